This is an optimization exercise on Yosys and OpenROAD, whose aim is small area, a short achievable clock period and few clock cycles, not a production implementation.
RTL that was checked went through simulation tests only; none was proved equivalent to the original.
The runs stand in the order in which they began. Some may have run side by side, so a run need not build on the results above it, and the first need not be the original design.
Not every run is shown, and edits may drop behaviour that the tests do not exercise.
The RTL of runs 3 to 15, 18 to 20 and 22 to 28 was laid out without a check of its function.
Power and IR drop assume default switching activity.

--- flow/config.mk ---
export PLATFORM = sky130hd
export DESIGN_NAME = is_prime
export DESIGN_NICKNAME = is_prime
export VERILOG_FILES = /design/flow/design.v
export SDC_FILE = /design/flow/constraint.sdc
export NUM_CORES = 4
export LEC_CHECK = 0
export CAP_MARGIN = 20
export CORE_MARGIN = 2
export CORE_UTILIZATION = 40
export SLEW_MARGIN = 20
--- flow/constraint.sdc ---
create_clock -name core_clock -period 5.0 [get_ports {clk}]
set_input_delay 1.0000 -clock core_clock [delete_from_list [all_inputs] [get_ports {clk}]]
set_output_delay 1.0000 -clock core_clock [all_outputs]
set_load 0.01 [all_outputs]
--- flow/design.v ---
module modulo_is_zero #(
    parameter WIDTH=32
)
(
    input              clk,
    input              rst_n,
    input              valid_i,
    output             ready_i,
    input  [WIDTH-1:0] a,
    input  [WIDTH-1:0] b,
    output             y,
    output             valid_o,
    input              ready_o
);
localparam COUNTER_WIDTH = $clog2(WIDTH+2);
reg [WIDTH-1:0] dividend;
reg [(2*WIDTH-1)-1:0] divisor;
reg busy;
reg [COUNTER_WIDTH-1:0] counter;
wire compute_done = (busy) && ((counter == 0) || (dividend == 0));
wire is_zero = (dividend == 0);
always @(posedge clk) begin
    if (~rst_n)
        busy <= 1'b0;
    else if (valid_i && ready_i)
        busy <= 1'b1;
    else if (valid_o && ready_o)
        busy <= 1'b0;
    else
        busy <= busy;
end
always @(posedge clk) begin
    if (valid_i && ready_i)
        counter <= WIDTH;
    else if (busy)
        counter <= counter - 1;
    else
        counter <= counter;
end
always @(posedge clk) begin
    if (valid_i && ready_i)
        divisor <= b << (WIDTH-1);
    else if (busy)
        divisor <= divisor >> 1;
    else
        divisor <= divisor;
end
always @(posedge clk) begin
    if (valid_i && ready_i)
        dividend <= a;
    else if (busy)
        dividend <= (dividend < divisor) ? dividend : (dividend - divisor);
    else
        dividend <= dividend;
end
assign ready_i = ~busy;
assign valid_o = compute_done;
assign y = is_zero;
endmodule
`timescale 1ns / 1ps
module is_prime
#(
    parameter WIDTH = 32
) (
    input clk,
    input rst_n,
    input valid_i,
    output ready_i,
    input [WIDTH-1:0] number,
    output reg result,
    output valid_o,
    input ready_o
);
    parameter IDLE=3'b000, PRE_CHECK = 3'b001, START = 3'b010, WAIT = 3'b011, DONE = 3'b100, FAIL= 3'b101;
    reg [2:0] state, next_state;
    reg [WIDTH-1:0] testnum;
    reg plusone;
    reg [WIDTH-1:0] num_q;
    wire sub_valid_i, sub_ready_i;
    wire sub_valid_o, sub_ready_o;
    wire modulo_result;
    assign valid_o = state==DONE;
    assign ready_i = state==IDLE;
    assign sub_valid_i = state == START;
    assign sub_ready_o = 1;
     modulo_is_zero m1(.clk(clk), .rst_n(rst_n), .a(num_q), .b(testnum), .y(modulo_result), .valid_o(sub_valid_o), .valid_i(sub_valid_i), .ready_i(sub_ready_i), .ready_o(sub_ready_o));
    always @(*) begin
        plusone = 0;
        if (state == WAIT) begin
            if ((sub_valid_o == 1) && (modulo_result == 0) && ( (num_q>>1) >= testnum) &&
                    testnum <= {(WIDTH/2){1'b1}})
                plusone = 1;
        end
    end
    always @(posedge clk, negedge rst_n) begin
        if (!rst_n) begin
            result <= 1'b0;
        end else begin
            case (state)
            PRE_CHECK: begin
                if(num_q == 2)
                    result <= 1;
                else
                    result <= 0;
            end
            WAIT: begin
                if((testnum > (num_q>>1) || testnum > {(WIDTH/2){1'b1}}) && (sub_valid_o == 1) && (modulo_result == 0))
                    result <= 1;
                else
                    result <= 0;
            end
            default: begin
                result <= result;
            end
            endcase
        end
    end
    always @(*) begin
        next_state = state;
        casex(state)
            IDLE:       begin
                            if(valid_i) begin
                                next_state = PRE_CHECK;
                            end else begin
                                next_state = IDLE;
                            end
                        end
            PRE_CHECK:  begin
                            if(num_q == 1 || num_q == 2) begin
                                next_state = DONE;
                            end else begin
                                next_state = START;
                            end
                        end
            START:      begin
                            next_state = WAIT;
                        end
            WAIT:       begin
                            if ((modulo_result == 1 && sub_valid_o == 1 ) || ((testnum > (num_q>>1) || testnum > {(WIDTH/2){1'b1}})   && sub_valid_o == 1 && modulo_result == 0)) begin
                                next_state = DONE;
                            end else if (!modulo_result && sub_valid_o == 1 && (  (num_q>>1) >= testnum) && testnum <= {(WIDTH/2){1'b1}}) begin
                                next_state = START;
                            end else begin
                                next_state = WAIT;
                            end
                        end
            DONE:       begin
                            if (ready_o) begin
                                next_state = IDLE;
                            end else begin
                                next_state = DONE;
                            end
                        end
            default:    begin
                            next_state = IDLE;
                        end
        endcase
    end
    always @(posedge clk, negedge rst_n) begin
        if (!rst_n) begin
            state <= IDLE;
        end else begin
            state <= next_state;
        end
    end
    always @(posedge clk) begin
            if (valid_i && ready_i)
                num_q <= number;
            if( state == IDLE) begin
                testnum <= 2;
            end
            else if(testnum[0] == 1'b1 && plusone) begin
                testnum <= testnum + 2;
            end
            else if(testnum[0] != 1'b1 && plusone) begin
                testnum <= testnum + 1;
            end 
            else begin
                testnum <= testnum;
            end
    end
endmodule
--- flow/run.sh ---
#!/bin/bash
# synth_recipe.tcl (not shown) runs the flow's synth.tcl, then flattens the netlist and writes it again
# the make line also repeats each setting of config.mk as NAME=value (left out here)
make -C /OpenROAD-flow-scripts/flow DESIGN_CONFIG=/design/flow/config.mk WORK_HOME=/design/flow/orfs CLKGATE_MAP_FILE= SYNTH_SCRIPT=/design/flow/synth_recipe.tcl finish
==> run notes, run 1 <==
Clock Power Share=22.9%; FP Rows=54; unique cell type count in the Yosys netlist=80; vias in the first global route=roughly 6400; Switch Pwr=0.001957 W; post_cts resized=0; setup violators final=0; Final Critical Period=3.290 ns; die area=approximately 23000 µm²; Num CTS Buffers=17; Hold Buf Count CTS=0; Critical Path RT=4.00 ns; # IOs=39; Crit Path Class=flip-flop to output pin; drt wl/cell=17.33 µm; vias per std cell=~5.4; Clock Latency Late Sink=roughly 0.43 ns; routed wire length=21330 µm; TritonCTS clock tree=yes; Switching Fraction=~37%; CP max FO=18; Synth Net Count=1004; fin util=46.36%; RSZ-0062 raised after global routing=false; mapped cell area=approximately 8900 µm²; Synth area leaders=edfxtp_1 32%, dfxtp_1 16%, ha_1 9.3%; met3 usage=2.807%; Clock Skew=0.009341 ns; global-route wire length before repair=34190 µm; chip width=153.2 µm; fin worst setup slack=1.710 ns; Worst-Margin Slew=0.9063 ns; R2R setup slack=1.95 ns; Core Footprint=21820 µm²; Fmax=around 0.30 GHz; number of fill cells=2075; combinational share of power=37.1%; Max-cap violations=0; pwr dens=approximately 530 nW/µm²; outcome=complete, no violations; # Post-CTS Setup Buffers=0; proportion of layout cells with a drive suffix above 1=6.835%; met2 Use GR=28.83%; synthesized area per cell=9.886 µm²; Initial Util=40.82%; DRT Pass-1 Iters=5; initial antenna violation count=0; Post-Syn Instances=901; pre-CTS setup slack=2.007 ns; cell taking the most area after synthesis=edfxtp_1; most frequent cells in the layout=101 x nand2_1, 96 x edfxtp_1, 83 x inv_1; met1 Use GR=26.20%; clock transition at the registers of the reported paths=0.06 ns; fin. max-slew vios=0; commonest non-fill, non-tap cell in the layout=nand2_1; Yosys top cell area share=32.36%; Setup crit start kind=flip-flop; setup_tns=0 ns; root buffer cell=clkbuf_16; Area growth, synth to finish=13.58%; Reg power frac=between 40% and 50%; clock sinks=170; clock tree buffer depth=2; Worst slew margin=38.02%; worst hold margin=~0.48 ns; R2R depth=9; period utilization=between 60% and 70%; largest net degree at the start of global routing=54; Via Count=roughly 6700; # diodes=0; #FFs+latches synth=170; Yosys warnings=2; final-report hold violation count=0; GRT overflow=0; EDFF count, synth=96; Initial DRC Count=~640; Final HPWL DP=16020 µm; I/O Buffers=38; register area share after synthesis=49.22%; Max H-tree Level=4; peak supply drop=0.2602 mV; WP data arrival=2.29 ns; most used flip-flop cell after synthesis=edfxtp_1; hold depth=2; Hold Crit Class=flip-flop to flip-flop; GRT Overall Usage=between 10% and 20%; Final nets=roughly 1000; drt drc=0; routability cong.=0.9216; Crit. End Element=output pin; Power Internal=0.003371 W; global routing's busiest layer=met2; asr flop ratio synth=2.353%; Lkg Pwr=3.602 nW; Die H=153.2 µm; post-route ant nets=0
Yosys cell counts (13+ instances only):
library cell and n:
nand2_1 101, edfxtp_1 96, inv_1 84, o21ai_0 76
dfxtp_1 70, ha_1 66, a21oi_1 61, nor2_1 42
o22ai_1 31, nor4_1 30, clkbuf_1 23, and2_1 18
nand4_1 15, nor3_1 14, a21o_1 13, xnor2_1 13
xor2_1 13
critical path, cell delays in order, from the launching register on:
cell             delay, ns
dfrtp_1               0.49
or3_1                 0.66
inv_1                 0.16
clkdlybuf4s50_1       0.54
worst paths after layout:
check	to	from
worst max-delay path	ready_i	state[0]$_DFF_PN0_
worst min-delay path	testnum[5]$_SDFFE_PP0P_	testnum[5]$_SDFFE_PP0P_
worst max register to register	m1.dividend[4]$_DFFE_PP_	m1.dividend[14]$_DFFE_PP_
worst min register to register	testnum[5]$_SDFFE_PP0P_	testnum[5]$_SDFFE_PP0P_
max in group asynchronous	state[0]$_DFF_PN0_	rst_n
min in group asynchronous	state[2]$_DFF_PN0_	rst_n
flip-flops by register name (all words and copies together) (netlist names):
name,count
m1.divisor,63
m1.dividend,32
num_q,32
testnum,32
m1.counter,6
state,3
m1.busy,1
result,1
metrics by stage:
stage               area (µm²)  std cells  power [W]
finish                   10120       1231   0.005328
global route             10120       1231   0.005686
CTS                      10120       1231   0.005356
detailed placement        9577       1199   0.004115
global placement          9577       1199   0.004102
floorplan                 8907        901   0.003629
logic make-up (layout without fill, tap and decap cells):
kind of cell,Yosys count,count (layout),synth area share (%)
and+or+nand+nor,277,277,16.13
AOI/OAI and AO/OA,243,243,17.04
DFF,170,170,49.22
buffers and inverters,114,164,5.099
adders and majority gates,67,67,9.496
xor gates and xnor gates,26,26,2.557
muxes,4,4,0.4636
power by group through the flow:
stage | Combinational (W) | Sequential (W) | Clock, W
2_1_floorplan | 0.00153 | 0.00210 | 0
3_3_place_gp | 0.00195 | 0.00216 | 0
3_5_place_dp | 0.00196 | 0.00216 | 0
4_1_cts | 0.00197 | 0.00213 | 0.00125
5_1_grt | 0.00221 | 0.00217 | 0.00131
6_report | 0.00197 | 0.00213 | 0.00122
routing by layer:
layer,vias to the layer above,share of wire (%)
met5,-,0
met4,0,2.3
met3,28,3.6
met2,133,45
met1,3129,49
li1,3384,-
area by class of cell:
type                       count  area, µm²  area share [%]
timing repair buffer          46      440.4           4.353
clock buffer                  21      471.7           4.662
sequential                   170       4384           43.33
inverter                      86      322.8           3.191
tap                          280      350.3           3.463
multi-input combinational    617       4079           40.32
clock inverter                11      68.82          0.6802
Testbench counts, summed over its fixed seeds: cycles 14,012,754.
==> run 2: changes to the inputs <==
==> flow/design.v (replaced) <==
module mont_step #(
    parameter K = 2,
    parameter W = 34
) (
    input  [W-1:0] s,
    input  [W-1:0] c,
    input  [K-1:0] a,
    input  [32:0]  b,
    input  [31:0]  n,
    output [W-1:0] s_o,
    output [W-1:0] c_o
);
    wire [W-1:0] ss [0:K];
    wire [W-1:0] cc [0:K];
    assign ss[0] = s;
    assign cc[0] = c;
    genvar k;
    generate
        for (k = 0; k < K; k = k + 1) begin : g_it
            wire [W-1:0] pp = a[k] ? {{(W-33){1'b0}}, b} : {W{1'b0}};
            wire         q  = ss[k][0] ^ cc[k][0] ^ pp[0];
            wire [W-1:0] qn = q ? {{(W-32){1'b0}}, n} : {W{1'b0}};
            wire [W-1:0] s1 = ss[k] ^ cc[k] ^ pp;
            wire [W:0]   c1 = {(ss[k] & cc[k]) | (ss[k] & pp) | (cc[k] & pp), 1'b0};
            wire [W:0]   s1x = {1'b0, s1};
            wire [W:0]   qnx = {1'b0, qn};
            wire [W:0]   s2 = s1x ^ c1 ^ qnx;
            wire [W:0]   c2 = (s1x & c1) | (s1x & qnx) | (c1 & qnx);
            assign ss[k+1] = s2[W:1];
            assign cc[k+1] = c2[W-1:0];
        end
    endgenerate
    assign s_o = ss[K];
    assign c_o = cc[K];
endmodule
`timescale 1ns / 1ps
module is_prime
#(
    parameter WIDTH = 32
) (
    input clk,
    input rst_n,
    input valid_i,
    output ready_i,
    input [WIDTH-1:0] number,
    output reg result,
    output valid_o,
    input ready_o
);
    localparam K  = 2;           
    localparam NC = 17;          
    localparam M  = K * NC;      
    localparam W  = 34;          
    localparam [2:0] ST_IDLE  = 3'd0,
                     ST_CLASS = 3'd1,
                     ST_SETUP = 3'd2,
                     ST_EXP   = 3'd3,
                     ST_MUL   = 3'd4,
                     ST_CONV  = 3'd5,
                     ST_DBL   = 3'd6,
                     ST_DONE  = 3'd7;
    localparam [1:0] OP_SQR  = 2'd0,     
                     OP_MULA = 2'd1,     
                     OP_CHK  = 2'd2,     
                     OP_SQRC = 2'd3;     
    reg [2:0]   state;
    reg [1:0]   op;
    reg [31:0]  n;
    reg [32:0]  x;           
    reg [32:0]  ar;          
    reg [W-1:0] sr, cr;      
    reg [K-1:0] ab;          
    reg [5:0]   cnt;
    reg [4:0]   e;           
    reg [1:0]   base;        
    reg [1:0]   r3;
    reg [2:0]   r5, r7;
    reg [3:0]   r11, r13;
    reg [4:0]   r17, r19, r23;
    assign ready_i = (state == ST_IDLE);
    assign valid_o = (state == ST_DONE);
    wire nbit = n[e];
    reg [4:0] top;           
    reg [4:0] spos;          
    integer i;
    always @(*) begin
        top = 5'd0;
        for (i = 0; i < 32; i = i + 1)
            if (n[i]) top = i[4:0];
        spos = 5'd0;
        for (i = 31; i >= 1; i = i - 1)
            if (n[i]) spos = i[4:0];
    end
    wire at_s = (e == spos);
    wire any_zero = (r3 == 0) | (r5 == 0) | (r7 == 0) | (r11 == 0) |
                    (r13 == 0) | (r17 == 0) | (r19 == 0) | (r23 == 0);
    wire small_n = (n[31:9] == 0);
    reg  small_prime;
    always @(*) begin
        case (n[4:0])
            5'd3, 5'd5, 5'd7, 5'd11, 5'd13, 5'd17, 5'd19, 5'd23: small_prime = (n[31:5] == 0);
            default: small_prime = 1'b0;
        endcase
    end
    wire [32:0]  bop   = (op == OP_MULA) ? ar : (op == OP_CHK) ? 33'd1 : x;
    wire [K-1:0] abits = (cnt == 0) ? x[K-1:0] : ab;
    wire [W-1:0] s_nx, c_nx;
    mont_step #(.K(K), .W(W)) u_step (
        .s(sr), .c(cr), .a(abits), .b(bop), .n(n), .s_o(s_nx), .c_o(c_nx)
    );
    wire [K-1:0] ab_nx = ({{(K*NC+K){1'b0}}, x} >> (K * (cnt + 1)));
    wire        conv = (state == ST_CONV);
    wire [34:0] ca   = {1'b0, sr} | (conv ? 35'd0 : {1'b0, x, 1'b0});
    wire [34:0] cb   = {1'b0, cr} | (conv ? 35'd0 : {2'b11, ~n, 1'b1});
    wire [34:0] sum  = ca + cb + {34'd0, ~conv};
    wire [32:0] dsel = sum[34] ? {x[31:0], 1'b0} : sum[32:0];
    wire [32:0] y = sum[32:0];
    wire chk_pass = (y == {1'b0, n[31:1], 1'b0}) | (at_s & (y == 33'd1));
    reg [32:0] cbase;
    always @(*) begin
        case (base)
            2'd0: cbase = 33'd7;
            default: cbase = 33'd61;
        endcase
    end
    reg [2:0] st_n;
    reg [1:0] op_n;
    reg [4:0] e_n;
    reg [1:0] base_n;
    reg [5:0] cnt_n;
    reg       res_n;
    reg       setup_start;     
    always @(*) begin
        st_n = state; op_n = op; e_n = e; base_n = base; cnt_n = cnt + 1;
        res_n = result; setup_start = 1'b0;
        case (state)
            ST_IDLE: begin
                if (valid_i) st_n = ST_CLASS;
            end
            ST_CLASS: begin
                if (!n[0] || n[31:1] == 0) begin
                    res_n = (n == 32'd2);
                    st_n  = ST_DONE;
                end else begin
                    base_n = 2'd0;
                    setup_start = 1'b1;
                end
            end
            ST_SETUP: begin
                e_n = e - 1;
                if (cnt == M - 1) begin
                    if (base == 0 && small_n) begin
                        res_n = !any_zero | small_prime;
                        st_n  = ST_DONE;
                    end else if (base == 0 && any_zero) begin
                        res_n = 1'b0;
                        st_n  = ST_DONE;
                    end else begin
                        e_n  = top;
                        st_n = ST_EXP;
                    end
                end
            end
            ST_EXP, ST_DBL: begin
                cnt_n = 0;
                st_n  = ST_MUL;
                if (at_s) op_n = OP_CHK;
                else begin op_n = OP_SQR; e_n = e - 1; end
            end
            ST_MUL: begin
                if (cnt == NC - 1) st_n = ST_CONV;
            end
            ST_CONV: begin
                cnt_n = 0;
                st_n  = ST_MUL;
                case (op)
                    OP_SQR: begin
                        if (nbit) begin
                            if (base == 0) st_n = ST_DBL;
                            else op_n = OP_MULA;
                        end else if (at_s) op_n = OP_CHK;
                        else begin op_n = OP_SQR; e_n = e - 1; end
                    end
                    OP_MULA: begin
                        if (at_s) op_n = OP_CHK;
                        else begin op_n = OP_SQR; e_n = e - 1; end
                    end
                    OP_SQRC: op_n = OP_CHK;
                    default: begin  
                        if (chk_pass) begin
                            if (base == 2) begin
                                res_n = 1'b1;
                                st_n  = ST_DONE;
                            end else begin
                                base_n = base + 1;
                                setup_start = 1'b1;
                            end
                        end else if (e == 1) begin
                            res_n = 1'b0;
                            st_n  = ST_DONE;
                        end else begin
                            op_n = OP_SQRC;
                            e_n  = e - 1;
                        end
                    end
                endcase
            end
            ST_DONE: begin
                if (ready_o) st_n = ST_IDLE;
            end
            default: st_n = ST_IDLE;
        endcase
        if (setup_start) begin
            st_n  = ST_SETUP;
            cnt_n = 0;
            e_n   = 5'd31;
        end
    end
    always @(posedge clk, negedge rst_n) begin
        if (!rst_n) begin
            state  <= ST_IDLE;
            result <= 1'b0;
        end else begin
            state  <= st_n;
            result <= res_n;
        end
    end
    always @(posedge clk) begin
        op   <= op_n;
        e    <= e_n;
        base <= base_n;
        cnt  <= cnt_n;
        if (state == ST_IDLE && valid_i)
            n <= number;
        sr <= (state == ST_MUL) ? s_nx : {W{1'b0}};
        cr <= (state == ST_MUL) ? c_nx : {W{1'b0}};
        ab <= ab_nx;
        if (setup_start)
            x <= (state == ST_CLASS) ? 33'd2 : cbase;
        else if (state == ST_SETUP || state == ST_DBL)
            x <= dsel;
        else if (state == ST_CONV && op != OP_CHK)
            x <= y;
        if (state == ST_SETUP && cnt == M - 1)
            ar <= dsel;
        if (setup_start) begin
            r3 <= 0; r5 <= 0; r7 <= 0; r11 <= 0; r13 <= 0; r17 <= 0; r19 <= 0; r23 <= 0;
        end else if (state == ST_SETUP && cnt < 32) begin
            r3  <= rmod3 ({r3,  nbit});
            r5  <= rmod5 ({r5,  nbit});
            r7  <= rmod7 ({r7,  nbit});
            r11 <= rmod11({r11, nbit});
            r13 <= rmod13({r13, nbit});
            r17 <= rmod17({r17, nbit});
            r19 <= rmod19({r19, nbit});
            r23 <= rmod23({r23, nbit});
        end
    end
    function [1:0] rmod3(input [2:0] t);  rmod3  = (t >= 3)  ? t - 3  : t; endfunction
    function [2:0] rmod5(input [3:0] t);  rmod5  = (t >= 5)  ? t - 5  : t; endfunction
    function [2:0] rmod7(input [3:0] t);  rmod7  = (t >= 7)  ? t - 7  : t; endfunction
    function [3:0] rmod11(input [4:0] t); rmod11 = (t >= 11) ? t - 11 : t; endfunction
    function [3:0] rmod13(input [4:0] t); rmod13 = (t >= 13) ? t - 13 : t; endfunction
    function [4:0] rmod17(input [5:0] t); rmod17 = (t >= 17) ? t - 17 : t; endfunction
    function [4:0] rmod19(input [5:0] t); rmod19 = (t >= 19) ? t - 19 : t; endfunction
    function [4:0] rmod23(input [5:0] t); rmod23 = (t >= 23) ? t - 23 : t; endfunction
endmodule
==> run notes, run 2 <==
outcome=complete, but fails checks (was complete, no violations); Layout Check Fails=setup timing; most frequent cells in the layout=402 x buf_4, 234 x nor2_1, 195 x nand2_1 (was 101 x nand2_1, 96 x edfxtp_1, 83 x inv_1); EDFF count, synth=102 (was 96); Clock Latency Late Sink=0.60 ns (was 0.43 ns); CP max FO=7 (was 18); most used flip-flop cell after synthesis=dfxtp_1 (was edfxtp_1); # IOs=39 (unchanged); Area growth, synth to finish=30.67% (was 13.58%); proportion of layout cells with a drive suffix above 1=24.89% (was 6.835%); mapped cell area=19180 µm² (was 8907 µm²); global-route wire length before repair=111600 µm (was 34190 µm); Final nets=2785 (was 1041); number of fill cells=4348 (was 2075); Crit Path Class=flip-flop to flip-flop (was flip-flop to output pin); largest net degree at the start of global routing=47 (was 54); fin. max-slew vios=0 (unchanged); drt drc=0 (unchanged); Register Area=5405 µm² (was 4384 µm²); clock tree buffer depth=3 (was 2); vias in the first global route=18596 (was 6396); clock transition at the registers of the reported paths=0.06 ns (about the same); DRT Pass-1 Iters=5 (unchanged); final-report hold violation count=0 (unchanged); GRT Overall Usage=29.56% (was 18.54%); #FFs+latches synth=218 (was 170); cell taking the most area after synthesis=edfxtp_1 (unchanged); setup violators final=113 (was 0); Yosys top cell area share=15.97% (was 32.36%); Regs by FF count=cr x34, sr x34; Worst slew margin=43.38% (was 38.02%); post-route ant nets=0 (unchanged); Worst path slowest cell=or4_4 (was or3_1); root buffer cell=clkbuf_16 (unchanged); Final HPWL DP=57050 µm (was 16020 µm); synthesized area per cell=8.706 µm² (was 9.886 µm²); unique cell type count in the Yosys netlist=97 (was 80); Crit. End Element=flip-flop (was output pin); Yosys warnings=2 (unchanged); Worst-Margin Slew=0.8387 ns (was 0.9063 ns); Post-synth top cells=239 x nor2_1, 201 x nand2_1, 183 x inv_1 (was 101 x nand2_1, 96 x edfxtp_1, 84 x inv_1); Synth Net Count=2427 (was 1004); WP data arrival=5.65 ns (was 2.29 ns); RSZ-0062 raised after global routing=true (was false); GRT overflow=0 (unchanged); vias per std cell=5.735 (was 5.422); crit-path max cell delay=0.55 ns (was 0.66 ns); register area share after synthesis=28.18% (was 49.22%); Initial Util=40.34% (was 40.82%); commonest non-fill, non-tap cell in the layout=buf_4 (was nand2_1); Clock Skew=0.04181 ns (was 0.009341 ns); Post-Syn Instances=2203 (was 901); multi-input logic area=13430 µm² (was 4079 µm²); r2r startpoint=state[2]$_DFFE_PN0P_ (was m1.dividend[14]$_DFFE_PP_); # diodes=0 (unchanged); Setup crit start kind=flip-flop (unchanged); Via Count=18342 (was 6674); CP Cell Sequence=nand2_4 -> nor2_4 -> inv_4 -> buf_12 -> fa_2 -> inv_2 -> fa_2 -> xnor2_2 -> a2111oi_4 -> buf_4 -> nand4_1 -> a2111oi_4 -> buf_4 -> o2111ai_4 -> or4_4 -> o41ai_4 -> o311ai_4 -> and2_4 -> clkinv_4 -> or3_4 -> buf_6 -> buf_12 (was or3_1 -> inv_1 -> clkdlybuf4s50_1); Max H-tree Level=1 (was 4); Initial DRC Count=1537 (was 642); drt wl/cell=22.96 µm (was 17.33 µm); routability cong.=1.004 (was 0.9216); HP Start=r23[4]$_SDFFE_PP0P_ (was testnum[5]$_SDFFE_PP0P_); clock sinks=218 (was 170); Critical Path RT=5.32 ns (was 4.00 ns); routed wire length=73430 µm (was 21330 µm); Fmax=0.1875 GHz (was 0.3039 GHz); initial antenna violation count=1 (was 0); chip width=223.0 µm (was 153.2 µm); fin worst setup slack=-0.3323 ns (was 1.710 ns); die area=49720 µm² (was 23480 µm²); count leader, synth=nor2_1 (was nand2_1); Final Critical Period=5.332 ns (was 3.290 ns); I/O Buffers=38 (unchanged); Max-cap violations=0 (unchanged); FP Rows=80 (was 54); Core Footprint=47550 µm² (was 21820 µm²); Crit. Startpoint=state[2]$_DFFE_PN0P_ (was state[0]$_DFF_PN0_); fin util=52.71% (was 46.36%); asr flop ratio synth=1.835% (was 2.353%); Synth area leaders=edfxtp_1 16%, fa_1 14%, dfxtp_1 12% (was edfxtp_1 32%, dfxtp_1 16%, ha_1 9.3%); Die H=223.0 µm (was 153.2 µm); TritonCTS clock tree=yes (unchanged); period utilization=106.6% (was 65.81%); Hold Buf Count CTS=0 (unchanged); Hold Crit Class=flip-flop to flip-flop (unchanged); Num CTS Buffers=28 (was 17)
## run 2: cell types whose count changed after synthesis, moves of 38 or more
cell and delta:
xnor2_1 +40, and2_1 +63, clkbuf_1 +83, fa_1 +130
nor2_1 +197, a211oi_1 +44, mux2i_1 +63, nand3_1 +38
a21o_1 +59, a21oi_1 +71, nand2_1 +100, dfxtp_1 +42
inv_1 +99
## run 2: kinds of logic (layout without fill, tap and decap cells)
family                   count (synthesis)  after routing  synth area share (%)
XOR/XNOR                                72             72                 3.653
AND/OR/NAND/NOR                        803            803                 20.39
buffers and inverters                  325            705                 6.719
multiplexers                            86             86                 5.675
flip-flops                             218            218                 28.18
adder cells (fa/ha/maj)                188            188                 17.39
AO/OA/AOI/OAI                          511            511                 17.99
## run 2: cell type report
cell class                      count  share of cell area (%)
Tap cell                          615                   3.070
Timing Repair Buffer              466                   15.33
Clock inverter                      8                  0.3844
Multi-Input combinational cell   1660                   53.58
Inverter                          187                   2.831
Clock buffer                       44                   3.240
Sequential cell                   218                   21.57
## run 2: per-stage QoR
stage                     hold slack [ns]  cells  instance area [µm²]  setup slack [ns]  setup TNS, ns
after floorplan                    0.4482   2203                19350           -0.3217         -17.02
after global placement             0.4636   3116                23030            -1.015        -103.47
after detailed placement           0.4699   3116                23030           -0.8247         -82.48
after CTS                          0.4812   3189                24620           -0.2895         -13.55
after global routing               0.5064   3198                25060           -0.4633         -36.55
final                              0.4772   3198                25060           -0.3323         -19.18
## run 2: metal layers
layer / track usage, % / vias to the layer above / wire, µm
li1: - / 8429 / -
met1: 38.87 / 9037 / 31280
met2: 48.31 / 708 / 33880
met3: 4.451 / 168 / 4704
met4: 13.14 / 0 / 3565
met5: 0 / - / 0
## run 2: worst paths after layout
kind | endpoint | slack [ns] | depth (start not counted)
worst min-delay path | r23[4]$_SDFFE_PP0P_ | 0.48 | 2
worst min register to register | r23[4]$_SDFFE_PP0P_ | 0.48 | 2
max in group asynchronous | state[1]$_DFFE_PN0P_ | 4.14 | 1
worst max-delay path | x[27]$_SDFFCE_PP0P_ | -0.33 | 22
worst max register to register | x[27]$_SDFFCE_PP0P_ | -0.33 | 22
min in group asynchronous | result$_DFFE_PN0P_ | 0.64 | 1
## run 2: repair_timing
action,in CTS,in global routing
setup buffers,18,13
cloned,4,1
resized for setup,93,71
setup endpoints to repair,116,115
pin swaps,20,30
## run 2: critical path, delay by kind of cell (launching register included)
| family | cells | cell delay [ns] |
|---|---|---|
| simple gates | 6 | 1.36 |
| compound gates | 5 | 1.31 |
| buf+inv | 8 | 0.99 |
| fa+ha+maj | 2 | 0.80 |
| flops | 1 | 0.40 |
| xor+xnor | 1 | 0.17 |
Testbench counts for the RTL of run 2, summed over its fixed seeds: cycles 39,338.
Power of run 2 is left out: the tool's default activity adds up to more than one toggle a clock period on the data nets, which glitch-free logic cannot reach.
==> run 3: changes to the inputs <==
==> flow/design.v (replaced) <==
module mont_step #(
    parameter K = 2,
    parameter W = 34
) (
    input  [W-1:0] s,
    input  [W-1:0] c,
    input  [K-1:0] a,
    input  [32:0]  b,
    input  [31:0]  n,
    output [W-1:0] s_o,
    output [W-1:0] c_o
);
    wire [W-1:0] ss [0:K];
    wire [W-1:0] cc [0:K];
    assign ss[0] = s;
    assign cc[0] = c;
    genvar k;
    generate
        for (k = 0; k < K; k = k + 1) begin : g_it
            wire [W-1:0] pp = a[k] ? {{(W-33){1'b0}}, b} : {W{1'b0}};
            wire         q  = ss[k][0] ^ cc[k][0] ^ pp[0];
            wire [W-1:0] qn = q ? {{(W-32){1'b0}}, n} : {W{1'b0}};
            wire [W-1:0] s1 = ss[k] ^ cc[k] ^ pp;
            wire [W:0]   c1 = {(ss[k] & cc[k]) | (ss[k] & pp) | (cc[k] & pp), 1'b0};
            wire [W:0]   s1x = {1'b0, s1};
            wire [W:0]   qnx = {1'b0, qn};
            wire [W:0]   s2 = s1x ^ c1 ^ qnx;
            wire [W:0]   c2 = (s1x & c1) | (s1x & qnx) | (c1 & qnx);
            assign ss[k+1] = s2[W:1];
            assign cc[k+1] = c2[W-1:0];
        end
    endgenerate
    assign s_o = ss[K];
    assign c_o = cc[K];
endmodule
`timescale 1ns / 1ps
module is_prime
#(
    parameter WIDTH = 32
) (
    input clk,
    input rst_n,
    input valid_i,
    output ready_i,
    input [WIDTH-1:0] number,
    output reg result,
    output valid_o,
    input ready_o
);
    localparam K  = 2;           
    localparam NC = 17;          
    localparam M  = K * NC;      
    localparam W  = 34;          
    localparam S_IDLE  = 0,
               S_CLASS = 1,
               S_SETUP = 2,      
               S_EXP   = 3,      
               S_MUL   = 4,      
               S_CONV  = 5,      
               S_DBL   = 6,      
               S_CHK   = 7,      
               S_DONE  = 8;
    localparam NS = 9;
    localparam [1:0] OP_SQR  = 2'd0,     
                     OP_SQRC = 2'd1,     
                     OP_MULA = 2'd2,     
                     OP_CHK  = 2'd3;     
    reg [NS-1:0] st;
    reg [1:0]   op;
    reg [31:0]  n;
    reg [32:0]  x;           
    reg [32:0]  ar;          
    reg [W-1:0] sr, cr;      
    reg [K-1:0] ab;          
    reg [5:0]   cnt;
    reg [4:0]   e;           
    reg [4:0]   spos;        
    reg [1:0]   base;        
    reg [1:0]   r3;
    reg [2:0]   r5, r7;
    reg [3:0]   r11, r13;
    reg [4:0]   r17, r19, r23;
    assign ready_i = st[S_IDLE];
    assign valid_o = st[S_DONE];
    wire nbit = n[e];
    wire at_s = (e == spos);
    wire any_zero = (r3 == 0) | (r5 == 0) | (r7 == 0) | (r11 == 0) |
                    (r13 == 0) | (r17 == 0) | (r19 == 0) | (r23 == 0);
    wire small_n = (n[31:9] == 0);
    reg  small_prime;
    always @(*) begin
        case (n[4:0])
            5'd3, 5'd5, 5'd7, 5'd11, 5'd13, 5'd17, 5'd19, 5'd23: small_prime = (n[31:5] == 0);
            default: small_prime = 1'b0;
        endcase
    end
    wire [32:0]  bop   = op[1] ? ar : x;
    wire [K-1:0] abits = (cnt == 0) ? x[K-1:0] : ab;
    wire [W-1:0] s_nx, c_nx;
    mont_step #(.K(K), .W(W)) u_step (
        .s(sr), .c(cr), .a(abits), .b(bop), .n(n), .s_o(s_nx), .c_o(c_nx)
    );
    wire [K*NC+K-1:0] xz = {{(K*NC+K-33){1'b0}}, x};
    wire [K-1:0] ab_nx = xz[K * cnt[4:0] + K +: K];
    wire        conv = st[S_CONV];
    wire [34:0] ca   = {1'b0, sr} | (conv ? 35'd0 : {1'b0, x, 1'b0});
    wire [34:0] cb   = {1'b0, cr} | (conv ? 35'd0 : {2'b11, ~n, 1'b1});
    wire [34:0] sum  = ca + cb + {34'd0, ~conv};
    wire [32:0] dsel = sum[34] ? {x[31:0], 1'b0} : sum[32:0];
    wire [32:0] y    = sum[32:0];
    wire chk_pass = (ar == {1'b0, n[31:1], 1'b0}) | (at_s & (ar == 33'd1));
    reg [NS-1:0] st_n;
    reg [1:0] op_n;
    reg [4:0] e_n;
    reg [1:0] base_n;
    reg [5:0] cnt_n;
    reg       res_n;
    reg       setup_start;     
    task advance;
        begin
            st_n[S_MUL] = 1'b1;
            cnt_n = 0;
            if (at_s) op_n = OP_CHK;
            else begin op_n = OP_SQR; e_n = e - 1; end
        end
    endtask
    always @(*) begin
        st_n = {NS{1'b0}}; op_n = op; e_n = e; base_n = base; cnt_n = cnt + 1;
        res_n = result; setup_start = 1'b0;
        if (st[S_IDLE]) begin
            if (valid_i) st_n[S_CLASS] = 1'b1;
            else st_n[S_IDLE] = 1'b1;
        end
        if (st[S_CLASS]) begin
            if (!n[0] || n[31:1] == 0) begin
                res_n = (n == 32'd2);
                st_n[S_DONE] = 1'b1;
            end else begin
                base_n = 2'd0;
                setup_start = 1'b1;
            end
        end
        if (st[S_SETUP]) begin
            e_n = e - 1;
            if (cnt == 32 && base == 0 && (small_n || any_zero)) begin
                res_n = !any_zero | small_prime;
                st_n[S_DONE] = 1'b1;
            end else if (cnt == M - 1) begin
                e_n = 5'd31;
                st_n[S_EXP] = 1'b1;
            end else
                st_n[S_SETUP] = 1'b1;
        end
        if (st[S_EXP]) begin
            if (!nbit) begin
                e_n = e - 1;
                st_n[S_EXP] = 1'b1;
            end else
                advance;
        end
        if (st[S_DBL])
            advance;
        if (st[S_MUL]) begin
            if (cnt == NC - 1) st_n[S_CONV] = 1'b1;
            else st_n[S_MUL] = 1'b1;
        end
        if (st[S_CONV]) begin
            cnt_n = 0;
            case (op)
                OP_SQR: begin
                    if (nbit) begin
                        if (base == 0) st_n[S_DBL] = 1'b1;
                        else begin op_n = OP_MULA; st_n[S_MUL] = 1'b1; end
                    end else advance;
                end
                OP_MULA: advance;
                OP_SQRC: begin op_n = OP_CHK; st_n[S_MUL] = 1'b1; end
                default: st_n[S_CHK] = 1'b1;
            endcase
        end
        if (st[S_CHK]) begin
            cnt_n = 0;
            if (chk_pass) begin
                if (base == 2) begin
                    res_n = 1'b1;
                    st_n[S_DONE] = 1'b1;
                end else begin
                    base_n = base + 1;
                    setup_start = 1'b1;
                end
            end else if (e == 1) begin
                res_n = 1'b0;
                st_n[S_DONE] = 1'b1;
            end else begin
                op_n = OP_SQRC;
                e_n  = e - 1;
                st_n[S_MUL] = 1'b1;
            end
        end
        if (st[S_DONE]) begin
            if (ready_o) st_n[S_IDLE] = 1'b1;
            else st_n[S_DONE] = 1'b1;
        end
        if (setup_start) begin
            st_n[S_SETUP] = 1'b1;
            cnt_n = 0;
            e_n   = 5'd31;
        end
    end
    always @(posedge clk, negedge rst_n) begin
        if (!rst_n) begin
            st     <= {{(NS-1){1'b0}}, 1'b1};
            result <= 1'b0;
        end else begin
            st     <= st_n;
            result <= res_n;
        end
    end
    always @(posedge clk) begin
        op   <= op_n;
        e    <= e_n;
        base <= base_n;
        cnt  <= cnt_n;
        if (st[S_IDLE] && valid_i)
            n <= number;
        sr <= st[S_MUL] ? s_nx : {W{1'b0}};
        cr <= st[S_MUL] ? c_nx : {W{1'b0}};
        ab <= ab_nx;
        if (setup_start)
            x <= st[S_CLASS] ? 33'd2 : (base == 0) ? 33'd7 : 33'd61;
        else if (st[S_SETUP] || st[S_DBL])
            x <= dsel;
        else if (st[S_CONV] && op != OP_CHK)
            x <= y;
        if (st[S_SETUP] && cnt == M - 1)
            ar <= dsel;
        else if (st[S_CONV] && op == OP_CHK)
            ar <= y;
        else if (st_n[S_MUL] && op_n == OP_CHK)
            ar <= 33'd1;
        if (st[S_SETUP] && !cnt[5] && nbit && e != 0)
            spos <= e;
        if (setup_start) begin
            r3 <= 0; r5 <= 0; r7 <= 0; r11 <= 0; r13 <= 0; r17 <= 0; r19 <= 0; r23 <= 0;
        end else begin
            r3  <= rmod3 ({r3,  nbit});
            r5  <= rmod5 ({r5,  nbit});
            r7  <= rmod7 ({r7,  nbit});
            r11 <= rmod11({r11, nbit});
            r13 <= rmod13({r13, nbit});
            r17 <= rmod17({r17, nbit});
            r19 <= rmod19({r19, nbit});
            r23 <= rmod23({r23, nbit});
        end
    end
    function [1:0] rmod3(input [2:0] t);  rmod3  = (t >= 3)  ? t - 3  : t; endfunction
    function [2:0] rmod5(input [3:0] t);  rmod5  = (t >= 5)  ? t - 5  : t; endfunction
    function [2:0] rmod7(input [3:0] t);  rmod7  = (t >= 7)  ? t - 7  : t; endfunction
    function [3:0] rmod11(input [4:0] t); rmod11 = (t >= 11) ? t - 11 : t; endfunction
    function [3:0] rmod13(input [4:0] t); rmod13 = (t >= 13) ? t - 13 : t; endfunction
    function [4:0] rmod17(input [5:0] t); rmod17 = (t >= 17) ? t - 17 : t; endfunction
    function [4:0] rmod19(input [5:0] t); rmod19 = (t >= 19) ? t - 19 : t; endfunction
    function [4:0] rmod23(input [5:0] t); rmod23 = (t >= 23) ? t - 23 : t; endfunction
endmodule
--- a/flow/config.mk
+++ b/flow/config.mk
@@ -5,7 +5,9 @@
 export SDC_FILE = /design/flow/constraint.sdc
 export NUM_CORES = 4
 export LEC_CHECK = 0
+export ABC_CLOCK_PERIOD_IN_PS = 2500
 export CAP_MARGIN = 20
 export CORE_MARGIN = 2
 export CORE_UTILIZATION = 40
+export SETUP_SLACK_MARGIN = 2.0
 export SLEW_MARGIN = 20
==> run notes, run 3 <==
R2R setup slack=0.98 ns (was -0.33 ns); Critical Path RT=5.47 ns (was 5.32 ns); fin worst setup slack=0.9762 ns (was -0.3323 ns); Worst Hold End=st[0]$_DFF_PN1_ (was r23[4]$_SDFFE_PP0P_); #FFs+latches synth=229 (was 218); CP max FO=5 (was 7); clock sinks=229 (was 218); Via Count=14026 (was 18342); Worst slew margin=21.82% (was 43.38%); I/O Buffers=38 (unchanged); Crit Path Class=flip-flop to flip-flop (unchanged); commonest non-fill, non-tap cell in the layout=inv_1 (was buf_4); FP Rows=74 (was 80); Post-Syn Instances=1715 (was 2203); GRT overflow=0 (unchanged); asr flop ratio synth=4.367% (was 1.835%); most frequent cells in the layout=161 x inv_1, 129 x nor2_1, 109 x dfxtp_1 (was 402 x buf_4, 234 x nor2_1, 195 x nand2_1); clock tree buffer depth=3 (unchanged); setup_tns=0 ns (was -19.18 ns); GRT Overall Usage=24.33% (was 29.56%); number of fill cells=3494 (was 4348); count leader, synth=inv_1 (was nor2_1); largest net degree at the start of global routing=71 (was 47); global-route wire length before repair=82300 µm (was 111600 µm); Initial DRC Count=1137 (was 1537); Synth Net Count=1941 (was 2427); Clock Latency Late Sink=0.58 ns (was 0.60 ns); Post-synth top cells=178 x inv_1, 146 x nor2_1, 131 x fa_1 (was 239 x nor2_1, 201 x nand2_1, 183 x inv_1); r2r startpoint=cnt[1]$_SDFF_PP0_ (was state[2]$_DFFE_PN0P_); pre-CTS setup slack=0.5551 ns (was -0.8247 ns); Worst-Margin Slew=1.173 ns (was 0.8387 ns); reg2reg end=sr[6]$_SDFF_PN0_ (was x[27]$_SDFFCE_PP0P_); Num CTS Buffers=29 (was 28); Hold Crit Class=flip-flop to flip-flop (unchanged); Crit. Startpoint=cnt[1]$_SDFF_PP0_ (was state[2]$_DFFE_PN0P_); Regs by FF count=cr x34, sr x34 (unchanged); final-report hold violation count=0 (unchanged); # IOs=39 (unchanged); drt wl/cell=22.19 µm (was 22.96 µm); vias in the first global route=14048 (was 18596); Max-cap violations=0 (unchanged); multi-input logic area=11730 µm² (was 13430 µm²); proportion of layout cells with a drive suffix above 1=29.30% (was 24.89%); mapped cell area=16740 µm² (was 19180 µm²); chip width=208.6 µm (was 223.0 µm); HP Start=st[0]$_DFF_PN1_ (was r23[4]$_SDFFE_PP0P_); vias per std cell=5.786 (was 5.735); Register Area=5688 µm² (was 5405 µm²); die area=43490 µm² (was 49720 µm²); fin. max-slew vios=0 (unchanged); DRT Pass-1 Iters=5 (unchanged); Final nets=2096 (was 2785); Initial Util=40.71% (was 40.34%); routed wire length=53790 µm (was 73430 µm); Core Footprint=41110 µm² (was 47550 µm²); unique cell type count in the Yosys netlist=74 (was 97); drt drc=0 (unchanged); Yosys warnings=2 (unchanged); most used flip-flop cell after synthesis=dfxtp_1 (unchanged); Clock Skew=0.03325 ns (was 0.04181 ns); clock transition at the registers of the reported paths=0.06 ns (about the same); TritonCTS clock tree=yes (unchanged); Die H=208.6 µm (was 223.0 µm); post-route ant nets=0 (unchanged); initial antenna violation count=1 (unchanged); Hold Buf Count CTS=0 (unchanged); period utilization=80.48% (was 106.6%); Final Critical Period=4.024 ns (was 5.332 ns); register area share after synthesis=33.86% (was 28.18%); routability cong.=0.8555 (was 1.004); cell taking the most area after synthesis=edfxtp_1 (unchanged); hold depth=2 (unchanged); Crit. End Element=flip-flop (unchanged); Area growth, synth to finish=33.59% (was 30.67%); R2R depth=15 (was 22); EDFF count, synth=103 (was 102); root buffer cell=clkbuf_16 (unchanged); setup violators final=0 (was 113); Yosys top cell area share=18.48% (was 15.97%); Setup crit start kind=flip-flop (unchanged); Final HPWL DP=33570 µm (was 57050 µm); Fmax=0.2485 GHz (was 0.1875 GHz); WP data arrival=4.50 ns (was 5.65 ns); RSZ-0062 raised after global routing=true (unchanged); Synth area leaders=edfxtp_1 18%, fa_1 16%, dfxtp_1 14% (was edfxtp_1 16%, fa_1 14%, dfxtp_1 12%); fin util=54.39% (was 52.71%); Max H-tree Level=1 (unchanged); outcome=complete, no violations (was complete, but fails checks); synthesized area per cell=9.759 µm² (was 8.706 µm²)
run 3: cell types whose count changed after synthesis, sizes merged, moves of 25 or more:
cell    change
nor2      -102
a21oi      -55
clkbuf     -46
nor3       -25
a21o       -27
a211oi     -34
o21ai      -32
nand2     -117
run 3: through the flow:
step           cell area, µm²  hold WS (ns)  instances
6_report                22360        0.4788       2424
5_1_grt                 22360        0.5056       2424
4_1_cts                 21410        0.4835       2398
3_5_place_dp            18070        0.4739       2228
3_3_place_gp            18070        0.4634       2228
2_1_floorplan           17270        0.4064       1715
run 3: layer usage:
| layer | part of all wire [%] | vias up | track usage, % | wire (µm) |
|---|---|---|---|---|
| met3 | 8.2 | 151 | 4.181 | 4416 |
| li1 | - | 6260 | - | - |
| met5 | 0 | - | 0 | 0 |
| met1 | 41 | 7020 | 32.31 | 22180 |
| met2 | 47 | 595 | 39.89 | 25040 |
| met4 | 4.0 | 0 | 9.138 | 2155 |
run 3: cells by family after synthesis:
logic type | synth area share (%)
xor gates and xnor gates | 4.030
adders and majority gates | 20.08
buffers and inverters | 6.213
and+or+nand+nor | 15.98
AOI/OAI and AO/OA | 13.90
muxes | 5.936
DFF | 33.86
run 3: final cells by class:
type	instances	share of cell area (%)
clock buffers	41	3.817
diodes	1	0.01119
clock inverters	11	0.3638
inverters	179	3.078
multi-input cells	1223	52.47
flip-flops and latches	229	25.44
repair buffers	206	11.73
repair inverters	2	0.1119
well taps	532	2.977
run 3: worst max-delay path: stages (launching register included):
cell       delay, ns
dfxtp_2         0.32
inv_2           0.07
ha_4            0.14
nand2_4         0.05
nor3_4          0.18
mux2i_4         0.36
nor2_4          0.05
fa_2            0.59
nand2_2         0.07
fa_1            0.54
fa_2            0.49
buf_12          0.18
clkbuf_16       0.18
nor2b_4         0.12
fa_2            0.43
and2_1          0.14
run 3: what timing repair did:
item                       in CTS  in global routing
setup endpoints to repair     242                239
gates resized for setup       246                154
pin swaps                      69                 94
setup buffers                  96                 23
gates cloned                   22                  2
run 3: worst max path at each step:
stage	end	slack [ns]
detailed placement	sr[19]$_SDFF_PN0_	0.56
floorplan	sr[22]$_SDFF_PN0_	0.62
global route	sr[6]$_SDFF_PN0_	0.86
finish	sr[6]$_SDFF_PN0_	0.98
CTS	sr[2]$_SDFF_PN0_	1.06
global placement	sr[22]$_SDFF_PN0_	0.63
Power of run 3 is left out for the same reason.
==> run 4: changes to the inputs <==
--- a/flow/design.v
+++ b/flow/design.v
@@ -47,8 +47,8 @@
     output valid_o,
     input ready_o
 );
-    localparam K  = 2;           
-    localparam NC = 17;          
+    localparam K  = 4;           
+    localparam NC = 9;           
     localparam M  = K * NC;      
     localparam W  = 34;          
     localparam S_IDLE  = 0,
@@ -101,7 +101,7 @@
         .s(sr), .c(cr), .a(abits), .b(bop), .n(n), .s_o(s_nx), .c_o(c_nx)
     );
     wire [K*NC+K-1:0] xz = {{(K*NC+K-33){1'b0}}, x};
-    wire [K-1:0] ab_nx = xz[K * cnt[4:0] + K +: K];
+    wire [K-1:0] ab_nx = xz[K * cnt + K +: K];
     wire        conv = st[S_CONV];
     wire [34:0] ca   = {1'b0, sr} | (conv ? 35'd0 : {1'b0, x, 1'b0});
     wire [34:0] cb   = {1'b0, cr} | (conv ? 35'd0 : {2'b11, ~n, 1'b1});
==> run notes, run 4 <==
# diodes=0 (was 1); Clock Latency Late Sink=0.58 ns (about the same); most used flip-flop cell after synthesis=dfxtp_1 (unchanged); Initial DRC Count=1465 (was 1137); routability cong.=0.9226 (was 0.8555); chip width=228.9 µm (was 208.6 µm); DRT Pass-1 Iters=5 (unchanged); Worst path slowest cell=fa_2 (unchanged); proportion of layout cells with a drive suffix above 1=25.70% (was 29.30%); HP Start=r5[1]$_SDFF_PN0_ (was st[0]$_DFF_PN1_); drt wl/cell=20.47 µm (was 22.19 µm); die area=52370 µm² (was 43490 µm²); count leader, synth=fa_1 (was inv_1); # IOs=39 (unchanged); #FFs+latches synth=231 (was 229); GRT overflow=0 (unchanged); CP max FO=14 (was 5); TritonCTS clock tree=yes (unchanged); I/O Buffers=38 (unchanged); Crit Path Class=flip-flop to flip-flop (unchanged); final-report hold violation count=0 (unchanged); GRT Overall Usage=22.98% (was 24.33%); # placed instances=2801 (was 2228); synthesized area per cell=10.16 µm² (was 9.759 µm²); mapped cell area=20220 µm² (was 16740 µm²); unique cell type count in the Yosys netlist=79 (was 74); crit-path max cell delay=0.61 ns (was 0.59 ns); commonest non-fill, non-tap cell in the layout=fa_1 (was inv_1); Max-cap violations=0 (unchanged); Max H-tree Level=1 (unchanged); Worst-Margin Slew=0.9827 ns (was 1.173 ns); Die H=228.9 µm (was 208.6 µm); Area growth, synth to finish=29.55% (was 33.59%); post-route ant nets=0 (unchanged); vias in the first global route=16563 (was 14048); Synth area leaders=fa_1 26%, edfxtp_1 15%, dfxtp_1 12% (was edfxtp_1 18%, fa_1 16%, dfxtp_1 14%); cell taking the most area after synthesis=fa_1 (was edfxtp_1); Hold Crit Class=flip-flop to flip-flop (unchanged); drt drc=0 (unchanged); Final Critical Period=6.371 ns (was 4.024 ns); reg2reg end=sr[19]$_SDFF_PN0_ (was sr[6]$_SDFF_PN0_); RSZ-0062 raised after global routing=true (unchanged); Crit. End Element=flip-flop (unchanged); Worst slew margin=33.56% (was 21.82%); Layout Cells excl Fill=2956 (was 2424); Fmax=0.1570 GHz (was 0.2485 GHz); Layout Check Fails=setup timing; Post-synth top cells=261 x fa_1, 207 x inv_1, 166 x nand2_1 (was 178 x inv_1, 146 x nor2_1, 131 x fa_1); hold depth=2 (unchanged); outcome=complete, but fails checks (was complete, no violations); largest net degree at the start of global routing=70 (was 71); Yosys warnings=2 (unchanged); CP dominant cell by count=fa_1 (was fa_2); r2r startpoint=cnt[3]$_SDFF_PP0_ (was cnt[1]$_SDFF_PP0_); routed wire length=60520 µm (was 53790 µm); period utilization=127.4% (was 80.48%); Regs by FF count=cr x34, sr x34 (unchanged); register area share after synthesis=28.22% (was 33.86%); setup violators final=66 (was 0); CP Cell Sequence=or3_4 -> nand2b_4 -> mux2i_4 -> inv_2 -> nand2_2 -> fa_2 -> buf_6 -> nand2b_4 -> fa_1 -> fa_1 -> inv_2 -> fa_1 -> inv_1 -> fa_1 -> nand2b_4 -> fa_1 -> fa_2 -> buf_6 -> buf_12 -> nor2b_1 -> fa_1 -> and2_1 (was inv_2 -> ha_4 -> nand2_4 -> nor3_4 -> mux2i_4 -> nor2_4 -> fa_2 -> nand2_2 -> fa_1 -> fa_2 -> buf_12 -> clkbuf_16 -> nor2b_4 -> fa_2 -> and2_1); Num CTS Buffers=30 (was 29); setup_tns=-80.99 ns (was 0 ns); EDFF count, synth=103 (unchanged); R2R depth=22 (was 15); global-route wire length before repair=93850 µm (was 82300 µm); WP data arrival=6.84 ns (was 4.50 ns); Core Footprint=50070 µm² (was 41110 µm²); vias per std cell=5.364 (was 5.786); Critical Path RT=5.47 ns (about the same); Clock Skew=0.01728 ns (was 0.03325 ns); Final HPWL DP=43040 µm (was 33570 µm); fin. max-slew vios=0 (unchanged); Final nets=2621 (was 2096); fin util=52.33% (was 54.39%); Initial Util=40.39% (was 40.71%); root buffer cell=clkbuf_16 (unchanged); Yosys top cell area share=25.84% (was 18.48%); Setup crit start kind=flip-flop (unchanged); Via Count=15855 (was 14026); pre-CTS setup slack=-1.381 ns (was 0.5551 ns); clock tree buffer depth=3 (unchanged); clock transition at the registers of the reported paths=0.06 ns (about the same); FP Rows=82 (was 74); R2R setup slack=-1.37 ns (was 0.98 ns); Synth Net Count=2351 (was 1941); fin worst setup slack=-1.371 ns (was 0.9762 ns); asr flop ratio synth=4.329% (was 4.367%); initial antenna violation count=1 (unchanged); Post-Syn Instances=1990 (was 1715); clock sinks=231 (was 229); most frequent cells in the layout=228 x fa_1, 203 x buf_4, 199 x inv_1 (was 161 x inv_1, 129 x nor2_1, 109 x dfxtp_1); Worst Hold End=r5[2]$_SDFF_PN0_ (was st[0]$_DFF_PN1_)
==> run 4: changes by cell type after synthesis, moves of 14 or more <==
cell	delta
buf_2	-14
nand3_1	-39
a21oi_1	-21
nand2b_1	+90
xor2_1	+35
mux2_2	+25
inv_1	+29
nor2b_1	+32
nand2_1	+81
xnor2_1	-28
fa_1	+130
==> run 4: area by class of cell <==
class	count	area [µm²]
Clock inverter	18	175.2
Fill cell	4465	23870
Clock buffer	38	853.3
Tap cell	672	840.8
Timing Repair Buffer	317	3282
Inverter	208	790.8
Multi-Input combinational cell	1472	14530
Sequential cell	231	5723
==> run 4: per-layer routing <==
layer / routed length [µm] / global-route usage (%) / share of wire (%)
met1: 25210 / 30.60 / 42
met2: 28960 / 38.48 / 48
met5: 0 / 0 / 0
met3: 4267 / 3.568 / 7.1
met4: 2089 / 7.386 / 3.5
==> run 4: worst max-delay path: cells and delay by family, from the launching register on <==
kind	cells	cell delay (ns)
and+or+nand+nor	7	1.13
muxes	1	0.22
buffers and inverters	6	0.58
adders and majority gates	8	3.99
DFF	1	0.32
==> run 4: worst max-delay path by stage <==
stage | from | endpoint | slack [ns] | cells past startpoint
floorplan | cnt[0]$_SDFF_PP0_ | sr[30]$_SDFF_PN0_ | -1.67 | 27
global placement | cnt[5]$_SDFF_PP0_ | sr[30]$_SDFF_PN0_ | -1.26 | 22
detailed placement | cnt[5]$_SDFF_PP0_ | sr[30]$_SDFF_PN0_ | -1.38 | 22
CTS | cnt[3]$_SDFF_PP0_ | sr[29]$_SDFF_PN0_ | -1.37 | 23
global route | cnt[3]$_SDFF_PP0_ | sr[27]$_SDFF_PN0_ | -1.50 | 22
finish | cnt[3]$_SDFF_PP0_ | sr[19]$_SDFF_PN0_ | -1.37 | 22
==> run 4: kinds of logic (layout without fill, tap and decap cells) <==
kind of cell	count (synthesis)	count (layout)	synth area share, %
flip-flops	231	231	28.22
XOR/XNOR	85	85	3.718
AO/OA/AOI/OAI	287	287	9.577
buffers and inverters	287	581	5.395
adder cells (fa/ha/maj)	325	325	29.80
multiplexers	100	100	6.304
AND/OR/NAND/NOR	675	675	16.99
==> run 4: stage by stage <==
stage               area, µm²  hold slack (ns)
finish                  26200           0.4958
global route            26200           0.5180
CTS                     25230           0.4811
detailed placement      22760           0.4732
global placement        22760           0.4592
floorplan               20540           0.4064
==> run 4: what timing repair did <==
action                     in CTS  in global routing
setup buffers                  40                 41
setup endpoints to repair     251                251
pin swaps                      81                 60
hold buffers                    0                  0
gates resized for setup       179                129
hold endpoints to repair        0                  0
cloned                         15                  3
Power of run 4 is left out for the same reason.
==> run 5: changes to the inputs <==
--- a/flow/design.v
+++ b/flow/design.v
@@ -47,8 +47,8 @@
     output valid_o,
     input ready_o
 );
-    localparam K  = 4;           
-    localparam NC = 9;           
+    localparam K  = 2;           
+    localparam NC = 17;          
     localparam M  = K * NC;      
     localparam W  = 34;          
     localparam S_IDLE  = 0,
@@ -72,6 +72,7 @@
     reg [32:0]  ar;          
     reg [W-1:0] sr, cr;      
     reg [K-1:0] ab;          
+    reg         first;       
     reg [5:0]   cnt;
     reg [4:0]   e;           
     reg [4:0]   spos;        
@@ -95,7 +96,7 @@
         endcase
     end
     wire [32:0]  bop   = op[1] ? ar : x;
-    wire [K-1:0] abits = (cnt == 0) ? x[K-1:0] : ab;
+    wire [K-1:0] abits = first ? x[K-1:0] : ab;
     wire [W-1:0] s_nx, c_nx;
     mont_step #(.K(K), .W(W)) u_step (
         .s(sr), .c(cr), .a(abits), .b(bop), .n(n), .s_o(s_nx), .c_o(c_nx)
@@ -226,6 +227,7 @@
         sr <= st[S_MUL] ? s_nx : {W{1'b0}};
         cr <= st[S_MUL] ? c_nx : {W{1'b0}};
         ab <= ab_nx;
+        first <= !st[S_MUL];
         if (setup_start)
             x <= st[S_CLASS] ? 33'd2 : (base == 0) ? 33'd7 : 33'd61;
         else if (st[S_SETUP] || st[S_DBL])
==> flow/config.mk (replaced) <==
export PLATFORM = sky130hd
export DESIGN_NAME = is_prime
export DESIGN_NICKNAME = is_prime
export VERILOG_FILES = /design/flow/design.v
export SDC_FILE = /design/flow/constraint.sdc
export NUM_CORES = 4
export LEC_CHECK = 0
export CAP_MARGIN = 20
export CORE_MARGIN = 2
export CORE_UTILIZATION = 40
export SLEW_MARGIN = 20
==> run notes, run 5 <==
FP Rows=75 (was 82); RSZ-0062 raised after global routing=false (was true); Initial Util=40.26% (was 40.39%); Crit Path Class=flip-flop to flip-flop (unchanged); GRT overflow=0 (unchanged); multi-input logic area=10220 µm² (was 14530 µm²); vias per std cell=5.624 (was 5.364); r2r startpoint=st[5]$_DFF_PN0_ (was cnt[3]$_SDFF_PP0_); Post-Syn Instances=1712 (was 1990); routability cong.=0.9093 (was 0.9226); Final HPWL DP=34590 µm (was 43040 µm); # diodes=0 (unchanged); Synth area leaders=edfxtp_1 18%, fa_1 16%, dfxtp_1 14% (was fa_1 26%, edfxtp_1 15%, dfxtp_1 12%); clock sinks=230 (was 231); die area=43680 µm² (was 52370 µm²); Max-cap violations=0 (unchanged); drt wl/cell=20.27 µm (was 20.47 µm); Worst slew margin=28.17% (was 33.56%); unique cell type count in the Yosys netlist=75 (was 79); setup violators final=0 (was 66); Synth Net Count=1938 (was 2351); Die H=209.0 µm (was 228.9 µm); Num CTS Buffers=30 (unchanged); count leader, synth=inv_1 (was fa_1); TritonCTS clock tree=yes (unchanged); # IOs=39 (unchanged); Worst-Margin Slew=1.076 ns (was 0.9827 ns); clock tree buffer depth=3 (unchanged); mapped cell area=16810 µm² (was 20220 µm²); cell taking the most area after synthesis=edfxtp_1 (was fa_1); Core Footprint=41760 µm² (was 50070 µm²); Setup crit start kind=flip-flop (unchanged); I/O Buffers=38 (unchanged); Via Count=12935 (was 15855); Hold Buf Count CTS=0 (unchanged); post_cts resized=0 (was 179); Regs by FF count=cr x34, sr x34 (unchanged); Post-synth top cells=168 x inv_1, 167 x nor2_1, 131 x fa_1 (was 261 x fa_1, 207 x inv_1, 166 x nand2_1); HP Start=st[0]$_DFF_PN1_ (was r5[1]$_SDFF_PN0_); asr flop ratio synth=4.348% (was 4.329%); DRT Pass-1 Iters=5 (unchanged); #FFs+latches synth=230 (was 231); pre-CTS setup slack=0.2853 ns (was -1.381 ns); Final Critical Period=4.776 ns (was 6.371 ns); worst hold margin=0.4827 ns (was 0.4958 ns); commonest non-fill, non-tap cell in the layout=inv_1 (was fa_1); largest net degree at the start of global routing=70 (unchanged); final-report hold violation count=0 (unchanged); most frequent cells in the layout=168 x inv_1, 166 x nor2_1, 131 x fa_1 (was 228 x fa_1, 203 x buf_4, 199 x inv_1); outcome=complete, no violations (was complete, but fails checks); global-route wire length before repair=74710 µm (was 93850 µm); Fmax=0.2094 GHz (was 0.1570 GHz); WP data arrival=5.09 ns (was 6.84 ns); chip width=209.0 µm (was 228.9 µm); Initial DRC Count=950 (was 1465); GRT Overall Usage=21.76% (was 22.98%); reg2reg end=ar[30]$_DFFE_PP_ (was sr[19]$_SDFF_PN0_); Yosys top cell area share=18.40% (was 25.84%); setup_tns=0 ns (was -80.99 ns); period utilization=95.52% (was 127.4%); routed wire length=46620 µm (was 60520 µm); number of fill cells=3954 (was 4465); Yosys warnings=2 (unchanged); Register Area=5689 µm² (was 5723 µm²); CP max FO=24 (was 14); Hold Crit Class=flip-flop to flip-flop (unchanged); drt drc=0 (unchanged); fin worst setup slack=0.2238 ns (was -1.371 ns); Final nets=1963 (was 2621); root buffer cell=clkbuf_16 (unchanged); # Post-CTS Setup Buffers=0 (was 40); R2R setup slack=0.22 ns (was -1.37 ns); Crit. End Element=flip-flop (unchanged); Area growth, synth to finish=12.04% (was 29.55%); Clock Skew=0.03664 ns (was 0.01728 ns); register area share after synthesis=33.83% (was 28.22%); Max H-tree Level=1 (unchanged); synthesized area per cell=9.820 µm² (was 10.16 µm²); fin. max-slew vios=0 (unchanged); R2R depth=13 (was 22); vias in the first global route=13244 (was 16563); Worst Hold End=st[0]$_DFF_PN1_ (was r5[2]$_SDFF_PN0_); hold depth=2 (unchanged); clock transition at the registers of the reported paths=0.06 ns (about the same); post-route ant nets=0 (unchanged); EDFF count, synth=103 (unchanged); initial antenna violation count=0 (was 1); Critical Path RT=5.31 ns (was 5.47 ns); most used flip-flop cell after synthesis=dfxtp_1 (unchanged); proportion of layout cells with a drive suffix above 1=8.518% (was 25.70%); Clock Latency Late Sink=0.59 ns (was 0.58 ns)
run 5: worst max-delay path, cell delays in order (launching register included):
cell,delay [ns]
dfrtp_1,0.40
inv_2,0.41
fa_1,0.35
fa_1,0.25
a211oi_1,0.10
o21ai_1,0.29
nand4_1,0.19
a41o_1,0.39
a211o_1,0.40
o211a_1,0.30
nor3_2,0.80
nor3_4,0.10
buf_4,0.25
mux2_2,0.28
run 5: worst max path at each step:
| stage | start | endpoint | cells after the start |
|---|---|---|---|
| 6_report | st[5]$_DFF_PN0_ | ar[30]$_DFFE_PP_ | 13 |
| 5_1_grt | st[5]$_DFF_PN0_ | x[3]$_DFFE_PP_ | 12 |
| 4_1_cts | st[5]$_DFF_PN0_ | ar[30]$_DFFE_PP_ | 13 |
| 3_5_place_dp | st[5]$_DFF_PN0_ | ar[22]$_DFFE_PP_ | 13 |
| 3_3_place_gp | st[5]$_DFF_PN0_ | ar[20]$_DFFE_PP_ | 13 |
| 2_1_floorplan | st[5]$_DFF_PN0_ | ar[11]$_DFFE_PP_ | 15 |
run 5: cell type report:
class	count	share of cell area (%)
timing repair buffer	72	3.375
clock buffer	38	4.311
multi-input combinational	1233	54.25
sequential	230	30.20
inverter	170	3.388
clock inverter	18	0.8901
tap	539	3.580
run 5: kinds of logic (layout without fill, tap and decap cells):
group	count (synthesis)	count (layout)	share of synthesized area, %
multiplexers	88	88	6.892
flip-flops	230	230	33.83
adder cells (fa/ha/maj)	190	190	19.99
AND/OR/NAND/NOR	547	547	16.37
XOR/XNOR	73	73	3.803
AO/OA/AOI/OAI	335	335	13.36
buffers and inverters	249	298	5.761
run 5: per-layer routing:
metal	up-vias	share of wire (%)	wire length (µm)	GRT usage, %
li1	5944	-	-	-
met1	6422	43	20160	29.95
met2	472	45	21190	34.74
met3	97	7.9	3664	3.637
met4	0	3.4	1608	7.685
met5	-	0	0	0
run 5: stage by stage:
step / util (%) / instance area, µm² / cells
after floorplan: - / 16810 / 1712
after global placement: 42.74 / 17850 / 2244
after detailed placement: 42.74 / 17850 / 2244
after CTS: 45.09 / 18830 / 2300
after global routing: 45.11 / 18840 / 2300
final: 45.11 / 18840 / 2300
Power of run 5 is not shown: the default activity estimate is doubtful for this run.
==> run 6: changes to the inputs <==
--- a/flow/config.mk
+++ b/flow/config.mk
@@ -5,7 +5,9 @@
 export SDC_FILE = /design/flow/constraint.sdc
 export NUM_CORES = 4
 export LEC_CHECK = 0
+export ABC_CLOCK_PERIOD_IN_PS = 2000
 export CAP_MARGIN = 20
 export CORE_MARGIN = 2
 export CORE_UTILIZATION = 40
+export SETUP_SLACK_MARGIN = 2.5
 export SLEW_MARGIN = 20
==> run notes, run 6 <==
outcome=complete, no violations (unchanged); Crit. End Element=flip-flop (unchanged); commonest non-fill, non-tap cell in the layout=nor2_1 (was inv_1); die area=43680 µm² (unchanged); Initial DRC Count=1449 (was 950); initial antenna violation count=0 (unchanged); largest net degree at the start of global routing=69 (was 70); Via Count=14431 (was 12935); post-route ant nets=0 (unchanged); unique cell type count in the Yosys netlist=75 (unchanged); Yosys warnings=2 (unchanged); Die H=209.0 µm (unchanged); number of fill cells=3398 (was 3954); chip width=209.0 µm (unchanged); Yosys top cell area share=18.40% (unchanged); clock tree buffer depth=3 (unchanged); routability cong.=0.9209 (was 0.9093); final-report hold violation count=0 (unchanged); Regs by FF count=cr x34, sr x34 (unchanged); placed standard-cell area=18320 µm² (was 17850 µm²); Worst-Margin Slew=1.173 ns (was 1.076 ns); post-route cell area=23360 µm² (was 18840 µm²); vias per std cell=5.733 (was 5.624); Fmax=0.2536 GHz (was 0.2094 GHz); # placed instances=2241 (was 2244); routed wire length=56970 µm (was 46620 µm); Max H-tree Level=1 (unchanged); Hold Crit Class=flip-flop to flip-flop (unchanged); Post-synth top cells=168 x inv_1, 167 x nor2_1, 131 x fa_1 (unchanged); WP data arrival=4.29 ns (was 5.09 ns); GRT Overall Usage=25.05% (was 21.76%); Final nets=2180 (was 1963); synthesized area per cell=9.820 µm² (unchanged); Max-cap violations=0 (unchanged); Critical Path RT=5.34 ns (was 5.31 ns); Core Footprint=41760 µm² (unchanged); fin. max-slew vios=0 (unchanged); CP dominant cell by count=buf_6 (was fa_1); TritonCTS clock tree=yes (unchanged); Layout Cells excl Fill=2517 (was 2300); proportion of layout cells with a drive suffix above 1=34.23% (was 8.518%); Clock Latency Late Sink=0.59 ns (about the same); # IOs=39 (unchanged); vias in the first global route=14434 (was 13244); worst hold margin=0.4921 ns (was 0.4827 ns); most frequent cells in the layout=148 x nor2_1, 142 x inv_1, 112 x dfxtp_1 (was 168 x inv_1, 166 x nor2_1, 131 x fa_1); asr flop ratio synth=4.348% (unchanged); Worst path slowest cell=edfxtp_1 (was nor3_2); Synth Net Count=1938 (unchanged); Synth area leaders=edfxtp_1 18%, fa_1 16%, dfxtp_1 14% (unchanged); setup violators final=0 (unchanged); global-route wire length before repair=84830 µm (was 74710 µm); mapped cell area=16810 µm² (unchanged); Final HPWL DP=33790 µm (was 34590 µm); Initial Util=40.26% (unchanged); DRT Pass-1 Iters=6 (was 5); I/O Buffers=38 (unchanged); cell taking the most area after synthesis=edfxtp_1 (unchanged); GRT overflow=0 (unchanged); CP max FO=8 (was 24); CP Cell Sequence=buf_6 -> buf_4 -> a21o_1 -> fa_2 -> a211oi_4 -> o21ai_4 -> nand4_1 -> a41o_2 -> a211o_4 -> o211ai_1 -> buf_4 -> a211oi_4 -> buf_6 -> buf_6 -> buf_12 -> buf_16 -> nor3_2 -> o21a_1 (was inv_2 -> fa_1 -> fa_1 -> a211oi_1 -> o21ai_1 -> nand4_1 -> a41o_1 -> a211o_1 -> o211a_1 -> nor3_2 -> nor3_4 -> buf_4 -> mux2_2); Num CTS Buffers=30 (unchanged); root buffer cell=clkbuf_16 (unchanged); most used flip-flop cell after synthesis=dfxtp_1 (unchanged); crit-path max cell delay=0.48 ns (was 0.80 ns); EDFF count, synth=103 (unchanged); Final Critical Period=3.943 ns (was 4.776 ns); drt wl/cell=22.63 µm (was 20.27 µm); #FFs+latches synth=230 (unchanged); period utilization=78.85% (was 95.52%); Area growth, synth to finish=38.98% (was 12.04%); RSZ-0062 raised after global routing=true (was false); Crit Path Class=flip-flop to flip-flop (unchanged); register area share after synthesis=33.83% (unchanged); clock sinks=230 (unchanged); Post-Syn Instances=1712 (unchanged); setup_tns=0 ns (unchanged); Setup crit start kind=flip-flop (unchanged); count leader, synth=inv_1 (unchanged); FP Rows=75 (unchanged); # diodes=0 (unchanged); drt drc=0 (unchanged); clock transition at the registers of the reported paths=0.06 ns (about the same); Clock Skew=0.01841 ns (was 0.03664 ns); Worst slew margin=21.51% (was 28.17%)
run 6: cell counts after synthesis:
No cell type changed its count.
run 6: timing repair:
item / 4_1_cts / 5_1_grt
endpoints found under the setup margin: 258 / 256
setup buffers: 115 / 79
pin swaps: 110 / 137
cloned: 25 / 1
hold buffers: 0 / 0
gates resized for setup: 319 / 226
run 6: logic make-up after synthesis:
family,Yosys count,share of synthesized area [%]
AND/OR/NAND/NOR,547,16.37
AO/OA/AOI/OAI,335,13.36
buffers and inverters,249,5.761
flip-flops,230,33.83
adder cells (fa/ha/maj),190,19.99
multiplexers,88,6.892
XOR/XNOR,73,3.803
run 6: routing by layer:
layer / track usage, % / vias up / part of all wire [%] / wire [µm]
li1: - / 6398 / - / -
met1: 32.78 / 7111 / 39 / 22360
met2: 41.14 / 728 / 47 / 26740
met3: 4.448 / 194 / 9.0 / 5120
met4: 10.27 / 0 / 4.8 / 2747
met5: 0 / - / 0 / 0
run 6: area by class of cell:
| type | instances | area [µm²] | share of cell area (%) |
|---|---|---|---|
| Multi-Input combinational cell | 1239 | 12100 | 51.77 |
| Sequential cell | 230 | 5704 | 24.41 |
| Timing Repair Buffer | 281 | 3224 | 13.80 |
| Clock buffer | 41 | 875.8 | 3.749 |
| Tap cell | 539 | 674.4 | 2.887 |
| Inverter | 170 | 661.9 | 2.833 |
| Clock inverter | 15 | 105.1 | 0.4498 |
| Timing Repair inverter | 2 | 22.52 | 0.09640 |
run 6: critical path, delay by kind of cell (launching register included):
family / cells / cell delay, ns
DFF: 1 / 0.48
AOI/OAI and AO/OA: 8 / 1.65
adders and majority gates: 1 / 0.43
buffers and inverters: 7 / 0.95
and+or+nand+nor: 2 / 0.17
run 6: per-stage QoR:
step                      worst slack (ns)  util (%)
after floorplan                      1.262         -
after global placement              0.5956     43.87
after global routing                0.9650     55.95
after detailed placement            0.5201     43.87
final                                1.057     55.95
after CTS                            1.067     52.50
run 6: final timing paths:
| kind | start | end | slack, ns | depth (start not counted) |
|---|---|---|---|---|
| min in group asynchronous | rst_n | st[8]$_DFF_PN0_ | 0.76 | 1 |
| max | x[0]$_DFFE_PP_ | x[19]$_SDFFCE_PN0P_ | 1.06 | 18 |
| max reg2reg | x[0]$_DFFE_PP_ | x[19]$_SDFFCE_PN0P_ | 1.06 | 18 |
| max in group asynchronous | rst_n | st[5]$_DFF_PN0_ | 3.86 | 1 |
| min reg2reg | st[0]$_DFF_PN1_ | st[0]$_DFF_PN1_ | 0.49 | 2 |
| min | st[0]$_DFF_PN1_ | st[0]$_DFF_PN1_ | 0.49 | 2 |
Power of run 6 is not shown: the default activity estimate is doubtful for this run.
==> run 7: changes to the inputs <==
==> flow/config.mk (replaced) <==
export PLATFORM = sky130hd
export DESIGN_NAME = is_prime
export DESIGN_NICKNAME = is_prime
export VERILOG_FILES = /design/flow/design.v
export SDC_FILE = /design/flow/constraint.sdc
export NUM_CORES = 4
export LEC_CHECK = 0
export ABC_CLOCK_PERIOD_IN_PS = 3000
export CAP_MARGIN = 20
export CORE_MARGIN = 2
export CORE_UTILIZATION = 40
export SETUP_SLACK_MARGIN = 1.7
export SLEW_MARGIN = 20
==> run notes, run 7 <==
# diodes=0 (unchanged); outcome=complete, no violations (unchanged); vias in the first global route=13826 (was 14434); vias per std cell=5.722 (was 5.733); FP Rows=75 (unchanged); GRT Overall Usage=23.71% (was 25.05%); setup violators final=0 (unchanged); CP max FO=5 (was 8); WP data arrival=4.32 ns (was 4.29 ns); post-synthesis simple-gate area fraction=16.37% (unchanged); setup_tns=0 ns (unchanged); EDFF count, synth=103 (unchanged); clock tree buffer depth=3 (unchanged); Synth Area in Adders=19.99% (unchanged); period utilization=76.93% (was 78.85%); die area=43680 µm² (unchanged); initial antenna violation count=0 (unchanged); unique cell type count in the Yosys netlist=75 (unchanged); drt drc=0 (unchanged); Post-synth top cells=168 x inv_1, 167 x nor2_1, 131 x fa_1 (unchanged); post-route ant nets=0 (unchanged); I/O Buffers=38 (unchanged); Initial Util=40.26% (unchanged); count leader, synth=inv_1 (unchanged); global-route wire length before repair=80240 µm (was 84830 µm); Yosys top cell area share=18.40% (unchanged); most frequent cells in the layout=166 x inv_1, 157 x nor2_1, 112 x dfxtp_1 (was 148 x nor2_1, 142 x inv_1, 112 x dfxtp_1); most used flip-flop cell after synthesis=dfxtp_1 (unchanged); Synth Net Count=1938 (unchanged); Final Critical Period=3.847 ns (was 3.943 ns); GRT overflow=0 (unchanged); chip width=209.0 µm (unchanged); Hold Crit Class=flip-flop to flip-flop (unchanged); Max H-tree Level=1 (unchanged); Synth Area in Compound Gates=13.36% (unchanged); # IOs=39 (unchanged); Crit. Startpoint=x[0]$_DFFE_PP_ (unchanged); register area share after synthesis=33.83% (unchanged); Area growth, synth to finish=29.67% (was 38.98%); fin. max-slew vios=0 (unchanged); Num CTS Buffers=30 (unchanged); Critical Path RT=5.48 ns (was 5.34 ns); #FFs+latches synth=230 (unchanged); xor and xnor area share after synthesis=3.803% (unchanged); TritonCTS clock tree=yes (unchanged); Worst slew margin=23.14% (was 21.51%); commonest non-fill, non-tap cell in the layout=inv_1 (was nor2_1); Regs by FF count=cr x34, sr x34 (unchanged); drt wl/cell=21.99 µm (was 22.63 µm); asr flop ratio synth=4.348% (unchanged); largest net degree at the start of global routing=69 (unchanged); Final HPWL DP=33680 µm (was 33790 µm); cell taking the most area after synthesis=edfxtp_1 (unchanged); mux share of post-synthesis cell area=6.892% (unchanged); Clock Latency Late Sink=0.58 ns (was 0.59 ns); Worst-Margin Slew=1.149 ns (was 1.173 ns); worst hold margin=0.4947 ns (was 0.4921 ns); Setup crit start kind=flip-flop (unchanged); largest family of logic cells by synthesized area=adder cells (unchanged); Synth area leaders=edfxtp_1 18%, fa_1 16%, dfxtp_1 14% (unchanged); number of fill cells=3642 (was 3398); root buffer cell=clkbuf_16 (unchanged); final-report hold violation count=0 (unchanged); Yosys warnings=2 (unchanged); routability cong.=0.9245 (was 0.9209); r2r startpoint=x[0]$_DFFE_PP_ (unchanged); Clock Skew=0.01080 ns (was 0.01841 ns); proportion of layout cells with a drive suffix above 1=24.99% (was 34.23%); Via Count=13915 (was 14431); routed wire length=53470 µm (was 56970 µm); DRT Pass-1 Iters=5 (was 6); RSZ-0062 raised after global routing=true (unchanged); Core Footprint=41760 µm² (unchanged); HP Start=st[0]$_DFF_PN1_ (unchanged); Post-Syn Instances=1712 (unchanged); Max-cap violations=0 (unchanged); Fmax=0.2600 GHz (was 0.2536 GHz); Crit Path Class=flip-flop to flip-flop (unchanged); synthesized area per cell=9.820 µm² (unchanged); Final nets=2095 (was 2180); clock transition at the registers of the reported paths=0.06 ns (about the same); Crit. End Element=flip-flop (unchanged); mapped cell area=16810 µm² (unchanged); Die H=209.0 µm (unchanged); clock sinks=230 (unchanged); Initial DRC Count=1265 (was 1449)
-- run 7: cell counts after synthesis --
No cell type changed its count.
-- run 7: final timing paths --
check                                    to  slack [ns]  cells past startpoint
setup / recovery           sr[8]$_SDFF_PN0_        1.15                     13
hold / removal              st[0]$_DFF_PN1_        0.49                      2
setup reg to reg           sr[8]$_SDFF_PN0_        1.15                     13
hold reg to reg             st[0]$_DFF_PN1_        0.49                      2
max in group asynchronous   st[5]$_DFF_PN0_        3.89                      1
min in group asynchronous   st[4]$_DFF_PN0_        0.75                      1
-- run 7: final cells by class --
cell class	instances	area (µm²)	share of cell area, %
Clock buffer	41	853.3	3.914
Multi-Input combinational cell	1242	11490	52.69
Timing Repair inverter	2	12.51	0.05740
Clock inverter	15	157.7	0.7232
Tap cell	539	674.4	3.094
Inverter	170	659.4	3.025
Timing Repair Buffer	193	2258	10.36
Sequential cell	230	5697	26.13
-- run 7: worst max-delay path: stages (launching register included) --
cell and delay [ns]:
edfxtp_1 0.49, mux2i_4 0.27, nor2_2 0.09, fa_1 0.53
buf_6 0.12, nand2_4 0.05, fa_1 0.56, fa_1 0.47
buf_6 0.18, buf_12 0.14, buf_16 0.15, nor2b_4 0.11
fa_2 0.43, and2_4 0.16
-- run 7: cells by family after synthesis --
| kind of cell | count (synthesis) |
|---|---|
| buf+inv | 249 |
| flops | 230 |
| mux | 88 |
| fa+ha+maj | 190 |
| xor+xnor | 73 |
| simple gates | 547 |
| compound gates | 335 |
-- run 7: layer usage --
layer | vias to the layer above | GRT usage [%] | part of all wire, %
li1 | 6255 | - | -
met1 | 6931 | 32.08 | 42
met2 | 580 | 37.80 | 46
met3 | 149 | 3.772 | 8.1
met4 | 0 | 10.20 | 4.5
met5 | - | 0 | 0
-- run 7: metrics by stage --
stage               cell area (µm²)  setup WS, ns  utilization, %  std cells
global route                  21800         1.047           52.20       2432
detailed placement            18090        0.5688           43.32       2244
floorplan                     17210         1.262               -       1712
finish                        21800         1.154           52.20       2432
CTS                           20830         1.204           49.88       2385
global placement              18090        0.6737           43.32       2244
-- run 7: repair_timing --
| action | in CTS | in global routing |
|---|---|---|
| gates resized for setup | 234 | 123 |
| hold buffers | 0 | 0 |
| buffers inserted | 66 | 39 |
| endpoints found under the setup margin | 240 | 231 |
| pin swaps | 54 | 67 |
| gates cloned | 19 | 8 |
Power of run 7 is not shown: the default activity estimate is doubtful for this run.
==> run 8: changes to the inputs <==
--- a/flow/design.v
+++ b/flow/design.v
@@ -1,37 +1,37 @@
 module mont_step #(
-    parameter K = 2,
     parameter W = 34
 ) (
     input  [W-1:0] s,
     input  [W-1:0] c,
-    input  [K-1:0] a,
+    input  [1:0]   a,
     input  [32:0]  b,
     input  [31:0]  n,
     output [W-1:0] s_o,
     output [W-1:0] c_o
 );
-    wire [W-1:0] ss [0:K];
-    wire [W-1:0] cc [0:K];
-    assign ss[0] = s;
-    assign cc[0] = c;
-    genvar k;
-    generate
-        for (k = 0; k < K; k = k + 1) begin : g_it
-            wire [W-1:0] pp = a[k] ? {{(W-33){1'b0}}, b} : {W{1'b0}};
-            wire         q  = ss[k][0] ^ cc[k][0] ^ pp[0];
-            wire [W-1:0] qn = q ? {{(W-32){1'b0}}, n} : {W{1'b0}};
-            wire [W-1:0] s1 = ss[k] ^ cc[k] ^ pp;
-            wire [W:0]   c1 = {(ss[k] & cc[k]) | (ss[k] & pp) | (cc[k] & pp), 1'b0};
-            wire [W:0]   s1x = {1'b0, s1};
-            wire [W:0]   qnx = {1'b0, qn};
-            wire [W:0]   s2 = s1x ^ c1 ^ qnx;
-            wire [W:0]   c2 = (s1x & c1) | (s1x & qnx) | (c1 & qnx);
-            assign ss[k+1] = s2[W:1];
-            assign cc[k+1] = c2[W-1:0];
-        end
-    endgenerate
-    assign s_o = ss[K];
-    assign c_o = cc[K];
+    wire [W-1:0] p0 = a[0] ? {{(W-33){1'b0}}, b} : {W{1'b0}};
+    wire [W-1:0] p1 = a[1] ? {{(W-33){1'b0}}, b} : {W{1'b0}};
+    wire q0 = s[0] ^ c[0] ^ p0[0];
+    wire m0 = (s[0] & c[0]) | (s[0] & p0[0]) | (c[0] & p0[0]);
+    wire q1 = s[1] ^ c[1] ^ p0[1] ^ p1[0] ^ m0 ^ (q0 & ~n[1]);
+    wire [W-1:0] n0 = q0 ? {{(W-32){1'b0}}, n} : {W{1'b0}};
+    wire [W-1:0] n1 = q1 ? {{(W-32){1'b0}}, n} : {W{1'b0}};
+    wire [W-1:0] u1 = s ^ c ^ p0;
+    wire [W:0]   v1 = {(s & c) | (s & p0) | (c & p0), 1'b0};
+    wire [W:0]   u1x = {1'b0, u1};
+    wire [W:0]   n0x = {1'b0, n0};
+    wire [W:0]   u2 = u1x ^ v1 ^ n0x;
+    wire [W:0]   v2 = (u1x & v1) | (u1x & n0x) | (v1 & n0x);
+    wire [W-1:0] ts = u2[W:1];
+    wire [W-1:0] tc = v2[W-1:0];
+    wire [W-1:0] u3 = ts ^ tc ^ p1;
+    wire [W:0]   v3 = {(ts & tc) | (ts & p1) | (tc & p1), 1'b0};
+    wire [W:0]   u3x = {1'b0, u3};
+    wire [W:0]   n1x = {1'b0, n1};
+    wire [W:0]   u4 = u3x ^ v3 ^ n1x;
+    wire [W:0]   v4 = (u3x & v3) | (u3x & n1x) | (v3 & n1x);
+    assign s_o = u4[W:1];
+    assign c_o = v4[W-1:0];
 endmodule
 `timescale 1ns / 1ps
 module is_prime
@@ -59,20 +59,19 @@
                S_CONV  = 5,      
                S_DBL   = 6,      
                S_CHK   = 7,      
-               S_DONE  = 8;
-    localparam NS = 9;
+               S_DONE  = 8,
+               S_HORN  = 9;      
+    localparam NS = 10;
     localparam [1:0] OP_SQR  = 2'd0,     
                      OP_SQRC = 2'd1,     
-                     OP_MULA = 2'd2,     
                      OP_CHK  = 2'd3;     
     reg [NS-1:0] st;
     reg [1:0]   op;
     reg [31:0]  n;
-    reg [32:0]  x;           
+    reg [33:0]  x;           
     reg [32:0]  ar;          
     reg [W-1:0] sr, cr;      
     reg [K-1:0] ab;          
-    reg         first;       
     reg [5:0]   cnt;
     reg [4:0]   e;           
     reg [4:0]   spos;        
@@ -95,19 +94,48 @@
             default: small_prime = 1'b0;
         endcase
     end
-    wire [32:0]  bop   = op[1] ? ar : x;
-    wire [K-1:0] abits = first ? x[K-1:0] : ab;
+    wire [32:0]  bop   = op[1] ? ar : x[32:0];
+    wire         mul   = st[S_MUL];
+    wire [K-1:0] abits = mul ? ab : {K{1'b0}};
+    wire [W-1:0] s_in  = mul ? sr : {W{1'b0}};
+    wire [W-1:0] c_in  = mul ? cr : {W{1'b0}};
     wire [W-1:0] s_nx, c_nx;
-    mont_step #(.K(K), .W(W)) u_step (
-        .s(sr), .c(cr), .a(abits), .b(bop), .n(n), .s_o(s_nx), .c_o(c_nx)
+    mont_step #(.W(W)) u_step (
+        .s(s_in), .c(c_in), .a(abits), .b(bop), .n(n), .s_o(s_nx), .c_o(c_nx)
     );
-    wire [K*NC+K-1:0] xz = {{(K*NC+K-33){1'b0}}, x};
+    wire [K*NC+K-1:0] xz = {{(K*NC+K-33){1'b0}}, x[32:0]};
     wire [K-1:0] ab_nx = xz[K * cnt + K +: K];
+    localparam [1:0] H_DBL = 2'd0, H_ADD = 2'd1, H_RED = 2'd2;
+    reg [1:0] hop;
+    reg       hlast;
+    always @(*) begin
+        hop = H_DBL; hlast = 1'b0;
+        if (base == 1) begin           
+            case (cnt[3:0])
+                4'd1, 4'd4: hop = H_ADD;
+                4'd2, 4'd5: hop = H_RED;
+                default:    hop = H_DBL;
+            endcase
+            hlast = (cnt[3:0] == 4'd5);
+        end else begin                 
+            case (cnt[3:0])
+                4'd1, 4'd4, 4'd7, 4'd11: hop = H_ADD;
+                4'd2, 4'd5, 4'd8, 4'd12: hop = H_RED;
+                default:                 hop = H_DBL;
+            endcase
+            hlast = (cnt[3:0] == 4'd12);
+        end
+    end
+    wire do_dbl = st[S_SETUP] | st[S_DBL] | (st[S_HORN] & (hop == H_DBL));
+    wire do_add = st[S_HORN] & (hop == H_ADD);
+    wire do_red = st[S_HORN] & (hop == H_RED);
     wire        conv = st[S_CONV];
-    wire [34:0] ca   = {1'b0, sr} | (conv ? 35'd0 : {1'b0, x, 1'b0});
-    wire [34:0] cb   = {1'b0, cr} | (conv ? 35'd0 : {2'b11, ~n, 1'b1});
-    wire [34:0] sum  = ca + cb + {34'd0, ~conv};
-    wire [32:0] dsel = sum[34] ? {x[31:0], 1'b0} : sum[32:0];
+    wire [34:0] ca   = {1'b0, sr} | (do_dbl ? {1'b0, x[32:0], 1'b0} : 35'd0)
+                                  | (do_add | do_red ? {1'b0, x} : 35'd0);
+    wire [34:0] cb   = {1'b0, cr} | (do_dbl | do_red ? {2'b11, ~n, 1'b1} : 35'd0)
+                                  | (do_add ? {2'b00, ar} : 35'd0);
+    wire [34:0] sum  = ca + cb + {34'd0, do_dbl | do_red};
+    wire        neg  = sum[34];
     wire [32:0] y    = sum[32:0];
     wire chk_pass = (ar == {1'b0, n[31:1], 1'b0}) | (at_s & (ar == 33'd1));
     reg [NS-1:0] st_n;
@@ -161,6 +189,10 @@
         end
         if (st[S_DBL])
             advance;
+        if (st[S_HORN]) begin
+            if (hlast) advance;
+            else st_n[S_HORN] = 1'b1;
+        end
         if (st[S_MUL]) begin
             if (cnt == NC - 1) st_n[S_CONV] = 1'b1;
             else st_n[S_MUL] = 1'b1;
@@ -171,10 +203,9 @@
                 OP_SQR: begin
                     if (nbit) begin
                         if (base == 0) st_n[S_DBL] = 1'b1;
-                        else begin op_n = OP_MULA; st_n[S_MUL] = 1'b1; end
+                        else begin cnt_n = 0; st_n[S_HORN] = 1'b1; end
                     end else advance;
                 end
-                OP_MULA: advance;
                 OP_SQRC: begin op_n = OP_CHK; st_n[S_MUL] = 1'b1; end
                 default: st_n[S_CHK] = 1'b1;
             endcase
@@ -208,6 +239,16 @@
             e_n   = 5'd31;
         end
     end
+    reg [33:0] x_nx;
+    always @(*) begin
+        x_nx = x;
+        if (setup_start)
+            x_nx = st[S_CLASS] ? 34'd2 : (base == 0) ? 34'd7 : 34'd61;
+        else if (do_dbl)
+            x_nx = neg ? {x[32:0], 1'b0} : sum[33:0];
+        else if ((do_red && !neg) || do_add || (st[S_CONV] && op != OP_CHK))
+            x_nx = sum[33:0];
+    end
     always @(posedge clk, negedge rst_n) begin
         if (!rst_n) begin
             st     <= {{(NS-1){1'b0}}, 1'b1};
@@ -224,22 +265,14 @@
         cnt  <= cnt_n;
         if (st[S_IDLE] && valid_i)
             n <= number;
-        sr <= st[S_MUL] ? s_nx : {W{1'b0}};
-        cr <= st[S_MUL] ? c_nx : {W{1'b0}};
-        ab <= ab_nx;
-        first <= !st[S_MUL];
-        if (setup_start)
-            x <= st[S_CLASS] ? 33'd2 : (base == 0) ? 33'd7 : 33'd61;
-        else if (st[S_SETUP] || st[S_DBL])
-            x <= dsel;
-        else if (st[S_CONV] && op != OP_CHK)
-            x <= y;
-        if (st[S_SETUP] && cnt == M - 1)
-            ar <= dsel;
-        else if (st[S_CONV] && op == OP_CHK)
+        sr <= s_nx;
+        cr <= c_nx;
+        ab <= (st_n[S_MUL] && !mul) ? x_nx[K-1:0] : ab_nx;
+        x  <= x_nx;
+        if (st_n[S_MUL] && op_n == OP_CHK)
+            ar <= 33'd1;
+        else if (st[S_CONV])
             ar <= y;
-        else if (st_n[S_MUL] && op_n == OP_CHK)
-            ar <= 33'd1;
         if (st[S_SETUP] && !cnt[5] && nbit && e != 0)
             spos <= e;
         if (setup_start) begin
==> run notes, run 8 <==
outcome=complete, no violations (unchanged); combinational share of power=54.3%; most used flip-flop cell after synthesis=dfxtp_1 (unchanged); largest net degree at the start of global routing=40 (was 69); Synth Area in Adders=20.22% (was 19.99%); vias in the first global route=14458 (was 13826); post-synthesis simple-gate area fraction=16.48% (was 16.37%); # diodes=0 (unchanged); HP Start=r5[2]$_SDFF_PP0_ (was st[0]$_DFF_PN1_); pwr dens=575.3 nW/µm²; WP data arrival=4.97 ns (was 4.32 ns); count leader, synth=nor2_1 (was inv_1); EDFF count, synth=69 (was 103); Fmax=0.2214 GHz (was 0.2600 GHz); xor and xnor area share after synthesis=4.568% (was 3.803%); Area growth, synth to finish=30.41% (was 29.67%); Clock Power Share=between 10% and 20%; Hold Crit Class=flip-flop to flip-flop (unchanged); Synth Area in Compound Gates=14.22% (was 13.36%); peak supply drop=0.3195 mV; I/O Buffers=38 (unchanged); drt drc=0 (unchanged); CP max FO=13 (was 5); most frequent cells in the layout=182 x nor2_1, 144 x dfxtp_1, 132 x inv_1 (was 166 x inv_1, 157 x nor2_1, 112 x dfxtp_1); Post-synth top cells=188 x nor2_1, 157 x inv_1, 153 x dfxtp_1 (was 168 x inv_1, 167 x nor2_1, 131 x fa_1); # placed instances=2279 (was 2244); cell taking the most area after synthesis=dfxtp_1 (was edfxtp_1); clock sinks=233 (was 230); Worst slew margin=54.30% (was 23.14%); Reg power frac=about a quarter; Final nets=2118 (was 2095); fin. max-slew vios=0 (unchanged); Max-cap violations=0 (unchanged); Switching Fraction=41.88%; Yosys top cell area share=18.36% (was 18.40%); # IOs=39 (unchanged); RSZ-0062 raised after global routing=true (unchanged); Worst-Margin Slew=0.6798 ns (was 1.149 ns); Die H=208.2 µm (was 209.0 µm); Critical Path RT=5.45 ns (was 5.48 ns); R2R setup slack=0.48 ns (was 1.15 ns); Clock Latency Late Sink=0.58 ns (about the same); register area share after synthesis=32.44% (was 33.83%); chip width=208.2 µm (was 209.0 µm); Crit Path Class=flip-flop to flip-flop (unchanged); Setup crit start kind=flip-flop (unchanged); Register Area=5435 µm² (was 5697 µm²); proportion of layout cells with a drive suffix above 1=26.95% (was 24.99%); initial antenna violation count=0 (unchanged); setup_tns=0 ns (unchanged); Initial Util=40.67% (was 40.26%); Post-Syn Instances=1748 (was 1712); Power Internal=0.007273 W; drt wl/cell=22.25 µm (was 21.99 µm); #FFs+latches synth=233 (was 230); die area=43350 µm² (was 43680 µm²); Clock Skew=0.01077 ns (was 0.01080 ns); Layout Cells excl Fill=2447 (was 2432); Via Count=14102 (was 13915); GRT Overall Usage=24.60% (was 23.71%); r2r startpoint=cnt[1]$_SDFF_PP0_ (was x[0]$_DFFE_PP_); Switch Pwr=0.005241 W; clock tree buffer depth=3 (unchanged); root buffer cell=clkbuf_16 (unchanged); mapped cell area=16680 µm² (was 16810 µm²); clock transition at the registers of the reported paths=0.06 ns (about the same); unique cell type count in the Yosys netlist=87 (was 75); Yosys warnings=1 (was 2); Regs by FF count=cr x34, sr x34, x x34 (was cr x34, sr x34); Lkg Pwr=8.951 nW; Synth Net Count=1975 (was 1938); TritonCTS clock tree=yes (unchanged); asr flop ratio synth=4.721% (was 4.348%); final-report hold violation count=0 (unchanged); Max H-tree Level=1 (unchanged); Core Footprint=41020 µm² (was 41760 µm²); fin util=53.03% (was 52.20%); largest family of logic cells by synthesized area=adder cells (unchanged); routed wire length=54440 µm (was 53470 µm); Final Critical Period=4.517 ns (was 3.847 ns); multi-input logic area=12060 µm² (was 11490 µm²); pre-CTS setup slack=0.1447 ns (was 0.5688 ns); FP Rows=74 (was 75); commonest non-fill, non-tap cell in the layout=nor2_1 (was inv_1); Synth area leaders=dfxtp_1 18%, fa_1 16%, edfxtp_1 12% (was edfxtp_1 18%, fa_1 16%, dfxtp_1 14%); DRT Pass-1 Iters=5 (unchanged); mux share of post-synthesis cell area=6.646% (was 6.892%); fin worst setup slack=0.4831 ns (was 1.154 ns); Initial DRC Count=1084 (was 1265); number of fill cells=3595 (was 3642); synthesized area per cell=9.542 µm² (was 9.820 µm²); Worst Hold End=r5[2]$_SDFF_PP0_ (was st[0]$_DFF_PN1_); Crit. End Element=flip-flop (unchanged); global-route wire length before repair=83370 µm (was 80240 µm); vias per std cell=5.763 (was 5.722); Final HPWL DP=35860 µm (was 33680 µm); period utilization=90.34% (was 76.93%); routability cong.=0.9503 (was 0.9245); Num CTS Buffers=30 (unchanged); Hold Buf Count CTS=0 (unchanged); reg2reg end=ab[1]$_DFF_P_ (was sr[8]$_SDFF_PN0_); setup violators final=0 (unchanged); GRT overflow=0 (unchanged); R2R depth=21 (was 13); post-route ant nets=0 (unchanged); hold depth=2 (unchanged)
## run 8: metal layers
metal	GRT usage, %	part of all wire, %	vias to the layer above	routed length [µm]
met5	0	0	-	0
met4	9.799	5.1	0	2781
met3	4.362	7.3	159	3983
met2	41.39	47	558	25480
met1	31.41	41	7038	22200
li1	-	-	6347	-
## run 8: how the worst max path moves through the flow
stage	startpoint	end	slack (ns)	depth (start not counted)
3_3_place_gp	cnt[3]$_SDFF_PP0_	x[29]$_SDFFCE_PP0P_	0.23	16
3_5_place_dp	cnt[1]$_SDFF_PP0_	ab[0]$_DFF_P_	0.14	19
6_report	cnt[1]$_SDFF_PP0_	ab[1]$_DFF_P_	0.48	21
2_1_floorplan	cnt[0]$_SDFF_PP0_	ab[0]$_DFF_P_	0.19	21
4_1_cts	cnt[1]$_SDFF_PP0_	x[29]$_SDFFCE_PP0P_	0.57	19
5_1_grt	cnt[1]$_SDFF_PP0_	ab[1]$_DFF_P_	0.39	21
## run 8: cell type report
type                       count  area share (%)
inverter                     158           2.784
tap                          532           3.060
multi-input combinational   1283           55.42
sequential                   233           24.99
clock inverter                20           1.404
timing repair buffer         185           8.645
clock buffer                  36           3.699
## run 8: worst max-delay path, cell delays in order, from the launching register on
cell	delay [ns]
dfxtp_2	0.36
inv_4	0.06
ha_4	0.18
mux2i_4	0.18
a2bb2oi_4	0.20
nor3b_4	0.07
buf_12	0.13
or2_4	0.34
a221o_1	0.38
ha_1	0.41
and4_1	0.29
nand4_1	0.09
buf_4	0.19
nor4_4	0.30
buf_4	0.17
o31ai_4	0.09
buf_6	0.17
buf_6	0.11
a31o_4	0.21
o221ai_2	0.17
o211a_1	0.21
o31ai_2	0.07
## run 8: what timing repair did
item                       4_1_cts  5_1_grt
setup buffers                   71       33
resized for setup              230      114
setup endpoints to repair      207      201
pin swaps                      134       75
gates cloned                     5        3
## run 8: power by group through the flow
stage / clock network (W) / logic, W / registers (W)
finish: 0.00246 / 0.00680 / 0.00325
global route: 0.00258 / 0.00734 / 0.00330
CTS: 0.00252 / 0.00597 / 0.00319
detailed placement: 0 / 0.00514 / 0.00323
global placement: 0 / 0.00505 / 0.00321
floorplan: 0 / 0.00403 / 0.00290
## run 8: per-stage QoR
stage,power [W],hold WS (ns),area (µm²)
after global placement,0.008266,0.4582,18170
final,0.01251,0.4766,21750
after floorplan,0.006931,0.4029,17240
after CTS,0.01168,0.4789,20950
after global routing,0.01321,0.5278,21750
after detailed placement,0.008370,0.4689,18170
## run 8: kinds of logic (layout without fill, tap and decap cells)
kind of cell	count (synthesis)	in the layout
buf+inv	235	399
flops	233	233
xor+xnor	87	87
mux	94	94
fa+ha+maj	191	191
compound gates	357	358
simple gates	551	553
==> run 9: changes to the inputs <==
==> flow/config.mk (replaced) <==
export PLATFORM = sky130hd
export DESIGN_NAME = is_prime
export DESIGN_NICKNAME = is_prime
export VERILOG_FILES = /design/flow/design.v
export SDC_FILE = /design/flow/constraint.sdc
export NUM_CORES = 4
export LEC_CHECK = 0
export ABC_CLOCK_PERIOD_IN_PS = 2500
export CAP_MARGIN = 20
export CORE_MARGIN = 2
export CORE_UTILIZATION = 40
export SETUP_SLACK_MARGIN = 2.2
export SLEW_MARGIN = 20
==> run notes, run 9 <==
outcome=complete, no violations (unchanged); Initial DRC Count=1391 (was 1084); Area growth, synth to finish=43.24% (was 30.41%); FP Rows=74 (unchanged); placed standard-cell area=18430 µm² (was 18170 µm²); # IOs=39 (unchanged); peak supply drop=0.3767 mV (was 0.3195 mV); Synth Net Count=1975 (unchanged); reg2reg end=ab[1]$_DFF_P_ (unchanged); CP max FO=6 (was 13); final-report hold violation count=0 (unchanged); TritonCTS clock tree=yes (unchanged); Worst Hold End=st[0]$_DFF_PN1_ (was r5[2]$_SDFF_PP0_); die area=43350 µm² (unchanged); Max-cap violations=0 (unchanged); Final HPWL DP=36290 µm (was 35860 µm); R2R depth=18 (was 21); CP dominant cell by count=buf_6; Post-synth top cells=188 x nor2_1, 157 x inv_1, 153 x dfxtp_1 (unchanged); CP Cell Sequence=or3b_4 -> a2bb2oi_4 -> and3_4 -> or2_4 -> buf_8 -> buf_6 -> a221o_1 -> ha_4 -> and4_4 -> o2111ai_4 -> a2111oi_4 -> o31ai_4 -> buf_6 -> buf_6 -> a31o_4 -> o221ai_2 -> o211a_1 -> o31ai_4 (was inv_4 -> ha_4 -> mux2i_4 -> a2bb2oi_4 -> nor3b_4 -> buf_12 -> or2_4 -> a221o_1 -> ha_1 -> and4_1 -> nand4_1 -> buf_4 -> nor4_4 -> buf_4 -> o31ai_4 -> buf_6 -> buf_6 -> a31o_4 -> o221ai_2 -> o211a_1 -> o31ai_2); proportion of layout cells with a drive suffix above 1=35.94% (was 26.95%); Worst path slowest cell=a2111oi_4 (was ha_1); post-route ant nets=0 (unchanged); routed wire length=61010 µm (was 54440 µm); routability cong.=0.9486 (was 0.9503); GRT Overall Usage=26.97% (was 24.60%); Fmax=0.2196 GHz (was 0.2214 GHz); crit-path max cell delay=0.43 ns (was 0.41 ns); Crit path depth=18 (was 21); Worst-Margin Slew=1.030 ns (was 0.6798 ns); Core Footprint=41020 µm² (unchanged); Lkg Pwr=9.761 nW (was 8.951 nW); Clock Skew=0.03771 ns (was 0.01077 ns); Max H-tree Level=1 (unchanged); CP Buf/Inv Count=4 (was 6); I/O Buffers=38 (unchanged); RSZ-0062 raised after global routing=true (unchanged); Crit. End Element=flip-flop (unchanged); fin. max-slew vios=0 (unchanged); clock tree buffer depth=3 (unchanged); chip width=208.2 µm (unchanged); Die H=208.2 µm (unchanged); register area share after synthesis=32.44% (unchanged); setup_tns=0 ns (unchanged); global-route wire length before repair=90250 µm (was 83370 µm); Worst slew margin=31.32% (was 54.30%); r2r startpoint=base[1]$_DFF_P_ (was cnt[1]$_SDFF_PP0_); CP top delay family=compound AO/OA/AOI/OAI gates (unchanged); HP Start=st[0]$_DFF_PN1_ (was r5[2]$_SDFF_PP0_); WP data arrival=4.98 ns (was 4.97 ns); asr flop ratio synth=4.721% (unchanged); initial antenna violation count=2 (was 0); Post-Syn Instances=1748 (unchanged); most frequent cells in the layout=170 x nor2_1, 141 x dfxtp_1, 134 x buf_4 (was 182 x nor2_1, 144 x dfxtp_1, 132 x inv_1); EDFF count, synth=69 (unchanged); Crit Path Class=flip-flop to flip-flop (unchanged); Initial Util=40.67% (unchanged); Final nets=2213 (was 2118); period utilization=91.08% (was 90.34%); Setup crit start kind=flip-flop (unchanged); Synth area leaders=dfxtp_1 18%, fa_1 16%, edfxtp_1 12% (unchanged); Critical Path RT=5.43 ns (was 5.45 ns); count leader, synth=nor2_1 (unchanged); drt drc=0 (unchanged); largest net degree at the start of global routing=39 (was 40); Hold Buf Count CTS=0 (unchanged); fin util=58.25% (was 53.03%); setup violators final=0 (unchanged); Regs by FF count=cr x34, sr x34, x x34 (unchanged); drt wl/cell=23.99 µm (was 22.25 µm); pwr dens=582.5 nW/µm² (was 575.3 nW/µm²); mapped cell area=16680 µm² (unchanged); Hold Crit Class=flip-flop to flip-flop (unchanged); #FFs+latches synth=233 (unchanged); Yosys warnings=1 (unchanged); Layout Cells excl Fill=2543 (was 2447); most used flip-flop cell after synthesis=dfxtp_1 (unchanged); commonest non-fill, non-tap cell in the layout=nor2_1 (unchanged); Num CTS Buffers=29 (was 30); multi-input logic area=12850 µm² (was 12060 µm²); hold depth=2 (unchanged); cell taking the most area after synthesis=dfxtp_1 (unchanged); Register Area=5444 µm² (was 5435 µm²); Via Count=15217 (was 14102); number of fill cells=3283 (was 3595); R2R setup slack=0.45 ns (was 0.48 ns); synthesized area per cell=9.542 µm² (unchanged); clock transition at the registers of the reported paths=0.06 ns (about the same); DRT Pass-1 Iters=6 (was 5); post-route cell area=23890 µm² (was 21750 µm²); clock sinks=233 (unchanged); # placed instances=2278 (was 2279); root buffer cell=clkbuf_16 (unchanged); vias per std cell=5.984 (was 5.763); unique cell type count in the Yosys netlist=87 (unchanged); GRT overflow=0 (unchanged); Final Critical Period=4.554 ns (was 4.517 ns); Yosys top cell area share=18.36% (unchanged); Clock Latency Late Sink=0.60 ns (was 0.58 ns); vias in the first global route=14963 (was 14458)
[run 9: cell counts after synthesis]
Identical to the previous run, type by type.
[run 9: timing repair]
item                                    4_1_cts  5_1_grt
endpoints found under the setup margin      226      218
pin swaps                                   116      115
resized for setup                           298      186
buffers inserted                            110       72
gates cloned                                 25        2
[run 9: how the worst max path moves through the flow]
stage / end / slack (ns) / start
floorplan: ab[0]$_DFF_P_ / 0.19 / cnt[0]$_SDFF_PP0_
global placement: x[29]$_SDFFCE_PP0P_ / 0.12 / cnt[1]$_SDFF_PP0_
detailed placement: x[22]$_SDFFCE_PP0P_ / 0.05 / cnt[1]$_SDFF_PP0_
CTS: ab[1]$_DFF_P_ / 0.55 / base[1]$_DFF_P_
global route: ab[1]$_DFF_P_ / 0.39 / base[1]$_DFF_P_
finish: ab[1]$_DFF_P_ / 0.45 / base[1]$_DFF_P_
[run 9: power breakdown]
group / internal [W] / switching (W) / total, W / leakage, nW
logic: 0.00411 / 0.00417 / 0.00828 / 7.19
clock network: 0.00133 / 0.000941 / 0.00227 / 0.500
registers: 0.00255 / 0.000814 / 0.00336 / 2.07
[run 9: final cells by class]
| cell class | instances | share of cell area (%) |
|---|---|---|
| Multi-Input combinational cell | 1284 | 53.78 |
| Sequential cell | 233 | 22.79 |
| Timing Repair Buffer | 280 | 13.82 |
| Clock buffer | 34 | 3.425 |
| Tap cell | 532 | 2.786 |
| Inverter | 158 | 2.566 |
| Clock inverter | 20 | 0.8222 |
| Antenna cell | 2 | 0.02095 |
[run 9: cells by family (layout without fill, tap and decap cells)]
group	after synthesis	in the layout	share of synthesized area, %
simple gates	551	554	16.48
mux	94	94	6.646
other cells	0	2	0
compound gates	357	358	14.22
xor+xnor	87	87	4.568
flops	233	233	32.44
fa+ha+maj	191	191	20.22
buf+inv	235	492	5.416
[run 9: per-layer routing]
metal  global-route usage (%)  vias up  share of wire (%)  wire, µm
met5                        0        -                  0         0
met4                    12.50        0                5.2      3179
met3                    5.857      232                 10      6312
met2                    42.79      857                 46     28060
met1                    35.26     7536                 38     23460
li1                         -     6592                  -         -
[run 9: stage by stage]
step | worst slack (ns) | hold WS [ns] | total power, W
floorplan | 0.1907 | 0.4029 | 0.007064
global placement | 0.1174 | 0.4574 | 0.008289
detailed placement | 0.04554 | 0.4711 | 0.008405
CTS | 0.5543 | 0.4873 | 0.01230
global route | 0.3876 | 0.5155 | 0.01452
finish | 0.4459 | 0.4855 | 0.01392
[run 9: worst min-delay path: stages (launching register included)]
cell	delay, ns
dfstp_2	0.37
inv_1	0.04
o21ai_0	0.07
==> run 10: changes to the inputs <==
--- a/flow/design.v
+++ b/flow/design.v
@@ -106,29 +106,26 @@
     wire [K*NC+K-1:0] xz = {{(K*NC+K-33){1'b0}}, x[32:0]};
     wire [K-1:0] ab_nx = xz[K * cnt + K +: K];
     localparam [1:0] H_DBL = 2'd0, H_ADD = 2'd1, H_RED = 2'd2;
-    reg [1:0] hop;
-    reg       hlast;
-    always @(*) begin
-        hop = H_DBL; hlast = 1'b0;
-        if (base == 1) begin           
-            case (cnt[3:0])
-                4'd1, 4'd4: hop = H_ADD;
-                4'd2, 4'd5: hop = H_RED;
-                default:    hop = H_DBL;
-            endcase
-            hlast = (cnt[3:0] == 4'd5);
-        end else begin                 
-            case (cnt[3:0])
-                4'd1, 4'd4, 4'd7, 4'd11: hop = H_ADD;
-                4'd2, 4'd5, 4'd8, 4'd12: hop = H_RED;
-                default:                 hop = H_DBL;
-            endcase
-            hlast = (cnt[3:0] == 4'd12);
-        end
-    end
-    wire do_dbl = st[S_SETUP] | st[S_DBL] | (st[S_HORN] & (hop == H_DBL));
-    wire do_add = st[S_HORN] & (hop == H_ADD);
-    wire do_red = st[S_HORN] & (hop == H_RED);
+    function [1:0] hop_of(input [1:0] b, input [3:0] k);
+        begin
+            hop_of = H_DBL;
+            if (b == 1) begin              
+                case (k)
+                    4'd1, 4'd4: hop_of = H_ADD;
+                    4'd2, 4'd5: hop_of = H_RED;
+                    default:    hop_of = H_DBL;
+                endcase
+            end else begin                 
+                case (k)
+                    4'd1, 4'd4, 4'd7, 4'd11: hop_of = H_ADD;
+                    4'd2, 4'd5, 4'd8, 4'd12: hop_of = H_RED;
+                    default:                 hop_of = H_DBL;
+                endcase
+            end
+        end
+    endfunction
+    wire hlast = (base == 1) ? (cnt[3:0] == 4'd5) : (cnt[3:0] == 4'd12);
+    reg do_dbl, do_add, do_red, do_cx;
     wire        conv = st[S_CONV];
     wire [34:0] ca   = {1'b0, sr} | (do_dbl ? {1'b0, x[32:0], 1'b0} : 35'd0)
                                   | (do_add | do_red ? {1'b0, x} : 35'd0);
@@ -246,7 +243,7 @@
             x_nx = st[S_CLASS] ? 34'd2 : (base == 0) ? 34'd7 : 34'd61;
         else if (do_dbl)
             x_nx = neg ? {x[32:0], 1'b0} : sum[33:0];
-        else if ((do_red && !neg) || do_add || (st[S_CONV] && op != OP_CHK))
+        else if ((do_red && !neg) || do_add || do_cx)
             x_nx = sum[33:0];
     end
     always @(posedge clk, negedge rst_n) begin
@@ -265,6 +262,10 @@
         cnt  <= cnt_n;
         if (st[S_IDLE] && valid_i)
             n <= number;
+        do_dbl <= st_n[S_SETUP] | st_n[S_DBL] | (st_n[S_HORN] & (hop_of(base_n, cnt_n[3:0]) == H_DBL));
+        do_add <= st_n[S_HORN] & (hop_of(base_n, cnt_n[3:0]) == H_ADD);
+        do_red <= st_n[S_HORN] & (hop_of(base_n, cnt_n[3:0]) == H_RED);
+        do_cx  <= st_n[S_CONV] & (op_n != OP_CHK);
         sr <= s_nx;
         cr <= c_nx;
         ab <= (st_n[S_MUL] && !mul) ? x_nx[K-1:0] : ab_nx;
==> flow/config.mk (replaced) <==
export PLATFORM = sky130hd
export DESIGN_NAME = is_prime
export DESIGN_NICKNAME = is_prime
export VERILOG_FILES = /design/flow/design.v
export SDC_FILE = /design/flow/constraint.sdc
export NUM_CORES = 4
export LEC_CHECK = 0
export ABC_CLOCK_PERIOD_IN_PS = 3000
export CAP_MARGIN = 20
export CORE_MARGIN = 2
export CORE_UTILIZATION = 40
export SETUP_SLACK_MARGIN = 1.7
export SLEW_MARGIN = 20
==> run notes, run 10 <==
Via Count=14731 (was 15217); Max H-tree Level=1 (unchanged); Synth Net Count=2055 (was 1975); Num CTS Buffers=30 (was 29); CP max FO=8 (was 6); Setup crit start kind=flip-flop (unchanged); clock tree buffer depth=3 (unchanged); drt wl/cell=21.92 µm (was 23.99 µm); Clock Latency Late Sink=0.59 ns (was 0.60 ns); Max-cap violations=0 (unchanged); Synth area leaders=dfxtp_1 18%, fa_1 15%, edfxtp_1 12% (was dfxtp_1 18%, fa_1 16%, edfxtp_1 12%); Post-synth top cells=201 x nor2_1, 164 x inv_1, 155 x dfxtp_1 (was 188 x nor2_1, 157 x inv_1, 153 x dfxtp_1); worst hold margin=0.4778 ns (was 0.4855 ns); Worst-Margin Slew=1.117 ns (was 1.030 ns); chip width=211.2 µm (was 208.2 µm); Lkg Pwr=9.144 nW (was 9.761 nW); clock sinks=235 (was 233); Worst slew margin=24.88% (was 31.32%); # diodes=0 (was 2); setup violators final=0 (unchanged); asr flop ratio synth=4.681% (was 4.721%); FP Rows=75 (was 74); Core Footprint=42130 µm² (was 41020 µm²); global-route wire length before repair=84970 µm (was 90250 µm); Crit Path Class=flip-flop to flip-flop (unchanged); most used flip-flop cell after synthesis=dfxtp_1 (unchanged); Final nets=2224 (was 2213); root buffer cell=clkbuf_16 (unchanged); Post-Syn Instances=1829 (was 1748); count leader, synth=nor2_1 (unchanged); setup_tns=0 ns (unchanged); Hold Buf Count CTS=0 (unchanged); CP Cell Sequence=or2_4 -> a21o_1 -> fa_2 -> fa_2 -> a211oi_2 -> o21bai_2 -> a221oi_4 -> o22ai_4 -> a211oi_4 -> or2_4 -> buf_12 -> buf_4 -> mux2_4 -> nand2_1 -> a21oi_1 (was or3b_4 -> a2bb2oi_4 -> and3_4 -> or2_4 -> buf_8 -> buf_6 -> a221o_1 -> ha_4 -> and4_4 -> o2111ai_4 -> a2111oi_4 -> o31ai_4 -> buf_6 -> buf_6 -> a31o_4 -> o221ai_2 -> o211a_1 -> o31ai_4); Final HPWL DP=36640 µm (was 36290 µm); Initial DRC Count=1327 (was 1391); EDFF count, synth=69 (unchanged); vias per std cell=5.752 (was 5.984); routability cong.=0.9420 (was 0.9486); number of fill cells=3694 (was 3283); period utilization=80.53% (was 91.08%); overall power=0.01317 W (was 0.01392 W); placed standard-cell area=18270 µm² (was 18430 µm²); largest net degree at the start of global routing=42 (was 39); WP data arrival=4.34 ns (was 4.98 ns); most frequent cells in the layout=184 x nor2_1, 145 x inv_1, 145 x dfxtp_1 (was 170 x nor2_1, 141 x dfxtp_1, 134 x buf_4); die area=44610 µm² (was 43350 µm²); routed wire length=56140 µm (was 61010 µm); cell taking the most area after synthesis=dfxtp_1 (unchanged); post-route cell area=22180 µm² (was 23890 µm²); DRT Pass-1 Iters=5 (was 6); I/O Buffers=38 (unchanged); Regs by FF count=cr x34, sr x34, x x34 (unchanged); Yosys warnings=1 (unchanged); Worst path slowest cell=fa_2 (was a2111oi_4); # IOs=39 (unchanged); GRT Overall Usage=24.61% (was 26.97%); clock transition at the registers of the reported paths=0.06 ns (about the same); mapped cell area=17170 µm² (was 16680 µm²); Die H=211.2 µm (was 208.2 µm); RSZ-0062 raised after global routing=true (unchanged); synthesized area per cell=9.390 µm² (was 9.542 µm²); Crit. End Element=flip-flop (unchanged); initial antenna violation count=0 (was 2); fin util=52.64% (was 58.25%); pwr dens=593.7 nW/µm² (was 582.5 nW/µm²); register area share after synthesis=31.74% (was 32.44%); Final Critical Period=4.027 ns (was 4.554 ns); Initial Util=40.76% (was 40.67%); TritonCTS clock tree=yes (unchanged); vias in the first global route=14536 (was 14963); Fmax=0.2484 GHz (was 0.2196 GHz); Area growth, synth to finish=29.13% (was 43.24%); Yosys top cell area share=18.07% (was 18.36%); post-route ant nets=0 (unchanged); proportion of layout cells with a drive suffix above 1=26.85% (was 35.94%); #FFs+latches synth=235 (was 233); drt drc=0 (unchanged); fin. max-slew vios=0 (unchanged); Hold Crit Class=flip-flop to flip-flop (unchanged); GRT overflow=0 (unchanged); Clock Skew=0.02061 ns (was 0.03771 ns); crit-path max cell delay=0.38 ns (was 0.43 ns); peak supply drop=0.3157 mV (was 0.3767 mV); final-report hold violation count=0 (unchanged); Critical Path RT=5.31 ns (was 5.43 ns); outcome=complete, no violations (unchanged); commonest non-fill, non-tap cell in the layout=nor2_1 (unchanged); unique cell type count in the Yosys netlist=84 (was 87)
run 10: cell families after synthesis:
logic type	Yosys count	synth area share, %
AO/OA/AOI/OAI	345	13.62
AND/OR/NAND/NOR	622	17.73
XOR/XNOR	81	4.131
adder cells (fa/ha/maj)	190	19.57
multiplexers	103	7.373
flip-flops	235	31.74
buffers and inverters	253	5.843
run 10: final cells by class:
class                           count  area, µm²  share of cell area, %
Sequential cell                   235       5480                  24.71
Clock inverter                     10      73.82                 0.3329
Multi-Input combinational cell   1347      12230                  55.16
Timing Repair Buffer              218       2215                  9.986
Inverter                          166      628.1                  2.832
Tap cell                          539      674.4                  3.041
Clock buffer                       46      872.1                  3.932
run 10: worst paths after layout:
path                            startpoint                 end  slack (ns)  cells after the start
setup / recovery            do_add$_DFF_P_  x[8]$_SDFFCE_PP0P_        0.97                     15
hold / removal             st[0]$_DFF_PN1_     st[0]$_DFF_PN1_        0.48                      2
setup reg to reg            do_add$_DFF_P_  x[8]$_SDFFCE_PP0P_        0.97                     15
hold reg to reg            st[0]$_DFF_PN1_     st[0]$_DFF_PN1_        0.48                      2
max in group asynchronous            rst_n     st[4]$_DFF_PN0_        3.79                      1
min in group asynchronous            rst_n     st[2]$_DFF_PN0_        0.79                      1
run 10: worst max-delay path: cells and delay by family (launching register included):
family	cells	cell delay [ns]
AOI/OAI and AO/OA	7	1.47
adders and majority gates	2	0.75
and+or+nand+nor	3	0.63
DFF	1	0.37
muxes	1	0.29
buffers and inverters	2	0.25
run 10: per-layer routing:
layer / wire length [µm] / track usage [%]
met5: 0 / 0
met4: 2230 / 9.058
met3: 4340 / 3.940
met2: 25740 / 39.30
met1: 23830 / 33.74
run 10: report_power, final:
part	leakage [nW]	switching [W]	total [W]	internal, W
registers	2.08	0.000807	0.00342	0.00261
clock network	0.469	0.000866	0.00211	0.00124
logic	6.59	0.00412	0.00764	0.00352
total	9.14	0.00579	0.0132	0.00737
run 10: repair_timing:
item	in CTS	in global routing
buffers inserted	88	55
pin swaps	93	118
gates resized for setup	185	229
cloned	9	3
setup endpoints to repair	196	153
run 10: per-stage QoR:
step | std cells | setup slack, ns
6_report | 2561 | 0.9735
5_1_grt | 2561 | 0.8553
4_1_cts | 2503 | 1.066
3_5_place_dp | 2350 | 0.6179
3_3_place_gp | 2350 | 0.7483
2_1_floorplan | 1829 | 1.008
==> run 11: changes to the inputs <==
--- a/flow/design.v
+++ b/flow/design.v
@@ -3,35 +3,37 @@
 ) (
     input  [W-1:0] s,
     input  [W-1:0] c,
+    input          ci,
     input  [1:0]   a,
     input  [32:0]  b,
     input  [31:0]  n,
     output [W-1:0] s_o,
-    output [W-1:0] c_o
+    output [W-1:0] c_o,
+    output         ci_o
 );
-    wire [W-1:0] p0 = a[0] ? {{(W-33){1'b0}}, b} : {W{1'b0}};
-    wire [W-1:0] p1 = a[1] ? {{(W-33){1'b0}}, b} : {W{1'b0}};
-    wire q0 = s[0] ^ c[0] ^ p0[0];
-    wire m0 = (s[0] & c[0]) | (s[0] & p0[0]) | (c[0] & p0[0]);
-    wire q1 = s[1] ^ c[1] ^ p0[1] ^ p1[0] ^ m0 ^ (q0 & ~n[1]);
-    wire [W-1:0] n0 = q0 ? {{(W-32){1'b0}}, n} : {W{1'b0}};
-    wire [W-1:0] n1 = q1 ? {{(W-32){1'b0}}, n} : {W{1'b0}};
-    wire [W-1:0] u1 = s ^ c ^ p0;
-    wire [W:0]   v1 = {(s & c) | (s & p0) | (c & p0), 1'b0};
-    wire [W:0]   u1x = {1'b0, u1};
-    wire [W:0]   n0x = {1'b0, n0};
-    wire [W:0]   u2 = u1x ^ v1 ^ n0x;
-    wire [W:0]   v2 = (u1x & v1) | (u1x & n0x) | (v1 & n0x);
-    wire [W-1:0] ts = u2[W:1];
-    wire [W-1:0] tc = v2[W-1:0];
-    wire [W-1:0] u3 = ts ^ tc ^ p1;
-    wire [W:0]   v3 = {(ts & tc) | (ts & p1) | (tc & p1), 1'b0};
-    wire [W:0]   u3x = {1'b0, u3};
-    wire [W:0]   n1x = {1'b0, n1};
-    wire [W:0]   u4 = u3x ^ v3 ^ n1x;
-    wire [W:0]   v4 = (u3x & v3) | (u3x & n1x) | (v3 & n1x);
-    assign s_o = u4[W:1];
-    assign c_o = v4[W-1:0];
+    localparam WT = W + 3;
+    wire [WT-1:0] p0 = a[0] ? {{(WT-33){1'b0}}, b} : {WT{1'b0}};
+    wire [WT-1:0] p1 = a[1] ? {{(WT-33){1'b0}}, b} : {WT{1'b0}};
+    wire [WT-1:0] sx = {{(WT-W){1'b0}}, s};
+    wire [WT-1:0] cx = {{(WT-W){1'b0}}, c};
+    wire [2:0] k0 = s[0] + c[0] + ci + p0[0];
+    wire q0  = s[0] ^ c[0] ^ ci ^ p0[0];
+    wire c0m = (k0 == 3'd1) | (k0 == 3'd2);      
+    wire q1  = s[1] ^ c[1] ^ p0[1] ^ (q0 & n[1]) ^ c0m ^ p1[0];
+    wire [WT-1:0] m0 = q0 ? {{(WT-32){1'b0}}, n} : {WT{1'b0}};
+    wire [WT-1:0] m1 = q1 ? {{(WT-33){1'b0}}, n, 1'b0} : {WT{1'b0}};
+    wire [WT-1:0] o2 = {p1[WT-2:0], ci};
+    wire [WT-1:0] u1 = sx ^ cx ^ p0;
+    wire [WT-1:0] v1 = {((sx & cx) | (sx & p0) | (cx & p0)), 1'b0};
+    wire [WT-1:0] u2 = u1 ^ v1 ^ o2;
+    wire [WT-1:0] v2 = {((u1 & v1) | (u1 & o2) | (v1 & o2)), 1'b0};
+    wire [WT-1:0] u3 = u2 ^ v2 ^ m0;
+    wire [WT-1:0] v3 = {((u2 & v2) | (u2 & m0) | (v2 & m0)), 1'b0};
+    wire [WT-1:0] u4 = u3 ^ v3 ^ m1;
+    wire [WT-1:0] v4 = (u3 & v3) | (u3 & m1) | (v3 & m1);
+    assign s_o  = u4[W+1:2];
+    assign c_o  = v4[W:1];
+    assign ci_o = v4[0];
 endmodule
 `timescale 1ns / 1ps
 module is_prime
@@ -71,6 +73,7 @@
     reg [33:0]  x;           
     reg [32:0]  ar;          
     reg [W-1:0] sr, cr;      
+    reg         ci;
     reg [K-1:0] ab;          
     reg [5:0]   cnt;
     reg [4:0]   e;           
@@ -99,9 +102,12 @@
     wire [K-1:0] abits = mul ? ab : {K{1'b0}};
     wire [W-1:0] s_in  = mul ? sr : {W{1'b0}};
     wire [W-1:0] c_in  = mul ? cr : {W{1'b0}};
+    wire         ci_in = mul & ci;
     wire [W-1:0] s_nx, c_nx;
+    wire         ci_nx;
     mont_step #(.W(W)) u_step (
-        .s(s_in), .c(c_in), .a(abits), .b(bop), .n(n), .s_o(s_nx), .c_o(c_nx)
+        .s(s_in), .c(c_in), .ci(ci_in), .a(abits), .b(bop), .n(n),
+        .s_o(s_nx), .c_o(c_nx), .ci_o(ci_nx)
     );
     wire [K*NC+K-1:0] xz = {{(K*NC+K-33){1'b0}}, x[32:0]};
     wire [K-1:0] ab_nx = xz[K * cnt + K +: K];
@@ -126,12 +132,13 @@
     endfunction
     wire hlast = (base == 1) ? (cnt[3:0] == 4'd5) : (cnt[3:0] == 4'd12);
     reg do_dbl, do_add, do_red, do_cx;
+    reg sa_x2, sa_x1, sb_n, sb_ar;    
     wire        conv = st[S_CONV];
-    wire [34:0] ca   = {1'b0, sr} | (do_dbl ? {1'b0, x[32:0], 1'b0} : 35'd0)
-                                  | (do_add | do_red ? {1'b0, x} : 35'd0);
-    wire [34:0] cb   = {1'b0, cr} | (do_dbl | do_red ? {2'b11, ~n, 1'b1} : 35'd0)
-                                  | (do_add ? {2'b00, ar} : 35'd0);
-    wire [34:0] sum  = ca + cb + {34'd0, do_dbl | do_red};
+    wire [34:0] ca   = {1'b0, sr} | (sa_x2 ? {1'b0, x[32:0], 1'b0} : 35'd0)
+                                  | (sa_x1 ? {1'b0, x} : 35'd0);
+    wire [34:0] cb   = {1'b0, cr} | (sb_n ? {2'b11, ~n, 1'b1} : 35'd0)
+                                  | (sb_ar ? {2'b00, ar} : 35'd0);
+    wire [34:0] sum  = ca + cb + {34'd0, sb_n | ci};
     wire        neg  = sum[34];
     wire [32:0] y    = sum[32:0];
     wire chk_pass = (ar == {1'b0, n[31:1], 1'b0}) | (at_s & (ar == 33'd1));
@@ -266,6 +273,11 @@
         do_add <= st_n[S_HORN] & (hop_of(base_n, cnt_n[3:0]) == H_ADD);
         do_red <= st_n[S_HORN] & (hop_of(base_n, cnt_n[3:0]) == H_RED);
         do_cx  <= st_n[S_CONV] & (op_n != OP_CHK);
+        sa_x2 <= st_n[S_SETUP] | st_n[S_DBL] | (st_n[S_HORN] & (hop_of(base_n, cnt_n[3:0]) == H_DBL));
+        sa_x1 <= st_n[S_HORN] & (hop_of(base_n, cnt_n[3:0]) != H_DBL);
+        sb_n  <= st_n[S_SETUP] | st_n[S_DBL] | (st_n[S_HORN] & (hop_of(base_n, cnt_n[3:0]) != H_ADD));
+        sb_ar <= st_n[S_HORN] & (hop_of(base_n, cnt_n[3:0]) == H_ADD);
+        ci <= ci_nx;
         sr <= s_nx;
         cr <= c_nx;
         ab <= (st_n[S_MUL] && !mul) ? x_nx[K-1:0] : ab_nx;
==> run notes, run 11 <==
Switch Pwr=0.007519 W (was 0.005794 W); met1 Use GR=35.18% (was 33.74%); Final Critical Period=3.983 ns (was 4.027 ns); Max-cap violations=0 (unchanged); initial antenna violation count=0 (unchanged); Synth Net Count=2097 (was 2055); Clock Latency Late Sink=0.59 ns (about the same); r2r startpoint=n[0]$_DFFE_PP_ (was do_add$_DFF_P_); clock sinks=237 (was 235); CP Cell Sequence=inv_1 -> a221o_1 -> fa_2 -> a211oi_2 -> o21ai_2 -> and2_4 -> o2111a_2 -> a211oi_4 -> buf_6 -> mux2i_4 -> a21oi_4 -> o21ba_4 -> a221o_1 (was or2_4 -> a21o_1 -> fa_2 -> fa_2 -> a211oi_2 -> o21bai_2 -> a221oi_4 -> o22ai_4 -> a211oi_4 -> or2_4 -> buf_12 -> buf_4 -> mux2_4 -> nand2_1 -> a21oi_1); TritonCTS clock tree=yes (unchanged); GRT overflow=0 (unchanged); most frequent cells in the layout=170 x inv_1, 151 x dfxtp_1, 147 x buf_4 (was 184 x nor2_1, 145 x inv_1, 145 x dfxtp_1); met2 Use GR=44.42% (was 39.30%); # IOs=39 (unchanged); Core Footprint=43270 µm² (was 42130 µm²); multi-input logic area=12460 µm² (was 12230 µm²); Area growth, synth to finish=33.03% (was 29.13%); #FFs+latches synth=237 (was 235); Regs by FF count=cr x34, sr x34, x x34 (unchanged); setup violators final=0 (unchanged); Clock Power Share=13.6% (was 16.0%); setup_tns=0 ns (unchanged); Layout Cells excl Fill=2693 (was 2561); Critical Path RT=5.34 ns (was 5.31 ns); xor and xnor area share after synthesis=3.982% (was 4.131%); Hold Buf Count CTS=0 (unchanged); Worst Hold End=st[0]$_DFF_PN1_ (unchanged); CP top delay family=compound AO/OA/AOI/OAI gates (unchanged); mux share of post-synthesis cell area=5.973% (was 7.373%); Crit path depth=13 (was 15); combinational share of power=63.6% (was 58.0%); unique cell type count in the Yosys netlist=83 (was 84); Final nets=2312 (was 2224); GRT Overall Usage=27.08% (was 24.61%); Hold Crit Class=flip-flop to flip-flop (unchanged); post-route ant nets=0 (unchanged); post-synthesis simple-gate area fraction=18.39% (was 17.73%); drt wl/cell=23.37 µm (was 21.92 µm); Post-synth top cells=191 x inv_1, 157 x dfxtp_1, 142 x nor2_1 (was 201 x nor2_1, 164 x inv_1, 155 x dfxtp_1); HP Start=st[0]$_DFF_PN1_ (unchanged); most used flip-flop cell after synthesis=dfxtp_1 (unchanged); register area share after synthesis=31.21% (was 31.74%); vias per std cell=5.882 (was 5.752); Switching Fraction=44.67% (was 44.00%); Worst slew margin=39.67% (was 24.88%); crit-path max cell delay=0.43 ns (was 0.38 ns); chip width=213.7 µm (was 211.2 µm); reg2reg end=x[5]$_DFFE_PP_ (was x[8]$_SDFFCE_PP0P_); Power Internal=0.009313 W (was 0.007373 W); period utilization=79.67% (was 80.53%); die area=45690 µm² (was 44610 µm²); Final HPWL DP=39610 µm (was 36640 µm); I/O Buffers=38 (unchanged); pwr dens=719.0 nW/µm² (was 593.7 nW/µm²); Register Area=5518 µm² (was 5480 µm²); drt drc=0 (unchanged); global-route wire length before repair=93930 µm (was 84970 µm); met3 usage=4.511% (was 3.940%); hold depth=2 (unchanged); proportion of layout cells with a drive suffix above 1=29.22% (was 26.85%); peak supply drop=0.3393 mV (was 0.3157 mV); commonest non-fill, non-tap cell in the layout=inv_1 (was nor2_1); Synth area leaders=dfxtp_1 18%, fa_1 15%, edfxtp_1 12% (unchanged); mapped cell area=17600 µm² (was 17170 µm²); Initial Util=40.67% (was 40.76%); largest net degree at the start of global routing=45 (was 42); Synth Area in Compound Gates=14.95% (was 13.62%); cell taking the most area after synthesis=dfxtp_1 (unchanged); Crit Path Class=flip-flop to flip-flop (unchanged); final-report hold violation count=0 (unchanged); Yosys warnings=1 (unchanged); Worst path slowest cell=a221o_1 (was fa_2); Num CTS Buffers=30 (unchanged); EDFF count, synth=69 (unchanged); Die H=213.7 µm (was 211.2 µm); largest family of logic cells by synthesized area=adder cells (unchanged); clock tree buffer depth=3 (unchanged); Initial DRC Count=1604 (was 1327); Lkg Pwr=9.536 nW (was 9.144 nW); routability cong.=0.9472 (was 0.9420); outcome=complete, no violations (unchanged); Worst-Margin Slew=0.9040 ns (was 1.117 ns); Via Count=15841 (was 14731); # diodes=0 (unchanged); WP data arrival=4.32 ns (was 4.34 ns); Fmax=0.2510 GHz (was 0.2484 GHz); Clock Skew=0.01610 ns (was 0.02061 ns); fin. max-slew vios=0 (unchanged); R2R depth=13 (was 15); Crit. End Element=flip-flop (unchanged); vias in the first global route=15883 (was 14536); DRT Pass-1 Iters=6 (was 5); CP Buf/Inv Count=2 (unchanged); CP max FO=6 (was 8); # placed instances=2446 (was 2350); count leader, synth=inv_1 (was nor2_1); Yosys top cell area share=17.86% (was 18.07%); RSZ-0062 raised after global routing=true (unchanged); Reg power frac=22.8% (was 26.0%); synthesized area per cell=9.415 µm² (was 9.390 µm²); global routing's busiest layer=met2 (unchanged); root buffer cell=clkbuf_16 (unchanged); Setup crit start kind=flip-flop (unchanged); Synth Area in Adders=19.16% (was 19.57%); Post-Syn Instances=1869 (was 1829); routed wire length=62930 µm (was 56140 µm); asr flop ratio synth=4.641% (was 4.681%); FP Rows=76 (was 75); CP dominant cell by count=a221o_1; number of fill cells=3742 (was 3694); Max H-tree Level=1 (unchanged); clock transition at the registers of the reported paths=0.07 ns (was 0.06 ns); R2R setup slack=1.02 ns (was 0.97 ns)
## run 11: changes by cell type in the layout (fill, tap and decap cells not counted), sizes merged, moves of 11 or more
cell,change
nand2b,+11
mux2i,-29
nor2,-59
or3,+11
o21ai,-23
a221o,+33
and3,+17
inv,+27
mux2,+15
nor2b,+25
buf,+52
clkbuf,-11
## run 11: power by group through the flow
stage	registers (W)	clock network [W]	logic, W
floorplan	0.00323	0	0.00563
global placement	0.00385	0	0.00687
detailed placement	0.00387	0	0.00705
CTS	0.00382	0.00232	0.00930
global route	0.00388	0.00239	0.0114
finish	0.00384	0.00229	0.0107
## run 11: per-stage QoR
| stage | setup WS [ns] | utilization (%) | power, W | hold slack [ns] | area [µm²] |
|---|---|---|---|---|---|
| after floorplan | 1.159 | - | 0.008861 | 0.4064 | 17900 |
| after global placement | 0.6773 | 43.65 | 0.01073 | 0.4549 | 18890 |
| after detailed placement | 0.6301 | 43.70 | 0.01092 | 0.4790 | 18910 |
| after CTS | 1.108 | 51.48 | 0.01543 | 0.4910 | 22270 |
| after global routing | 0.9688 | 54.10 | 0.01770 | 0.5279 | 23410 |
| final | 1.017 | 54.10 | 0.01683 | 0.4868 | 23410 |
## run 11: worst max-delay path by stage
stage | startpoint | endpoint | slack (ns)
6_report | n[0]$_DFFE_PP_ | x[5]$_DFFE_PP_ | 1.02
5_1_grt | do_add$_DFF_P_ | x[5]$_DFFE_PP_ | 0.97
4_1_cts | do_add$_DFF_P_ | x[5]$_DFFE_PP_ | 1.11
3_5_place_dp | e[2]$_SDFF_PP1_ | do_add$_DFF_P_ | 0.63
3_3_place_gp | e[2]$_SDFF_PP1_ | do_add$_DFF_P_ | 0.68
2_1_floorplan | do_add$_DFF_P_ | x[4]$_DFFE_PP_ | 1.16
## run 11: routing by layer
| layer | vias up | wire (µm) |
|---|---|---|
| li1 | 6957 | - |
| met1 | 7886 | 24950 |
| met2 | 782 | 29120 |
| met3 | 216 | 5585 |
| met4 | 0 | 3274 |
| met5 | - | 0 |
## run 11: logic make-up after synthesis
family                   after synthesis
flip-flops                           237
AND/OR/NAND/NOR                      630
buffers and inverters                285
AO/OA/AOI/OAI                        360
XOR/XNOR                              80
adder cells (fa/ha/maj)              192
multiplexers                          85
## run 11: worst register-to-register path: stages (launching register included)
cell and delay [ns]:
edfxtp_1 0.42, inv_1 0.16, a221o_1 0.43, fa_2 0.39
a211oi_2 0.29, o21ai_2 0.11, and2_4 0.16, o2111a_2 0.28
a211oi_4 0.25, buf_6 0.16, mux2i_4 0.37, a21oi_4 0.14
o21ba_4 0.26, a221o_1 0.32
## run 11: cell type report
cell class              instances  share of cell area [%]
clock buffers                  36                   3.437
clock inverters                20                  0.9461
inverters                     193                   3.127
multi-input cells            1352                   53.24
flip-flops and latches        237                   23.57
well taps                     585                   3.127
repair buffers                269                   12.53
repair inverters                1                 0.02673
## run 11: what timing repair did
item | 4_1_cts | 5_1_grt
setup endpoints to repair | 215 | 201
setup buffers | 118 | 51
cloned | 21 | 1
pin swaps | 135 | 110
resized for setup | 252 | 174
==> run 12: changes to the inputs <==
==> flow/config.mk (replaced) <==
export PLATFORM = sky130hd
export DESIGN_NAME = is_prime
export DESIGN_NICKNAME = is_prime
export VERILOG_FILES = /design/flow/design.v
export SDC_FILE = /design/flow/constraint.sdc
export NUM_CORES = 4
export LEC_CHECK = 0
export ABC_CLOCK_PERIOD_IN_PS = 2200
export CAP_MARGIN = 20
export CORE_MARGIN = 2
export CORE_UTILIZATION = 40
export SETUP_SLACK_MARGIN = 2.0
export SLEW_MARGIN = 20
==> run notes, run 12 <==
outcome=complete, no violations (unchanged); multi-input logic area=12910 µm² (was 12460 µm²); R2R setup slack=1.04 ns (was 1.02 ns); GRT overflow=0 (unchanged); routability cong.=0.9223 (was 0.9472); CP Cell Sequence=buf_12 -> buf_4 -> a221o_1 -> ha_1 -> nand3_1 -> nor3_1 -> and2_4 -> o2111a_2 -> a211oi_4 -> buf_6 -> mux2i_4 -> and2_4 -> buf_12 -> or4_1 -> a21oi_1 (was inv_1 -> a221o_1 -> fa_2 -> a211oi_2 -> o21ai_2 -> and2_4 -> o2111a_2 -> a211oi_4 -> buf_6 -> mux2i_4 -> a21oi_4 -> o21ba_4 -> a221o_1); Worst path slowest cell=or4_1 (was a221o_1); #FFs+latches synth=237 (unchanged); unique cell type count in the Yosys netlist=83 (unchanged); Clock Latency Late Sink=0.59 ns (about the same); Worst-Margin Slew=0.9610 ns (was 0.9040 ns); die area=45690 µm² (unchanged); DRT Pass-1 Iters=6 (unchanged); mapped cell area=17600 µm² (unchanged); I/O Buffers=38 (unchanged); Switching Fraction=44.61% (was 44.67%); hold depth=2 (unchanged); Fmax=0.2522 GHz (was 0.2510 GHz); fin util=55.66% (was 54.10%); R2R depth=15 (was 13); count leader, synth=inv_1 (unchanged); largest net degree at the start of global routing=39 (was 45); post-route ant nets=0 (unchanged); Clock Skew=0.01699 ns (was 0.01610 ns); RSZ-0062 raised after global routing=true (unchanged); most frequent cells in the layout=158 x inv_1, 151 x dfxtp_1, 124 x buf_4 (was 170 x inv_1, 151 x dfxtp_1, 147 x buf_4); peak supply drop=0.3669 mV (was 0.3393 mV); Final Critical Period=3.965 ns (was 3.983 ns); Reg power frac=22.7% (was 22.8%); crit-path max cell delay=0.54 ns (was 0.43 ns); setup violators final=0 (unchanged); Yosys top cell area share=17.86% (unchanged); uppermost layer routed=met5 (was met4); clock transition at the registers of the reported paths=0.06 ns (was 0.07 ns); Register Area=5515 µm² (was 5518 µm²); clock sinks=237 (unchanged); asr flop ratio synth=4.641% (unchanged); WP data arrival=4.39 ns (was 4.32 ns); Area growth, synth to finish=36.86% (was 33.03%); register area share after synthesis=31.21% (unchanged); TritonCTS clock tree=yes (unchanged); Yosys warnings=1 (unchanged); fin worst setup slack=1.035 ns (was 1.017 ns); drt wl/cell=23.91 µm (was 23.37 µm); Hold Crit Class=flip-flop to flip-flop (unchanged); Synth Net Count=2097 (unchanged); Switch Pwr=0.007683 W (was 0.007519 W); pre-CTS setup slack=0.4076 ns (was 0.6301 ns); Max-cap violations=0 (unchanged); drt drc=0 (unchanged); vias per std cell=5.853 (was 5.882); Setup crit start kind=flip-flop (unchanged); commonest non-fill, non-tap cell in the layout=inv_1 (unchanged); fin. max-slew vios=0 (unchanged); period utilization=79.30% (was 79.67%); synthesized area per cell=9.415 µm² (unchanged); Crit. Startpoint=do_add$_DFF_P_ (was n[0]$_DFFE_PP_); setup_tns=0 ns (unchanged); Final nets=2309 (was 2312); Core Footprint=43270 µm² (unchanged); Worst slew margin=35.87% (was 39.67%); Regs by FF count=cr x34, sr x34, x x34 (unchanged); routed wire length=64300 µm (was 62930 µm); Lkg Pwr=9.717 nW (was 9.536 nW); CP max FO=8 (was 6); chip width=213.7 µm (unchanged); M1 WL=25230 µm (was 24950 µm); reg2reg end=x[20]$_SDFFCE_PP0P_ (was x[5]$_DFFE_PP_); Final HPWL DP=38670 µm (was 39610 µm); vias in the first global route=15649 (was 15883); most used flip-flop cell after synthesis=dfxtp_1 (unchanged); Power Internal=0.009541 W (was 0.009313 W); clock tree buffer depth=3 (unchanged); global-route wire length before repair=95080 µm (was 93930 µm); number of fill cells=3650 (was 3742); initial antenna violation count=2 (was 0); met2 routed WL=29340 µm (was 29120 µm); Initial DRC Count=1617 (was 1604); cell taking the most area after synthesis=dfxtp_1 (unchanged); GRT Overall Usage=27.85% (was 27.08%); # IOs=39 (unchanged); EDFF count, synth=69 (unchanged); Crit Path Class=flip-flop to flip-flop (unchanged); Num CTS Buffers=30 (unchanged); Clock Power Share=13.5% (was 13.6%); Worst Hold End=st[0]$_DFF_PN1_ (unchanged); Max H-tree Level=1 (unchanged); proportion of layout cells with a drive suffix above 1=32.13% (was 29.22%); Crit. End Element=flip-flop (unchanged); # diodes=0 (unchanged); pwr dens=715.2 nW/µm² (was 719.0 nW/µm²); Initial Util=40.67% (unchanged); Die H=213.7 µm (unchanged); Hold Buf Count CTS=0 (unchanged); Via Count=15739 (was 15841); HP Start=st[0]$_DFF_PN1_ (unchanged); final-report hold violation count=0 (unchanged); Post-synth top cells=191 x inv_1, 157 x dfxtp_1, 142 x nor2_1 (unchanged); Critical Path RT=5.43 ns (was 5.34 ns); metal3 WL=6154 µm (was 5585 µm); Synth area leaders=dfxtp_1 18%, fa_1 15%, edfxtp_1 12% (unchanged); r2r startpoint=do_add$_DFF_P_ (was n[0]$_DFFE_PP_); root buffer cell=clkbuf_16 (unchanged); combinational share of power=63.8% (was 63.6%); FP Rows=76 (unchanged); Post-Syn Instances=1869 (unchanged)
## run 12: logic make-up after synthesis
logic type | after synthesis | share of synthesized area [%]
buf+inv | 285 | 6.335
fa+ha+maj | 192 | 19.16
mux | 85 | 5.973
xor+xnor | 80 | 3.982
flops | 237 | 31.21
compound gates | 360 | 14.95
simple gates | 630 | 18.39
## run 12: power groups by stage
| stage | combinational [W] | clock, W | sequential, W |
|---|---|---|---|
| after floorplan | 0.00608 | 0 | 0.00325 |
| after global placement | 0.00714 | 0 | 0.00388 |
| after detailed placement | 0.00730 | 0 | 0.00389 |
| after CTS | 0.00962 | 0.00237 | 0.00384 |
| after global routing | 0.0117 | 0.00243 | 0.00396 |
| final | 0.0110 | 0.00233 | 0.00391 |
## run 12: area by class of cell
cell class,count,area share [%]
well taps,585,3.039
repair inverters,1,0.06754
clock inverters,9,0.4780
multi-input cells,1351,53.63
repair buffers,267,12.93
flip-flops and latches,237,22.90
inverters,193,3.039
clock buffers,46,3.922
## run 12: timing repair
item                                    4_1_cts  5_1_grt
pin swaps                                   136       93
setup buffers                               128       51
endpoints found under the setup margin      221      214
hold endpoints to repair                      0        0
cloned                                       22        2
resized for setup                           264      162
## run 12: metrics by stage
step	total power, W	instance area [µm²]	cells	hold slack, ns
2_1_floorplan	0.009330	18520	1869	0.4064
3_3_place_gp	0.01102	19280	2431	0.4603
3_5_place_dp	0.01119	19280	2431	0.4648
4_1_cts	0.01583	22990	2636	0.4766
5_1_grt	0.01812	24080	2689	0.5414
6_report	0.01722	24080	2689	0.4835
## run 12: worst max-delay path: cells and delay by family, from the launching register on
| family | cells | cell delay, ns |
|---|---|---|
| buffers and inverters | 4 | 0.58 |
| flip-flops | 1 | 0.36 |
| multiplexers | 1 | 0.20 |
| AO/OA/AOI/OAI | 4 | 0.77 |
| AND/OR/NAND/NOR | 5 | 1.50 |
| adder cells (fa/ha/maj) | 1 | 0.37 |
## run 12: routing by layer
layer | up-vias | GRT usage (%)
met5 | - | 0
met3 | 225 | 5.111
li1 | 6942 | -
met4 | 2 | 14.13
met2 | 834 | 44.45
met1 | 7736 | 36.31
## run 12: how the worst max path moves through the flow
stage	endpoint	slack [ns]	cells past startpoint
detailed placement	x[5]$_DFFE_PP_	0.41	10
CTS	x[5]$_DFFE_PP_	1.15	15
global route	x[20]$_SDFFCE_PP0P_	0.98	15
global placement	x[5]$_DFFE_PP_	0.46	10
finish	x[20]$_SDFFCE_PP0P_	1.04	15
floorplan	x[4]$_DFFE_PP_	1.16	16
==> run 13: changes to the inputs <==
--- a/flow/design.v
+++ b/flow/design.v
@@ -132,6 +132,7 @@
     endfunction
     wire hlast = (base == 1) ? (cnt[3:0] == 4'd5) : (cnt[3:0] == 4'd12);
     reg do_dbl, do_add, do_red, do_cx;
+    reg do_sum, do_cond;              
     reg sa_x2, sa_x1, sb_n, sb_ar;    
     wire        conv = st[S_CONV];
     wire [34:0] ca   = {1'b0, sr} | (sa_x2 ? {1'b0, x[32:0], 1'b0} : 35'd0)
@@ -243,16 +244,17 @@
             e_n   = 5'd31;
         end
     end
-    reg [33:0] x_nx;
+    reg [33:0] x_alt;
     always @(*) begin
-        x_nx = x;
-        if (setup_start)
-            x_nx = st[S_CLASS] ? 34'd2 : (base == 0) ? 34'd7 : 34'd61;
-        else if (do_dbl)
-            x_nx = neg ? {x[32:0], 1'b0} : sum[33:0];
-        else if ((do_red && !neg) || do_add || do_cx)
-            x_nx = sum[33:0];
+        if (do_dbl)
+            x_alt = {x[32:0], 1'b0};
+        else if (setup_start)
+            x_alt = st[S_CLASS] ? 34'd2 : (base == 0) ? 34'd7 : 34'd61;
+        else
+            x_alt = x;
     end
+    wire       take_sum = do_sum | (do_cond & !neg);
+    wire [33:0] x_nx = take_sum ? sum[33:0] : x_alt;
     always @(posedge clk, negedge rst_n) begin
         if (!rst_n) begin
             st     <= {{(NS-1){1'b0}}, 1'b1};
@@ -277,6 +279,9 @@
         sa_x1 <= st_n[S_HORN] & (hop_of(base_n, cnt_n[3:0]) != H_DBL);
         sb_n  <= st_n[S_SETUP] | st_n[S_DBL] | (st_n[S_HORN] & (hop_of(base_n, cnt_n[3:0]) != H_ADD));
         sb_ar <= st_n[S_HORN] & (hop_of(base_n, cnt_n[3:0]) == H_ADD);
+        do_sum  <= (st_n[S_HORN] & (hop_of(base_n, cnt_n[3:0]) == H_ADD)) |
+                   (st_n[S_CONV] & (op_n != OP_CHK));
+        do_cond <= st_n[S_SETUP] | st_n[S_DBL] | (st_n[S_HORN] & (hop_of(base_n, cnt_n[3:0]) != H_ADD));
         ci <= ci_nx;
         sr <= s_nx;
         cr <= c_nx;
==> flow/config.mk (replaced) <==
export PLATFORM = sky130hd
export DESIGN_NAME = is_prime
export DESIGN_NICKNAME = is_prime
export VERILOG_FILES = /design/flow/design.v
export SDC_FILE = /design/flow/constraint.sdc
export NUM_CORES = 4
export LEC_CHECK = 0
export ABC_CLOCK_PERIOD_IN_PS = 3000
export CAP_MARGIN = 20
export CORE_MARGIN = 2
export CORE_UTILIZATION = 40
export SETUP_SLACK_MARGIN = 1.7
export SLEW_MARGIN = 20
==> run notes, run 13 <==
#FFs+latches synth=236 (was 237); Final HPWL DP=33150 µm (was 38670 µm); Final Critical Period=3.561 ns (was 3.965 ns); largest net degree at the start of global routing=46 (was 39); GRT Overall Usage=23.62% (was 27.85%); commonest non-fill, non-tap cell in the layout=nand2_1 (was inv_1); Synth area leaders=dfxtp_1 19%, fa_1 16%, edfxtp_1 12% (was dfxtp_1 18%, fa_1 15%, edfxtp_1 12%); Worst slew margin=34.42% (was 35.87%); Worst-Margin Slew=0.9824 ns (was 0.9610 ns); Regs by FF count=cr x34, sr x34, x x34 (unchanged); # IOs=39 (unchanged); number of fill cells=3772 (was 3650); fin. max-slew vios=0 (unchanged); setup violators final=0 (unchanged); initial antenna violation count=1 (was 2); Hold Buf Count CTS=0 (unchanged); Via Count=13745 (was 15739); Initial Util=40.64% (was 40.67%); period utilization=71.23% (was 79.30%); unique cell type count in the Yosys netlist=74 (was 83); vias per std cell=5.578 (was 5.853); Synth Net Count=1992 (was 2097); peak supply drop=0.3029 mV (was 0.3669 mV); asr flop ratio synth=4.661% (was 4.641%); cell taking the most area after synthesis=dfxtp_1 (unchanged); root buffer cell=clkbuf_16 (unchanged); crit-path max cell delay=0.54 ns (about the same); Setup crit start kind=flip-flop (unchanged); fin worst setup slack=1.439 ns (was 1.035 ns); global-route wire length before repair=80130 µm (was 95080 µm); CP Cell Sequence=nor4_2 -> nand4_1 -> buf_4 -> nor4bb_4 -> nor2_1 -> or4_4 -> inv_4 -> nand2_4 -> ha_2 -> o21a_1 -> a31o_1 -> or2_1 -> o31ai_2 (was buf_12 -> buf_4 -> a221o_1 -> ha_1 -> nand3_1 -> nor3_1 -> and2_4 -> o2111a_2 -> a211oi_4 -> buf_6 -> mux2i_4 -> and2_4 -> buf_12 -> or4_1 -> a21oi_1); post-route ant nets=0 (unchanged); clock tree buffer depth=3 (unchanged); register area share after synthesis=32.89% (was 31.21%); drt drc=0 (unchanged); Max-cap violations=0 (unchanged); CP max FO=6 (was 8); final-report hold violation count=0 (unchanged); vias in the first global route=14057 (was 15649); most frequent cells in the layout=194 x nand2_1, 148 x dfxtp_1, 125 x inv_1 (was 158 x inv_1, 151 x dfxtp_1, 124 x buf_4); pre-CTS setup slack=0.7103 ns (was 0.4076 ns); TritonCTS clock tree=yes (unchanged); FP Rows=74 (was 76); clock sinks=236 (was 237); EDFF count, synth=69 (unchanged); WP data arrival=4.01 ns (was 4.39 ns); Worst path slowest cell=or4_4 (was or4_1); clock transition at the registers of the reported paths=0.06 ns (about the same); most used flip-flop cell after synthesis=dfxtp_1 (unchanged); Area growth, synth to finish=26.82% (was 36.86%); Yosys warnings=1 (unchanged); RSZ-0062 raised after global routing=true (unchanged); Clock Latency Late Sink=0.58 ns (was 0.59 ns); Crit Path Class=flip-flop to flip-flop (unchanged); I/O Buffers=38 (unchanged); GRT overflow=0 (unchanged); mapped cell area=16630 µm² (was 17600 µm²); Post-Syn Instances=1764 (was 1869); routability cong.=0.9025 (was 0.9223); setup_tns=0 ns (unchanged); Hold Crit Class=flip-flop to flip-flop (unchanged); Post-synth top cells=203 x nand2_1, 161 x inv_1, 156 x dfxtp_1 (was 191 x inv_1, 157 x dfxtp_1, 142 x nor2_1); CP Buf/Inv Count=2 (was 4); DRT Pass-1 Iters=5 (was 6); Max H-tree Level=1 (unchanged); Num CTS Buffers=29 (was 30); synthesized area per cell=9.429 µm² (was 9.415 µm²); proportion of layout cells with a drive suffix above 1=24.81% (was 32.13%); Crit. End Element=flip-flop (unchanged); Final nets=2136 (was 2309); pwr dens=632.2 nW/µm² (was 715.2 nW/µm²); Die H=207.9 µm (was 213.7 µm); CP top delay family=simple AND/OR/NAND/NOR gates (unchanged); Initial DRC Count=945 (was 1617); chip width=207.9 µm (was 213.7 µm); count leader, synth=nand2_1 (was inv_1); die area=43230 µm² (was 45690 µm²); drt wl/cell=21.00 µm (was 23.91 µm); Clock Skew=0.01877 ns (was 0.01699 ns); Fmax=0.2808 GHz (was 0.2522 GHz); overall power=0.01333 W (was 0.01722 W); Critical Path RT=5.45 ns (was 5.43 ns); routed wire length=51740 µm (was 64300 µm); Yosys top cell area share=18.78% (was 17.86%); Core Footprint=40920 µm² (was 43270 µm²); outcome=complete, no violations (unchanged); Lkg Pwr=8.651 nW (was 9.717 nW)
-- run 13: changes by cell type after synthesis, sizes merged, moves of 9 or more --
| cell | before | now |
|---|---|---|
| nor3 | 36 | 20 |
| inv | 192 | 161 |
| mux2i | 42 | 51 |
| and3 | 29 | 7 |
| a21oi | 101 | 122 |
| o21ai | 52 | 82 |
| a221o | 68 | 4 |
| nand2 | 126 | 203 |
| nand3 | 39 | 25 |
| xor2 | 14 | 23 |
| nor2 | 142 | 104 |
-- run 13: tightest hold or removal path, cell delays in order (launching register included) --
cell and delay (ns):
dfstp_2 0.37, inv_1 0.04, o21ai_0 0.06
-- run 13: timing repair --
action                                  CTS  global route
gates resized for setup                 160           175
buffers inserted                         88            26
pin swaps                                71           105
gates cloned                             14             1
endpoints found under the setup margin  201           182
-- run 13: layout make-up --
class	instances	area [µm²]	area share [%]
Antenna cell	1	2.502	0.01186
Tap cell	532	665.6	3.156
Timing Repair Buffer	187	2037	9.657
Clock inverter	19	231.5	1.097
Sequential cell	236	5497	26.06
Clock buffer	35	788.3	3.737
Inverter	162	620.6	2.942
Multi-Input combinational cell	1292	11250	53.34
-- run 13: logic make-up after synthesis --
kind of cell,share of synthesized area (%)
flip-flops,32.89
buffers and inverters,5.521
XOR/XNOR,4.528
AO/OA/AOI/OAI,11.53
multiplexers,7.470
AND/OR/NAND/NOR,17.79
adder cells (fa/ha/maj),20.26
-- run 13: per-layer routing --
layer,vias up,GRT usage (%),wire (µm)
met5,-,0,0
met4,0,9.269,2184
met3,135,4.513,4215
met2,510,37.81,23650
met1,6834,31.61,21690
li1,6266,-,-
-- run 13: final timing paths --
check,start,endpoint,slack (ns),depth (start not counted)
hold reg to reg,st[0]$_DFF_PN1_,st[0]$_DFF_PN1_,0.48,2
setup reg to reg,n[29]$_DFFE_PP_,do_dbl$_DFF_P_,1.44,13
setup / recovery,n[29]$_DFFE_PP_,do_dbl$_DFF_P_,1.44,13
max in group asynchronous,rst_n,st[4]$_DFF_PN0_,3.73,1
hold / removal,st[0]$_DFF_PN1_,st[0]$_DFF_PN1_,0.48,2
min in group asynchronous,rst_n,st[1]$_DFF_PN0_,0.82,1
-- run 13: report_power, final --
group	switching, W	internal [W]	total (W)	leakage, nW
registers	0.000959	0.00276	0.00372	2.09
clock network	0.000892	0.00138	0.00227	0.503
logic	0.00389	0.00346	0.00735	6.06
total	0.00574	0.00760	0.0133	8.65
-- run 13: metrics by stage --
step	cell area [µm²]	hold slack [ns]	instances	utilization, %
2_1_floorplan	16910	0.4064	1764	-
3_3_place_gp	17730	0.4584	2280	43.33
3_5_place_dp	17730	0.4644	2280	43.33
4_1_cts	20320	0.4745	2436	49.66
5_1_grt	21090	0.5291	2463	51.54
6_report	21090	0.4793	2464	51.54
==> run 14: changes to the inputs <==
--- a/flow/config.mk
+++ b/flow/config.mk
@@ -8,6 +8,6 @@
 export ABC_CLOCK_PERIOD_IN_PS = 3000
 export CAP_MARGIN = 20
 export CORE_MARGIN = 2
-export CORE_UTILIZATION = 40
+export CORE_UTILIZATION = 60
 export SETUP_SLACK_MARGIN = 1.7
 export SLEW_MARGIN = 20
==> run notes, run 14 <==
Hold Crit Class=flip-flop to flip-flop (unchanged); Via Count=14155 (was 13745); fin. max-slew vios=0 (unchanged); multi-input logic area=11390 µm² (was 11250 µm²); Initial DRC Count=1359 (was 945); WP data arrival=3.88 ns (was 4.01 ns); # IOs=39 (unchanged); Synth Net Count=1992 (unchanged); CP Cell Sequence=clkinvlp_4 -> buf_8 -> buf_12 -> o21ai_0 -> ha_1 -> a21oi_1 -> o21ai_1 -> a32o_1 -> o21bai_2 -> nand2_2 -> buf_6 -> a211o_4 -> buf_12 -> a31o_2 (was nor4_2 -> nand4_1 -> buf_4 -> nor4bb_4 -> nor2_1 -> or4_4 -> inv_4 -> nand2_4 -> ha_2 -> o21a_1 -> a31o_1 -> or2_1 -> o31ai_2); outcome=complete, no violations (unchanged); I/O Buffers=38 (unchanged); chip width=170.5 µm (was 207.9 µm); Post-Syn Instances=1764 (unchanged); GRT Overall Usage=34.28% (was 23.62%); clock tree buffer depth=3 (unchanged); hold depth=2 (unchanged); Worst-Margin Slew=1.054 ns (was 0.9824 ns); Max-cap violations=0 (unchanged); unique cell type count in the Yosys netlist=74 (unchanged); vias per std cell=6.109 (was 5.578); asr flop ratio synth=4.661% (unchanged); routability cong.=0.9470 (was 0.9025); Yosys top cell area share=18.78% (unchanged); Synth area leaders=dfxtp_1 19%, fa_1 16%, edfxtp_1 12% (unchanged); commonest non-fill, non-tap cell in the layout=nand2_1 (unchanged); fin util=78.10% (was 51.54%); GRT overflow=0 (unchanged); Fmax=0.2804 GHz (was 0.2808 GHz); Clock Skew=0.01596 ns (was 0.01877 ns); number of fill cells=1771 (was 3772); mapped cell area=16630 µm² (unchanged); vias in the first global route=13595 (was 14057); Crit. End Element=flip-flop (unchanged); most used flip-flop cell after synthesis=dfxtp_1 (unchanged); Register Area=5500 µm² (was 5497 µm²); count leader, synth=nand2_1 (unchanged); placed standard-cell area=17510 µm² (was 17730 µm²); routed wire length=51920 µm (was 51740 µm); EDFF count, synth=69 (unchanged); Num CTS Buffers=28 (was 29); crit-path max cell delay=0.40 ns (was 0.54 ns); synthesized area per cell=9.429 µm² (unchanged); setup_tns=0 ns (unchanged); register area share after synthesis=32.89% (unchanged); setup violators final=0 (unchanged); CP max FO=14 (was 6); period utilization=71.32% (was 71.23%); Regs by FF count=cr x34, sr x34, x x34 (unchanged); Max H-tree Level=1 (unchanged); most frequent cells in the layout=191 x nand2_1, 147 x dfxtp_1, 144 x inv_1 (was 194 x nand2_1, 148 x dfxtp_1, 125 x inv_1); post-route cell area=21170 µm² (was 21090 µm²); Final Critical Period=3.566 ns (was 3.561 ns); Clock Latency Late Sink=0.56 ns (was 0.58 ns); drt wl/cell=22.41 µm (was 21.00 µm); TritonCTS clock tree=yes (unchanged); proportion of layout cells with a drive suffix above 1=24.18% (was 24.81%); peak supply drop=0.3529 mV (was 0.3029 mV); HP Start=st[0]$_DFF_PN1_ (unchanged); RSZ-0062 raised after global routing=true (unchanged); R2R depth=14 (was 13); Final HPWL DP=31730 µm (was 33150 µm); drt drc=0 (unchanged); Setup crit start kind=flip-flop (unchanged); Crit Path Class=flip-flop to flip-flop (unchanged); Die H=170.5 µm (was 207.9 µm); reg2reg end=x[29]$_DFFE_PP_ (was do_dbl$_DFF_P_); R2R setup slack=1.43 ns (was 1.44 ns); clock transition at the registers of the reported paths=0.06 ns (about the same); largest net degree at the start of global routing=74 (was 46); Initial Util=61.38% (was 40.64%); Worst path slowest cell=a211o_4 (was or4_4); root buffer cell=clkbuf_16 (unchanged); global-route wire length before repair=76570 µm (was 80130 µm); Post-synth top cells=203 x nand2_1, 161 x inv_1, 156 x dfxtp_1 (unchanged); Area growth, synth to finish=27.25% (was 26.82%); Worst Hold End=st[0]$_DFF_PN1_ (unchanged); r2r startpoint=do_cond$_DFF_P_ (was n[29]$_DFFE_PP_); Worst slew margin=29.72% (was 34.42%); FP Rows=60 (was 74); cell taking the most area after synthesis=dfxtp_1 (unchanged); clock sinks=236 (unchanged); pwr dens=657.5 nW/µm² (was 632.2 nW/µm²); initial antenna violation count=1 (unchanged); Critical Path RT=5.31 ns (was 5.45 ns); Core Footprint=27100 µm² (was 40920 µm²); Final nets=2149 (was 2136); #FFs+latches synth=236 (unchanged); Yosys warnings=1 (unchanged); DRT Pass-1 Iters=5 (unchanged); die area=29070 µm² (was 43230 µm²); CP dominant cell by count=buf_12; post-route ant nets=0 (unchanged); final-report hold violation count=0 (unchanged); Lkg Pwr=8.766 nW (was 8.651 nW)
[run 14: critical path, delay by kind of cell (launching register included)]
family,cells,cell delay [ns]
buf+inv,5,0.78
flops,1,0.38
compound gates,7,1.68
fa+ha+maj,1,0.35
simple gates,1,0.11
[run 14: worst max-delay path by stage]
stage,start,endpoint,cells after the start
2_1_floorplan,sa_x1$_DFF_P_,x[10]$_DFFE_PP_,15
3_3_place_gp,e[1]$_SDFF_PP1_,do_dbl$_DFF_P_,12
3_5_place_dp,e[1]$_SDFF_PP1_,do_dbl$_DFF_P_,12
4_1_cts,sb_ar$_DFF_P_,x[25]$_DFFE_PP_,12
5_1_grt,do_cond$_DFF_P_,x[32]$_DFFE_PP_,15
6_report,do_cond$_DFF_P_,x[29]$_DFFE_PP_,14
[run 14: cells by family after synthesis]
logic type	count (synthesis)	synth area share, %
multiplexers	99	7.470
buffers and inverters	240	5.521
adder cells (fa/ha/maj)	192	20.26
flip-flops	236	32.89
XOR/XNOR	86	4.528
AO/OA/AOI/OAI	313	11.53
AND/OR/NAND/NOR	598	17.79
[run 14: metal layers]
metal,wire length [µm],GRT usage (%),vias to the layer above
li1,-,-,6294
met1,20810,46.10,6940
met2,23880,55.99,746
met3,4890,6.223,175
met4,2350,12.00,0
met5,0,0,-
[run 14: final cells by class]
cell class | count | area share [%]
multi-input combinational | 1292 | 53.81
sequential | 236 | 25.99
timing repair buffer | 201 | 10.65
clock buffer | 41 | 3.830
inverter | 162 | 2.926
tap | 372 | 2.199
clock inverter | 8 | 0.5438
antenna | 5 | 0.05911
[run 14: metrics by stage]
step / total power [W] / instances / hold WS, ns / worst slack (ns)
3_5_place_dp: 0.009242 / 2119 / 0.4683 / 0.7863
6_report: 0.01392 / 2317 / 0.4769 / 1.434
2_1_floorplan: 0.007747 / 1764 / 0.4064 / 1.606
5_1_grt: 0.01465 / 2312 / 0.4954 / 1.324
4_1_cts: 0.01242 / 2248 / 0.4799 / 1.555
3_3_place_gp: 0.009112 / 2119 / 0.4653 / 0.7906
[run 14: repair_timing]
| item | CTS | global route |
|---|---|---|
| buffers inserted | 67 | 59 |
| resized for setup | 181 | 177 |
| pin swaps | 83 | 93 |
| setup endpoints to repair | 198 | 177 |
| hold buffers | 0 | 0 |
| gates cloned | 13 | 5 |
[run 14: power breakdown]
part	switching, W	internal, W
clock	0.000840	0.00127
sequential	0.000931	0.00276
combinational	0.00421	0.00391
==> run 15: changes to the inputs <==
--- a/flow/design.v
+++ b/flow/design.v
@@ -62,8 +62,9 @@
                S_DBL   = 6,      
                S_CHK   = 7,      
                S_DONE  = 8,
-               S_HORN  = 9;      
-    localparam NS = 10;
+               S_HORN  = 9,      
+               S_CHKW  = 10;     
+    localparam NS = 11;
     localparam [1:0] OP_SQR  = 2'd0,     
                      OP_SQRC = 2'd1,     
                      OP_CHK  = 2'd3;     
@@ -86,18 +87,19 @@
     assign ready_i = st[S_IDLE];
     assign valid_o = st[S_DONE];
     wire nbit = n[e];
+    reg  nbr;                
     wire at_s = (e == spos);
     wire any_zero = (r3 == 0) | (r5 == 0) | (r7 == 0) | (r11 == 0) |
                     (r13 == 0) | (r17 == 0) | (r19 == 0) | (r23 == 0);
-    wire small_n = (n[31:9] == 0);
-    reg  small_prime;
+    reg n_le1, n_eq2, small_n, small_prime;
+    reg sp_in;
     always @(*) begin
-        case (n[4:0])
-            5'd3, 5'd5, 5'd7, 5'd11, 5'd13, 5'd17, 5'd19, 5'd23: small_prime = (n[31:5] == 0);
-            default: small_prime = 1'b0;
+        case (number[4:0])
+            5'd3, 5'd5, 5'd7, 5'd11, 5'd13, 5'd17, 5'd19, 5'd23: sp_in = (number[31:5] == 0);
+            default: sp_in = 1'b0;
         endcase
     end
-    wire [32:0]  bop   = op[1] ? ar : x[32:0];
+    wire [32:0]  bop   = x[32:0];
     wire         mul   = st[S_MUL];
     wire [K-1:0] abits = mul ? ab : {K{1'b0}};
     wire [W-1:0] s_in  = mul ? sr : {W{1'b0}};
@@ -142,7 +144,8 @@
     wire [34:0] sum  = ca + cb + {34'd0, sb_n | ci};
     wire        neg  = sum[34];
     wire [32:0] y    = sum[32:0];
-    wire chk_pass = (ar == {1'b0, n[31:1], 1'b0}) | (at_s & (ar == 33'd1));
+    reg  eq_m1, eq_1;        
+    wire chk_pass = eq_m1 | (at_s & eq_1);
     reg [NS-1:0] st_n;
     reg [1:0] op_n;
     reg [4:0] e_n;
@@ -166,8 +169,8 @@
             else st_n[S_IDLE] = 1'b1;
         end
         if (st[S_CLASS]) begin
-            if (!n[0] || n[31:1] == 0) begin
-                res_n = (n == 32'd2);
+            if (!n[0] || n_le1) begin
+                res_n = n_eq2;
                 st_n[S_DONE] = 1'b1;
             end else begin
                 base_n = 2'd0;
@@ -176,7 +179,7 @@
         end
         if (st[S_SETUP]) begin
             e_n = e - 1;
-            if (cnt == 32 && base == 0 && (small_n || any_zero)) begin
+            if (cnt == M - 1 && base == 0 && (small_n || any_zero)) begin
                 res_n = !any_zero | small_prime;
                 st_n[S_DONE] = 1'b1;
             end else if (cnt == M - 1) begin
@@ -212,9 +215,11 @@
                     end else advance;
                 end
                 OP_SQRC: begin op_n = OP_CHK; st_n[S_MUL] = 1'b1; end
-                default: st_n[S_CHK] = 1'b1;
+                default: st_n[S_CHKW] = 1'b1;
             endcase
         end
+        if (st[S_CHKW])
+            st_n[S_CHK] = 1'b1;
         if (st[S_CHK]) begin
             cnt_n = 0;
             if (chk_pass) begin
@@ -269,8 +274,15 @@
         e    <= e_n;
         base <= base_n;
         cnt  <= cnt_n;
-        if (st[S_IDLE] && valid_i)
+        if (st[S_IDLE] && valid_i) begin
             n <= number;
+            n_le1 <= (number[31:1] == 0);
+            n_eq2 <= (number == 32'd2);
+            small_n <= (number[31:9] == 0);
+            small_prime <= sp_in;
+        end
+        eq_m1 <= (ar == {1'b0, n[31:1], 1'b0});
+        eq_1  <= (ar == 33'd1);
         do_dbl <= st_n[S_SETUP] | st_n[S_DBL] | (st_n[S_HORN] & (hop_of(base_n, cnt_n[3:0]) == H_DBL));
         do_add <= st_n[S_HORN] & (hop_of(base_n, cnt_n[3:0]) == H_ADD);
         do_red <= st_n[S_HORN] & (hop_of(base_n, cnt_n[3:0]) == H_RED);
@@ -285,25 +297,27 @@
         ci <= ci_nx;
         sr <= s_nx;
         cr <= c_nx;
-        ab <= (st_n[S_MUL] && !mul) ? x_nx[K-1:0] : ab_nx;
+        if (st_n[S_MUL] && !mul)
+            ab <= (op_n == OP_CHK) ? {{(K-1){1'b0}}, 1'b1} : x_nx[K-1:0];
+        else
+            ab <= (op == OP_CHK) ? {K{1'b0}} : ab_nx;
         x  <= x_nx;
-        if (st_n[S_MUL] && op_n == OP_CHK)
-            ar <= 33'd1;
-        else if (st[S_CONV])
+        if (st[S_CONV])
             ar <= y;
         if (st[S_SETUP] && !cnt[5] && nbit && e != 0)
             spos <= e;
-        if (setup_start) begin
+        nbr <= nbit;
+        if (!st[S_SETUP] || cnt == 0) begin
             r3 <= 0; r5 <= 0; r7 <= 0; r11 <= 0; r13 <= 0; r17 <= 0; r19 <= 0; r23 <= 0;
         end else begin
-            r3  <= rmod3 ({r3,  nbit});
-            r5  <= rmod5 ({r5,  nbit});
-            r7  <= rmod7 ({r7,  nbit});
-            r11 <= rmod11({r11, nbit});
-            r13 <= rmod13({r13, nbit});
-            r17 <= rmod17({r17, nbit});
-            r19 <= rmod19({r19, nbit});
-            r23 <= rmod23({r23, nbit});
+            r3  <= rmod3 ({r3,  nbr});
+            r5  <= rmod5 ({r5,  nbr});
+            r7  <= rmod7 ({r7,  nbr});
+            r11 <= rmod11({r11, nbr});
+            r13 <= rmod13({r13, nbr});
+            r17 <= rmod17({r17, nbr});
+            r19 <= rmod19({r19, nbr});
+            r23 <= rmod23({r23, nbr});
         end
     end
     function [1:0] rmod3(input [2:0] t);  rmod3  = (t >= 3)  ? t - 3  : t; endfunction
--- a/flow/config.mk
+++ b/flow/config.mk
@@ -8,6 +8,6 @@
 export ABC_CLOCK_PERIOD_IN_PS = 3000
 export CAP_MARGIN = 20
 export CORE_MARGIN = 2
-export CORE_UTILIZATION = 60
+export CORE_UTILIZATION = 40
 export SETUP_SLACK_MARGIN = 1.7
 export SLEW_MARGIN = 20
==> run notes, run 15 <==
#FFs+latches synth=244 (was 236); R2R setup slack=1.10 ns (was 1.43 ns); I/O Buffers=38 (unchanged); asr flop ratio synth=4.918% (was 4.661%); largest net degree at the start of global routing=55 (was 74); Yosys warnings=1 (unchanged); chip width=209.6 µm (was 170.5 µm); Num CTS Buffers=30 (was 28); Worst-Margin Slew=1.067 ns (was 1.054 ns); Fmax=0.2567 GHz (was 0.2804 GHz); crit-path max cell delay=0.52 ns (was 0.40 ns); Hold Buf Count CTS=0 (unchanged); Initial DRC Count=1235 (was 1359); register area share after synthesis=35.54% (was 32.89%); post-route cell area=20480 µm² (was 21170 µm²); FP Rows=75 (was 60); clock tree buffer depth=3 (unchanged); outcome=complete, no violations (unchanged); GRT overflow=0 (unchanged); Final HPWL DP=36840 µm (was 31730 µm); Worst path slowest cell=mux4_2 (was a211o_4); GRT Overall Usage=24.52% (was 34.28%); RSZ-0062 raised after global routing=true (unchanged); count leader, synth=inv_1 (was nand2_1); proportion of layout cells with a drive suffix above 1=16.58% (was 24.18%); Max H-tree Level=1 (unchanged); Clock Latency Late Sink=0.59 ns (was 0.56 ns); Layout Cells excl Fill=2391 (was 2317); Area growth, synth to finish=21.18% (was 27.25%); Yosys top cell area share=18.83% (was 18.78%); CP max FO=3 (was 14); unique cell type count in the Yosys netlist=80 (was 74); WP data arrival=4.41 ns (was 3.88 ns); clock sinks=244 (was 236); CP Cell Sequence=mux4_2 -> mux2i_4 -> a22oi_2 -> nand2_2 -> clkinv_4 -> a21oi_4 -> nand3_4 -> ha_4 -> or2_4 -> mux2i_1 -> mux4_2 -> o211ai_1 -> o311ai_1 -> o21bai_1 -> buf_4 -> buf_6 -> a221oi_2 -> o21ai_1 (was clkinvlp_4 -> buf_8 -> buf_12 -> o21ai_0 -> ha_1 -> a21oi_1 -> o21ai_1 -> a32o_1 -> o21bai_2 -> nand2_2 -> buf_6 -> a211o_4 -> buf_12 -> a31o_2); mapped cell area=16900 µm² (was 16630 µm²); DRT Pass-1 Iters=5 (unchanged); clock transition at the registers of the reported paths=0.06 ns (about the same); # IOs=39 (unchanged); most used flip-flop cell after synthesis=dfxtp_1 (unchanged); Post-synth top cells=180 x inv_1, 170 x nand2_1, 129 x fa_1 (was 203 x nand2_1, 161 x inv_1, 156 x dfxtp_1); TritonCTS clock tree=yes (unchanged); Synth Net Count=1934 (was 1992); Max-cap violations=0 (unchanged); R2R depth=18 (was 14); CP top delay family=multiplexers (was compound AO/OA/AOI/OAI gates); die area=43910 µm² (was 29070 µm²); Hold Crit Class=flip-flop to flip-flop (unchanged); setup_tns=0 ns (unchanged); Core Footprint=41850 µm² (was 27100 µm²); Post-Syn Instances=1706 (was 1764); # diodes=0 (was 5); routability cong.=0.9371 (was 0.9470); post-route ant nets=0 (unchanged); Final nets=2056 (was 2149); vias per std cell=5.754 (was 6.109); final-report hold violation count=0 (unchanged); CP dominant cell by count=mux4_2 (was buf_12); Worst Hold End=st[7]$_DFF_PN0_ (was st[0]$_DFF_PN1_); Setup crit start kind=flip-flop (unchanged); HP Start=st[10]$_DFF_PN0_ (was st[0]$_DFF_PN1_); drt wl/cell=22.32 µm (was 22.41 µm); fin. max-slew vios=0 (unchanged); global-route wire length before repair=82530 µm (was 76570 µm); Initial Util=40.38% (was 61.38%); commonest non-fill, non-tap cell in the layout=inv_1 (was nand2_1); Regs by FF count=cr x34, sr x34, x x34 (unchanged); most frequent cells in the layout=180 x inv_1, 165 x nand2_1, 127 x fa_1 (was 191 x nand2_1, 147 x dfxtp_1, 144 x inv_1); cell taking the most area after synthesis=edfxtp_1 (was dfxtp_1); Crit. End Element=flip-flop (unchanged); initial antenna violation count=0 (was 1); r2r startpoint=n[19]$_DFFE_PP_ (was do_cond$_DFF_P_); Critical Path RT=5.51 ns (was 5.31 ns); EDFF count, synth=106 (was 69); Clock Skew=0.02278 ns (was 0.01596 ns); vias in the first global route=13770 (was 13595); Crit Path Class=flip-flop to flip-flop (unchanged); drt drc=0 (unchanged); setup violators final=0 (unchanged); peak supply drop=0.3275 mV (was 0.3529 mV); hold depth=0 (was 2); CP Buf/Inv Count=3 (was 5); Lkg Pwr=8.887 nW (was 8.766 nW); Die H=209.6 µm (was 170.5 µm); reg2reg end=do_cond$_DFF_P_ (was x[29]$_DFFE_PP_); overall power=0.009400 W (was 0.01392 W); Final Critical Period=3.895 ns (was 3.566 ns); period utilization=77.90% (was 71.32%); root buffer cell=clkbuf_16 (unchanged); pwr dens=459.0 nW/µm² (was 657.5 nW/µm²); synthesized area per cell=9.907 µm² (was 9.429 µm²); fin worst setup slack=1.105 ns (was 1.434 ns); number of fill cells=3828 (was 1771); Synth area leaders=edfxtp_1 19%, fa_1 15%, dfxtp_1 15% (was dfxtp_1 19%, fa_1 16%, edfxtp_1 12%); routed wire length=53360 µm (was 51920 µm); placed standard-cell area=18100 µm² (was 17510 µm²); Worst slew margin=28.31% (was 29.72%); # placed instances=2254 (was 2119); pre-CTS setup slack=0.3673 ns (was 0.7863 ns); Via Count=13757 (was 14155)
## run 15: cell types whose count changed in the layout (fill, tap and decap cells not counted), sizes merged, moves of 22 or more
cell	delta
dfxtp	-30
nand2	-32
a221o	+32
inv	+23
mux2	-24
a21oi	-25
and2	-23
mux2i	-24
buf	-39
edfxtp	+37
a211oi	+29
and3	+36
o21ai	-53
a21o	+22
## run 15: worst reg2reg max path, delay by kind of cell, from the launching register on
kind,cells,cell delay [ns]
flip-flops,1,0.49
buffers and inverters,3,0.31
AO/OA/AOI/OAI,7,1.02
AND/OR/NAND/NOR,3,0.33
multiplexers,4,1.35
adder cells (fa/ha/maj),1,0.32
## run 15: final cells by class
type,count,area (µm²),area share [%]
repair buffers,155,1511,7.380
clock inverters,10,68.82,0.3360
well taps,539,674.4,3.293
inverters,182,688.2,3.360
multi-input cells,1215,10570,51.62
clock buffers,46,939.7,4.588
flip-flops and latches,244,6027,29.43
## run 15: worst max-delay path by stage
stage / from / end / slack, ns / depth (start not counted)
after floorplan: do_cond$_DFF_P_ / x[10]$_DFFE_PP_ / 1.16 / 13
after global placement: do_dbl$_DFF_P_ / x[15]$_DFFE_PP_ / 0.44 / 11
after detailed placement: do_dbl$_DFF_P_ / x[14]$_DFFE_PP_ / 0.37 / 11
after CTS: n[31]$_DFFE_PP_ / do_dbl$_DFF_P_ / 1.09 / 16
after global routing: n[31]$_DFFE_PP_ / do_dbl$_DFF_P_ / 0.96 / 16
final: n[19]$_DFFE_PP_ / do_cond$_DFF_P_ / 1.10 / 18
## run 15: per-stage QoR
stage	hold slack [ns]	util, %
6_report	0.3532	48.94
5_1_grt	0.3694	48.94
4_1_cts	0.3544	47.96
3_5_place_dp	0.3464	43.24
3_3_place_gp	0.3326	43.22
2_1_floorplan	0.3312	-
## run 15: what timing repair did
action	in CTS	in global routing
pin swaps	32	32
setup endpoints to repair	149	139
setup buffers	57	17
cloned	7	0
gates resized for setup	80	61
## run 15: power breakdown
part	leakage (nW)	internal (W)	switching (W)	total, W
Combinational	6.22	0.00181	0.00229	0.00411
Clock	0.500	0.00130	0.000922	0.00222
Sequential	2.17	0.00256	0.000512	0.00308
## run 15: cells by family after synthesis
family,count (synthesis),synth area share [%]
AND/OR/NAND/NOR,561,16.51
AO/OA/AOI/OAI,326,14.01
buffers and inverters,252,5.760
flip-flops,244,35.54
adder cells (fa/ha/maj),192,19.94
XOR/XNOR,83,4.301
multiplexers,48,3.931
## run 15: per-layer routing
| layer | wire length [µm] | GRT usage [%] |
|---|---|---|
| met1 | 23280 | 34.53 |
| met2 | 23510 | 38.57 |
| met3 | 4730 | 4.788 |
| met4 | 1843 | 6.970 |
| met5 | 0 | 0 |
==> run 16: changes to the inputs <==
--- a/flow/design.v
+++ b/flow/design.v
@@ -62,9 +62,8 @@
                S_DBL   = 6,      
                S_CHK   = 7,      
                S_DONE  = 8,
-               S_HORN  = 9,      
-               S_CHKW  = 10;     
-    localparam NS = 11;
+               S_HORN  = 9;      
+    localparam NS = 10;
     localparam [1:0] OP_SQR  = 2'd0,     
                      OP_SQRC = 2'd1,     
                      OP_CHK  = 2'd3;     
@@ -91,12 +90,12 @@
     wire at_s = (e == spos);
     wire any_zero = (r3 == 0) | (r5 == 0) | (r7 == 0) | (r11 == 0) |
                     (r13 == 0) | (r17 == 0) | (r19 == 0) | (r23 == 0);
-    reg n_le1, n_eq2, small_n, small_prime;
-    reg sp_in;
+    wire small_n = (n[31:9] == 0);
+    reg  small_prime;
     always @(*) begin
-        case (number[4:0])
-            5'd3, 5'd5, 5'd7, 5'd11, 5'd13, 5'd17, 5'd19, 5'd23: sp_in = (number[31:5] == 0);
-            default: sp_in = 1'b0;
+        case (n[4:0])
+            5'd3, 5'd5, 5'd7, 5'd11, 5'd13, 5'd17, 5'd19, 5'd23: small_prime = (n[31:5] == 0);
+            default: small_prime = 1'b0;
         endcase
     end
     wire [32:0]  bop   = x[32:0];
@@ -144,8 +143,7 @@
     wire [34:0] sum  = ca + cb + {34'd0, sb_n | ci};
     wire        neg  = sum[34];
     wire [32:0] y    = sum[32:0];
-    reg  eq_m1, eq_1;        
-    wire chk_pass = eq_m1 | (at_s & eq_1);
+    wire chk_pass = (ar == {1'b0, n[31:1], 1'b0}) | (at_s & (ar == 33'd1));
     reg [NS-1:0] st_n;
     reg [1:0] op_n;
     reg [4:0] e_n;
@@ -169,8 +167,8 @@
             else st_n[S_IDLE] = 1'b1;
         end
         if (st[S_CLASS]) begin
-            if (!n[0] || n_le1) begin
-                res_n = n_eq2;
+            if (!n[0] || n[31:1] == 0) begin
+                res_n = (n == 32'd2);
                 st_n[S_DONE] = 1'b1;
             end else begin
                 base_n = 2'd0;
@@ -215,11 +213,9 @@
                     end else advance;
                 end
                 OP_SQRC: begin op_n = OP_CHK; st_n[S_MUL] = 1'b1; end
-                default: st_n[S_CHKW] = 1'b1;
+                default: st_n[S_CHK] = 1'b1;
             endcase
         end
-        if (st[S_CHKW])
-            st_n[S_CHK] = 1'b1;
         if (st[S_CHK]) begin
             cnt_n = 0;
             if (chk_pass) begin
@@ -274,15 +270,8 @@
         e    <= e_n;
         base <= base_n;
         cnt  <= cnt_n;
-        if (st[S_IDLE] && valid_i) begin
+        if (st[S_IDLE] && valid_i)
             n <= number;
-            n_le1 <= (number[31:1] == 0);
-            n_eq2 <= (number == 32'd2);
-            small_n <= (number[31:9] == 0);
-            small_prime <= sp_in;
-        end
-        eq_m1 <= (ar == {1'b0, n[31:1], 1'b0});
-        eq_1  <= (ar == 33'd1);
         do_dbl <= st_n[S_SETUP] | st_n[S_DBL] | (st_n[S_HORN] & (hop_of(base_n, cnt_n[3:0]) == H_DBL));
         do_add <= st_n[S_HORN] & (hop_of(base_n, cnt_n[3:0]) == H_ADD);
         do_red <= st_n[S_HORN] & (hop_of(base_n, cnt_n[3:0]) == H_RED);
==> run notes, run 16 <==
Switch Pwr=0.004272 W (was 0.003726 W); setup violators final=0 (unchanged); CP max FO=7 (was 3); peak supply drop=0.2792 mV (was 0.3275 mV); placed standard-cell area=17480 µm² (was 18100 µm²); period utilization=69.27% (was 77.90%); global-route wire length before repair=80300 µm (was 82530 µm); Synth area leaders=edfxtp_1 19%, fa_1 16%, dfxtp_1 15% (was edfxtp_1 19%, fa_1 15%, dfxtp_1 15%); routed wire length=52530 µm (was 53360 µm); Setup crit start kind=flip-flop (unchanged); RSZ-0062 raised after global routing=true (unchanged); Clock Skew=0.01457 ns (was 0.02278 ns); Via Count=13617 (was 13757); mapped cell area=16380 µm² (was 16900 µm²); most used flip-flop cell after synthesis=dfxtp_1 (unchanged); largest net degree at the start of global routing=37 (was 55); Yosys top cell area share=18.70% (was 18.83%); # diodes=0 (unchanged); Fmax=0.2887 GHz (was 0.2567 GHz); Critical Path RT=5.47 ns (was 5.51 ns); Hold Crit Class=flip-flop to flip-flop (unchanged); Crit. End Element=flip-flop (unchanged); Synth Net Count=1873 (was 1934); Die H=206.4 µm (was 209.6 µm); cell taking the most area after synthesis=edfxtp_1 (unchanged); initial antenna violation count=1 (was 0); Regs by FF count=cr x34, sr x34, x x34 (unchanged); Final HPWL DP=34540 µm (was 36840 µm); root buffer cell=clkbuf_16 (unchanged); FP Rows=74 (was 75); crit-path max cell delay=0.39 ns (was 0.52 ns); clock tree buffer depth=3 (unchanged); Switching Fraction=39.91% (was 39.64%); setup_tns=0 ns (unchanged); Lkg Pwr=8.951 nW (was 8.887 nW); DRT Pass-1 Iters=7 (was 5); Yosys warnings=1 (unchanged); vias in the first global route=13624 (was 13770); pre-CTS setup slack=0.9631 ns (was 0.3673 ns); Power Internal=0.006431 W (was 0.005674 W); chip width=206.4 µm (was 209.6 µm); fin. max-slew vios=0 (unchanged); Hold Buf Count CTS=0 (unchanged); xor and xnor area share after synthesis=4.598% (was 4.301%); Post-Syn Instances=1645 (was 1706); Post-synth top cells=185 x inv_1, 134 x nand2_1, 129 x fa_1 (was 180 x inv_1, 170 x nand2_1, 129 x fa_1); synthesized area per cell=9.959 µm² (was 9.907 µm²); register area share after synthesis=35.54% (about the same); #FFs+latches synth=237 (was 244); Clock Latency Late Sink=0.57 ns (was 0.59 ns); Reg power frac=29.7% (was 32.7%); Crit Path Class=flip-flop to flip-flop (unchanged); fin worst setup slack=1.537 ns (was 1.105 ns); drt drc=0 (unchanged); CP Cell Sequence=a211o_1 -> fa_2 -> fa_2 -> a211oi_2 -> o21bai_2 -> a21oi_4 -> o2111ai_2 -> nand2_2 -> a221oi_4 -> a41oi_4 -> buf_12 -> buf_12 -> mux2_4 -> a31o_2 (was mux4_2 -> mux2i_4 -> a22oi_2 -> nand2_2 -> clkinv_4 -> a21oi_4 -> nand3_4 -> ha_4 -> or2_4 -> mux2i_1 -> mux4_2 -> o211ai_1 -> o311ai_1 -> o21bai_1 -> buf_4 -> buf_6 -> a221oi_2 -> o21ai_1); pwr dens=511.9 nW/µm² (was 459.0 nW/µm²); outcome=complete, no violations (unchanged); clock sinks=237 (was 244); vias per std cell=5.775 (was 5.754); Area growth, synth to finish=27.62% (was 21.18%); clock transition at the registers of the reported paths=0.06 ns (about the same); asr flop ratio synth=4.641% (was 4.918%); Worst slew margin=26.64% (was 28.31%); TritonCTS clock tree=yes (unchanged); WP data arrival=3.93 ns (was 4.41 ns); GRT Overall Usage=24.57% (was 24.52%); drt wl/cell=22.28 µm (was 22.32 µm); Worst path slowest cell=edfxtp_1 (was mux4_2); count leader, synth=inv_1 (unchanged); post-synthesis simple-gate area fraction=17.15% (was 16.51%); Max-cap violations=0 (unchanged); die area=42590 µm² (was 43910 µm²); commonest non-fill, non-tap cell in the layout=inv_1 (unchanged); GRT overflow=0 (unchanged); Core Footprint=40650 µm² (was 41850 µm²); Clock Power Share=20.5% (was 23.6%); Max H-tree Level=1 (unchanged); post-route ant nets=0 (unchanged); unique cell type count in the Yosys netlist=76 (was 80); final-report hold violation count=0 (unchanged); I/O Buffers=38 (unchanged); Initial DRC Count=1311 (was 1235); mux share of post-synthesis cell area=3.483% (was 3.931%); post-route cell area=20910 µm² (was 20480 µm²); Initial Util=40.30% (was 40.38%); # IOs=39 (unchanged); largest family of logic cells by synthesized area=adder cells (unchanged); EDFF count, synth=102 (was 106); proportion of layout cells with a drive suffix above 1=22.23% (was 16.58%); Final nets=2031 (was 2056); number of fill cells=3547 (was 3828); Worst-Margin Slew=1.100 ns (was 1.067 ns); Synth Area in Adders=20.58% (was 19.94%); Num CTS Buffers=29 (was 30); Final Critical Period=3.463 ns (was 3.895 ns); combinational share of power=49.8% (was 43.7%); most frequent cells in the layout=179 x inv_1, 124 x nand2_1, 123 x fa_1 (was 180 x inv_1, 165 x nand2_1, 127 x fa_1); Synth Area in Compound Gates=12.82% (was 14.01%); routability cong.=0.9677 (was 0.9371)
run 16: cell count changes in the layout (fill, tap and decap cells not counted), moves of 16 or more:
| cell | previous run | this run |
|---|---|---|
| a211oi_2 | 26 | 2 |
| a21o_1 | 41 | 18 |
| a21oi_1 | 87 | 52 |
| a221o_1 | 36 | 53 |
| and2_4 | 2 | 18 |
| buf_4 | 83 | 102 |
| ha_4 | 1 | 17 |
| nand2_1 | 165 | 124 |
| xnor2_1 | 41 | 63 |
| xor2_1 | 37 | 21 |
run 16: cell families after synthesis:
family,after synthesis
buffers and inverters,253
AOI/OAI and AO/OA,289
adders and majority gates,192
DFF,237
xor gates and xnor gates,86
and+or+nand+nor,550
muxes,38
run 16: worst paths after layout:
kind	endpoint	slack (ns)	cells past startpoint	startpoint
setup / recovery	ab[1]$_DFF_P_	1.54	14	ar[0]$_DFFE_PP_
hold / removal	r5[2]$_SDFF_PP0_	0.49	2	r5[2]$_SDFF_PP0_
setup reg to reg	ab[1]$_DFF_P_	1.54	14	ar[0]$_DFFE_PP_
hold reg to reg	r5[2]$_SDFF_PP0_	0.49	2	r5[2]$_SDFF_PP0_
max in group asynchronous	st[4]$_DFF_PN0_	3.77	1	rst_n
min in group asynchronous	st[4]$_DFF_PN0_	0.80	1	rst_n
run 16: what timing repair did:
action,in CTS,in global routing
setup buffers,75,45
gates resized for setup,149,120
cloned,9,2
endpoints found under the setup margin,152,115
pin swaps,52,100
run 16: critical path, delay by kind of cell, from the launching register on:
kind,cells,cell delay [ns]
AO/OA/AOI/OAI,8,1.46
flip-flops,1,0.39
multiplexers,1,0.31
AND/OR/NAND/NOR,1,0.13
buffers and inverters,2,0.31
adder cells (fa/ha/maj),2,0.73
run 16: stage by stage:
step	hold WS (ns)	instances	util, %	total power, W
floorplan	0.4029	1645	-	0.005730
global placement	0.4532	2173	43.00	0.006737
detailed placement	0.4793	2173	43.00	0.006794
CTS	0.4890	2311	49.26	0.01003
global route	0.5017	2358	51.43	0.01117
finish	0.4915	2358	51.43	0.01070
run 16: power groups by stage:
| stage | Clock, W | Sequential [W] | Combinational (W) |
|---|---|---|---|
| 5_1_grt | 0.00230 | 0.00323 | 0.00564 |
| 6_report | 0.00219 | 0.00318 | 0.00533 |
| 4_1_cts | 0.00222 | 0.00316 | 0.00465 |
| 3_3_place_gp | 0 | 0.00322 | 0.00352 |
| 3_5_place_dp | 0 | 0.00323 | 0.00357 |
| 2_1_floorplan | 0 | 0.00286 | 0.00287 |
run 16: final cells by class:
class	count	area, µm²	share of cell area (%)
multi-input combinational	1156	10600	50.71
sequential	237	5851	27.98
timing repair buffer	192	2092	10.01
clock buffer	47	925.9	4.429
inverter	187	709.4	3.393
tap	532	665.6	3.184
clock inverter	7	61.31	0.2933
run 16: metal layers:
metal  global-route usage [%]  vias to the layer above  wire length, µm
met5                        0                        -                9
met4                    8.087                        2             1644
met3                    3.910                      115             4513
met2                    39.55                      610            24330
li1                         -                     6044                -
met1                    33.77                     6846            22030
Testbench counts for the RTL of run 16, summed over its fixed seeds: cycles 36,610.
==> run 17: changes to the inputs <==
--- a/flow/design.v
+++ b/flow/design.v
@@ -62,8 +62,9 @@
                S_DBL   = 6,      
                S_CHK   = 7,      
                S_DONE  = 8,
-               S_HORN  = 9;      
-    localparam NS = 10;
+               S_HORN  = 9,      
+               S_CHKW  = 10;     
+    localparam NS = 11;
     localparam [1:0] OP_SQR  = 2'd0,     
                      OP_SQRC = 2'd1,     
                      OP_CHK  = 2'd3;     
@@ -87,23 +88,24 @@
     assign valid_o = st[S_DONE];
     wire nbit = n[e];
     reg  nbr;                
+    reg [4:0] tpos;          
     wire at_s = (e == spos);
     wire any_zero = (r3 == 0) | (r5 == 0) | (r7 == 0) | (r11 == 0) |
                     (r13 == 0) | (r17 == 0) | (r19 == 0) | (r23 == 0);
-    wire small_n = (n[31:9] == 0);
-    reg  small_prime;
+    reg n_le1, n_eq2, small_n, small_prime;
+    reg sp_in;
     always @(*) begin
-        case (n[4:0])
-            5'd3, 5'd5, 5'd7, 5'd11, 5'd13, 5'd17, 5'd19, 5'd23: small_prime = (n[31:5] == 0);
-            default: small_prime = 1'b0;
+        case (number[4:0])
+            5'd3, 5'd5, 5'd7, 5'd11, 5'd13, 5'd17, 5'd19, 5'd23: sp_in = (number[31:5] == 0);
+            default: sp_in = 1'b0;
         endcase
     end
     wire [32:0]  bop   = x[32:0];
     wire         mul   = st[S_MUL];
-    wire [K-1:0] abits = mul ? ab : {K{1'b0}};
-    wire [W-1:0] s_in  = mul ? sr : {W{1'b0}};
-    wire [W-1:0] c_in  = mul ? cr : {W{1'b0}};
-    wire         ci_in = mul & ci;
+    wire [K-1:0] abits = ab;
+    wire [W-1:0] s_in  = sr;
+    wire [W-1:0] c_in  = cr;
+    wire         ci_in = ci;
     wire [W-1:0] s_nx, c_nx;
     wire         ci_nx;
     mont_step #(.W(W)) u_step (
@@ -143,7 +145,8 @@
     wire [34:0] sum  = ca + cb + {34'd0, sb_n | ci};
     wire        neg  = sum[34];
     wire [32:0] y    = sum[32:0];
-    wire chk_pass = (ar == {1'b0, n[31:1], 1'b0}) | (at_s & (ar == 33'd1));
+    reg  eq_m1, eq_1;        
+    wire chk_pass = eq_m1 | (at_s & eq_1);
     reg [NS-1:0] st_n;
     reg [1:0] op_n;
     reg [4:0] e_n;
@@ -167,8 +170,8 @@
             else st_n[S_IDLE] = 1'b1;
         end
         if (st[S_CLASS]) begin
-            if (!n[0] || n[31:1] == 0) begin
-                res_n = (n == 32'd2);
+            if (!n[0] || n_le1) begin
+                res_n = n_eq2;
                 st_n[S_DONE] = 1'b1;
             end else begin
                 base_n = 2'd0;
@@ -181,18 +184,13 @@
                 res_n = !any_zero | small_prime;
                 st_n[S_DONE] = 1'b1;
             end else if (cnt == M - 1) begin
-                e_n = 5'd31;
+                e_n = tpos;
                 st_n[S_EXP] = 1'b1;
             end else
                 st_n[S_SETUP] = 1'b1;
         end
-        if (st[S_EXP]) begin
-            if (!nbit) begin
-                e_n = e - 1;
-                st_n[S_EXP] = 1'b1;
-            end else
-                advance;
-        end
+        if (st[S_EXP])       
+            advance;
         if (st[S_DBL])
             advance;
         if (st[S_HORN]) begin
@@ -207,15 +205,17 @@
             cnt_n = 0;
             case (op)
                 OP_SQR: begin
-                    if (nbit) begin
+                    if (nbr) begin       
                         if (base == 0) st_n[S_DBL] = 1'b1;
                         else begin cnt_n = 0; st_n[S_HORN] = 1'b1; end
                     end else advance;
                 end
                 OP_SQRC: begin op_n = OP_CHK; st_n[S_MUL] = 1'b1; end
-                default: st_n[S_CHK] = 1'b1;
+                default: st_n[S_CHKW] = 1'b1;
             endcase
         end
+        if (st[S_CHKW])
+            st_n[S_CHK] = 1'b1;
         if (st[S_CHK]) begin
             cnt_n = 0;
             if (chk_pass) begin
@@ -270,8 +270,15 @@
         e    <= e_n;
         base <= base_n;
         cnt  <= cnt_n;
-        if (st[S_IDLE] && valid_i)
+        if (st[S_IDLE] && valid_i) begin
             n <= number;
+            n_le1 <= (number[31:1] == 0);
+            n_eq2 <= (number == 32'd2);
+            small_n <= (number[31:9] == 0);
+            small_prime <= sp_in;
+        end
+        eq_m1 <= (ar == {1'b0, n[31:1], 1'b0});
+        eq_1  <= (ar == 33'd1);
         do_dbl <= st_n[S_SETUP] | st_n[S_DBL] | (st_n[S_HORN] & (hop_of(base_n, cnt_n[3:0]) == H_DBL));
         do_add <= st_n[S_HORN] & (hop_of(base_n, cnt_n[3:0]) == H_ADD);
         do_red <= st_n[S_HORN] & (hop_of(base_n, cnt_n[3:0]) == H_RED);
@@ -283,9 +290,9 @@
         do_sum  <= (st_n[S_HORN] & (hop_of(base_n, cnt_n[3:0]) == H_ADD)) |
                    (st_n[S_CONV] & (op_n != OP_CHK));
         do_cond <= st_n[S_SETUP] | st_n[S_DBL] | (st_n[S_HORN] & (hop_of(base_n, cnt_n[3:0]) != H_ADD));
-        ci <= ci_nx;
-        sr <= s_nx;
-        cr <= c_nx;
+        ci <= mul & ci_nx;
+        sr <= mul ? s_nx : {W{1'b0}};
+        cr <= mul ? c_nx : {W{1'b0}};
         if (st_n[S_MUL] && !mul)
             ab <= (op_n == OP_CHK) ? {{(K-1){1'b0}}, 1'b1} : x_nx[K-1:0];
         else
@@ -295,6 +302,10 @@
             ar <= y;
         if (st[S_SETUP] && !cnt[5] && nbit && e != 0)
             spos <= e;
+        if (setup_start)
+            tpos <= 5'd0;
+        else if (st[S_SETUP] && !cnt[5] && nbit && tpos == 0)
+            tpos <= e;
         nbr <= nbit;
         if (!st[S_SETUP] || cnt == 0) begin
             r3 <= 0; r5 <= 0; r7 <= 0; r11 <= 0; r13 <= 0; r17 <= 0; r19 <= 0; r23 <= 0;
==> run notes, run 17 <==
most used flip-flop cell after synthesis=dfxtp_1 (unchanged); initial antenna violation count=0 (was 1); Initial DRC Count=1119 (was 1311); register area share after synthesis=36.75% (was 35.54%); GRT overflow=0 (unchanged); placed standard-cell area=17630 µm² (was 17480 µm²); Final nets=2011 (was 2031); Clock Latency Late Sink=0.59 ns (was 0.57 ns); Yosys warnings=1 (unchanged); final-report hold violation count=0 (unchanged); Max H-tree Level=1 (unchanged); Num CTS Buffers=31 (was 29); proportion of layout cells with a drive suffix above 1=15.76% (was 22.23%); Worst path slowest cell=or4_4 (was edfxtp_1); Max-cap violations=0 (unchanged); pwr dens=484.4 nW/µm² (was 511.9 nW/µm²); Synth area leaders=edfxtp_1 19%, dfxtp_1 16%, fa_1 16% (was edfxtp_1 19%, fa_1 16%, dfxtp_1 15%); RSZ-0062 raised after global routing=true (unchanged); routability cong.=0.9085 (was 0.9677); drt wl/cell=19.94 µm (was 22.28 µm); EDFF count, synth=106 (was 102); Regs by FF count=cr x34, sr x34, x x34 (unchanged); CP max FO=8 (was 7); Hold Crit Class=flip-flop to flip-flop (unchanged); Area growth, synth to finish=20.64% (was 27.62%); WP data arrival=3.78 ns (was 3.93 ns); largest net degree at the start of global routing=72 (was 37); clock tree buffer depth=3 (unchanged); I/O Buffers=38 (unchanged); GRT Overall Usage=21.16% (was 24.57%); commonest non-fill, non-tap cell in the layout=inv_1 (unchanged); Critical Path RT=5.31 ns (was 5.47 ns); die area=43190 µm² (was 42590 µm²); Via Count=12899 (was 13617); asr flop ratio synth=4.819% (was 4.641%); Yosys top cell area share=19.16% (was 18.70%); FP Rows=74 (unchanged); setup_tns=0 ns (unchanged); count leader, synth=nand2_1 (was inv_1); vias in the first global route=12737 (was 13624); worst hold margin=0.3548 ns (was 0.4915 ns); fin. max-slew vios=0 (unchanged); Crit. End Element=flip-flop (unchanged); Initial Util=40.60% (was 40.30%); TritonCTS clock tree=yes (unchanged); Synth Net Count=1900 (was 1873); CP Cell Sequence=buf_8 -> a221o_1 -> ha_4 -> or4_4 -> a31o_1 -> a311o_1 -> a21oi_4 -> o31ai_4 -> buf_4 -> or3_4 (was a211o_1 -> fa_2 -> fa_2 -> a211oi_2 -> o21bai_2 -> a21oi_4 -> o2111ai_2 -> nand2_2 -> a221oi_4 -> a41oi_4 -> buf_12 -> buf_12 -> mux2_4 -> a31o_2); clock sinks=249 (was 237); drt drc=0 (unchanged); #FFs+latches synth=249 (was 237); cell taking the most area after synthesis=edfxtp_1 (unchanged); routed wire length=46660 µm (was 52530 µm); clock transition at the registers of the reported paths=0.07 ns (was 0.06 ns); setup violators final=0 (unchanged); Post-synth top cells=200 x nand2_1, 187 x inv_1, 142 x and2_1 (was 185 x inv_1, 134 x nand2_1, 129 x fa_1); Final Critical Period=3.472 ns (was 3.463 ns); DRT Pass-1 Iters=7 (unchanged); crit-path max cell delay=0.52 ns (was 0.39 ns); Die H=207.8 µm (was 206.4 µm); Crit Path Class=flip-flop to flip-flop (unchanged); Worst-Margin Slew=1.100 ns (about the same); outcome=complete, no violations (unchanged); Worst slew margin=26.66% (was 26.64%); most frequent cells in the layout=185 x inv_1, 179 x nand2_1, 141 x and2_1 (was 179 x inv_1, 124 x nand2_1, 123 x fa_1); Post-Syn Instances=1672 (was 1645); vias per std cell=5.512 (was 5.775); chip width=207.8 µm (was 206.4 µm); root buffer cell=clkbuf_16 (unchanged); global-route wire length before repair=72610 µm (was 80300 µm); post-route ant nets=0 (unchanged); Core Footprint=40920 µm² (was 40650 µm²); synthesized area per cell=9.938 µm² (was 9.959 µm²); Clock Skew=0.01847 ns (was 0.01457 ns); period utilization=69.45% (was 69.27%); post-route cell area=20050 µm² (was 20910 µm²); Fmax=0.2880 GHz (was 0.2887 GHz); Lkg Pwr=8.514 nW (was 8.951 nW); unique cell type count in the Yosys netlist=75 (was 76); Setup crit start kind=flip-flop (unchanged); mapped cell area=16620 µm² (was 16380 µm²); peak supply drop=0.3308 mV (was 0.2792 mV); # diodes=0 (unchanged); Final HPWL DP=32090 µm (was 34540 µm); # IOs=39 (unchanged)
run 17: cell types whose count changed in the layout (fill, tap and decap cells not counted), sizes merged, moves of 29 or more:
cell,before,now
buf,152,94
and2,87,142
nand2,134,200
a21oi,65,94
nand3,41,12
and3,50,10
run 17: worst paths after layout:
| kind | endpoint | start | slack, ns | cells past startpoint |
|---|---|---|---|---|
| max | x[31]$_DFFE_PP_ | do_cond$_DFF_P_ | 1.53 | 10 |
| min | st[7]$_DFF_PN0_ | st[10]$_DFF_PN0_ | 0.35 | 0 |
| max reg2reg | x[31]$_DFFE_PP_ | do_cond$_DFF_P_ | 1.53 | 10 |
| min reg2reg | st[7]$_DFF_PN0_ | st[10]$_DFF_PN0_ | 0.35 | 0 |
| max in group asynchronous | st[4]$_DFF_PN0_ | rst_n | 3.80 | 1 |
| min in group asynchronous | st[1]$_DFF_PN0_ | rst_n | 0.78 | 1 |
run 17: final cells by class:
cell class                      count  area, µm²
Tap cell                          532      665.6
Multi-Input combinational cell   1177      10170
Clock inverter                     13      93.84
Sequential cell                   249       6128
Inverter                          188      705.7
Clock buffer                       45      910.9
Timing Repair Buffer              136       1373
Fill cell                        3777      20880
run 17: cells by family (layout without fill, tap and decap cells):
group | count (synthesis) | count (layout) | synth area share, %
AND/OR/NAND/NOR | 557 | 559 | 16.66
AO/OA/AOI/OAI | 302 | 302 | 12.29
flip-flops | 249 | 249 | 36.75
buffers and inverters | 248 | 382 | 5.700
adder cells (fa/ha/maj) | 193 | 193 | 20.35
XOR/XNOR | 87 | 87 | 4.586
multiplexers | 36 | 36 | 3.660
run 17: power breakdown:
part           switching [W]  internal [W]  total, W
clock               0.000909       0.00131   0.00222
combinational        0.00245       0.00189   0.00434
sequential          0.000500       0.00265   0.00315
total                0.00386       0.00585   0.00971
run 17: metal layers:
metal	vias to the layer above	part of all wire [%]	GRT usage (%)
met5	-	0	0
met4	0	3.0	5.234
met3	100	7.4	3.162
met2	453	46	34.92
met1	6420	43	29.25
li1	5926	-	-
run 17: what timing repair did:
action                     CTS  global route
setup endpoints to repair  138           116
buffers inserted            48            25
gates cloned                 3             6
hold buffers                 0             0
gates resized for setup     61           105
pin swaps                   23            30
run 17: worst max-delay path: cells and delay by family (launching register included):
family,cells,cell delay (ns)
and+or+nand+nor,2,0.99
DFF,1,0.40
AOI/OAI and AO/OA,5,1.30
buffers and inverters,2,0.33
adders and majority gates,1,0.18
run 17: through the flow:
stage               total power (W)  utilization [%]  cells  worst slack [ns]
finish                     0.009710            48.98   2340             1.528
detailed placement         0.006727            43.09   2200             1.091
CTS                        0.009372            47.39   2309             1.546
global route                0.01029            48.98   2340             1.473
global placement           0.006659            43.09   2200             1.169
floorplan                  0.005636                -   1672             1.599
Testbench counts for the RTL of run 17, summed over its fixed seeds: cycles 36,633.
==> run 18: changes to the inputs <==
--- a/flow/design.v
+++ b/flow/design.v
@@ -56,7 +56,7 @@
     localparam S_IDLE  = 0,
                S_CLASS = 1,
                S_SETUP = 2,      
-               S_EXP   = 3,      
+               S_FIX   = 3,      
                S_MUL   = 4,      
                S_CONV  = 5,      
                S_DBL   = 6,      
@@ -71,7 +71,7 @@
     reg [NS-1:0] st;
     reg [1:0]   op;
     reg [31:0]  n;
-    reg [33:0]  x;           
+    reg [34:0]  x;           
     reg [32:0]  ar;          
     reg [W-1:0] sr, cr;      
     reg         ci;
@@ -79,6 +79,7 @@
     reg [5:0]   cnt;
     reg [4:0]   e;           
     reg [4:0]   spos;        
+    reg [4:0]   tpos;        
     reg [1:0]   base;        
     reg [1:0]   r3;
     reg [2:0]   r5, r7;
@@ -88,7 +89,6 @@
     assign valid_o = st[S_DONE];
     wire nbit = n[e];
     reg  nbr;                
-    reg [4:0] tpos;          
     wire at_s = (e == spos);
     wire any_zero = (r3 == 0) | (r5 == 0) | (r7 == 0) | (r11 == 0) |
                     (r13 == 0) | (r17 == 0) | (r19 == 0) | (r23 == 0);
@@ -100,16 +100,11 @@
             default: sp_in = 1'b0;
         endcase
     end
-    wire [32:0]  bop   = x[32:0];
-    wire         mul   = st[S_MUL];
-    wire [K-1:0] abits = ab;
-    wire [W-1:0] s_in  = sr;
-    wire [W-1:0] c_in  = cr;
-    wire         ci_in = ci;
+    wire         mul = st[S_MUL];
     wire [W-1:0] s_nx, c_nx;
     wire         ci_nx;
     mont_step #(.W(W)) u_step (
-        .s(s_in), .c(c_in), .ci(ci_in), .a(abits), .b(bop), .n(n),
+        .s(sr), .c(cr), .ci(ci), .a(ab), .b(x[32:0]), .n(n),
         .s_o(s_nx), .c_o(c_nx), .ci_o(ci_nx)
     );
     wire [K*NC+K-1:0] xz = {{(K*NC+K-33){1'b0}}, x[32:0]};
@@ -134,16 +129,18 @@
         end
     endfunction
     wire hlast = (base == 1) ? (cnt[3:0] == 4'd5) : (cnt[3:0] == 4'd12);
-    reg do_dbl, do_add, do_red, do_cx;
-    reg do_sum, do_cond;              
-    reg sa_x2, sa_x1, sb_n, sb_ar;    
-    wire        conv = st[S_CONV];
-    wire [34:0] ca   = {1'b0, sr} | (sa_x2 ? {1'b0, x[32:0], 1'b0} : 35'd0)
-                                  | (sa_x1 ? {1'b0, x} : 35'd0);
-    wire [34:0] cb   = {1'b0, cr} | (sb_n ? {2'b11, ~n, 1'b1} : 35'd0)
-                                  | (sb_ar ? {2'b00, ar} : 35'd0);
-    wire [34:0] sum  = ca + cb + {34'd0, sb_n | ci};
-    wire        neg  = sum[34];
+    reg f_sum;               
+    reg f_dbl, f_add, f_red, f_fix;
+    reg pos_x;               
+    wire sgn  = x[34];
+    wire nneg = (f_dbl & !sgn) | (f_red & pos_x);    
+    wire npos = (f_dbl & sgn)  | (f_fix & sgn);      
+    wire [34:0] n2   = {2'b00, n, 1'b0};
+    wire [34:0] ca   = {1'b0, sr} | (f_dbl ? {x[33:0], 1'b0} : 35'd0)
+                                  | (f_add | f_red | f_fix ? x : 35'd0);
+    wire [34:0] cb   = {1'b0, cr} | (f_add ? {2'b00, ar} : 35'd0)
+                                  | (nneg ? ~n2 : 35'd0) | (npos ? n2 : 35'd0);
+    wire [34:0] sum  = ca + cb + {34'd0, nneg | ci};
     wire [32:0] y    = sum[32:0];
     reg  eq_m1, eq_1;        
     wire chk_pass = eq_m1 | (at_s & eq_1);
@@ -185,16 +182,16 @@
                 st_n[S_DONE] = 1'b1;
             end else if (cnt == M - 1) begin
                 e_n = tpos;
-                st_n[S_EXP] = 1'b1;
+                st_n[S_FIX] = 1'b1;
             end else
                 st_n[S_SETUP] = 1'b1;
         end
-        if (st[S_EXP])       
+        if (st[S_FIX])
             advance;
         if (st[S_DBL])
-            advance;
+            st_n[S_FIX] = 1'b1;
         if (st[S_HORN]) begin
-            if (hlast) advance;
+            if (hlast) st_n[S_FIX] = 1'b1;
             else st_n[S_HORN] = 1'b1;
         end
         if (st[S_MUL]) begin
@@ -207,7 +204,7 @@
                 OP_SQR: begin
                     if (nbr) begin       
                         if (base == 0) st_n[S_DBL] = 1'b1;
-                        else begin cnt_n = 0; st_n[S_HORN] = 1'b1; end
+                        else st_n[S_HORN] = 1'b1;
                     end else advance;
                 end
                 OP_SQRC: begin op_n = OP_CHK; st_n[S_MUL] = 1'b1; end
@@ -245,17 +242,15 @@
             e_n   = 5'd31;
         end
     end
-    reg [33:0] x_alt;
-    always @(*) begin
-        if (do_dbl)
-            x_alt = {x[32:0], 1'b0};
-        else if (setup_start)
-            x_alt = st[S_CLASS] ? 34'd2 : (base == 0) ? 34'd7 : 34'd61;
-        else
-            x_alt = x;
-    end
-    wire       take_sum = do_sum | (do_cond & !neg);
-    wire [33:0] x_nx = take_sum ? sum[33:0] : x_alt;
+    wire [1:0] hop_n  = hop_of(base_n, cnt_n[3:0]);
+    wire       dbl_n  = st_n[S_SETUP] | st_n[S_DBL] | (st_n[S_HORN] & (hop_n == H_DBL));
+    wire       add_n  = st_n[S_HORN] & (hop_n == H_ADD);
+    wire       red_n  = st_n[S_HORN] & (hop_n == H_RED);
+    wire       fix_n  = st_n[S_FIX];
+    wire       cx_n   = st_n[S_CONV] & (op_n != OP_CHK);
+    wire [34:0] x_nx = f_sum ? sum :
+                       setup_start ? (st[S_CLASS] ? 35'd2 : (base == 0) ? 35'd7 : 35'd61) :
+                       x;
     always @(posedge clk, negedge rst_n) begin
         if (!rst_n) begin
             st     <= {{(NS-1){1'b0}}, 1'b1};
@@ -279,17 +274,13 @@
         end
         eq_m1 <= (ar == {1'b0, n[31:1], 1'b0});
         eq_1  <= (ar == 33'd1);
-        do_dbl <= st_n[S_SETUP] | st_n[S_DBL] | (st_n[S_HORN] & (hop_of(base_n, cnt_n[3:0]) == H_DBL));
-        do_add <= st_n[S_HORN] & (hop_of(base_n, cnt_n[3:0]) == H_ADD);
-        do_red <= st_n[S_HORN] & (hop_of(base_n, cnt_n[3:0]) == H_RED);
-        do_cx  <= st_n[S_CONV] & (op_n != OP_CHK);
-        sa_x2 <= st_n[S_SETUP] | st_n[S_DBL] | (st_n[S_HORN] & (hop_of(base_n, cnt_n[3:0]) == H_DBL));
-        sa_x1 <= st_n[S_HORN] & (hop_of(base_n, cnt_n[3:0]) != H_DBL);
-        sb_n  <= st_n[S_SETUP] | st_n[S_DBL] | (st_n[S_HORN] & (hop_of(base_n, cnt_n[3:0]) != H_ADD));
-        sb_ar <= st_n[S_HORN] & (hop_of(base_n, cnt_n[3:0]) == H_ADD);
-        do_sum  <= (st_n[S_HORN] & (hop_of(base_n, cnt_n[3:0]) == H_ADD)) |
-                   (st_n[S_CONV] & (op_n != OP_CHK));
-        do_cond <= st_n[S_SETUP] | st_n[S_DBL] | (st_n[S_HORN] & (hop_of(base_n, cnt_n[3:0]) != H_ADD));
+        f_dbl <= dbl_n;
+        f_add <= add_n;
+        f_red <= red_n;
+        f_fix <= fix_n;
+        f_sum <= dbl_n | add_n | red_n | fix_n | cx_n;
+        if (f_add)
+            pos_x <= !sgn;
         ci <= mul & ci_nx;
         sr <= mul ? s_nx : {W{1'b0}};
         cr <= mul ? c_nx : {W{1'b0}};
--- a/flow/config.mk
+++ b/flow/config.mk
@@ -9,5 +9,5 @@
 export CAP_MARGIN = 20
 export CORE_MARGIN = 2
 export CORE_UTILIZATION = 40
-export SETUP_SLACK_MARGIN = 1.7
+export SETUP_SLACK_MARGIN = 1.3
 export SLEW_MARGIN = 20
==> run notes, run 18 <==
largest net degree at the start of global routing=72 (unchanged); EDFF count, synth=108 (was 106); register area share after synthesis=37.14% (was 36.75%); # diodes=0 (unchanged); Lkg Pwr=7.695 nW (was 8.514 nW); Area growth, synth to finish=14.74% (was 20.64%); count leader, synth=and2_1 (was nand2_1); CP max FO=10 (was 8); Worst Hold End=st[7]$_DFF_PN0_ (unchanged); most flop-heavy register=x; commonest non-fill, non-tap cell in the layout=and2_1 (was inv_1); Yosys top cell area share=19.53% (was 19.16%); clock tree buffer depth=3 (unchanged); Layout Cells excl Fill=2225 (was 2340); routed wire length=44940 µm (was 46660 µm); GRT overflow=0 (unchanged); Final HPWL DP=32260 µm (was 32090 µm); Critical Path RT=5.33 ns (was 5.31 ns); GRT Overall Usage=20.85% (was 21.16%); Clock Skew=0.01176 ns (was 0.01847 ns); fin worst setup slack=1.353 ns (was 1.528 ns); HP Start=st[10]$_DFF_PN0_ (unchanged); peak supply drop=0.2670 mV (was 0.3308 mV); Post-synth top cells=166 x and2_1, 161 x inv_1, 147 x nand2_1 (was 200 x nand2_1, 187 x inv_1, 142 x and2_1); Reg power frac=34.3% (was 32.5%); clock transition at the registers of the reported paths=0.06 ns (was 0.07 ns); WP data arrival=3.98 ns (was 3.78 ns); Switch Pwr=0.003818 W (was 0.003856 W); pre-CTS setup slack=0.8924 ns (was 1.091 ns); Worst path slowest cell=a2111o_1 (was or4_4); R2R depth=13 (was 10); fin util=46.56% (was 48.98%); Setup crit start kind=flip-flop (unchanged); Core Footprint=40920 µm² (unchanged); Crit Path Class=flip-flop to flip-flop (unchanged); drt wl/cell=20.20 µm (was 19.94 µm); Yosys warnings=1 (unchanged); routability cong.=0.9296 (was 0.9085); pwr dens=502.3 nW/µm² (was 484.4 nW/µm²); # IOs=39 (unchanged); DRT Pass-1 Iters=5 (was 7); root buffer cell=clkbuf_16 (unchanged); initial antenna violation count=0 (unchanged); Final Critical Period=3.647 ns (was 3.472 ns); cell taking the most area after synthesis=edfxtp_1 (unchanged); proportion of layout cells with a drive suffix above 1=9.333% (was 15.76%); r2r startpoint=f_red$_DFF_P_ (was do_cond$_DFF_P_); post-route ant nets=0 (unchanged); Synth area leaders=edfxtp_1 20%, dfxtp_1 16%, fa_1 16% (was edfxtp_1 19%, dfxtp_1 16%, fa_1 16%); worst hold margin=0.3474 ns (was 0.3548 ns); Worst-Margin Slew=1.011 ns (was 1.100 ns); R2R setup slack=1.35 ns (was 1.53 ns); outcome=complete, no violations (unchanged); fin. max-slew vios=0 (unchanged); final-report hold violation count=0 (unchanged); Power Internal=0.005754 W (was 0.005854 W); most frequent cells in the layout=165 x and2_1, 160 x inv_1, 144 x nand2_1 (was 185 x inv_1, 179 x nand2_1, 141 x and2_1); vias per std cell=5.536 (was 5.512); global-route wire length before repair=71410 µm (was 72610 µm); Regs by FF count=x x35, cr x34, sr x34 (was cr x34, sr x34, x x34); combinational share of power=43.3% (was 44.7%); Post-Syn Instances=1624 (was 1672); met2 Use GR=33.42% (was 34.92%); setup_tns=0 ns (unchanged); asr flop ratio synth=4.781% (was 4.819%); # placed instances=2154 (was 2200); setup violators final=0 (unchanged); Synth Net Count=1852 (was 1900); Max-cap violations=0 (unchanged); mapped cell area=16610 µm² (was 16620 µm²); drt drc=0 (unchanged); most used flip-flop cell after synthesis=dfxtp_1 (unchanged); Initial DRC Count=877 (was 1119); Hold Crit Class=flip-flop to flip-flop (unchanged); Max H-tree Level=1 (unchanged); period utilization=72.93% (was 69.45%); Crit. End Element=flip-flop (unchanged); crit-path max cell delay=0.47 ns (was 0.52 ns); Initial Util=40.58% (was 40.60%); clock sinks=251 (was 249); I/O Buffers=38 (unchanged); FP Rows=74 (unchanged); CP Cell Sequence=or3_4 -> buf_12 -> a221o_1 -> ha_4 -> a211oi_4 -> nor2_1 -> o21a_1 -> a2111o_1 -> nor2_2 -> nand2_2 -> a311oi_2 -> xnor2_1 -> and2_1 (was buf_8 -> a221o_1 -> ha_4 -> or4_4 -> a31o_1 -> a311o_1 -> a21oi_4 -> o31ai_4 -> buf_4 -> or3_4); vias in the first global route=12508 (was 12737); Final nets=1898 (was 2011); met1 Use GR=29.76% (was 29.25%); hold depth=0 (unchanged); TritonCTS clock tree=yes (unchanged); reg2reg end=x[32]$_DFFE_PP_ (was x[31]$_DFFE_PP_); die area=43160 µm² (was 43190 µm²); Worst slew margin=32.41% (was 26.66%); chip width=207.8 µm (about the same); Switching Fraction=39.89% (was 39.71%); met3 usage=3.116% (was 3.162%); Num CTS Buffers=29 (was 31); #FFs+latches synth=251 (was 249); RSZ-0062 raised after global routing=true (unchanged); Clock Power Share=22.4% (was 22.8%); global routing's busiest layer=met2 (unchanged); Fmax=0.2742 GHz (was 0.2880 GHz); unique cell type count in the Yosys netlist=80 (was 75); Clock Latency Late Sink=0.58 ns (was 0.59 ns); synthesized area per cell=10.23 µm² (was 9.938 µm²); Via Count=12318 (was 12899); max reg flops=35; Die H=207.8 µm (about the same)
==> run 18: cell types whose count changed after synthesis, sizes merged, moves of 5 or more <==
cell and change:
nand2 -53, o211ai +29, inv -25, and2 +24, o21ai -20, nand2b +13
a21oi -10, nor3 +9, a22oi +5, xnor2 -5
==> run 18: layout make-up <==
cell class,instances,area [µm²]
fill,3839,21870
multi-input combinational,1147,9864
sequential,251,6180
clock buffer,42,858.3
timing repair buffer,77,779.5
tap,532,665.6
inverter,164,615.6
clock inverter,12,92.59
==> run 18: worst max-delay path by stage <==
stage,from,to,cells past startpoint
floorplan,f_add$_DFF_P_,x[30]$_DFFE_PP_,16
global placement,f_dbl$_DFF_P_,x[30]$_DFFE_PP_,16
detailed placement,f_dbl$_DFF_P_,x[34]$_DFFE_PP_,16
CTS,f_add$_DFF_P_,x[31]$_DFFE_PP_,13
global route,f_dbl$_DFF_P_,x[32]$_DFFE_PP_,17
finish,f_red$_DFF_P_,x[32]$_DFFE_PP_,13
==> run 18: metrics by stage <==
stage | total power [W] | instance area (µm²)
floorplan | 0.005901 | 16620
global placement | 0.006957 | 17590
detailed placement | 0.007052 | 17610
CTS | 0.009376 | 18760
global route | 0.01019 | 19060
finish | 0.009572 | 19060
==> run 18: routing by layer <==
metal,vias up,part of all wire (%)
met3,63,6.6
li1,5679,-
met2,387,46
met5,-,0
met4,0,2.2
met1,6189,45
==> run 18: power groups by stage <==
| stage | combinational [W] | clock, W | sequential [W] |
|---|---|---|---|
| 2_1_floorplan | 0.00291 | 0 | 0.00299 |
| 3_5_place_dp | 0.00375 | 0 | 0.00330 |
| 6_report | 0.00414 | 0.00214 | 0.00329 |
| 3_3_place_gp | 0.00366 | 0 | 0.00330 |
| 4_1_cts | 0.00391 | 0.00219 | 0.00327 |
| 5_1_grt | 0.00456 | 0.00228 | 0.00335 |
==> run 18: kinds of logic (layout without fill, tap and decap cells) <==
logic type,Yosys count,after routing,share of synthesized area [%]
buffers and inverters,226,295,5.296
AOI/OAI and AO/OA,295,295,12.21
xor gates and xnor gates,85,85,4.483
and+or+nand+nor,542,542,17.09
adders and majority gates,193,193,20.36
DFF,251,251,37.14
muxes,32,32,3.436
==> run 18: repair_timing <==
action / in CTS / in global routing
pin swaps: 5 / 19
gates cloned: 2 / 1
setup endpoints to repair: 56 / 28
hold buffers: 0 / 0
setup buffers: 6 / 8
resized for setup: 28 / 39
==> run 18: critical path, delay by kind of cell, from the launching register on <==
family          cells  cell delay, ns
flops               1            0.33
fa+ha+maj           1            0.27
compound gates      5            1.53
xor+xnor            1            0.11
simple gates        5            0.97
buf+inv             1            0.17
==> run 19: changes to the inputs <==
--- a/flow/config.mk
+++ b/flow/config.mk
@@ -9,5 +9,5 @@
 export CAP_MARGIN = 20
 export CORE_MARGIN = 2
 export CORE_UTILIZATION = 40
-export SETUP_SLACK_MARGIN = 1.3
+export SETUP_SLACK_MARGIN = 1.7
 export SLEW_MARGIN = 20
==> run notes, run 19 <==
fin. max-slew vios=0 (unchanged); Synth Area in Adders=20.36% (unchanged); combinational share of power=45.0% (was 43.3%); Initial Util=40.58% (unchanged); fin worst setup slack=1.384 ns (was 1.353 ns); #FFs+latches synth=251 (unchanged); TritonCTS clock tree=yes (unchanged); Initial DRC Count=821 (was 877); drt drc=0 (unchanged); clock tree buffer depth=3 (unchanged); die area=43160 µm² (unchanged); multi-input logic area=10110 µm² (was 9864 µm²); GRT Overall Usage=20.94% (was 20.85%); most used flip-flop cell after synthesis=dfxtp_1 (unchanged); cell taking the most area after synthesis=edfxtp_1 (unchanged); GRT overflow=0 (unchanged); Register Area=6183 µm² (was 6180 µm²); # IOs=39 (unchanged); CP Buf/Inv Count=2 (was 1); max reg flops=35 (unchanged); Post-synth top cells=166 x and2_1, 161 x inv_1, 147 x nand2_1 (unchanged); post-route cell area=19370 µm² (was 19060 µm²); Die H=207.8 µm (unchanged); routed wire length=44770 µm (was 44940 µm); Final nets=1917 (was 1898); I/O Buffers=38 (unchanged); CP max FO=23 (was 10); routability cong.=0.9418 (was 0.9296); Area growth, synth to finish=16.66% (was 14.74%); most flop-heavy register=x (unchanged); Fmax=0.2765 GHz (was 0.2742 GHz); Critical Path RT=5.35 ns (was 5.33 ns); xor and xnor area share after synthesis=4.483% (unchanged); crit-path max cell delay=0.44 ns (was 0.47 ns); Switching Fraction=40.47% (was 39.89%); Crit Path Class=flip-flop to flip-flop (unchanged); post-synthesis simple-gate area fraction=17.09% (unchanged); Switch Pwr=0.003911 W (was 0.003818 W); period utilization=72.33% (was 72.93%); Yosys warnings=1 (unchanged); Yosys top cell area share=19.53% (unchanged); vias in the first global route=12613 (was 12508); Synth area leaders=edfxtp_1 20%, dfxtp_1 16%, fa_1 16% (unchanged); clock transition at the registers of the reported paths=0.07 ns (was 0.06 ns); Clock Skew=0.02178 ns (was 0.01176 ns); Hold Buf Count CTS=0 (unchanged); fin util=47.34% (was 46.56%); Reg power frac=33.5% (was 34.3%); Clock Power Share=21.5% (was 22.4%); vias per std cell=5.499 (was 5.536); most frequent cells in the layout=164 x and2_1, 159 x inv_1, 144 x nand2_1 (was 165 x and2_1, 160 x inv_1, 144 x nand2_1); count leader, synth=and2_1 (unchanged); Synth Net Count=1852 (unchanged); Synth Area in Compound Gates=12.21% (unchanged); commonest non-fill, non-tap cell in the layout=and2_1 (unchanged); CP top delay family=compound AO/OA/AOI/OAI gates (unchanged); Clock Latency Late Sink=0.59 ns (was 0.58 ns); Final Critical Period=3.616 ns (was 3.647 ns); Worst-Margin Slew=0.8739 ns (was 1.011 ns); post-route ant nets=0 (unchanged); Final HPWL DP=32120 µm (was 32260 µm); worst hold margin=0.3481 ns (was 0.3474 ns); Lkg Pwr=7.815 nW (was 7.695 nW); Post-Syn Instances=1624 (unchanged); number of fill cells=3833 (was 3839); placed standard-cell area=17670 µm² (was 17610 µm²); largest family of logic cells by synthesized area=adder cells (unchanged); RSZ-0062 raised after global routing=true (unchanged); Core Footprint=40920 µm² (unchanged); Power Internal=0.005754 W (about the same); drt wl/cell=19.93 µm (was 20.20 µm); register area share after synthesis=37.14% (unchanged); Num CTS Buffers=30 (was 29); Max H-tree Level=1 (unchanged); Worst path slowest cell=a2111o_1 (unchanged); unique cell type count in the Yosys netlist=80 (unchanged); mapped cell area=16610 µm² (unchanged); root buffer cell=clkbuf_16 (unchanged); setup violators final=0 (unchanged); peak supply drop=0.2788 mV (was 0.2670 mV); Via Count=12351 (was 12318); largest net degree at the start of global routing=72 (unchanged); Hold Crit Class=flip-flop to flip-flop (unchanged); outcome=complete, no violations (unchanged); Crit. End Element=flip-flop (unchanged); global-route wire length before repair=71460 µm (was 71410 µm); Setup crit start kind=flip-flop (unchanged); Worst slew margin=41.66% (was 32.41%); chip width=207.8 µm (unchanged); CP Cell Sequence=or3_4 -> buf_12 -> a221o_1 -> ha_4 -> a21oi_2 -> o21ai_0 -> a21o_1 -> a2111o_1 -> buf_4 -> nor2_4 -> nand2_2 -> a311oi_2 -> xnor2_1 -> and2_1 (was or3_4 -> buf_12 -> a221o_1 -> ha_4 -> a211oi_4 -> nor2_1 -> o21a_1 -> a2111o_1 -> nor2_2 -> nand2_2 -> a311oi_2 -> xnor2_1 -> and2_1); synthesized area per cell=10.23 µm² (unchanged); pre-CTS setup slack=0.7158 ns (was 0.8924 ns); Max-cap violations=0 (unchanged); mux share of post-synthesis cell area=3.436% (unchanged); DRT Pass-1 Iters=5 (unchanged); Regs by FF count=x x35, cr x34, sr x34 (unchanged); clock sinks=251 (unchanged); setup_tns=0 ns (unchanged); FP Rows=74 (unchanged); proportion of layout cells with a drive suffix above 1=11.56% (was 9.333%); pwr dens=498.9 nW/µm² (was 502.3 nW/µm²); EDFF count, synth=108 (unchanged); WP data arrival=3.97 ns (was 3.98 ns); final-report hold violation count=0 (unchanged); initial antenna violation count=0 (unchanged); asr flop ratio synth=4.781% (unchanged)
-- run 19: cell count changes in the layout (fill, tap and decap cells not counted), sizes merged --
cell and change:
inv +1, bufinv -1, clkinv +3, bufbuf -1
diode +1, buf +20, clkinvlp +2, clkbuf -5
xor2 +1
-- run 19: metal layers --
metal / vias up / GRT usage, % / wire, µm
met5: - / 0 / 0
met4: 0 / 7.117 / 1646
met3: 85 / 3.843 / 2922
met2: 367 / 33.20 / 20200
met1: 6168 / 28.90 / 20010
li1: 5731 / - / -
-- run 19: what timing repair did --
item	in CTS	in global routing
gates cloned	1	0
pin swaps	23	22
hold endpoints to repair	0	0
gates resized for setup	54	28
endpoints found under the setup margin	112	57
buffers inserted	24	14
-- run 19: cells by family (layout without fill, tap and decap cells) --
group / Yosys count / after routing
DFF: 251 / 251
muxes: 32 / 32
AOI/OAI and AO/OA: 295 / 295
and+or+nand+nor: 542 / 542
other: 0 / 1
buffers and inverters: 226 / 314
xor gates and xnor gates: 85 / 86
adders and majority gates: 193 / 193
-- run 19: area by class of cell --
cell class                      count  area share, %
Clock inverter                     17         0.5877
Tap cell                          532          3.436
Multi-Input combinational cell   1148          52.16
Timing Repair Buffer               94          4.501
Inverter                          164          3.177
Antenna cell                        1        0.01292
Clock buffer                       39          4.204
Sequential cell                   251          31.92
-- run 19: power groups by stage --
stage	combinational (W)	clock (W)	sequential, W
global placement	0.00371	0	0.00327
global route	0.00477	0.00221	0.00330
floorplan	0.00299	0	0.00299
detailed placement	0.00380	0	0.00328
CTS	0.00413	0.00214	0.00323
finish	0.00435	0.00208	0.00324
-- run 19: worst register-to-register path: stages, from the launching register on --
cell      delay, ns
dfxtp_4        0.36
or3_4          0.39
buf_12         0.17
a221o_1        0.38
ha_4           0.25
a21oi_2        0.17
o21ai_0        0.12
a21o_1         0.19
a2111o_1       0.44
buf_4          0.18
nor2_4         0.10
nand2_2        0.08
a311oi_2       0.27
xnor2_1        0.12
and2_1         0.16
-- run 19: path summary, 6_finish.rpt --
| kind | from | to | slack (ns) | cells past startpoint |
|---|---|---|---|---|
| setup / recovery | f_add$_DFF_P_ | x[32]$_DFFE_PP_ | 1.38 | 14 |
| hold / removal | st[10]$_DFF_PN0_ | st[7]$_DFF_PN0_ | 0.35 | 0 |
| setup reg to reg | f_add$_DFF_P_ | x[32]$_DFFE_PP_ | 1.38 | 14 |
| hold reg to reg | st[10]$_DFF_PN0_ | st[7]$_DFF_PN0_ | 0.35 | 0 |
| max in group asynchronous | rst_n | st[4]$_DFF_PN0_ | 3.78 | 1 |
| min in group asynchronous | rst_n | st[8]$_DFF_PN0_ | 0.79 | 1 |
-- run 19: through the flow --
| stage | total power [W] | cells |
|---|---|---|
| after global placement | 0.006977 | 2149 |
| after floorplan | 0.005979 | 1624 |
| after global routing | 0.01028 | 2245 |
| final | 0.009665 | 2246 |
| after detailed placement | 0.007082 | 2150 |
| after CTS | 0.009491 | 2231 |
==> run 20: changes to the inputs <==
--- a/flow/design.v
+++ b/flow/design.v
@@ -131,13 +131,14 @@
     wire hlast = (base == 1) ? (cnt[3:0] == 4'd5) : (cnt[3:0] == 4'd12);
     reg f_sum;               
     reg f_dbl, f_add, f_red, f_fix;
+    reg f_ax;                
     reg pos_x;               
     wire sgn  = x[34];
     wire nneg = (f_dbl & !sgn) | (f_red & pos_x);    
     wire npos = (f_dbl & sgn)  | (f_fix & sgn);      
     wire [34:0] n2   = {2'b00, n, 1'b0};
     wire [34:0] ca   = {1'b0, sr} | (f_dbl ? {x[33:0], 1'b0} : 35'd0)
-                                  | (f_add | f_red | f_fix ? x : 35'd0);
+                                  | (f_ax ? x : 35'd0);
     wire [34:0] cb   = {1'b0, cr} | (f_add ? {2'b00, ar} : 35'd0)
                                   | (nneg ? ~n2 : 35'd0) | (npos ? n2 : 35'd0);
     wire [34:0] sum  = ca + cb + {34'd0, nneg | ci};
@@ -278,6 +279,7 @@
         f_add <= add_n;
         f_red <= red_n;
         f_fix <= fix_n;
+        f_ax  <= add_n | red_n | fix_n;
         f_sum <= dbl_n | add_n | red_n | fix_n | cx_n;
         if (f_add)
             pos_x <= !sgn;
--- a/flow/config.mk
+++ b/flow/config.mk
@@ -9,5 +9,5 @@
 export CAP_MARGIN = 20
 export CORE_MARGIN = 2
 export CORE_UTILIZATION = 40
-export SETUP_SLACK_MARGIN = 1.7
+export SETUP_SLACK_MARGIN = 1.3
 export SLEW_MARGIN = 20
==> run notes, run 20 <==
Lkg Pwr=7.604 nW (was 7.815 nW); post-route ant nets=0 (unchanged); routability cong.=0.9089 (was 0.9418); mapped cell area=16630 µm² (was 16610 µm²); unique cell type count in the Yosys netlist=76 (was 80); Via Count=12355 (was 12351); clock transition at the registers of the reported paths=0.06 ns (was 0.07 ns); # IOs=39 (unchanged); R2R depth=14 (unchanged); Final Critical Period=3.597 ns (was 3.616 ns); final-report hold violation count=0 (unchanged); hold depth=0 (unchanged); GRT overflow=0 (unchanged); fin util=46.11% (was 47.34%); clock tree buffer depth=3 (unchanged); routed wire length=44740 µm (was 44770 µm); Post-Syn Instances=1637 (was 1624); Hold Crit Class=flip-flop to flip-flop (unchanged); chip width=207.9 µm (was 207.8 µm); Crit Path Class=flip-flop to flip-flop (unchanged); CP Buf/Inv Count=3 (was 2); Max H-tree Level=1 (unchanged); Num CTS Buffers=30 (unchanged); Yosys warnings=1 (unchanged); Worst-Margin Slew=1.004 ns (was 0.8739 ns); Crit. End Element=flip-flop (unchanged); most used flip-flop cell after synthesis=dfxtp_1 (unchanged); die area=43230 µm² (was 43160 µm²); EDFF count, synth=108 (unchanged); drt drc=0 (unchanged); Hold Buf Count CTS=0 (unchanged); Yosys top cell area share=19.50% (was 19.53%); Fmax=0.2780 GHz (was 0.2765 GHz); Core Footprint=40920 µm² (unchanged); Max-cap violations=0 (unchanged); CP max FO=16 (was 23); initial antenna violation count=1 (was 0); drt wl/cell=20.02 µm (was 19.93 µm); Final nets=1907 (was 1917); max reg flops=35 (unchanged); synthesized area per cell=10.16 µm² (was 10.23 µm²); # diodes=0 (was 1); Clock Skew=0.02352 ns (was 0.02178 ns); crit-path max cell delay=0.43 ns (was 0.44 ns); reg2reg end=x[22]$_DFFE_PP_ (was x[32]$_DFFE_PP_); CP top delay family=compound AO/OA/AOI/OAI gates (unchanged); GRT Overall Usage=20.86% (was 20.94%); Synth area leaders=edfxtp_1 19%, dfxtp_1 16%, fa_1 16% (was edfxtp_1 20%, dfxtp_1 16%, fa_1 16%); DRT Pass-1 Iters=5 (unchanged); setup violators final=0 (unchanged); Synth Net Count=1865 (was 1852); commonest non-fill, non-tap cell in the layout=inv_1 (was and2_1); setup_tns=0 ns (unchanged); R2R setup slack=1.40 ns (was 1.38 ns); largest net degree at the start of global routing=72 (unchanged); vias in the first global route=12569 (was 12613); Initial DRC Count=1017 (was 821); Post-synth top cells=162 x inv_1, 159 x and2_1, 155 x nand2_1 (was 166 x and2_1, 161 x inv_1, 147 x nand2_1); WP data arrival=3.99 ns (was 3.97 ns); peak supply drop=0.2844 mV (was 0.2788 mV); Worst path slowest cell=or4_4 (was a2111o_1); TritonCTS clock tree=yes (unchanged); Die H=207.9 µm (was 207.8 µm); worst hold margin=0.3514 ns (was 0.3481 ns); pwr dens=508.2 nW/µm² (was 498.9 nW/µm²); proportion of layout cells with a drive suffix above 1=8.338% (was 11.56%); r2r startpoint=x[34]$_DFFE_PP_ (was f_add$_DFF_P_); Critical Path RT=5.39 ns (was 5.35 ns); asr flop ratio synth=4.762% (was 4.781%); CP Cell Sequence=inv_2 -> a22oi_2 -> buf_6 -> buf_8 -> o211ai_1 -> ha_1 -> nor2b_1 -> o31a_1 -> o31a_1 -> o21ba_4 -> o211ai_2 -> a21boi_2 -> or4_4 -> a31oi_1 (was or3_4 -> buf_12 -> a221o_1 -> ha_4 -> a21oi_2 -> o21ai_0 -> a21o_1 -> a2111o_1 -> buf_4 -> nor2_4 -> nand2_2 -> a311oi_2 -> xnor2_1 -> and2_1); period utilization=71.94% (was 72.33%); Clock Latency Late Sink=0.58 ns (was 0.59 ns); count leader, synth=inv_1 (was and2_1); I/O Buffers=38 (unchanged); CP dominant cell by count=o31a_1; outcome=complete, no violations (unchanged); Final HPWL DP=32500 µm (was 32120 µm); Regs by FF count=x x35, cr x34, sr x34 (unchanged); Setup crit start kind=flip-flop (unchanged); most flop-heavy register=x (unchanged); overall power=0.009590 W (was 0.009665 W); global-route wire length before repair=71420 µm (was 71460 µm); most frequent cells in the layout=160 x inv_1, 158 x and2_1, 154 x nand2_1 (was 164 x and2_1, 159 x inv_1, 144 x nand2_1); FP Rows=74 (unchanged); root buffer cell=clkbuf_16 (unchanged); register area share after synthesis=37.19% (was 37.14%); Worst Hold End=st[7]$_DFF_PN0_ (unchanged); #FFs+latches synth=252 (was 251); Initial Util=40.65% (was 40.58%); HP Start=st[10]$_DFF_PN0_ (unchanged); # placed instances=2165 (was 2150); Layout Cells excl Fill=2235 (was 2246); Worst slew margin=32.95% (was 41.66%); Area growth, synth to finish=13.43% (was 16.66%); RSZ-0062 raised after global routing=false (was true); fin. max-slew vios=0 (unchanged); clock sinks=252 (was 251); cell taking the most area after synthesis=edfxtp_1 (unchanged); vias per std cell=5.528 (was 5.499)
## run 20: worst max-delay path by stage
stage                    startpoint                to  depth (start not counted)  slack, ns
detailed placement    f_dbl$_DFF_P_  ar[30]$_DFFE_PP_                         13       0.62
global placement      f_dbl$_DFF_P_   x[30]$_DFFE_PP_                         13       0.74
finish              x[34]$_DFFE_PP_   x[22]$_DFFE_PP_                         14       1.40
floorplan             f_dbl$_DFF_P_   x[22]$_DFFE_PP_                         15       1.32
CTS                   f_dbl$_DFF_P_   x[31]$_DFFE_PP_                         14       1.32
global route        x[34]$_DFFE_PP_   x[20]$_DFFE_PP_                         15       1.31
## run 20: timing repair
action                                  in CTS  in global routing
resized for setup                           11                 21
gates cloned                                 1                  0
endpoints found under the setup margin      70                 26
pin swaps                                    3                 17
buffers inserted                             1                 12
## run 20: worst reg2reg max path: stages (launching register included)
cell and delay [ns]:
edfxtp_1 0.37, inv_2 0.06, a22oi_2 0.22, buf_6 0.15, buf_8 0.16, o211ai_1 0.10, ha_1 0.35, nor2b_1 0.17
o31a_1 0.30, o31a_1 0.38, o21ba_4 0.24, o211ai_2 0.19, a21boi_2 0.10, or4_4 0.43, a31oi_1 0.20
## run 20: cells by family (layout without fill, tap and decap cells)
kind of cell / after synthesis / count (layout) / share of synthesized area, %
AOI/OAI and AO/OA: 295 / 295 / 12.18
adders and majority gates: 193 / 193 / 20.32
and+or+nand+nor: 555 / 555 / 17.23
buffers and inverters: 225 / 290 / 5.250
muxes: 37 / 37 / 3.603
xor gates and xnor gates: 80 / 81 / 4.212
DFF: 252 / 252 / 37.19
## run 20: layer usage
metal	global-route usage, %	part of all wire [%]	vias up
met2	32.84	45	397
met3	3.034	6.4	77
met1	30.10	46	6164
li1	-	-	5717
met4	5.576	2.5	0
met5	0	0	-
## run 20: per-stage QoR
step	setup slack, ns	cell area (µm²)
global route	1.307	18870
floorplan	1.325	16640
CTS	1.318	18660
global placement	0.7372	17600
finish	1.403	18870
detailed placement	0.6195	17600
## run 20: layout make-up
class	count	area, µm²
Timing Repair Buffer	71	671.9
Fill cell	3937	22050
Inverter	163	611.8
Clock inverter	16	125.1
Tap cell	532	665.6
Sequential cell	252	6197
Clock buffer	40	858.3
Multi-Input combinational cell	1161	9739
## run 20: power breakdown
| group | total (W) | switching [W] | internal (W) | leakage [nW] |
|---|---|---|---|---|
| combinational | 0.00408 | 0.00233 | 0.00176 | 4.86 |
| sequential | 0.00332 | 0.000599 | 0.00272 | 2.25 |
| clock | 0.00219 | 0.000929 | 0.00126 | 0.494 |
==> run 21: changes to the inputs <==
==> flow/design.v: back to that of run 17 <==
==> run notes, run 21 <==
outcome=complete, no violations (unchanged); fin. max-slew vios=0 (unchanged); initial antenna violation count=0 (was 1); Yosys warnings=1 (unchanged); CP max FO=19 (was 16); WP data arrival=3.90 ns (was 3.99 ns); vias in the first global route=12579 (was 12569); unique cell type count in the Yosys netlist=75 (was 76); Final nets=1939 (was 1907); FP Rows=74 (unchanged); clock sinks=249 (was 252); vias per std cell=5.443 (was 5.528); Area growth, synth to finish=13.13% (was 13.43%); clock tree buffer depth=3 (unchanged); global-route wire length before repair=70410 µm (was 71420 µm); crit-path max cell delay=0.52 ns (was 0.43 ns); Clock Latency Late Sink=0.57 ns (was 0.58 ns); DRT Pass-1 Iters=5 (unchanged); mapped cell area=16620 µm² (was 16630 µm²); I/O Buffers=38 (unchanged); proportion of layout cells with a drive suffix above 1=8.074% (was 8.338%); CP Cell Sequence=buf_6 -> a221o_1 -> ha_1 -> or4_1 -> a31o_1 -> a311o_1 -> a21oi_4 -> o31ai_4 -> or3_4 (was inv_2 -> a22oi_2 -> buf_6 -> buf_8 -> o211ai_1 -> ha_1 -> nor2b_1 -> o31a_1 -> o31a_1 -> o21ba_4 -> o211ai_2 -> a21boi_2 -> or4_4 -> a31oi_1); fin worst setup slack=1.384 ns (was 1.403 ns); EDFF count, synth=106 (was 108); count leader, synth=nand2_1 (was inv_1); cell taking the most area after synthesis=edfxtp_1 (unchanged); Max-cap violations=0 (unchanged); Setup crit start kind=flip-flop (unchanged); GRT overflow=0 (unchanged); Fmax=0.2765 GHz (was 0.2780 GHz); final-report hold violation count=0 (unchanged); Crit Path Class=flip-flop to flip-flop (unchanged); drt wl/cell=19.28 µm (was 20.02 µm); Synth Net Count=1900 (was 1865); clock transition at the registers of the reported paths=0.06 ns (about the same); # diodes=0 (unchanged); largest net degree at the start of global routing=72 (unchanged); pwr dens=483.7 nW/µm² (was 508.2 nW/µm²); most used flip-flop cell after synthesis=dfxtp_1 (unchanged); RSZ-0062 raised after global routing=true (was false); # IOs=39 (unchanged); die area=43190 µm² (was 43230 µm²); Critical Path RT=5.28 ns (was 5.39 ns); setup violators final=0 (unchanged); #FFs+latches synth=249 (was 252); Max H-tree Level=1 (unchanged); routed wire length=43690 µm (was 44740 µm); Hold Crit Class=flip-flop to flip-flop (unchanged); register area share after synthesis=36.75% (was 37.19%); post-route ant nets=0 (unchanged); GRT Overall Usage=20.55% (was 20.86%); Clock Skew=0.01244 ns (was 0.02352 ns); Post-synth top cells=200 x nand2_1, 187 x inv_1, 142 x and2_1 (was 162 x inv_1, 159 x and2_1, 155 x nand2_1); commonest non-fill, non-tap cell in the layout=nand2_1 (was inv_1); Die H=207.8 µm (was 207.9 µm); Initial Util=40.60% (was 40.65%); TritonCTS clock tree=yes (unchanged); root buffer cell=clkbuf_16 (unchanged); asr flop ratio synth=4.819% (was 4.762%); drt drc=0 (unchanged); Yosys top cell area share=19.16% (was 19.50%); synthesized area per cell=9.938 µm² (was 10.16 µm²); chip width=207.8 µm (was 207.9 µm); pre-CTS setup slack=0.9156 ns (was 0.6195 ns); Worst path slowest cell=or4_1 (was or4_4); Synth area leaders=edfxtp_1 19%, dfxtp_1 16%, fa_1 16% (unchanged); Final HPWL DP=32350 µm (was 32500 µm); Num CTS Buffers=29 (was 30); Initial DRC Count=1013 (was 1017); peak supply drop=0.2768 mV (was 0.2844 mV); Core Footprint=40920 µm² (unchanged); Worst-Margin Slew=1.044 ns (was 1.004 ns); Post-Syn Instances=1672 (was 1637); routability cong.=0.8946 (was 0.9089); most frequent cells in the layout=200 x nand2_1, 187 x inv_1, 141 x and2_1 (was 160 x inv_1, 158 x and2_1, 154 x nand2_1); setup_tns=0 ns (unchanged); Final Critical Period=3.616 ns (was 3.597 ns); Worst slew margin=29.50% (was 32.95%); period utilization=72.33% (was 71.94%); Via Count=12333 (was 12355); worst hold margin=0.3548 ns (was 0.3514 ns); Crit. End Element=flip-flop (unchanged); Regs by FF count=cr x34, sr x34, x x34 (was x x35, cr x34, sr x34); Lkg Pwr=7.927 nW (was 7.604 nW); Hold Buf Count CTS=0 (unchanged)
==> run 21: worst paths after layout <==
kind	from	end	slack, ns	cells past startpoint
hold reg to reg	st[10]$_DFF_PN0_	st[7]$_DFF_PN0_	0.35	0
setup / recovery	sb_ar$_DFF_P_	x[29]$_DFFE_PP_	1.38	9
min in group asynchronous	rst_n	st[1]$_DFF_PN0_	0.82	1
hold / removal	st[10]$_DFF_PN0_	st[7]$_DFF_PN0_	0.35	0
setup reg to reg	sb_ar$_DFF_P_	x[29]$_DFFE_PP_	1.38	9
max in group asynchronous	rst_n	st[4]$_DFF_PN0_	3.72	1
==> run 21: layout make-up <==
class,count,area (µm²)
clock buffer,37,817.0
inverter,188,705.7
tap,532,665.6
multi-input combinational,1177,9673
timing repair buffer,66,618.1
clock inverter,17,198.9
fill,3910,22130
sequential,249,6120
==> run 21: worst max-delay path: cells and delay by family (launching register included) <==
kind | cells | cell delay (ns)
AND/OR/NAND/NOR | 2 | 1.03
flip-flops | 1 | 0.42
buffers and inverters | 1 | 0.20
AO/OA/AOI/OAI | 5 | 1.27
adder cells (fa/ha/maj) | 1 | 0.38
==> run 21: what timing repair did <==
| item | 4_1_cts | 5_1_grt |
|---|---|---|
| setup endpoints to repair | 97 | 90 |
| gates resized for setup | 12 | 18 |
| setup buffers | 2 | 5 |
| pin swaps | 3 | 9 |
| cloned | 1 | 1 |
==> run 21: metrics by stage <==
stage / utilization [%] / power (W) / instance area [µm²] / cells
after floorplan: - / 0.005588 / 16620 / 1672
after global placement: 43.02 / 0.006645 / 17610 / 2203
after detailed placement: 43.02 / 0.006727 / 17610 / 2203
after CTS: 45.67 / 0.009083 / 18690 / 2260
after global routing: 45.93 / 0.009701 / 18800 / 2266
final: 45.93 / 0.009092 / 18800 / 2266
==> run 21: kinds of logic (layout without fill, tap and decap cells) <==
logic type | Yosys count | after routing | synth area share (%)
adder cells (fa/ha/maj) | 193 | 193 | 20.35
multiplexers | 36 | 36 | 3.660
XOR/XNOR | 87 | 87 | 4.586
AND/OR/NAND/NOR | 557 | 559 | 16.66
flip-flops | 249 | 249 | 36.75
AO/OA/AOI/OAI | 302 | 302 | 12.29
buffers and inverters | 248 | 308 | 5.700
==> run 21: report_power, final <==
| part | internal, W | total (W) | switching, W |
|---|---|---|---|
| Clock | 0.00136 | 0.00227 | 0.000904 |
| Sequential | 0.00265 | 0.00314 | 0.000488 |
| Combinational | 0.00152 | 0.00369 | 0.00217 |
| Total | 0.00553 | 0.00909 | 0.00356 |
==> run 21: per-layer routing <==
metal / share of wire, % / global-route usage, % / vias up
li1: - / - / 5758
met1: 44 / 28.11 / 6136
met2: 46 / 33.42 / 361
met3: 6.6 / 3.510 / 78
met4: 3.1 / 6.236 / 0
met5: 0 / 0 / -
Testbench counts for the RTL of run 21, summed over its fixed seeds: cycles 36,633.
==> run 22: changes to the inputs <==
==> flow/design.v: back to that of run 20 <==
--- a/flow/config.mk
+++ b/flow/config.mk
@@ -5,7 +5,7 @@
 export SDC_FILE = /design/flow/constraint.sdc
 export NUM_CORES = 4
 export LEC_CHECK = 0
-export ABC_CLOCK_PERIOD_IN_PS = 3000
+export ABC_CLOCK_PERIOD_IN_PS = 2000
 export CAP_MARGIN = 20
 export CORE_MARGIN = 2
 export CORE_UTILIZATION = 40
==> run notes, run 22 <==
setup_tns=0 ns (unchanged); setup violators final=0 (unchanged); EDFF count, synth=108 (was 106); Core Footprint=40920 µm² (unchanged); Yosys warnings=1 (unchanged); RSZ-0062 raised after global routing=false (was true); period utilization=71.94% (was 72.33%); peak supply drop=0.2844 mV (was 0.2768 mV); overall power=0.009590 W (was 0.009092 W); die area=43230 µm² (was 43190 µm²); # IOs=39 (unchanged); routed wire length=44740 µm (was 43690 µm); TritonCTS clock tree=yes (unchanged); Area growth, synth to finish=13.43% (was 13.13%); unique cell type count in the Yosys netlist=76 (was 75); drt wl/cell=20.02 µm (was 19.28 µm); vias per std cell=5.528 (was 5.443); Lkg Pwr=7.604 nW (was 7.927 nW); Hold Crit Class=flip-flop to flip-flop (unchanged); Crit. End Element=flip-flop (unchanged); Fmax=0.2780 GHz (was 0.2765 GHz); largest net degree at the start of global routing=72 (unchanged); pwr dens=508.2 nW/µm² (was 483.7 nW/µm²); clock sinks=252 (was 249); WP data arrival=3.99 ns (was 3.90 ns); cell taking the most area after synthesis=edfxtp_1 (unchanged); root buffer cell=clkbuf_16 (unchanged); most used flip-flop cell after synthesis=dfxtp_1 (unchanged); Final Critical Period=3.597 ns (was 3.616 ns); Hold Buf Count CTS=0 (unchanged); Clock Skew=0.02352 ns (was 0.01244 ns); Synth Net Count=1865 (was 1900); Num CTS Buffers=30 (was 29); Critical Path RT=5.39 ns (was 5.28 ns); Via Count=12355 (was 12333); initial antenna violation count=1 (was 0); Post-Syn Instances=1637 (was 1672); fin. max-slew vios=0 (unchanged); register area share after synthesis=37.19% (was 36.75%); outcome=complete, no violations (unchanged); Crit Path Class=flip-flop to flip-flop (unchanged); Setup crit start kind=flip-flop (unchanged); Yosys top cell area share=19.50% (was 19.16%); Max H-tree Level=1 (unchanged); GRT Overall Usage=20.86% (was 20.55%); Initial DRC Count=1017 (was 1013); asr flop ratio synth=4.762% (was 4.819%); Final HPWL DP=32500 µm (was 32350 µm); most flop-heavy register=x; Worst-Margin Slew=1.004 ns (was 1.044 ns); Synth area leaders=edfxtp_1 19%, dfxtp_1 16%, fa_1 16% (unchanged); Post-synth top cells=162 x inv_1, 159 x and2_1, 155 x nand2_1 (was 200 x nand2_1, 187 x inv_1, 142 x and2_1); DRT Pass-1 Iters=5 (unchanged); Worst slew margin=32.95% (was 29.50%); count leader, synth=inv_1 (was nand2_1); mapped cell area=16630 µm² (was 16620 µm²); #FFs+latches synth=252 (was 249); # diodes=0 (unchanged); Final nets=1907 (was 1939); Clock Latency Late Sink=0.58 ns (was 0.57 ns); post-route ant nets=0 (unchanged); number of fill cells=3937 (was 3910); routability cong.=0.9089 (was 0.8946); Initial Util=40.65% (was 40.60%); final-report hold violation count=0 (unchanged); chip width=207.9 µm (was 207.8 µm); most frequent cells in the layout=160 x inv_1, 158 x and2_1, 154 x nand2_1 (was 200 x nand2_1, 187 x inv_1, 141 x and2_1); FP Rows=74 (unchanged); Regs by FF count=x x35, cr x34, sr x34 (was cr x34, sr x34, x x34); global-route wire length before repair=71420 µm (was 70410 µm); CP max FO=16 (was 19); I/O Buffers=38 (unchanged); Max-cap violations=0 (unchanged); max reg flops=35; synthesized area per cell=10.16 µm² (was 9.938 µm²); clock tree buffer depth=3 (unchanged); commonest non-fill, non-tap cell in the layout=inv_1 (was nand2_1); Die H=207.9 µm (was 207.8 µm); GRT overflow=0 (unchanged); vias in the first global route=12569 (was 12579); drt drc=0 (unchanged); proportion of layout cells with a drive suffix above 1=8.338% (was 8.074%); clock transition at the registers of the reported paths=0.06 ns (about the same)
## run 22: cell types whose count changed after synthesis, sizes merged, moves of 10 or more
cell    previous run  this run
nand2            200       155
o211ai             7        37
inv              188       163
and2             142       159
o21ai             63        47
xor2              41        31
## run 22: worst paths after layout
| kind | from | endpoint | slack, ns | cells past startpoint |
|---|---|---|---|---|
| max | x[34]$_DFFE_PP_ | x[22]$_DFFE_PP_ | 1.40 | 14 |
| min | st[10]$_DFF_PN0_ | st[7]$_DFF_PN0_ | 0.35 | 0 |
| max reg2reg | x[34]$_DFFE_PP_ | x[22]$_DFFE_PP_ | 1.40 | 14 |
| min reg2reg | st[10]$_DFF_PN0_ | st[7]$_DFF_PN0_ | 0.35 | 0 |
| max in group asynchronous | rst_n | st[4]$_DFF_PN0_ | 3.81 | 1 |
| min in group asynchronous | rst_n | st[2]$_DFF_PN0_ | 0.77 | 1 |
## run 22: power breakdown
part	total (W)	internal, W	switching [W]
Clock	0.00219	0.00126	0.000929
Sequential	0.00332	0.00272	0.000599
Combinational	0.00408	0.00176	0.00233
Total	0.00959	0.00573	0.00386
## run 22: critical path, cell delays in order, from the launching register on
cell and delay (ns):
edfxtp_1 0.37, inv_2 0.06, a22oi_2 0.22, buf_6 0.15
buf_8 0.15, o211ai_1 0.10, ha_1 0.35, nor2b_1 0.17
o31a_1 0.30, o31a_1 0.38, o21ba_4 0.24, o211ai_2 0.19
a21boi_2 0.10, or4_4 0.43, a31oi_1 0.20
## run 22: final cells by class
cell class                 count  area (µm²)  area share [%]
clock buffer                  40       858.3           4.549
clock inverter                16       125.1          0.6631
inverter                     163       611.8           3.242
multi-input combinational   1161        9739           51.61
sequential                   252        6197           32.84
tap                          532       665.6           3.528
timing repair buffer          71       671.9           3.561
## run 22: logic make-up (layout without fill, tap and decap cells)
kind of cell,count (synthesis),count (layout),synth area share [%]
XOR/XNOR,80,81,4.212
buffers and inverters,225,290,5.250
flip-flops,252,252,37.19
adder cells (fa/ha/maj),193,193,20.32
AND/OR/NAND/NOR,555,555,17.23
multiplexers,37,37,3.603
AO/OA/AOI/OAI,295,295,12.18
## run 22: metrics by stage
stage          hold WS, ns  util (%)  setup slack [ns]  instance area (µm²)  cells
2_1_floorplan       0.3312         -             1.325                16640   1637
3_3_place_gp        0.3334     43.01            0.7372                17600   2165
3_5_place_dp        0.3381     43.01            0.6195                17600   2165
4_1_cts             0.3521     45.60             1.318                18660   2223
5_1_grt             0.3666     46.11             1.307                18870   2235
6_report            0.3514     46.11             1.403                18870   2235
## run 22: what timing repair did
action,4_1_cts,5_1_grt
setup buffers,1,12
resized for setup,11,21
endpoints found under the setup margin,70,26
pin swaps,3,17
gates cloned,1,0
## run 22: routing by layer
metal	share of wire, %	global-route usage [%]
met1	46	30.10
met2	45	32.84
met3	6.4	3.034
met4	2.5	5.576
met5	0	0
==> run 23: changes to the inputs <==
--- a/flow/design.v
+++ b/flow/design.v
@@ -129,19 +129,18 @@
         end
     endfunction
     wire hlast = (base == 1) ? (cnt[3:0] == 4'd5) : (cnt[3:0] == 4'd12);
-    reg f_sum;               
+    reg f_conv;              
+    reg f_rst;               
     reg f_dbl, f_add, f_red, f_fix;
     reg f_ax;                
-    reg pos_x;               
-    wire sgn  = x[34];
-    wire nneg = (f_dbl & !sgn) | (f_red & pos_x);    
-    wire npos = (f_dbl & sgn)  | (f_fix & sgn);      
+    reg nneg;                
+    reg npos;                
     wire [34:0] n2   = {2'b00, n, 1'b0};
-    wire [34:0] ca   = {1'b0, sr} | (f_dbl ? {x[33:0], 1'b0} : 35'd0)
+    wire [34:0] ca   = (f_conv ? {1'b0, sr} : 35'd0) | (f_dbl ? {x[33:0], 1'b0} : 35'd0)
                                   | (f_ax ? x : 35'd0);
-    wire [34:0] cb   = {1'b0, cr} | (f_add ? {2'b00, ar} : 35'd0)
+    wire [34:0] cb   = (f_conv ? {1'b0, cr} : 35'd0) | (f_add | f_rst ? {2'b00, ar} : 35'd0)
                                   | (nneg ? ~n2 : 35'd0) | (npos ? n2 : 35'd0);
-    wire [34:0] sum  = ca + cb + {34'd0, nneg | ci};
+    wire [34:0] sum  = ca + cb + {34'd0, nneg | (f_conv & ci)};
     wire [32:0] y    = sum[32:0];
     reg  eq_m1, eq_1;        
     wire chk_pass = eq_m1 | (at_s & eq_1);
@@ -249,9 +248,9 @@
     wire       red_n  = st_n[S_HORN] & (hop_n == H_RED);
     wire       fix_n  = st_n[S_FIX];
     wire       cx_n   = st_n[S_CONV] & (op_n != OP_CHK);
-    wire [34:0] x_nx = f_sum ? sum :
-                       setup_start ? (st[S_CLASS] ? 35'd2 : (base == 0) ? 35'd7 : 35'd61) :
-                       x;
+    wire [34:0] x_nx = setup_start ? (st[S_CLASS] ? 35'd2 : (base == 0) ? 35'd7 : 35'd61) :
+                       sum;
+    wire hold_n = st_n[S_MUL] | st_n[S_CHKW] | st_n[S_DONE] | st_n[S_IDLE] | st_n[S_CLASS];
     always @(posedge clk, negedge rst_n) begin
         if (!rst_n) begin
             st     <= {{(NS-1){1'b0}}, 1'b1};
@@ -273,16 +272,17 @@
             small_n <= (number[31:9] == 0);
             small_prime <= sp_in;
         end
-        eq_m1 <= (ar == {1'b0, n[31:1], 1'b0});
-        eq_1  <= (ar == 33'd1);
+        eq_m1 <= (x[32:0] == {1'b0, n[31:1], 1'b0});
+        eq_1  <= (x[32:0] == 33'd1);
         f_dbl <= dbl_n;
         f_add <= add_n;
         f_red <= red_n;
         f_fix <= fix_n;
-        f_ax  <= add_n | red_n | fix_n;
-        f_sum <= dbl_n | add_n | red_n | fix_n | cx_n;
-        if (f_add)
-            pos_x <= !sgn;
+        f_ax  <= add_n | red_n | fix_n | hold_n;
+        f_conv <= st_n[S_CONV];
+        f_rst  <= st_n[S_CHK];
+        nneg <= (dbl_n & !x_nx[34]) | (red_n & !x[34]);
+        npos <= (dbl_n | fix_n) & x_nx[34];
         ci <= mul & ci_nx;
         sr <= mul ? s_nx : {W{1'b0}};
         cr <= mul ? c_nx : {W{1'b0}};
@@ -292,7 +292,7 @@
             ab <= (op == OP_CHK) ? {K{1'b0}} : ab_nx;
         x  <= x_nx;
         if (st[S_CONV])
-            ar <= y;
+            ar <= (op == OP_CHK) ? x[32:0] : y;
         if (st[S_SETUP] && !cnt[5] && nbit && e != 0)
             spos <= e;
         if (setup_start)
--- a/flow/config.mk
+++ b/flow/config.mk
@@ -5,7 +5,7 @@
 export SDC_FILE = /design/flow/constraint.sdc
 export NUM_CORES = 4
 export LEC_CHECK = 0
-export ABC_CLOCK_PERIOD_IN_PS = 2000
+export ABC_CLOCK_PERIOD_IN_PS = 3000
 export CAP_MARGIN = 20
 export CORE_MARGIN = 2
 export CORE_UTILIZATION = 40
==> run notes, run 23 <==
outcome=complete, no violations (unchanged); post-route ant nets=0 (unchanged); FP Rows=75 (was 74); routed wire length=45070 µm (was 44740 µm); Final Critical Period=3.606 ns (was 3.597 ns); Worst path slowest cell=a2111oi_1 (was or4_4); proportion of layout cells with a drive suffix above 1=12.29% (was 8.338%); # diodes=0 (unchanged); Crit. End Element=flip-flop (unchanged); Lkg Pwr=8.005 nW (was 7.604 nW); vias per std cell=5.581 (was 5.528); clock transition at the registers of the reported paths=0.07 ns (was 0.06 ns); Max-cap violations=0 (unchanged); Setup crit start kind=flip-flop (unchanged); clock tree buffer depth=3 (unchanged); Worst-Margin Slew=1.068 ns (was 1.004 ns); DRT Pass-1 Iters=10 (was 5); RSZ-0062 raised after global routing=true (was false); GRT overflow=0 (unchanged); Die H=209.9 µm (was 207.9 µm); most flop-heavy register=x (unchanged); mapped cell area=16960 µm² (was 16630 µm²); most frequent cells in the layout=189 x inv_1, 157 x dfxtp_1, 141 x nand2_1 (was 160 x inv_1, 158 x and2_1, 154 x nand2_1); Hold Crit Class=flip-flop to flip-flop (unchanged); Max H-tree Level=1 (unchanged); Layout Cells excl Fill=2305 (was 2235); peak supply drop=0.2938 mV (was 0.2844 mV); synthesized area per cell=9.806 µm² (was 10.16 µm²); Yosys warnings=1 (unchanged); most used flip-flop cell after synthesis=dfxtp_1 (unchanged); Final nets=1970 (was 1907); max reg flops=35 (unchanged); Worst Hold End=f_rst$_DFF_P_ (was st[7]$_DFF_PN0_); R2R depth=13 (was 14); Area growth, synth to finish=13.65% (was 13.43%); pwr dens=524.8 nW/µm² (was 508.2 nW/µm²); chip width=209.9 µm (was 207.9 µm); Num CTS Buffers=30 (unchanged); CP Cell Sequence=buf_4 -> mux2_2 -> a221o_1 -> ha_2 -> a21oi_1 -> o22ai_2 -> a2111oi_1 -> o21ai_2 -> a41oi_2 -> o22ai_1 -> o22ai_1 -> xor2_1 -> a21oi_1 (was inv_2 -> a22oi_2 -> buf_6 -> buf_8 -> o211ai_1 -> ha_1 -> nor2b_1 -> o31a_1 -> o31a_1 -> o21ba_4 -> o211ai_2 -> a21boi_2 -> or4_4 -> a31oi_1); hold depth=0 (unchanged); count leader, synth=inv_1 (unchanged); Initial DRC Count=1164 (was 1017); cell taking the most area after synthesis=dfxtp_1 (was edfxtp_1); #FFs+latches synth=252 (unchanged); routability cong.=0.9327 (was 0.9089); CP max FO=6 (was 16); drt drc=0 (unchanged); Critical Path RT=5.30 ns (was 5.39 ns); root buffer cell=clkbuf_16 (unchanged); unique cell type count in the Yosys netlist=84 (was 76); TritonCTS clock tree=yes (unchanged); WP data arrival=3.91 ns (was 3.99 ns); vias in the first global route=12850 (was 12569); Post-synth top cells=189 x inv_1, 166 x dfxtp_1, 141 x and2_1, 141 x nand2_1, 128 x fa_1 (was 162 x inv_1, 159 x and2_1, 155 x nand2_1); Core Footprint=41950 µm² (was 40920 µm²); reg2reg end=ar[25]$_DFFE_PP_ (was x[22]$_DFFE_PP_); CP Buf/Inv Count=1 (was 3); register area share after synthesis=34.47% (was 37.19%); Synth Net Count=1958 (was 1865); Final HPWL DP=31330 µm (was 32500 µm); Via Count=12865 (was 12355); Initial Util=40.44% (was 40.65%); die area=44070 µm² (was 43230 µm²); Fmax=0.2773 GHz (was 0.2780 GHz); clock sinks=252 (unchanged); GRT Overall Usage=20.64% (was 20.86%); # IOs=39 (unchanged); Synth area leaders=dfxtp_1 20%, fa_1 15%, edfxtp_1 13% (was edfxtp_1 19%, dfxtp_1 16%, fa_1 16%); HP Start=st[10]$_DFF_PN0_ (unchanged); asr flop ratio synth=4.762% (unchanged); CP top delay family=compound AO/OA/AOI/OAI gates (unchanged); # placed instances=2229 (was 2165); Regs by FF count=x x35, cr x34, sr x34 (unchanged); I/O Buffers=38 (unchanged); Crit Path Class=flip-flop to flip-flop (unchanged); fin. max-slew vios=0 (unchanged); r2r startpoint=n[5]$_DFFE_PP_ (was x[34]$_DFFE_PP_); R2R setup slack=1.39 ns (was 1.40 ns); crit-path max cell delay=0.45 ns (was 0.43 ns); Yosys top cell area share=19.59% (was 19.50%); largest net degree at the start of global routing=54 (was 72); period utilization=72.12% (was 71.94%); final-report hold violation count=0 (unchanged); EDFF count, synth=74 (was 108); initial antenna violation count=0 (was 1); Worst slew margin=28.80% (was 32.95%); setup violators final=0 (unchanged); setup_tns=0 ns (unchanged); Clock Skew=0.01468 ns (was 0.02352 ns); commonest non-fill, non-tap cell in the layout=inv_1 (unchanged); Post-Syn Instances=1730 (was 1637); drt wl/cell=19.55 µm (was 20.02 µm); global-route wire length before repair=71590 µm (was 71420 µm); Clock Latency Late Sink=0.58 ns (about the same)
[run 23: how the worst max path moves through the flow]
stage	startpoint	end	slack (ns)	cells past startpoint
finish	n[5]$_DFFE_PP_	ar[25]$_DFFE_PP_	1.39	13
global route	n[5]$_DFFE_PP_	ar[31]$_DFFE_PP_	1.25	13
CTS	f_rst$_DFF_P_	ar[32]$_DFFE_PP_	1.28	12
detailed placement	npos$_DFF_P_	ar[25]$_DFFE_PP_	0.73	12
global placement	npos$_DFF_P_	ar[25]$_DFFE_PP_	0.92	12
floorplan	f_rst$_DFF_P_	ar[25]$_DFFE_PP_	1.39	14
[run 23: logic make-up (layout without fill, tap and decap cells)]
kind of cell | after synthesis | count (layout) | synth area share (%)
adder cells (fa/ha/maj) | 193 | 193 | 19.88
AO/OA/AOI/OAI | 297 | 297 | 12.75
multiplexers | 62 | 62 | 5.347
XOR/XNOR | 89 | 89 | 4.595
flip-flops | 252 | 252 | 34.47
AND/OR/NAND/NOR | 540 | 542 | 16.22
buffers and inverters | 297 | 331 | 6.741
[run 23: worst reg2reg max path, delay by kind of cell, from the launching register on]
family / cells / cell delay [ns]
AOI/OAI and AO/OA: 9 / 1.99
DFF: 1 / 0.32
buffers and inverters: 1 / 0.15
muxes: 1 / 0.34
adders and majority gates: 1 / 0.34
xor gates and xnor gates: 1 / 0.20
[run 23: repair_timing]
item                                    in CTS  in global routing
buffers inserted                             6                 11
pin swaps                                    5                 17
hold buffers                                 0                  0
cloned                                       2                  0
resized for setup                           19                 38
endpoints found under the setup margin      33                 81
[run 23: cell type report]
type,count,area [µm²]
Tap cell,539,674.4
Clock inverter,20,219.0
Clock buffer,36,814.5
Timing Repair Buffer,84,769.5
Inverter,191,716.9
Fill cell,3947,22670
Multi-Input combinational cell,1183,10210
Sequential cell,252,5871
[run 23: layer usage]
metal	wire length [µm]	up-vias	global-route usage [%]
li1	-	5914	-
met1	19790	6428	27.82
met2	20530	434	33.15
met3	3180	89	4.246
met4	1571	0	7.117
met5	0	-	0
[run 23: through the flow]
step | hold WS [ns] | util, % | power (W) | worst slack, ns | cell area [µm²]
2_1_floorplan | 0.3439 | - | 0.006432 | 1.390 | 16960
3_3_place_gp | 0.3734 | 42.47 | 0.007431 | 0.9166 | 17810
3_5_place_dp | 0.3828 | 42.51 | 0.007544 | 0.7316 | 17830
4_1_cts | 0.3909 | 45.27 | 0.009943 | 1.283 | 18990
5_1_grt | 0.4157 | 45.96 | 0.01079 | 1.252 | 19280
6_report | 0.4005 | 45.96 | 0.01012 | 1.394 | 19280
[run 23: power by group]
group          switching, W  internal, W  leakage [nW]
clock network      0.000945      0.00137         0.502
logic               0.00234      0.00203          5.31
registers          0.000827      0.00261          2.19
total               0.00412      0.00600          8.00
==> run 24: changes to the inputs <==
--- a/flow/design.v
+++ b/flow/design.v
@@ -129,18 +129,17 @@
         end
     endfunction
     wire hlast = (base == 1) ? (cnt[3:0] == 4'd5) : (cnt[3:0] == 4'd12);
-    reg f_conv;              
-    reg f_rst;               
+    reg f_sum;               
     reg f_dbl, f_add, f_red, f_fix;
     reg f_ax;                
     reg nneg;                
     reg npos;                
     wire [34:0] n2   = {2'b00, n, 1'b0};
-    wire [34:0] ca   = (f_conv ? {1'b0, sr} : 35'd0) | (f_dbl ? {x[33:0], 1'b0} : 35'd0)
+    wire [34:0] ca   = {1'b0, sr} | (f_dbl ? {x[33:0], 1'b0} : 35'd0)
                                   | (f_ax ? x : 35'd0);
-    wire [34:0] cb   = (f_conv ? {1'b0, cr} : 35'd0) | (f_add | f_rst ? {2'b00, ar} : 35'd0)
+    wire [34:0] cb   = {1'b0, cr} | (f_add ? {2'b00, ar} : 35'd0)
                                   | (nneg ? ~n2 : 35'd0) | (npos ? n2 : 35'd0);
-    wire [34:0] sum  = ca + cb + {34'd0, nneg | (f_conv & ci)};
+    wire [34:0] sum  = ca + cb + {34'd0, nneg | ci};
     wire [32:0] y    = sum[32:0];
     reg  eq_m1, eq_1;        
     wire chk_pass = eq_m1 | (at_s & eq_1);
@@ -248,9 +247,9 @@
     wire       red_n  = st_n[S_HORN] & (hop_n == H_RED);
     wire       fix_n  = st_n[S_FIX];
     wire       cx_n   = st_n[S_CONV] & (op_n != OP_CHK);
-    wire [34:0] x_nx = setup_start ? (st[S_CLASS] ? 35'd2 : (base == 0) ? 35'd7 : 35'd61) :
-                       sum;
-    wire hold_n = st_n[S_MUL] | st_n[S_CHKW] | st_n[S_DONE] | st_n[S_IDLE] | st_n[S_CLASS];
+    wire [34:0] x_nx = f_sum ? sum :
+                       setup_start ? (st[S_CLASS] ? 35'd2 : (base == 0) ? 35'd7 : 35'd61) :
+                       x;
     always @(posedge clk, negedge rst_n) begin
         if (!rst_n) begin
             st     <= {{(NS-1){1'b0}}, 1'b1};
@@ -272,15 +271,14 @@
             small_n <= (number[31:9] == 0);
             small_prime <= sp_in;
         end
-        eq_m1 <= (x[32:0] == {1'b0, n[31:1], 1'b0});
-        eq_1  <= (x[32:0] == 33'd1);
+        eq_m1 <= (ar == {1'b0, n[31:1], 1'b0});
+        eq_1  <= (ar == 33'd1);
         f_dbl <= dbl_n;
         f_add <= add_n;
         f_red <= red_n;
         f_fix <= fix_n;
-        f_ax  <= add_n | red_n | fix_n | hold_n;
-        f_conv <= st_n[S_CONV];
-        f_rst  <= st_n[S_CHK];
+        f_ax  <= add_n | red_n | fix_n;
+        f_sum <= dbl_n | add_n | red_n | fix_n | cx_n;
         nneg <= (dbl_n & !x_nx[34]) | (red_n & !x[34]);
         npos <= (dbl_n | fix_n) & x_nx[34];
         ci <= mul & ci_nx;
@@ -292,7 +290,7 @@
             ab <= (op == OP_CHK) ? {K{1'b0}} : ab_nx;
         x  <= x_nx;
         if (st[S_CONV])
-            ar <= (op == OP_CHK) ? x[32:0] : y;
+            ar <= y;
         if (st[S_SETUP] && !cnt[5] && nbit && e != 0)
             spos <= e;
         if (setup_start)
==> run notes, run 24 <==
Synth Net Count=1879 (was 1958); CP Buf/Inv Count=2 (was 1); Max H-tree Level=1 (unchanged); Post-Syn Instances=1651 (was 1730); clock transition at the registers of the reported paths=0.06 ns (was 0.07 ns); Final nets=1904 (was 1970); post-route ant nets=0 (unchanged); TritonCTS clock tree=yes (unchanged); Yosys warnings=1 (unchanged); asr flop ratio synth=4.781% (was 4.762%); Core Footprint=41670 µm² (was 41950 µm²); Initial Util=40.26% (was 40.44%); Worst path slowest cell=or3b_4 (was a2111oi_1); CP top delay family=compound AO/OA/AOI/OAI gates (unchanged); CP max FO=31 (was 6); DRT Pass-1 Iters=5 (was 10); most frequent cells in the layout=162 x inv_1, 158 x and2_1, 156 x nand2_1 (was 189 x inv_1, 157 x dfxtp_1, 141 x nand2_1); CP Cell Sequence=inv_1 -> buf_8 -> o211ai_1 -> ha_1 -> a2111oi_2 -> o21ai_1 -> o2111ai_1 -> or3b_4 -> a31oi_2 -> o21bai_1 -> or3_1 -> nand3_1 (was buf_4 -> mux2_2 -> a221o_1 -> ha_2 -> a21oi_1 -> o22ai_2 -> a2111oi_1 -> o21ai_2 -> a41oi_2 -> o22ai_1 -> o22ai_1 -> xor2_1 -> a21oi_1); EDFF count, synth=106 (was 74); count leader, synth=inv_1 (unchanged); Regs by FF count=x x35, cr x34, sr x34 (unchanged); max reg flops=35 (unchanged); Crit. End Element=flip-flop (unchanged); routed wire length=44190 µm (was 45070 µm); Final HPWL DP=32450 µm (was 31330 µm); Clock Skew=0.01641 ns (was 0.01468 ns); I/O Buffers=38 (unchanged); R2R depth=12 (was 13); hold depth=0 (unchanged); drt drc=0 (unchanged); vias per std cell=5.520 (was 5.581); routability cong.=0.9043 (was 0.9327); Fmax=0.2852 GHz (was 0.2773 GHz); drt wl/cell=19.73 µm (was 19.55 µm); most used flip-flop cell after synthesis=dfxtp_1 (unchanged); cell taking the most area after synthesis=edfxtp_1 (was dfxtp_1); proportion of layout cells with a drive suffix above 1=7.176% (was 12.29%); final-report hold violation count=0 (unchanged); Post-synth top cells=162 x inv_1, 159 x and2_1, 156 x nand2_1 (was 189 x inv_1, 166 x dfxtp_1, 141 x and2_1, 141 x nand2_1, 128 x fa_1); setup_tns=0 ns (unchanged); crit-path max cell delay=0.47 ns (was 0.45 ns); GRT overflow=0 (unchanged); Crit Path Class=flip-flop to flip-flop (unchanged); Crit path depth=12 (was 13); register area share after synthesis=36.65% (was 34.47%); Lkg Pwr=7.637 nW (was 8.005 nW); Final Critical Period=3.506 ns (was 3.606 ns); unique cell type count in the Yosys netlist=81 (was 84); Hold Buf Count CTS=0 (unchanged); synthesized area per cell=10.16 µm² (was 9.806 µm²); RSZ-0062 raised after global routing=true (unchanged); Max-cap violations=0 (unchanged); # diodes=0 (unchanged); Via Count=12360 (was 12865); Initial DRC Count=860 (was 1164); fin. max-slew vios=0 (unchanged); mapped cell area=16770 µm² (was 16960 µm²); clock tree buffer depth=3 (unchanged); pre-CTS setup slack=1.039 ns (was 0.7316 ns); outcome=complete, no violations (unchanged); pwr dens=515.8 nW/µm² (was 524.8 nW/µm²); number of fill cells=3951 (was 3947); Worst-Margin Slew=1.154 ns (was 1.068 ns); commonest non-fill, non-tap cell in the layout=inv_1 (unchanged); initial antenna violation count=1 (was 0); clock sinks=251 (was 252); fin worst setup slack=1.494 ns (was 1.394 ns); GRT Overall Usage=20.83% (was 20.64%); Critical Path RT=5.44 ns (was 5.30 ns); #FFs+latches synth=251 (was 252); Hold Crit Class=flip-flop to flip-flop (unchanged); most flop-heavy register=x (unchanged); # IOs=39 (unchanged); Synth area leaders=edfxtp_1 19%, dfxtp_1 16%, fa_1 15% (was dfxtp_1 20%, fa_1 15%, edfxtp_1 13%); Clock Latency Late Sink=0.59 ns (was 0.58 ns); Die H=208.8 µm (was 209.9 µm); period utilization=70.13% (was 72.12%); Yosys top cell area share=18.98% (was 19.59%); FP Rows=75 (unchanged); global-route wire length before repair=71630 µm (was 71590 µm); chip width=208.8 µm (was 209.9 µm); peak supply drop=0.3875 mV (was 0.2938 mV); setup violators final=0 (unchanged); Num CTS Buffers=30 (unchanged); die area=43590 µm² (was 44070 µm²); WP data arrival=3.94 ns (was 3.91 ns); largest net degree at the start of global routing=70 (was 54); Setup crit start kind=flip-flop (unchanged); root buffer cell=clkbuf_16 (unchanged); overall power=0.009723 W (was 0.01012 W); Worst slew margin=23.04% (was 28.80%); vias in the first global route=12731 (was 12850); Area growth, synth to finish=12.38% (was 13.65%)
[run 24: cell types whose count changed after synthesis, moves of 32 or more]
cell | previous run | this run
a21oi_1 | 63 | 103
o21ai_0 | 67 | 33
a222oi_1 | 33 | 0
dfxtp_1 | 166 | 133
clkbuf_1 | 85 | 53
edfxtp_1 | 74 | 106
mux2_2 | 33 | 1
o211ai_1 | 3 | 35
[run 24: metrics by stage]
stage,instance area (µm²),hold WS (ns),utilization (%),instances
after floorplan,16780,0.3312,-,1651
after global placement,17730,0.3342,42.55,2183
after detailed placement,17730,0.3402,42.56,2183
after CTS,18780,0.3546,45.08,2239
after global routing,18850,0.3762,45.25,2239
final,18850,0.3518,45.25,2239
[run 24: area by class of cell]
class	count	area (µm²)	share of cell area, %
Sequential cell	251	6151	32.63
Inverter	163	611.8	3.246
Clock inverter	8	86.33	0.4580
Clock buffer	48	930.9	4.938
Multi-Input combinational cell	1170	9832	52.15
Timing Repair Buffer	60	565.5	3.000
Tap cell	539	674.4	3.577
[run 24: final timing paths]
kind	from	end	slack [ns]
min reg2reg	st[10]$_DFF_PN0_	st[7]$_DFF_PN0_	0.35
max	nneg$_DFF_P_	x[21]$_DFFE_PP_	1.49
max in group asynchronous	rst_n	st[7]$_DFF_PN0_	3.81
min	st[10]$_DFF_PN0_	st[7]$_DFF_PN0_	0.35
min in group asynchronous	rst_n	st[8]$_DFF_PN0_	0.79
max reg2reg	nneg$_DFF_P_	x[21]$_DFFE_PP_	1.49
[run 24: power by group]
group	switching, W	internal [W]
registers	0.000598	0.00271
logic	0.00243	0.00176
clock network	0.000904	0.00132
total	0.00393	0.00580
[run 24: worst register-to-register path, cell delays in order, from the launching register on]
cell,delay [ns]
dfxtp_1,0.36
inv_1,0.15
buf_8,0.26
o211ai_1,0.15
ha_1,0.42
a2111oi_2,0.32
o21ai_1,0.14
o2111ai_1,0.13
or3b_4,0.47
a31oi_2,0.33
o21bai_1,0.16
or3_1,0.36
nand3_1,0.10
[run 24: logic make-up (layout without fill, tap and decap cells)]
| group | Yosys count | after routing | share of synthesized area [%] |
|---|---|---|---|
| xor+xnor | 81 | 81 | 4.408 |
| simple gates | 548 | 548 | 16.98 |
| compound gates | 313 | 313 | 12.95 |
| mux | 35 | 35 | 3.543 |
| fa+ha+maj | 193 | 193 | 20.15 |
| buf+inv | 230 | 279 | 5.326 |
| flops | 251 | 251 | 36.65 |
[run 24: repair_timing]
action | CTS | global route
pin swaps | 1 | 1
gates resized for setup | 8 | 15
setup endpoints to repair | 45 | 34
setup buffers | 0 | 0
[run 24: layer usage]
layer	vias up	wire length (µm)	global-route usage [%]
li1	5753	-	-
met1	6157	19620	28.20
met2	349	20490	34.14
met3	99	2391	2.810
met4	2	1677	7.808
met5	-	8	0
==> run 25: changes to the inputs <==
--- a/flow/design.v
+++ b/flow/design.v
@@ -5,6 +5,7 @@
     input  [W-1:0] c,
     input          ci,
     input  [1:0]   a,
+    input  [1:0]   an,
     input  [32:0]  b,
     input  [31:0]  n,
     output [W-1:0] s_o,
@@ -16,10 +17,13 @@
     wire [WT-1:0] p1 = a[1] ? {{(WT-33){1'b0}}, b} : {WT{1'b0}};
     wire [WT-1:0] sx = {{(WT-W){1'b0}}, s};
     wire [WT-1:0] cx = {{(WT-W){1'b0}}, c};
-    wire [2:0] k0 = s[0] + c[0] + ci + p0[0];
-    wire q0  = s[0] ^ c[0] ^ ci ^ p0[0];
+    wire qp00 = !an[0] & b[0];
+    wire qp01 = !an[0] & b[1];
+    wire qp10 = !an[1] & b[0];
+    wire [2:0] k0 = s[0] + c[0] + ci + qp00;
+    wire q0  = s[0] ^ c[0] ^ ci ^ qp00;
     wire c0m = (k0 == 3'd1) | (k0 == 3'd2);      
-    wire q1  = s[1] ^ c[1] ^ p0[1] ^ (q0 & n[1]) ^ c0m ^ p1[0];
+    wire q1  = s[1] ^ c[1] ^ qp01 ^ (q0 & n[1]) ^ c0m ^ qp10;
     wire [WT-1:0] m0 = q0 ? {{(WT-32){1'b0}}, n} : {WT{1'b0}};
     wire [WT-1:0] m1 = q1 ? {{(WT-33){1'b0}}, n, 1'b0} : {WT{1'b0}};
     wire [WT-1:0] o2 = {p1[WT-2:0], ci};
@@ -76,6 +80,7 @@
     reg [W-1:0] sr, cr;      
     reg         ci;
     reg [K-1:0] ab;          
+    reg [K-1:0] abn;         
     reg [5:0]   cnt;
     reg [4:0]   e;           
     reg [4:0]   spos;        
@@ -104,7 +109,7 @@
     wire [W-1:0] s_nx, c_nx;
     wire         ci_nx;
     mont_step #(.W(W)) u_step (
-        .s(sr), .c(cr), .ci(ci), .a(ab), .b(x[32:0]), .n(n),
+        .s(sr), .c(cr), .ci(ci), .a(ab), .an(abn), .b(x[32:0]), .n(n),
         .s_o(s_nx), .c_o(c_nx), .ci_o(ci_nx)
     );
     wire [K*NC+K-1:0] xz = {{(K*NC+K-33){1'b0}}, x[32:0]};
@@ -284,10 +289,13 @@
         ci <= mul & ci_nx;
         sr <= mul ? s_nx : {W{1'b0}};
         cr <= mul ? c_nx : {W{1'b0}};
-        if (st_n[S_MUL] && !mul)
-            ab <= (op_n == OP_CHK) ? {{(K-1){1'b0}}, 1'b1} : x_nx[K-1:0];
-        else
-            ab <= (op == OP_CHK) ? {K{1'b0}} : ab_nx;
+        if (st_n[S_MUL] && !mul) begin
+            ab  <= (op_n == OP_CHK) ? {{(K-1){1'b0}}, 1'b1} : x_nx[K-1:0];
+            abn <= ~((op_n == OP_CHK) ? {{(K-1){1'b0}}, 1'b1} : x_nx[K-1:0]);
+        end else begin
+            ab  <= (op == OP_CHK) ? {K{1'b0}} : ab_nx;
+            abn <= ~((op == OP_CHK) ? {K{1'b0}} : ab_nx);
+        end
         x  <= x_nx;
         if (st[S_CONV])
             ar <= y;
==> run notes, run 25 <==
Clock Skew=0.02057 ns (was 0.01641 ns); period utilization=72.29% (was 70.13%); Area growth, synth to finish=13.18% (was 12.38%); clock sinks=253 (was 251); largest family of logic cells by synthesized area=adder cells (unchanged); global routing's busiest layer=met2 (unchanged); met3 usage=3.697% (was 2.810%); drt wl/cell=20.44 µm (was 19.73 µm); max reg flops=35 (unchanged); # diodes=0 (unchanged); FP Rows=75 (unchanged); most frequent cells in the layout=164 x and2_1, 156 x inv_1, 150 x nand2_1 (was 162 x inv_1, 158 x and2_1, 156 x nand2_1); Initial Util=40.30% (was 40.26%); I/O Buffers=38 (unchanged); Synth Area in Compound Gates=12.97% (was 12.95%); routability cong.=0.9408 (was 0.9043); final-report hold violation count=0 (unchanged); DRT Pass-1 Iters=5 (unchanged); RSZ-0062 raised after global routing=true (unchanged); proportion of layout cells with a drive suffix above 1=8.065% (was 7.176%); root buffer cell=clkbuf_16 (unchanged); fin util=45.62% (was 45.25%); Fmax=0.2767 GHz (was 0.2852 GHz); outcome=complete, no violations (unchanged); Setup crit start kind=flip-flop (unchanged); commonest non-fill, non-tap cell in the layout=and2_1 (was inv_1); clock transition at the registers of the reported paths=0.06 ns (about the same); Die H=209.1 µm (was 208.8 µm); Synth Area in Adders=20.28% (was 20.15%); overall power=0.009690 W (was 0.009723 W); count leader, synth=and2_1 (was inv_1); Final nets=1917 (was 1904); initial antenna violation count=0 (was 1); # IOs=39 (unchanged); pwr dens=508.7 nW/µm² (was 515.8 nW/µm²); Final HPWL DP=33700 µm (was 32450 µm); mapped cell area=16830 µm² (was 16770 µm²); Clock Latency Late Sink=0.60 ns (was 0.59 ns); register area share after synthesis=36.76% (was 36.65%); met1 Use GR=30.26% (was 28.20%); #FFs+latches synth=253 (was 251); CP max FO=18 (was 31); Synth area leaders=edfxtp_1 19%, dfxtp_1 16%, fa_1 15% (unchanged); number of fill cells=3863 (was 3951); Post-Syn Instances=1655 (was 1651); unique cell type count in the Yosys netlist=76 (was 81); Core Footprint=41760 µm² (was 41670 µm²); setup_tns=0 ns (unchanged); Max-cap violations=0 (unchanged); Synth Net Count=1885 (was 1879); Critical Path RT=5.51 ns (was 5.44 ns); Worst slew margin=24.16% (was 23.04%); fin. max-slew vios=0 (unchanged); GRT Overall Usage=21.16% (was 20.83%); Via Count=12568 (was 12360); clock tree buffer depth=3 (unchanged); peak supply drop=0.2757 mV (was 0.3875 mV); Final Critical Period=3.614 ns (was 3.506 ns); TritonCTS clock tree=yes (unchanged); Hold Crit Class=flip-flop to flip-flop (unchanged); drt drc=0 (unchanged); synthesized area per cell=10.17 µm² (was 10.16 µm²); met2 Use GR=33.03% (was 34.14%); largest net degree at the start of global routing=72 (was 70); GRT overflow=0 (unchanged); cell taking the most area after synthesis=edfxtp_1 (unchanged); routed wire length=45990 µm (was 44190 µm); mux share of post-synthesis cell area=3.398% (was 3.543%); Num CTS Buffers=30 (unchanged); WP data arrival=4.13 ns (was 3.94 ns); post-route ant nets=0 (unchanged); chip width=209.1 µm (was 208.8 µm); global-route wire length before repair=72350 µm (was 71630 µm); setup violators final=0 (unchanged); EDFF count, synth=106 (unchanged); most used flip-flop cell after synthesis=dfxtp_1 (unchanged); xor and xnor area share after synthesis=4.423% (was 4.408%); vias in the first global route=12465 (was 12731); most flop-heavy register=x (unchanged); Initial DRC Count=1033 (was 860); die area=43730 µm² (was 43590 µm²); Yosys top cell area share=18.91% (was 18.98%); Post-synth top cells=165 x and2_1, 156 x inv_1, 150 x nand2_1 (was 162 x inv_1, 159 x and2_1, 156 x nand2_1); Regs by FF count=x x35, cr x34, sr x34 (unchanged); Crit. End Element=flip-flop (unchanged); Lkg Pwr=7.630 nW (was 7.637 nW); Max H-tree Level=1 (unchanged); Worst-Margin Slew=1.138 ns (was 1.154 ns); Yosys warnings=1 (unchanged); post-synthesis simple-gate area fraction=17.11% (was 16.98%); Crit Path Class=flip-flop to flip-flop (unchanged); vias per std cell=5.586 (was 5.520); asr flop ratio synth=4.743% (was 4.781%)
## run 25: cell count changes after synthesis, sizes merged, moves of 7 or more
cell	change
nor3	+9
a22o	+7
o21ai	+7
nand2b	-7
a21oi	-19
## run 25: power by group
group / leakage, nW / total, W / switching, W / internal (W)
Sequential: 2.26 / 0.00332 / 0.000612 / 0.00271
Combinational: 4.86 / 0.00410 / 0.00237 / 0.00173
Clock: 0.509 / 0.00227 / 0.000940 / 0.00133
Total: 7.63 / 0.00969 / 0.00392 / 0.00577
## run 25: what timing repair did
item | in CTS | in global routing
cloned | 0 | 1
setup endpoints to repair | 45 | 42
hold buffers | 0 | 0
resized for setup | 11 | 27
endpoints found under the hold margin | 0 | 0
pin swaps | 2 | 6
setup buffers | 1 | 5
## run 25: layout make-up
class	count	area [µm²]	area share (%)
Multi-Input combinational cell	1179	9910	52.02
Clock inverter	16	158.9	0.8342
Tap cell	539	674.4	3.540
Clock buffer	40	872.1	4.578
Inverter	159	596.8	3.133
Timing Repair Buffer	64	629.4	3.304
Sequential cell	253	6207	32.59
## run 25: per-layer routing
| metal | part of all wire (%) | routed length (µm) |
|---|---|---|
| met2 | 45 | 20600 |
| met4 | 2.9 | 1339 |
| met5 | 0 | 0 |
| met3 | 7.4 | 3399 |
| met1 | 45 | 20660 |
## run 25: cell families after synthesis
kind of cell | Yosys count
xor gates and xnor gates | 85
muxes | 34
adders and majority gates | 195
buffers and inverters | 223
and+or+nand+nor | 552
DFF | 253
AOI/OAI and AO/OA | 313
## run 25: final timing paths
path / cells past startpoint / start / slack (ns) / to
min in group asynchronous: 1 / rst_n / 0.80 / st[8]$_DFF_PN0_
worst min-delay path: 0 / st[10]$_DFF_PN0_ / 0.36 / st[7]$_DFF_PN0_
worst max register to register: 10 / f_dbl$_DFF_P_ / 1.39 / nneg$_DFF_P_
worst max-delay path: 10 / f_dbl$_DFF_P_ / 1.39 / nneg$_DFF_P_
worst min register to register: 0 / st[10]$_DFF_PN0_ / 0.36 / st[7]$_DFF_PN0_
max in group asynchronous: 1 / rst_n / 3.75 / st[4]$_DFF_PN0_
## run 25: worst max-delay path: stages (launching register included)
cell	delay, ns
dfxtp_4	0.42
buf_4	0.23
a221o_1	0.33
ha_1	0.34
and2_1	0.22
a221o_1	0.40
or2_2	0.38
o21a_1	0.19
or4b_4	0.53
mux2_2	0.29
o32ai_2	0.18
## run 25: metrics by stage
stage | hold WS [ns] | cells | instance area [µm²] | setup slack, ns
2_1_floorplan | 0.3312 | 1655 | 16830 | 1.379
4_1_cts | 0.3548 | 2244 | 18890 | 1.300
3_5_place_dp | 0.3387 | 2187 | 17810 | 0.9637
3_3_place_gp | 0.3349 | 2187 | 17800 | 1.075
6_report | 0.3554 | 2250 | 19050 | 1.386
5_1_grt | 0.3585 | 2250 | 19050 | 1.248
==> run 26: changes to the inputs <==
--- a/flow/design.v
+++ b/flow/design.v
@@ -5,7 +5,6 @@
     input  [W-1:0] c,
     input          ci,
     input  [1:0]   a,
-    input  [1:0]   an,
     input  [32:0]  b,
     input  [31:0]  n,
     output [W-1:0] s_o,
@@ -17,13 +16,10 @@
     wire [WT-1:0] p1 = a[1] ? {{(WT-33){1'b0}}, b} : {WT{1'b0}};
     wire [WT-1:0] sx = {{(WT-W){1'b0}}, s};
     wire [WT-1:0] cx = {{(WT-W){1'b0}}, c};
-    wire qp00 = !an[0] & b[0];
-    wire qp01 = !an[0] & b[1];
-    wire qp10 = !an[1] & b[0];
-    wire [2:0] k0 = s[0] + c[0] + ci + qp00;
-    wire q0  = s[0] ^ c[0] ^ ci ^ qp00;
+    wire [2:0] k0 = s[0] + c[0] + ci + p0[0];
+    wire q0  = s[0] ^ c[0] ^ ci ^ p0[0];
     wire c0m = (k0 == 3'd1) | (k0 == 3'd2);      
-    wire q1  = s[1] ^ c[1] ^ qp01 ^ (q0 & n[1]) ^ c0m ^ qp10;
+    wire q1  = s[1] ^ c[1] ^ p0[1] ^ (q0 & n[1]) ^ c0m ^ p1[0];
     wire [WT-1:0] m0 = q0 ? {{(WT-32){1'b0}}, n} : {WT{1'b0}};
     wire [WT-1:0] m1 = q1 ? {{(WT-33){1'b0}}, n, 1'b0} : {WT{1'b0}};
     wire [WT-1:0] o2 = {p1[WT-2:0], ci};
@@ -80,7 +76,6 @@
     reg [W-1:0] sr, cr;      
     reg         ci;
     reg [K-1:0] ab;          
-    reg [K-1:0] abn;         
     reg [5:0]   cnt;
     reg [4:0]   e;           
     reg [4:0]   spos;        
@@ -109,7 +104,7 @@
     wire [W-1:0] s_nx, c_nx;
     wire         ci_nx;
     mont_step #(.W(W)) u_step (
-        .s(sr), .c(cr), .ci(ci), .a(ab), .an(abn), .b(x[32:0]), .n(n),
+        .s(sr), .c(cr), .ci(ci), .a(ab), .b(x[32:0]), .n(n),
         .s_o(s_nx), .c_o(c_nx), .ci_o(ci_nx)
     );
     wire [K*NC+K-1:0] xz = {{(K*NC+K-33){1'b0}}, x[32:0]};
@@ -289,13 +284,10 @@
         ci <= mul & ci_nx;
         sr <= mul ? s_nx : {W{1'b0}};
         cr <= mul ? c_nx : {W{1'b0}};
-        if (st_n[S_MUL] && !mul) begin
-            ab  <= (op_n == OP_CHK) ? {{(K-1){1'b0}}, 1'b1} : x_nx[K-1:0];
-            abn <= ~((op_n == OP_CHK) ? {{(K-1){1'b0}}, 1'b1} : x_nx[K-1:0]);
-        end else begin
-            ab  <= (op == OP_CHK) ? {K{1'b0}} : ab_nx;
-            abn <= ~((op == OP_CHK) ? {K{1'b0}} : ab_nx);
-        end
+        if (st_n[S_MUL] && !mul)
+            ab <= (op_n == OP_CHK) ? {{(K-1){1'b0}}, 1'b1} : x_nx[K-1:0];
+        else
+            ab <= (op == OP_CHK) ? {K{1'b0}} : ab_nx;
         x  <= x_nx;
         if (st[S_CONV])
             ar <= y;
--- a/flow/config.mk
+++ b/flow/config.mk
@@ -9,5 +9,5 @@
 export CAP_MARGIN = 20
 export CORE_MARGIN = 2
 export CORE_UTILIZATION = 40
-export SETUP_SLACK_MARGIN = 1.3
+export SETUP_SLACK_MARGIN = 1.0
 export SLEW_MARGIN = 20
==> run notes, run 26 <==
largest net degree at the start of global routing=70 (was 72); synthesized area per cell=10.16 µm² (was 10.17 µm²); Clock Skew=0.02075 ns (was 0.02057 ns); setup violators final=0 (unchanged); clock tree buffer depth=3 (unchanged); clock transition at the registers of the reported paths=0.06 ns (about the same); Worst path slowest cell=o2111ai_1 (was or4b_4); met1 Use GR=28.22% (was 30.26%); CP Cell Sequence=inv_1 -> buf_4 -> o211ai_1 -> ha_1 -> a21oi_1 -> o211ai_1 -> o2111ai_1 -> a21boi_0 -> a211o_1 -> a21oi_1 -> mux2i_1 (was buf_4 -> a221o_1 -> ha_1 -> and2_1 -> a221o_1 -> or2_2 -> o21a_1 -> or4b_4 -> mux2_2 -> o32ai_2); fin. max-slew vios=0 (unchanged); Via Count=12329 (was 12568); die area=43590 µm² (was 43730 µm²); unique cell type count in the Yosys netlist=81 (was 76); TritonCTS clock tree=yes (unchanged); root buffer cell=clkbuf_16 (unchanged); Area growth, synth to finish=12.05% (was 13.18%); Final Critical Period=3.761 ns (was 3.614 ns); proportion of layout cells with a drive suffix above 1=6.953% (was 8.065%); Lkg Pwr=7.645 nW (was 7.630 nW); Initial DRC Count=1006 (was 1033); GRT Overall Usage=20.78% (was 21.16%); Crit. End Element=flip-flop (unchanged); Regs by FF count=x x35, cr x34, sr x34 (unchanged); Die H=208.8 µm (was 209.1 µm); Setup crit start kind=flip-flop (unchanged); max reg flops=35 (unchanged); Critical Path RT=5.41 ns (was 5.51 ns); outcome=complete, no violations (unchanged); Fmax=0.2659 GHz (was 0.2767 GHz); CP top delay family=compound AO/OA/AOI/OAI gates (was simple AND/OR/NAND/NOR gates); pwr dens=521.1 nW/µm² (was 508.7 nW/µm²); cell taking the most area after synthesis=edfxtp_1 (unchanged); RSZ-0062 raised after global routing=false (was true); peak supply drop=0.3024 mV (was 0.2757 mV); vias per std cell=5.514 (was 5.586); Max-cap violations=0 (unchanged); register area share after synthesis=36.65% (was 36.76%); global-route wire length before repair=71460 µm (was 72350 µm); Final HPWL DP=32650 µm (was 33700 µm); global routing's busiest layer=met2 (unchanged); count leader, synth=inv_1 (was and2_1); met2 Use GR=33.82% (was 33.03%); Synth area leaders=edfxtp_1 19%, dfxtp_1 16%, fa_1 15% (unchanged); Core Footprint=41670 µm² (was 41760 µm²); setup_tns=0 ns (unchanged); Clock Latency Late Sink=0.58 ns (was 0.60 ns); asr flop ratio synth=4.781% (was 4.743%); period utilization=75.23% (was 72.29%); Yosys warnings=1 (unchanged); Max H-tree Level=1 (unchanged); Num CTS Buffers=30 (unchanged); vias in the first global route=12681 (was 12465); drt drc=0 (unchanged); met3 usage=3.381% (was 3.697%); # IOs=39 (unchanged); most used flip-flop cell after synthesis=dfxtp_1 (unchanged); CP max FO=31 (was 18); Hold Buf Count CTS=0 (unchanged); WP data arrival=4.17 ns (was 4.13 ns); I/O Buffers=38 (unchanged); CP Buf/Inv Count=2 (was 1); crit-path max cell delay=0.61 ns (was 0.53 ns); mapped cell area=16770 µm² (was 16830 µm²); Synth Net Count=1879 (was 1885); Worst-Margin Slew=0.9103 ns (was 1.138 ns); final-report hold violation count=0 (unchanged); routability cong.=0.8942 (was 0.9408); most flop-heavy register=x (unchanged); EDFF count, synth=106 (unchanged); # diodes=0 (unchanged); Post-Syn Instances=1651 (was 1655); Post-synth top cells=162 x inv_1, 159 x and2_1, 156 x nand2_1 (was 165 x and2_1, 156 x inv_1, 150 x nand2_1); commonest non-fill, non-tap cell in the layout=inv_1 (was and2_1); Hold Crit Class=flip-flop to flip-flop (unchanged); Final nets=1901 (was 1917); initial antenna violation count=0 (unchanged); DRT Pass-1 Iters=5 (unchanged); routed wire length=44500 µm (was 45990 µm); FP Rows=75 (unchanged); drt wl/cell=19.90 µm (was 20.44 µm); overall power=0.009794 W (was 0.009690 W); post-route ant nets=0 (unchanged); most frequent cells in the layout=162 x inv_1, 158 x and2_1, 156 x nand2_1 (was 164 x and2_1, 156 x inv_1, 150 x nand2_1); fin worst setup slack=1.239 ns (was 1.386 ns); clock sinks=251 (was 253); #FFs+latches synth=251 (was 253); Initial Util=40.26% (was 40.30%); Crit Path Class=flip-flop to flip-flop (unchanged); Worst slew margin=39.23% (was 24.16%); GRT overflow=0 (unchanged); pre-CTS setup slack=1.083 ns (was 0.9637 ns); chip width=208.8 µm (was 209.1 µm); Yosys top cell area share=18.98% (was 18.91%)
## run 26: final cells by class
class	count	area, µm²
sequential	251	6150
clock inverter	15	163.9
fill	3952	22870
clock buffer	41	905.9
tap	539	674.4
timing repair buffer	57	523.0
inverter	163	611.8
multi-input combinational	1170	9767
## run 26: layer usage
| layer | routed length (µm) | vias up |
|---|---|---|
| met5 | 0 | - |
| met4 | 1587 | 0 |
| met3 | 2638 | 81 |
| met2 | 20670 | 365 |
| met1 | 19600 | 6160 |
| li1 | - | 5723 |
## run 26: kinds of logic (layout without fill, tap and decap cells)
| kind of cell | count (synthesis) | count (layout) | share of synthesized area [%] |
|---|---|---|---|
| flops | 251 | 251 | 36.65 |
| buf+inv | 230 | 276 | 5.326 |
| fa+ha+maj | 193 | 193 | 20.15 |
| simple gates | 548 | 548 | 16.98 |
| xor+xnor | 81 | 81 | 4.408 |
| compound gates | 313 | 313 | 12.95 |
| mux | 35 | 35 | 3.543 |
## run 26: power breakdown
group / total (W) / internal (W) / switching, W / leakage, nW
Combinational: 0.00409 / 0.00174 / 0.00235 / 4.88
Sequential: 0.00335 / 0.00271 / 0.000646 / 2.24
Clock: 0.00235 / 0.00142 / 0.000928 / 0.524
## run 26: path summary, 6_finish.rpt
kind                                  start          endpoint  slack, ns  cells after the start
min                        st[10]$_DFF_PN0_   st[7]$_DFF_PN0_       0.34                      0
max reg2reg                    nneg$_DFF_P_   x[20]$_DFFE_PP_       1.24                     11
max                            nneg$_DFF_P_   x[20]$_DFFE_PP_       1.24                     11
max in group asynchronous             rst_n  result$_DFF_PN0_       3.80                      1
min in group asynchronous             rst_n   st[7]$_DFF_PN0_       0.80                      1
min reg2reg                st[10]$_DFF_PN0_   st[7]$_DFF_PN0_       0.34                      0
## run 26: worst reg2reg max path: stages, from the launching register on
cell and delay [ns]:
dfxtp_1 0.36, inv_1 0.12, buf_4 0.39, o211ai_1 0.17, ha_1 0.39, a21oi_1 0.29
o211ai_1 0.14, o2111ai_1 0.61, a21boi_0 0.29, a211o_1 0.33, a21oi_1 0.26, mux2i_1 0.25
## run 26: through the flow
step | util (%) | hold slack, ns | std cells | cell area [µm²]
finish | 45.11 | 0.3442 | 2236 | 18800
global route | 45.11 | 0.3668 | 2236 | 18800
CTS | 45.07 | 0.3489 | 2236 | 18780
detailed placement | 42.50 | 0.3441 | 2180 | 17710
global placement | 42.49 | 0.3390 | 2180 | 17700
floorplan | - | 0.3312 | 1651 | 16770
## run 26: timing repair
action,in CTS,in global routing
setup buffers,0,0
resized for setup,0,5
endpoints found under the setup margin,0,21
==> run 27: changes to the inputs <==
--- a/flow/config.mk
+++ b/flow/config.mk
@@ -9,5 +9,8 @@
 export CAP_MARGIN = 20
 export CORE_MARGIN = 2
 export CORE_UTILIZATION = 40
-export SETUP_SLACK_MARGIN = 1.0
+export CTS_BUF_LIST = sky130_fd_sc_hd__clkbuf_8
+export CTS_CLUSTER_DIAMETER = 60
+export CTS_CLUSTER_SIZE = 16
+export SETUP_SLACK_MARGIN = 1.3
 export SLEW_MARGIN = 20
==> run notes, run 27 <==
outcome=complete, no violations (unchanged); met3 usage=2.855% (was 3.381%); Final nets=1905 (was 1901); Final HPWL DP=32450 µm (was 32650 µm); die area=43590 µm² (unchanged); Worst slew margin=22.47% (was 39.23%); vias per std cell=5.508 (was 5.514); clock tree buffer depth=3 (unchanged); global routing's busiest layer=met2 (unchanged); most flop-heavy register=x (unchanged); GRT Overall Usage=20.72% (was 20.78%); Hold Crit Class=flip-flop to flip-flop (unchanged); r2r startpoint=nneg$_DFF_P_ (unchanged); commonest non-fill, non-tap cell in the layout=inv_1 (unchanged); Initial DRC Count=791 (was 1006); Die H=208.8 µm (unchanged); number of fill cells=3992 (was 3952); period utilization=70.82% (was 75.23%); Worst Hold End=st[7]$_DFF_PN0_ (unchanged); #FFs+latches synth=251 (unchanged); FP Rows=75 (unchanged); met2 Use GR=33.87% (was 33.82%); Final Critical Period=3.541 ns (was 3.761 ns); overall power=0.009157 W (was 0.009794 W); RSZ-0062 raised after global routing=true (was false); pre-CTS setup slack=1.039 ns (was 1.083 ns); Power Internal=0.005235 W (was 0.005870 W); HP Start=st[10]$_DFF_PN0_ (unchanged); global-route wire length before repair=71130 µm (was 71460 µm); setup_tns=0 ns (unchanged); # Post-CTS Setup Buffers=0 (unchanged); R2R setup slack=1.46 ns (was 1.24 ns); # diodes=0 (unchanged); final-report hold violation count=0 (unchanged); Max H-tree Level=1 (unchanged); Clock Power Share=18.2% (was 24.0%); Regs by FF count=x x35, cr x34, sr x34 (unchanged); CP top delay family=simple AND/OR/NAND/NOR gates (was compound AO/OA/AOI/OAI gates); Reg power frac=36.0% (was 34.2%); Clock Latency Late Sink=0.64 ns (was 0.58 ns); hold depth=0 (unchanged); synthesized area per cell=10.16 µm² (unchanged); Crit. End Element=flip-flop (unchanged); routability cong.=0.9043 (was 0.8942); Post-Syn Instances=1651 (unchanged); asr flop ratio synth=4.781% (unchanged); max reg flops=35 (unchanged); Worst-Margin Slew=1.163 ns (was 0.9103 ns); Switch Pwr=0.003922 W (was 0.003923 W); drt drc=0 (unchanged); Fmax=0.2824 GHz (was 0.2659 GHz); setup violators final=0 (unchanged); fin. max-slew vios=0 (unchanged); I/O Buffers=38 (unchanged); most frequent cells in the layout=164 x inv_1, 158 x and2_1, 156 x nand2_1 (was 162 x inv_1, 158 x and2_1, 156 x nand2_1); # placed instances=2183 (was 2180); peak supply drop=0.2157 mV (was 0.3024 mV); most used flip-flop cell after synthesis=dfxtp_1 (unchanged); Worst path slowest cell=or4_1 (was o2111ai_1); TritonCTS clock tree=yes (unchanged); Synth area leaders=edfxtp_1 19%, dfxtp_1 16%, fa_1 15% (unchanged); WP data arrival=3.92 ns (was 4.17 ns); Layout Cells excl Fill=2240 (was 2236); drt wl/cell=19.75 µm (was 19.90 µm); Crit path depth=12 (was 11); EDFF count, synth=106 (unchanged); fin worst setup slack=1.459 ns (was 1.239 ns); cell taking the most area after synthesis=edfxtp_1 (unchanged); reg2reg end=x[23]$_DFFE_PP_ (was x[20]$_DFFE_PP_); Max-cap violations=0 (unchanged); DRT Pass-1 Iters=5 (unchanged); post-route cell area=18560 µm² (was 18800 µm²); clock transition at the registers of the reported paths=0.11 ns (was 0.06 ns); Area growth, synth to finish=10.64% (was 12.05%); largest net degree at the start of global routing=70 (unchanged); CP Cell Sequence=inv_1 -> buf_8 -> o211ai_1 -> ha_1 -> nand4_1 -> or4_1 -> a21oi_1 -> or3b_4 -> a31oi_2 -> o21ai_1 -> xor2_1 -> and2_1 (was inv_1 -> buf_4 -> o211ai_1 -> ha_1 -> a21oi_1 -> o211ai_1 -> o2111ai_1 -> a21boi_0 -> a211o_1 -> a21oi_1 -> mux2i_1); Setup crit start kind=flip-flop (unchanged); unique cell type count in the Yosys netlist=81 (unchanged); combinational share of power=45.7% (was 41.8%); Crit Path Class=flip-flop to flip-flop (unchanged); Critical Path RT=5.38 ns (was 5.41 ns); root buffer cell=clkbuf_8 (was clkbuf_16); vias in the first global route=12652 (was 12681); placed standard-cell area=17730 µm² (was 17710 µm²); Yosys top cell area share=18.98% (unchanged); register area share after synthesis=36.65% (unchanged); Switching Fraction=42.83% (was 40.06%); count leader, synth=inv_1 (unchanged); CP Buf/Inv Count=2 (unchanged); mapped cell area=16770 µm² (unchanged); initial antenna violation count=2 (was 0); proportion of layout cells with a drive suffix above 1=7.878% (was 6.953%); chip width=208.8 µm (unchanged); clock sinks=251 (unchanged); Num CTS Buffers=30 (unchanged); Yosys warnings=1 (unchanged); Initial Util=40.26% (unchanged); post-route ant nets=0 (unchanged); Via Count=12338 (was 12329); Clock Skew=0.02919 ns (was 0.02075 ns); Hold Buf Count CTS=0 (unchanged); # IOs=39 (unchanged); GRT overflow=0 (unchanged); crit-path max cell delay=0.46 ns (was 0.61 ns); pwr dens=493.4 nW/µm² (was 521.1 nW/µm²); Post-synth top cells=162 x inv_1, 159 x and2_1, 156 x nand2_1 (unchanged); met1 Use GR=28.07% (was 28.22%); CP max FO=31 (unchanged); Core Footprint=41670 µm² (unchanged); Lkg Pwr=7.516 nW (was 7.645 nW); Synth Net Count=1879 (unchanged); R2R depth=12 (was 11); routed wire length=44240 µm (was 44500 µm)
[run 27: cell counts after synthesis]
No cell type changed its count.
[run 27: cell families after synthesis]
| family | Yosys count | share of synthesized area [%] |
|---|---|---|
| and+or+nand+nor | 548 | 16.98 |
| AOI/OAI and AO/OA | 313 | 12.95 |
| DFF | 251 | 36.65 |
| buffers and inverters | 230 | 5.326 |
| adders and majority gates | 193 | 20.15 |
| xor gates and xnor gates | 81 | 4.408 |
| muxes | 35 | 3.543 |
[run 27: how the worst max path moves through the flow]
stage                       start         endpoint  slack, ns
global route        f_add$_DFF_P_  x[32]$_DFFE_PP_       1.25
detailed placement   f_ax$_DFF_P_  x[32]$_DFFE_PP_       1.04
floorplan           f_add$_DFF_P_  x[32]$_DFFE_PP_       1.34
CTS                  f_ax$_DFF_P_  x[32]$_DFFE_PP_       1.29
global placement       number[31]  n_eq2$_DFFE_PP_       0.45
finish               nneg$_DFF_P_  x[23]$_DFFE_PP_       1.46
[run 27: timing repair]
| item | CTS | global route |
|---|---|---|
| setup endpoints to repair | 47 | 37 |
| cloned | 0 | 1 |
| pin swaps | 1 | 1 |
| resized for setup | 10 | 15 |
[run 27: metrics by stage]
stage	hold WS (ns)	util, %
floorplan	0.3312	-
global placement	0.3342	42.55
detailed placement	0.3402	42.56
CTS	0.3652	44.33
global route	0.3882	44.55
finish	0.3718	44.55
[run 27: routing by layer]
layer  part of all wire [%]  routed length (µm)  up-vias
met5                  0.057                  25        -
met4                    3.7                1638        4
met3                    4.9                2167       86
met2                     47               20770      350
met1                     44               19640     6145
li1                       -                   -     5753
[run 27: area by class of cell]
type	instances	area, µm²	share of cell area (%)
Timing Repair Buffer	61	590.6	3.182
Multi-Input combinational cell	1170	9838	53.01
Sequential cell	251	6152	33.15
Clock buffer	37	509.2	2.744
Inverter	163	611.8	3.296
Tap cell	539	674.4	3.634
Clock inverter	19	183.9	0.9910
[run 27: power groups by stage]
stage               clock network (W)  logic, W  registers, W
floorplan                           0   0.00322       0.00302
global placement                    0   0.00401       0.00332
detailed placement                  0   0.00411       0.00333
CTS                           0.00172   0.00415       0.00328
global route                  0.00179   0.00466       0.00335
finish                        0.00167   0.00419       0.00330
[run 27: worst register-to-register path: cells and delay by family (launching register included)]
family	cells	cell delay, ns
compound gates	4	0.80
fa+ha+maj	1	0.45
buf+inv	2	0.41
simple gates	4	1.13
xor+xnor	1	0.13
flops	1	0.38
==> run 28: changes to the inputs <==
--- a/flow/config.mk
+++ b/flow/config.mk
@@ -9,8 +9,8 @@
 export CAP_MARGIN = 20
 export CORE_MARGIN = 2
 export CORE_UTILIZATION = 40
-export CTS_BUF_LIST = sky130_fd_sc_hd__clkbuf_8
-export CTS_CLUSTER_DIAMETER = 60
-export CTS_CLUSTER_SIZE = 16
+export CTS_BUF_LIST = sky130_fd_sc_hd__clkbuf_4 sky130_fd_sc_hd__clkbuf_8
+export CTS_CLUSTER_DIAMETER = 40
+export CTS_CLUSTER_SIZE = 12
 export SETUP_SLACK_MARGIN = 1.3
 export SLEW_MARGIN = 20
==> run notes, run 28 <==
Synth area leaders=edfxtp_1 19%, dfxtp_1 16%, fa_1 15% (unchanged); clock sinks=251 (unchanged); Via Count=12452 (was 12338); most frequent cells in the layout=162 x inv_1, 158 x and2_1, 156 x nand2_1 (was 164 x inv_1, 158 x and2_1, 156 x nand2_1); Lkg Pwr=7.748 nW (was 7.516 nW); vias in the first global route=12856 (was 12652); Area growth, synth to finish=13.65% (was 10.64%); fin worst setup slack=1.487 ns (was 1.459 ns); Initial Util=40.26% (unchanged); initial antenna violation count=1 (was 2); clock transition at the registers of the reported paths=0.06 ns (was 0.11 ns); clock tree buffer depth=3 (unchanged); GRT Overall Usage=21.11% (was 20.72%); reg2reg end=nneg$_DFF_P_ (was x[23]$_DFFE_PP_); post-route ant nets=0 (unchanged); commonest non-fill, non-tap cell in the layout=inv_1 (unchanged); Worst slew margin=22.96% (was 22.47%); Post-synth top cells=162 x inv_1, 159 x and2_1, 156 x nand2_1 (unchanged); Setup crit start kind=flip-flop (unchanged); routability cong.=0.9043 (unchanged); routed wire length=44540 µm (was 44240 µm); max reg flops=35 (unchanged); largest net degree at the start of global routing=70 (unchanged); #FFs+latches synth=251 (unchanged); count leader, synth=inv_1 (unchanged); Fmax=0.2847 GHz (was 0.2824 GHz); outcome=complete, no violations (unchanged); R2R setup slack=1.49 ns (was 1.46 ns); Hold Buf Count CTS=0 (unchanged); asr flop ratio synth=4.781% (unchanged); most used flip-flop cell after synthesis=dfxtp_1 (unchanged); # Post-CTS Setup Buffers=0 (unchanged); # IOs=39 (unchanged); vias per std cell=5.469 (was 5.508); cell taking the most area after synthesis=edfxtp_1 (unchanged); mapped cell area=16770 µm² (unchanged); setup violators final=0 (unchanged); Final HPWL DP=32450 µm (unchanged); Synth Net Count=1879 (unchanged); synthesized area per cell=10.16 µm² (unchanged); peak supply drop=0.2175 mV (was 0.2157 mV); FP Rows=75 (unchanged); Crit. Startpoint=npos$_DFF_P_ (was nneg$_DFF_P_); most flop-heavy register=x (unchanged); Hold Crit Class=flip-flop to flip-flop (unchanged); Max-cap violations=0 (unchanged); Crit Path Class=flip-flop to flip-flop (unchanged); Worst-Margin Slew=1.156 ns (was 1.163 ns); Core Footprint=41670 µm² (unchanged); DRT Pass-1 Iters=5 (unchanged); Max H-tree Level=2 (was 1); unique cell type count in the Yosys netlist=81 (unchanged); CP max FO=18 (was 31); I/O Buffers=38 (unchanged); Num CTS Buffers=51 (was 30); EDFF count, synth=106 (unchanged); r2r startpoint=npos$_DFF_P_ (was nneg$_DFF_P_); Clock Skew=0.01881 ns (was 0.02919 ns); # diodes=0 (unchanged); Final nets=1925 (was 1905); number of fill cells=3953 (was 3992); Die H=208.8 µm (unchanged); R2R depth=12 (unchanged); Setup crit end=nneg$_DFF_P_ (was x[23]$_DFFE_PP_); WP data arrival=4.05 ns (was 3.92 ns); fin. max-slew vios=0 (unchanged); global-route wire length before repair=71990 µm (was 71130 µm); pwr dens=526.6 nW/µm² (was 493.4 nW/µm²); setup_tns=0 ns (unchanged); chip width=208.8 µm (unchanged); drt drc=0 (unchanged); pre-CTS setup slack=1.039 ns (unchanged); Initial DRC Count=779 (was 791); Post-Syn Instances=1651 (unchanged); TritonCTS clock tree=yes (unchanged); Yosys warnings=1 (unchanged); Clock Latency Late Sink=0.62 ns (was 0.64 ns); root buffer cell=clkbuf_8 (unchanged); RSZ-0062 raised after global routing=true (unchanged); Final Critical Period=3.513 ns (was 3.541 ns); Regs by FF count=x x35, cr x34, sr x34 (unchanged); register area share after synthesis=36.65% (unchanged); die area=43590 µm² (unchanged); Critical Path RT=5.53 ns (was 5.38 ns); drt wl/cell=19.56 µm (was 19.75 µm); GRT overflow=0 (unchanged); proportion of layout cells with a drive suffix above 1=9.896% (was 7.878%); Crit. End Element=flip-flop (unchanged); period utilization=70.26% (was 70.82%); final-report hold violation count=0 (unchanged); Yosys top cell area share=18.98% (unchanged)
-- run 28: worst max-delay path: stages (launching register included) --
cell      delay [ns]
dfxtp_2         0.55
buf_4           0.33
nand2_1         0.08
o211ai_1        0.11
ha_1            0.37
o21a_1          0.25
o21a_1          0.18
o21ai_1         0.21
o311ai_1        0.22
o21a_1          0.26
or4_1           0.40
a32o_1          0.29
o21ai_0         0.18
-- run 28: worst min-delay path by stage --
stage | cells past startpoint | startpoint | endpoint
2_1_floorplan | 0 | st[10]$_DFF_PN0_ | st[7]$_DFF_PN0_
3_3_place_gp | 0 | st[10]$_DFF_PN0_ | st[7]$_DFF_PN0_
3_5_place_dp | 0 | st[10]$_DFF_PN0_ | st[7]$_DFF_PN0_
4_1_cts | 0 | st[10]$_DFF_PN0_ | st[7]$_DFF_PN0_
5_1_grt | 0 | st[10]$_DFF_PN0_ | st[7]$_DFF_PN0_
6_report | 0 | st[10]$_DFF_PN0_ | st[7]$_DFF_PN0_
-- run 28: metrics by stage --
stage          utilization, %  cell area [µm²]  power (W)  hold WS [ns]  cells
6_report                45.76            19060    0.01004        0.3536   2277
3_3_place_gp            42.55            17730   0.007327        0.3342   2183
5_1_grt                 45.76            19060    0.01072        0.3780   2277
2_1_floorplan               -            16780   0.006230        0.3312   1651
4_1_cts                 45.56            18980    0.01005        0.3553   2277
3_5_place_dp            42.56            17730   0.007436        0.3402   2183
-- run 28: repair_timing --
item | CTS | global route
endpoints found under the setup margin | 43 | 30
gates cloned | 0 | 0
resized for setup | 8 | 18
pin swaps | 1 | 1
-- run 28: cell type report --
cell class                 instances  area, µm²  share of cell area (%)
tap                              539      674.4                   3.537
inverter                         163      611.8                   3.209
clock buffer                      59      780.7                   4.095
sequential                       251       6153                   32.28
clock inverter                    35      437.9                   2.297
timing repair buffer              60      561.8                   2.947
multi-input combinational       1170       9844                   51.64
-- run 28: metal layers --
layer | part of all wire (%) | global-route usage, % | wire length [µm] | vias to the layer above
li1 | - | - | - | 5811
met1 | 44 | 28.11 | 19470 | 6156
met2 | 47 | 34.24 | 20750 | 394
met3 | 5.8 | 3.141 | 2568 | 89
met4 | 3.9 | 9.409 | 1739 | 2
met5 | 0.018 | 0 | 8 | -
-- run 28: logic make-up after synthesis --
group	share of synthesized area (%)
adders and majority gates	20.15
and+or+nand+nor	16.98
AOI/OAI and AO/OA	12.95
buffers and inverters	5.326
muxes	3.543
DFF	36.65
xor gates and xnor gates	4.408
-- run 28: report_power, final --
| part | leakage, nW | total (W) | internal [W] | switching [W] |
|---|---|---|---|---|
| clock | 0.602 | 0.00255 | 0.00149 | 0.00106 |
| combinational | 4.91 | 0.00418 | 0.00176 | 0.00242 |
| sequential | 2.24 | 0.00330 | 0.00271 | 0.000595 |
| total | 7.75 | 0.0100 | 0.00597 | 0.00407 |
==> run 29: changes to the inputs <==
--- a/flow/design.v
+++ b/flow/design.v
@@ -16,10 +16,17 @@
     wire [WT-1:0] p1 = a[1] ? {{(WT-33){1'b0}}, b} : {WT{1'b0}};
     wire [WT-1:0] sx = {{(WT-W){1'b0}}, s};
     wire [WT-1:0] cx = {{(WT-W){1'b0}}, c};
-    wire [2:0] k0 = s[0] + c[0] + ci + p0[0];
-    wire q0  = s[0] ^ c[0] ^ ci ^ p0[0];
-    wire c0m = (k0 == 3'd1) | (k0 == 3'd2);      
-    wire q1  = s[1] ^ c[1] ^ p0[1] ^ (q0 & n[1]) ^ c0m ^ p1[0];
+    wire q0 = s[0] ^ c[0] ^ ci ^ p0[0];
+    reg  g;
+    always @(*) begin
+        case ({s[0], c[0], ci, p0[0]})
+            4'b0000, 4'b1111: g = 1'b0;                              
+            4'b0001, 4'b0010, 4'b0100, 4'b1000: g = !n[1];           
+            4'b0111, 4'b1011, 4'b1101, 4'b1110: g = n[1];            
+            default: g = 1'b1;                                       
+        endcase
+    end
+    wire q1 = s[1] ^ c[1] ^ p0[1] ^ p1[0] ^ g;
     wire [WT-1:0] m0 = q0 ? {{(WT-32){1'b0}}, n} : {WT{1'b0}};
     wire [WT-1:0] m1 = q1 ? {{(WT-33){1'b0}}, n, 1'b0} : {WT{1'b0}};
     wire [WT-1:0] o2 = {p1[WT-2:0], ci};
--- a/flow/config.mk
+++ b/flow/config.mk
@@ -9,8 +9,5 @@
 export CAP_MARGIN = 20
 export CORE_MARGIN = 2
 export CORE_UTILIZATION = 40
-export CTS_BUF_LIST = sky130_fd_sc_hd__clkbuf_4 sky130_fd_sc_hd__clkbuf_8
-export CTS_CLUSTER_DIAMETER = 40
-export CTS_CLUSTER_SIZE = 12
 export SETUP_SLACK_MARGIN = 1.3
 export SLEW_MARGIN = 20
==> run notes, run 29 <==
synthesized area per cell=10.14 µm² (was 10.16 µm²); final-report hold violation count=0 (unchanged); Critical Path RT=5.47 ns (was 5.53 ns); Final HPWL DP=31730 µm (was 32450 µm); die area=43420 µm² (was 43590 µm²); most flop-heavy register=x (unchanged); max reg flops=35 (unchanged); Hold Crit Class=flip-flop to flip-flop (unchanged); post-route ant nets=0 (unchanged); routed wire length=43300 µm (was 44540 µm); Setup crit start kind=flip-flop (unchanged); clock tree buffer depth=3 (unchanged); Fmax=0.2869 GHz (was 0.2847 GHz); RSZ-0062 raised after global routing=false (was true); global-route wire length before repair=69830 µm (was 71990 µm); Die H=208.4 µm (was 208.8 µm); drt drc=0 (unchanged); Layout Cells excl Fill=2226 (was 2277); largest net degree at the start of global routing=72 (was 70); clock sinks=251 (unchanged); Crit. Startpoint=ab[0]$_DFF_P_ (was npos$_DFF_P_); clock transition at the registers of the reported paths=0.06 ns (about the same); TritonCTS clock tree=yes (unchanged); Yosys warnings=2 (was 1); Worst-Margin Slew=1.083 ns (was 1.156 ns); Core Footprint=41020 µm² (was 41670 µm²); Lkg Pwr=7.562 nW (was 7.748 nW); Synth Net Count=1874 (was 1879); pwr dens=504.8 nW/µm² (was 526.6 nW/µm²); Initial Util=40.74% (was 40.26%); Crit Path Class=flip-flop to flip-flop (unchanged); peak supply drop=0.3254 mV (was 0.2175 mV); number of fill cells=3866 (was 3953); routability cong.=0.9303 (was 0.9043); r2r startpoint=ab[0]$_DFF_P_ (was npos$_DFF_P_); fin. max-slew vios=0 (unchanged); Clock Latency Late Sink=0.57 ns (was 0.62 ns); DRT Pass-1 Iters=5 (unchanged); Yosys top cell area share=19.05% (was 18.98%); Register Area=6158 µm² (was 6153 µm²); Final Critical Period=3.486 ns (was 3.513 ns); most used flip-flop cell after synthesis=dfxtp_1 (unchanged); EDFF count, synth=106 (unchanged); CP max FO=32 (was 18); Synth area leaders=edfxtp_1 19%, dfxtp_1 16%, fa_1 15% (unchanged); R2R setup slack=1.51 ns (was 1.49 ns); chip width=208.4 µm (was 208.8 µm); Initial DRC Count=900 (was 779); drt wl/cell=19.45 µm (was 19.56 µm); commonest non-fill, non-tap cell in the layout=inv_1 (unchanged); Setup crit end=sr[17]$_SDFF_PN0_ (was nneg$_DFF_P_); Area growth, synth to finish=11.91% (was 13.65%); #FFs+latches synth=251 (unchanged); proportion of layout cells with a drive suffix above 1=7.025% (was 9.896%); Max-cap violations=0 (unchanged); GRT Overall Usage=20.39% (was 21.11%); I/O Buffers=38 (unchanged); register area share after synthesis=36.79% (was 36.65%); initial antenna violation count=0 (was 1); Final nets=1896 (was 1925); most frequent cells in the layout=166 x inv_1, 158 x and2_1, 151 x nand2_1 (was 162 x inv_1, 158 x and2_1, 156 x nand2_1); root buffer cell=clkbuf_16 (was clkbuf_8); cell taking the most area after synthesis=edfxtp_1 (unchanged); asr flop ratio synth=4.781% (unchanged); count leader, synth=inv_1 (unchanged); Max H-tree Level=1 (was 2); multi-input logic area=9751 µm² (was 9844 µm²); Post-synth top cells=166 x inv_1, 159 x and2_1, 151 x nand2_1 (was 162 x inv_1, 159 x and2_1, 156 x nand2_1); Worst slew margin=27.77% (was 22.96%); # placed instances=2170 (was 2183); Clock Skew=0.01392 ns (was 0.01881 ns); unique cell type count in the Yosys netlist=74 (was 81); # IOs=39 (unchanged); Num CTS Buffers=30 (was 51); FP Rows=74 (was 75); setup violators final=0 (unchanged); Crit. End Element=flip-flop (unchanged); vias per std cell=5.489 (was 5.469); Regs by FF count=x x35, cr x34, sr x34 (unchanged); R2R depth=9 (was 12); Post-Syn Instances=1648 (was 1651); reg2reg end=sr[17]$_SDFF_PN0_ (was nneg$_DFF_P_); period utilization=69.71% (was 70.26%); outcome=complete, no violations (unchanged); # diodes=0 (unchanged); mapped cell area=16710 µm² (was 16770 µm²); Via Count=12219 (was 12452); WP data arrival=3.95 ns (was 4.05 ns); GRT overflow=0 (unchanged); setup_tns=0 ns (unchanged); vias in the first global route=12456 (was 12856)
[run 29: area by class of cell]
type	instances	share of cell area, %
Inverter	168	3.373
Timing Repair Buffer	55	2.784
Multi-Input combinational cell	1164	52.15
Clock buffer	43	4.711
Clock inverter	13	0.4885
Tap cell	532	3.560
Sequential cell	251	32.94
[run 29: repair_timing]
item | 4_1_cts | 5_1_grt
resized for setup | 9 | 12
endpoints found under the setup margin | 95 | 36
buffers inserted | 0 | 0
hold buffers | 0 | 0
pin swaps | 0 | 5
[run 29: power breakdown]
| group | internal (W) | switching, W |
|---|---|---|
| combinational | 0.00170 | 0.00223 |
| clock | 0.00127 | 0.000896 |
| sequential | 0.00270 | 0.000642 |
| total | 0.00567 | 0.00377 |
[run 29: kinds of logic (layout without fill, tap and decap cells)]
family	count (synthesis)	count (layout)	synth area share, %
and+or+nand+nor	556	556	17.35
xor gates and xnor gates	84	84	4.493
buffers and inverters	233	279	5.429
DFF	251	251	36.79
adders and majority gates	191	191	20.08
AOI/OAI and AO/OA	295	295	12.00
muxes	38	38	3.857
[run 29: through the flow]
| step | hold slack, ns | power, W | area [µm²] | setup slack, ns | utilization (%) |
|---|---|---|---|---|---|
| after floorplan | 0.3312 | 0.006103 | 16710 | 1.419 | - |
| after global placement | 0.3339 | 0.007123 | 17640 | 0.8401 | 43.01 |
| after detailed placement | 0.3418 | 0.007228 | 17650 | 0.7718 | 43.03 |
| after CTS | 0.3544 | 0.009443 | 18650 | 1.373 | 45.47 |
| after global routing | 0.3714 | 0.01008 | 18700 | 1.279 | 45.59 |
| final | 0.3520 | 0.009439 | 18700 | 1.514 | 45.59 |
[run 29: critical path: stages (launching register included)]
cell      delay [ns]
dfxtp_2         0.54
nand2_1         0.20
fa_1            0.58
inv_1           0.07
o21ai_0         0.11
a221oi_2        0.14
xnor2_4         0.85
and2_1          0.27
fa_1            0.42
and2_1          0.16
[run 29: worst min-delay path by stage]
stage	cells past startpoint	from	slack, ns	endpoint
6_report	0	st[10]$_DFF_PN0_	0.35	st[7]$_DFF_PN0_
3_3_place_gp	0	st[10]$_DFF_PN0_	0.33	st[7]$_DFF_PN0_
2_1_floorplan	0	st[10]$_DFF_PN0_	0.33	st[7]$_DFF_PN0_
3_5_place_dp	0	st[10]$_DFF_PN0_	0.34	st[7]$_DFF_PN0_
4_1_cts	0	st[10]$_DFF_PN0_	0.35	st[7]$_DFF_PN0_
5_1_grt	0	st[10]$_DFF_PN0_	0.37	st[7]$_DFF_PN0_
[run 29: layer usage]
layer,track usage (%),wire length [µm]
met1,27.85,19080
met2,32.59,19700
met3,4.347,3196
met4,6.078,1317
met5,0,0
Testbench counts for the RTL of run 29, summed over its fixed seeds: cycles 37,394.
==> run 30: changes to the inputs <==
--- a/flow/config.mk
+++ b/flow/config.mk
@@ -9,5 +9,5 @@
 export CAP_MARGIN = 20
 export CORE_MARGIN = 2
 export CORE_UTILIZATION = 40
-export SETUP_SLACK_MARGIN = 1.3
+export SETUP_SLACK_MARGIN = 1.5
 export SLEW_MARGIN = 20
==> run notes, run 30 <==
outcome=complete, no violations (unchanged); Power Internal=0.005976 W (was 0.005667 W); combinational share of power=42.4% (was 41.7%); fin worst setup slack=1.597 ns (was 1.514 ns); Worst Hold End=st[7]$_DFF_PN0_ (unchanged); post-route ant nets=0 (unchanged); asr flop ratio synth=4.781% (unchanged); pre-CTS setup slack=0.7474 ns (was 0.7718 ns); hold depth=0 (unchanged); Initial DRC Count=887 (was 900); clock sinks=251 (unchanged); routability cong.=0.9362 (was 0.9303); root buffer cell=clkbuf_16 (unchanged); RSZ-0062 raised after global routing=true (was false); Switching Fraction=39.18% (was 39.97%); Clock Latency Late Sink=0.58 ns (was 0.57 ns); setup_tns=0 ns (unchanged); reg2reg end=nneg$_DFF_P_ (was sr[17]$_SDFF_PN0_); CP max FO=23 (was 32); max reg flops=35 (unchanged); Yosys top cell area share=19.05% (unchanged); Post-Syn Instances=1648 (unchanged); setup violators final=0 (unchanged); unique cell type count in the Yosys netlist=74 (unchanged); vias in the first global route=12427 (was 12456); Worst slew margin=33.15% (was 27.77%); die area=43420 µm² (unchanged); TritonCTS clock tree=yes (unchanged); peak supply drop=0.3306 mV (was 0.3254 mV); Final HPWL DP=31680 µm (was 31730 µm); routed wire length=43900 µm (was 43300 µm); Regs by FF count=x x35, cr x34, sr x34 (unchanged); clock transition at the registers of the reported paths=0.06 ns (about the same); Critical Path RT=5.45 ns (was 5.47 ns); most flop-heavy register=x (unchanged); commonest non-fill, non-tap cell in the layout=inv_1 (unchanged); multi-input logic area=9856 µm² (was 9751 µm²); Synth area leaders=edfxtp_1 19%, dfxtp_1 16%, fa_1 15% (unchanged); final-report hold violation count=0 (unchanged); GRT overflow=0 (unchanged); Clock Skew=0.02184 ns (was 0.01392 ns); Num CTS Buffers=29 (was 30); drt drc=0 (unchanged); drt wl/cell=19.55 µm (was 19.45 µm); period utilization=68.05% (was 69.71%); Via Count=12401 (was 12219); Post-synth top cells=166 x inv_1, 159 x and2_1, 151 x nand2_1 (unchanged); r2r startpoint=f_ax$_DFF_P_ (was ab[0]$_DFF_P_); Yosys warnings=2 (unchanged); Register Area=6167 µm² (was 6158 µm²); #FFs+latches synth=251 (unchanged); Setup crit start kind=flip-flop (unchanged); Reg power frac=34.0% (was 35.4%); Max-cap violations=0 (unchanged); WP data arrival=3.85 ns (was 3.95 ns); most frequent cells in the layout=166 x inv_1, 157 x and2_1, 151 x nand2_1 (was 166 x inv_1, 158 x and2_1, 151 x nand2_1); number of fill cells=3803 (was 3866); Synth Net Count=1874 (unchanged); Worst-Margin Slew=1.000 ns (was 1.083 ns); pwr dens=515.4 nW/µm² (was 504.8 nW/µm²); Crit Path Class=flip-flop to flip-flop (unchanged); HP Start=st[10]$_DFF_PN0_ (unchanged); initial antenna violation count=2 (was 0); DRT Pass-1 Iters=5 (unchanged); Die H=208.4 µm (unchanged); Area growth, synth to finish=14.09% (was 11.91%); GRT Overall Usage=20.58% (was 20.39%); I/O Buffers=38 (unchanged); Switch Pwr=0.003849 W (was 0.003773 W); mapped cell area=16710 µm² (unchanged); FP Rows=74 (unchanged); chip width=208.4 µm (unchanged); Crit. End Element=flip-flop (unchanged); # IOs=39 (unchanged); clock tree buffer depth=3 (unchanged); count leader, synth=inv_1 (unchanged); # diodes=0 (unchanged); Final Critical Period=3.403 ns (was 3.486 ns); Clock Power Share=23.7% (was 22.9%); Initial Util=40.74% (unchanged); Lkg Pwr=7.720 nW (was 7.562 nW); largest net degree at the start of global routing=72 (unchanged); Fmax=0.2939 GHz (was 0.2869 GHz); fin. max-slew vios=0 (unchanged); Final nets=1916 (was 1896); synthesized area per cell=10.14 µm² (unchanged); EDFF count, synth=106 (unchanged); Hold Crit Class=flip-flop to flip-flop (unchanged); cell taking the most area after synthesis=edfxtp_1 (unchanged); proportion of layout cells with a drive suffix above 1=8.990% (was 7.025%); R2R depth=12 (was 9); R2R setup slack=1.60 ns (was 1.51 ns); vias per std cell=5.524 (was 5.489); most used flip-flop cell after synthesis=dfxtp_1 (unchanged); Max H-tree Level=1 (unchanged); global-route wire length before repair=70410 µm (was 69830 µm); register area share after synthesis=36.79% (unchanged); Core Footprint=41020 µm² (unchanged)
run 30: changes by cell type in the layout (fill, tap and decap cells not counted), moves of 4 or more:
cell	previous run	this run
buf_4	16	31
bufinv_16	1	6
clkbuf_1	6	2
clkbuf_8	6	2
ha_1	60	53
ha_2	1	5
run 30: stage by stage:
stage          total power, W  cell area (µm²)  instances  util [%]  hold slack, ns
5_1_grt               0.01048            19060       2245     46.48          0.3697
3_5_place_dp         0.007227            17650       2170     43.03          0.3418
3_3_place_gp         0.007122            17640       2170     43.01          0.3331
6_report             0.009824            19060       2245     46.48          0.3604
4_1_cts              0.009704            18850       2233     45.96          0.3648
2_1_floorplan        0.006103            16710       1648         -          0.3312
run 30: critical path: stages (launching register included):
cell       delay (ns)
dfxtp_1          0.31
buf_6            0.17
a221o_1          0.34
ha_1             0.35
and4_2           0.27
and2_4           0.15
a221o_1          0.42
a2111oi_4        0.36
buf_4            0.20
nor3b_4          0.06
o21a_1           0.22
o31ai_2          0.29
o32ai_1          0.13
run 30: metal layers:
metal | global-route usage (%) | wire [µm] | up-vias
met2 | 33.12 | 20040 | 401
li1 | - | - | 5743
met4 | 6.227 | 1320 | 0
met3 | 2.974 | 3058 | 76
met5 | 0 | 0 | -
met1 | 28.78 | 19480 | 6181
run 30: cell type report:
cell class	count	area share, %
Tap cell	532	3.492
Multi-Input combinational cell	1165	51.70
Sequential cell	251	32.35
Inverter	168	3.308
Clock inverter	20	1.345
Clock buffer	34	4.122
Timing Repair Buffer	75	3.682
run 30: what timing repair did:
action | CTS | global route
gates cloned | 1 | 0
gates resized for setup | 16 | 31
endpoints found under the setup margin | 105 | 41
hold buffers | 0 | 0
setup buffers | 8 | 12
pin swaps | 8 | 15
run 30: cell families (layout without fill, tap and decap cells):
group | Yosys count | count (layout) | share of synthesized area [%]
AO/OA/AOI/OAI | 295 | 295 | 12.00
XOR/XNOR | 84 | 85 | 4.493
adder cells (fa/ha/maj) | 191 | 191 | 20.08
buffers and inverters | 233 | 297 | 5.429
flip-flops | 251 | 251 | 36.79
multiplexers | 38 | 38 | 3.857
AND/OR/NAND/NOR | 556 | 556 | 17.35
run 30: worst max path at each step:
stage               depth (start not counted)  slack (ns)          endpoint     startpoint
floorplan                                  13        1.52   x[32]$_DFFE_PP_   f_ax$_DFF_P_
global placement                           11        0.83  ar[32]$_DFFE_PP_  f_add$_DFF_P_
detailed placement                         11        0.75  ar[32]$_DFFE_PP_  f_add$_DFF_P_
CTS                                        12        1.48     x[34]$_DFF_P_   nneg$_DFF_P_
global route                               12        1.47   x[30]$_DFFE_PP_  f_add$_DFF_P_
finish                                     12        1.60      nneg$_DFF_P_   f_ax$_DFF_P_
run 30: power groups by stage:
stage	clock, W	combinational [W]	sequential, W
3_3_place_gp	0	0.00376	0.00336
5_1_grt	0.00246	0.00461	0.00341
4_1_cts	0.00237	0.00400	0.00333
6_report	0.00232	0.00416	0.00334
3_5_place_dp	0	0.00386	0.00337
2_1_floorplan	0	0.00309	0.00301
==> run 31: changes to the inputs <==
--- a/flow/config.mk
+++ b/flow/config.mk
@@ -9,5 +9,8 @@
 export CAP_MARGIN = 20
 export CORE_MARGIN = 2
 export CORE_UTILIZATION = 40
-export SETUP_SLACK_MARGIN = 1.5
+export CTS_BUF_LIST = sky130_fd_sc_hd__clkbuf_8
+export CTS_CLUSTER_DIAMETER = 60
+export CTS_CLUSTER_SIZE = 16
+export SETUP_SLACK_MARGIN = 1.3
 export SLEW_MARGIN = 20
==> run notes, run 31 <==
outcome=complete, no violations (unchanged); die area=43420 µm² (unchanged); Hold Buf Count CTS=0 (unchanged); CP max FO=19 (was 23); Post-Syn Instances=1648 (unchanged); mapped cell area=16710 µm² (unchanged); Post-synth top cells=166 x inv_1, 159 x and2_1, 151 x nand2_1 (unchanged); drt wl/cell=19.49 µm (was 19.55 µm); proportion of layout cells with a drive suffix above 1=7.438% (was 8.990%); clock transition at the registers of the reported paths=0.10 ns (was 0.06 ns); EDFF count, synth=106 (unchanged); Final nets=1896 (was 1916); overall power=0.009001 W (was 0.009824 W); Switch Pwr=0.003853 W (was 0.003849 W); multi-input logic area=9744 µm² (was 9856 µm²); Initial DRC Count=981 (was 887); RSZ-0062 raised after global routing=true (unchanged); peak supply drop=0.2316 mV (was 0.3306 mV); uppermost layer routed=met4 (unchanged); crit-path max cell delay=0.50 ns (was 0.42 ns); GRT overflow=0 (unchanged); root buffer cell=clkbuf_8 (was clkbuf_16); Crit path depth=9 (was 12); Clock Skew=0.02712 ns (was 0.02184 ns); Crit. End Element=flip-flop (unchanged); met2 routed WL=19800 µm (was 20040 µm); #FFs+latches synth=251 (unchanged); Regs by FF count=x x35, cr x34, sr x34 (unchanged); Final HPWL DP=31730 µm (was 31680 µm); count leader, synth=inv_1 (unchanged); WP data arrival=3.98 ns (was 3.85 ns); post-route ant nets=0 (unchanged); routed wire length=43380 µm (was 43900 µm); final-report hold violation count=0 (unchanged); setup_tns=0 ns (unchanged); TritonCTS clock tree=yes (unchanged); Initial Util=40.74% (unchanged); Worst slew margin=28.41% (was 33.15%); CP top delay family=simple AND/OR/NAND/NOR gates (was compound AO/OA/AOI/OAI gates); global-route wire length before repair=70080 µm (was 70410 µm); pwr dens=488.2 nW/µm² (was 515.4 nW/µm²); Worst path slowest cell=or4b_1 (was a221o_1); # Post-CTS Setup Buffers=0 (was 8); CP Cell Sequence=buf_4 -> a221o_1 -> ha_1 -> nand4_1 -> nor4b_2 -> o221ai_1 -> nor2b_2 -> or4b_1 -> a31oi_1 (was buf_6 -> a221o_1 -> ha_1 -> and4_2 -> and2_4 -> a221o_1 -> a2111oi_4 -> buf_4 -> nor3b_4 -> o21a_1 -> o31ai_2 -> o32ai_1); setup violators final=0 (unchanged); hold depth=0 (unchanged); chip width=208.4 µm (unchanged); Register Area=6162 µm² (was 6167 µm²); unique cell type count in the Yosys netlist=74 (unchanged); Clock Latency Late Sink=0.64 ns (was 0.58 ns); Switching Fraction=42.80% (was 39.18%); Die H=208.4 µm (unchanged); Num CTS Buffers=30 (was 29); routability cong.=0.9303 (was 0.9362); Synth Net Count=1874 (unchanged); asr flop ratio synth=4.781% (unchanged); Max-cap violations=0 (unchanged); Yosys top cell area share=19.05% (unchanged); initial antenna violation count=0 (was 2); most used flip-flop cell after synthesis=dfxtp_1 (unchanged); Area growth, synth to finish=10.35% (was 14.09%); Lkg Pwr=7.436 nW (was 7.720 nW); Setup crit start kind=flip-flop (unchanged); Max H-tree Level=1 (unchanged); Hold Crit Class=flip-flop to flip-flop (unchanged); most frequent cells in the layout=167 x inv_1, 158 x and2_1, 151 x nand2_1 (was 166 x inv_1, 157 x and2_1, 151 x nand2_1); M1 WL=19180 µm (was 19480 µm); commonest non-fill, non-tap cell in the layout=inv_1 (unchanged); # IOs=39 (unchanged); Crit Path Class=flip-flop to flip-flop (unchanged); R2R depth=9 (was 12); Clock Power Share=19.1% (was 23.7%); FP Rows=74 (unchanged); GRT Overall Usage=20.43% (was 20.58%); I/O Buffers=38 (unchanged); Reg power frac=37.1% (was 34.0%); # diodes=0 (unchanged); period utilization=69.89% (was 68.05%); Final Critical Period=3.494 ns (was 3.403 ns); clock tree buffer depth=3 (unchanged); cell taking the most area after synthesis=edfxtp_1 (unchanged); vias per std cell=5.474 (was 5.524); Synth area leaders=edfxtp_1 19%, dfxtp_1 16%, fa_1 15% (unchanged); synthesized area per cell=10.14 µm² (unchanged); CP Buf/Inv Count=1 (was 2); Fmax=0.2862 GHz (was 0.2939 GHz); drt drc=0 (unchanged); register area share after synthesis=36.79% (unchanged); DRT Pass-1 Iters=5 (unchanged); Via Count=12186 (was 12401); Core Footprint=41020 µm² (unchanged); vias in the first global route=12528 (was 12427); fin. max-slew vios=0 (unchanged); number of fill cells=3891 (was 3803); largest net degree at the start of global routing=72 (unchanged); max reg flops=35 (unchanged); Yosys warnings=2 (unchanged); metal3 WL=3177 µm (was 3058 µm); Worst-Margin Slew=1.074 ns (was 1.000 ns); clock sinks=251 (unchanged); Power Internal=0.005148 W (was 0.005976 W); combinational share of power=43.7% (was 42.4%); Critical Path RT=5.48 ns (was 5.45 ns); most flop-heavy register=x (unchanged)
==> run 31: worst register-to-register path: cells and delay by family (launching register included) <==
kind | cells | cell delay [ns]
buf+inv | 1 | 0.28
compound gates | 3 | 0.76
flops | 1 | 0.48
simple gates | 4 | 1.38
fa+ha+maj | 1 | 0.44
==> run 31: worst paths after layout <==
| check | start | endpoint | slack [ns] |
|---|---|---|---|
| worst max-delay path | f_dbl$_DFF_P_ | x[27]$_DFFE_PP_ | 1.51 |
| worst min-delay path | st[10]$_DFF_PN0_ | st[7]$_DFF_PN0_ | 0.37 |
| worst max register to register | f_dbl$_DFF_P_ | x[27]$_DFFE_PP_ | 1.51 |
| worst min register to register | st[10]$_DFF_PN0_ | st[7]$_DFF_PN0_ | 0.37 |
| max in group asynchronous | rst_n | st[4]$_DFF_PN0_ | 3.78 |
| min in group asynchronous | rst_n | st[4]$_DFF_PN0_ | 0.74 |
==> run 31: layer usage <==
layer  up-vias  track usage (%)
li1       5709                -
met1      6033            27.73
met2       372            32.70
met3        72            4.619
met4         0            5.979
met5         -                0
==> run 31: cell families after synthesis <==
kind of cell | after synthesis | synth area share [%]
AND/OR/NAND/NOR | 556 | 17.35
AO/OA/AOI/OAI | 295 | 12.00
flip-flops | 251 | 36.79
buffers and inverters | 233 | 5.429
adder cells (fa/ha/maj) | 191 | 20.08
XOR/XNOR | 84 | 4.493
multiplexers | 38 | 3.857
==> run 31: layout make-up <==
| class | instances | share of cell area, % |
|---|---|---|
| clock buffers | 31 | 2.314 |
| flip-flops and latches | 251 | 33.42 |
| multi-input cells | 1164 | 52.85 |
| well taps | 532 | 3.610 |
| inverters | 168 | 3.420 |
| repair buffers | 55 | 2.843 |
| clock inverters | 25 | 1.540 |
==> run 31: power groups by stage <==
stage / logic [W] / registers (W) / clock network [W]
6_report: 0.00393 / 0.00334 / 0.00172
5_1_grt: 0.00438 / 0.00341 / 0.00184
4_1_cts: 0.00390 / 0.00333 / 0.00177
3_5_place_dp: 0.00386 / 0.00337 / 0
3_3_place_gp: 0.00376 / 0.00336 / 0
2_1_floorplan: 0.00309 / 0.00301 / 0
==> run 31: what timing repair did <==
action	CTS	global route
endpoints found under the setup margin	95	43
pin swaps	0	4
gates resized for setup	9	14
endpoints found under the hold margin	0	0
==> run 31: stage by stage <==
stage,hold slack (ns),cells,util (%),setup slack [ns],cell area [µm²]
after floorplan,0.3312,1648,-,1.419,16710
after detailed placement,0.3418,2170,43.03,0.7718,17650
after CTS,0.3618,2226,44.84,1.347,18390
after global routing,0.3865,2226,44.95,1.265,18440
final,0.3675,2226,44.95,1.506,18440
after global placement,0.3339,2170,43.01,0.8401,17640
==> run 32: changes to the inputs <==
--- a/flow/config.mk
+++ b/flow/config.mk
@@ -12,5 +12,5 @@
 export CTS_BUF_LIST = sky130_fd_sc_hd__clkbuf_8
 export CTS_CLUSTER_DIAMETER = 60
 export CTS_CLUSTER_SIZE = 16
-export SETUP_SLACK_MARGIN = 1.3
+export SETUP_SLACK_MARGIN = 1.7
 export SLEW_MARGIN = 20
==> run notes, run 32 <==
outcome=complete, no violations (unchanged); Hold Buf Count CTS=0 (unchanged); # IOs=39 (unchanged); vias in the first global route=12583 (was 12528); Synth area leaders=edfxtp_1 19%, dfxtp_1 16%, fa_1 15% (unchanged); Lkg Pwr=7.789 nW (was 7.436 nW); count leader, synth=inv_1 (unchanged); max reg flops=35 (unchanged); post-route ant nets=0 (unchanged); Post-synth top cells=166 x inv_1, 159 x and2_1, 151 x nand2_1 (unchanged); Fmax=0.3015 GHz (was 0.2862 GHz); Setup crit start kind=flip-flop (unchanged); setup_tns=0 ns (unchanged); final-report hold violation count=0 (unchanged); CP max FO=9 (was 19); worst hold margin=0.3516 ns (was 0.3675 ns); Worst-Margin Slew=1.007 ns (was 1.074 ns); Initial Util=40.74% (unchanged); period utilization=66.33% (was 69.89%); Critical Path RT=5.40 ns (was 5.48 ns); vias per std cell=5.522 (was 5.474); asr flop ratio synth=4.781% (unchanged); drt drc=0 (unchanged); clock transition at the registers of the reported paths=0.10 ns (about the same); CP Cell Sequence=buf_12 -> a21oi_1 -> fa_2 -> fa_2 -> nand2b_1 -> a21oi_2 -> a221o_1 -> a2111oi_4 -> buf_6 -> nor3b_4 -> o21bai_1 -> a21o_1 -> and3_1 (was buf_4 -> a221o_1 -> ha_1 -> nand4_1 -> nor4b_2 -> o221ai_1 -> nor2b_2 -> or4b_1 -> a31oi_1); most used flip-flop cell after synthesis=dfxtp_1 (unchanged); HP Start=st[10]$_DFF_PN0_ (unchanged); Num CTS Buffers=28 (was 30); Layout Cells excl Fill=2274 (was 2226); Crit Path Class=flip-flop to flip-flop (unchanged); setup violators final=0 (unchanged); Regs by FF count=x x35, cr x34, sr x34 (unchanged); mapped cell area=16710 µm² (unchanged); synthesized area per cell=10.14 µm² (unchanged); RSZ-0062 raised after global routing=true (unchanged); register area share after synthesis=36.79% (unchanged); overall power=0.009474 W (was 0.009001 W); I/O Buffers=38 (unchanged); commonest non-fill, non-tap cell in the layout=inv_1 (unchanged); Worst slew margin=32.84% (was 28.41%); peak supply drop=0.2267 mV (was 0.2316 mV); Crit. Startpoint=f_ax$_DFF_P_ (was f_dbl$_DFF_P_); unique cell type count in the Yosys netlist=74 (unchanged); crit-path max cell delay=0.44 ns (was 0.50 ns); DRT Pass-1 Iters=5 (unchanged); GRT overflow=0 (unchanged); pwr dens=492.2 nW/µm² (was 488.2 nW/µm²); fin. max-slew vios=0 (unchanged); root buffer cell=clkbuf_8 (unchanged); most frequent cells in the layout=167 x inv_1, 157 x and2_1, 151 x nand2_1 (was 167 x inv_1, 158 x and2_1, 151 x nand2_1); fin util=46.93% (was 44.95%); Yosys warnings=2 (unchanged); Worst path slowest cell=dfxtp_4 (was or4b_1); initial antenna violation count=1 (was 0); die area=43420 µm² (unchanged); FP Rows=74 (unchanged); Core Footprint=41020 µm² (unchanged); CP top delay family=compound AO/OA/AOI/OAI gates (was simple AND/OR/NAND/NOR gates); Post-Syn Instances=1648 (unchanged); clock sinks=251 (unchanged); Hold Crit Class=flip-flop to flip-flop (unchanged); drt wl/cell=19.93 µm (was 19.49 µm); Max-cap violations=0 (unchanged); cell taking the most area after synthesis=edfxtp_1 (unchanged); CP Buf/Inv Count=2 (was 1); Final Critical Period=3.316 ns (was 3.494 ns); WP data arrival=3.72 ns (was 3.98 ns); most flop-heavy register=x (unchanged); TritonCTS clock tree=yes (unchanged); number of fill cells=3854 (was 3891); CP dominant cell by count=fa_2; clock tree buffer depth=3 (unchanged); #FFs+latches synth=251 (unchanged); EDFF count, synth=106 (unchanged); Synth Net Count=1874 (unchanged); chip width=208.4 µm (unchanged); routed wire length=45320 µm (was 43380 µm); Final nets=1944 (was 1896); Die H=208.4 µm (unchanged); Crit. End Element=flip-flop (unchanged); Area growth, synth to finish=15.19% (was 10.35%); global-route wire length before repair=71680 µm (was 70080 µm); r2r startpoint=f_ax$_DFF_P_ (was f_dbl$_DFF_P_); Initial DRC Count=826 (was 981); # placed instances=2168 (was 2170); GRT Overall Usage=21.01% (was 20.43%); Clock Latency Late Sink=0.64 ns (about the same); Max H-tree Level=1 (unchanged); Via Count=12558 (was 12186); proportion of layout cells with a drive suffix above 1=12.24% (was 7.438%); largest net degree at the start of global routing=72 (unchanged); Final HPWL DP=31520 µm (was 31730 µm); Yosys top cell area share=19.05% (unchanged); routability cong.=0.9103 (was 0.9303); Clock Skew=0.02910 ns (was 0.02712 ns)
run 32: changes by cell type in the layout (fill, tap and decap cells not counted), moves of 5 or more:
| cell | change |
|---|---|
| buf_12 | +7 |
| ha_4 | +9 |
| buf_6 | +6 |
| a21oi_2 | +5 |
| ha_1 | -12 |
| buf_4 | +35 |
run 32: final timing paths:
kind	to	slack, ns	cells after the start
max in group asynchronous	st[4]$_DFF_PN0_	3.76	1
max reg2reg	x[30]$_DFFE_PP_	1.68	13
max	x[30]$_DFFE_PP_	1.68	13
min in group asynchronous	st[6]$_DFF_PN0_	0.75	1
min reg2reg	st[7]$_DFF_PN0_	0.35	0
min	st[7]$_DFF_PN0_	0.35	0
run 32: where the power goes:
group	switching (W)	total, W	internal, W
Sequential	0.000626	0.00332	0.00270
Combinational	0.00244	0.00445	0.00202
Clock	0.000923	0.00170	0.000772
Total	0.00399	0.00947	0.00549
run 32: area by class of cell:
| cell class | count | area [µm²] | share of cell area (%) |
|---|---|---|---|
| multi-input cells | 1165 | 10050 | 52.20 |
| flip-flops and latches | 251 | 6176 | 32.09 |
| repair buffers | 104 | 1027 | 5.337 |
| well taps | 532 | 665.6 | 3.458 |
| inverters | 168 | 638.1 | 3.315 |
| clock buffers | 30 | 412.9 | 2.145 |
| clock inverters | 22 | 275.3 | 1.430 |
| diodes | 2 | 5.005 | 0.02600 |
run 32: worst reg2reg max path, stage by stage (launching register included):
cell	delay, ns
dfxtp_4	0.44
buf_12	0.16
a21oi_1	0.09
fa_2	0.37
fa_2	0.40
nand2b_1	0.16
a21oi_2	0.16
a221o_1	0.29
a2111oi_4	0.10
buf_6	0.16
nor3b_4	0.27
o21bai_1	0.12
a21o_1	0.19
and3_1	0.16
run 32: cell families (layout without fill, tap and decap cells):
group                    count (synthesis)  after routing  synth area share (%)
AO/OA/AOI/OAI                          295            295                 12.00
XOR/XNOR                                84             85                 4.493
adder cells (fa/ha/maj)                191            191                 20.08
buffers and inverters                  233            324                 5.429
flip-flops                             251            251                 36.79
multiplexers                            38             38                 3.857
other                                    0              2                     0
AND/OR/NAND/NOR                        556            556                 17.35
run 32: metal layers:
layer | track usage, % | share of wire [%]
met5 | 0 | 0
met1 | 29.63 | 46
met2 | 33.76 | 45
met4 | 5.110 | 2.3
met3 | 3.487 | 6.5
run 32: what timing repair did:
item	4_1_cts	5_1_grt
setup endpoints to repair	116	60
cloned	2	0
pin swaps	19	32
setup buffers	26	24
resized for setup	51	39
run 32: per-stage QoR:
step	setup WS (ns)	instance area, µm²
after global placement	0.9605	17640
after CTS	1.634	18920
after global routing	1.526	19240
final	1.684	19250
after detailed placement	0.8299	17640
after floorplan	1.701	16720
==> run 33: changes to the inputs <==
--- a/flow/config.mk
+++ b/flow/config.mk
@@ -12,5 +12,5 @@
 export CTS_BUF_LIST = sky130_fd_sc_hd__clkbuf_8
 export CTS_CLUSTER_DIAMETER = 60
 export CTS_CLUSTER_SIZE = 16
-export SETUP_SLACK_MARGIN = 1.7
+export SETUP_SLACK_MARGIN = 1.5
 export SLEW_MARGIN = 20
==> run notes, run 33 <==
r2r startpoint=f_dbl$_DFF_P_ (was f_ax$_DFF_P_); Max H-tree Level=1 (unchanged); setup violators final=0 (unchanged); R2R setup slack=1.61 ns (was 1.68 ns); Crit Path Class=flip-flop to flip-flop (unchanged); most flop-heavy register=x (unchanged); cell taking the most area after synthesis=edfxtp_1 (unchanged); routability cong.=0.9362 (was 0.9103); Yosys top cell area share=19.05% (unchanged); WP data arrival=3.84 ns (was 3.72 ns); Setup crit start kind=flip-flop (unchanged); period utilization=67.86% (was 66.33%); Core Footprint=41020 µm² (unchanged); Worst Hold End=st[7]$_DFF_PN0_ (unchanged); HP Start=st[10]$_DFF_PN0_ (unchanged); Clock Skew=0.04862 ns (was 0.02910 ns); FP Rows=74 (unchanged); Die H=208.4 µm (unchanged); #FFs+latches synth=251 (unchanged); Crit. End Element=flip-flop (unchanged); clock sinks=251 (unchanged); hold depth=0 (unchanged); Clock Latency Late Sink=0.64 ns (about the same); Synth Net Count=1874 (unchanged); routed wire length=43760 µm (was 45320 µm); DRT Pass-1 Iters=5 (unchanged); Final nets=1911 (was 1944); peak supply drop=0.2447 mV (was 0.2267 mV); chip width=208.4 µm (unchanged); register area share after synthesis=36.79% (unchanged); fin util=45.79% (was 46.93%); reg2reg end=x[27]$_DFFE_PP_ (was x[30]$_DFFE_PP_); Layout Cells excl Fill=2239 (was 2274); R2R depth=10 (was 13); vias in the first global route=12377 (was 12583); global-route wire length before repair=69820 µm (was 71680 µm); Yosys warnings=2 (unchanged); clock transition at the registers of the reported paths=0.10 ns (about the same); asr flop ratio synth=4.781% (unchanged); Final HPWL DP=31680 µm (was 31520 µm); setup_tns=0 ns (unchanged); overall power=0.009227 W (was 0.009474 W); unique cell type count in the Yosys netlist=74 (unchanged); Fmax=0.2947 GHz (was 0.3015 GHz); mapped cell area=16710 µm² (unchanged); worst hold margin=0.3671 ns (was 0.3516 ns); # IOs=39 (unchanged); GRT overflow=0 (unchanged); proportion of layout cells with a drive suffix above 1=9.150% (was 12.24%); number of fill cells=3839 (was 3854); outcome=complete, no violations (unchanged); vias per std cell=5.494 (was 5.522); most used flip-flop cell after synthesis=dfxtp_1 (unchanged); GRT Overall Usage=20.40% (was 21.01%); post-route ant nets=0 (unchanged); clock tree buffer depth=3 (unchanged); max reg flops=35 (unchanged); drt wl/cell=19.55 µm (was 19.93 µm); die area=43420 µm² (unchanged); CP max FO=19 (was 9); Post-synth top cells=166 x inv_1, 159 x and2_1, 151 x nand2_1 (unchanged); Critical Path RT=5.45 ns (was 5.40 ns); Final Critical Period=3.393 ns (was 3.316 ns); Regs by FF count=x x35, cr x34, sr x34 (unchanged); initial antenna violation count=2 (was 1); I/O Buffers=38 (unchanged); RSZ-0062 raised after global routing=true (unchanged); Num CTS Buffers=26 (was 28); commonest non-fill, non-tap cell in the layout=inv_1 (unchanged); root buffer cell=clkbuf_8 (unchanged); Worst slew margin=33.06% (was 32.84%); Lkg Pwr=7.548 nW (was 7.789 nW); TritonCTS clock tree=yes (unchanged); Worst-Margin Slew=1.002 ns (was 1.007 ns); EDFF count, synth=106 (unchanged); # placed instances=2170 (was 2168); Initial Util=40.74% (unchanged); synthesized area per cell=10.14 µm² (unchanged); Via Count=12300 (was 12558); Synth area leaders=edfxtp_1 19%, dfxtp_1 16%, fa_1 15% (unchanged); largest net degree at the start of global routing=72 (unchanged); Max-cap violations=0 (unchanged); Area growth, synth to finish=12.41% (was 15.19%); Post-Syn Instances=1648 (unchanged); fin. max-slew vios=0 (unchanged); final-report hold violation count=0 (unchanged); most frequent cells in the layout=167 x inv_1, 157 x and2_1, 151 x nand2_1 (unchanged); pwr dens=491.3 nW/µm² (was 492.2 nW/µm²); drt drc=0 (unchanged); Initial DRC Count=901 (was 826); count leader, synth=inv_1 (unchanged); Hold Crit Class=flip-flop to flip-flop (unchanged)
run 33: kinds of logic (layout without fill, tap and decap cells):
kind of cell	Yosys count	count (layout)	synth area share, %
xor+xnor	84	86	4.493
compound gates	295	295	12.00
simple gates	556	556	17.35
flops	251	251	36.79
buf+inv	233	288	5.429
fa+ha+maj	191	191	20.08
other cells	0	2	0
mux	38	38	3.857
run 33: where the power goes:
part           switching, W  total, W  internal [W]
combinational       0.00232   0.00418       0.00186
clock              0.000857   0.00171      0.000854
sequential         0.000638   0.00333       0.00270
total               0.00382   0.00923       0.00541
run 33: per-stage QoR:
step | setup WS (ns) | instance area, µm²
after floorplan | 1.522 | 16710
after global placement | 0.8272 | 17640
after detailed placement | 0.7474 | 17650
after CTS | 1.477 | 18480
after global routing | 1.465 | 18780
final | 1.607 | 18780
run 33: critical path: stages, from the launching register on:
cell and delay [ns]:
dfxtp_4 0.45, buf_4 0.24, a221o_1 0.37, ha_1 0.42, nand4_1 0.23, nor4b_2 0.29, buf_4 0.16, o221ai_1 0.19
nor2b_4 0.20, or4b_1 0.49, a31oi_1 0.15
run 33: layout make-up:
class                      count  area (µm²)  share of cell area [%]
multi-input combinational   1166        9945                   52.95
sequential                   251        6167                   32.84
timing repair buffer          72       680.7                   3.624
tap                          532       665.6                   3.544
inverter                     168       630.6                   3.358
clock buffer                  27       371.6                   1.979
clock inverter                21       316.6                   1.685
antenna                        2       5.005                 0.02665
run 33: worst max path at each step:
stage                    startpoint                to  slack (ns)  depth (start not counted)
finish                f_dbl$_DFF_P_   x[27]$_DFFE_PP_        1.61                         10
global route        ar[0]$_DFFE_PP_   x[30]$_DFFE_PP_        1.46                         12
CTS                    nneg$_DFF_P_     x[34]$_DFF_P_        1.48                         12
detailed placement    f_add$_DFF_P_  ar[32]$_DFFE_PP_        0.75                         11
global placement      f_add$_DFF_P_  ar[32]$_DFFE_PP_        0.83                         11
floorplan              f_ax$_DFF_P_   x[32]$_DFFE_PP_        1.52                         13
run 33: repair_timing:
item / 4_1_cts / 5_1_grt
setup buffers: 5 / 12
pin swaps: 7 / 20
endpoints found under the setup margin: 105 / 54
hold buffers: 0 / 0
endpoints found under the hold margin: 0 / 0
gates resized for setup: 17 / 39
gates cloned: 1 / 1
run 33: metal layers:
layer | vias to the layer above | global-route usage, % | part of all wire, %
li1 | 5726 | - | -
met1 | 6127 | 28.20 | 45
met2 | 375 | 32.67 | 46
met3 | 70 | 3.819 | 7.1
met4 | 2 | 5.929 | 2.7
met5 | - | 0 | 0.030
==> run 34: changes to the inputs <==
--- a/flow/design.v
+++ b/flow/design.v
@@ -88,6 +88,10 @@
     reg [4:0]   spos;        
     reg [4:0]   tpos;        
     reg [1:0]   base;        
+    reg [7:0]   bq;          
+    reg [2:0]   blead;       
+    reg [2:0]   hidx;        
+    reg [1:0]   hph;         
     reg [1:0]   r3;
     reg [2:0]   r5, r7;
     reg [3:0]   r11, r13;
@@ -99,6 +103,45 @@
     wire at_s = (e == spos);
     wire any_zero = (r3 == 0) | (r5 == 0) | (r7 == 0) | (r11 == 0) |
                     (r13 == 0) | (r17 == 0) | (r19 == 0) | (r23 == 0);
+    function [10:0] rom_b(input [4:0] h);
+        case (h)
+            5'd0: rom_b = {3'd2, 8'd7};
+            5'd1: rom_b = {3'd7, 8'd197};
+            5'd2: rom_b = {3'd6, 8'd102};
+            5'd3: rom_b = {3'd6, 8'd102};
+            5'd4: rom_b = {3'd7, 8'd194};
+            5'd5: rom_b = {3'd3, 8'd10};
+            5'd6: rom_b = {3'd6, 8'd65};
+            5'd7: rom_b = {3'd2, 8'd5};
+            5'd8: rom_b = {3'd5, 8'd43};
+            5'd9: rom_b = {3'd3, 8'd15};
+            5'd10: rom_b = {3'd7, 8'd178};
+            5'd11: rom_b = {3'd4, 8'd22};
+            5'd12: rom_b = {3'd4, 8'd21};
+            5'd13: rom_b = {3'd3, 8'd15};
+            5'd14: rom_b = {3'd5, 8'd41};
+            5'd15: rom_b = {3'd3, 8'd10};
+            5'd16: rom_b = {3'd3, 8'd13};
+            5'd17: rom_b = {3'd3, 8'd11};
+            5'd18: rom_b = {3'd6, 8'd75};
+            5'd19: rom_b = {3'd3, 8'd11};
+            5'd20: rom_b = {3'd2, 8'd7};
+            5'd21: rom_b = {3'd2, 8'd5};
+            5'd22: rom_b = {3'd3, 8'd14};
+            5'd23: rom_b = {3'd2, 8'd7};
+            5'd24: rom_b = {3'd3, 8'd11};
+            5'd25: rom_b = {3'd2, 8'd7};
+            5'd26: rom_b = {3'd2, 8'd7};
+            5'd27: rom_b = {3'd4, 8'd17};
+            5'd28: rom_b = {3'd6, 8'd69};
+            5'd29: rom_b = {3'd6, 8'd101};
+            5'd30: rom_b = {3'd4, 8'd22};
+            5'd31: rom_b = {3'd5, 8'd39};
+            default: rom_b = {3'd2, 8'd7};
+        endcase
+    endfunction
+    wire [4:0] hash_in = number[4:0] ^ number[9:5] ^ number[14:10] ^ number[19:15] ^
+                         number[24:20] ^ number[29:25] ^ {3'b000, number[31:30]};
     reg n_le1, n_eq2, small_n, small_prime;
     reg sp_in;
     always @(*) begin
@@ -117,25 +160,6 @@
     wire [K*NC+K-1:0] xz = {{(K*NC+K-33){1'b0}}, x[32:0]};
     wire [K-1:0] ab_nx = xz[K * cnt + K +: K];
     localparam [1:0] H_DBL = 2'd0, H_ADD = 2'd1, H_RED = 2'd2;
-    function [1:0] hop_of(input [1:0] b, input [3:0] k);
-        begin
-            hop_of = H_DBL;
-            if (b == 1) begin              
-                case (k)
-                    4'd1, 4'd4: hop_of = H_ADD;
-                    4'd2, 4'd5: hop_of = H_RED;
-                    default:    hop_of = H_DBL;
-                endcase
-            end else begin                 
-                case (k)
-                    4'd1, 4'd4, 4'd7, 4'd11: hop_of = H_ADD;
-                    4'd2, 4'd5, 4'd8, 4'd12: hop_of = H_RED;
-                    default:                 hop_of = H_DBL;
-                endcase
-            end
-        end
-    endfunction
-    wire hlast = (base == 1) ? (cnt[3:0] == 4'd5) : (cnt[3:0] == 4'd12);
     reg f_sum;               
     reg f_dbl, f_add, f_red, f_fix;
     reg f_ax;                
@@ -157,6 +181,8 @@
     reg [5:0] cnt_n;
     reg       res_n;
     reg       setup_start;     
+    reg [2:0] hidx_n;
+    reg [1:0] hph_n;
     task advance;
         begin
             st_n[S_MUL] = 1'b1;
@@ -167,6 +193,7 @@
     endtask
     always @(*) begin
         st_n = {NS{1'b0}}; op_n = op; e_n = e; base_n = base; cnt_n = cnt + 1;
+        hidx_n = hidx; hph_n = hph;
         res_n = result; setup_start = 1'b0;
         if (st[S_IDLE]) begin
             if (valid_i) st_n[S_CLASS] = 1'b1;
@@ -197,8 +224,20 @@
         if (st[S_DBL])
             st_n[S_FIX] = 1'b1;
         if (st[S_HORN]) begin
-            if (hlast) st_n[S_FIX] = 1'b1;
-            else st_n[S_HORN] = 1'b1;
+            st_n[S_HORN] = 1'b1;
+            case (hph)
+                H_DBL: begin
+                    if (bq[hidx]) hph_n = H_ADD;
+                    else if (hidx == 0) begin st_n[S_HORN] = 1'b0; st_n[S_FIX] = 1'b1; end
+                    else hidx_n = hidx - 1;
+                end
+                H_ADD: hph_n = H_RED;
+                default: begin
+                    hph_n = H_DBL;
+                    if (hidx == 0) begin st_n[S_HORN] = 1'b0; st_n[S_FIX] = 1'b1; end
+                    else hidx_n = hidx - 1;
+                end
+            endcase
         end
         if (st[S_MUL]) begin
             if (cnt == NC - 1) st_n[S_CONV] = 1'b1;
@@ -210,7 +249,11 @@
                 OP_SQR: begin
                     if (nbr) begin       
                         if (base == 0) st_n[S_DBL] = 1'b1;
-                        else st_n[S_HORN] = 1'b1;
+                        else begin
+                            st_n[S_HORN] = 1'b1;
+                            hidx_n = blead - 1;
+                            hph_n  = H_DBL;
+                        end
                     end else advance;
                 end
                 OP_SQRC: begin op_n = OP_CHK; st_n[S_MUL] = 1'b1; end
@@ -222,7 +265,7 @@
         if (st[S_CHK]) begin
             cnt_n = 0;
             if (chk_pass) begin
-                if (base == 2) begin
+                if (base == 1) begin
                     res_n = 1'b1;
                     st_n[S_DONE] = 1'b1;
                 end else begin
@@ -248,14 +291,14 @@
             e_n   = 5'd31;
         end
     end
-    wire [1:0] hop_n  = hop_of(base_n, cnt_n[3:0]);
+    wire [1:0] hop_n  = hph_n;
     wire       dbl_n  = st_n[S_SETUP] | st_n[S_DBL] | (st_n[S_HORN] & (hop_n == H_DBL));
     wire       add_n  = st_n[S_HORN] & (hop_n == H_ADD);
     wire       red_n  = st_n[S_HORN] & (hop_n == H_RED);
     wire       fix_n  = st_n[S_FIX];
     wire       cx_n   = st_n[S_CONV] & (op_n != OP_CHK);
     wire [34:0] x_nx = f_sum ? sum :
-                       setup_start ? (st[S_CLASS] ? 35'd2 : (base == 0) ? 35'd7 : 35'd61) :
+                       setup_start ? (st[S_CLASS] ? 35'd2 : {27'd0, bq}) :
                        x;
     always @(posedge clk, negedge rst_n) begin
         if (!rst_n) begin
@@ -271,12 +314,15 @@
         e    <= e_n;
         base <= base_n;
         cnt  <= cnt_n;
+        hidx <= hidx_n;
+        hph  <= hph_n;
         if (st[S_IDLE] && valid_i) begin
             n <= number;
             n_le1 <= (number[31:1] == 0);
             n_eq2 <= (number == 32'd2);
             small_n <= (number[31:9] == 0);
             small_prime <= sp_in;
+            {blead, bq} <= rom_b(hash_in);
         end
         eq_m1 <= (ar == {1'b0, n[31:1], 1'b0});
         eq_1  <= (ar == 33'd1);
==> run notes, run 34 <==
period utilization=67.75% (was 67.86%); Synth Net Count=2001 (was 1874); die area=46250 µm² (was 43420 µm²); Area growth, synth to finish=11.33% (was 12.41%); count leader, synth=nand2_1 (was inv_1); post-route ant nets=0 (unchanged); Hold Crit Class=flip-flop to flip-flop (unchanged); TritonCTS clock tree=yes (unchanged); largest net degree at the start of global routing=72 (unchanged); Lkg Pwr=7.875 nW (was 7.548 nW); Yosys warnings=2 (unchanged); synthesized area per cell=10.09 µm² (was 10.14 µm²); Post-synth top cells=176 x nand2_1, 165 x and2_1, 165 x inv_1 (was 166 x inv_1, 159 x and2_1, 151 x nand2_1); fin. max-slew vios=0 (unchanged); Max-cap violations=0 (unchanged); Worst-Margin Slew=1.045 ns (was 1.002 ns); Setup crit start kind=flip-flop (unchanged); Final HPWL DP=36780 µm (was 31680 µm); # IOs=39 (unchanged); Post-Syn Instances=1766 (was 1648); register area share after synthesis=36.92% (was 36.79%); Initial Util=40.38% (was 40.74%); vias in the first global route=13382 (was 12377); vias per std cell=5.523 (was 5.494); hold depth=0 (unchanged); FP Rows=77 (was 74); Clock Latency Late Sink=0.67 ns (was 0.64 ns); commonest non-fill, non-tap cell in the layout=nand2_1 (was inv_1); proportion of layout cells with a drive suffix above 1=8.832% (was 9.150%); Hold Buf Count CTS=0 (unchanged); Crit Path Class=flip-flop to flip-flop (unchanged); CP Buf/Inv Count=1 (was 2); Via Count=13343 (was 12300); WP data arrival=3.79 ns (was 3.84 ns); root buffer cell=clkbuf_8 (unchanged); global-route wire length before repair=78430 µm (was 69820 µm); CP top delay family=compound AO/OA/AOI/OAI gates (was simple AND/OR/NAND/NOR gates); Clock Skew=0.04294 ns (was 0.04862 ns); Final Critical Period=3.387 ns (was 3.393 ns); Regs by FF count=x x35, cr x34, sr x34 (unchanged); Fmax=0.2952 GHz (was 0.2947 GHz); most frequent cells in the layout=176 x nand2_1, 168 x inv_1, 164 x and2_1 (was 167 x inv_1, 157 x and2_1, 151 x nand2_1); most flop-heavy register=x (unchanged); Crit. End Element=flip-flop (unchanged); reg2reg end=x[31]$_DFFE_PP_ (was x[27]$_DFFE_PP_); most used flip-flop cell after synthesis=dfxtp_1 (unchanged); routability cong.=0.9170 (was 0.9362); #FFs+latches synth=267 (was 251); mapped cell area=17820 µm² (was 16710 µm²); pwr dens=494.0 nW/µm² (was 491.3 nW/µm²); clock sinks=267 (was 251); CP Cell Sequence=buf_4 -> a221o_1 -> ha_1 -> nor2b_1 -> o2111ai_2 -> a2111oi_2 -> a211o_1 -> a311oi_4 -> a21oi_2 -> a31oi_1 -> xnor2_1 -> and2_1 (was buf_4 -> a221o_1 -> ha_1 -> nand4_1 -> nor4b_2 -> buf_4 -> o221ai_1 -> nor2b_4 -> or4b_1 -> a31oi_1); clock transition at the registers of the reported paths=0.10 ns (about the same); Num CTS Buffers=30 (was 26); Final nets=2034 (was 1911); outcome=complete, no violations (unchanged); max reg flops=35 (unchanged); Core Footprint=44120 µm² (was 41020 µm²); GRT Overall Usage=21.61% (was 20.40%); number of fill cells=4300 (was 3839); unique cell type count in the Yosys netlist=93 (was 74); clock tree buffer depth=3 (unchanged); RSZ-0062 raised after global routing=true (unchanged); final-report hold violation count=0 (unchanged); Worst path slowest cell=dfxtp_4 (was or4b_1); Die H=215.1 µm (was 208.4 µm); r2r startpoint=f_dbl$_DFF_P_ (unchanged); cell taking the most area after synthesis=edfxtp_1 (unchanged); asr flop ratio synth=4.494% (was 4.781%); drt wl/cell=20.45 µm (was 19.55 µm); GRT overflow=0 (unchanged); Yosys top cell area share=19.72% (was 19.05%); CP max FO=8 (was 19); R2R depth=12 (was 10); Synth area leaders=edfxtp_1 20%, dfxtp_1 16%, fa_1 14% (was edfxtp_1 19%, dfxtp_1 16%, fa_1 15%); setup_tns=0 ns (unchanged); Critical Path RT=5.40 ns (was 5.45 ns); EDFF count, synth=117 (was 106); HP Start=st[10]$_DFF_PN0_ (unchanged); crit-path max cell delay=0.38 ns (was 0.49 ns); DRT Pass-1 Iters=5 (unchanged); peak supply drop=0.2164 mV (was 0.2447 mV); fin util=44.96% (was 45.79%); Initial DRC Count=1087 (was 901); I/O Buffers=38 (unchanged); Max H-tree Level=1 (unchanged); Worst Hold End=st[7]$_DFF_PN0_ (unchanged); initial antenna violation count=2 (unchanged); drt drc=0 (unchanged); R2R setup slack=1.61 ns (about the same); Worst slew margin=29.80% (was 33.06%); setup violators final=0 (unchanged); routed wire length=49410 µm (was 43760 µm); chip width=215.1 µm (was 208.4 µm)
## run 34: cell count changes in the layout (fill, tap and decap cells not counted), moves of 6 or more
cell and change:
and2_1 +7, edfxtp_1 +11, ha_1 +18, nand2_1 +25, nand2b_1 -8, nor3b_1 -6, o21a_1 +7, o21ai_1 +6
xnor2_1 +21, xor2_1 +9
## run 34: cells by family (layout without fill, tap and decap cells)
family                   count (synthesis)  after routing  share of synthesized area (%)
XOR/XNOR                               114            114                          5.604
buffers and inverters                  236            293                          5.063
multiplexers                            34             34                          3.357
adder cells (fa/ha/maj)                200            200                          19.47
other                                    0              1                              0
AND/OR/NAND/NOR                        582            582                          16.85
flip-flops                             267            267                          36.92
AO/OA/AOI/OAI                          333            333                          12.74
## run 34: cell type report
class	instances	area (µm²)	area share (%)
antenna	1	2.502	0.01262
timing repair buffer	70	685.7	3.457
clock inverter	25	274.0	1.381
clock buffer	31	426.7	2.151
inverter	167	631.9	3.185
multi-input combinational	1263	10480	52.81
sequential	267	6600	33.27
tap	592	740.7	3.734
## run 34: how the worst max path moves through the flow
stage,slack (ns),end,startpoint,depth (start not counted)
after floorplan,1.57,x[32]$_DFFE_PP_,f_add$_DFF_P_,14
after global placement,1.20,bq[1]$_DFFE_PP_,number[1],10
after detailed placement,1.13,npos$_DFF_P_,f_add$_DFF_P_,12
after CTS,1.49,x[23]$_DFFE_PP_,f_ax$_DFF_P_,12
after global routing,1.46,x[23]$_DFFE_PP_,f_dbl$_DFF_P_,12
final,1.61,x[31]$_DFFE_PP_,f_dbl$_DFF_P_,12
## run 34: metrics by stage
step / area (µm²) / setup WS (ns) / hold WS [ns] / total power (W) / std cells
after floorplan: 17820 / 1.565 / 0.3312 / 0.006617 / 1766
after global placement: 18840 / 1.196 / 0.3427 / 0.007797 / 2347
after detailed placement: 18840 / 1.130 / 0.3418 / 0.007891 / 2347
after CTS: 19640 / 1.493 / 0.3861 / 0.009697 / 2406
after global routing: 19840 / 1.456 / 0.4072 / 0.01051 / 2416
final: 19840 / 1.613 / 0.3906 / 0.009799 / 2416
## run 34: repair_timing
action / 4_1_cts / 5_1_grt
buffers inserted: 2 / 9
endpoints found under the setup margin: 41 / 24
pin swaps: 2 / 7
gates resized for setup: 18 / 23
endpoints found under the hold margin: 0 / 0
cloned: 1 / 0
## run 34: power breakdown
group          internal, W  switching, W
Clock             0.000746      0.000983
Sequential         0.00290      0.000662
Combinational      0.00193       0.00257
## run 34: routing by layer
metal	vias to the layer above	part of all wire (%)	routed length (µm)	global-route usage, %
li1	6149	-	-	-
met4	2	3.9	1904	7.425
met1	6625	44	21570	29.56
met3	116	6.9	3428	3.015
met5	-	0.026	13	0
met2	451	46	22490	35.29
Testbench counts for the RTL of run 34, summed over its fixed seeds: cycles 28,683.
==> run 35: changes to the inputs <==
--- a/flow/config.mk
+++ b/flow/config.mk
@@ -12,5 +12,5 @@
 export CTS_BUF_LIST = sky130_fd_sc_hd__clkbuf_8
 export CTS_CLUSTER_DIAMETER = 60
 export CTS_CLUSTER_SIZE = 16
-export SETUP_SLACK_MARGIN = 1.5
+export SETUP_SLACK_MARGIN = 2.0
 export SLEW_MARGIN = 20
==> run notes, run 35 <==
outcome=complete, no violations (unchanged); EDFF count, synth=117 (unchanged); DRT Pass-1 Iters=5 (unchanged); Num CTS Buffers=30 (unchanged); hold depth=0 (unchanged); root buffer cell=clkbuf_8 (unchanged); initial antenna violation count=2 (unchanged); HP Start=st[10]$_DFF_PN0_ (unchanged); register area share after synthesis=36.92% (unchanged); r2r startpoint=f_ax$_DFF_P_ (was f_dbl$_DFF_P_); synthesized area per cell=10.09 µm² (unchanged); Initial DRC Count=1195 (was 1087); Initial Util=40.38% (unchanged); I/O Buffers=38 (unchanged); period utilization=66.13% (was 67.75%); CP dominant cell by count=buf_4; global-route wire length before repair=81340 µm (was 78430 µm); Core Footprint=44120 µm² (unchanged); Max H-tree Level=1 (unchanged); Post-synth top cells=176 x nand2_1, 165 x and2_1, 165 x inv_1 (unchanged); post-route ant nets=0 (unchanged); R2R depth=12 (unchanged); Critical Path RT=5.43 ns (was 5.40 ns); most flop-heavy register=x (unchanged); Hold Buf Count CTS=0 (unchanged); Worst Hold End=st[7]$_DFF_PN0_ (unchanged); reg2reg end=x[28]$_DFFE_PP_ (was x[31]$_DFFE_PP_); count leader, synth=nand2_1 (unchanged); number of fill cells=4129 (was 4300); Worst path slowest cell=a221o_2 (was dfxtp_4); #FFs+latches synth=267 (unchanged); FP Rows=77 (unchanged); final-report hold violation count=0 (unchanged); Die H=215.1 µm (unchanged); CP Cell Sequence=buf_4 -> a221o_1 -> ha_4 -> a211o_1 -> a21oi_1 -> o21ai_1 -> a221oi_2 -> nand3_2 -> a221o_2 -> buf_4 -> xor2_1 -> and2_1 (was buf_4 -> a221o_1 -> ha_1 -> nor2b_1 -> o2111ai_2 -> a2111oi_2 -> a211o_1 -> a311oi_4 -> a21oi_2 -> a31oi_1 -> xnor2_1 -> and2_1); Clock Latency Late Sink=0.68 ns (was 0.67 ns); routed wire length=52160 µm (was 49410 µm); drt wl/cell=20.94 µm (was 20.45 µm); largest net degree at the start of global routing=72 (unchanged); CP max FO=7 (was 8); commonest non-fill, non-tap cell in the layout=nand2_1 (unchanged); setup violators final=0 (unchanged); drt drc=0 (unchanged); # placed instances=2345 (was 2347); clock sinks=267 (unchanged); Via Count=13649 (was 13343); setup_tns=0 ns (unchanged); Worst-Margin Slew=0.9143 ns (was 1.045 ns); max reg flops=35 (unchanged); routability cong.=0.9177 (was 0.9170); unique cell type count in the Yosys netlist=93 (unchanged); Yosys top cell area share=19.72% (unchanged); Lkg Pwr=8.405 nW (was 7.875 nW); Yosys warnings=2 (unchanged); Worst slew margin=38.61% (was 29.80%); Area growth, synth to finish=20.41% (was 11.33%); clock transition at the registers of the reported paths=0.11 ns (was 0.10 ns); GRT overflow=0 (unchanged); cell taking the most area after synthesis=edfxtp_1 (unchanged); GRT Overall Usage=22.74% (was 21.61%); proportion of layout cells with a drive suffix above 1=22.08% (was 8.832%); chip width=215.1 µm (unchanged); clock tree buffer depth=3 (unchanged); WP data arrival=3.74 ns (was 3.79 ns); RSZ-0062 raised after global routing=true (unchanged); vias per std cell=5.479 (was 5.523); fin. max-slew vios=0 (unchanged); Synth Net Count=2001 (unchanged); crit-path max cell delay=0.43 ns (was 0.38 ns); mapped cell area=17820 µm² (unchanged); most used flip-flop cell after synthesis=dfxtp_1 (unchanged); Setup crit start kind=flip-flop (unchanged); Clock Skew=0.06619 ns (was 0.04294 ns); Hold Crit Class=flip-flop to flip-flop (unchanged); asr flop ratio synth=4.494% (unchanged); worst hold margin=0.3798 ns (was 0.3906 ns); Regs by FF count=x x35, cr x34, sr x34 (unchanged); pwr dens=502.9 nW/µm² (was 494.0 nW/µm²); Synth area leaders=edfxtp_1 20%, dfxtp_1 16%, fa_1 14% (unchanged); TritonCTS clock tree=yes (unchanged); die area=46250 µm² (unchanged); Max-cap violations=0 (unchanged); Final HPWL DP=35230 µm (was 36780 µm); most frequent cells in the layout=171 x nand2_1, 135 x inv_1, 127 x dfxtp_1 (was 176 x nand2_1, 168 x inv_1, 164 x and2_1); Post-Syn Instances=1766 (unchanged); Layout Cells excl Fill=2491 (was 2416); vias in the first global route=13702 (was 13382); peak supply drop=0.2511 mV (was 0.2164 mV); Fmax=0.3024 GHz (was 0.2952 GHz); Final nets=2109 (was 2034); Crit Path Class=flip-flop to flip-flop (unchanged); Final Critical Period=3.307 ns (was 3.387 ns); # IOs=39 (unchanged); R2R setup slack=1.69 ns (was 1.61 ns); Crit. End Element=flip-flop (unchanged)
-- run 35: cell types whose count changed in the layout (fill, tap and decap cells not counted), sizes merged, moves of 2 or more --
cell and change:
buf +72, bufinv +2, clkinvlp -4, inv +4
-- run 35: final cells by class --
cell class	count	area [µm²]	area share, %
inverter	167	639.4	2.980
sequential	267	6610	30.81
timing repair buffer	143	1588	7.401
antenna	1	2.502	0.01166
timing repair inverter	1	8.758	0.04083
clock buffer	31	426.7	1.989
tap	592	740.7	3.453
clock inverter	25	276.5	1.289
multi-input combinational	1264	11160	52.02
-- run 35: how the worst max path moves through the flow --
stage	startpoint	to	slack, ns	depth (start not counted)
finish	f_ax$_DFF_P_	x[28]$_DFFE_PP_	1.69	12
global route	f_add$_DFF_P_	x[28]$_DFFE_PP_	1.60	13
CTS	f_ax$_DFF_P_	x[31]$_DFFE_PP_	1.76	12
detailed placement	number[1]	blead[2]$_DFFE_PP_	1.06	10
global placement	number[1]	blead[2]$_DFFE_PP_	1.06	10
floorplan	f_add$_DFF_P_	x[32]$_DFFE_PP_	1.91	14
-- run 35: where the power goes --
| part | internal, W | switching [W] |
|---|---|---|
| registers | 0.00290 | 0.000575 |
| clock network | 0.000831 | 0.000954 |
| logic | 0.00255 | 0.00298 |
| total | 0.00628 | 0.00450 |
-- run 35: routing by layer --
| metal | GRT usage [%] | up-vias | share of wire, % |
|---|---|---|---|
| met2 | 36.28 | 475 | 46 |
| met3 | 3.171 | 105 | 6.7 |
| met4 | 9.770 | 0 | 4.8 |
| met5 | 0 | - | 0 |
| met1 | 31.05 | 6764 | 43 |
| li1 | - | 6305 | - |
-- run 35: logic make-up after synthesis --
| family | share of synthesized area [%] |
|---|---|
| DFF | 36.92 |
| AOI/OAI and AO/OA | 12.74 |
| buffers and inverters | 5.063 |
| and+or+nand+nor | 16.85 |
| xor gates and xnor gates | 5.604 |
| adders and majority gates | 19.47 |
| muxes | 3.357 |
-- run 35: worst max-delay path, delay by kind of cell (launching register included) --
| kind | cells | cell delay (ns) |
|---|---|---|
| AOI/OAI and AO/OA | 6 | 1.54 |
| DFF | 1 | 0.42 |
| buffers and inverters | 2 | 0.34 |
| and+or+nand+nor | 2 | 0.34 |
| adders and majority gates | 1 | 0.25 |
| xor gates and xnor gates | 1 | 0.16 |
-- run 35: repair_timing --
item	in CTS	in global routing
pin swaps	72	30
setup buffers	57	21
setup endpoints to repair	160	132
endpoints found under the hold margin	0	0
gates cloned	10	1
resized for setup	159	88
-- run 35: per-stage QoR --
step	cell area, µm²	utilization [%]	power (W)	setup WS [ns]
2_1_floorplan	18030	-	0.006752	1.915
5_1_grt	21450	48.62	0.01152	1.602
6_report	21450	48.62	0.01079	1.693
3_3_place_gp	18980	43.01	0.007836	1.064
3_5_place_dp	18980	43.01	0.007915	1.061
4_1_cts	20970	47.53	0.01049	1.763
==> run 36: changes to the inputs <==
--- a/flow/config.mk
+++ b/flow/config.mk
@@ -12,5 +12,5 @@
 export CTS_BUF_LIST = sky130_fd_sc_hd__clkbuf_8
 export CTS_CLUSTER_DIAMETER = 60
 export CTS_CLUSTER_SIZE = 16
-export SETUP_SLACK_MARGIN = 2.0
+export SETUP_SLACK_MARGIN = 1.3
 export SLEW_MARGIN = 20
==> run notes, run 36 <==
outcome=complete, no violations (unchanged); FP Rows=77 (unchanged); die area=46250 µm² (unchanged); Post-synth top cells=176 x nand2_1, 165 x and2_1, 165 x inv_1 (unchanged); Worst slew margin=30.88% (was 38.61%); Setup crit start kind=flip-flop (unchanged); GRT overflow=0 (unchanged); unique cell type count in the Yosys netlist=93 (unchanged); most used flip-flop cell after synthesis=dfxtp_1 (unchanged); Max-cap violations=0 (unchanged); Yosys warnings=2 (unchanged); Crit Path Class=flip-flop to flip-flop (unchanged); count leader, synth=nand2_1 (unchanged); Yosys top cell area share=19.72% (unchanged); post-route cell area=19630 µm² (was 21450 µm²); commonest non-fill, non-tap cell in the layout=nand2_1 (unchanged); RSZ-0062 raised after global routing=false (was true); Final Critical Period=3.513 ns (was 3.307 ns); max reg flops=35 (unchanged); Final nets=2022 (was 2109); CP max FO=20 (was 7); Die H=215.1 µm (unchanged); Fmax=0.2847 GHz (was 0.3024 GHz); period utilization=70.25% (was 66.13%); pwr dens=493.9 nW/µm² (was 502.9 nW/µm²); Worst path slowest cell=dfxtp_2 (was a221o_2); largest net degree at the start of global routing=72 (unchanged); proportion of layout cells with a drive suffix above 1=7.620% (was 22.08%); CP top delay family=compound AO/OA/AOI/OAI gates (unchanged); mapped cell area=17820 µm² (unchanged); register area share after synthesis=36.92% (unchanged); Initial Util=40.38% (unchanged); Final HPWL DP=36780 µm (was 35230 µm); setup_tns=0 ns (unchanged); fin worst setup slack=1.487 ns (was 1.693 ns); GRT Overall Usage=21.46% (was 22.74%); synthesized area per cell=10.09 µm² (unchanged); Initial DRC Count=1053 (was 1195); clock tree buffer depth=3 (unchanged); most frequent cells in the layout=176 x nand2_1, 168 x inv_1, 164 x and2_1 (was 171 x nand2_1, 135 x inv_1, 127 x dfxtp_1); Hold Buf Count CTS=0 (unchanged); initial antenna violation count=2 (unchanged); asr flop ratio synth=4.494% (unchanged); Core Footprint=44120 µm² (unchanged); Clock Latency Late Sink=0.67 ns (was 0.68 ns); Max H-tree Level=1 (unchanged); CP Buf/Inv Count=1 (was 2); Clock Skew=0.03400 ns (was 0.06619 ns); EDFF count, synth=117 (unchanged); Worst-Margin Slew=1.029 ns (was 0.9143 ns); placed standard-cell area=18840 µm² (was 18980 µm²); Via Count=13279 (was 13649); clock sinks=267 (unchanged); #FFs+latches synth=267 (unchanged); Critical Path RT=5.41 ns (was 5.43 ns); fin util=44.49% (was 48.62%); most flop-heavy register=x (unchanged); I/O Buffers=38 (unchanged); Hold Crit Class=flip-flop to flip-flop (unchanged); Regs by FF count=x x35, cr x34, sr x34 (unchanged); WP data arrival=3.92 ns (was 3.74 ns); chip width=215.1 µm (unchanged); DRT Pass-1 Iters=9 (was 5); setup violators final=0 (unchanged); TritonCTS clock tree=yes (unchanged); Num CTS Buffers=30 (unchanged); routed wire length=48980 µm (was 52160 µm); routability cong.=0.9170 (was 0.9177); cell taking the most area after synthesis=edfxtp_1 (unchanged); worst hold margin=0.3883 ns (was 0.3798 ns); Synth area leaders=edfxtp_1 20%, dfxtp_1 16%, fa_1 14% (unchanged); crit-path max cell delay=0.65 ns (was 0.43 ns); drt wl/cell=20.37 µm (was 20.94 µm); CP Cell Sequence=buf_4 -> nand2_1 -> o211ai_1 -> ha_1 -> a211o_1 -> a21oi_1 -> o21ai_1 -> a221oi_2 -> nand3_2 -> a221o_2 -> a31oi_1 -> xnor2_1 -> and2_1 (was buf_4 -> a221o_1 -> ha_4 -> a211o_1 -> a21oi_1 -> o21ai_1 -> a221oi_2 -> nand3_2 -> a221o_2 -> buf_4 -> xor2_1 -> and2_1); Post-Syn Instances=1766 (unchanged); global-route wire length before repair=77990 µm (was 81340 µm); post-route ant nets=0 (unchanged); Lkg Pwr=7.795 nW (was 8.405 nW); clock transition at the registers of the reported paths=0.10 ns (was 0.11 ns); root buffer cell=clkbuf_8 (unchanged); vias per std cell=5.524 (was 5.479); # Post-CTS Setup Buffers=0 (was 57); # IOs=39 (unchanged); fin. max-slew vios=0 (unchanged); drt drc=0 (unchanged); Area growth, synth to finish=10.18% (was 20.41%); Crit. End Element=flip-flop (unchanged); Synth Net Count=2001 (unchanged); final-report hold violation count=0 (unchanged); pre-CTS setup slack=1.130 ns (was 1.061 ns); vias in the first global route=13377 (was 13702); peak supply drop=0.2158 mV (was 0.2511 mV)
run 36: cell types whose count changed in the layout (fill, tap and decap cells not counted), sizes merged:
cell      previous run  this run
inv                181       178
clkinvlp             0         4
bufinv               4         2
xnor2               75        74
bufbuf               1         0
buf                103        20
clkbuf              32        31
run 36: cell type report:
cell class              instances  area, µm²
diodes                          1      2.502
clock buffers                  31      426.7
clock inverters                25      274.0
fillers                      4322      24490
inverters                     167      629.4
multi-input cells            1263      10420
flip-flops and latches        267       6590
well taps                     592      740.7
repair buffers                 58      546.8
run 36: worst reg2reg max path: stages, from the launching register on:
cell,delay [ns]
dfxtp_2,0.65
buf_4,0.29
nand2_1,0.07
o211ai_1,0.11
ha_1,0.33
a211o_1,0.28
a21oi_1,0.11
o21ai_1,0.09
a221oi_2,0.25
nand3_2,0.15
a221o_2,0.47
a31oi_1,0.22
xnor2_1,0.11
and2_1,0.16
run 36: timing repair:
action,4_1_cts,5_1_grt
hold endpoints to repair,0,0
setup endpoints to repair,17,20
pin swaps,0,1
gates resized for setup,5,18
run 36: worst paths after layout:
path / from / endpoint / slack (ns) / cells after the start
setup / recovery: npos$_DFF_P_ / x[32]$_DFFE_PP_ / 1.49 / 13
hold / removal: st[10]$_DFF_PN0_ / st[7]$_DFF_PN0_ / 0.39 / 0
setup reg to reg: npos$_DFF_P_ / x[32]$_DFFE_PP_ / 1.49 / 13
hold reg to reg: st[10]$_DFF_PN0_ / st[7]$_DFF_PN0_ / 0.39 / 0
max in group asynchronous: rst_n / st[4]$_DFF_PN0_ / 3.84 / 1
min in group asynchronous: rst_n / st[1]$_DFF_PN0_ / 0.72 / 1
run 36: where the power goes:
part / switching [W] / internal [W]
combinational: 0.00252 / 0.00187
clock: 0.000982 / 0.000746
sequential: 0.000679 / 0.00290
run 36: metal layers:
layer  wire, µm  vias to the layer above  global-route usage (%)
met4       1721                        2                   7.770
met1      21650                     6658                   29.42
met2      22490                      416                   34.82
met3       3115                       87                   2.944
li1           -                     6116                       -
met5         10                        -                       0
run 36: stage by stage:
step                std cells  power [W]
finish                   2404   0.009695
global route             2404    0.01040
CTS                      2403   0.009669
detailed placement       2347   0.007891
global placement         2347   0.007797
floorplan                1766   0.006617
run 36: cell families (layout without fill, tap and decap cells):
family | Yosys count | after routing | synth area share, %
simple gates | 582 | 582 | 16.85
compound gates | 333 | 333 | 12.74
flops | 267 | 267 | 36.92
buf+inv | 236 | 281 | 5.063
fa+ha+maj | 200 | 200 | 19.47
xor+xnor | 114 | 114 | 5.604
mux | 34 | 34 | 3.357
other cells | 0 | 1 | 0
==> run 37: changes to the inputs <==
--- a/flow/config.mk
+++ b/flow/config.mk
@@ -12,5 +12,5 @@
 export CTS_BUF_LIST = sky130_fd_sc_hd__clkbuf_8
 export CTS_CLUSTER_DIAMETER = 60
 export CTS_CLUSTER_SIZE = 16
-export SETUP_SLACK_MARGIN = 1.3
+export SETUP_SLACK_MARGIN = 1.7
 export SLEW_MARGIN = 20
==> run notes, run 37 <==
die area=46250 µm² (unchanged); Crit Path Class=flip-flop to flip-flop (unchanged); Post-Syn Instances=1766 (unchanged); hold depth=0 (unchanged); EDFF count, synth=117 (unchanged); routability cong.=0.9646 (was 0.9170); vias per std cell=5.486 (was 5.524); chip width=215.1 µm (unchanged); Layout Cells excl Fill=2456 (was 2404); period utilization=65.79% (was 70.25%); pwr dens=495.6 nW/µm² (was 493.9 nW/µm²); Max-cap violations=0 (unchanged); Synth Net Count=2001 (unchanged); worst hold margin=0.3716 ns (was 0.3883 ns); Core Footprint=44120 µm² (unchanged); register area share after synthesis=36.92% (unchanged); overall power=0.01010 W (was 0.009695 W); unique cell type count in the Yosys netlist=93 (unchanged); Register Area=6606 µm² (was 6590 µm²); Worst Hold End=st[7]$_DFF_PN0_ (unchanged); Synth area leaders=edfxtp_1 20%, dfxtp_1 16%, fa_1 14% (unchanged); Area growth, synth to finish=14.39% (was 10.18%); Worst-Margin Slew=0.9647 ns (was 1.029 ns); max reg flops=35 (unchanged); Critical Path RT=5.49 ns (was 5.41 ns); #FFs+latches synth=267 (unchanged); post-route ant nets=0 (unchanged); GRT Overall Usage=21.95% (was 21.46%); clock sinks=267 (unchanged); Regs by FF count=x x35, cr x34, sr x34 (unchanged); Fmax=0.3040 GHz (was 0.2847 GHz); clock tree buffer depth=3 (unchanged); count leader, synth=nand2_1 (unchanged); multi-input logic area=10750 µm² (was 10420 µm²); HP Start=st[10]$_DFF_PN0_ (unchanged); Hold Crit Class=flip-flop to flip-flop (unchanged); # placed instances=2354 (was 2347); Clock Latency Late Sink=0.66 ns (was 0.67 ns); reg2reg end=x[23]$_DFFE_PP_ (was x[32]$_DFFE_PP_); drt wl/cell=20.91 µm (was 20.37 µm); CP max FO=5 (was 20); final-report hold violation count=0 (unchanged); R2R setup slack=1.71 ns (was 1.49 ns); initial antenna violation count=2 (unchanged); global-route wire length before repair=79150 µm (was 77990 µm); # diodes=0 (was 1); Final HPWL DP=37340 µm (was 36780 µm); TritonCTS clock tree=yes (unchanged); cell taking the most area after synthesis=edfxtp_1 (unchanged); commonest non-fill, non-tap cell in the layout=nand2_1 (unchanged); outcome=complete, no violations (unchanged); Final Critical Period=3.290 ns (was 3.513 ns); Clock Skew=0.04223 ns (was 0.03400 ns); Crit. End Element=flip-flop (unchanged); Worst slew margin=35.23% (was 30.88%); R2R depth=12 (was 13); DRT Pass-1 Iters=5 (was 9); WP data arrival=3.78 ns (was 3.92 ns); Max H-tree Level=1 (unchanged); Final nets=2077 (was 2022); proportion of layout cells with a drive suffix above 1=12.66% (was 7.620%); I/O Buffers=38 (unchanged); setup_tns=0 ns (unchanged); RSZ-0062 raised after global routing=true (was false); Yosys warnings=2 (unchanged); Num CTS Buffers=28 (was 30); Initial Util=40.38% (unchanged); GRT overflow=0 (unchanged); asr flop ratio synth=4.494% (unchanged); routed wire length=51360 µm (was 48980 µm); Initial DRC Count=1097 (was 1053); most frequent cells in the layout=176 x nand2_1, 169 x inv_1, 163 x and2_1 (was 176 x nand2_1, 168 x inv_1, 164 x and2_1); most used flip-flop cell after synthesis=dfxtp_1 (unchanged); # IOs=39 (unchanged); number of fill cells=4172 (was 4322); Post-synth top cells=176 x nand2_1, 165 x and2_1, 165 x inv_1 (unchanged); Die H=215.1 µm (unchanged); setup violators final=0 (unchanged); FP Rows=77 (unchanged); Via Count=13473 (was 13279); fin. max-slew vios=0 (unchanged); drt drc=0 (unchanged); most flop-heavy register=x (unchanged); vias in the first global route=13476 (was 13377); synthesized area per cell=10.09 µm² (unchanged); r2r startpoint=x[2]$_DFFE_PP_ (was npos$_DFF_P_); largest net degree at the start of global routing=72 (unchanged); root buffer cell=clkbuf_8 (unchanged); peak supply drop=0.2390 mV (was 0.2158 mV); clock transition at the registers of the reported paths=0.10 ns (about the same); Setup crit start kind=flip-flop (unchanged); Hold Buf Count CTS=0 (unchanged); mapped cell area=17820 µm² (unchanged); Yosys top cell area share=19.72% (unchanged); Lkg Pwr=8.098 nW (was 7.795 nW)
==> run 37: repair_timing <==
action                     4_1_cts  5_1_grt
buffers inserted                17       31
cloned                           1        1
pin swaps                       14       31
setup endpoints to repair      123       39
resized for setup               45       44
==> run 37: stage by stage <==
step                setup slack, ns  instance area (µm²)  utilization [%]
floorplan                     1.702                17830                -
global placement              1.400                18900            42.83
detailed placement            1.298                18900            42.83
CTS                           1.676                19930            45.16
global route                  1.584                20380            46.19
finish                        1.710                20380            46.19
==> run 37: report_power, final <==
part           internal, W  switching (W)
Combinational      0.00220        0.00279
Clock             0.000654       0.000945
Sequential         0.00290       0.000610
Total              0.00575        0.00435
==> run 37: routing by layer <==
metal | vias to the layer above | wire length (µm) | global-route usage, % | share of wire, %
li1 | 6232 | - | - | -
met1 | 6684 | 21910 | 29.34 | 43
met2 | 439 | 23790 | 35.33 | 46
met3 | 116 | 3415 | 3.921 | 6.6
met4 | 2 | 2235 | 8.943 | 4.4
met5 | - | 10 | 0 | 0.019
==> run 37: worst max-delay path by stage <==
stage                                    to  depth (start not counted)  slack, ns           start
final                       x[23]$_DFFE_PP_                         12       1.71  x[2]$_DFFE_PP_
after CTS                   x[31]$_DFFE_PP_                         12       1.68    f_ax$_DFF_P_
after global routing        x[23]$_DFFE_PP_                         12       1.58  x[2]$_DFFE_PP_
after floorplan             x[32]$_DFFE_PP_                         14       1.70   f_add$_DFF_P_
after global placement    sr[27]$_SDFF_PN0_                          9       1.40   ab[0]$_DFF_P_
after detailed placement    x[31]$_DFFE_PP_                         12       1.30    f_ax$_DFF_P_
==> run 37: final cells by class <==
class,instances,area share (%)
Inverter,167,3.088
Clock buffer,29,1.958
Multi-Input combinational cell,1264,52.75
Tap cell,592,3.634
Clock inverter,23,1.093
Timing Repair Buffer,114,5.059
Sequential cell,267,32.41
==> run 37: worst max-delay path, cell delays in order, from the launching register on <==
cell and delay, ns:
edfxtp_1 0.43, buf_4 0.17, a221o_1 0.38, ha_4 0.25, a21o_1 0.16, a21oi_2 0.20
a211oi_2 0.13, o32ai_4 0.38, o31ai_4 0.12, a211oi_2 0.23, nor2_1 0.11, or4_4 0.43
a31oi_1 0.14
==> run 37: cell families (layout without fill, tap and decap cells) <==
| family | after synthesis | after routing | share of synthesized area, % |
|---|---|---|---|
| AOI/OAI and AO/OA | 333 | 333 | 12.74 |
| xor gates and xnor gates | 114 | 115 | 5.604 |
| adders and majority gates | 200 | 200 | 19.47 |
| buffers and inverters | 236 | 333 | 5.063 |
| DFF | 267 | 267 | 36.92 |
| muxes | 34 | 34 | 3.357 |
| and+or+nand+nor | 582 | 582 | 16.85 |
==> run 38: changes to the inputs <==
--- a/flow/config.mk
+++ b/flow/config.mk
@@ -8,7 +8,7 @@
 export ABC_CLOCK_PERIOD_IN_PS = 3000
 export CAP_MARGIN = 20
 export CORE_MARGIN = 2
-export CORE_UTILIZATION = 40
+export CORE_UTILIZATION = 50
 export CTS_BUF_LIST = sky130_fd_sc_hd__clkbuf_8
 export CTS_CLUSTER_DIAMETER = 60
 export CTS_CLUSTER_SIZE = 16
==> run notes, run 38 <==
most frequent cells in the layout=176 x nand2_1, 167 x inv_1, 164 x and2_1 (was 176 x nand2_1, 169 x inv_1, 163 x and2_1); DRT Pass-1 Iters=7 (was 5); most flop-heavy register=x (unchanged); chip width=192.8 µm (was 215.1 µm); WP data arrival=3.73 ns (was 3.78 ns); Crit. End Element=flip-flop (unchanged); Worst path slowest cell=a221o_1 (was edfxtp_1); Fmax=0.3022 GHz (was 0.3040 GHz); Worst slew margin=50.23% (was 35.23%); mapped cell area=17820 µm² (unchanged); proportion of layout cells with a drive suffix above 1=13.51% (was 12.66%); #FFs+latches synth=267 (unchanged); drt wl/cell=21.07 µm (was 20.91 µm); I/O Buffers=38 (unchanged); post-route ant nets=0 (unchanged); initial antenna violation count=1 (was 2); Synth area leaders=edfxtp_1 20%, dfxtp_1 16%, fa_1 14% (unchanged); Clock Latency Late Sink=0.66 ns (about the same); # diodes=0 (unchanged); Yosys top cell area share=19.72% (unchanged); Max H-tree Level=1 (unchanged); count leader, synth=nand2_1 (unchanged); most used flip-flop cell after synthesis=dfxtp_1 (unchanged); Regs by FF count=x x35, cr x34, sr x34 (unchanged); setup_tns=0 ns (unchanged); Reg power frac=34.1% (was 34.7%); Worst-Margin Slew=0.7397 ns (was 0.9647 ns); vias per std cell=5.793 (was 5.486); clock sinks=267 (unchanged); root buffer cell=clkbuf_8 (unchanged); Setup crit start kind=flip-flop (unchanged); Max-cap violations=0 (unchanged); Initial DRC Count=1148 (was 1097); GRT overflow=0 (unchanged); setup violators final=0 (unchanged); vias in the first global route=13289 (was 13476); Hold Buf Count CTS=0 (unchanged); Lkg Pwr=8.227 nW (was 8.098 nW); max reg flops=35 (unchanged); Synth Net Count=2001 (unchanged); Crit Path Class=flip-flop to flip-flop (unchanged); synthesized area per cell=10.09 µm² (unchanged); Switch Pwr=0.004303 W (was 0.004348 W); number of fill cells=3100 (was 4172); worst hold margin=0.3687 ns (was 0.3716 ns); Final HPWL DP=35410 µm (was 37340 µm); multi-input logic area=10650 µm² (was 10750 µm²); CP Buf/Inv Count=2 (was 1); Switching Fraction=42.26% (was 43.05%); CP Cell Sequence=clkinv_8 -> buf_12 -> o211ai_1 -> ha_4 -> a211o_1 -> a21oi_2 -> o21ai_2 -> a221oi_2 -> nand3_2 -> a221o_1 -> a31oi_1 -> xnor2_1 -> and2_1 (was buf_4 -> a221o_1 -> ha_4 -> a21o_1 -> a21oi_2 -> a211oi_2 -> o32ai_4 -> o31ai_4 -> a211oi_2 -> nor2_1 -> or4_4 -> a31oi_1); fin. max-slew vios=0 (unchanged); pwr dens=498.8 nW/µm² (was 495.6 nW/µm²); Post-Syn Instances=1766 (unchanged); outcome=complete, no violations (unchanged); FP Rows=69 (was 77); routability cong.=0.9207 (was 0.9646); Post-synth top cells=176 x nand2_1, 165 x and2_1, 165 x inv_1 (unchanged); unique cell type count in the Yosys netlist=93 (unchanged); Area growth, synth to finish=14.58% (was 14.39%); TritonCTS clock tree=yes (unchanged); Die H=192.8 µm (was 215.1 µm); largest net degree at the start of global routing=72 (unchanged); asr flop ratio synth=4.494% (unchanged); Via Count=13602 (was 13473); Initial Util=50.46% (was 40.38%); period utilization=66.19% (was 65.79%); final-report hold violation count=0 (unchanged); RSZ-0062 raised after global routing=true (unchanged); Power Internal=0.005880 W (was 0.005753 W); clock tree buffer depth=3 (unchanged); Critical Path RT=5.42 ns (was 5.49 ns); peak supply drop=0.2997 mV (was 0.2390 mV); drt drc=0 (unchanged); CP max FO=7 (was 5); combinational share of power=48.3% (was 49.4%); die area=37160 µm² (was 46250 µm²); Final nets=2097 (was 2077); Core Footprint=35310 µm² (was 44120 µm²); Num CTS Buffers=31 (was 28); cell taking the most area after synthesis=edfxtp_1 (unchanged); # IOs=39 (unchanged); global-route wire length before repair=77470 µm (was 79150 µm); Clock Power Share=17.6% (was 15.8%); routed wire length=49470 µm (was 51360 µm); clock transition at the registers of the reported paths=0.10 ns (about the same); crit-path max cell delay=0.42 ns (was 0.43 ns); register area share after synthesis=36.92% (unchanged); Clock Skew=0.02714 ns (was 0.04223 ns); Final Critical Period=3.309 ns (was 3.290 ns); Register Area=6598 µm² (was 6606 µm²); CP top delay family=compound AO/OA/AOI/OAI gates (unchanged); Hold Crit Class=flip-flop to flip-flop (unchanged); Yosys warnings=2 (unchanged); GRT Overall Usage=27.46% (was 21.95%); EDFF count, synth=117 (unchanged); commonest non-fill, non-tap cell in the layout=nand2_1 (unchanged)
==> run 38: changes by cell type in the layout (fill, tap and decap cells not counted), sizes merged <==
cell,previous run,this run
clkinv,7,11
clkinvlp,0,2
bufbuf,0,2
bufinv,1,3
clkbuf,30,32
buf,75,91
inv,182,178
xnor2,75,74
==> run 38: kinds of logic (layout without fill, tap and decap cells) <==
kind of cell | Yosys count | count (layout) | synth area share (%)
buffers and inverters | 236 | 357 | 5.063
XOR/XNOR | 114 | 114 | 5.604
AND/OR/NAND/NOR | 582 | 582 | 16.85
multiplexers | 34 | 34 | 3.357
AO/OA/AOI/OAI | 333 | 333 | 12.74
adder cells (fa/ha/maj) | 200 | 200 | 19.47
flip-flops | 267 | 267 | 36.92
==> run 38: worst paths after layout <==
kind                                  start               to  slack [ns]  depth (start not counted)
max                            nneg$_DFF_P_  x[32]$_DFFE_PP_        1.69                         13
min                        st[10]$_DFF_PN0_  st[7]$_DFF_PN0_        0.37                          0
max reg2reg                    nneg$_DFF_P_  x[32]$_DFFE_PP_        1.69                         13
min reg2reg                st[10]$_DFF_PN0_  st[7]$_DFF_PN0_        0.37                          0
max in group asynchronous             rst_n  st[4]$_DFF_PN0_        3.79                          1
min in group asynchronous             rst_n  st[9]$_DFF_PN0_        0.73                          1
==> run 38: what timing repair did <==
action | CTS | global route
endpoints found under the setup margin | 96 | 74
cloned | 2 | 1
resized for setup | 39 | 46
pin swaps | 13 | 37
setup buffers | 22 | 45
==> run 38: power groups by stage <==
stage	clock network (W)	registers, W	logic, W
finish	0.00179	0.00347	0.00492
global route	0.00191	0.00352	0.00545
CTS	0.00183	0.00347	0.00453
detailed placement	0	0.00352	0.00433
global placement	0	0.00352	0.00427
floorplan	0	0.00322	0.00340
==> run 38: routing by layer <==
metal | GRT usage, % | routed length (µm) | up-vias
met5 | 0 | 13 | -
met4 | 9.278 | 1979 | 2
met3 | 5.146 | 3580 | 116
met2 | 42.18 | 22080 | 511
met1 | 39.09 | 21820 | 6680
li1 | - | - | 6293
==> run 38: metrics by stage <==
stage | power, W | cell area, µm² | utilization, % | worst slack, ns | instances
6_report | 0.01018 | 20410 | 57.82 | 1.691 | 2348
3_5_place_dp | 0.007855 | 18700 | 52.95 | 1.167 | 2220
5_1_grt | 0.01088 | 20410 | 57.82 | 1.580 | 2348
2_1_floorplan | 0.006618 | 17830 | - | 1.702 | 1766
4_1_cts | 0.009826 | 19820 | 56.14 | 1.693 | 2302
3_3_place_gp | 0.007785 | 18700 | 52.95 | 1.222 | 2220
==> run 38: layout make-up <==
| class | count | share of cell area (%) |
|---|---|---|
| Tap cell | 461 | 2.825 |
| Sequential cell | 267 | 32.32 |
| Inverter | 167 | 3.132 |
| Timing Repair Buffer | 132 | 5.970 |
| Clock inverter | 27 | 1.495 |
| Clock buffer | 31 | 2.090 |
| Multi-Input combinational cell | 1263 | 52.17 |
==> run 39: changes to the inputs <==
--- a/flow/config.mk
+++ b/flow/config.mk
@@ -6,11 +6,11 @@
 export NUM_CORES = 4
 export LEC_CHECK = 0
 export ABC_CLOCK_PERIOD_IN_PS = 3000
-export CAP_MARGIN = 20
+export CAP_MARGIN = 0
 export CORE_MARGIN = 2
-export CORE_UTILIZATION = 50
+export CORE_UTILIZATION = 40
 export CTS_BUF_LIST = sky130_fd_sc_hd__clkbuf_8
 export CTS_CLUSTER_DIAMETER = 60
 export CTS_CLUSTER_SIZE = 16
 export SETUP_SLACK_MARGIN = 1.7
-export SLEW_MARGIN = 20
+export SLEW_MARGIN = 0
==> run notes, run 39 <==
Yosys warnings=2 (unchanged); Die H=215.1 µm (was 192.8 µm); Post-Syn Instances=1766 (unchanged); Via Count=13472 (was 13602); Max H-tree Level=1 (unchanged); final-report hold violation count=0 (unchanged); most used flip-flop cell after synthesis=dfxtp_1 (unchanged); max reg flops=35 (unchanged); EDFF count, synth=117 (unchanged); Synth area leaders=edfxtp_1 20%, dfxtp_1 16%, fa_1 14% (unchanged); vias in the first global route=13476 (was 13289); clock sinks=267 (unchanged); GRT overflow=0 (unchanged); CP dominant cell by count=a211oi_2; unique cell type count in the Yosys netlist=93 (unchanged); Crit Path Class=flip-flop to flip-flop (unchanged); Switching Fraction=43.05% (was 42.26%); global-route wire length before repair=79150 µm (was 77470 µm); most frequent cells in the layout=176 x nand2_1, 169 x inv_1, 163 x and2_1 (was 176 x nand2_1, 167 x inv_1, 164 x and2_1); post-route cell area=20380 µm² (was 20410 µm²); chip width=215.1 µm (was 192.8 µm); WP data arrival=3.78 ns (was 3.73 ns); drt wl/cell=20.91 µm (was 21.07 µm); Hold Buf Count CTS=0 (unchanged); FP Rows=77 (was 69); die area=46250 µm² (was 37160 µm²); placed standard-cell area=18900 µm² (was 18700 µm²); Synth Net Count=2001 (unchanged); outcome=complete, no violations (unchanged); Clock Skew=0.04223 ns (was 0.02714 ns); most flop-heavy register=x (unchanged); combinational share of power=49.4% (was 48.3%); fin worst setup slack=1.710 ns (was 1.691 ns); clock tree buffer depth=3 (unchanged); proportion of layout cells with a drive suffix above 1=12.66% (was 13.51%); pwr dens=495.6 nW/µm² (was 498.8 nW/µm²); CP Cell Sequence=buf_4 -> a221o_1 -> ha_4 -> a21o_1 -> a21oi_2 -> a211oi_2 -> o32ai_4 -> o31ai_4 -> a211oi_2 -> nor2_1 -> or4_4 -> a31oi_1 (was clkinv_8 -> buf_12 -> o211ai_1 -> ha_4 -> a211o_1 -> a21oi_2 -> o21ai_2 -> a221oi_2 -> nand3_2 -> a221o_1 -> a31oi_1 -> xnor2_1 -> and2_1); asr flop ratio synth=4.494% (unchanged); Worst slew margin=26.09% (was 50.23%); cell taking the most area after synthesis=edfxtp_1 (unchanged); Worst path slowest cell=edfxtp_1 (was a221o_1); CP Buf/Inv Count=1 (was 2); Hold Crit Class=flip-flop to flip-flop (unchanged); Register Area=6606 µm² (was 6598 µm²); peak supply drop=0.2390 mV (was 0.2997 mV); register area share after synthesis=36.92% (unchanged); Lkg Pwr=8.097 nW (was 8.227 nW); fin. max-slew vios=0 (unchanged); Worst-Margin Slew=1.109 ns (was 0.7397 ns); root buffer cell=clkbuf_8 (unchanged); routability cong.=0.9646 (was 0.9207); CP top delay family=compound AO/OA/AOI/OAI gates (unchanged); Final Critical Period=3.290 ns (was 3.309 ns); CP max FO=5 (was 7); DRT Pass-1 Iters=5 (was 7); Setup crit start kind=flip-flop (unchanged); Switch Pwr=0.004348 W (was 0.004303 W); TritonCTS clock tree=yes (unchanged); Regs by FF count=x x35, cr x34, sr x34 (unchanged); Initial Util=40.38% (was 50.46%); count leader, synth=nand2_1 (unchanged); Critical Path RT=5.49 ns (was 5.42 ns); number of fill cells=4173 (was 3100); Max-cap violations=0 (unchanged); Reg power frac=34.8% (was 34.1%); routed wire length=51360 µm (was 49470 µm); Final HPWL DP=37340 µm (was 35410 µm); Power Internal=0.005753 W (was 0.005880 W); initial antenna violation count=2 (was 1); Area growth, synth to finish=14.38% (was 14.58%); largest net degree at the start of global routing=72 (unchanged); overall power=0.01010 W (was 0.01018 W); crit-path max cell delay=0.43 ns (was 0.42 ns); Clock Latency Late Sink=0.66 ns (about the same); Num CTS Buffers=28 (was 31); post-route ant nets=0 (unchanged); Yosys top cell area share=19.72% (unchanged); Post-synth top cells=176 x nand2_1, 165 x and2_1, 165 x inv_1 (unchanged); synthesized area per cell=10.09 µm² (unchanged); # IOs=39 (unchanged); pre-CTS setup slack=1.298 ns (was 1.167 ns); Core Footprint=44120 µm² (was 35310 µm²); Final nets=2077 (was 2097); #FFs+latches synth=267 (unchanged); drt drc=0 (unchanged); clock transition at the registers of the reported paths=0.10 ns (about the same); vias per std cell=5.485 (was 5.793); setup_tns=0 ns (unchanged); # diodes=0 (unchanged); setup violators final=0 (unchanged); mapped cell area=17820 µm² (unchanged); RSZ-0062 raised after global routing=true (unchanged); I/O Buffers=38 (unchanged); multi-input logic area=10750 µm² (was 10650 µm²); period utilization=65.79% (was 66.19%); Fmax=0.3040 GHz (was 0.3022 GHz); Clock Power Share=15.8% (was 17.6%); worst hold margin=0.3716 ns (was 0.3687 ns); GRT Overall Usage=21.95% (was 27.46%); Initial DRC Count=1097 (was 1148); Crit. End Element=flip-flop (unchanged); commonest non-fill, non-tap cell in the layout=nand2_1 (unchanged)
-- run 39: path summary, 6_finish.rpt --
path,from,endpoint,slack [ns],depth (start not counted)
max,x[2]$_DFFE_PP_,x[23]$_DFFE_PP_,1.71,12
min,st[10]$_DFF_PN0_,st[7]$_DFF_PN0_,0.37,0
max reg2reg,x[2]$_DFFE_PP_,x[23]$_DFFE_PP_,1.71,12
min reg2reg,st[10]$_DFF_PN0_,st[7]$_DFF_PN0_,0.37,0
max in group asynchronous,rst_n,st[4]$_DFF_PN0_,3.80,1
min in group asynchronous,rst_n,result$_DFF_PN0_,0.74,1
-- run 39: worst reg2reg max path: cells and delay by family (launching register included) --
family                     cells  cell delay, ns
AOI/OAI and AO/OA              8            1.74
and+or+nand+nor                2            0.55
DFF                            1            0.43
adders and majority gates      1            0.25
buffers and inverters          1            0.17
-- run 39: logic make-up (layout without fill, tap and decap cells) --
logic type      after synthesis  after routing  share of synthesized area [%]
xor+xnor                    114            115                          5.604
fa+ha+maj                   200            200                          19.47
buf+inv                     236            333                          5.063
flops                       267            267                          36.92
compound gates              333            333                          12.74
mux                          34             34                          3.357
simple gates                582            582                          16.85
-- run 39: power groups by stage --
| stage | Clock [W] | Sequential [W] | Combinational (W) |
|---|---|---|---|
| final | 0.00160 | 0.00351 | 0.00499 |
| after global routing | 0.00171 | 0.00356 | 0.00549 |
| after CTS | 0.00163 | 0.00350 | 0.00464 |
| after detailed placement | 0 | 0.00356 | 0.00432 |
| after global placement | 0 | 0.00355 | 0.00424 |
| after floorplan | 0 | 0.00322 | 0.00340 |
-- run 39: stage by stage --
stage | cells | util (%)
3_3_place_gp | 2354 | 42.83
2_1_floorplan | 1766 | -
5_1_grt | 2456 | 46.19
6_report | 2456 | 46.19
4_1_cts | 2424 | 45.16
3_5_place_dp | 2354 | 42.83
-- run 39: layout make-up --
| class | count | area share, % |
|---|---|---|
| multi-input cells | 1264 | 52.75 |
| flip-flops and latches | 267 | 32.42 |
| repair buffers | 114 | 5.059 |
| well taps | 592 | 3.635 |
| inverters | 167 | 3.088 |
| clock buffers | 29 | 1.959 |
| clock inverters | 23 | 1.093 |
-- run 39: metal layers --
layer  vias up  track usage, %  wire length, µm
met5         -               0               10
met2       437           35.33            23790
met3       116           3.921             3410
met1      6685           29.34            21910
met4         2           8.943             2235
li1       6232               -                -
-- run 39: timing repair --
item / in CTS / in global routing
gates cloned: 1 / 1
gates resized for setup: 45 / 44
setup buffers: 17 / 31
endpoints found under the setup margin: 123 / 39
pin swaps: 14 / 31
==> run 40: changes to the inputs <==
--- a/flow/config.mk
+++ b/flow/config.mk
@@ -6,11 +6,11 @@
 export NUM_CORES = 4
 export LEC_CHECK = 0
 export ABC_CLOCK_PERIOD_IN_PS = 3000
-export CAP_MARGIN = 0
+export CAP_MARGIN = 10
 export CORE_MARGIN = 2
 export CORE_UTILIZATION = 40
 export CTS_BUF_LIST = sky130_fd_sc_hd__clkbuf_8
 export CTS_CLUSTER_DIAMETER = 60
 export CTS_CLUSTER_SIZE = 16
 export SETUP_SLACK_MARGIN = 1.7
-export SLEW_MARGIN = 0
+export SLEW_MARGIN = 10
==> run notes, run 40 <==
Crit Path Class=flip-flop to flip-flop (unchanged); clock sinks=267 (unchanged); Layout Cells excl Fill=2456 (unchanged); Die H=215.1 µm (unchanged); most used flip-flop cell after synthesis=dfxtp_1 (unchanged); Post-Syn Instances=1766 (unchanged); RSZ-0062 raised after global routing=true (unchanged); pre-CTS setup slack=1.298 ns (unchanged); Initial Util=40.38% (unchanged); Post-synth top cells=176 x nand2_1, 165 x and2_1, 165 x inv_1 (unchanged); Max H-tree Level=1 (unchanged); mapped cell area=17820 µm² (unchanged); drt drc=0 (unchanged); initial antenna violation count=2 (unchanged); Max-cap violations=0 (unchanged); Regs by FF count=x x35, cr x34, sr x34 (unchanged); Clock Skew=0.04223 ns (unchanged); cell taking the most area after synthesis=edfxtp_1 (unchanged); Num CTS Buffers=28 (unchanged); Power Internal=0.005753 W (unchanged); GRT Overall Usage=21.95% (unchanged); routability cong.=0.9646 (unchanged); chip width=215.1 µm (unchanged); combinational share of power=49.4% (about the same); Synth Net Count=2001 (unchanged); Clock Power Share=15.8% (about the same); number of fill cells=4173 (unchanged); setup violators final=0 (unchanged); period utilization=65.79% (unchanged); CP top delay family=compound AO/OA/AOI/OAI gates (unchanged); Area growth, synth to finish=14.38% (unchanged); Switch Pwr=0.004348 W (unchanged); most flop-heavy register=x (unchanged); # IOs=39 (unchanged); Yosys top cell area share=19.72% (unchanged); GRT overflow=0 (unchanged); outcome=complete, no violations (unchanged); setup_tns=0 ns (unchanged); DRT Pass-1 Iters=5 (unchanged); clock transition at the registers of the reported paths=0.10 ns (about the same); max reg flops=35 (unchanged); I/O Buffers=38 (unchanged); Clock Latency Late Sink=0.66 ns (about the same); post-route cell area=20380 µm² (unchanged); global-route wire length before repair=79150 µm (unchanged); peak supply drop=0.2390 mV (unchanged); EDFF count, synth=117 (unchanged); Initial DRC Count=1097 (unchanged); #FFs+latches synth=267 (unchanged); vias in the first global route=13476 (unchanged); Switching Fraction=43.05% (unchanged); unique cell type count in the Yosys netlist=93 (unchanged); synthesized area per cell=10.09 µm² (unchanged); Final nets=2077 (unchanged); TritonCTS clock tree=yes (unchanged); placed standard-cell area=18900 µm² (unchanged); CP max FO=5 (unchanged); Via Count=13472 (unchanged); Final HPWL DP=37340 µm (unchanged); Worst-Margin Slew=1.109 ns (unchanged); Critical Path RT=5.49 ns (about the same); FP Rows=77 (unchanged); asr flop ratio synth=4.494% (unchanged); largest net degree at the start of global routing=72 (unchanged); clock tree buffer depth=3 (unchanged); Worst slew margin=26.09% (unchanged); Hold Crit Class=flip-flop to flip-flop (unchanged); Final Critical Period=3.290 ns (unchanged); most frequent cells in the layout=176 x nand2_1, 169 x inv_1, 163 x and2_1 (unchanged); crit-path max cell delay=0.43 ns (about the same); die area=46250 µm² (unchanged); register area share after synthesis=36.92% (unchanged); Worst path slowest cell=edfxtp_1 (unchanged); Setup crit start kind=flip-flop (unchanged); proportion of layout cells with a drive suffix above 1=12.66% (unchanged); Synth area leaders=edfxtp_1 20%, dfxtp_1 16%, fa_1 14% (unchanged); # diodes=0 (unchanged); post-route ant nets=0 (unchanged); Lkg Pwr=8.097 nW (unchanged); count leader, synth=nand2_1 (unchanged); fin. max-slew vios=0 (unchanged); routed wire length=51360 µm (unchanged); Yosys warnings=2 (unchanged); final-report hold violation count=0 (unchanged); commonest non-fill, non-tap cell in the layout=nand2_1 (unchanged); root buffer cell=clkbuf_8 (unchanged); Reg power frac=34.8% (about the same); Fmax=0.3040 GHz (unchanged); Core Footprint=44120 µm² (unchanged); # placed instances=2354 (unchanged); drt wl/cell=20.91 µm (unchanged); Crit. End Element=flip-flop (unchanged); worst hold margin=0.3716 ns (unchanged); CP Buf/Inv Count=1 (unchanged); CP Cell Sequence=buf_4 -> a221o_1 -> ha_4 -> a21o_1 -> a21oi_2 -> a211oi_2 -> o32ai_4 -> o31ai_4 -> a211oi_2 -> nor2_1 -> or4_4 -> a31oi_1 (unchanged); vias per std cell=5.485 (unchanged); fin worst setup slack=1.710 ns (unchanged); Hold Buf Count CTS=0 (unchanged); CP dominant cell by count=a211oi_2 (unchanged); pwr dens=495.6 nW/µm² (unchanged); WP data arrival=3.78 ns (about the same)
-- run 40: cell counts after synthesis --
Identical to the previous run, type by type.
-- run 40: area by class of cell --
type / instances / area, µm² / area share (%)
multi-input cells: 1264 / 10750 / 52.75
flip-flops and latches: 267 / 6606 / 32.42
repair buffers: 114 / 1031 / 5.059
well taps: 592 / 740.7 / 3.635
inverters: 167 / 629.4 / 3.088
clock buffers: 29 / 399.1 / 1.959
clock inverters: 23 / 222.7 / 1.093
-- run 40: cells by family (layout without fill, tap and decap cells) --
family / count (synthesis) / in the layout / synth area share, %
AO/OA/AOI/OAI: 333 / 333 / 12.74
XOR/XNOR: 114 / 115 / 5.604
adder cells (fa/ha/maj): 200 / 200 / 19.47
buffers and inverters: 236 / 333 / 5.063
flip-flops: 267 / 267 / 36.92
multiplexers: 34 / 34 / 3.357
AND/OR/NAND/NOR: 582 / 582 / 16.85
-- run 40: power by group through the flow --
stage	logic, W	registers [W]	clock network, W
4_1_cts	0.00464	0.00350	0.00163
2_1_floorplan	0.00340	0.00322	0
3_5_place_dp	0.00432	0.00356	0
6_report	0.00499	0.00351	0.00160
3_3_place_gp	0.00424	0.00355	0
5_1_grt	0.00549	0.00356	0.00171
-- run 40: worst reg2reg max path, delay by kind of cell (launching register included) --
kind / cells / cell delay, ns
AO/OA/AOI/OAI: 8 / 1.74
flip-flops: 1 / 0.43
AND/OR/NAND/NOR: 2 / 0.55
adder cells (fa/ha/maj): 1 / 0.25
buffers and inverters: 1 / 0.17
-- run 40: metrics by stage --
| step | util [%] | total power, W |
|---|---|---|
| finish | 46.19 | 0.01010 |
| global route | 46.19 | 0.01076 |
| CTS | 45.16 | 0.009778 |
| detailed placement | 42.83 | 0.007880 |
| global placement | 42.83 | 0.007783 |
| floorplan | - | 0.006618 |
-- run 40: what timing repair did --
action | in CTS | in global routing
pin swaps | 14 | 31
cloned | 1 | 1
setup endpoints to repair | 123 | 39
hold endpoints to repair | 0 | 0
gates resized for setup | 45 | 44
setup buffers | 17 | 31
-- run 40: layer usage --
metal,routed length [µm],vias up,share of wire [%],GRT usage (%)
met2,23790,437,46,35.33
met3,3410,116,6.6,3.921
li1,-,6232,-,-
met4,2235,2,4.4,8.943
met5,10,-,0.019,0
met1,21910,6685,43,29.34
-- run 40: final timing paths --
| kind | startpoint | end | slack, ns | cells past startpoint |
|---|---|---|---|---|
| min | st[10]$_DFF_PN0_ | st[7]$_DFF_PN0_ | 0.37 | 0 |
| max | x[2]$_DFFE_PP_ | x[23]$_DFFE_PP_ | 1.71 | 12 |
| max reg2reg | x[2]$_DFFE_PP_ | x[23]$_DFFE_PP_ | 1.71 | 12 |
| min in group asynchronous | rst_n | result$_DFF_PN0_ | 0.74 | 1 |
| min reg2reg | st[10]$_DFF_PN0_ | st[7]$_DFF_PN0_ | 0.37 | 0 |
| max in group asynchronous | rst_n | st[4]$_DFF_PN0_ | 3.80 | 1 |

-- port drivers added, routing unchanged --
No port has a modelled driver above. Below, the same layouts with a new extraction and two added sets of constraints.
Step 1 assumes that a clkbuf_16 drives the clock port and a buf_2 every other input.
Step 2 also shifts input and output timing later by t, the mid clock arrival at the registers, as if the neighbouring blocks saw the same clock.
Slacks: no drivers / after step 1 / after step 2; pairs: no drivers / after step 1.
| run | shift t [ns] | setup slack, ns | pins driven straight from the clock port |
|---|---|---|---|
| run 1 | 0.471 | 1.710 / 1.665 / 1.951 | 1 |
| run 2 | 0.643 | -0.332 / -0.332 / -0.332 | 1 |
| run 3 | 0.623 | 0.976 / 0.976 / 0.976 | 1 |
| run 4 | 0.639 | -1.371 / -1.371 / -1.371 | 1 |
| run 5 | 0.631 | 0.224 / 0.224 / 0.224 | 1 |
| run 6 | 0.640 | 1.057 / 1.057 / 1.057 | 1 |
| run 7 | 0.633 | 1.153 / 1.154 / 1.154 | 1 |
| run 8 | 0.637 | 0.483 / 0.483 / 0.483 | 1 |
| run 9 | 0.635 | 0.446 / 0.446 / 0.446 | 1 |
| run 10 | 0.629 | 0.973 / 0.973 / 0.973 | 1 |
| run 11 | 0.638 | 1.017 / 1.017 / 1.017 | 1 |
| run 12 | 0.643 | 1.035 / 1.035 / 1.035 | 1 |
| run 13 | 0.632 | 1.439 / 1.439 / 1.439 | 1 |
| run 14 | 0.606 | 1.434 / 1.434 / 1.434 | 1 |
| run 15 | 0.633 | 1.105 / 1.105 / 1.105 | 1 |
| run 16 | 0.623 | 1.537 / 1.537 / 1.537 | 1 |
| run 17 | 0.629 | 1.528 / 1.528 / 1.424 | 1 |
| run 18 | 0.621 | 1.353 / 1.353 / 1.353 | 1 |
| run 19 | 0.635 | 1.384 / 1.384 / 1.238 | 1 |
| run 20 | 0.626 | 1.403 / 1.403 / 1.326 | 1 |
| run 21 | 0.615 | 1.384 / 1.384 / 1.384 | 1 |
| run 22 | 0.626 | 1.403 / 1.403 / 1.326 | 1 |
| run 23 | 0.629 | 1.394 / 1.394 / 1.269 | 1 |
| run 24 | 0.633 | 1.494 / 1.494 / 1.056 | 1 |
| run 25 | 0.641 | 1.386 / 1.386 / 1.386 | 1 |
| run 26 | 0.627 | 1.239 / 1.239 / 0.986 | 1 |
| run 27 | 0.678 | 1.459 / 1.459 / 1.044 | 1 |
| run 28 | 0.661 | 1.487 / 1.487 / 1.058 | 1 |
| run 29 | 0.619 | 1.514 / 1.514 / 1.514 | 1 |
| run 30 | 0.621 | 1.597 / 1.597 / 1.563 | 1 |
| run 31 | 0.679 | 1.506 / 1.506 / 1.506 | 1 |
| run 32 | 0.677 | 1.684 / 1.684 / 1.426 | 1 |
| run 33 | 0.667 | 1.607 / 1.607 / 1.517 | 1 |
| run 34 | 0.702 | 1.613 / 1.613 / 1.196 | 1 |
| run 35 | 0.697 | 1.693 / 1.693 / 1.465 | 1 |
| run 36 | 0.700 | 1.487 / 1.487 / 1.166 | 1 |
| run 37 | 0.691 | 1.710 / 1.710 / 1.377 | 1 |
| run 38 | 0.698 | 1.691 / 1.691 / 1.373 | 1 |
| run 39 | 0.691 | 1.710 / 1.710 / 1.377 | 1 |
| run 40 | 0.691 | 1.710 / 1.710 / 1.377 | 1 |
The setup slack of run 24, which loses most, moves by 0.000 ns with the drivers and by -0.438 ns with both steps.
